Source: an optimization exercise on an open RTL-to-GDS flow (aim: a short achievable clock period and few clock cycles). Production flows keep margins and buffers that such runs may drop.
Where RTL was checked, it was by simulation tests only, not by an equivalence proof against the original.
Runs are listed by start time; runs that overlapped did not see each other's results, and the first one shown may already differ from the original design.
The series may have gaps, and a smaller design here may also do less where the tests do not look.
For runs 4, 5, 12 to 19, 21, 24 to 27, 29, 35 to 38, 40 to 42 and 44, only the layout was checked, not whether the RTL still works.
The clock cells of runs 9 to 44 come from the design's own scripts or RTL, not from TritonCTS.
The clock input has no modelled driver; a real chip could not lean on it and would need a root buffer or a full tree.
No activity file was given, so power comes from the tool's default toggle rates.

<file path="design/flow/constraint.sdc">
create_clock -name core_clock -period 4.0 [get_ports {clk}]
set_input_delay 0.8000 -clock core_clock [delete_from_list [all_inputs] [get_ports {clk}]]
set_output_delay 0.8000 -clock core_clock [all_outputs]
set_load 0.01 [all_outputs]
</file>
<file path="design/flow/run.sh">
#!/bin/bash
# synth_recipe.tcl (not shown) runs the flow's synth.tcl, then flattens the netlist and writes it again
# the make line also repeats each setting of config.mk as NAME=value (left out here)
make -C /OpenROAD-flow-scripts/flow DESIGN_CONFIG=/design/flow/config.mk WORK_HOME=/design/flow/orfs CLKGATE_MAP_FILE= SYNTH_SCRIPT=/design/flow/synth_recipe.tcl finish
</file>
<file path="design/flow/design.v">
`timescale 1ns / 1ps
module day4_top( clk, rst, rom_addr, rom_data, sum_overlap, sum_contain, done );
    input clk;
    input rst;
    output [13:0] rom_addr;
    input [7:0] rom_data;
    output [15:0] sum_contain;
    output [15:0] sum_overlap;
    output done;
    localparam S_NEW = 0,    
               S_RA  = 1,    
               S_RD1 = 2,    
               S_RB2 = 3,    
               S_RC2 = 4,    
               S_RC  = 5,    
               S_RB3 = 6,    
               S_RD3 = 7,    
               S_RD4 = 8,    
               S_RB4 = 9,    
               S_IDL = 10;   
    localparam NS = 11;
    reg [13:0] addr;
    reg [7:0]  data_q;
    reg [NS-1:0] f_st, b_st;
    reg [11:0]   f_line, b_line;
    reg [6:0]    f_a, f_b, f_c, f_d;
    reg [6:0]    b_a, b_b, b_c, b_d;
    reg [11:0] next_line;
    reg        term;
    reg        r_v;
    reg [6:0]  r_a, r_b, r_c, r_d;
    reg        inc_c, inc_o;
    reg [15:0] cnt_c, cnt_o;
    reg [2:0]  fc, fo;         
    reg        all_idle_q;
    reg        int_done;
    assign rom_addr = addr;
    assign sum_contain = cnt_c;
    assign sum_overlap = cnt_o;
    assign done = int_done;
    wire [6:0] v = data_q[6:0];
    wire zero = (data_q == 8'd0);
    wire lt_a = v < f_a;
    wire lt_c = v < f_c;
    wire kill     = f_st[S_RA] & (zero | term);
    wire fin_dis  = (f_st[S_RD1] & lt_a) | (f_st[S_RB3] & lt_c) | (f_st[S_RD4] & lt_a);
    wire fin_full = f_st[S_RC2] | f_st[S_RD3] | f_st[S_RB4];
    wire free     = fin_dis | fin_full | f_st[S_NEW];
    wire new_line = free & ~term;
    wire to_idle  = kill | (free & term) | f_st[S_IDL];
    reg [NS-1:0] n_st;
    always @(*) begin
        n_st = {NS{1'b0}};
        if (new_line)
            n_st[S_RA] = 1'b1;
        else if (to_idle)
            n_st[S_IDL] = 1'b1;
        else begin
            n_st[S_RD1] = f_st[S_RA] & v[6];
            n_st[S_RC]  = f_st[S_RA] & ~v[6];
            n_st[S_RB2] = f_st[S_RD1];
            n_st[S_RC2] = f_st[S_RB2];
            n_st[S_RB3] = f_st[S_RC] & ~lt_a;
            n_st[S_RD4] = f_st[S_RC] & lt_a;
            n_st[S_RD3] = f_st[S_RB3];
            n_st[S_RB4] = f_st[S_RD4];
        end
    end
    wire [1:0] n_off = (n_st[S_RD1] | n_st[S_RD3] | n_st[S_RD4]) ? 2'd3 :
                       (n_st[S_RC2] | n_st[S_RC]) ? 2'd2 :
                       (n_st[S_RB2] | n_st[S_RB3] | n_st[S_RB4]) ? 2'd1 : 2'd0;
    wire [6:0] n_a = f_st[S_RA] ? v : f_a;
    wire [6:0] n_b = (f_st[S_RB2] | f_st[S_RB3] | f_st[S_RB4]) ? v : f_b;
    wire [6:0] n_c = (f_st[S_RC2] | f_st[S_RC]) ? v : f_c;
    wire [6:0] n_d = (f_st[S_RD1] | f_st[S_RD3] | f_st[S_RD4]) ? v : f_d;
    wire [11:0] n_line = new_line ? next_line : f_line;
    wire f_idle = f_st[S_IDL];
    wire b_idle = b_st[S_IDL];
    always @(posedge clk) begin
        data_q <= rom_data;
        if (rst) begin
            addr <= 14'd0;
            f_st <= {{(NS-1){1'b0}}, 1'b1} << S_NEW;
            b_st <= {{(NS-1){1'b0}}, 1'b1} << S_RA;
            f_line <= 12'd0;
            b_line <= 12'd0;
            next_line <= 12'd1;
            term <= 1'b0;
            r_v <= 1'b0;
            inc_c <= 1'b0;
            inc_o <= 1'b0;
            cnt_c <= 16'd0;
            cnt_o <= 16'd0;
            fc <= 3'd0;
            fo <= 3'd0;
            all_idle_q <= 1'b0;
            int_done <= 1'b0;
        end else begin
            addr <= {n_line, n_off};
            f_st <= b_st;
            f_line <= b_line;
            b_st <= n_st;
            b_line <= n_line;
            if (new_line)
                next_line <= next_line + 12'd1;
            if (f_st[S_RA] & zero)
                term <= 1'b1;
            r_v <= fin_full;
            inc_c <= r_v & (((r_a <= r_c) & (r_d <= r_b)) | ((r_c <= r_a) & (r_b <= r_d)));
            inc_o <= r_v & (r_a <= r_d) & (r_c <= r_b);
            if (inc_c) begin
                cnt_c[3:0] <= cnt_c[3:0] + 4'd1;
                if (fc[0]) cnt_c[7:4] <= cnt_c[7:4] + 4'd1;
                if (fc[0] & fc[1]) cnt_c[11:8] <= cnt_c[11:8] + 4'd1;
                if (fc[0] & fc[1] & fc[2]) cnt_c[15:12] <= cnt_c[15:12] + 4'd1;
                fc[0] <= (cnt_c[3:0] == 4'd14);
                if (fc[0]) fc[1] <= (cnt_c[7:4] == 4'd14);
                if (fc[0] & fc[1]) fc[2] <= (cnt_c[11:8] == 4'd14);
            end
            if (inc_o) begin
                cnt_o[3:0] <= cnt_o[3:0] + 4'd1;
                if (fo[0]) cnt_o[7:4] <= cnt_o[7:4] + 4'd1;
                if (fo[0] & fo[1]) cnt_o[11:8] <= cnt_o[11:8] + 4'd1;
                if (fo[0] & fo[1] & fo[2]) cnt_o[15:12] <= cnt_o[15:12] + 4'd1;
                fo[0] <= (cnt_o[3:0] == 4'd14);
                if (fo[0]) fo[1] <= (cnt_o[7:4] == 4'd14);
                if (fo[0] & fo[1]) fo[2] <= (cnt_o[11:8] == 4'd14);
            end
            all_idle_q <= term & f_idle & b_idle;
            if (all_idle_q)
                int_done <= 1'b1;
        end
        f_a <= b_a; f_b <= b_b; f_c <= b_c; f_d <= b_d;
        b_a <= n_a; b_b <= n_b; b_c <= n_c; b_d <= n_d;
        r_a <= n_a; r_b <= n_b; r_c <= n_c; r_d <= n_d;
    end
endmodule
</file>
<file path="design/flow/config.mk">
export PLATFORM = sky130hd
export DESIGN_NAME = day4_top
export DESIGN_NICKNAME = day4_top
export VERILOG_FILES = /design/flow/design.v
export SDC_FILE = /design/flow/constraint.sdc
export NUM_CORES = 4
export LEC_CHECK = 0
export CAP_MARGIN = 20
export CORE_MARGIN = 2
export CORE_UTILIZATION = 40
export SLEW_MARGIN = 20
</file>
==> flow_summary.toml, run 1 <==
[timing]
worst_slew_pin_slew_ps = 914
fin_crit_ps = 2570
timing.fmax_ghz = 0.389
fin_crit_sh_pct = 64.3
rsz0062_at_grt = "false"
setup_violations = 0
fin_setup_tns_ps = 0
finalHoldViolCount = 0
maxSlewViolCount = 0
relSlewSlack_pct = 38.8
finClkSkew_ps = 6.51

[clock_tree]
cts_tree = "built"
insertion_delay_ps = 420
post_cts_resized = 0
clock-root-buffer = "clkbuf_16"
cts_buffers = 17
holdBufCountCts = 0
clkSinkCount = 167
cts_buffer_depth = 2
path_clk_slew_ps = 60
post-cts-setup-buffers = 0
h-tree-depth = 4

[yosys]
async_flop_share_pct = 0
synth_ff_type = "dfxtp_1"
synth_seq_area_share_pct = 51.9
yosysUniqueCellTypes = 50
synth_edf_count = 0
ys_ff_latch = 167
synth-simple-area-share_pct = 15.7
synth_top_family_by_area = "simple AND/OR/NAND/NOR gates"
synthXorXnorAreaFrac_pct = 3.26
synth.area.mux_share_pct = 3.84
synth_compound_area_share_pct = 10.5
synthCells = 637
synth_fa_ha_area_share_pct = 10.7
netlist_area_um2 = 6450
syn-num-nets = 702
yosysWarnings = 1
avgSynthCellArea_um2 = 10.1

[worst_setup_path]
critPathLaunchType = "register"
max_stage_delay_ps = 630
cp_cell_sequence = "ha_1 -> and4_1 -> o21ai_0 -> o2111ai_1 -> o211ai_2 -> a2111oi_2 -> and3_2"
cpLargestDelayFamily = "compound AO/OA/AOI/OAI gates"
cp_max_fo = 16
crit_path_top_delay_cell = "a2111oi_2"
critPathBufInv = 0
critPathKind = "reg -> reg"
cp_num_cells = 7
r2r_cells = 7
cp.arrival_ps = 2940
required_ps = 4370
cp-end-kind = "register"

[final_layout]
final_cell_mix = "167 x dfxtp_1, 55 x ha_1, 55 x clkdlybuf4s50_1"
finalInstanceArea_um2 = 7740
layout-drive-gt1-share_pct = 8.95
final_common_cell = "dfxtp_1"
diodes = 0
syn_to_final_growth_pct = 20.1
fin_nets = 757

[route]
drtAntennaViolNets = 0
firstDrtPassIters = 4
drt_iter0_drc = 171
num_vias = 4488
routed_wl_mm = 12.5
post-route-drc-count = 0
avgRoutedWirePerCell_um = 13.6
via_per_inst = 4.88

[global_route]
grt_max_degree = 48
grt_antenna_before_repair = 0
grt_pass1_vias = 4325
grt_use_total_pct = 15.9
grt_pass1_wl_mm = 20.9
overflow = 0

[die]
pin_count = 57
die_h_um = 131
core_um2 = 15800
dieArea_um2 = 17100
die_w_um = 131
initial_core_util_pct = 40.7
row_count = 46

[pwr]
leakagePower_nw = 3.00
power_density_nw_per_um2 = 473
peakVddDrop_mv = 0.299

[hold_path]
hp-class = "reg -> reg"
min_path_cells = 0

[placed_design]
gp_congestion = 0.802
port_buffers = 56
dp_hpwl_mm = 8.95
dpl_cell_area_um2 = 7200

[status]
status = "timing/DRC/antenna clean"

[run]
max_cap_violations = 0
==> worst paths after layout <==
| path | start | end | slack [ps] |
|---|---|---|---|
| min reg2reg | r_d[1]$_DFF_P_ | f_d[1]$_DFF_P_ | 350 |
| max | data_q[5]$_DFF_P_ | b_st[6]$_SDFF_PP0_ | 1430 |
| min | r_d[1]$_DFF_P_ | f_d[1]$_DFF_P_ | 350 |
| max reg2reg | data_q[5]$_DFF_P_ | b_st[6]$_SDFF_PP0_ | 1430 |
==> final cells by class <==
cell class	instances	area (um^2)
Clock buffer	24	472
Clock inverter	7	72.6
Fill cell	1445	8080
Inverter	47	176
Multi-Input combinational cell	401	2840
Sequential cell	167	3340
Tap cell	216	270
Timing Repair Buffer	58	571
==> metrics by stage <==
stage               util, %  cells  worst slack [ps]  power [mW]  hold slack, ps
global placement       45.5    889              1530        2.18             342
detailed placement     45.5    889              1450        2.19             337
global route           48.9    920              1160        3.85             363
CTS                    48.9    920              1440        3.70             355
finish                 48.9    920              1430        3.67             353
floorplan                 -    637              1830        2.09             331
==> flip-flops by register name (all words and copies together), names as in the netlist, 3 cells and up <==
name	count
b_st	10
cnt_c	16
addr	14
r_c	7
f_a	7
data_q	8
next_line	12
fc	3
cnt_o	16
f_d	7
r_a	7
f_line	12
r_b	7
f_st	11
fo	3
f_c	7
r_d	7
f_b	7
==> synth_stat cells, types with 7 or more instances <==
cell type	n	area, um^2
dfxtp_1	167	3340
ha_1	55	688
inv_1	47	176
a21oi_1	42	210
nor2_1	42	158
nand2_1	41	154
nor2b_1	26	163
nand3_1	25	125
mux2_2	22	248
o21ai_0	20	100
nand4_1	17	106
xor2_1	17	149
clkbuf_1	16	60.1
a211oi_1	9	67.6
and2_1	9	56.3
nand2b_1	7	43.8
xnor2_1	7	61.3
==> where the power goes <==
group	internal [mW]	switching [mW]	leakage, nW	total (mW)
clock network	0.884	0.626	0.249	1.51
logic	0.163	0.176	1.38	0.339
registers	1.75	0.0617	1.36	1.82
==> routing by layer <==
| metal | routed length [um] | vias to the layer above | track usage, % |
|---|---|---|---|
| met5 | 0 | - | 0 |
| met2 | 5580 | 88 | 24.0 |
| li1 | - | 2302 | - |
| met3 | 470 | 25 | 4.40 |
| met1 | 6190 | 2073 | 21.2 |
| met4 | 273 | 0 | 6.82 |
==> cells by family (layout without fill, tap and decap cells) <==
logic type               count (synthesis)  count (layout)
flip-flops                             167             167
buffers and inverters                   69             136
AO/OA/AOI/OAI                          104             104
adder cells (fa/ha/maj)                 55              55
multiplexers                            22              22
AND/OR/NAND/NOR                        196             196
XOR/XNOR                                24              24
Testbench counts, summed over its fixed seeds: cycles 23,939.
==> run 2, diff against run 1 <==
--- a/design/flow/config.mk
+++ b/design/flow/config.mk
@@ -5,7 +5,11 @@
 export SDC_FILE = /design/flow/constraint.sdc
 export NUM_CORES = 4
 export LEC_CHECK = 0
+export ABC_CLOCK_PERIOD_IN_PS = 1500
 export CAP_MARGIN = 20
 export CORE_MARGIN = 2
-export CORE_UTILIZATION = 40
+export CORE_UTILIZATION = 60
+export PLACE_DENSITY = 0.7
+export SETUP_SLACK_MARGIN = 2.2
 export SLEW_MARGIN = 20
+export TNS_END_PERCENT = 100
==> flow_summary.toml, run 2 <==
[timing]
finClkSkew_ps = 7.38
timing.fmax_ghz = 0.446
rsz0062_at_grt = "true"
worst_slew_pin_slew_ps = 783
fin_crit_sh_pct = 56.1
setup_violations = 0
setup_slack_ps = 1760
finalHoldViolCount = 0
fin_crit_ps = 2240
fin_setup_tns_ps = 0
maxSlewViolCount = 0
relSlewSlack_pct = 47.3

[pwr]
peakVddDrop_mv = 0.448
power_density_nw_per_um2 = 442
leakagePower_nw = 3.52

[route]
post-route-drc-count = 0
drt_iter0_drc = 299
via_per_inst = 5.55
drtAntennaViolNets = 0
routed_wl_mm = 15.4
num_vias = 4988
firstDrtPassIters = 5
avgRoutedWirePerCell_um = 17.2

[hold_path]
hp-class = "reg -> reg"
min_path_cells = 0
holdPathEnd = "f_c[0]$_DFF_P_"
hp-start = "r_c[0]$_DFF_P_"

[final_layout]
fin_util_pct = 83.1
fin_nets = 814
final_common_cell = "dfxtp_1"
instances_no_fill = 898
diodes = 0
final_cell_mix = "106 x dfxtp_1, 50 x dfxtp_2, 50 x buf_4"
layout-drive-gt1-share_pct = 34.8
syn_to_final_growth_pct = 33.6
reg_top3 = "cnt_c (16), cnt_o (16), addr (14)"

[placed_design]
dp.cells = 810
gp_congestion = 0.822
port_buffers = 56
dp_hpwl_mm = 8.94
preCtsSetupSlack_ps = 1600

[worst_setup_path]
cp-end-kind = "register"
startpoint = "f_a[3]$_DFF_P_"
required_ps = 4460
r2r-start = "f_a[3]$_DFF_P_"
critPathLaunchType = "register"
critPathKind = "reg -> reg"
cp_max_fo = 5
worstReg2RegEnd = "next_line[3]$_SDFFE_PP0P_"
cp.arrival_ps = 2700
reg2reg_setup_slack_ps = 1760
r2r_cells = 9

[clock_tree]
cts_buffer_depth = 2
h-tree-depth = 4
cts_tree = "built"
holdBufCountCts = 0
clkSinkCount = 167
path_clk_slew_ps = 60
clock-root-buffer = "clkbuf_8"
insertion_delay_ps = 530
cts_buffers = 17

[die]
pin_count = 57
initial_core_util_pct = 62.2
die_h_um = 108
row_count = 37
die_w_um = 108
dieArea_um2 = 11600
core_um2 = 10400

[yosys]
yosys.area.top_type = "dfxtp_1"
yosys.cell_count.top_type = "dfxtp_1"
ys_ff_latch = 167
synth_common_cells = "167 x dfxtp_1, 55 x ha_1, 47 x inv_1"
yosysWarnings = 1
synth_ff_type = "dfxtp_1"
synthCells = 637
avgSynthCellArea_um2 = 10.1
syn-num-nets = 702
synth_top_area_share_pct = 51.9
netlist_top_cells_area = "dfxtp_1 52%, ha_1 11%, mux2_2 3.8%"
netlist_area_um2 = 6450
yosysUniqueCellTypes = 50
synth_edf_count = 0
async_flop_share_pct = 0
synth_seq_area_share_pct = 51.9

[global_route]
overflow = 0
grt.busiest_layer = "met2"
grt_antenna_before_repair = 0
grt_max_degree = 50
grt_use_met3_pct = 5.33
grt_pass1_vias = 4908
grt_use_total_pct = 26.6
grt_pass1_wl_mm = 23.8
met2_usage_pct = 44.5
grtUsageMet1_pct = 33.7

[run]
max_cap_violations = 0

[status]
status = "timing/DRC/antenna clean"
## run 2: cell counts after synthesis
No cell type changed its count.
## run 2: stage by stage
step / cell area (um^2) / hold WS, ps / power [mW]
global route: 8610 / 357 / 3.96
finish: 8610 / 349 / 3.81
floorplan: 6490 / 331 / 2.09
CTS: 8160 / 350 / 3.75
detailed placement: 7140 / 335 / 2.20
global placement: 7140 / 336 / 2.19
## run 2: worst max-delay path by stage
| stage | end | slack (ps) |
|---|---|---|
| global route | next_line[9]$_SDFFE_PP0P_ | 1680 |
| CTS | next_line[8]$_SDFFE_PP0P_ | 1810 |
| global placement | b_st[6]$_SDFF_PP0_ | 1620 |
| floorplan | next_line[7]$_SDFFE_PP0P_ | 1890 |
| detailed placement | b_st[6]$_SDFF_PP0_ | 1600 |
| finish | next_line[3]$_SDFFE_PP0P_ | 1760 |
## run 2: cell type report
class	count	area (um^2)
flip-flops and latches	167	3450
multi-input cells	405	3200
fillers	564	1760
repair buffers	111	1060
clock buffers	21	459
inverters	47	180
well taps	136	170
clock inverters	11	98.8
## run 2: repair_timing
action	in CTS	in global routing
pin swaps	13	13
hold endpoints to repair	0	0
buffers inserted	43	9
setup endpoints to repair	85	87
gates resized for setup	282	72
cloned	3	1
## run 2: cell families after synthesis
kind of cell	synth area share [%]
AOI/OAI and AO/OA	10.5
xor gates and xnor gates	3.26
adders and majority gates	10.7
buffers and inverters	4.15
DFF	51.9
muxes	3.84
and+or+nand+nor	15.7
## run 2: where the power goes
part,switching [mW],internal [mW]
Sequential,0.0671,1.75
Clock,0.644,0.873
Combinational,0.249,0.227
## run 2: worst max-delay path, cell delays in order (launching register included)
cell and delay [ps]:
dfxtp_1 340, inv_1 70, ha_1 180, a211o_1 330, a21oi_4 190, o21ai_4 110, buf_6 140, o311a_4 320
or3_4 360, a21oi_1 120
## run 2: per-layer routing
layer	wire length (um)	share of wire, %
met5	0	0
met2	7730	50
met4	190	1.2
met1	6880	45
met3	648	4.2
==> run 3, diff against run 2 <==
--- a/design/flow/config.mk
+++ b/design/flow/config.mk
@@ -8,8 +8,7 @@
 export ABC_CLOCK_PERIOD_IN_PS = 1500
 export CAP_MARGIN = 20
 export CORE_MARGIN = 2
-export CORE_UTILIZATION = 60
-export PLACE_DENSITY = 0.7
-export SETUP_SLACK_MARGIN = 2.2
+export CORE_UTILIZATION = 40
+export SETUP_SLACK_MARGIN = 2.5
 export SLEW_MARGIN = 20
 export TNS_END_PERCENT = 100
==> flow_summary.toml, run 3 <==
[pwr]
power_density_nw_per_um2 = 443
leakagePower_nw = 3.61
peakVddDrop_mv = 0.328

[route]
avgRoutedWirePerCell_um = 15.5
drt_iter0_drc = 403
num_vias = 4975
firstDrtPassIters = 6
post-route-drc-count = 0
drtAntennaViolNets = 0
routed_wl_mm = 15.2
via_per_inst = 5.07

[yosys]
synth_seq_area_share_pct = 51.9
yosysWarnings = 1
yosys.cell_count.top_type = "dfxtp_1"
async_flop_share_pct = 0
synth_edf_count = 0
yosysUniqueCellTypes = 50
syn-num-nets = 702
yosys.area.top_type = "dfxtp_1"
synth_ff_type = "dfxtp_1"
synth_common_cells = "167 x dfxtp_1, 55 x ha_1, 47 x inv_1"
synth_top_area_share_pct = 51.9
netlist_top_cells_area = "dfxtp_1 52%, ha_1 11%, mux2_2 3.8%"
netlist_area_um2 = 6450
synthCells = 637
ys_ff_latch = 167
avgSynthCellArea_um2 = 10.1

[timing]
finClkSkew_ps = 6.15
rsz0062_at_grt = "true"
finalHoldViolCount = 0
relSlewSlack_pct = 51.3
setup_slack_ps = 1730
fin_setup_tns_ps = 0
worst_slew_pin_slew_ps = 724
fin_crit_ps = 2270
setup_violations = 0
fin_crit_sh_pct = 56.7
timing.fmax_ghz = 0.441
maxSlewViolCount = 0

[global_route]
overflow = 0
grt_use_total_pct = 18.2
grt_max_degree = 54
grt_pass1_vias = 4962
grt_pass1_wl_mm = 24.2
grt_antenna_before_repair = 0

[placed_design]
port_buffers = 56
dp.cells = 889
dp_hpwl_mm = 8.98
gp_congestion = 0.772
preCtsSetupSlack_ps = 1490

[die]
initial_core_util_pct = 40.7
pin_count = 57
die_h_um = 131
core_um2 = 15800
die_w_um = 131
row_count = 46
dieArea_um2 = 17100

[run]
max_cap_violations = 0

[final_layout]
instances_no_fill = 981
fin_util_pct = 56.5
reg_top3 = "cnt_c (16), cnt_o (16), addr (14)"
diodes = 0
final_cell_mix = "101 x dfxtp_1, 54 x buf_4, 53 x dfxtp_2, 53 x buf_6, 46 x ha_1"
fin_nets = 820
fillers = 1342
final_common_cell = "dfxtp_1"
layout-drive-gt1-share_pct = 38.3
syn_to_final_growth_pct = 38.6

[clock_tree]
insertion_delay_ps = 420
clkSinkCount = 167
clock-root-buffer = "clkbuf_16"
cts_tree = "built"
h-tree-depth = 4
cts_buffer_depth = 2
path_clk_slew_ps = 60
cts_buffers = 17

[worst_setup_path]
reg2reg_setup_slack_ps = 1730
r2r_cells = 8
worstReg2RegEnd = "next_line[9]$_SDFFE_PP0P_"
cp_max_fo = 6
cp.arrival_ps = 2620
required_ps = 4350
critPathLaunchType = "register"
cp-end-kind = "register"
critPathKind = "reg -> reg"
r2r-start = "f_a[4]$_DFF_P_"

[hold_path]
min_path_cells = 0
hp-class = "reg -> reg"
hp-start = "r_d[3]$_DFF_P_"
holdPathEnd = "f_d[3]$_DFF_P_"

[status]
status = "timing/DRC/antenna clean"
-- run 3: cell counts after synthesis --
Identical to the previous run, type by type.
-- run 3: worst max path at each step --
stage | from | endpoint | slack [ps]
3_5_place_dp | data_q[6]$_DFF_P_ | next_line[9]$_SDFFE_PP0P_ | 1490
6_report | f_a[4]$_DFF_P_ | next_line[9]$_SDFFE_PP0P_ | 1730
4_1_cts | f_a[4]$_DFF_P_ | next_line[9]$_SDFFE_PP0P_ | 1790
3_3_place_gp | data_q[6]$_DFF_P_ | next_line[5]$_SDFFE_PP0P_ | 1600
5_1_grt | f_a[4]$_DFF_P_ | next_line[11]$_SDFFE_PP0P_ | 1690
2_1_floorplan | f_a[4]$_DFF_P_ | next_line[7]$_SDFFE_PP0P_ | 1890
-- run 3: routing by layer --
| metal | share of wire (%) | GRT usage (%) |
|---|---|---|
| met1 | 45 | 22.7 |
| met2 | 49 | 30.5 |
| met3 | 3.5 | 3.75 |
| met4 | 2.0 | 8.01 |
| met5 | 0 | 0 |
-- run 3: logic make-up after synthesis --
| group | synth area share (%) |
|---|---|
| simple gates | 15.7 |
| flops | 51.9 |
| compound gates | 10.5 |
| buf+inv | 4.15 |
| fa+ha+maj | 10.7 |
| xor+xnor | 3.26 |
| mux | 3.84 |
-- run 3: cell type report --
cell class	count	area, um^2	share of cell area, %
clock buffer	22	505	5.66
clock inverter	7	92.6	1.04
inverter	47	183	2.04
multi-input combinational	407	3340	37.4
sequential	167	3460	38.7
tap	216	270	3.02
timing repair buffer	115	1080	12.1
-- run 3: critical path, stage by stage, from the launching register on --
cell and delay (ps):
dfxtp_2 330, inv_2 50, ha_4 230, a211o_1 270
a21oi_2 210, o21ai_4 140, o311a_4 370, or4_4 430
a21oi_2 170
-- run 3: power by group --
| part | internal (mW) | switching [mW] |
|---|---|---|
| Combinational | 0.240 | 0.251 |
| Sequential | 1.75 | 0.0687 |
| Clock | 1.01 | 0.635 |
| Total | 3.00 | 0.955 |
-- run 3: through the flow --
stage | power (mW) | instance area [um^2] | hold slack, ps
floorplan | 2.10 | 6510 | 331
global placement | 2.19 | 7250 | 339
detailed placement | 2.21 | 7250 | 337
CTS | 3.94 | 8740 | 351
global route | 4.13 | 8940 | 360
finish | 3.96 | 8940 | 349
-- run 3: timing repair --
item / CTS / global route
hold buffers: 0 / 0
resized for setup: 355 / 35
gates cloned: 7 / 0
setup buffers: 48 / 8
setup endpoints to repair: 133 / 94
pin swaps: 28 / 27
==> run 4, diff against run 3 <==
==> design/flow/design.v (replaced) <==
`timescale 1ns / 1ps
module day4_top( clk, rst, rom_addr, rom_data, sum_overlap, sum_contain, done );
    input clk;
    input rst;
    output [13:0] rom_addr;
    input [7:0] rom_data;
    output [15:0] sum_contain;
    output [15:0] sum_overlap;
    output done;
    localparam S_NEW = 0,    
               S_RA  = 1,    
               S_RD1 = 2,    
               S_RB2 = 3,    
               S_RC2 = 4,    
               S_RC  = 5,    
               S_RB3 = 6,    
               S_RD3 = 7,    
               S_RD4 = 8,    
               S_RB4 = 9,    
               S_IDL = 10;   
    localparam NS = 11;
    reg [13:0] addr;
    reg [7:0]  data_q;
    reg [NS-1:0] st0;
    reg [11:0]   line0;
    reg [6:0]    a0, b0, c0, d0;
    reg [NS-1:0] st1;
    reg [11:0]   line1;
    reg [6:0]    a1, b1, c1, d1;
    reg          free1;       
    reg          both1;       
    reg          full1;       
    reg          zero1;       
    reg [NS-1:0] cont1;       
    reg [1:0]    off1;        
    reg [NS-1:0] st2;
    reg [11:0]   line2;
    reg [6:0]    a2, b2, c2, d2;
    reg [11:0] next_line;
    reg        term;
    reg        inc_c, inc_o;
    reg [15:0] cnt_c, cnt_o;
    reg [2:0]  fc, fo;         
    reg        int_done;
    assign rom_addr = addr;
    assign sum_contain = cnt_c;
    assign sum_overlap = cnt_o;
    assign done = int_done;
    wire [6:0] v = data_q[6:0];
    wire zero = (data_q == 8'd0);
    wire lt_a = v < a0;
    wire lt_c = v < c0;
    wire eq_a = v == a0;
    wire eq_d = v == d0;
    wire is99 = v == 7'd99;
    wire fin_dis  = (st0[S_RD1] & lt_a) | (st0[S_RB3] & lt_c) | (st0[S_RD4] & lt_a);
    wire fin_both = (st0[S_RB2] & eq_d) | (st0[S_RC] & eq_a) |
                    (st0[S_RB3] & ~lt_c & is99) | (st0[S_RD4] & ~lt_a & is99);
    wire fin_full = st0[S_RC2] | st0[S_RD3] | st0[S_RB4];
    wire [NS-1:0] cont;
    assign cont[S_NEW] = 1'b0;
    assign cont[S_RA]  = 1'b0;
    assign cont[S_RD1] = st0[S_RA] & v[6];
    assign cont[S_RC]  = st0[S_RA] & ~v[6];
    assign cont[S_RB2] = st0[S_RD1];
    assign cont[S_RC2] = st0[S_RB2];
    assign cont[S_RB3] = st0[S_RC] & ~lt_a;
    assign cont[S_RD4] = st0[S_RC] & lt_a;
    assign cont[S_RD3] = st0[S_RB3];
    assign cont[S_RB4] = st0[S_RD4];
    assign cont[S_IDL] = st0[S_IDL];
    wire [1:0] cont_off = (cont[S_RD1] | cont[S_RD3] | cont[S_RD4]) ? 2'd3 :
                          (cont[S_RC2] | cont[S_RC]) ? 2'd2 :
                          (cont[S_RB2] | cont[S_RB3] | cont[S_RB4]) ? 2'd1 : 2'd0;
    wire new_line = free1 & ~term;
    wire to_idle  = (st1[S_RA] & (zero1 | term)) | (free1 & term) | st1[S_IDL];
    wire [NS-1:0] n_st = new_line ? ({{(NS-1){1'b0}}, 1'b1} << S_RA) :
                         to_idle  ? ({{(NS-1){1'b0}}, 1'b1} << S_IDL) : cont1;
    wire [11:0] n_line = new_line ? next_line : line1;
    wire [1:0]  n_off  = new_line ? 2'd0 : off1;
    always @(posedge clk) begin
        data_q <= rom_data;
        if (rst) begin
            addr <= 14'd0;
            st0 <= {{(NS-1){1'b0}}, 1'b1} << S_NEW;
            st1 <= {{(NS-1){1'b0}}, 1'b1} << S_NEW;
            st2 <= {{(NS-1){1'b0}}, 1'b1} << S_RA;
            free1 <= 1'b1;
            both1 <= 1'b0;
            full1 <= 1'b0;
            zero1 <= 1'b0;
            line2 <= 12'd0;
            next_line <= 12'd1;
            term <= 1'b0;
            inc_c <= 1'b0;
            inc_o <= 1'b0;
            cnt_c <= 16'd0;
            cnt_o <= 16'd0;
            fc <= 3'd0;
            fo <= 3'd0;
            int_done <= 1'b0;
        end else begin
            st1 <= st0;
            free1 <= fin_dis | fin_both | fin_full | st0[S_NEW];
            both1 <= fin_both;
            full1 <= fin_full;
            zero1 <= st0[S_RA] & zero;
            addr <= {n_line, n_off};
            st2 <= n_st;
            line2 <= n_line;
            if (new_line)
                next_line <= next_line + 12'd1;
            if (st1[S_RA] & zero1)
                term <= 1'b1;
            st0 <= st2;
            inc_c <= both1 | (full1 & (((a1 <= c1) & (d1 <= b1)) | ((c1 <= a1) & (b1 <= d1))));
            inc_o <= both1 | (full1 & (a1 <= d1) & (c1 <= b1));
            if (inc_c) begin
                cnt_c[3:0] <= cnt_c[3:0] + 4'd1;
                if (fc[0]) cnt_c[7:4] <= cnt_c[7:4] + 4'd1;
                if (fc[0] & fc[1]) cnt_c[11:8] <= cnt_c[11:8] + 4'd1;
                if (fc[0] & fc[1] & fc[2]) cnt_c[15:12] <= cnt_c[15:12] + 4'd1;
                fc[0] <= (cnt_c[3:0] == 4'd14);
                if (fc[0]) fc[1] <= (cnt_c[7:4] == 4'd14);
                if (fc[0] & fc[1]) fc[2] <= (cnt_c[11:8] == 4'd14);
            end
            if (inc_o) begin
                cnt_o[3:0] <= cnt_o[3:0] + 4'd1;
                if (fo[0]) cnt_o[7:4] <= cnt_o[7:4] + 4'd1;
                if (fo[0] & fo[1]) cnt_o[11:8] <= cnt_o[11:8] + 4'd1;
                if (fo[0] & fo[1] & fo[2]) cnt_o[15:12] <= cnt_o[15:12] + 4'd1;
                fo[0] <= (cnt_o[3:0] == 4'd14);
                if (fo[0]) fo[1] <= (cnt_o[7:4] == 4'd14);
                if (fo[0] & fo[1]) fo[2] <= (cnt_o[11:8] == 4'd14);
            end
            if (term & st0[S_IDL] & st1[S_IDL] & st2[S_IDL])
                int_done <= 1'b1;
        end
        cont1 <= cont;
        off1 <= cont_off;
        line1 <= line0;
        a1 <= st0[S_RA] ? v : a0;
        b1 <= (st0[S_RB2] | st0[S_RB3] | st0[S_RB4]) ? v : b0;
        c1 <= (st0[S_RC2] | st0[S_RC]) ? v : c0;
        d1 <= (st0[S_RD1] | st0[S_RD3] | st0[S_RD4]) ? v : d0;
        a2 <= a1; b2 <= b1; c2 <= c1; d2 <= d1;
        line0 <= line2;
        a0 <= a2; b0 <= b2; c0 <= c2; d0 <= d2;
    end
endmodule
--- a/design/flow/config.mk
+++ b/design/flow/config.mk
@@ -8,7 +8,8 @@
 export ABC_CLOCK_PERIOD_IN_PS = 1500
 export CAP_MARGIN = 20
 export CORE_MARGIN = 2
-export CORE_UTILIZATION = 40
-export SETUP_SLACK_MARGIN = 2.5
+export CORE_UTILIZATION = 60
+export PLACE_DENSITY = 0.7
+export SETUP_SLACK_MARGIN = 2.4
 export SLEW_MARGIN = 20
 export TNS_END_PERCENT = 100
==> flow_summary.toml, run 4 <==
[route]
firstDrtPassIters = 4
post-route-drc-count = 0
drtAntennaViolNets = 0
via_per_inst = 5.17
routed_wl_mm = 15.1
avgRoutedWirePerCell_um = 14.9
num_vias = 5222
drt_iter0_drc = 250

[global_route]
grt_antenna_before_repair = 0
grt_max_degree = 63
grt_pass1_vias = 5089
grt_pass1_wl_mm = 24.3
overflow = 0
grt_use_total_pct = 22.4

[worst_setup_path]
startpoint = "a1[5]$_DFF_P_"
cp.arrival_ps = 2260
required_ps = 4390
r2r-start = "a1[5]$_DFF_P_"
crit_path_end = "inc_c$_SDFF_PP0_"
worstReg2RegEnd = "inc_c$_SDFF_PP0_"
cp-end-kind = "register"
critPathKind = "reg -> reg"
reg2reg_setup_slack_ps = 2130
critPathLaunchType = "register"
r2r_cells = 6
cp_max_fo = 3

[run]
max_cap_violations = 0

[timing]
fin_setup_tns_ps = 0
finClkSkew_ps = 12.3
relSlewSlack_pct = 55.3
rsz0062_at_grt = "true"
setup_violations = 0
maxSlewViolCount = 0
fin_crit_ps = 1870
fin_crit_sh_pct = 46.8
worst_slew_pin_slew_ps = 667
finalHoldViolCount = 0
timing.fmax_ghz = 0.534

[yosys]
yosys.cell_count.top_type = "dfxtp_1"
netlist_area_um2 = 7540
synth_common_cells = "222 x dfxtp_1, 61 x nor2_1, 56 x ha_1"
synthCells = 704
synth_ff_type = "dfxtp_1"
ys_ff_latch = 222
avgSynthCellArea_um2 = 10.7
synth_seq_area_share_pct = 58.9
yosysUniqueCellTypes = 41
yosys.area.top_type = "dfxtp_1"
syn-num-nets = 770
synth_edf_count = 0
async_flop_share_pct = 0
synth_top_area_share_pct = 58.9
netlist_top_cells_area = "dfxtp_1 59%, ha_1 9.3%, xor2_1 3.3%"
yosysWarnings = 1

[die]
dieArea_um2 = 13500
row_count = 40
die_w_um = 116
pin_count = 57
core_um2 = 12200
initial_core_util_pct = 62.0
die_h_um = 116

[status]
status = "timing/DRC/antenna clean"

[clock_tree]
insertion_delay_ps = 490
path_clk_slew_ps = 70
clkSinkCount = 222
clock-root-buffer = "clkbuf_16"
cts_tree = "built"
cts_buffer_depth = 3
cts_buffers = 21
h-tree-depth = 1

[final_layout]
final_common_cell = "dfxtp_1"
layout-drive-gt1-share_pct = 34.6
reg_top3 = "cnt_c (16), cnt_o (16)"
fin_nets = 895
final_cell_mix = "153 x dfxtp_1, 64 x buf_4, 57 x nor2_1"
fin_util_pct = 81.3
syn_to_final_growth_pct = 31.0
diodes = 0

[pwr]
peakVddDrop_mv = 0.381
power_density_nw_per_um2 = 469
leakagePower_nw = 4.08

[placed_design]
gp_congestion = 0.799
dp_hpwl_mm = 9.37
port_buffers = 56

[hold_path]
hp-class = "reg -> reg"
[run 4: cell types whose count changed in the layout (fill, tap and decap cells not counted), moves of 6 or more]
cell,delta
buf_4,+10
buf_6,-6
dfxtp_1,+52
nand2_1,+18
nand3_1,-12
nand4_1,+6
nor2_1,+17
nor2b_1,-9
o311a_4,-6
xor2_1,+11
[run 4: power by group]
part	total [mW]	internal [mW]	leakage, nW	switching, mW
Sequential	2.34	2.29	1.84	0.0548
Clock	1.94	1.16	0.346	0.788
Combinational	0.345	0.166	1.90	0.178
[run 4: cell families after synthesis]
group,Yosys count,synth area share (%)
flip-flops,222,58.9
adder cells (fa/ha/maj),56,9.29
buffers and inverters,64,3.53
AO/OA/AOI/OAI,90,6.88
AND/OR/NAND/NOR,216,14.2
XOR/XNOR,37,4.30
multiplexers,19,2.84
[run 4: worst max-delay path, cell delays in order, from the launching register on]
cell	delay (ps)
dfxtp_2	350
inv_1	60
ha_1	310
o21ai_1	180
o22ai_2	110
or4_4	480
a311oi_2	280
[run 4: worst min-delay path by stage]
| stage | startpoint | to | cells past startpoint |
|---|---|---|---|
| after floorplan | a2[0]$_DFF_P_ | a0[0]$_DFF_P_ | 0 |
| after global placement | c2[5]$_DFF_P_ | c0[5]$_DFF_P_ | 0 |
| after detailed placement | b2[0]$_DFF_P_ | b0[0]$_DFF_P_ | 0 |
| after CTS | d2[2]$_DFF_P_ | d0[2]$_DFF_P_ | 0 |
| after global routing | d2[2]$_DFF_P_ | d0[2]$_DFF_P_ | 0 |
| final | d2[2]$_DFF_P_ | d0[2]$_DFF_P_ | 0 |
[run 4: what timing repair did]
action / in CTS / in global routing
pin swaps: 12 / 14
endpoints found under the setup margin: 93 / 119
hold buffers: 0 / 0
gates resized for setup: 331 / 40
buffers inserted: 50 / 15
[run 4: cell type report]
| type | count | area (um^2) |
|---|---|---|
| Sequential cell | 222 | 4580 |
| Multi-Input combinational cell | 418 | 3140 |
| Fill cell | 745 | 2280 |
| Timing Repair Buffer | 122 | 1100 |
| Clock buffer | 30 | 629 |
| Tap cell | 168 | 210 |
| Inverter | 44 | 165 |
| Clock inverter | 6 | 58.8 |
[run 4: routing by layer]
metal	wire (um)	track usage, %	vias up
li1	-	-	2614
met1	6790	28.3	2473
met2	7300	39.7	109
met3	612	3.53	26
met4	378	7.30	0
met5	0	0	-
[run 4: stage by stage]
step	total power, mW	instances	cell area [um^2]	hold slack (ps)	setup WS (ps)
after floorplan	2.56	704	7600	310	2310
after global placement	2.63	909	8280	310	1980
after detailed placement	2.64	909	8280	312	1940
after CTS	4.61	995	9610	320	2100
after global routing	4.81	1010	9880	320	2060
final	4.63	1010	9880	313	2130
==> run 5, diff against run 4 <==
--- a/design/flow/design.v
+++ b/design/flow/design.v
@@ -19,6 +19,22 @@
                S_RB4 = 9,    
                S_IDL = 10;   
     localparam NS = 11;
+    function lt7(input [6:0] x, input [6:0] y);
+        reg [6:0] e;
+        begin
+            e = ~(x ^ y);
+            lt7 = (~x[6] & y[6]) |
+                  (e[6] & ~x[5] & y[5]) |
+                  (e[6] & e[5] & ~x[4] & y[4]) |
+                  (e[6] & e[5] & e[4] & ~x[3] & y[3]) |
+                  (e[6] & e[5] & e[4] & e[3] & ~x[2] & y[2]) |
+                  (e[6] & e[5] & e[4] & e[3] & e[2] & ~x[1] & y[1]) |
+                  (e[6] & e[5] & e[4] & e[3] & e[2] & e[1] & ~x[0] & y[0]);
+        end
+    endfunction
+    function eq7(input [6:0] x, input [6:0] y);
+        eq7 = (x == y);
+    endfunction
     reg [13:0] addr;
     reg [7:0]  data_q;
     reg [NS-1:0] st0;
@@ -27,6 +43,7 @@
     reg [NS-1:0] st1;
     reg [11:0]   line1;
     reg [6:0]    a1, b1, c1, d1;
+    reg          ac1, ca1, db1, bd1, ad1, cb1;   
     reg          free1;       
     reg          both1;       
     reg          full1;       
@@ -36,6 +53,8 @@
     reg [NS-1:0] st2;
     reg [11:0]   line2;
     reg [6:0]    a2, b2, c2, d2;
+    reg          ac2, ca2, db2, bd2, ad2, cb2;
+    reg          ac0, ca0, db0, bd0, ad0, cb0;
     reg [11:0] next_line;
     reg        term;
     reg        inc_c, inc_o;
@@ -48,11 +67,21 @@
     assign done = int_done;
     wire [6:0] v = data_q[6:0];
     wire zero = (data_q == 8'd0);
-    wire lt_a = v < a0;
-    wire lt_c = v < c0;
-    wire eq_a = v == a0;
-    wire eq_d = v == d0;
-    wire is99 = v == 7'd99;
+    wire lt_a = lt7(v, a0);
+    wire lt_b = lt7(v, b0);
+    wire lt_c = lt7(v, c0);
+    wire lt_d = lt7(v, d0);
+    wire eq_a = eq7(v, a0);
+    wire eq_b = eq7(v, b0);
+    wire eq_d = eq7(v, d0);
+    wire is99 = (v == 7'd99);
+    wire rd_b = st0[S_RB2] | st0[S_RB3] | st0[S_RB4];
+    wire rd_c = st0[S_RC2] | st0[S_RC];
+    wire rd_d = st0[S_RD1] | st0[S_RD3] | st0[S_RD4];
+    wire b_after_d = st0[S_RB2] | st0[S_RB4];
+    wire d_after_b = st0[S_RD3];
+    wire b_after_c = st0[S_RB3] | st0[S_RB4];
+    wire c_after_b = st0[S_RC2];
     wire fin_dis  = (st0[S_RD1] & lt_a) | (st0[S_RB3] & lt_c) | (st0[S_RD4] & lt_a);
     wire fin_both = (st0[S_RB2] & eq_d) | (st0[S_RC] & eq_a) |
                     (st0[S_RB3] & ~lt_c & is99) | (st0[S_RD4] & ~lt_a & is99);
@@ -113,8 +142,8 @@
             if (st1[S_RA] & zero1)
                 term <= 1'b1;
             st0 <= st2;
-            inc_c <= both1 | (full1 & (((a1 <= c1) & (d1 <= b1)) | ((c1 <= a1) & (b1 <= d1))));
-            inc_o <= both1 | (full1 & (a1 <= d1) & (c1 <= b1));
+            inc_c <= both1 | (full1 & ((ac1 & db1) | (ca1 & bd1)));
+            inc_o <= both1 | (full1 & ad1 & cb1);
             if (inc_c) begin
                 cnt_c[3:0] <= cnt_c[3:0] + 4'd1;
                 if (fc[0]) cnt_c[7:4] <= cnt_c[7:4] + 4'd1;
@@ -140,11 +169,19 @@
         off1 <= cont_off;
         line1 <= line0;
         a1 <= st0[S_RA] ? v : a0;
-        b1 <= (st0[S_RB2] | st0[S_RB3] | st0[S_RB4]) ? v : b0;
-        c1 <= (st0[S_RC2] | st0[S_RC]) ? v : c0;
-        d1 <= (st0[S_RD1] | st0[S_RD3] | st0[S_RD4]) ? v : d0;
+        b1 <= rd_b ? v : b0;
+        c1 <= rd_c ? v : c0;
+        d1 <= rd_d ? v : d0;
+        ac1 <= rd_c ? ~lt_a : ac0;
+        ca1 <= rd_c ? (lt_a | eq_a) : ca0;
+        ad1 <= rd_d ? ~lt_a : ad0;
+        db1 <= b_after_d ? ~lt_d : d_after_b ? (lt_b | eq_b) : db0;
+        bd1 <= b_after_d ? (lt_d | eq_d) : d_after_b ? ~lt_b : bd0;
+        cb1 <= b_after_c ? ~lt_c : c_after_b ? (lt_b | eq_b) : cb0;
         a2 <= a1; b2 <= b1; c2 <= c1; d2 <= d1;
+        ac2 <= ac1; ca2 <= ca1; db2 <= db1; bd2 <= bd1; ad2 <= ad1; cb2 <= cb1;
         line0 <= line2;
         a0 <= a2; b0 <= b2; c0 <= c2; d0 <= d2;
+        ac0 <= ac2; ca0 <= ca2; db0 <= db2; bd0 <= bd2; ad0 <= ad2; cb0 <= cb2;
     end
 endmodule
==> flow_summary.toml, run 5 <==
[status]
status = "timing/DRC/antenna clean"

[yosys]
ys_ff_latch = 240
synth_seq_area_share_pct = 64.0
netlist_top_cells_area = "dfxtp_1 64%, nand2_1 3.3%, ha_1 3.2%"
netlist_area_um2 = 7510
avgSynthCellArea_um2 = 10.8
syn-num-nets = 724
yosysUniqueCellTypes = 49
yosysWarnings = 1
synth_common_cells = "240 x dfxtp_1, 67 x nand2_1, 56 x nor2_1"
async_flop_share_pct = 0
synth_edf_count = 0
synth_top_area_share_pct = 64.0
yosys.area.top_type = "dfxtp_1"
synth_ff_type = "dfxtp_1"
yosys.cell_count.top_type = "dfxtp_1"
synthCells = 695

[global_route]
grt_pass1_vias = 5171
grt_pass1_wl_mm = 24.5
grt_use_total_pct = 22.9
overflow = 0
grt_max_degree = 51
grt_antenna_before_repair = 0

[final_layout]
final_cell_mix = "184 x dfxtp_1, 67 x nand2_1, 64 x buf_4"
reg_top3 = "cnt_c (16), cnt_o (16)"
instances_no_fill = 1004
final_common_cell = "dfxtp_1"
finalInstanceArea_um2 = 9840
fin_nets = 850
layout-drive-gt1-share_pct = 30.9
syn_to_final_growth_pct = 31.0
diodes = 0

[timing]
whs_ps = 325
fin_crit_ps = 2020
setup_violations = 0
fin_setup_tns_ps = 0
timing.fmax_ghz = 0.496
relSlewSlack_pct = 50.7
rsz0062_at_grt = "true"
finalHoldViolCount = 0
finClkSkew_ps = 12.7
maxSlewViolCount = 0
fin_crit_sh_pct = 50.4
worst_slew_pin_slew_ps = 733

[clock_tree]
cts_tree = "built"
clkSinkCount = 240
cts_buffers = 23
cts_buffer_depth = 3
holdBufCountCts = 0
path_clk_slew_ps = 60
h-tree-depth = 1
clock-root-buffer = "clkbuf_16"
insertion_delay_ps = 500

[die]
pin_count = 57
dieArea_um2 = 13400
core_um2 = 12100
die_w_um = 116
initial_core_util_pct = 62.0
row_count = 40
die_h_um = 116

[route]
routed_wl_mm = 15.7
drt_iter0_drc = 314
via_per_inst = 5.19
post-route-drc-count = 0
firstDrtPassIters = 7
drtAntennaViolNets = 0
num_vias = 5207
avgRoutedWirePerCell_um = 15.6

[placed_design]
dp_hpwl_mm = 9.08
port_buffers = 56
gp_congestion = 0.851
dp.cells = 896
dpl_cell_area_um2 = 8220

[pwr]
power_mw = 4.83
power_density_nw_per_um2 = 491
peakVddDrop_mv = 0.434
leakagePower_nw = 3.95

[worst_setup_path]
critPathLaunchType = "register"
cp-end-kind = "register"
cp.arrival_ps = 2380
cp_max_fo = 3
required_ps = 4370
critPathKind = "reg -> reg"

[run]
max_cap_violations = 0

[hold_path]
hp-class = "reg -> reg"
[run 5: layer usage]
| layer | share of wire (%) | routed length, um | GRT usage, % | vias to the layer above |
|---|---|---|---|---|
| li1 | - | - | - | 2576 |
| met1 | 43 | 6690 | 27.3 | 2463 |
| met2 | 50 | 7860 | 40.8 | 125 |
| met3 | 3.5 | 545 | 3.77 | 43 |
| met4 | 3.7 | 586 | 9.92 | 0 |
| met5 | 0 | 0 | 0 | - |
[run 5: logic make-up (layout without fill, tap and decap cells)]
kind of cell    after synthesis  after routing  share of synthesized area, %
simple gates                239            239                          15.9
mux                           9              9                          1.35
fa+ha+maj                    24             24                          3.83
flops                       240            240                          64.0
buf+inv                      45            186                          2.46
xor+xnor                     42             42                          4.90
compound gates               96             96                          7.58
[run 5: repair_timing]
item,4_1_cts,5_1_grt
buffers inserted,52,16
gates resized for setup,325,33
gates cloned,0,0
pin swaps,14,11
setup endpoints to repair,73,118
[run 5: power breakdown]
| group | leakage (nW) | internal (mW) | switching, mW |
|---|---|---|---|
| logic | 1.62 | 0.114 | 0.116 |
| clock network | 0.349 | 1.23 | 0.833 |
| registers | 1.98 | 2.48 | 0.0589 |
| total | 3.95 | 3.83 | 1.01 |
[run 5: final cells by class]
| class | instances | area [um^2] |
|---|---|---|
| Clock inverter | 6 | 86.3 |
| Multi-Input combinational cell | 410 | 2750 |
| Fill cell | 737 | 2270 |
| Clock buffer | 34 | 637 |
| Sequential cell | 240 | 4910 |
| Tap cell | 168 | 210 |
| Timing Repair Buffer | 128 | 1170 |
| Inverter | 18 | 80.1 |
[run 5: worst paths after layout]
kind / start / slack [ps] / depth (start not counted) / end
setup / recovery: data_q[6]$_DFF_P_ / 1980 / 7 / off1[1]$_SDFF_PP1_
hold reg to reg: b2[2]$_DFF_P_ / 330 / 0 / b0[2]$_DFF_P_
hold / removal: b2[2]$_DFF_P_ / 330 / 0 / b0[2]$_DFF_P_
setup reg to reg: data_q[6]$_DFF_P_ / 1980 / 7 / off1[1]$_SDFF_PP1_
[run 5: per-stage QoR]
step / setup WS [ps] / util, %
floorplan: 2070 / -
global placement: 1940 / 67.9
detailed placement: 1880 / 67.9
CTS: 2010 / 79.5
global route: 1940 / 81.2
finish: 1980 / 81.2
[run 5: critical path: stages, from the launching register on]
cell,delay [ps]
dfxtp_4,370
inv_6,30
ha_4,210
and3b_2,230
nor4_4,300
o311ai_2,160
and3_4,200
or4_1,390
==> run 6, diff against run 5 <==
==> design/flow/design.v (replaced) <==
`timescale 1ns / 1ps
module day4_top( clk, rst, rom_addr, rom_data, sum_overlap, sum_contain, done );
    input clk;
    input rst;
    output [13:0] rom_addr;
    input [7:0] rom_data;
    output [15:0] sum_contain;
    output [15:0] sum_overlap;
    output done;
    function lt7(input [6:0] x, input [6:0] y);
        reg [6:0] e;
        begin
            e = ~(x ^ y);
            lt7 = (~x[6] & y[6]) |
                  (e[6] & ~x[5] & y[5]) |
                  (e[6] & e[5] & ~x[4] & y[4]) |
                  (e[6] & e[5] & e[4] & ~x[3] & y[3]) |
                  (e[6] & e[5] & e[4] & e[3] & ~x[2] & y[2]) |
                  (e[6] & e[5] & e[4] & e[3] & e[2] & ~x[1] & y[1]) |
                  (e[6] & e[5] & e[4] & e[3] & e[2] & e[1] & ~x[0] & y[0]);
        end
    endfunction
    localparam S_NEW = 0,    
               S_RA  = 1,    
               S_RD1 = 2,    
               S_RB2 = 3,    
               S_RC2 = 4,    
               S_RC  = 5,    
               S_RB3 = 6,    
               S_RD3 = 7,    
               S_RD4 = 8,    
               S_RB4 = 9,    
               S_IDL = 10;   
    localparam NS = 11;
    reg [13:0] addr;
    reg [6:0]  data_q;
    reg q_lt_a, q_lt_b, q_lt_c, q_lt_d, q_eq_a, q_eq_b, q_eq_d, q_99, q_zero;
    reg [NS-1:0] f_st, b_st;
    reg [11:0]   f_line, b_line;
    reg [6:0]    f_a, f_b, f_c, f_d;
    reg [6:0]    b_a, b_b, b_c, b_d;
    reg          f_ac, f_ca, f_db, f_bd, f_ad, f_cb;
    reg          b_ac, b_ca, b_db, b_bd, b_ad, b_cb;
    reg [11:0] next_line;
    reg        term;
    reg        inc_c, inc_o;
    reg [15:0] cnt_c, cnt_o;
    reg [2:0]  fc, fo;         
    reg        int_done;
    assign rom_addr = addr;
    assign sum_contain = cnt_c;
    assign sum_overlap = cnt_o;
    assign done = int_done;
    wire [6:0] r = rom_data[6:0];
    wire in_lt_a = lt7(r, b_a);
    wire in_lt_b = lt7(r, b_b);
    wire in_lt_c = lt7(r, b_c);
    wire in_lt_d = lt7(r, b_d);
    wire in_eq_a = (r == b_a);
    wire in_eq_b = (r == b_b);
    wire in_eq_d = (r == b_d);
    wire in_99   = (r == 7'd99);
    wire in_zero = (rom_data == 8'd0);
    wire [6:0] v = data_q;
    wire kill     = f_st[S_RA] & (q_zero | term);
    wire fin_dis  = (f_st[S_RD1] & q_lt_a) | (f_st[S_RB3] & q_lt_c) | (f_st[S_RD4] & q_lt_a);
    wire fin_both = (f_st[S_RB2] & q_eq_d) | (f_st[S_RC] & q_eq_a) |
                    (f_st[S_RB3] & ~q_lt_c & q_99) | (f_st[S_RD4] & ~q_lt_a & q_99);
    wire fin_full = f_st[S_RC2] | f_st[S_RD3] | f_st[S_RB4];
    wire free     = fin_dis | fin_both | fin_full | f_st[S_NEW];
    wire new_line = free & ~term;
    wire to_idle  = kill | (free & term) | f_st[S_IDL];
    reg [NS-1:0] n_st;
    always @(*) begin
        n_st = {NS{1'b0}};
        if (new_line)
            n_st[S_RA] = 1'b1;
        else if (to_idle)
            n_st[S_IDL] = 1'b1;
        else begin
            n_st[S_RD1] = f_st[S_RA] & v[6];
            n_st[S_RC]  = f_st[S_RA] & ~v[6];
            n_st[S_RB2] = f_st[S_RD1];
            n_st[S_RC2] = f_st[S_RB2];
            n_st[S_RB3] = f_st[S_RC] & ~q_lt_a;
            n_st[S_RD4] = f_st[S_RC] & q_lt_a;
            n_st[S_RD3] = f_st[S_RB3];
            n_st[S_RB4] = f_st[S_RD4];
        end
    end
    wire [1:0] n_off = (n_st[S_RD1] | n_st[S_RD3] | n_st[S_RD4]) ? 2'd3 :
                       (n_st[S_RC2] | n_st[S_RC]) ? 2'd2 :
                       (n_st[S_RB2] | n_st[S_RB3] | n_st[S_RB4]) ? 2'd1 : 2'd0;
    wire rd_a = f_st[S_RA];
    wire rd_b = f_st[S_RB2] | f_st[S_RB3] | f_st[S_RB4];
    wire rd_c = f_st[S_RC2] | f_st[S_RC];
    wire rd_d = f_st[S_RD1] | f_st[S_RD3] | f_st[S_RD4];
    wire b_after_d = f_st[S_RB2] | f_st[S_RB4];
    wire d_after_b = f_st[S_RD3];
    wire b_after_c = f_st[S_RB3] | f_st[S_RB4];
    wire c_after_b = f_st[S_RC2];
    wire n_ac = rd_c ? ~q_lt_a : f_ac;
    wire n_ca = rd_c ? (q_lt_a | q_eq_a) : f_ca;
    wire n_ad = rd_d ? ~q_lt_a : f_ad;
    wire n_db = b_after_d ? ~q_lt_d : d_after_b ? (q_lt_b | q_eq_b) : f_db;
    wire n_bd = b_after_d ? (q_lt_d | q_eq_d) : d_after_b ? ~q_lt_b : f_bd;
    wire n_cb = b_after_c ? ~q_lt_c : c_after_b ? (q_lt_b | q_eq_b) : f_cb;
    wire [11:0] n_line = new_line ? next_line : f_line;
    always @(posedge clk) begin
        data_q <= rom_data[6:0];
        q_lt_a <= in_lt_a;
        q_lt_b <= in_lt_b;
        q_lt_c <= in_lt_c;
        q_lt_d <= in_lt_d;
        q_eq_a <= in_eq_a;
        q_eq_b <= in_eq_b;
        q_eq_d <= in_eq_d;
        q_99 <= in_99;
        q_zero <= in_zero;
        if (rst) begin
            addr <= 14'd0;
            f_st <= {{(NS-1){1'b0}}, 1'b1} << S_NEW;
            b_st <= {{(NS-1){1'b0}}, 1'b1} << S_RA;
            f_line <= 12'd0;
            b_line <= 12'd0;
            next_line <= 12'd1;
            term <= 1'b0;
            inc_c <= 1'b0;
            inc_o <= 1'b0;
            cnt_c <= 16'd0;
            cnt_o <= 16'd0;
            fc <= 3'd0;
            fo <= 3'd0;
            int_done <= 1'b0;
        end else begin
            addr <= {n_line, n_off};
            f_st <= b_st;
            f_line <= b_line;
            b_st <= n_st;
            b_line <= n_line;
            if (new_line)
                next_line <= next_line + 12'd1;
            if (f_st[S_RA] & q_zero)
                term <= 1'b1;
            inc_c <= fin_both | (fin_full & ((n_ac & n_db) | (n_ca & n_bd)));
            inc_o <= fin_both | (fin_full & n_ad & n_cb);
            if (inc_c) begin
                cnt_c[3:0] <= cnt_c[3:0] + 4'd1;
                if (fc[0]) cnt_c[7:4] <= cnt_c[7:4] + 4'd1;
                if (fc[0] & fc[1]) cnt_c[11:8] <= cnt_c[11:8] + 4'd1;
                if (fc[0] & fc[1] & fc[2]) cnt_c[15:12] <= cnt_c[15:12] + 4'd1;
                fc[0] <= (cnt_c[3:0] == 4'd14);
                if (fc[0]) fc[1] <= (cnt_c[7:4] == 4'd14);
                if (fc[0] & fc[1]) fc[2] <= (cnt_c[11:8] == 4'd14);
            end
            if (inc_o) begin
                cnt_o[3:0] <= cnt_o[3:0] + 4'd1;
                if (fo[0]) cnt_o[7:4] <= cnt_o[7:4] + 4'd1;
                if (fo[0] & fo[1]) cnt_o[11:8] <= cnt_o[11:8] + 4'd1;
                if (fo[0] & fo[1] & fo[2]) cnt_o[15:12] <= cnt_o[15:12] + 4'd1;
                fo[0] <= (cnt_o[3:0] == 4'd14);
                if (fo[0]) fo[1] <= (cnt_o[7:4] == 4'd14);
                if (fo[0] & fo[1]) fo[2] <= (cnt_o[11:8] == 4'd14);
            end
            if (term & f_st[S_IDL] & b_st[S_IDL])
                int_done <= 1'b1;
        end
        f_a <= b_a; f_b <= b_b; f_c <= b_c; f_d <= b_d;
        f_ac <= b_ac; f_ca <= b_ca; f_db <= b_db; f_bd <= b_bd; f_ad <= b_ad; f_cb <= b_cb;
        b_a <= rd_a ? v : f_a;
        b_b <= rd_b ? v : f_b;
        b_c <= rd_c ? v : f_c;
        b_d <= rd_d ? v : f_d;
        b_ac <= n_ac; b_ca <= n_ca; b_db <= n_db; b_bd <= n_bd; b_ad <= n_ad; b_cb <= n_cb;
    end
endmodule
==> flow_summary.toml, run 6 <==
[status]
status = "timing/DRC/antenna clean"

[final_layout]
syn_to_final_growth_pct = 34.3
finalInstanceArea_um2 = 8940
final_cell_mix = "122 x dfxtp_1, 64 x buf_4, 60 x buf_6"
diodes = 0
final_common_cell = "dfxtp_1"
reg_top3 = "cnt_c (16), cnt_o (16), addr (14)"
layout-drive-gt1-share_pct = 41.2
fin_nets = 792
fillers = 623

[run]
max_cap_violations = 0

[global_route]
grt_use_total_pct = 25.7
grt_pass1_vias = 4800
grt_pass1_wl_mm = 23.5
overflow = 0
grt_max_degree = 80
grt_antenna_before_repair = 0

[placed_design]
preCtsSetupSlack_ps = 1200
port_buffers = 56
gp_congestion = 0.833
dp_hpwl_mm = 8.53
dpl_cell_area_um2 = 7280

[timing]
maxSlewViolCount = 0
worst_slew_pin_slew_ps = 580
rsz0062_at_grt = "true"
finalHoldViolCount = 0
setup_violations = 0
timing.fmax_ghz = 0.546
fin_setup_tns_ps = 0
fin_crit_sh_pct = 45.8
setup_slack_ps = 2170
fin_crit_ps = 1830
relSlewSlack_pct = 61.2
finClkSkew_ps = 6.58

[clock_tree]
cts_tree = "built"
h-tree-depth = 4
clkSinkCount = 185
cts_buffers = 17
clock-root-buffer = "clkbuf_8"
cts_buffer_depth = 2
path_clk_slew_ps = 70
holdBufCountCts = 0
insertion_delay_ps = 520

[worst_setup_path]
startpoint = "f_st[9]$_SDFF_PP0_"
r2r_cells = 6
cp.arrival_ps = 2260
cp-end-kind = "register"
cp_cell_sequence = "nor3_4 -> nand3_4 -> buf_6 -> o311ai_4 -> o21ai_0 -> a21oi_1"
required_ps = 4430
r2r-start = "f_st[9]$_SDFF_PP0_"
max_stage_delay_ps = 390
critPathKind = "reg -> reg"
critPathLaunchType = "register"
cp_max_fo = 8
crit_path_top_delay_cell = "o311ai_4"

[hold_path]
hp-class = "reg -> reg"
min_path_cells = 0
hp-start = "b_ac$_DFF_P_"

[die]
dieArea_um2 = 12000
initial_core_util_pct = 61.4
row_count = 38
core_um2 = 10800
die_h_um = 109
pin_count = 57
die_w_um = 109

[route]
drt_iter0_drc = 358
via_per_inst = 5.59
firstDrtPassIters = 5
post-route-drc-count = 0
avgRoutedWirePerCell_um = 17.2
drtAntennaViolNets = 0
routed_wl_mm = 15.8
num_vias = 5120

[yosys]
syn-num-nets = 666
netlist_top_cells_area = "dfxtp_1 56%, mux2_2 4.6%, ha_1 3.6%"
netlist_area_um2 = 6660
async_flop_share_pct = 0
synth_top_area_share_pct = 55.6
synth_seq_area_share_pct = 55.6
yosys.cell_count.top_type = "dfxtp_1"
ys_ff_latch = 185
synthCells = 637
synth_edf_count = 0
synth_ff_type = "dfxtp_1"
synth_common_cells = "185 x dfxtp_1, 51 x nor2_1, 40 x a21oi_1"
yosys.area.top_type = "dfxtp_1"
avgSynthCellArea_um2 = 10.4
yosysUniqueCellTypes = 58
yosysWarnings = 1

[pwr]
peakVddDrop_mv = 0.476
power_density_nw_per_um2 = 440
power_mw = 3.94
leakagePower_nw = 3.61
## run 6: cell count changes after synthesis, moves of 8 or more
cell,delta
dfxtp_1,-55
nand2_1,-29
mux2_2,+18
and2_1,-8
## run 6: final timing paths
path / to / slack (ps)
setup / recovery: next_line[7]$_SDFFE_PP0N_ / 2170
hold / removal: f_ac$_DFF_P_ / 330
setup reg to reg: next_line[7]$_SDFFE_PP0N_ / 2170
hold reg to reg: f_ac$_DFF_P_ / 330
## run 6: kinds of logic (layout without fill, tap and decap cells)
group | count (synthesis) | after routing | share of synthesized area, %
fa+ha+maj | 32 | 32 | 5.66
mux | 29 | 29 | 4.91
flops | 185 | 185 | 55.6
compound gates | 104 | 104 | 9.72
simple gates | 202 | 205 | 16.0
xor+xnor | 37 | 37 | 4.87
buf+inv | 48 | 184 | 3.18
## run 6: area by class of cell
cell class | count | area, um^2 | area share [%]
tap | 140 | 175 | 1.96
inverter | 18 | 72.6 | 0.812
timing repair buffer | 134 | 1260 | 14.0
clock inverter | 12 | 140 | 1.57
multi-input combinational | 407 | 3020 | 33.8
clock buffer | 20 | 455 | 5.09
sequential | 185 | 3820 | 42.7
## run 6: per-stage QoR
stage,util [%],hold slack (ps),instances
final,82.5,329,916
after global routing,82.5,338,916
after CTS,79.1,330,890
after detailed placement,67.2,316,804
after global placement,67.2,311,804
after floorplan,-,310,637
## run 6: critical path: cells and delay by family (launching register included)
kind / cells / cell delay [ps]
AND/OR/NAND/NOR: 2 / 400
AO/OA/AOI/OAI: 3 / 810
buffers and inverters: 1 / 160
flip-flops: 1 / 370
## run 6: repair_timing
item                       CTS  global route
buffers inserted            51            26
cloned                       3             0
setup endpoints to repair  117            89
gates resized for setup    361            63
pin swaps                   16            38
## run 6: power breakdown
group          switching (mW)  total, mW  internal [mW]
Clock                   0.708       1.66          0.948
Combinational           0.121      0.255          0.134
Sequential             0.0783       2.02           1.95
## run 6: per-layer routing
metal  vias up  share of wire, %  track usage [%]
li1       2458                 -                -
met1      2509                42             30.0
met2       129                53             45.7
met3        24               3.9             6.46
met4         0               1.6             8.95
met5         -                 0                0
Testbench counts for the RTL of run 6, summed over its fixed seeds: cycles 23,671.
==> run 7, diff against run 6 <==
==> design/flow/design.v (replaced) <==
`timescale 1ns / 1ps
module day4_top( clk, rst, rom_addr, rom_data, sum_overlap, sum_contain, done );
    input clk;
    input rst;
    output [13:0] rom_addr;
    input [7:0] rom_data;
    output [15:0] sum_contain;
    output [15:0] sum_overlap;
    output done;
    localparam S_NEW = 0,    
               S_RA  = 1,    
               S_RD1 = 2,    
               S_RB2 = 3,    
               S_RC2 = 4,    
               S_RC  = 5,    
               S_RB3 = 6,    
               S_RD3 = 7,    
               S_RD4 = 8,    
               S_RB4 = 9,    
               S_IDL = 10;   
    localparam NS = 11;
    function lt7(input [6:0] x, input [6:0] y);
        reg [6:0] e;
        begin
            e = ~(x ^ y);
            lt7 = (~x[6] & y[6]) |
                  (e[6] & ~x[5] & y[5]) |
                  (e[6] & e[5] & ~x[4] & y[4]) |
                  (e[6] & e[5] & e[4] & ~x[3] & y[3]) |
                  (e[6] & e[5] & e[4] & e[3] & ~x[2] & y[2]) |
                  (e[6] & e[5] & e[4] & e[3] & e[2] & ~x[1] & y[1]) |
                  (e[6] & e[5] & e[4] & e[3] & e[2] & e[1] & ~x[0] & y[0]);
        end
    endfunction
    reg [13:0] addr;
    reg [6:0]  data_q;
    reg q_lt_a, q_lt_b, q_lt_c, q_lt_d, q_eq_a, q_eq_b, q_eq_d, q_99, q_zero;
    reg [NS-1:0] st0;
    reg [11:0]   line0;
    reg [6:0]    a0, b0, c0, d0;
    reg          ac0, ca0, db0, bd0, ad0, cb0;   
    reg [NS-1:0] st1;
    reg [11:0]   line1;
    reg [6:0]    a1, b1, c1, d1;
    reg          ac1, ca1, db1, bd1, ad1, cb1;
    reg          free1;       
    reg          zero1;       
    reg [NS-1:0] cont1;       
    reg [1:0]    off1;        
    reg [NS-1:0] st2;
    reg [11:0]   line2;
    reg [6:0]    a2, b2, c2, d2;
    reg          ac2, ca2, db2, bd2, ad2, cb2;
    reg [11:0] next_line;
    reg        term;
    reg        inc_c, inc_o;
    reg [15:0] cnt_c, cnt_o;
    reg [2:0]  fc, fo;         
    reg        int_done;
    assign rom_addr = addr;
    assign sum_contain = cnt_c;
    assign sum_overlap = cnt_o;
    assign done = int_done;
    wire [6:0] r = rom_data[6:0];
    wire in_lt_a = lt7(r, a2);
    wire in_lt_b = lt7(r, b2);
    wire in_lt_c = lt7(r, c2);
    wire in_lt_d = lt7(r, d2);
    wire in_eq_a = (r == a2);
    wire in_eq_b = (r == b2);
    wire in_eq_d = (r == d2);
    wire in_99   = (r == 7'd99);
    wire in_zero = (rom_data == 8'd0);
    wire [6:0] v = data_q;
    wire zero = q_zero;
    wire lt_a = q_lt_a;
    wire lt_b = q_lt_b;
    wire lt_c = q_lt_c;
    wire lt_d = q_lt_d;
    wire eq_a = q_eq_a;
    wire eq_b = q_eq_b;
    wire eq_d = q_eq_d;
    wire is99 = q_99;
    wire rd_a = st0[S_RA];
    wire rd_b = st0[S_RB2] | st0[S_RB3] | st0[S_RB4];
    wire rd_c = st0[S_RC2] | st0[S_RC];
    wire rd_d = st0[S_RD1] | st0[S_RD3] | st0[S_RD4];
    wire b_after_d = st0[S_RB2] | st0[S_RB4];
    wire d_after_b = st0[S_RD3];
    wire b_after_c = st0[S_RB3] | st0[S_RB4];
    wire c_after_b = st0[S_RC2];
    wire n_ac = rd_c ? ~lt_a : ac0;
    wire n_ca = rd_c ? (lt_a | eq_a) : ca0;
    wire n_ad = rd_d ? ~lt_a : ad0;
    wire n_db = b_after_d ? ~lt_d : d_after_b ? (lt_b | eq_b) : db0;
    wire n_bd = b_after_d ? (lt_d | eq_d) : d_after_b ? ~lt_b : bd0;
    wire n_cb = b_after_c ? ~lt_c : c_after_b ? (lt_b | eq_b) : cb0;
    wire fin_dis  = (st0[S_RD1] & lt_a) | (st0[S_RB3] & lt_c) | (st0[S_RD4] & lt_a);
    wire fin_both = (st0[S_RB2] & eq_d) | (st0[S_RC] & eq_a) |
                    (st0[S_RB3] & ~lt_c & is99) | (st0[S_RD4] & ~lt_a & is99);
    wire fin_full = st0[S_RC2] | st0[S_RD3] | st0[S_RB4];
    wire [NS-1:0] cont;
    assign cont[S_NEW] = 1'b0;
    assign cont[S_RA]  = 1'b0;
    assign cont[S_RD1] = st0[S_RA] & v[6];
    assign cont[S_RC]  = st0[S_RA] & ~v[6];
    assign cont[S_RB2] = st0[S_RD1];
    assign cont[S_RC2] = st0[S_RB2];
    assign cont[S_RB3] = st0[S_RC] & ~lt_a;
    assign cont[S_RD4] = st0[S_RC] & lt_a;
    assign cont[S_RD3] = st0[S_RB3];
    assign cont[S_RB4] = st0[S_RD4];
    assign cont[S_IDL] = st0[S_IDL];
    wire [1:0] cont_off = (cont[S_RD1] | cont[S_RD3] | cont[S_RD4]) ? 2'd3 :
                          (cont[S_RC2] | cont[S_RC]) ? 2'd2 :
                          (cont[S_RB2] | cont[S_RB3] | cont[S_RB4]) ? 2'd1 : 2'd0;
    wire new_line = free1 & ~term;
    wire to_idle  = (st1[S_RA] & (zero1 | term)) | (free1 & term) | st1[S_IDL];
    wire [NS-1:0] n_st = new_line ? ({{(NS-1){1'b0}}, 1'b1} << S_RA) :
                         to_idle  ? ({{(NS-1){1'b0}}, 1'b1} << S_IDL) : cont1;
    wire [11:0] n_line = new_line ? next_line : line1;
    wire [1:0]  n_off  = new_line ? 2'd0 : off1;
    always @(posedge clk) begin
        data_q <= rom_data[6:0];
        q_lt_a <= in_lt_a;
        q_lt_b <= in_lt_b;
        q_lt_c <= in_lt_c;
        q_lt_d <= in_lt_d;
        q_eq_a <= in_eq_a;
        q_eq_b <= in_eq_b;
        q_eq_d <= in_eq_d;
        q_99 <= in_99;
        q_zero <= in_zero;
        if (rst) begin
            addr <= 14'd0;
            st0 <= {{(NS-1){1'b0}}, 1'b1} << S_NEW;
            st1 <= {{(NS-1){1'b0}}, 1'b1} << S_NEW;
            st2 <= {{(NS-1){1'b0}}, 1'b1} << S_RA;
            free1 <= 1'b1;
            zero1 <= 1'b0;
            line2 <= 12'd0;
            next_line <= 12'd1;
            term <= 1'b0;
            inc_c <= 1'b0;
            inc_o <= 1'b0;
            cnt_c <= 16'd0;
            cnt_o <= 16'd0;
            fc <= 3'd0;
            fo <= 3'd0;
            int_done <= 1'b0;
        end else begin
            st1 <= st0;
            free1 <= fin_dis | fin_both | fin_full | st0[S_NEW];
            zero1 <= st0[S_RA] & zero;
            addr <= {n_line, n_off};
            st2 <= n_st;
            line2 <= n_line;
            if (new_line)
                next_line <= next_line + 12'd1;
            if (st1[S_RA] & zero1)
                term <= 1'b1;
            st0 <= st2;
            inc_c <= fin_both | (fin_full & ((n_ac & n_db) | (n_ca & n_bd)));
            inc_o <= fin_both | (fin_full & n_ad & n_cb);
            if (inc_c) begin
                cnt_c[3:0] <= cnt_c[3:0] + 4'd1;
                if (fc[0]) cnt_c[7:4] <= cnt_c[7:4] + 4'd1;
                if (fc[0] & fc[1]) cnt_c[11:8] <= cnt_c[11:8] + 4'd1;
                if (fc[0] & fc[1] & fc[2]) cnt_c[15:12] <= cnt_c[15:12] + 4'd1;
                fc[0] <= (cnt_c[3:0] == 4'd14);
                if (fc[0]) fc[1] <= (cnt_c[7:4] == 4'd14);
                if (fc[0] & fc[1]) fc[2] <= (cnt_c[11:8] == 4'd14);
            end
            if (inc_o) begin
                cnt_o[3:0] <= cnt_o[3:0] + 4'd1;
                if (fo[0]) cnt_o[7:4] <= cnt_o[7:4] + 4'd1;
                if (fo[0] & fo[1]) cnt_o[11:8] <= cnt_o[11:8] + 4'd1;
                if (fo[0] & fo[1] & fo[2]) cnt_o[15:12] <= cnt_o[15:12] + 4'd1;
                fo[0] <= (cnt_o[3:0] == 4'd14);
                if (fo[0]) fo[1] <= (cnt_o[7:4] == 4'd14);
                if (fo[0] & fo[1]) fo[2] <= (cnt_o[11:8] == 4'd14);
            end
            if (term & st0[S_IDL] & st1[S_IDL] & st2[S_IDL])
                int_done <= 1'b1;
        end
        cont1 <= cont;
        off1 <= cont_off;
        line1 <= line0;
        a1 <= rd_a ? v : a0;
        b1 <= rd_b ? v : b0;
        c1 <= rd_c ? v : c0;
        d1 <= rd_d ? v : d0;
        ac1 <= n_ac; ca1 <= n_ca; db1 <= n_db; bd1 <= n_bd; ad1 <= n_ad; cb1 <= n_cb;
        a2 <= a1; b2 <= b1; c2 <= c1; d2 <= d1;
        ac2 <= ac1; ca2 <= ca1; db2 <= db1; bd2 <= bd1; ad2 <= ad1; cb2 <= cb1;
        line0 <= line2;
        a0 <= a2; b0 <= b2; c0 <= c2; d0 <= d2;
        ac0 <= ac2; ca0 <= ca2; db0 <= db2; bd0 <= bd2; ad0 <= ad2; cb0 <= cb2;
    end
endmodule
==> design/flow/flow/run.sh (new file) <==
#!/bin/bash
# The standard layout, with the clock tree that ORFS's CTS builds replaced
# by a two-level one (flow/clocktree.tcl, run as ORFS's POST_CTS_TCL hook).
set -euo pipefail
here=$(pwd)
echo "export POST_CTS_TCL = $here/flow/clocktree.tcl" >> config.mk
bash standard.sh finish > standard_make.log 2>&1
==> design/flow/flow/clocktree.tcl (new file) <==
# Rebuild the clock tree with two levels of buffers: the clock port drives
# four clkbuf_16 buffers, one per quadrant of the registers' placement, and
# each of those drives LEAVES clkbuf_16 buffers, each driving the registers
# of one part of its quadrant (split at the median along the wider side).
# Run as POST_CTS_TCL, after ORFS's CTS.
set block [ord::get_db_block]
set db [ord::get_db]
set clk_net [$block findNet clk]
set bufm [$db findMaster sky130_fd_sc_hd__clkbuf_16]

# all clock sinks (register clock pins) reached from the clock port
set sinks {}
set cts_bufs {}
proc walk {net} {
  global sinks cts_bufs
  foreach it [$net getITerms] {
    set inst [$it getInst]
    if {[$it getIoType] != "INPUT"} { continue }
    set m [[$inst getMaster] getName]
    if {[string match "sky130_fd_sc_hd__clkbuf_*" $m] || [string match "sky130_fd_sc_hd__clkinv*" $m] || [string match "sky130_fd_sc_hd__buf_*" $m]} {
      lappend cts_bufs $inst
      foreach o [$inst getITerms] {
        if {[$o getIoType] == "OUTPUT" && [$o getNet] != "NULL"} { walk [$o getNet] }
      }
    } else {
      lappend sinks $it
    }
  }
}
walk $clk_net
puts "clocktree: [llength $sinks] sinks, [llength $cts_bufs] old buffers"


if {![info exists ::env(CT_LEAVES)]} { set ::env(CT_LEAVES) 3 }
set leaves_per_root $::env(CT_LEAVES)

# sink positions
set pos [dict create]
foreach it $sinks {
  set b [[$it getInst] getBBox]
  dict set pos $it [list [expr {([$b xMin] + [$b xMax]) / 2}] [expr {([$b yMin] + [$b yMax]) / 2}]]
}
proc ctr {items} {
  global pos
  set sx 0; set sy 0
  foreach it $items { lassign [dict get $pos $it] x y; incr sx $x; incr sy $y }
  set n [llength $items]
  return [list [expr {$sx / $n}] [expr {$sy / $n}]]
}
# split items into n parts of near-equal size, cutting across the wider side
proc bisect {items n} {
  global pos
  if {$n <= 1 || [llength $items] < 2} { return [list $items] }
  set xs {}; set ys {}
  foreach it $items { lassign [dict get $pos $it] x y; lappend xs $x; lappend ys $y }
  set xs [lsort -integer $xs]; set ys [lsort -integer $ys]
  set wx [expr {[lindex $xs end] - [lindex $xs 0]}]
  set wy [expr {[lindex $ys end] - [lindex $ys 0]}]
  set k [expr {$wx >= $wy ? 0 : 1}]
  set sorted [lsort -integer -index 1 [lmap it $items {list $it [lindex [dict get $pos $it] $k]}]]
  set n1 [expr {$n / 2}]
  set cut [expr {[llength $items] * $n1 / $n}]
  set a [lmap p [lrange $sorted 0 [expr {$cut - 1}]] {lindex $p 0}]
  set b [lmap p [lrange $sorted $cut end] {lindex $p 0}]
  return [concat [bisect $a $n1] [bisect $b [expr {$n - $n1}]]]
}
proc place_buf {name master x y} {
  global block
  set inst [odb::dbInst_create $block $master $name]
  $inst setLocation [expr {$x - [$master getWidth] / 2}] [expr {$y - [$master getHeight] / 2}]
  $inst setPlacementStatus PLACED
  return $inst
}
# drop the old tree
set old_nets {}
foreach inst $cts_bufs {
  foreach o [$inst getITerms] {
    if {[$o getIoType] == "OUTPUT" && [$o getNet] != "NULL"} { lappend old_nets [$o getNet] }
  }
}
foreach it $sinks { $it disconnect }
foreach inst $cts_bufs { odb::dbInst_destroy $inst }
foreach n [lsort -unique $old_nets] {
  if {[llength [$n getITerms]] == 0 && [llength [$n getBTerms]] == 0} { odb::dbNet_destroy $n }
}


set roots [bisect $sinks 4]
set r 0
foreach rg $roots {
  set rnet [odb::dbNet_create $block "clknet_r$r"]
  $rnet setSigType CLOCK
  set l 0
  set lcs {}
  foreach lg [bisect $rg $leaves_per_root] {
    set lnet [odb::dbNet_create $block "clknet_r${r}_l$l"]
    $lnet setSigType CLOCK
    lassign [ctr $lg] cx cy
    lappend lcs [list $cx $cy]
    set inst [place_buf "clkbuf_r${r}_l$l" $bufm $cx $cy]
    [$inst findITerm A] connect $rnet
    [$inst findITerm X] connect $lnet
    foreach it $lg { $it connect $lnet }
    puts "clocktree: root $r leaf $l: [llength $lg] sinks at [expr {$cx / 1000.0}] [expr {$cy / 1000.0}]"
    incr l
  }
  set sx 0; set sy 0
  foreach c $lcs { incr sx [lindex $c 0]; incr sy [lindex $c 1] }
  set inst [place_buf "clkbuf_r$r" $bufm [expr {$sx / [llength $lcs]}] [expr {$sy / [llength $lcs]}]]
  [$inst findITerm A] connect $clk_net
  [$inst findITerm X] connect $rnet
  incr r
}

detailed_placement
estimate_parasitics -placement
repair_timing_helper
detailed_placement
check_placement -verbose
==> design/flow/standard.sh (new file) <==
#!/bin/bash
# synth_recipe.tcl (not shown) runs the flow's synth.tcl, then flattens the netlist and writes it again
# the make line also repeats each setting of config.mk as NAME=value (left out here)
make -C /OpenROAD-flow-scripts/flow DESIGN_CONFIG=/design/flow/config.mk WORK_HOME=/design/flow/orfs CLKGATE_MAP_FILE= SYNTH_SCRIPT=/design/flow/synth_recipe.tcl "${@:-finish}"
--- a/design/flow/config.mk
+++ b/design/flow/config.mk
@@ -13,3 +13,4 @@
 export SETUP_SLACK_MARGIN = 2.4
 export SLEW_MARGIN = 20
 export TNS_END_PERCENT = 100
+export POST_CTS_TCL = /design/flow/flow/clocktree.tcl
removed: design/flow/run.sh
==> flow_summary.toml, run 7 <==
[yosys]
synth_common_cells = "246 x dfxtp_1, 50 x nor2_1, 42 x nand2_1"
netlist_top_cells_area = "dfxtp_1 63%, mux2_2 3.9%, ha_1 3.1%"
yosysWarnings = 1
syn-num-nets = 709
synth_top_area_share_pct = 63.4
yosys.cell_count.top_type = "dfxtp_1"
yosys.area.top_type = "dfxtp_1"
synthCells = 680
synth_ff_type = "dfxtp_1"
synth_seq_area_share_pct = 63.4
async_flop_share_pct = 0
ys_ff_latch = 246
avgSynthCellArea_um2 = 11.4
synth_edf_count = 0
netlist_area_um2 = 7760
yosysUniqueCellTypes = 57

[placed_design]
preCtsSetupSlack_ps = 1450
dp_hpwl_mm = 9.19
gp_congestion = 0.831
port_buffers = 56

[die]
die_w_um = 118
die_h_um = 118
initial_core_util_pct = 61.5
row_count = 41
pin_count = 57

[clock_tree]
clkSinkCount = 246

[status]
status = "stopped before the end"
stop_stage = "4_1_cts"
tool.error = "Error: cts.tcl, 90 divide by zero"
[run 7: changes by cell type after synthesis, moves of 6 or more]
cell | before | now
a21oi_1 | 40 | 30
and2_1 | 6 | 14
clkbuf_1 | 16 | 8
dfxtp_1 | 185 | 246
inv_1 | 17 | 23
maj3_2 | 7 | 0
nand2b_1 | 10 | 19
nor2b_1 | 29 | 23
o21ai_0 | 29 | 10
[run 7: worst min path at each step]
stage | slack, ps | depth (start not counted) | endpoint
after detailed placement | 310 | 0 | d2[6]$_DFF_P_
after global placement | 310 | 0 | db2$_DFF_P_
after floorplan | 310 | 0 | a2[0]$_DFF_P_
[run 7: power groups by stage]
stage	logic [mW]	clock network (mW)	registers, mW
2_1_floorplan	0.118	0	2.64
3_3_place_gp	0.146	0	2.66
3_5_place_dp	0.152	0	2.66
[run 7: stage by stage]
stage	std cells	utilization [%]	instance area (um^2)
after detailed placement	883	66.7	8420
after global placement	883	66.7	8420
after floorplan	680	-	7810
[run 7: kinds of logic after synthesis]
kind of cell / Yosys count / share of synthesized area, %
xor gates and xnor gates: 43 / 4.85
AOI/OAI and AO/OA: 74 / 6.17
and+or+nand+nor: 216 / 14.8
muxes: 29 / 4.17
adders and majority gates: 23 / 3.58
DFF: 246 / 63.4
buffers and inverters: 49 / 3.00
Testbench counts for the RTL of run 7, summed over its fixed seeds: cycles 23,731.
==> run 8, diff against run 7 <==
==> design/flow/run.sh (new file) <==
#!/bin/bash
# synth_recipe.tcl (not shown) runs the flow's synth.tcl, then flattens the netlist and writes it again
# the make line also repeats each setting of config.mk as NAME=value (left out here)
make -C /OpenROAD-flow-scripts/flow DESIGN_CONFIG=/design/flow/config.mk WORK_HOME=/design/flow/orfs CLKGATE_MAP_FILE= SYNTH_SCRIPT=/design/flow/synth_recipe.tcl finish
--- a/design/flow/config.mk
+++ b/design/flow/config.mk
@@ -13,4 +13,3 @@
 export SETUP_SLACK_MARGIN = 2.4
 export SLEW_MARGIN = 20
 export TNS_END_PERCENT = 100
-export POST_CTS_TCL = /design/flow/flow/clocktree.tcl
removed: design/flow/flow/run.sh
removed: design/flow/flow/clocktree.tcl
removed: design/flow/standard.sh
==> flow_summary.toml, run 8 <==
[global_route]
grt_pass1_wl_mm = 24.2
grt_use_total_pct = 21.2
met2_usage_pct = 36.9
grt.busiest_layer = "met2"
grt_pass1_vias = 4997
grt_use_met3_pct = 3.78
grt_max_degree = 59
grtUsageMet1_pct = 26.6
grt_antenna_before_repair = 0
overflow = 0

[yosys]
ys_ff_latch = 246
yosysUniqueCellTypes = 57
netlist_area_um2 = 7760
synth_top_area_share_pct = 63.4
synth_common_cells = "246 x dfxtp_1, 50 x nor2_1, 42 x nand2_1"
synth_edf_count = 0
yosys.cell_count.top_type = "dfxtp_1"
netlist_top_cells_area = "dfxtp_1 63%, mux2_2 3.9%, ha_1 3.1%"
syn-num-nets = 709
async_flop_share_pct = 0
yosys.area.top_type = "dfxtp_1"
avgSynthCellArea_um2 = 11.4
yosysWarnings = 1
synthCells = 680
synth_ff_type = "dfxtp_1"
synth_seq_area_share_pct = 63.4

[pwr]
switching_share_pct = 20.6
leakagePower_nw = 4.04
pwr-share-comb_pct = 3.2
clock_power_share_pct = 46.3
power_frac_seq_pct = 50.5
p_int_mw = 4.09
switchingPower_mw = 1.06
power_density_nw_per_um2 = 526
peakVddDrop_mv = 0.387

[final_layout]
diodes = 0
layout-drive-gt1-share_pct = 29.8
fin_nets = 811
final_cell_mix = "198 x dfxtp_1, 50 x nor2_1, 48 x buf_6"
finalInstanceArea_um2 = 9810
reg_top3 = "cnt_c (16), cnt_o (16)"
syn_to_final_growth_pct = 26.4
multiInputGateArea_um2 = 2690
fin_util_pct = 77.8
final_common_cell = "dfxtp_1"
instances_no_fill = 972
fillers = 842
regArea_um2 = 5000

[die]
core_um2 = 12600
pin_count = 57
dieArea_um2 = 13900
row_count = 41
die_w_um = 118
initial_core_util_pct = 61.5
die_h_um = 118

[timing]
fin_crit_sh_pct = 44.5
timing.fmax_ghz = 0.562
relSlewSlack_pct = 58.7
whs_ps = 325
worst_slew_pin_slew_ps = 619
rsz0062_at_grt = "true"
setup_violations = 0
fin_setup_tns_ps = 0
finalHoldViolCount = 0
maxSlewViolCount = 0
finClkSkew_ps = 26.9
fin_crit_ps = 1780

[placed_design]
dp_hpwl_mm = 9.19
port_buffers = 56
dp.cells = 883
dpl_cell_area_um2 = 8420
gp_congestion = 0.831

[clock_tree]
clkSinkCount = 246
cts_buffer_depth = 3
h-tree-depth = 1
clock-root-buffer = "clkbuf_16"
insertion_delay_ps = 520
cts_buffers = 24
path_clk_slew_ps = 60
holdBufCountCts = 0
cts_tree = "built"

[worst_setup_path]
reg2reg_setup_slack_ps = 2490
startpoint = "cnt_o[0]$_SDFFE_PP0P_"
cp_cell_sequence = "buf_6"
r2r_cells = 4
required_ps = 3200
r2r-start = "inc_o$_SDFF_PP0_"
cp.arrival_ps = 980
cp-end-kind = "output port"
critPathBufInv = 1
crit_path_end = "sum_overlap[0]"
max_stage_delay_ps = 350
critPathLaunchType = "register"
crit_path_top_delay_cell = "dfxtp_4"
cp_num_cells = 1
cpLargestDelayFamily = "flip-flops"
cp_max_fo = 2
critPathKind = "reg -> out"
worstReg2RegEnd = "cnt_o[15]$_SDFFE_PP0P_"

[route]
post-route-drc-count = 0
drtAntennaViolNets = 0
num_vias = 5004
firstDrtPassIters = 4
drt_iter0_drc = 231
avgRoutedWirePerCell_um = 15.4
via_per_inst = 5.15
routed_wl_mm = 14.9

[status]
status = "timing/DRC/antenna clean"

[hold_path]
hp-start = "bd1$_DFF_P_"
hp-class = "reg -> reg"

[run]
max_cap_violations = 0
run 8: cell counts after synthesis:
Identical to the previous run, type by type.
run 8: final cells by class:
class | instances | area share [%]
sequential | 246 | 51.0
multi-input combinational | 385 | 27.4
timing repair buffer | 102 | 9.52
clock buffer | 35 | 7.46
tap | 172 | 2.19
clock inverter | 9 | 1.52
inverter | 23 | 0.905
run 8: worst min-delay path by stage:
stage / to / depth (start not counted)
after CTS: bd2$_DFF_P_ / 0
final: bd2$_DFF_P_ / 0
after floorplan: a2[0]$_DFF_P_ / 0
after global placement: db2$_DFF_P_ / 0
after global routing: c2[4]$_DFF_P_ / 0
after detailed placement: d2[6]$_DFF_P_ / 0
run 8: kinds of logic (layout without fill, tap and decap cells):
family / after synthesis / after routing / share of synthesized area [%]
DFF: 246 / 246 / 63.4
and+or+nand+nor: 216 / 216 / 14.8
AOI/OAI and AO/OA: 74 / 74 / 6.17
buffers and inverters: 49 / 169 / 3.00
xor gates and xnor gates: 43 / 43 / 4.85
muxes: 29 / 29 / 4.17
adders and majority gates: 23 / 23 / 3.58
run 8: per-layer routing:
layer	up-vias	routed length, um
met5	-	0
met4	0	414
met3	31	483
met2	96	7420
met1	2379	6620
li1	2498	-
run 8: power groups by stage:
stage / Combinational [mW] / Clock (mW) / Sequential [mW]
2_1_floorplan: 0.118 / 0 / 2.64
3_3_place_gp: 0.146 / 0 / 2.66
3_5_place_dp: 0.152 / 0 / 2.66
4_1_cts: 0.162 / 2.42 / 2.61
5_1_grt: 0.180 / 2.53 / 2.61
6_report: 0.163 / 2.39 / 2.60
run 8: stage by stage:
step	total power, mW	setup WS, ps
floorplan	2.75	2220
global placement	2.80	1510
detailed placement	2.81	1450
CTS	5.19	2070
global route	5.32	2190
finish	5.16	2220
run 8: worst register-to-register path, stage by stage, from the launching register on:
cell and delay (ps):
dfxtp_1 490, and3_4 340, nand2_4 80, or3_1 350, a21oi_1 160
run 8: timing repair:
item / in CTS / in global routing
cloned: 0 / 0
endpoints found under the setup margin: 97 / 123
gates resized for setup: 317 / 13
pin swaps: 3 / 3
setup buffers: 33 / 12
==> run 9, diff against run 8 <==
==> design/flow/flow/run.sh (new file) <==
#!/bin/bash
# The standard layout, with the clock tree that ORFS's CTS builds replaced
# by a two-level one (flow/clocktree.tcl, run as ORFS's POST_CTS_TCL hook).
set -euo pipefail
here=$(pwd)
echo "export POST_CTS_TCL = $here/flow/clocktree.tcl" >> config.mk
bash standard.sh finish > standard_make.log 2>&1
==> design/flow/flow/clocktree.tcl (new file) <==
# Rebuild the clock tree with two levels of buffers: the clock port drives
# four clkbuf_16 buffers, one per quadrant of the registers' placement, and
# each of those drives LEAVES clkbuf_16 buffers, each driving the registers
# of one part of its quadrant (split at the median along the wider side).
# Run as POST_CTS_TCL, after ORFS's CTS.
set ::block [ord::get_db_block]
set db [ord::get_db]
set clk_net [$::block findNet clk]
set bufm [$db findMaster sky130_fd_sc_hd__clkbuf_16]

# all clock sinks (register clock pins) reached from the clock port
set ::sinks {}
set ::cts_bufs {}
proc walk {net} {
  foreach it [$net getITerms] {
    set inst [$it getInst]
    if {[$it getIoType] != "INPUT"} { continue }
    set m [[$inst getMaster] getName]
    if {[string match "sky130_fd_sc_hd__clkbuf_*" $m] || [string match "sky130_fd_sc_hd__clkinv*" $m] || [string match "sky130_fd_sc_hd__buf_*" $m]} {
      lappend ::cts_bufs $inst
      foreach o [$inst getITerms] {
        if {[$o getIoType] == "OUTPUT" && [$o getNet] != "NULL"} { walk [$o getNet] }
      }
    } else {
      lappend ::sinks $it
    }
  }
}
walk $clk_net
puts "clocktree: [llength $::sinks] sinks, [llength $::cts_bufs] old buffers"


if {![info exists ::env(CT_LEAVES)]} { set ::env(CT_LEAVES) 3 }
set leaves_per_root $::env(CT_LEAVES)

# sink positions
set ::pos [dict create]
foreach it $::sinks {
  set b [[$it getInst] getBBox]
  dict set ::pos $it [list [expr {([$b xMin] + [$b xMax]) / 2}] [expr {([$b yMin] + [$b yMax]) / 2}]]
}
proc ctr {items} {
  set sx 0; set sy 0
  foreach it $items { lassign [dict get $::pos $it] x y; incr sx $x; incr sy $y }
  set n [llength $items]
  return [list [expr {$sx / $n}] [expr {$sy / $n}]]
}
# split items into n parts of near-equal size, cutting across the wider side
proc bisect {items n} {
  if {$n <= 1 || [llength $items] < 2} { return [list $items] }
  set xs {}; set ys {}
  foreach it $items { lassign [dict get $::pos $it] x y; lappend xs $x; lappend ys $y }
  set xs [lsort -integer $xs]; set ys [lsort -integer $ys]
  set wx [expr {[lindex $xs end] - [lindex $xs 0]}]
  set wy [expr {[lindex $ys end] - [lindex $ys 0]}]
  set k [expr {$wx >= $wy ? 0 : 1}]
  set sorted [lsort -integer -index 1 [lmap it $items {list $it [lindex [dict get $::pos $it] $k]}]]
  set n1 [expr {$n / 2}]
  set cut [expr {[llength $items] * $n1 / $n}]
  set a [lmap p [lrange $sorted 0 [expr {$cut - 1}]] {lindex $p 0}]
  set b [lmap p [lrange $sorted $cut end] {lindex $p 0}]
  return [concat [bisect $a $n1] [bisect $b [expr {$n - $n1}]]]
}
proc place_buf {name master x y} {
  set inst [odb::dbInst_create $::block $master $name]
  $inst setLocation [expr {$x - [$master getWidth] / 2}] [expr {$y - [$master getHeight] / 2}]
  $inst setPlacementStatus PLACED
  return $inst
}
# drop the old tree
set old_nets {}
foreach inst $::cts_bufs {
  foreach o [$inst getITerms] {
    if {[$o getIoType] == "OUTPUT" && [$o getNet] != "NULL"} { lappend old_nets [$o getNet] }
  }
}
foreach it $::sinks { $it disconnect }
foreach inst $::cts_bufs { odb::dbInst_destroy $inst }
foreach n [lsort -unique $old_nets] {
  if {[llength [$n getITerms]] == 0 && [llength [$n getBTerms]] == 0} { odb::dbNet_destroy $n }
}


set roots [bisect $::sinks 4]
set r 0
foreach rg $roots {
  set rnet [odb::dbNet_create $::block "clknet_r$r"]
  $rnet setSigType CLOCK
  set l 0
  set lcs {}
  foreach lg [bisect $rg $leaves_per_root] {
    set lnet [odb::dbNet_create $::block "clknet_r${r}_l$l"]
    $lnet setSigType CLOCK
    lassign [ctr $lg] cx cy
    lappend lcs [list $cx $cy]
    set inst [place_buf "clkbuf_r${r}_l$l" $bufm $cx $cy]
    [$inst findITerm A] connect $rnet
    [$inst findITerm X] connect $lnet
    foreach it $lg { $it connect $lnet }
    puts "clocktree: root $r leaf $l: [llength $lg] sinks at [expr {$cx / 1000.0}] [expr {$cy / 1000.0}]"
    incr l
  }
  set sx 0; set sy 0
  foreach c $lcs { incr sx [lindex $c 0]; incr sy [lindex $c 1] }
  set inst [place_buf "clkbuf_r$r" $bufm [expr {$sx / [llength $lcs]}] [expr {$sy / [llength $lcs]}]]
  [$inst findITerm A] connect $clk_net
  [$inst findITerm X] connect $rnet
  incr r
}

detailed_placement
estimate_parasitics -placement
repair_timing_helper
detailed_placement
check_placement -verbose
==> design/flow/standard.sh (new file) <==
#!/bin/bash
# synth_recipe.tcl (not shown) runs the flow's synth.tcl, then flattens the netlist and writes it again
# the make line also repeats each setting of config.mk as NAME=value (left out here)
make -C /OpenROAD-flow-scripts/flow DESIGN_CONFIG=/design/flow/config.mk WORK_HOME=/design/flow/orfs CLKGATE_MAP_FILE= SYNTH_SCRIPT=/design/flow/synth_recipe.tcl "${@:-finish}"
--- a/design/flow/config.mk
+++ b/design/flow/config.mk
@@ -13,3 +13,4 @@
 export SETUP_SLACK_MARGIN = 2.4
 export SLEW_MARGIN = 20
 export TNS_END_PERCENT = 100
+export POST_CTS_TCL = /design/flow/flow/clocktree.tcl
removed: design/flow/run.sh
==> flow_summary.toml, run 9 <==
[run]
max_cap_violations = 0

[placed_design]
dp_hpwl_mm = 9.19
dpl_cell_area_um2 = 8420
gp_congestion = 0.831
port_buffers = 56
preCtsSetupSlack_ps = 1450

[yosys]
yosysWarnings = 1
synth_top_area_share_pct = 63.4
synth_ff_type = "dfxtp_1"
yosysUniqueCellTypes = 57
syn-num-nets = 709
yosys.cell_count.top_type = "dfxtp_1"
ys_ff_latch = 246
netlist_top_cells_area = "dfxtp_1 63%, mux2_2 3.9%, ha_1 3.1%"
synth_common_cells = "246 x dfxtp_1, 50 x nor2_1, 42 x nand2_1"
async_flop_share_pct = 0
yosys.area.top_type = "dfxtp_1"
netlist_area_um2 = 7760
avgSynthCellArea_um2 = 11.4
synth_edf_count = 0
synthCells = 680
synth_seq_area_share_pct = 63.4

[timing]
rsz0062_at_grt = "true"
relSlewSlack_pct = 57.9
whs_ps = 323
timing.fmax_ghz = 0.639
finalHoldViolCount = 0
finClkSkew_ps = 10.8
setup_slack_ps = 2430
fin_crit_sh_pct = 39.1
fin_crit_ps = 1570
fin_setup_tns_ps = 0
worst_slew_pin_slew_ps = 631
setup_violations = 0
maxSlewViolCount = 0

[final_layout]
fillers = 876
diodes = 0
fin_nets = 795
syn_to_final_growth_pct = 21.7
final_cell_mix = "199 x dfxtp_1, 50 x nor2_1, 50 x buf_6"
reg_top3 = "cnt_c (16), cnt_o (16)"
layout-drive-gt1-share_pct = 27.6
finalInstanceArea_um2 = 9450
final_common_cell = "dfxtp_1"

[pwr]
power_density_nw_per_um2 = 464
leakagePower_nw = 3.83
peakVddDrop_mv = 0.495

[die]
core_um2 = 12600
die_w_um = 118
pin_count = 57
die_h_um = 118
dieArea_um2 = 13900
row_count = 41
initial_core_util_pct = 61.5

[worst_setup_path]
reg2reg_setup_slack_ps = 2500
cp.arrival_ps = 1770
critPathLaunchType = "input port"
r2r-start = "term$_SDFFE_PP0P_"
required_ps = 4210
worstReg2RegEnd = "next_line[11]$_SDFFE_PP0P_"
r2r_cells = 4
cp_max_fo = 4
critPathKind = "in -> reg"
startpoint = "rom_data[6]"
cp-end-kind = "register"

[route]
routed_wl_mm = 14.6
drt_iter0_drc = 259
post-route-drc-count = 0
via_per_inst = 5.24
drtAntennaViolNets = 0
num_vias = 4921
avgRoutedWirePerCell_um = 15.6
firstDrtPassIters = 5

[global_route]
grt_antenna_before_repair = 0
grt_max_degree = 59
grt_use_total_pct = 21.3
grt_pass1_vias = 4958
grt_pass1_wl_mm = 24.1
overflow = 0

[hold_path]
min_path_cells = 0
hp-start = "ac2$_DFF_P_"
hp-class = "reg -> reg"
holdPathEnd = "ac0$_DFF_P_"

[clock_tree]
clkSinkCount = 246
insertion_delay_ps = 290
path_clk_slew_ps = 80

[status]
status = "timing/DRC/antenna clean"
[run 9: cell counts after synthesis]
No cell type changed its count.
[run 9: where the power goes]
part / switching [mW] / total (mW) / internal [mW]
Sequential: 0.0611 / 2.60 / 2.54
Combinational: 0.0886 / 0.173 / 0.0846
Clock: 0.697 / 1.61 / 0.915
[run 9: worst max-delay path by stage]
stage / to / slack [ps]
6_report: q_eq_a$_DFF_P_ / 2430
3_3_place_gp: q_lt_a$_DFF_P_ / 1510
5_1_grt: q_eq_d$_DFF_P_ / 2350
2_1_floorplan: q_lt_a$_DFF_P_ / 2220
3_5_place_dp: q_lt_a$_DFF_P_ / 1450
[run 9: per-layer routing]
metal	part of all wire [%]	track usage, %	wire length (um)	vias to the layer above
met2	50	37.3	7270	107
met5	0	0	0	-
met4	2.7	6.70	389	0
li1	-	-	-	2448
met1	44	26.6	6390	2334
met3	3.9	4.02	575	32
[run 9: layout make-up]
| cell class | instances | area (um^2) | share of cell area (%) |
|---|---|---|---|
| Multi-Input combinational cell | 385 | 2740 | 29.0 |
| Sequential cell | 246 | 5000 | 52.9 |
| Timing Repair Buffer | 94 | 911 | 9.64 |
| Clock inverter | 3 | 90.1 | 0.953 |
| Inverter | 23 | 91.3 | 0.966 |
| Buffer | 16 | 400 | 4.24 |
| Tap cell | 172 | 215 | 2.28 |
[run 9: worst max-delay path, stage by stage]
cell	delay (ps)
buf_6	90
inv_6	50
ha_4	260
and3_1	190
nand3_1	150
nor3_1	220
[run 9: through the flow]
step	instances	util, %	power [mW]
floorplan	680	-	2.75
global placement	883	66.7	2.80
detailed placement	883	66.7	2.81
global route	939	74.9	4.54
finish	939	74.9	4.39
[run 9: kinds of logic (layout without fill, tap and decap cells)]
logic type	Yosys count	after routing	synth area share [%]
AO/OA/AOI/OAI	74	74	6.17
XOR/XNOR	43	43	4.85
adder cells (fa/ha/maj)	23	23	3.58
buffers and inverters	49	136	3.00
flip-flops	246	246	63.4
multiplexers	29	29	4.17
AND/OR/NAND/NOR	216	216	14.8
==> run 10, diff against run 9 <==
--- a/design/flow/config.mk
+++ b/design/flow/config.mk
@@ -10,7 +10,7 @@
 export CORE_MARGIN = 2
 export CORE_UTILIZATION = 60
 export PLACE_DENSITY = 0.7
-export SETUP_SLACK_MARGIN = 2.4
+export SETUP_SLACK_MARGIN = 2.9
 export SLEW_MARGIN = 20
 export TNS_END_PERCENT = 100
 export POST_CTS_TCL = /design/flow/flow/clocktree.tcl
==> flow_summary.toml, run 10 <==
[route]
via_per_inst = 5.64
drt_iter0_drc = 389
wl_met3_um = 993
top_layer = "met4"
drt-met1-wl_mm = 8.84
route.met2.wl_mm = 11.6
routed_wl_mm = 22.4
firstDrtPassIters = 5
post-route-drc-count = 0
drtAntennaViolNets = 0
num_vias = 5744
avgRoutedWirePerCell_um = 22.0

[yosys]
ys_ff_latch = 246
netlist_top_cells_area = "dfxtp_1 63%, mux2_2 3.9%, ha_1 3.1%"
syn-num-nets = 709
netlist_area_um2 = 7760
yosysUniqueCellTypes = 57
synthCells = 680
synth_edf_count = 0
yosys.cell_count.top_type = "dfxtp_1"
avgSynthCellArea_um2 = 11.4
synth_common_cells = "246 x dfxtp_1, 50 x nor2_1, 42 x nand2_1"
async_flop_share_pct = 0
yosysWarnings = 1
synth_top_area_share_pct = 63.4
synth_ff_type = "dfxtp_1"
synth_seq_area_share_pct = 63.4
yosys.area.top_type = "dfxtp_1"

[final_layout]
fillers = 455
layout-drive-gt1-share_pct = 52.8
final_cell_mix = "170 x dfxtp_1, 84 x buf_6, 73 x buf_4"
fin_nets = 874
syn_to_final_growth_pct = 46.0
diodes = 0
reg_top3 = "cnt_c (16), cnt_o (16)"
final_common_cell = "dfxtp_1"

[worst_setup_path]
critPathLaunchType = "register"
cp_max_fo = 2
cp-end-kind = "output port"
critPathKind = "reg -> out"
required_ps = 3200
crit_path_top_delay_cell = "dfxtp_2"
cpLargestDelayFamily = "flip-flops"
cp_cell_sequence = "buf_6"
critPathBufInv = 1
cp.arrival_ps = 830
max_stage_delay_ps = 400

[global_route]
grt_antenna_before_repair = 0
overflow = 0
grt_use_total_pct = 27.0
grt_pass1_wl_mm = 29.9
grt_max_degree = 28
grt_pass1_vias = 5724

[pwr]
peakVddDrop_mv = 0.529
leakagePower_nw = 4.65
power_density_nw_per_um2 = 403

[clock_tree]
insertion_delay_ps = 300
path_clk_slew_ps = 90
clkSinkCount = 246

[die]
die_w_um = 118
dieArea_um2 = 13900
core_um2 = 12600
die_h_um = 118
initial_core_util_pct = 61.5
pin_count = 57
row_count = 41

[timing]
setup_violations = 0
setup_slack_ps = 2370
fin_crit_sh_pct = 40.6
finalHoldViolCount = 0
timing.fmax_ghz = 0.615
fin_setup_tns_ps = 0
fin_crit_ps = 1630
maxSlewViolCount = 0
rsz0062_at_grt = "true"
finClkSkew_ps = 19.2
worst_slew_pin_slew_ps = 364
relSlewSlack_pct = 75.5

[placed_design]
preCtsSetupSlack_ps = 1440
gp_congestion = 0.804
dp_hpwl_mm = 9.07
port_buffers = 56

[status]
status = "timing/DRC/antenna clean"

[hold_path]
hp-class = "reg -> reg"

[run]
max_cap_violations = 0
==> run 10: cell counts after synthesis <==
No cell type changed its count.
==> run 10: final cells by class <==
| cell class | count | area (um^2) | area share, % |
|---|---|---|---|
| buffer | 16 | 400 | 3.53 |
| multi-input combinational | 385 | 3570 | 31.5 |
| sequential | 246 | 5110 | 45.1 |
| timing repair buffer | 173 | 1850 | 16.3 |
| inverter | 23 | 98.8 | 0.872 |
| tap | 172 | 215 | 1.90 |
| clock inverter | 3 | 90.1 | 0.795 |
==> run 10: routing by layer <==
metal	global-route usage [%]	up-vias
met2	49.7	217
met1	32.3	2844
met4	8.58	0
met5	0	-
li1	-	2606
met3	4.22	77
==> run 10: worst paths after layout <==
path                                                start                          to  slack [ps]  cells after the start
worst max register to register  next_line[9]$_SDFFE_PP0P_  next_line[11]$_SDFFE_PP0P_        2590                      4
worst max-delay path               cnt_o[13]$_SDFFE_PP0P_             sum_overlap[13]        2370                      1
worst min-delay path                        a1[0]$_DFF_P_               a2[0]$_DFF_P_         330                      0
worst min register to register              a1[0]$_DFF_P_               a2[0]$_DFF_P_         330                      0
==> run 10: power breakdown <==
| part | switching [mW] | total [mW] | leakage [nW] | internal [mW] |
|---|---|---|---|---|
| clock network | 0.738 | 1.65 | 0.240 | 0.917 |
| logic | 0.150 | 0.319 | 2.36 | 0.169 |
| registers | 0.0666 | 2.59 | 2.05 | 2.53 |
==> run 10: cells by family (layout without fill, tap and decap cells) <==
| group | Yosys count | count (layout) | share of synthesized area, % |
|---|---|---|---|
| DFF | 246 | 246 | 63.4 |
| and+or+nand+nor | 216 | 216 | 14.8 |
| AOI/OAI and AO/OA | 74 | 74 | 6.17 |
| buffers and inverters | 49 | 215 | 3.00 |
| xor gates and xnor gates | 43 | 43 | 4.85 |
| muxes | 29 | 29 | 4.17 |
| adders and majority gates | 23 | 23 | 3.58 |
==> run 10: stage by stage <==
stage | instances | util, % | hold slack [ps] | instance area, um^2 | power, mW
2_1_floorplan | 680 | - | 310 | 8280 | 2.77
3_3_place_gp | 884 | 69.4 | 310 | 8750 | 2.80
3_5_place_dp | 884 | 69.4 | 312 | 8750 | 2.81
5_1_grt | 1018 | 89.8 | 338 | 11300 | 4.69
6_report | 1018 | 89.8 | 326 | 11300 | 4.57
==> run 11, diff against run 10 <==
--- a/design/flow/flow/clocktree.tcl
+++ b/design/flow/flow/clocktree.tcl
@@ -1,12 +1,15 @@
-# Rebuild the clock tree with two levels of buffers: the clock port drives
-# four clkbuf_16 buffers, one per quadrant of the registers' placement, and
-# each of those drives LEAVES clkbuf_16 buffers, each driving the registers
-# of one part of its quadrant (split at the median along the wider side).
-# Run as POST_CTS_TCL, after ORFS's CTS.
+# Rebuild the clock tree with two levels of inverters: the clock port drives
+# four clkinv_16, one per quadrant of the registers' placement, and each of
+# those drives CT_LEAVES clkinv_8, each driving the registers of one part of
+# its quadrant (split at the median along the wider side), so the registers
+# see the clock twice inverted. Run as POST_CTS_TCL, after ORFS's CTS.
 set ::block [ord::get_db_block]
 set db [ord::get_db]
 set clk_net [$::block findNet clk]
-set bufm [$db findMaster sky130_fd_sc_hd__clkbuf_16]
+if {![info exists ::env(CT_ROOT)]} { set ::env(CT_ROOT) sky130_fd_sc_hd__clkinv_16 }
+if {![info exists ::env(CT_LEAF)]} { set ::env(CT_LEAF) sky130_fd_sc_hd__clkinv_8 }
+set rootm [$db findMaster $::env(CT_ROOT)]
+set leafm [$db findMaster $::env(CT_LEAF)]
 
 # all clock sinks (register clock pins) reached from the clock port
 set ::sinks {}
@@ -16,7 +19,7 @@
     set inst [$it getInst]
     if {[$it getIoType] != "INPUT"} { continue }
     set m [[$inst getMaster] getName]
-    if {[string match "sky130_fd_sc_hd__clkbuf_*" $m] || [string match "sky130_fd_sc_hd__clkinv*" $m] || [string match "sky130_fd_sc_hd__buf_*" $m]} {
+    if {[string match "sky130_fd_sc_hd__clkbuf_*" $m] || [string match "sky130_fd_sc_hd__clkinv*" $m] || [string match "sky130_fd_sc_hd__buf_*" $m] || [string match "sky130_fd_sc_hd__inv_*" $m]} {
       lappend ::cts_bufs $inst
       foreach o [$inst getITerms] {
         if {[$o getIoType] == "OUTPUT" && [$o getNet] != "NULL"} { walk [$o getNet] }
@@ -30,7 +33,7 @@
 puts "clocktree: [llength $::sinks] sinks, [llength $::cts_bufs] old buffers"
 
 
-if {![info exists ::env(CT_LEAVES)]} { set ::env(CT_LEAVES) 3 }
+if {![info exists ::env(CT_LEAVES)]} { set ::env(CT_LEAVES) 4 }
 set leaves_per_root $::env(CT_LEAVES)
 
 # sink positions
@@ -60,6 +63,11 @@
   set a [lmap p [lrange $sorted 0 [expr {$cut - 1}]] {lindex $p 0}]
   set b [lmap p [lrange $sorted $cut end] {lindex $p 0}]
   return [concat [bisect $a $n1] [bisect $b [expr {$n - $n1}]]]
+}
+proc outpin {master} {
+  foreach mt [$master getMTerms] {
+    if {[$mt getIoType] == "OUTPUT"} { return [$mt getName] }
+  }
 }
 proc place_buf {name master x y} {
   set inst [odb::dbInst_create $::block $master $name]
@@ -93,18 +101,18 @@
     $lnet setSigType CLOCK
     lassign [ctr $lg] cx cy
     lappend lcs [list $cx $cy]
-    set inst [place_buf "clkbuf_r${r}_l$l" $bufm $cx $cy]
+    set inst [place_buf "clkbuf_r${r}_l$l" $leafm $cx $cy]
     [$inst findITerm A] connect $rnet
-    [$inst findITerm X] connect $lnet
+    [$inst findITerm [outpin $leafm]] connect $lnet
     foreach it $lg { $it connect $lnet }
     puts "clocktree: root $r leaf $l: [llength $lg] sinks at [expr {$cx / 1000.0}] [expr {$cy / 1000.0}]"
     incr l
   }
   set sx 0; set sy 0
   foreach c $lcs { incr sx [lindex $c 0]; incr sy [lindex $c 1] }
-  set inst [place_buf "clkbuf_r$r" $bufm [expr {$sx / [llength $lcs]}] [expr {$sy / [llength $lcs]}]]
+  set inst [place_buf "clkbuf_r$r" $rootm [expr {$sx / [llength $lcs]}] [expr {$sy / [llength $lcs]}]]
   [$inst findITerm A] connect $clk_net
-  [$inst findITerm X] connect $rnet
+  [$inst findITerm [outpin $rootm]] connect $rnet
   incr r
 }
 
--- a/design/flow/config.mk
+++ b/design/flow/config.mk
@@ -10,7 +10,7 @@
 export CORE_MARGIN = 2
 export CORE_UTILIZATION = 60
 export PLACE_DENSITY = 0.7
-export SETUP_SLACK_MARGIN = 2.9
+export SETUP_SLACK_MARGIN = 2.4
 export SLEW_MARGIN = 20
 export TNS_END_PERCENT = 100
 export POST_CTS_TCL = /design/flow/flow/clocktree.tcl
==> flow_summary.toml, run 11 <==
[status]
status = "timing/DRC/antenna clean"

[worst_setup_path]
critPathKind = "in -> reg"
cp.arrival_ps = 1790
cp_cell_sequence = "buf_8 -> inv_8 -> ha_4 -> nand4_1 -> a2111o_1 -> nor4_2"
cp-end-kind = "register"
critPathLaunchType = "input port"
max_stage_delay_ps = 330
required_ps = 4060
cp_max_fo = 4
crit_path_top_delay_cell = "a2111o_1"

[placed_design]
dp_hpwl_mm = 9.19
gp_congestion = 0.831
port_buffers = 56

[pwr]
power_frac_seq_pct = 62.5
leakagePower_nw = 3.82
switchingPower_mw = 1.07
switching_share_pct = 25.6
power_density_nw_per_um2 = 437
peakVddDrop_mv = 0.423
clock_power_share_pct = 33.0
p_int_mw = 3.09
pwr-share-comb_pct = 4.5

[clock_tree]
clkSinkCount = 246
path_clk_slew_ps = 60
insertion_delay_ps = 150

[yosys]
async_flop_share_pct = 0
synth_ff_type = "dfxtp_1"
yosysUniqueCellTypes = 57
synth_common_cells = "246 x dfxtp_1, 50 x nor2_1, 42 x nand2_1"
yosysWarnings = 1
synth_seq_area_share_pct = 63.4
netlist_top_cells_area = "dfxtp_1 63%, mux2_2 3.9%, ha_1 3.1%"
yosys.cell_count.top_type = "dfxtp_1"
avgSynthCellArea_um2 = 11.4
yosys.area.top_type = "dfxtp_1"
netlist_area_um2 = 7760
syn-num-nets = 709
synth_top_area_share_pct = 63.4
synthCells = 680
ys_ff_latch = 246
synth_edf_count = 0

[global_route]
grt_max_degree = 59
overflow = 0
grt_pass1_wl_mm = 24.2
grt_use_total_pct = 21.5
grt_pass1_vias = 4968
grt_antenna_before_repair = 0

[route]
post-route-drc-count = 0
firstDrtPassIters = 4
drtAntennaViolNets = 0
via_per_inst = 5.26
routed_wl_mm = 14.7
drt_iter0_drc = 194
num_vias = 4970
avgRoutedWirePerCell_um = 15.5

[final_layout]
layout-drive-gt1-share_pct = 29.0
diodes = 0
reg_top3 = "cnt_c (16), cnt_o (16)"
final_common_cell = "dfxtp_1"
fillers = 870
fin_nets = 801
final_cell_mix = "199 x dfxtp_1, 50 x nor2_1, 47 x buf_6"
regArea_um2 = 5000
multiInputGateArea_um2 = 2780
syn_to_final_growth_pct = 22.6

[die]
dieArea_um2 = 13900
die_h_um = 118
initial_core_util_pct = 61.5
pin_count = 57
die_w_um = 118
core_um2 = 12600
row_count = 41

[hold_path]
hp-class = "reg -> reg"

[timing]
fin_crit_sh_pct = 43.1
finClkSkew_ps = 13.2
timing.fmax_ghz = 0.580
rsz0062_at_grt = "true"
setup_violations = 0
maxSlewViolCount = 0
whs_ps = 323
worst_slew_pin_slew_ps = 612
fin_setup_tns_ps = 0
fin_crit_ps = 1720
finalHoldViolCount = 0
relSlewSlack_pct = 59.1

[run]
max_cap_violations = 0
## run 11: cell types whose count changed in the layout (fill, tap and decap cells not counted), sizes merged
cell and delta:
buf -77, bufbuf -2, clkbuf -16, clkdlybuf4s15 +1, clkdlybuf4s50 +1, clkinv +20
## run 11: path summary, 6_finish.rpt
path	from	endpoint	slack (ps)	cells after the start
max	rom_data[6]	q_eq_d$_DFF_P_	2280	6
min	ac2$_DFF_P_	ac0$_DFF_P_	320	0
max reg2reg	st0[4]$_SDFF_PP0_	inc_c$_SDFF_PP0_	2510	4
min reg2reg	ac2$_DFF_P_	ac0$_DFF_P_	320	0
## run 11: routing by layer
metal	GRT usage, %	vias up	routed length [um]
met5	0	-	0
met4	7.38	0	426
met3	4.60	40	488
met2	37.1	93	7260
met1	26.7	2367	6490
li1	-	2470	-
## run 11: cell families after synthesis
kind of cell | synth area share [%]
fa+ha+maj | 3.58
compound gates | 6.17
xor+xnor | 4.85
simple gates | 14.8
mux | 4.17
flops | 63.4
buf+inv | 3.00
## run 11: power groups by stage
stage               clock network (mW)  registers, mW  logic [mW]
floorplan                            0           2.64       0.118
finish                            1.37           2.60       0.187
global placement                     0           2.66       0.146
detailed placement                   0           2.66       0.152
global route                      1.51           2.61       0.204
## run 11: critical path: cells and delay by family
family / cells / cell delay (ps)
buf+inv: 2 / 130
fa+ha+maj: 1 / 250
compound gates: 1 / 330
simple gates: 2 / 270
## run 11: area by class of cell
class / count / area share (%)
flip-flops and latches: 246 / 52.6
multi-input cells: 385 / 29.2
repair buffers: 96 / 10.1
inverters: 43 / 4.98
well taps: 172 / 2.26
clock inverters: 3 / 0.947
## run 11: through the flow
stage          power [mW]  instances  setup slack, ps  area, um^2  util [%]
2_1_floorplan        2.75        680             2220        7810         -
3_3_place_gp         2.80        883             1510        8420      66.7
3_5_place_dp         2.81        883             1450        8420      66.7
5_1_grt              4.33        945             2200        9520      75.4
6_report             4.16        945             2280        9520      75.4
==> run 12, diff against run 11 <==
--- a/design/flow/design.v
+++ b/design/flow/design.v
@@ -19,22 +19,30 @@
                S_RB4 = 9,    
                S_IDL = 10;   
     localparam NS = 11;
-    function lt7(input [6:0] x, input [6:0] y);
+    function lt_hi(input [6:0] x, input [6:0] y);
         reg [6:0] e;
         begin
             e = ~(x ^ y);
-            lt7 = (~x[6] & y[6]) |
-                  (e[6] & ~x[5] & y[5]) |
-                  (e[6] & e[5] & ~x[4] & y[4]) |
-                  (e[6] & e[5] & e[4] & ~x[3] & y[3]) |
-                  (e[6] & e[5] & e[4] & e[3] & ~x[2] & y[2]) |
-                  (e[6] & e[5] & e[4] & e[3] & e[2] & ~x[1] & y[1]) |
-                  (e[6] & e[5] & e[4] & e[3] & e[2] & e[1] & ~x[0] & y[0]);
+            lt_hi = (~x[6] & y[6]) |
+                    (e[6] & ~x[5] & y[5]) |
+                    (e[6] & e[5] & ~x[4] & y[4]) |
+                    (e[6] & e[5] & e[4] & ~x[3] & y[3]);
+        end
+    endfunction
+    function lt_lo(input [6:0] x, input [6:0] y);
+        reg [6:0] e;
+        begin
+            e = ~(x ^ y);
+            lt_lo = (~x[2] & y[2]) |
+                    (e[2] & ~x[1] & y[1]) |
+                    (e[2] & e[1] & ~x[0] & y[0]);
         end
     endfunction
     reg [13:0] addr;
     reg [6:0]  data_q;
-    reg q_lt_a, q_lt_b, q_lt_c, q_lt_d, q_eq_a, q_eq_b, q_eq_d, q_99, q_zero;
+    reg [3:0] q_a, q_b, q_d;
+    reg [2:0] q_c;
+    reg q_99, q_zero;
     reg [NS-1:0] st0;
     reg [11:0]   line0;
     reg [6:0]    a0, b0, c0, d0;
@@ -62,24 +70,21 @@
     assign sum_overlap = cnt_o;
     assign done = int_done;
     wire [6:0] r = rom_data[6:0];
-    wire in_lt_a = lt7(r, a2);
-    wire in_lt_b = lt7(r, b2);
-    wire in_lt_c = lt7(r, c2);
-    wire in_lt_d = lt7(r, d2);
-    wire in_eq_a = (r == a2);
-    wire in_eq_b = (r == b2);
-    wire in_eq_d = (r == d2);
+    wire [3:0] in_a = {r[2:0] == a2[2:0], lt_lo(r, a2), r[6:3] == a2[6:3], lt_hi(r, a2)};
+    wire [3:0] in_b = {r[2:0] == b2[2:0], lt_lo(r, b2), r[6:3] == b2[6:3], lt_hi(r, b2)};
+    wire [2:0] in_c = {lt_lo(r, c2), r[6:3] == c2[6:3], lt_hi(r, c2)};
+    wire [3:0] in_d = {r[2:0] == d2[2:0], lt_lo(r, d2), r[6:3] == d2[6:3], lt_hi(r, d2)};
     wire in_99   = (r == 7'd99);
     wire in_zero = (rom_data == 8'd0);
     wire [6:0] v = data_q;
     wire zero = q_zero;
-    wire lt_a = q_lt_a;
-    wire lt_b = q_lt_b;
-    wire lt_c = q_lt_c;
-    wire lt_d = q_lt_d;
-    wire eq_a = q_eq_a;
-    wire eq_b = q_eq_b;
-    wire eq_d = q_eq_d;
+    wire lt_a = q_a[0] | (q_a[1] & q_a[2]);
+    wire lt_b = q_b[0] | (q_b[1] & q_b[2]);
+    wire lt_c = q_c[0] | (q_c[1] & q_c[2]);
+    wire lt_d = q_d[0] | (q_d[1] & q_d[2]);
+    wire eq_a = q_a[1] & q_a[3];
+    wire eq_b = q_b[1] & q_b[3];
+    wire eq_d = q_d[1] & q_d[3];
     wire is99 = q_99;
     wire rd_a = st0[S_RA];
     wire rd_b = st0[S_RB2] | st0[S_RB3] | st0[S_RB4];
@@ -122,13 +127,10 @@
     wire [1:0]  n_off  = new_line ? 2'd0 : off1;
     always @(posedge clk) begin
         data_q <= rom_data[6:0];
-        q_lt_a <= in_lt_a;
-        q_lt_b <= in_lt_b;
-        q_lt_c <= in_lt_c;
-        q_lt_d <= in_lt_d;
-        q_eq_a <= in_eq_a;
-        q_eq_b <= in_eq_b;
-        q_eq_d <= in_eq_d;
+        q_a <= in_a;
+        q_b <= in_b;
+        q_c <= in_c;
+        q_d <= in_d;
         q_99 <= in_99;
         q_zero <= in_zero;
         if (rst) begin
==> flow_summary.toml, run 12 <==
[yosys]
synth_fa_ha_area_share_pct = 4.00
synth_top_family_by_area = "simple AND/OR/NAND/NOR gates"
async_flop_share_pct = 0
synth_seq_area_share_pct = 64.0
ys_ff_latch = 254
synth_ff_type = "dfxtp_1"
synth-simple-area-share_pct = 13.4
yosysWarnings = 1
synthCells = 689
syn-num-nets = 722
synth.area.mux_share_pct = 4.16
synth_common_cells = "254 x dfxtp_1, 54 x nor2_1, 42 x nand2_1"
netlist_top_cells_area = "dfxtp_1 64%, mux2_2 4.0%, ha_1 3.6%"
avgSynthCellArea_um2 = 11.5
yosys.area.top_type = "dfxtp_1"
synth_compound_area_share_pct = 6.47
synth_top_area_share_pct = 64.0
yosys.cell_count.top_type = "dfxtp_1"
netlist_area_um2 = 7950
synthXorXnorAreaFrac_pct = 5.29
yosysUniqueCellTypes = 50
synth_edf_count = 0

[timing]
rsz0062_at_grt = "true"
finClkSkew_ps = 8.65
fin_setup_tns_ps = 0
timing.fmax_ghz = 0.636
maxSlewViolCount = 0
setup_violations = 0
fin_crit_ps = 1570
finalHoldViolCount = 0
worst_slew_pin_slew_ps = 632
fin_crit_sh_pct = 39.3
setup_slack_ps = 2430
relSlewSlack_pct = 57.8

[final_layout]
syn_to_final_growth_pct = 22.6
instances_no_fill = 961
fin_util_pct = 74.4
layout-drive-gt1-share_pct = 28.3
reg_top3 = "cnt_c (16), cnt_o (16)"
final_cell_mix = "209 x dfxtp_1, 54 x nor2_1, 45 x buf_6"
final_common_cell = "dfxtp_1"
fin_nets = 814
diodes = 0

[status]
status = "timing/DRC/antenna clean"

[global_route]
grt_pass1_wl_mm = 24.6
overflow = 0
grt_max_degree = 41
grt_antenna_before_repair = 0
grt_use_total_pct = 21.5
grt_pass1_vias = 5055

[pwr]
switching_share_pct = 24.5
power_frac_seq_pct = 60.0
p_int_mw = 3.38
leakagePower_nw = 4.01
power_density_nw_per_um2 = 460
power_mw = 4.48
clock_power_share_pct = 35.8
peakVddDrop_mv = 0.345
switchingPower_mw = 1.10
pwr-share-comb_pct = 4.1

[worst_setup_path]
critPathKind = "in -> reg"
cp_cell_sequence = "buf_4 -> inv_6 -> ha_4 -> nand3_2 -> nor3b_1 -> a211o_1"
cp.arrival_ps = 1670
required_ps = 4100
critPathLaunchType = "input port"
crit_path_top_delay_cell = "ha_4"
worstReg2RegEnd = "b1[1]$_DFF_P_"
r2r-start = "st0[3]$_SDFF_PP0_"
r2r_cells = 3
startpoint = "rom_data[6]"
cp-end-kind = "register"
crit_path_end = "q_b[0]$_DFF_P_"
reg2reg_setup_slack_ps = 2450
cp_max_fo = 4
max_stage_delay_ps = 270

[placed_design]
gp_congestion = 0.835
dp.cells = 898
port_buffers = 56
preCtsSetupSlack_ps = 1600
dp_hpwl_mm = 9.12

[hold_path]
hp-class = "reg -> reg"

[route]
routed_wl_mm = 14.9
firstDrtPassIters = 4
avgRoutedWirePerCell_um = 15.5
via_per_inst = 5.18
drtAntennaViolNets = 0
drt_iter0_drc = 257
post-route-drc-count = 0
num_vias = 4977

[die]
row_count = 42
initial_core_util_pct = 60.7
core_um2 = 13100
pin_count = 57
die_w_um = 119
dieArea_um2 = 14200
die_h_um = 119

[clock_tree]
clkSinkCount = 254
insertion_delay_ps = 150
path_clk_slew_ps = 60

[run]
max_cap_violations = 0
## run 12: logic make-up after synthesis
group / after synthesis
compound gates: 80
buf+inv: 46
xor+xnor: 48
flops: 254
mux: 29
fa+ha+maj: 26
simple gates: 206
## run 12: worst min path at each step
stage	startpoint	endpoint	slack (ps)	cells past startpoint
floorplan	a1[0]$_DFF_P_	a2[0]$_DFF_P_	310	0
global placement	cb1$_DFF_P_	cb2$_DFF_P_	310	0
detailed placement	b1[1]$_DFF_P_	b2[1]$_DFF_P_	310	0
global route	a1[4]$_DFF_P_	a2[4]$_DFF_P_	330	0
finish	d1[2]$_DFF_P_	d2[2]$_DFF_P_	320	0
## run 12: stage by stage
step / hold slack, ps / cell area (um^2)
floorplan: 310 / 7980
global placement: 310 / 8610
detailed placement: 312 / 8610
global route: 332 / 9740
finish: 325 / 9740
## run 12: cell type report
type	count	area (um^2)
multi-input cells	389	2770
repair buffers	94	945
inverters	42	468
fillers	874	3350
clock inverters	6	180
flip-flops and latches	254	5160
well taps	176	220
## run 12: critical path: cells and delay by family
family | cells | cell delay (ps)
compound gates | 1 | 130
fa+ha+maj | 1 | 270
buf+inv | 2 | 190
simple gates | 2 | 280
## run 12: routing by layer
metal	GRT usage [%]	wire, um
met3	3.78	477
met1	26.7	6630
met5	0	0
met4	5.28	299
met2	38.8	7530
## run 12: power by group through the flow
stage / clock network, mW / registers, mW / logic (mW)
after global routing: 1.74 / 2.70 / 0.203
final: 1.61 / 2.69 / 0.185
after global placement: 0 / 2.75 / 0.155
after detailed placement: 0 / 2.75 / 0.162
after floorplan: 0 / 2.73 / 0.125
==> run 13, diff against run 12 <==
--- a/design/flow/config.mk
+++ b/design/flow/config.mk
@@ -10,7 +10,7 @@
 export CORE_MARGIN = 2
 export CORE_UTILIZATION = 60
 export PLACE_DENSITY = 0.7
-export SETUP_SLACK_MARGIN = 2.4
+export SETUP_SLACK_MARGIN = 2.6
 export SLEW_MARGIN = 20
 export TNS_END_PERCENT = 100
 export POST_CTS_TCL = /design/flow/flow/clocktree.tcl
==> flow_summary.toml, run 13 <==
[die]
core_um2 = 13100
row_count = 42
dieArea_um2 = 14200
pin_count = 57
die_w_um = 119
initial_core_util_pct = 60.7
die_h_um = 119

[final_layout]
instances_no_fill = 981
layout-drive-gt1-share_pct = 35.9
fin_util_pct = 77.6
syn_to_final_growth_pct = 27.8
final_common_cell = "dfxtp_1"
fin_nets = 838
final_cell_mix = "195 x dfxtp_1, 57 x buf_4, 50 x nor2_1"
diodes = 0
reg_top3 = "cnt_c (16), cnt_o (16)"

[route]
via_per_inst = 5.26
drtAntennaViolNets = 0
firstDrtPassIters = 4
routed_wl_mm = 15.8
avgRoutedWirePerCell_um = 16.1
num_vias = 5163
post-route-drc-count = 0
drt_iter0_drc = 264

[yosys]
synth_top_area_share_pct = 64.0
avgSynthCellArea_um2 = 11.5
async_flop_share_pct = 0
yosys.cell_count.top_type = "dfxtp_1"
synthCells = 689
yosysUniqueCellTypes = 50
synth_edf_count = 0
synth_seq_area_share_pct = 64.0
netlist_top_cells_area = "dfxtp_1 64%, mux2_2 4.0%, ha_1 3.6%"
synth_common_cells = "254 x dfxtp_1, 54 x nor2_1, 42 x nand2_1"
ys_ff_latch = 254
yosysWarnings = 1
netlist_area_um2 = 7950
syn-num-nets = 722
synth_ff_type = "dfxtp_1"
yosys.area.top_type = "dfxtp_1"

[global_route]
overflow = 0
grt_max_degree = 43
grt_use_total_pct = 21.8
grt_antenna_before_repair = 0
grt_pass1_wl_mm = 25.1
grt_pass1_vias = 5237

[worst_setup_path]
cp.arrival_ps = 1780
cp_max_fo = 12
reg2reg_setup_slack_ps = 2590
critPathLaunchType = "input port"
r2r-start = "next_line[0]$_SDFFE_PP1P_"
startpoint = "rom_data[4]"
required_ps = 4090
worstReg2RegEnd = "next_line[6]$_SDFFE_PP0P_"
r2r_cells = 4
cp-end-kind = "register"
critPathKind = "in -> reg"

[timing]
finalHoldViolCount = 0
maxSlewViolCount = 0
fin_crit_ps = 1700
relSlewSlack_pct = 57.2
fin_setup_tns_ps = 0
setup_violations = 0
worst_slew_pin_slew_ps = 641
timing.fmax_ghz = 0.590
finClkSkew_ps = 17.2
rsz0062_at_grt = "true"
fin_crit_sh_pct = 42.4

[hold_path]
min_path_cells = 0
holdPathEnd = "ca0$_DFF_P_"
hp-class = "reg -> reg"
hp-start = "ca2$_DFF_P_"

[clock_tree]
clkSinkCount = 254
insertion_delay_ps = 160
path_clk_slew_ps = 70

[placed_design]
port_buffers = 56
dp.cells = 899
dp_hpwl_mm = 9.06
gp_congestion = 0.827

[pwr]
power_mw = 4.25
power_density_nw_per_um2 = 418
peakVddDrop_mv = 0.316
leakagePower_nw = 4.16

[status]
status = "timing/DRC/antenna clean"

[run]
max_cap_violations = 0
[run 13: kinds of logic (layout without fill, tap and decap cells)]
family          count (synthesis)  after routing  synth area share, %
compound gates                 80             80                 6.47
xor+xnor                       48             48                 5.29
fa+ha+maj                      26             26                 4.00
buf+inv                        46            162                 2.65
flops                         254            254                 64.0
mux                            29             29                 4.16
simple gates                  206            206                 13.4
[run 13: worst max path at each step]
stage                           to  slack, ps  depth (start not counted)
finish              q_c[0]$_DFF_P_       2300                          5
global route        q_c[0]$_DFF_P_       2310                          5
detailed placement  q_a[0]$_DFF_P_       1570                          4
global placement    q_a[0]$_DFF_P_       1630                          4
floorplan           q_a[0]$_DFF_P_       2410                          4
[run 13: cell type report]
type	instances	area, um^2
Sequential cell	254	5190
Multi-Input combinational cell	389	3020
Fill cell	823	2930
Timing Repair Buffer	118	1190
Inverter	42	483
Tap cell	176	220
Clock inverter	2	60.1
[run 13: where the power goes]
| part | leakage (nW) | internal [mW] | switching, mW |
|---|---|---|---|
| clock | 0.184 | 0.393 | 0.920 |
| combinational | 1.87 | 0.124 | 0.112 |
| sequential | 2.10 | 2.63 | 0.0675 |
| total | 4.16 | 3.15 | 1.10 |
[run 13: critical path: stages]
cell,delay [ps]
buf_12,120
xnor2_1,250
nand3_4,110
nor3b_1,340
a211o_1,160
[run 13: per-stage QoR]
stage | instance area [um^2] | hold WS (ps) | setup slack, ps
2_1_floorplan | 8130 | 310 | 2410
3_3_place_gp | 8690 | 311 | 1630
5_1_grt | 10200 | 327 | 2310
3_5_place_dp | 8690 | 312 | 1570
6_report | 10200 | 314 | 2300
[run 13: routing by layer]
| metal | share of wire, % | up-vias | routed length [um] | global-route usage [%] |
|---|---|---|---|---|
| met5 | 0 | - | 0 | 0 |
| met4 | 2.9 | 0 | 453 | 7.89 |
| met3 | 3.2 | 33 | 503 | 3.98 |
| met2 | 51 | 108 | 8000 | 37.6 |
| met1 | 43 | 2492 | 6820 | 27.4 |
| li1 | - | 2530 | - | - |
==> run 14, diff against run 13 <==
--- a/design/flow/config.mk
+++ b/design/flow/config.mk
@@ -10,7 +10,7 @@
 export CORE_MARGIN = 2
 export CORE_UTILIZATION = 60
 export PLACE_DENSITY = 0.7
-export SETUP_SLACK_MARGIN = 2.6
+export SETUP_SLACK_MARGIN = 2.8
 export SLEW_MARGIN = 20
 export TNS_END_PERCENT = 100
 export POST_CTS_TCL = /design/flow/flow/clocktree.tcl
==> flow_summary.toml, run 14 <==
[global_route]
grt.busiest_layer = "met2"
grt_use_total_pct = 26.4
grtUsageMet1_pct = 32.0
overflow = 0
grt_antenna_before_repair = 0
grt_pass1_wl_mm = 29.7
grt_max_degree = 33
grt_pass1_vias = 5780
met2_usage_pct = 48.0
grt_use_met3_pct = 4.21

[worst_setup_path]
r2r-start = "q_c[2]$_DFF_P_"
crit_path_top_delay_cell = "a211o_1"
cp_cell_sequence = "buf_12 -> inv_12 -> ha_4 -> nand3_4 -> nor3b_2 -> a211o_1"
critPathBufInv = 2
required_ps = 4030
critPathKind = "in -> reg"
cp-end-kind = "register"
critPathLaunchType = "input port"
cp_max_fo = 4
startpoint = "rom_data[6]"
max_stage_delay_ps = 230
cp.arrival_ps = 1540
cpLargestDelayFamily = "compound AO/OA/AOI/OAI gates"

[yosys]
synth_edf_count = 0
avgSynthCellArea_um2 = 11.5
yosysWarnings = 1
ys_ff_latch = 254
yosys.cell_count.top_type = "dfxtp_1"
synth_seq_area_share_pct = 64.0
yosys.area.top_type = "dfxtp_1"
synth_top_area_share_pct = 64.0
synth_common_cells = "254 x dfxtp_1, 54 x nor2_1, 42 x nand2_1"
synth_ff_type = "dfxtp_1"
synthCells = 689
netlist_top_cells_area = "dfxtp_1 64%, mux2_2 4.0%, ha_1 3.6%"
netlist_area_um2 = 7950
syn-num-nets = 722
yosysUniqueCellTypes = 50
async_flop_share_pct = 0

[final_layout]
final_common_cell = "dfxtp_1"
reg_top3 = "cnt_c (16), cnt_o (16)"
instances_no_fill = 1034
syn_to_final_growth_pct = 44.0
fin_util_pct = 87.4
finalInstanceArea_um2 = 11400
fillers = 551
regArea_um2 = 5220
final_cell_mix = "187 x dfxtp_1, 83 x buf_4, 64 x buf_6"
layout-drive-gt1-share_pct = 51.2
multiInputGateArea_um2 = 3610
fin_nets = 889
diodes = 0

[clock_tree]
path_clk_slew_ps = 60
insertion_delay_ps = 160
clkSinkCount = 254

[die]
die_w_um = 119
pin_count = 57
core_um2 = 13100
initial_core_util_pct = 60.7
die_h_um = 119
row_count = 42
dieArea_um2 = 14200

[timing]
timing.fmax_ghz = 0.665
fin_crit_ps = 1500
fin_setup_tns_ps = 0
fin_crit_sh_pct = 37.6
relSlewSlack_pct = 74.7
setup_slack_ps = 2500
rsz0062_at_grt = "true"
worst_slew_pin_slew_ps = 380
finalHoldViolCount = 0
finClkSkew_ps = 10.6
whs_ps = 324
setup_violations = 0
maxSlewViolCount = 0

[route]
num_vias = 5714
via_per_inst = 5.53
drtAntennaViolNets = 0
avgRoutedWirePerCell_um = 20.7
routed_wl_mm = 21.4
post-route-drc-count = 0
firstDrtPassIters = 5
drt_iter0_drc = 372

[pwr]
power_density_nw_per_um2 = 396
peakVddDrop_mv = 0.327
power_mw = 4.53
leakagePower_nw = 4.69

[run]
max_cap_violations = 0

[status]
status = "timing/DRC/antenna clean"

[hold_path]
hp-class = "reg -> reg"
hp-start = "b1[0]$_DFF_P_"

[placed_design]
port_buffers = 56
dp.cells = 899
dp_hpwl_mm = 9.14
preCtsSetupSlack_ps = 1540
gp_congestion = 0.851
dpl_cell_area_um2 = 8960
## run 14: area by class of cell
cell class,count,share of cell area [%]
clock inverters,4,1.05
inverters,42,4.32
repair buffers,169,15.5
multi-input cells,389,31.6
flip-flops and latches,254,45.6
well taps,176,1.93
## run 14: power breakdown
group / total, mW / switching [mW] / leakage, nW / internal, mW
logic: 0.346 / 0.161 / 2.37 / 0.185
clock network: 1.49 / 0.961 / 0.212 / 0.525
registers: 2.70 / 0.0756 / 2.11 / 2.62
## run 14: cell families (layout without fill, tap and decap cells)
group           count (synthesis)  after routing  synth area share (%)
flops                         254            254                  64.0
xor+xnor                       48             48                  5.29
compound gates                 80             80                  6.47
simple gates                  206            206                  13.4
fa+ha+maj                      26             26                  4.00
buf+inv                        46            215                  2.65
mux                            29             29                  4.16
## run 14: final timing paths
kind,to,slack [ps],depth (start not counted)
setup / recovery,q_c[0]$_DFF_P_,2500,6
hold / removal,b2[0]$_DFF_P_,320,0
setup reg to reg,inc_c$_SDFF_PP0_,2630,4
hold reg to reg,b2[0]$_DFF_P_,320,0
## run 14: routing by layer
layer / up-vias / wire (um)
li1: 2649 / -
met3: 63 / 800
met5: - / 0
met1: 2816 / 8490
met4: 0 / 753
met2: 186 / 11300
==> run 15, diff against run 14 <==
==> design/flow/design.v (replaced) <==
`timescale 1ns / 1ps
module day4_top( clk, rst, rom_addr, rom_data, sum_overlap, sum_contain, done );
    input clk;
    input rst;
    output [13:0] rom_addr;
    input [7:0] rom_data;
    output [15:0] sum_contain;
    output [15:0] sum_overlap;
    output done;
    function lt7(input [6:0] x, input [6:0] y);
        reg [6:0] e;
        begin
            e = ~(x ^ y);
            lt7 = (~x[6] & y[6]) |
                  (e[6] & ~x[5] & y[5]) |
                  (e[6] & e[5] & ~x[4] & y[4]) |
                  (e[6] & e[5] & e[4] & ~x[3] & y[3]) |
                  (e[6] & e[5] & e[4] & e[3] & ~x[2] & y[2]) |
                  (e[6] & e[5] & e[4] & e[3] & e[2] & ~x[1] & y[1]) |
                  (e[6] & e[5] & e[4] & e[3] & e[2] & e[1] & ~x[0] & y[0]);
        end
    endfunction
    localparam S_NEW = 0,    
               S_RA  = 1,    
               S_RD1 = 2,    
               S_RB2 = 3,    
               S_RC2 = 4,    
               S_RC  = 5,    
               S_RB3 = 6,    
               S_RD3 = 7,    
               S_RD4 = 8,    
               S_RB4 = 9,    
               S_IDL = 10;   
    localparam NS = 11;
    localparam [NS-1:0] ST_NEW = 1 << S_NEW, ST_RA = 1 << S_RA, ST_IDL = 1 << S_IDL;
    reg [13:0] addr;
    reg [7:0]  data_q;
    reg [NS-1:0] stA;
    reg [11:0]   lineA;
    reg [6:0]    aA, bA, cA, dA;
    reg          acA, caA, dbA, bdA, adA, cbA;   
    reg [NS-1:0] stB;
    reg [11:0]   lineB;
    reg [6:0]    aB, bB, cB, dB;
    reg          acB, caB, dbB, bdB, adB, cbB;
    reg          hiB;         
    reg          lt_a, lt_b, lt_c, lt_d, eq_a, eq_b, eq_d, is99, zero;
    reg [NS-1:0] stC;
    reg [11:0]   lineC;
    reg [6:0]    aC, bC, cC, dC;
    reg          acC, caC, dbC, bdC, adC, cbC;
    reg          freeC;       
    reg          zeroC;       
    reg [NS-1:0] contC;       
    reg [1:0]    offC;        
    reg [NS-1:0] stD;
    reg [11:0]   lineD;
    reg [6:0]    aD, bD, cD, dD;
    reg          acD, caD, dbD, bdD, adD, cbD;
    reg [11:0] next_line;
    reg        term;
    reg        inc_c, inc_o;
    reg [15:0] cnt_c, cnt_o;
    reg [2:0]  fc, fo;         
    reg        int_done;
    assign rom_addr = addr;
    assign sum_contain = cnt_c;
    assign sum_overlap = cnt_o;
    assign done = int_done;
    wire [6:0] v = data_q[6:0];
    wire rd_a = stA[S_RA];
    wire rd_b = stA[S_RB2] | stA[S_RB3] | stA[S_RB4];
    wire rd_c = stA[S_RC2] | stA[S_RC];
    wire rd_d = stA[S_RD1] | stA[S_RD3] | stA[S_RD4];
    wire fin_dis  = (stB[S_RD1] & lt_a) | (stB[S_RB3] & lt_c) | (stB[S_RD4] & lt_a);
    wire fin_both = (stB[S_RB2] & eq_d) | (stB[S_RC] & eq_a) |
                    (stB[S_RB3] & ~lt_c & is99) | (stB[S_RD4] & ~lt_a & is99);
    wire fin_full = stB[S_RC2] | stB[S_RD3] | stB[S_RB4];
    wire [NS-1:0] cont;
    assign cont[S_NEW] = 1'b0;
    assign cont[S_RA]  = 1'b0;
    assign cont[S_RD1] = stB[S_RA] & hiB;
    assign cont[S_RC]  = stB[S_RA] & ~hiB;
    assign cont[S_RB2] = stB[S_RD1];
    assign cont[S_RC2] = stB[S_RB2];
    assign cont[S_RB3] = stB[S_RC] & ~lt_a;
    assign cont[S_RD4] = stB[S_RC] & lt_a;
    assign cont[S_RD3] = stB[S_RB3];
    assign cont[S_RB4] = stB[S_RD4];
    assign cont[S_IDL] = stB[S_IDL];
    wire [1:0] cont_off = (cont[S_RD1] | cont[S_RD3] | cont[S_RD4]) ? 2'd3 :
                          (cont[S_RC2] | cont[S_RC]) ? 2'd2 :
                          (cont[S_RB2] | cont[S_RB3] | cont[S_RB4]) ? 2'd1 : 2'd0;
    wire b_after_d = stB[S_RB2] | stB[S_RB4];
    wire d_after_b = stB[S_RD3];
    wire b_after_c = stB[S_RB3] | stB[S_RB4];
    wire c_after_b = stB[S_RC2];
    wire c_read    = stB[S_RC2] | stB[S_RC];
    wire d_read    = stB[S_RD1] | stB[S_RD3] | stB[S_RD4];
    wire n_ac = c_read ? ~lt_a : acB;
    wire n_ca = c_read ? (lt_a | eq_a) : caB;
    wire n_ad = d_read ? ~lt_a : adB;
    wire n_db = b_after_d ? ~lt_d : d_after_b ? (lt_b | eq_b) : dbB;
    wire n_bd = b_after_d ? (lt_d | eq_d) : d_after_b ? ~lt_b : bdB;
    wire n_cb = b_after_c ? ~lt_c : c_after_b ? (lt_b | eq_b) : cbB;
    wire new_line = freeC & ~term;
    wire to_idle  = (stC[S_RA] & (zeroC | term)) | (freeC & term) | stC[S_IDL];
    wire [NS-1:0] n_st = new_line ? ST_RA : to_idle ? ST_IDL : contC;
    wire [11:0] n_line = new_line ? next_line : lineC;
    wire [1:0]  n_off  = new_line ? 2'd0 : offC;
    always @(posedge clk) begin
        data_q <= rom_data;
        if (rst) begin
            addr <= 14'd0;
            stA <= ST_NEW;
            stB <= ST_NEW;
            stC <= ST_NEW;
            stD <= ST_RA;
            freeC <= 1'b1;
            zeroC <= 1'b0;
            lineD <= 12'd0;
            next_line <= 12'd1;
            term <= 1'b0;
            inc_c <= 1'b0;
            inc_o <= 1'b0;
            cnt_c <= 16'd0;
            cnt_o <= 16'd0;
            fc <= 3'd0;
            fo <= 3'd0;
            int_done <= 1'b0;
        end else begin
            stB <= stA;
            stC <= stB;
            freeC <= fin_dis | fin_both | fin_full | stB[S_NEW];
            zeroC <= stB[S_RA] & zero;
            addr <= {n_line, n_off};
            stD <= n_st;
            lineD <= n_line;
            if (new_line)
                next_line <= next_line + 12'd1;
            if (stC[S_RA] & zeroC)
                term <= 1'b1;
            stA <= stD;
            inc_c <= fin_both | (fin_full & ((n_ac & n_db) | (n_ca & n_bd)));
            inc_o <= fin_both | (fin_full & n_ad & n_cb);
            if (inc_c) begin
                cnt_c[3:0] <= cnt_c[3:0] + 4'd1;
                if (fc[0]) cnt_c[7:4] <= cnt_c[7:4] + 4'd1;
                if (fc[0] & fc[1]) cnt_c[11:8] <= cnt_c[11:8] + 4'd1;
                if (fc[0] & fc[1] & fc[2]) cnt_c[15:12] <= cnt_c[15:12] + 4'd1;
                fc[0] <= (cnt_c[3:0] == 4'd14);
                if (fc[0]) fc[1] <= (cnt_c[7:4] == 4'd14);
                if (fc[0] & fc[1]) fc[2] <= (cnt_c[11:8] == 4'd14);
            end
            if (inc_o) begin
                cnt_o[3:0] <= cnt_o[3:0] + 4'd1;
                if (fo[0]) cnt_o[7:4] <= cnt_o[7:4] + 4'd1;
                if (fo[0] & fo[1]) cnt_o[11:8] <= cnt_o[11:8] + 4'd1;
                if (fo[0] & fo[1] & fo[2]) cnt_o[15:12] <= cnt_o[15:12] + 4'd1;
                fo[0] <= (cnt_o[3:0] == 4'd14);
                if (fo[0]) fo[1] <= (cnt_o[7:4] == 4'd14);
                if (fo[0] & fo[1]) fo[2] <= (cnt_o[11:8] == 4'd14);
            end
            if (term & stA[S_IDL] & stB[S_IDL] & stC[S_IDL] & stD[S_IDL])
                int_done <= 1'b1;
        end
        lineB <= lineA;
        aB <= rd_a ? v : aA;
        bB <= rd_b ? v : bA;
        cB <= rd_c ? v : cA;
        dB <= rd_d ? v : dA;
        acB <= acA; caB <= caA; dbB <= dbA; bdB <= bdA; adB <= adA; cbB <= cbA;
        hiB <= v[6];
        lt_a <= lt7(v, aA);
        lt_b <= lt7(v, bA);
        lt_c <= lt7(v, cA);
        lt_d <= lt7(v, dA);
        eq_a <= (v == aA);
        eq_b <= (v == bA);
        eq_d <= (v == dA);
        is99 <= (v == 7'd99);
        zero <= (data_q == 8'd0);
        lineC <= lineB;
        aC <= aB; bC <= bB; cC <= cB; dC <= dB;
        acC <= n_ac; caC <= n_ca; dbC <= n_db; bdC <= n_bd; adC <= n_ad; cbC <= n_cb;
        contC <= cont;
        offC <= cont_off;
        aD <= aC; bD <= bC; cD <= cC; dD <= dC;
        acD <= acC; caD <= caC; dbD <= dbC; bdD <= bdC; adD <= adC; cbD <= cbC;
        lineA <= lineD;
        aA <= aD; bA <= bD; cA <= cD; dA <= dD;
        acA <= acD; caA <= caD; dbA <= dbD; bdA <= bdD; adA <= adD; cbA <= cbD;
    end
endmodule
==> flow_summary.toml, run 15 <==
[yosys]
yosys.cell_count.top_type = "dfxtp_1"
yosysUniqueCellTypes = 51
synthCells = 766
synth.area.mux_share_pct = 1.38
synth_fa_ha_area_share_pct = 3.73
synth_edf_count = 0
ys_ff_latch = 305
synthXorXnorAreaFrac_pct = 4.63
synth-simple-area-share_pct = 13.1
synth_top_family_by_area = "simple AND/OR/NAND/NOR gates"
netlist_area_um2 = 8890
synth_ff_type = "dfxtp_1"
synth_compound_area_share_pct = 5.90
netlist_top_cells_area = "dfxtp_1 69%, ha_1 2.7%, nand2_1 2.7%"
async_flop_share_pct = 0
avgSynthCellArea_um2 = 11.6
synth_common_cells = "305 x dfxtp_1, 63 x nand2_1, 59 x nor2_1"
yosys.area.top_type = "dfxtp_1"
syn-num-nets = 795
synth_top_area_share_pct = 68.7
synth_seq_area_share_pct = 68.7
yosysWarnings = 1

[worst_setup_path]
critPathBufInv = 0
r2r_cells = 5
cp_cell_sequence = "nand2b_4 -> maj3_2 -> maj3_2 -> maj3_2 -> o21ai_2"
worstReg2RegEnd = "lt_d$_DFF_P_"
cp.arrival_ps = 1670
reg2reg_setup_slack_ps = 2430
cp-end-kind = "register"
cpLargestDelayFamily = "adder cells"
r2r-start = "data_q[0]$_DFF_P_"
max_stage_delay_ps = 360
crit_path_end = "lt_d$_DFF_P_"
cp_num_cells = 5
cp_max_fo = 5
crit_path_top_delay_cell = "dfxtp_4"
worst_path_most_repeated_cell = "maj3_2"
critPathKind = "reg -> reg"
startpoint = "data_q[0]$_DFF_P_"
critPathLaunchType = "register"
required_ps = 4090

[timing]
fin_crit_ps = 1570
maxSlewViolCount = 0
worst_slew_pin_slew_ps = 500
fin_setup_tns_ps = 0
fin_crit_sh_pct = 39.4
relSlewSlack_pct = 66.6
rsz0062_at_grt = "true"
setup_violations = 0
finClkSkew_ps = 10.7
timing.fmax_ghz = 0.635
finalHoldViolCount = 0
setup_slack_ps = 2430

[placed_design]
gp_congestion = 0.773
dp_hpwl_mm = 9.68
preCtsSetupSlack_ps = 1870
port_buffers = 56
dp.cells = 980

[global_route]
grt_pass1_vias = 5751
grt_max_degree = 34
grt_pass1_wl_mm = 28.6
grt_use_total_pct = 22.4
overflow = 0
grt_antenna_before_repair = 0

[route]
routed_wl_mm = 18.5
avgRoutedWirePerCell_um = 16.8
drtAntennaViolNets = 0
num_vias = 5741
drt_iter0_drc = 272
via_per_inst = 5.20
post-route-drc-count = 0
firstDrtPassIters = 4

[hold_path]
hp-class = "reg -> reg"
min_path_cells = 0
hp-start = "dC[3]$_DFF_P_"

[run]
max_cap_violations = 0

[final_layout]
multiInputGateArea_um2 = 3120
layout-drive-gt1-share_pct = 39.5
fin_util_pct = 81.4
final_common_cell = "dfxtp_1"
fillers = 800
diodes = 0
regArea_um2 = 6260
syn_to_final_growth_pct = 32.6
instances_no_fill = 1103
final_cell_mix = "236 x dfxtp_1, 78 x buf_4, 62 x buf_6"
reg_top3 = "cnt_c (16), cnt_o (16)"
fin_nets = 949

[pwr]
power_mw = 4.71
power_density_nw_per_um2 = 400
leakagePower_nw = 4.69
peakVddDrop_mv = 0.417

[die]
core_um2 = 14500
dieArea_um2 = 15800
row_count = 44
die_w_um = 126
initial_core_util_pct = 61.4
die_h_um = 126
pin_count = 57

[clock_tree]
insertion_delay_ps = 160
clkSinkCount = 305
path_clk_slew_ps = 70

[status]
status = "timing/DRC/antenna clean"
## run 15: worst min path at each step
stage                          endpoint  slack [ps]
after global routing      dD[4]$_DFF_P_         330
after global placement    dC[1]$_DFF_P_         310
after floorplan           aA[0]$_DFF_P_         310
final                     dD[3]$_DFF_P_         320
after detailed placement  dA[1]$_DFF_P_         310
## run 15: power breakdown
part           internal (mW)  switching, mW  total [mW]
clock                  0.328           1.03        1.36
sequential              3.10         0.0527        3.15
combinational          0.114         0.0907       0.205
total                   3.54           1.17        4.71
## run 15: kinds of logic after synthesis
| kind of cell | Yosys count |
|---|---|
| AOI/OAI and AO/OA | 90 |
| xor gates and xnor gates | 47 |
| adders and majority gates | 28 |
| buffers and inverters | 49 |
| DFF | 305 |
| muxes | 11 |
| and+or+nand+nor | 236 |
## run 15: stage by stage
stage / area (um^2) / hold WS [ps]
after global routing: 11800 / 334
after global placement: 9790 / 310
final: 11800 / 321
after floorplan: 9320 / 310
after detailed placement: 9790 / 312
## run 15: final cells by class
cell class | count | share of cell area [%]
sequential | 305 | 53.1
multi-input combinational | 412 | 26.5
timing repair buffer | 161 | 14.3
inverter | 40 | 3.91
tap | 184 | 1.95
clock inverter | 1 | 0.255
## run 15: routing by layer
layer	share of wire [%]	GRT usage (%)
met1	42	27.2
met2	51	39.6
met3	3.0	3.27
met4	3.3	10.2
met5	0	0
==> run 16, diff against run 15 <==
--- a/design/flow/config.mk
+++ b/design/flow/config.mk
@@ -10,7 +10,7 @@
 export CORE_MARGIN = 2
 export CORE_UTILIZATION = 60
 export PLACE_DENSITY = 0.7
-export SETUP_SLACK_MARGIN = 2.8
+export SETUP_SLACK_MARGIN = 2.4
 export SLEW_MARGIN = 20
 export TNS_END_PERCENT = 100
 export POST_CTS_TCL = /design/flow/flow/clocktree.tcl
==> flow_summary.toml, run 16 <==
[status]
status = "timing/DRC/antenna clean"

[global_route]
grt_max_degree = 58
grt_use_total_pct = 19.4
overflow = 0
grt_antenna_before_repair = 0
grt_pass1_wl_mm = 25.3
grt_pass1_vias = 5313

[final_layout]
final_common_cell = "dfxtp_1"
diodes = 0
final_cell_mix = "251 x dfxtp_1, 63 x nand2_1, 56 x nor2_1"
fin_nets = 892
finalInstanceArea_um2 = 10500
layout-drive-gt1-share_pct = 23.8
syn_to_final_growth_pct = 18.6
fin_util_pct = 72.8
reg_top3 = "cnt_c (16), cnt_o (16)"
instances_no_fill = 1046

[die]
die_h_um = 126
row_count = 44
dieArea_um2 = 15800
initial_core_util_pct = 61.4
die_w_um = 126
pin_count = 57
core_um2 = 14500

[timing]
relSlewSlack_pct = 61.9
fin_setup_tns_ps = 0
finClkSkew_ps = 11.5
fin_crit_ps = 1570
rsz0062_at_grt = "true"
worst_slew_pin_slew_ps = 570
timing.fmax_ghz = 0.636
setup_violations = 0
finalHoldViolCount = 0
fin_crit_sh_pct = 39.3
maxSlewViolCount = 0

[worst_setup_path]
r2r_cells = 5
cp.arrival_ps = 1650
reg2reg_setup_slack_ps = 2430
cp_max_fo = 4
cp-end-kind = "register"
r2r-start = "data_q[6]$_DFF_P_"
critPathLaunchType = "register"
required_ps = 4070
worstReg2RegEnd = "eq_a$_DFF_P_"
critPathKind = "reg -> reg"

[placed_design]
gp_congestion = 0.798
port_buffers = 56
dpl_cell_area_um2 = 9550
dp_hpwl_mm = 9.56
dp.cells = 981

[clock_tree]
clkSinkCount = 305
insertion_delay_ps = 160
path_clk_slew_ps = 70

[yosys]
synth_ff_type = "dfxtp_1"
synth_top_area_share_pct = 68.7
synth_edf_count = 0
synthCells = 766
avgSynthCellArea_um2 = 11.6
yosys.cell_count.top_type = "dfxtp_1"
ys_ff_latch = 305
synth_common_cells = "305 x dfxtp_1, 63 x nand2_1, 59 x nor2_1"
syn-num-nets = 795
synth_seq_area_share_pct = 68.7
yosysUniqueCellTypes = 51
netlist_area_um2 = 8890
async_flop_share_pct = 0
netlist_top_cells_area = "dfxtp_1 69%, ha_1 2.7%, nand2_1 2.7%"
yosys.area.top_type = "dfxtp_1"
yosysWarnings = 1

[pwr]
power_density_nw_per_um2 = 440
leakagePower_nw = 4.17
peakVddDrop_mv = 0.343

[route]
firstDrtPassIters = 4
drt_iter0_drc = 161
via_per_inst = 5.09
drtAntennaViolNets = 0
routed_wl_mm = 15.3
avgRoutedWirePerCell_um = 14.7
post-route-drc-count = 0
num_vias = 5324

[hold_path]
holdPathEnd = "bA[5]$_DFF_P_"
hp-start = "bD[5]$_DFF_P_"
hp-class = "reg -> reg"
min_path_cells = 0

[run]
max_cap_violations = 0
[run 16: changes by cell type in the layout (fill, tap and decap cells not counted), sizes merged]
| cell | change |
|---|---|
| buf | -54 |
| bufbuf | -2 |
| clkbuf | -1 |
[run 16: how the worst max path moves through the flow]
stage	start	endpoint	cells past startpoint
3_5_place_dp	rst	zeroC$_SDFF_PP0_	4
5_1_grt	data_q[6]$_DFF_P_	eq_a$_DFF_P_	5
3_3_place_gp	rst	zeroC$_SDFF_PP0_	4
2_1_floorplan	data_q[6]$_DFF_P_	lt_a$_DFF_P_	6
6_report	data_q[6]$_DFF_P_	eq_a$_DFF_P_	5
[run 16: kinds of logic after synthesis]
| kind of cell | count (synthesis) | synth area share (%) |
|---|---|---|
| xor+xnor | 47 | 4.63 |
| fa+ha+maj | 28 | 3.73 |
| simple gates | 236 | 13.1 |
| buf+inv | 49 | 2.60 |
| compound gates | 90 | 5.90 |
| mux | 11 | 1.38 |
| flops | 305 | 68.7 |
[run 16: report_power, final]
part	internal (mW)	leakage [nW]	switching, mW
registers	3.10	2.50	0.0487
clock network	0.329	0.170	1.03
logic	0.0633	1.49	0.0628
total	3.49	4.17	1.14
[run 16: through the flow]
stage / hold slack (ps) / total power, mW / setup slack, ps
2_1_floorplan: 310 / 3.30 / 2410
3_3_place_gp: 310 / 3.33 / 1660
3_5_place_dp: 312 / 3.34 / 1640
5_1_grt: 324 / 4.81 / 2360
6_report: 320 / 4.64 / 2430
[run 16: layout make-up]
type	instances	area, um^2
Fill cell	1019	3930
Clock inverter	1	30.0
Tap cell	184	230
Sequential cell	305	6210
Timing Repair Buffer	104	1000
Multi-Input combinational cell	412	2610
Inverter	40	463
[run 16: routing by layer]
metal | vias up | share of wire (%) | wire (um) | track usage, %
li1 | 2701 | - | - | -
met1 | 2531 | 44 | 6820 | 23.9
met2 | 67 | 52 | 7910 | 35.2
met3 | 25 | 2.0 | 307 | 2.59
met4 | 0 | 2.0 | 303 | 6.34
met5 | - | 0 | 0 | 0
[run 16: critical path: stages (launching register included)]
cell and delay [ps]:
dfxtp_4 380, inv_8 40, ha_4 260, nand3_2 60, or4_4 490, nor4_2 260
==> run 17, diff against run 16 <==
--- a/design/flow/design.v
+++ b/design/flow/design.v
@@ -8,16 +8,17 @@
     output [15:0] sum_overlap;
     output done;
     function lt7(input [6:0] x, input [6:0] y);
-        reg [6:0] e;
+        reg [6:0] g, n;
         begin
-            e = ~(x ^ y);
-            lt7 = (~x[6] & y[6]) |
-                  (e[6] & ~x[5] & y[5]) |
-                  (e[6] & e[5] & ~x[4] & y[4]) |
-                  (e[6] & e[5] & e[4] & ~x[3] & y[3]) |
-                  (e[6] & e[5] & e[4] & e[3] & ~x[2] & y[2]) |
-                  (e[6] & e[5] & e[4] & e[3] & e[2] & ~x[1] & y[1]) |
-                  (e[6] & e[5] & e[4] & e[3] & e[2] & e[1] & ~x[0] & y[0]);
+            g = ~x & y;
+            n = ~x | y;    
+            lt7 = g[6] |
+                  (n[6] & g[5]) |
+                  (n[6] & n[5] & g[4]) |
+                  (n[6] & n[5] & n[4] & g[3]) |
+                  (n[6] & n[5] & n[4] & n[3] & g[2]) |
+                  (n[6] & n[5] & n[4] & n[3] & n[2] & g[1]) |
+                  (n[6] & n[5] & n[4] & n[3] & n[2] & n[1] & g[0]);
         end
     endfunction
     localparam S_NEW = 0,    
@@ -175,9 +176,9 @@
         lt_b <= lt7(v, bA);
         lt_c <= lt7(v, cA);
         lt_d <= lt7(v, dA);
-        eq_a <= (v == aA);
-        eq_b <= (v == bA);
-        eq_d <= (v == dA);
+        eq_a <= ~lt7(v, aA) & ~lt7(aA, v);
+        eq_b <= ~lt7(v, bA) & ~lt7(bA, v);
+        eq_d <= ~lt7(v, dA) & ~lt7(dA, v);
         is99 <= (v == 7'd99);
         zero <= (data_q == 8'd0);
         lineC <= lineB;
==> flow_summary.toml, run 17 <==
[placed_design]
gp_congestion = 0.778
dpl_cell_area_um2 = 9600
dp_hpwl_mm = 9.57
dp.cells = 991
port_buffers = 56

[final_layout]
reg_top3 = "cnt_c (16), cnt_o (16)"
finalInstanceArea_um2 = 10500
diodes = 0
fin_nets = 896
instances_no_fill = 1053
syn_to_final_growth_pct = 18.4
layout-drive-gt1-share_pct = 23.0
final_common_cell = "dfxtp_1"
final_cell_mix = "248 x dfxtp_1, 66 x nand2_1, 58 x nor2_1"

[hold_path]
hp-class = "reg -> reg"

[global_route]
grt_antenna_before_repair = 0
grt_pass1_vias = 5441
grt_use_total_pct = 19.7
overflow = 0
grt_max_degree = 53
grt_pass1_wl_mm = 25.8

[pwr]
clock_power_share_pct = 28.0
pwr-share-comb_pct = 2.9
p_int_mw = 3.43
leakagePower_nw = 4.12
switching_share_pct = 24.9
power_density_nw_per_um2 = 433
peakVddDrop_mv = 0.315
power_frac_seq_pct = 69.1
switchingPower_mw = 1.14

[yosys]
yosysWarnings = 1
synthCells = 777
synth_common_cells = "305 x dfxtp_1, 66 x nand2_1, 59 x nor2_1"
netlist_area_um2 = 8910
synth_ff_type = "dfxtp_1"
synth_edf_count = 0
netlist_top_cells_area = "dfxtp_1 69%, nand2_1 2.8%, xor2_1 2.6%"
synth_seq_area_share_pct = 68.5
async_flop_share_pct = 0
avgSynthCellArea_um2 = 11.5
syn-num-nets = 802
ys_ff_latch = 305
yosys.cell_count.top_type = "dfxtp_1"
synth_top_area_share_pct = 68.5
yosysUniqueCellTypes = 51
yosys.area.top_type = "dfxtp_1"

[timing]
timing.fmax_ghz = 0.629
worst_slew_pin_slew_ps = 712
maxSlewViolCount = 0
whs_ps = 325
fin_crit_ps = 1590
setup_violations = 0
finalHoldViolCount = 0
fin_setup_tns_ps = 0
fin_crit_sh_pct = 39.8
relSlewSlack_pct = 52.4
rsz0062_at_grt = "true"
finClkSkew_ps = 9.18

[die]
die_w_um = 126
row_count = 44
core_um2 = 14500
initial_core_util_pct = 61.3
die_h_um = 126
pin_count = 57
dieArea_um2 = 15800

[clock_tree]
clkSinkCount = 305
insertion_delay_ps = 160
path_clk_slew_ps = 70

[run]
max_cap_violations = 0

[route]
avgRoutedWirePerCell_um = 14.5
drt_iter0_drc = 322
firstDrtPassIters = 4
routed_wl_mm = 15.3
num_vias = 5446
drtAntennaViolNets = 0
post-route-drc-count = 0
via_per_inst = 5.17

[worst_setup_path]
cp_max_fo = 5
cp.arrival_ps = 1630
cp-end-kind = "register"
critPathLaunchType = "register"
required_ps = 4040
critPathKind = "reg -> reg"

[status]
status = "timing/DRC/antenna clean"
[run 17: changes by cell type in the layout (fill, tap and decap cells not counted), moves of 4 or more]
| cell | previous run | this run |
|---|---|---|
| dfxtp_2 | 41 | 45 |
| inv_1 | 15 | 20 |
| inv_2 | 4 | 0 |
| nand2b_1 | 8 | 18 |
| o21ai_0 | 22 | 26 |
| o21ai_1 | 6 | 0 |
| o221ai_1 | 1 | 7 |
| xnor2_1 | 22 | 11 |
[run 17: cell families after synthesis]
group,after synthesis,share of synthesized area [%]
flops,305,68.5
simple gates,243,13.4
compound gates,100,7.04
buf+inv,53,2.36
xor+xnor,37,3.64
fa+ha+maj,26,3.37
mux,13,1.64
[run 17: routing by layer]
metal | up-vias | share of wire, % | track usage [%]
met1 | 2568 | 46 | 25.2
met5 | - | 0 | 0
met2 | 100 | 49 | 34.5
met3 | 30 | 3.0 | 3.40
met4 | 0 | 2.4 | 5.62
li1 | 2748 | - | -
[run 17: area by class of cell]
class | count | area, um^2
timing repair buffer | 102 | 986
sequential | 305 | 6210
inverter | 43 | 477
fill | 1015 | 3990
multi-input combinational | 419 | 2650
tap | 184 | 230
[run 17: final timing paths]
kind,startpoint,endpoint,slack [ps],cells past startpoint
max reg2reg,data_q[5]$_DFF_P_,lt_b$_DFF_P_,2410,5
max,data_q[5]$_DFF_P_,lt_b$_DFF_P_,2410,5
min,bC[0]$_DFF_P_,bD[0]$_DFF_P_,320,0
min reg2reg,bC[0]$_DFF_P_,bD[0]$_DFF_P_,320,0
[run 17: per-stage QoR]
stage | total power, mW | util [%] | setup slack, ps
detailed placement | 3.34 | 66.1 | 1630
floorplan | 3.29 | - | 2450
global route | 4.75 | 72.6 | 2300
finish | 4.56 | 72.6 | 2410
global placement | 3.33 | 66.1 | 1690
[run 17: power groups by stage]
stage | Clock [mW] | Combinational, mW | Sequential (mW)
after floorplan | 0 | 0.0844 | 3.21
after global placement | 0 | 0.104 | 3.23
after detailed placement | 0 | 0.108 | 3.23
after global routing | 1.43 | 0.148 | 3.16
final | 1.28 | 0.132 | 3.15
[run 17: critical path, stage by stage, from the launching register on]
cell and delay, ps:
dfxtp_4 400, clkinvlp_4 170, maj3_2 360, nor2b_1 160, a21oi_2 50, maj3_1 340
==> run 18, diff against run 17 <==
==> design/flow/config.mk (replaced) <==
export PLATFORM = sky130hd
export DESIGN_NAME = day4_top
export DESIGN_NICKNAME = day4_top
export VERILOG_FILES = /design/flow/design.v
export SDC_FILE = /design/flow/constraint.sdc
export NUM_CORES = 4
export LEC_CHECK = 0
export ABC_CLOCK_PERIOD_IN_PS = 1000
export CAP_MARGIN = 20
export CORE_MARGIN = 2
export CORE_UTILIZATION = 60
export PLACE_DENSITY = 0.7
export SETUP_SLACK_MARGIN = 2.8
export SLEW_MARGIN = 20
export TNS_END_PERCENT = 100
export POST_CTS_TCL = /design/flow/flow/clocktree.tcl
==> flow_summary.toml, run 18 <==
[global_route]
grt_pass1_wl_mm = 28.2
grt_pass1_vias = 5910
grt_use_total_pct = 21.7
grt_antenna_before_repair = 0
grt_max_degree = 25
overflow = 0

[hold_path]
holdPathEnd = "dbB$_DFF_P_"
min_path_cells = 0
hp-class = "reg -> reg"
hp-start = "dbA$_DFF_P_"

[pwr]
p_int_mw = 3.67
leakagePower_nw = 4.70
switching_share_pct = 24.5
clock_power_share_pct = 31.0
power_mw = 4.87
power_frac_seq_pct = 64.7
pwr-share-comb_pct = 4.3
peakVddDrop_mv = 0.475
switchingPower_mw = 1.20
power_density_nw_per_um2 = 411

[status]
status = "timing/DRC/antenna clean"

[worst_setup_path]
max_stage_delay_ps = 390
cp_max_fo = 4
r2r-start = "data_q[0]$_DFF_P_"
critPathLaunchType = "register"
critPathKind = "reg -> reg"
reg2reg_setup_slack_ps = 2370
worstReg2RegEnd = "lt_d$_DFF_P_"
cp.arrival_ps = 1730
r2r_cells = 5
cp_cell_sequence = "or3b_1 -> a222oi_1 -> nor2_1 -> o221ai_2 -> maj3_2"
startpoint = "data_q[0]$_DFF_P_"
cp-end-kind = "register"
required_ps = 4100
crit_path_top_delay_cell = "or3b_1"

[timing]
fin_crit_sh_pct = 40.6
setup_violations = 0
fin_setup_tns_ps = 0
fin_crit_ps = 1630
relSlewSlack_pct = 73.2
timing.fmax_ghz = 0.615
rsz0062_at_grt = "true"
whs_ps = 318
maxSlewViolCount = 0
finClkSkew_ps = 27.8
worst_slew_pin_slew_ps = 402
finalHoldViolCount = 0

[yosys]
syn-num-nets = 802
synth_top_area_share_pct = 68.5
synth_common_cells = "305 x dfxtp_1, 66 x nand2_1, 59 x nor2_1"
yosys.area.top_type = "dfxtp_1"
synth_seq_area_share_pct = 68.5
netlist_area_um2 = 8910
async_flop_share_pct = 0
netlist_top_cells_area = "dfxtp_1 69%, nand2_1 2.8%, xor2_1 2.6%"
synth_ff_type = "dfxtp_1"
ys_ff_latch = 305
synth_edf_count = 0
synthCells = 777
avgSynthCellArea_um2 = 11.5
yosysUniqueCellTypes = 51
yosys.cell_count.top_type = "dfxtp_1"
yosysWarnings = 1

[route]
via_per_inst = 5.32
drt_iter0_drc = 310
drtAntennaViolNets = 0
post-route-drc-count = 0
firstDrtPassIters = 4
routed_wl_mm = 19.1
num_vias = 5913
avgRoutedWirePerCell_um = 17.2

[die]
row_count = 44
dieArea_um2 = 15800
initial_core_util_pct = 61.3
core_um2 = 14500
pin_count = 57
die_w_um = 126
die_h_um = 126

[clock_tree]
clkSinkCount = 305
path_clk_slew_ps = 70
insertion_delay_ps = 180

[final_layout]
fillers = 779
fin_nets = 952
final_cell_mix = "228 x dfxtp_1, 74 x buf_4, 62 x nand2_1"
layout-drive-gt1-share_pct = 38.9
syn_to_final_growth_pct = 33.1
diodes = 0
final_common_cell = "dfxtp_1"
reg_top3 = "cnt_c (16), cnt_o (16)"

[placed_design]
dp_hpwl_mm = 9.28
gp_congestion = 0.792
port_buffers = 56

[run]
max_cap_violations = 0
-- run 18: cell count changes in the layout (fill, tap and decap cells not counted), moves of 6 or more --
cell	delta
dfxtp_2	+11
a21oi_2	+17
nor2_4	+12
nor2_1	-14
a211oi_1	-6
a21oi_1	-19
a211oi_2	+6
dfxtp_4	+9
buf_4	+29
buf_6	+13
dfxtp_1	-20
-- run 18: worst max-delay path by stage --
stage	to	depth (start not counted)
final	lt_d$_DFF_P_	5
after global routing	lt_d$_DFF_P_	5
after detailed placement	cnt_c[2]$_SDFFE_PP0P_	3
after global placement	cnt_c[0]$_SDFFE_PP0P_	3
after floorplan	lt_d$_DFF_P_	5
-- run 18: cell families after synthesis --
group,synth area share (%)
mux,1.64
xor+xnor,3.64
simple gates,13.4
buf+inv,2.36
compound gates,7.04
fa+ha+maj,3.37
flops,68.5
-- run 18: area by class of cell --
| type | instances | area [um^2] | area share, % |
|---|---|---|---|
| flip-flops and latches | 305 | 6250 | 52.7 |
| multi-input cells | 419 | 3140 | 26.4 |
| clock inverters | 3 | 90.1 | 0.760 |
| inverters | 43 | 483 | 4.07 |
| repair buffers | 158 | 1670 | 14.0 |
| well taps | 184 | 230 | 1.94 |
-- run 18: per-stage QoR --
| stage | utilization [%] | std cells | cell area, um^2 | setup slack (ps) |
|---|---|---|---|---|
| after floorplan | - | 777 | 9120 | 2570 |
| after global placement | 66.8 | 992 | 9710 | 1940 |
| after detailed placement | 66.8 | 992 | 9710 | 1900 |
| after global routing | 81.6 | 1112 | 11900 | 2300 |
| final | 81.6 | 1112 | 11900 | 2370 |
-- run 18: worst max-delay path: cells and delay by family (launching register included) --
kind	cells	cell delay, ps
and+or+nand+nor	2	490
AOI/OAI and AO/OA	2	520
adders and majority gates	1	210
DFF	1	360
-- run 18: power by group through the flow --
stage	Combinational, mW	Clock (mW)	Sequential, mW
5_1_grt	0.224	1.66	3.16
2_1_floorplan	0.0958	0	3.21
3_3_place_gp	0.111	0	3.23
6_report	0.209	1.51	3.15
3_5_place_dp	0.113	0	3.23
-- run 18: per-layer routing --
metal  global-route usage [%]  vias up  wire, um
met4                     7.37        0       470
met3                     4.12       39       620
met5                        0        -         0
li1                         -     2873         -
met2                     38.3      116      9640
met1                     27.0     2885      8350
==> run 19, diff against run 18 <==
--- a/design/flow/config.mk
+++ b/design/flow/config.mk
@@ -5,7 +5,7 @@
 export SDC_FILE = /design/flow/constraint.sdc
 export NUM_CORES = 4
 export LEC_CHECK = 0
-export ABC_CLOCK_PERIOD_IN_PS = 1000
+export ABC_CLOCK_PERIOD_IN_PS = 1500
 export CAP_MARGIN = 20
 export CORE_MARGIN = 2
 export CORE_UTILIZATION = 60
==> flow_summary.toml, run 19 <==
[yosys]
synth-simple-area-share_pct = 13.4
yosys.cell_count.top_type = "dfxtp_1"
synthCells = 777
synth_top_family_by_area = "simple AND/OR/NAND/NOR gates"
avgSynthCellArea_um2 = 11.5
synth_ff_type = "dfxtp_1"
synthXorXnorAreaFrac_pct = 3.64
synth_seq_area_share_pct = 68.5
yosys.area.top_type = "dfxtp_1"
netlist_area_um2 = 8910
async_flop_share_pct = 0
syn-num-nets = 802
synth_edf_count = 0
synth_compound_area_share_pct = 7.04
yosysWarnings = 1
synth_top_area_share_pct = 68.5
synth_common_cells = "305 x dfxtp_1, 66 x nand2_1, 59 x nor2_1"
synth_fa_ha_area_share_pct = 3.37
yosysUniqueCellTypes = 51
synth.area.mux_share_pct = 1.64
ys_ff_latch = 305
netlist_top_cells_area = "dfxtp_1 69%, nand2_1 2.8%, xor2_1 2.6%"

[worst_setup_path]
critPathKind = "reg -> reg"
cp-end-kind = "register"
critPathLaunchType = "register"
critPathBufInv = 0
required_ps = 4100
cp_cell_sequence = "or3b_1 -> a222oi_1 -> nor2_1 -> o221ai_2 -> maj3_2"
cpLargestDelayFamily = "compound AO/OA/AOI/OAI gates"
max_stage_delay_ps = 390
cp_max_fo = 4
crit_path_top_delay_cell = "or3b_1"
cp.arrival_ps = 1720

[placed_design]
dp_hpwl_mm = 9.28
port_buffers = 56
dp.cells = 992
gp_congestion = 0.792

[route]
avgRoutedWirePerCell_um = 17.1
num_vias = 5935
post-route-drc-count = 0
via_per_inst = 5.34
routed_wl_mm = 19.1
firstDrtPassIters = 5
drtAntennaViolNets = 0
drt_iter0_drc = 295

[pwr]
leakagePower_nw = 4.70
peakVddDrop_mv = 0.475
power_mw = 4.87
power_density_nw_per_um2 = 411

[final_layout]
final_common_cell = "dfxtp_1"
multiInputGateArea_um2 = 3140
regArea_um2 = 6250
syn_to_final_growth_pct = 33.1
diodes = 0
layout-drive-gt1-share_pct = 38.9
fin_nets = 952
fillers = 779
fin_util_pct = 81.6
reg_top3 = "cnt_c (16), cnt_o (16)"
final_cell_mix = "228 x dfxtp_1, 74 x buf_4, 62 x nand2_1"
instances_no_fill = 1112

[die]
core_um2 = 14500
pin_count = 57
initial_core_util_pct = 61.3
row_count = 44
die_w_um = 126
die_h_um = 126
dieArea_um2 = 15800

[hold_path]
hp-class = "reg -> reg"

[global_route]
overflow = 0
grt_pass1_vias = 5910
grt_max_degree = 25
grt_use_total_pct = 21.7
grt_pass1_wl_mm = 28.2
grt_antenna_before_repair = 0

[status]
status = "timing/DRC/antenna clean"

[clock_tree]
insertion_delay_ps = 180
path_clk_slew_ps = 80
clkSinkCount = 305

[timing]
timing.fmax_ghz = 0.616
maxSlewViolCount = 0
setup_violations = 0
relSlewSlack_pct = 72.8
rsz0062_at_grt = "true"
finClkSkew_ps = 27.2
fin_setup_tns_ps = 0
whs_ps = 317
worst_slew_pin_slew_ps = 407
fin_crit_ps = 1620
finalHoldViolCount = 0
fin_crit_sh_pct = 40.6

[run]
max_cap_violations = 0
==> run 19: cell counts in the layout (fill, tap and decap cells not counted) <==
No cell type changed its count.
==> run 19: path summary, 6_finish.rpt <==
kind / from / endpoint / slack [ps] / cells after the start
setup reg to reg: data_q[0]$_DFF_P_ / lt_d$_DFF_P_ / 2380 / 5
setup / recovery: data_q[0]$_DFF_P_ / lt_d$_DFF_P_ / 2380 / 5
hold / removal: cbD$_DFF_P_ / cbA$_DFF_P_ / 320 / 0
hold reg to reg: cbD$_DFF_P_ / cbA$_DFF_P_ / 320 / 0
==> run 19: per-layer routing <==
metal / vias up / global-route usage [%] / part of all wire [%]
met5: - / 0 / 0
met4: 0 / 7.37 / 2.5
met3: 39 / 4.12 / 3.5
met2: 131 / 38.3 / 51
met1: 2891 / 27.0 / 43
li1: 2874 / - / -
==> run 19: report_power, final <==
| part | internal [mW] | total [mW] | leakage [nW] | switching [mW] |
|---|---|---|---|---|
| sequential | 3.10 | 3.15 | 2.52 | 0.0481 |
| combinational | 0.112 | 0.209 | 1.99 | 0.0966 |
| clock | 0.460 | 1.51 | 0.198 | 1.05 |
| total | 3.67 | 4.87 | 4.70 | 1.19 |
==> run 19: final cells by class <==
class | instances | share of cell area, %
Inverter | 43 | 4.07
Timing Repair Buffer | 158 | 14.0
Multi-Input combinational cell | 419 | 26.4
Clock inverter | 3 | 0.760
Sequential cell | 305 | 52.7
Tap cell | 184 | 1.94
==> run 19: worst register-to-register path: stages (launching register included) <==
cell and delay, ps:
dfxtp_4 360, or3b_1 390, a222oi_1 310, nor2_1 100, o221ai_2 210, maj3_2 210
==> run 19: cell families (layout without fill, tap and decap cells) <==
| family | count (synthesis) | after routing |
|---|---|---|
| DFF | 305 | 305 |
| and+or+nand+nor | 243 | 243 |
| AOI/OAI and AO/OA | 100 | 100 |
| buffers and inverters | 53 | 204 |
| xor gates and xnor gates | 37 | 37 |
| adders and majority gates | 26 | 26 |
| muxes | 13 | 13 |
==> run 19: per-stage QoR <==
| step | instance area [um^2] | setup slack, ps |
|---|---|---|
| 2_1_floorplan | 9120 | 2570 |
| 3_3_place_gp | 9710 | 1940 |
| 3_5_place_dp | 9710 | 1900 |
| 5_1_grt | 11900 | 2300 |
| 6_report | 11900 | 2380 |
==> run 20, diff against run 19 <==
--- a/design/flow/design.v
+++ b/design/flow/design.v
@@ -7,18 +7,25 @@
     output [15:0] sum_contain;
     output [15:0] sum_overlap;
     output done;
-    function lt7(input [6:0] x, input [6:0] y);
+    function lt_hi(input [6:0] x, input [6:0] y);
         reg [6:0] g, n;
         begin
             g = ~x & y;
             n = ~x | y;    
-            lt7 = g[6] |
-                  (n[6] & g[5]) |
-                  (n[6] & n[5] & g[4]) |
-                  (n[6] & n[5] & n[4] & g[3]) |
-                  (n[6] & n[5] & n[4] & n[3] & g[2]) |
-                  (n[6] & n[5] & n[4] & n[3] & n[2] & g[1]) |
-                  (n[6] & n[5] & n[4] & n[3] & n[2] & n[1] & g[0]);
+            lt_hi = g[6] |
+                    (n[6] & g[5]) |
+                    (n[6] & n[5] & g[4]) |
+                    (n[6] & n[5] & n[4] & g[3]);
+        end
+    endfunction
+    function lt_lo(input [6:0] x, input [6:0] y);
+        reg [6:0] g, n;
+        begin
+            g = ~x & y;
+            n = ~x | y;
+            lt_lo = g[2] |
+                    (n[2] & g[1]) |
+                    (n[2] & n[1] & g[0]);
         end
     endfunction
     localparam S_NEW = 0,    
@@ -45,7 +52,9 @@
     reg [6:0]    aB, bB, cB, dB;
     reg          acB, caB, dbB, bdB, adB, cbB;
     reg          hiB;         
-    reg          lt_a, lt_b, lt_c, lt_d, eq_a, eq_b, eq_d, is99, zero;
+    reg [3:0]    ca, cb, cd;
+    reg [2:0]    cc;
+    reg          is99, zero;
     reg [NS-1:0] stC;
     reg [11:0]   lineC;
     reg [6:0]    aC, bC, cC, dC;
@@ -60,6 +69,7 @@
     reg          acD, caD, dbD, bdD, adD, cbD;
     reg [11:0] next_line;
     reg        term;
+    reg        rst_q;          
     reg        inc_c, inc_o;
     reg [15:0] cnt_c, cnt_o;
     reg [2:0]  fc, fo;         
@@ -73,6 +83,13 @@
     wire rd_b = stA[S_RB2] | stA[S_RB3] | stA[S_RB4];
     wire rd_c = stA[S_RC2] | stA[S_RC];
     wire rd_d = stA[S_RD1] | stA[S_RD3] | stA[S_RD4];
+    wire lt_a = ca[0] | (~ca[1] & ca[2]);
+    wire lt_b = cb[0] | (~cb[1] & cb[2]);
+    wire lt_c = cc[0] | (~cc[1] & cc[2]);
+    wire lt_d = cd[0] | (~cd[1] & cd[2]);
+    wire eq_a = ~|ca;
+    wire eq_b = ~|cb;
+    wire eq_d = ~|cd;
     wire fin_dis  = (stB[S_RD1] & lt_a) | (stB[S_RB3] & lt_c) | (stB[S_RD4] & lt_a);
     wire fin_both = (stB[S_RB2] & eq_d) | (stB[S_RC] & eq_a) |
                     (stB[S_RB3] & ~lt_c & is99) | (stB[S_RD4] & ~lt_a & is99);
@@ -122,12 +139,6 @@
             lineD <= 12'd0;
             next_line <= 12'd1;
             term <= 1'b0;
-            inc_c <= 1'b0;
-            inc_o <= 1'b0;
-            cnt_c <= 16'd0;
-            cnt_o <= 16'd0;
-            fc <= 3'd0;
-            fo <= 3'd0;
             int_done <= 1'b0;
         end else begin
             stB <= stA;
@@ -142,6 +153,18 @@
             if (stC[S_RA] & zeroC)
                 term <= 1'b1;
             stA <= stD;
+            if (term & stA[S_IDL] & stB[S_IDL] & stC[S_IDL] & stD[S_IDL])
+                int_done <= 1'b1;
+        end
+        rst_q <= rst;
+        if (rst_q) begin
+            inc_c <= 1'b0;
+            inc_o <= 1'b0;
+            cnt_c <= 16'd0;
+            cnt_o <= 16'd0;
+            fc <= 3'd0;
+            fo <= 3'd0;
+        end else begin
             inc_c <= fin_both | (fin_full & ((n_ac & n_db) | (n_ca & n_bd)));
             inc_o <= fin_both | (fin_full & n_ad & n_cb);
             if (inc_c) begin
@@ -162,8 +185,6 @@
                 if (fo[0]) fo[1] <= (cnt_o[7:4] == 4'd14);
                 if (fo[0] & fo[1]) fo[2] <= (cnt_o[11:8] == 4'd14);
             end
-            if (term & stA[S_IDL] & stB[S_IDL] & stC[S_IDL] & stD[S_IDL])
-                int_done <= 1'b1;
         end
         lineB <= lineA;
         aB <= rd_a ? v : aA;
@@ -172,13 +193,10 @@
         dB <= rd_d ? v : dA;
         acB <= acA; caB <= caA; dbB <= dbA; bdB <= bdA; adB <= adA; cbB <= cbA;
         hiB <= v[6];
-        lt_a <= lt7(v, aA);
-        lt_b <= lt7(v, bA);
-        lt_c <= lt7(v, cA);
-        lt_d <= lt7(v, dA);
-        eq_a <= ~lt7(v, aA) & ~lt7(aA, v);
-        eq_b <= ~lt7(v, bA) & ~lt7(bA, v);
-        eq_d <= ~lt7(v, dA) & ~lt7(dA, v);
+        ca <= {lt_lo(aA, v), lt_lo(v, aA), lt_hi(aA, v), lt_hi(v, aA)};
+        cb <= {lt_lo(bA, v), lt_lo(v, bA), lt_hi(bA, v), lt_hi(v, bA)};
+        cc <= {lt_lo(v, cA), lt_hi(cA, v), lt_hi(v, cA)};
+        cd <= {lt_lo(dA, v), lt_lo(v, dA), lt_hi(dA, v), lt_hi(v, dA)};
         is99 <= (v == 7'd99);
         zero <= (data_q == 8'd0);
         lineC <= lineB;
--- a/design/flow/config.mk
+++ b/design/flow/config.mk
@@ -10,7 +10,7 @@
 export CORE_MARGIN = 2
 export CORE_UTILIZATION = 60
 export PLACE_DENSITY = 0.7
-export SETUP_SLACK_MARGIN = 2.8
+export SETUP_SLACK_MARGIN = 2.4
 export SLEW_MARGIN = 20
 export TNS_END_PERCENT = 100
 export POST_CTS_TCL = /design/flow/flow/clocktree.tcl
==> flow_summary.toml, run 20 <==
[status]
status = "timing/DRC/antenna clean"

[timing]
setup_slack_ps = 2440
fin_crit_ps = 1560
relSlewSlack_pct = 60.4
timing.fmax_ghz = 0.643
maxSlewViolCount = 0
finalHoldViolCount = 0
fin_crit_sh_pct = 38.9
setup_violations = 0
worst_slew_pin_slew_ps = 592
finClkSkew_ps = 11.1
rsz0062_at_grt = "false"
fin_setup_tns_ps = 0

[die]
pin_count = 57
core_um2 = 15000
dieArea_um2 = 16200
row_count = 45
die_h_um = 127
initial_core_util_pct = 60.6
die_w_um = 127

[global_route]
grt_max_degree = 41
grt_pass1_vias = 5424
grt_use_total_pct = 19.4
overflow = 0
grt_antenna_before_repair = 0
grt_pass1_wl_mm = 25.5

[placed_design]
port_buffers = 56
dp_hpwl_mm = 9.67
preCtsSetupSlack_ps = 2100
dpl_cell_area_um2 = 9820
gp_congestion = 0.790

[yosys]
synthCells = 784
yosysWarnings = 1
yosys.area.top_type = "dfxtp_1"
synth_edf_count = 0
avgSynthCellArea_um2 = 11.6
async_flop_share_pct = 0
netlist_area_um2 = 9110
synth_seq_area_share_pct = 69.0
synth_common_cells = "314 x dfxtp_1, 62 x nand2_1, 58 x nor2_1"
yosys.cell_count.top_type = "dfxtp_1"
synth_top_area_share_pct = 69.0
syn-num-nets = 809
synth_ff_type = "dfxtp_1"
yosysUniqueCellTypes = 47
netlist_top_cells_area = "dfxtp_1 69%, a21oi_1 2.8%, nand2_1 2.6%"
ys_ff_latch = 314

[final_layout]
layout-drive-gt1-share_pct = 23.6
finalInstanceArea_um2 = 10800
syn_to_final_growth_pct = 18.4
diodes = 0
reg_top3 = "cnt_c (16), cnt_o (16)"
fin_nets = 900
final_cell_mix = "262 x dfxtp_1, 62 x nand2_1, 55 x nor2_1"
final_common_cell = "dfxtp_1"

[worst_setup_path]
cp-end-kind = "register"
crit_path_end = "cc[0]$_DFF_P_"
reg2reg_setup_slack_ps = 2440
startpoint = "data_q[3]$_DFF_P_"
critPathKind = "reg -> reg"
r2r-start = "data_q[3]$_DFF_P_"
worstReg2RegEnd = "cc[0]$_DFF_P_"
required_ps = 4050
cp_max_fo = 13
critPathLaunchType = "register"
r2r_cells = 4
cp.arrival_ps = 1600

[route]
drt_iter0_drc = 264
post-route-drc-count = 0
drtAntennaViolNets = 0
via_per_inst = 5.11
routed_wl_mm = 15.0
avgRoutedWirePerCell_um = 14.1
firstDrtPassIters = 5
num_vias = 5443

[clock_tree]
insertion_delay_ps = 160
path_clk_slew_ps = 70
clkSinkCount = 314

[hold_path]
hp-class = "reg -> reg"

[pwr]
peakVddDrop_mv = 0.372
power_density_nw_per_um2 = 458
leakagePower_nw = 4.32

[run]
max_cap_violations = 0
## run 20: changes by cell type after synthesis, moves of 4 or more
cell / change
dfxtp_1: +9
maj3_2: +13
o21bai_1: +6
nand2_1: -4
xnor2_1: -4
a21oi_1: +16
buf_2: -7
o221ai_1: -7
## run 20: cell families after synthesis
kind of cell	Yosys count	synth area share [%]
flip-flops	314	69.0
AND/OR/NAND/NOR	234	12.8
AO/OA/AOI/OAI	104	6.58
buffers and inverters	50	2.25
adder cells (fa/ha/maj)	37	4.68
XOR/XNOR	32	3.08
multiplexers	13	1.61
## run 20: how the worst min path moves through the flow
stage | slack, ps | from | cells after the start | end
after floorplan | 310 | aD[0]$_DFF_P_ | 0 | aA[0]$_DFF_P_
after detailed placement | 310 | aD[3]$_DFF_P_ | 0 | aA[3]$_DFF_P_
final | 320 | bD[1]$_DFF_P_ | 0 | bA[1]$_DFF_P_
after global routing | 330 | bdC$_DFF_P_ | 0 | bdD$_DFF_P_
after global placement | 310 | aC[1]$_DFF_P_ | 0 | aD[1]$_DFF_P_
## run 20: worst max-delay path, cell delays in order, from the launching register on
cell	delay [ps]
dfxtp_4	450
nor2b_1	80
maj3_2	310
maj3_2	310
maj3_2	310
## run 20: area by class of cell
class | count | area, um^2
timing repair buffer | 97 | 928
clock inverter | 4 | 120
inverter | 42 | 463
fill | 1040 | 4250
tap | 188 | 235
sequential | 314 | 6370
multi-input combinational | 420 | 2670
## run 20: per-stage QoR
| step | std cells | total power [mW] | util, % | hold WS [ps] |
|---|---|---|---|---|
| global placement | 1005 | 3.44 | 65.3 | 310 |
| floorplan | 784 | 3.40 | - | 310 |
| detailed placement | 1005 | 3.44 | 65.3 | 312 |
| finish | 1065 | 4.94 | 71.8 | 324 |
| global route | 1065 | 5.15 | 71.8 | 333 |
## run 20: metal layers
layer / vias to the layer above / wire [um] / GRT usage [%]
met1: 2573 / 6650 / 24.8
met2: 86 / 7520 / 33.5
met4: 0 / 333 / 5.75
li1: 2754 / - / -
met3: 30 / 520 / 3.81
met5: - / 0 / 0
## run 20: power by group
part,switching (mW),internal [mW]
Combinational,0.0651,0.0574
Sequential,0.0461,3.20
Clock,1.05,0.528
Testbench counts for the RTL of run 20, summed over its fixed seeds: cycles 23,775.
==> run 21, diff against run 20 <==
--- a/design/flow/design.v
+++ b/design/flow/design.v
@@ -7,25 +7,18 @@
     output [15:0] sum_contain;
     output [15:0] sum_overlap;
     output done;
-    function lt_hi(input [6:0] x, input [6:0] y);
+    function lt7(input [6:0] x, input [6:0] y);
         reg [6:0] g, n;
         begin
             g = ~x & y;
             n = ~x | y;    
-            lt_hi = g[6] |
-                    (n[6] & g[5]) |
-                    (n[6] & n[5] & g[4]) |
-                    (n[6] & n[5] & n[4] & g[3]);
-        end
-    endfunction
-    function lt_lo(input [6:0] x, input [6:0] y);
-        reg [6:0] g, n;
-        begin
-            g = ~x & y;
-            n = ~x | y;
-            lt_lo = g[2] |
-                    (n[2] & g[1]) |
-                    (n[2] & n[1] & g[0]);
+            lt7 = g[6] |
+                  (n[6] & g[5]) |
+                  (n[6] & n[5] & g[4]) |
+                  (n[6] & n[5] & n[4] & g[3]) |
+                  (n[6] & n[5] & n[4] & n[3] & g[2]) |
+                  (n[6] & n[5] & n[4] & n[3] & n[2] & g[1]) |
+                  (n[6] & n[5] & n[4] & n[3] & n[2] & n[1] & g[0]);
         end
     endfunction
     localparam S_NEW = 0,    
@@ -52,9 +45,7 @@
     reg [6:0]    aB, bB, cB, dB;
     reg          acB, caB, dbB, bdB, adB, cbB;
     reg          hiB;         
-    reg [3:0]    ca, cb, cd;
-    reg [2:0]    cc;
-    reg          is99, zero;
+    reg          lt_a, lt_b, lt_c, lt_d, eq_a, eq_b, eq_d, is99, zero;
     reg [NS-1:0] stC;
     reg [11:0]   lineC;
     reg [6:0]    aC, bC, cC, dC;
@@ -83,13 +74,6 @@
     wire rd_b = stA[S_RB2] | stA[S_RB3] | stA[S_RB4];
     wire rd_c = stA[S_RC2] | stA[S_RC];
     wire rd_d = stA[S_RD1] | stA[S_RD3] | stA[S_RD4];
-    wire lt_a = ca[0] | (~ca[1] & ca[2]);
-    wire lt_b = cb[0] | (~cb[1] & cb[2]);
-    wire lt_c = cc[0] | (~cc[1] & cc[2]);
-    wire lt_d = cd[0] | (~cd[1] & cd[2]);
-    wire eq_a = ~|ca;
-    wire eq_b = ~|cb;
-    wire eq_d = ~|cd;
     wire fin_dis  = (stB[S_RD1] & lt_a) | (stB[S_RB3] & lt_c) | (stB[S_RD4] & lt_a);
     wire fin_both = (stB[S_RB2] & eq_d) | (stB[S_RC] & eq_a) |
                     (stB[S_RB3] & ~lt_c & is99) | (stB[S_RD4] & ~lt_a & is99);
@@ -193,10 +177,13 @@
         dB <= rd_d ? v : dA;
         acB <= acA; caB <= caA; dbB <= dbA; bdB <= bdA; adB <= adA; cbB <= cbA;
         hiB <= v[6];
-        ca <= {lt_lo(aA, v), lt_lo(v, aA), lt_hi(aA, v), lt_hi(v, aA)};
-        cb <= {lt_lo(bA, v), lt_lo(v, bA), lt_hi(bA, v), lt_hi(v, bA)};
-        cc <= {lt_lo(v, cA), lt_hi(cA, v), lt_hi(v, cA)};
-        cd <= {lt_lo(dA, v), lt_lo(v, dA), lt_hi(dA, v), lt_hi(v, dA)};
+        lt_a <= lt7(v, aA);
+        lt_b <= lt7(v, bA);
+        lt_c <= lt7(v, cA);
+        lt_d <= lt7(v, dA);
+        eq_a <= ~lt7(v, aA) & ~lt7(aA, v);
+        eq_b <= ~lt7(v, bA) & ~lt7(bA, v);
+        eq_d <= ~lt7(v, dA) & ~lt7(dA, v);
         is99 <= (v == 7'd99);
         zero <= (data_q == 8'd0);
         lineC <= lineB;
==> flow_summary.toml, run 21 <==
[die]
initial_core_util_pct = 61.4
core_um2 = 14500
dieArea_um2 = 15900
pin_count = 57
die_w_um = 126
row_count = 44
die_h_um = 126

[hold_path]
hp-start = "caC$_DFF_P_"
holdPathEnd = "caD$_DFF_P_"
hp-class = "reg -> reg"
min_path_cells = 0

[placed_design]
gp_congestion = 0.844
port_buffers = 56
dp_hpwl_mm = 9.41

[clock_tree]
clkSinkCount = 306
path_clk_slew_ps = 80
insertion_delay_ps = 160

[yosys]
avgSynthCellArea_um2 = 11.4
yosys.cell_count.top_type = "dfxtp_1"
yosysUniqueCellTypes = 51
netlist_area_um2 = 8920
netlist_top_cells_area = "dfxtp_1 69%, nand2_1 3.1%, nor2_1 2.6%"
synth_edf_count = 0
synthCells = 783
synth_ff_type = "dfxtp_1"
synth_top_area_share_pct = 68.7
synth_common_cells = "306 x dfxtp_1, 74 x nand2_1, 61 x nor2_1"
syn-num-nets = 808
async_flop_share_pct = 0
synth_seq_area_share_pct = 68.7
ys_ff_latch = 306
yosys.area.top_type = "dfxtp_1"
yosysWarnings = 1

[worst_setup_path]
critPathKind = "in -> reg"
r2r-start = "data_q[6]$_DFF_P_"
worstReg2RegEnd = "eq_a$_DFF_P_"
cp-end-kind = "register"
cp_max_fo = 53
reg2reg_setup_slack_ps = 2510
required_ps = 4100
critPathLaunchType = "input port"
startpoint = "rst"
r2r_cells = 5
cp.arrival_ps = 1670

[timing]
fin_setup_tns_ps = 0
finalHoldViolCount = 0
fin_crit_sh_pct = 39.1
fin_crit_ps = 1570
whs_ps = 315
rsz0062_at_grt = "true"
finClkSkew_ps = 12.4
timing.fmax_ghz = 0.639
maxSlewViolCount = 0
setup_violations = 0
relSlewSlack_pct = 50.0
worst_slew_pin_slew_ps = 748

[pwr]
switchingPower_mw = 1.16
pwr-share-comb_pct = 2.3
power_density_nw_per_um2 = 474
power_frac_seq_pct = 62.4
clock_power_share_pct = 35.3
leakagePower_nw = 4.23
peakVddDrop_mv = 0.379
switching_share_pct = 23.0
p_int_mw = 3.89

[final_layout]
diodes = 0
final_cell_mix = "253 x dfxtp_1, 74 x nand2_1, 59 x nor2_1"
reg_top3 = "cnt_c (16), cnt_o (16)"
layout-drive-gt1-share_pct = 22.1
final_common_cell = "dfxtp_1"
fin_nets = 902
syn_to_final_growth_pct = 19.5

[global_route]
grt_antenna_before_repair = 0
grt_pass1_wl_mm = 25.2
overflow = 0
grt_use_total_pct = 19.1
grt_pass1_vias = 5337
grt_max_degree = 54

[route]
drtAntennaViolNets = 0
avgRoutedWirePerCell_um = 14.2
routed_wl_mm = 15.1
num_vias = 5401
via_per_inst = 5.07
firstDrtPassIters = 4
post-route-drc-count = 0
drt_iter0_drc = 226

[run]
max_cap_violations = 0

[status]
status = "timing/DRC/antenna clean"
[run 21: power groups by stage]
stage	logic [mW]	clock network, mW	registers [mW]
detailed placement	0.109	0	3.24
global route	0.131	1.96	3.17
floorplan	0.0814	0	3.22
finish	0.117	1.78	3.16
global placement	0.107	0	3.23
[run 21: worst max-delay path, cell delays in order]
cell and delay, ps:
clkbuf_8 240, nor2_2 190, inv_1 100, nor2_4 170, and2_1 150
[run 21: metal layers]
metal  GRT usage (%)  vias to the layer above  routed length, um
met5               0                        -                  0
met4            5.75                        0                279
met3            2.59                       29                372
met2            33.3                       91               7480
met1            24.8                     2519               6980
li1                -                     2762                  -
[run 21: per-stage QoR]
| stage | power (mW) | setup WS (ps) | utilization [%] | std cells | area (um^2) |
|---|---|---|---|---|---|
| after floorplan | 3.30 | 2460 | - | 783 | 8920 |
| after global placement | 3.34 | 1850 | 65.9 | 999 | 9580 |
| after detailed placement | 3.34 | 1790 | 65.9 | 999 | 9580 |
| after global routing | 5.26 | 2370 | 73.3 | 1066 | 10700 |
| final | 5.06 | 2430 | 73.3 | 1066 | 10700 |
[run 21: cells by family (layout without fill, tap and decap cells)]
kind of cell	Yosys count	count (layout)	share of synthesized area, %
flops	306	306	68.7
xor+xnor	34	34	3.34
buf+inv	52	151	2.72
simple gates	250	250	14.0
fa+ha+maj	22	22	2.90
mux	7	7	0.884
compound gates	112	112	7.49
[run 21: worst max path at each step]
| stage | to | slack [ps] | cells after the start |
|---|---|---|---|
| 2_1_floorplan | int_done$_SDFFE_PP0P_ | 2460 | 3 |
| 3_3_place_gp | stD[9]$_SDFF_PP0_ | 1850 | 5 |
| 3_5_place_dp | stD[5]$_SDFF_PP0_ | 1790 | 5 |
| 6_report | stD[5]$_SDFF_PP0_ | 2430 | 5 |
| 5_1_grt | stD[8]$_SDFF_PP0_ | 2370 | 5 |
[run 21: final cells by class]
type | instances | area (um^2)
flip-flops and latches | 306 | 6220
fillers | 1027 | 3870
multi-input cells | 425 | 2570
repair buffers | 99 | 946
inverters | 45 | 482
well taps | 184 | 230
clock inverters | 7 | 210
==> run 22, diff against run 21 <==
==> design/flow/design.v: back to that of run 20 <==
--- a/design/flow/config.mk
+++ b/design/flow/config.mk
@@ -10,7 +10,7 @@
 export CORE_MARGIN = 2
 export CORE_UTILIZATION = 60
 export PLACE_DENSITY = 0.7
-export SETUP_SLACK_MARGIN = 2.4
+export SETUP_SLACK_MARGIN = 2.8
 export SLEW_MARGIN = 20
 export TNS_END_PERCENT = 100
 export POST_CTS_TCL = /design/flow/flow/clocktree.tcl
==> flow_summary.toml, run 22 <==
[final_layout]
layout-drive-gt1-share_pct = 37.4
final_cell_mix = "239 x dfxtp_1, 82 x buf_4, 64 x buf_6"
diodes = 0
syn_to_final_growth_pct = 29.2
final_common_cell = "dfxtp_1"
reg_top3 = "cnt_c (16), cnt_o (16)"
finalInstanceArea_um2 = 11800
fin_nets = 966

[timing]
finalHoldViolCount = 0
timing.fmax_ghz = 0.675
relSlewSlack_pct = 68.0
finClkSkew_ps = 13.3
setup_violations = 0
worst_slew_pin_slew_ps = 479
whs_ps = 323
fin_crit_sh_pct = 37.0
maxSlewViolCount = 0
fin_crit_ps = 1480
setup_slack_ps = 2520
fin_setup_tns_ps = 0
rsz0062_at_grt = "true"

[route]
drt_iter0_drc = 234
via_per_inst = 5.13
post-route-drc-count = 0
firstDrtPassIters = 4
num_vias = 5798
avgRoutedWirePerCell_um = 15.7
routed_wl_mm = 17.7
drtAntennaViolNets = 0

[placed_design]
preCtsSetupSlack_ps = 1970
port_buffers = 56
dpl_cell_area_um2 = 9900
dp_hpwl_mm = 9.52
gp_congestion = 0.787

[die]
initial_core_util_pct = 60.6
row_count = 45
dieArea_um2 = 16200
die_h_um = 127
core_um2 = 15000
die_w_um = 127
pin_count = 57

[worst_setup_path]
critPathLaunchType = "register"
required_ps = 4050
cp_cell_sequence = "nor2b_2 -> maj3_2 -> maj3_2 -> maj3_2"
cp.arrival_ps = 1530
crit_path_top_delay_cell = "dfxtp_4"
critPathBufInv = 0
critPathKind = "reg -> reg"
cp-end-kind = "register"
cpLargestDelayFamily = "adder cells"
max_stage_delay_ps = 420
worst_path_most_repeated_cell = "maj3_2"
cp_max_fo = 8

[yosys]
syn-num-nets = 809
async_flop_share_pct = 0
yosys.area.top_type = "dfxtp_1"
netlist_top_cells_area = "dfxtp_1 69%, a21oi_1 2.8%, nand2_1 2.6%"
yosys.cell_count.top_type = "dfxtp_1"
synth_ff_type = "dfxtp_1"
synth_seq_area_share_pct = 69.0
yosysUniqueCellTypes = 47
synth_common_cells = "314 x dfxtp_1, 62 x nand2_1, 58 x nor2_1"
avgSynthCellArea_um2 = 11.6
synth_edf_count = 0
netlist_area_um2 = 9110
ys_ff_latch = 314
yosysWarnings = 1
synthCells = 784
synth_top_area_share_pct = 69.0

[global_route]
grt_pass1_vias = 5887
grt.busiest_layer = "met2"
grt_max_degree = 41
grt_pass1_wl_mm = 28.1
grt_use_met3_pct = 2.85
overflow = 0
grt_use_total_pct = 21.4
grtUsageMet1_pct = 26.3
met2_usage_pct = 39.0
grt_antenna_before_repair = 0

[pwr]
leakagePower_nw = 4.79
peakVddDrop_mv = 0.330
power_density_nw_per_um2 = 422

[clock_tree]
path_clk_slew_ps = 70
clkSinkCount = 314
insertion_delay_ps = 170

[status]
status = "timing/DRC/antenna clean"

[run]
max_cap_violations = 0

[hold_path]
hp-class = "reg -> reg"
==> run 22: cell count changes after synthesis, moves of 5 or more <==
cell      before  now
mux2_2         7   13
clkbuf_1      17   23
maj3_2         1   15
nand2_1       74   62
o21ai_0       38   25
a21oi_1       36   51
dfxtp_1      306  314
o21bai_1       2    7
o221ai_1       5    0
==> run 22: logic make-up after synthesis <==
logic type / synth area share, %
compound gates: 6.58
buf+inv: 2.25
flops: 69.0
xor+xnor: 3.08
simple gates: 12.8
fa+ha+maj: 4.68
mux: 1.61
==> run 22: stage by stage <==
step / utilization (%) / instances / power (mW)
after floorplan: - / 784 / 3.41
after global placement: 65.8 / 1004 / 3.45
after detailed placement: 65.8 / 1004 / 3.45
after global routing: 78.3 / 1130 / 5.13
final: 78.3 / 1130 / 4.96
==> run 22: power breakdown <==
group | internal, mW | leakage, nW | switching [mW] | total (mW)
Clock | 0.461 | 0.198 | 1.07 | 1.53
Combinational | 0.0968 | 2.00 | 0.0857 | 0.183
Sequential | 3.20 | 2.59 | 0.0520 | 3.25
Total | 3.76 | 4.79 | 1.21 | 4.96
==> run 22: cell type report <==
class | instances | area [um^2]
Multi-Input combinational cell | 420 | 2960
Fill cell | 867 | 3260
Timing Repair Buffer | 163 | 1580
Tap cell | 188 | 235
Clock inverter | 3 | 90.1
Inverter | 42 | 477
Sequential cell | 314 | 6430
==> run 22: worst paths after layout <==
| path | from | to | slack [ps] | depth (start not counted) |
|---|---|---|---|---|
| worst max-delay path | data_q[3]$_DFF_P_ | cc[0]$_DFF_P_ | 2520 | 4 |
| worst min register to register | aD[0]$_DFF_P_ | aA[0]$_DFF_P_ | 320 | 0 |
| worst min-delay path | aD[0]$_DFF_P_ | aA[0]$_DFF_P_ | 320 | 0 |
| worst max register to register | data_q[3]$_DFF_P_ | cc[0]$_DFF_P_ | 2520 | 4 |
==> run 22: worst reg2reg max path: stages (launching register included) <==
cell,delay (ps)
dfxtp_4,420
nor2b_2,60
maj3_2,300
maj3_2,300
maj3_2,280
==> run 22: routing by layer <==
metal,vias up,share of wire (%)
met5,-,0
met3,30,2.7
met4,0,2.0
li1,2890,-
met1,2763,43
met2,115,52
Testbench counts for the RTL of run 22, summed over its fixed seeds: cycles 23,775.
==> run 23, diff against run 22 <==
--- a/design/flow/config.mk
+++ b/design/flow/config.mk
@@ -10,7 +10,7 @@
 export CORE_MARGIN = 2
 export CORE_UTILIZATION = 60
 export PLACE_DENSITY = 0.7
-export SETUP_SLACK_MARGIN = 2.8
+export SETUP_SLACK_MARGIN = 2.6
 export SLEW_MARGIN = 20
 export TNS_END_PERCENT = 100
 export POST_CTS_TCL = /design/flow/flow/clocktree.tcl
==> flow_summary.toml, run 23 <==
[global_route]
grt.busiest_layer = "met2"
grt_max_degree = 54
grt_use_met3_pct = 2.97
grt_antenna_before_repair = 0
grt_pass1_vias = 5605
met2_usage_pct = 37.3
overflow = 0
grtUsageMet1_pct = 24.9
grt_use_total_pct = 20.5
grt_pass1_wl_mm = 27.0

[final_layout]
fin_nets = 925
layout-drive-gt1-share_pct = 29.9
reg_top3 = "cnt_c (16), cnt_o (16)"
final_cell_mix = "249 x dfxtp_1, 62 x nand2_1, 60 x buf_4"
fillers = 979
final_common_cell = "dfxtp_1"
finalInstanceArea_um2 = 11300
diodes = 0
syn_to_final_growth_pct = 24.1
instances_no_fill = 1094

[timing]
timing.fmax_ghz = 0.678
fin_crit_sh_pct = 36.9
fin_crit_ps = 1480
fin_setup_tns_ps = 0
setup_violations = 0
relSlewSlack_pct = 63.4
finClkSkew_ps = 19.2
rsz0062_at_grt = "true"
maxSlewViolCount = 0
finalHoldViolCount = 0
worst_slew_pin_slew_ps = 548
whs_ps = 315

[placed_design]
dp.cells = 1002
dp_hpwl_mm = 9.63
dpl_cell_area_um2 = 9810
port_buffers = 56
gp_congestion = 0.860

[pwr]
switching_share_pct = 23.0
clock_power_share_pct = 35.4
power_density_nw_per_um2 = 468
p_int_mw = 4.08
switchingPower_mw = 1.22
peakVddDrop_mv = 0.359
power_frac_seq_pct = 61.4
pwr-share-comb_pct = 3.2
leakagePower_nw = 4.56

[yosys]
yosys.area.top_type = "dfxtp_1"
yosysUniqueCellTypes = 47
async_flop_share_pct = 0
ys_ff_latch = 314
yosys.cell_count.top_type = "dfxtp_1"
synth_edf_count = 0
synthCells = 784
netlist_area_um2 = 9110
yosysWarnings = 1
synth_common_cells = "314 x dfxtp_1, 62 x nand2_1, 58 x nor2_1"
syn-num-nets = 809
netlist_top_cells_area = "dfxtp_1 69%, a21oi_1 2.8%, nand2_1 2.6%"
avgSynthCellArea_um2 = 11.6
synth_seq_area_share_pct = 69.0
synth_top_area_share_pct = 69.0
synth_ff_type = "dfxtp_1"

[route]
drtAntennaViolNets = 0
via_per_inst = 5.11
avgRoutedWirePerCell_um = 15.1
num_vias = 5590
routed_wl_mm = 16.5
firstDrtPassIters = 4
drt_iter0_drc = 196
post-route-drc-count = 0

[status]
status = "timing/DRC/antenna clean"

[worst_setup_path]
cp_cell_sequence = "nor2b_1 -> maj3_2 -> maj3_2 -> maj3_2"
cp_max_fo = 6
cp-end-kind = "register"
worst_path_most_repeated_cell = "maj3_2"
cp.arrival_ps = 1530
critPathKind = "reg -> reg"
required_ps = 4050
crit_path_top_delay_cell = "dfxtp_4"
critPathLaunchType = "register"
max_stage_delay_ps = 410

[hold_path]
hp-class = "reg -> reg"

[die]
core_um2 = 15000
initial_core_util_pct = 60.6
pin_count = 57
row_count = 45
dieArea_um2 = 16200
die_w_um = 127
die_h_um = 127

[run]
max_cap_violations = 0

[clock_tree]
path_clk_slew_ps = 80
insertion_delay_ps = 170
clkSinkCount = 314
## run 23: metal layers
metal | vias to the layer above | wire length [um]
met5 | - | 0
met4 | 0 | 432
met3 | 35 | 403
met2 | 92 | 8490
met1 | 2647 | 7180
li1 | 2816 | -
## run 23: power by group through the flow
stage	logic [mW]	registers (mW)	clock network, mW
5_1_grt	0.185	3.26	2.06
6_report	0.168	3.25	1.88
3_3_place_gp	0.117	3.32	0
2_1_floorplan	0.0921	3.31	0
3_5_place_dp	0.120	3.33	0
## run 23: worst max-delay path: cells and delay by family (launching register included)
kind / cells / cell delay (ps)
flip-flops: 1 / 410
AND/OR/NAND/NOR: 1 / 70
adder cells (fa/ha/maj): 3 / 900
## run 23: worst paths after layout
path                startpoint            end  slack, ps  depth (start not counted)
min              dD[2]$_DFF_P_  dA[2]$_DFF_P_        310                          0
max          data_q[3]$_DFF_P_  cb[0]$_DFF_P_       2520                          4
max reg2reg  data_q[3]$_DFF_P_  cb[0]$_DFF_P_       2520                          4
min reg2reg      dD[2]$_DFF_P_  dA[2]$_DFF_P_        310                          0
## run 23: kinds of logic after synthesis
kind of cell    Yosys count  synth area share [%]
compound gates          104                  6.58
xor+xnor                 32                  3.08
fa+ha+maj                37                  4.68
buf+inv                  50                  2.25
flops                   314                  69.0
mux                      13                  1.61
simple gates            234                  12.8
## run 23: final cells by class
type / instances / area [um^2] / area share (%)
clock inverter: 8 / 240 / 2.12
multi-input combinational: 420 / 2790 / 24.7
sequential: 314 / 6410 / 56.6
timing repair buffer: 122 / 1160 / 10.3
tap: 188 / 235 / 2.08
inverter: 42 / 472 / 4.17
## run 23: per-stage QoR
step	setup WS, ps	total power, mW	utilization, %
floorplan	2590	3.40	-
global placement	1840	3.44	65.3
detailed placement	1780	3.45	65.3
global route	2460	5.51	75.2
finish	2520	5.29	75.2
==> run 24, diff against run 23 <==
--- a/design/flow/design.v
+++ b/design/flow/design.v
@@ -153,7 +153,7 @@
             if (stC[S_RA] & zeroC)
                 term <= 1'b1;
             stA <= stD;
-            if (term & stA[S_IDL] & stB[S_IDL] & stC[S_IDL] & stD[S_IDL])
+            if (term & stA[S_IDL] & stB[S_IDL] & (stC[S_IDL] | stC[S_RA] | freeC) & stD[S_IDL])
                 int_done <= 1'b1;
         end
         rst_q <= rst;
==> flow_summary.toml, run 24 <==
[worst_setup_path]
required_ps = 4040
critPathKind = "reg -> reg"
cp_max_fo = 7
cp-end-kind = "register"
cp.arrival_ps = 1540
critPathLaunchType = "register"

[yosys]
synth_top_area_share_pct = 68.9
synth_seq_area_share_pct = 68.9
yosysWarnings = 1
yosysUniqueCellTypes = 46
netlist_area_um2 = 9120
avgSynthCellArea_um2 = 11.6
ys_ff_latch = 314
yosys.cell_count.top_type = "dfxtp_1"
synth_common_cells = "314 x dfxtp_1, 62 x nand2_1, 60 x nor2_1"
synthCells = 786
netlist_top_cells_area = "dfxtp_1 69%, a21oi_1 2.8%, nand2_1 2.6%"
syn-num-nets = 811
async_flop_share_pct = 0
synth_ff_type = "dfxtp_1"
synth_edf_count = 0
yosys.area.top_type = "dfxtp_1"

[run]
max_cap_violations = 0

[clock_tree]
path_clk_slew_ps = 70
clkSinkCount = 314
insertion_delay_ps = 160

[placed_design]
port_buffers = 56
gp_congestion = 0.873
dp_hpwl_mm = 9.70

[hold_path]
hp-class = "reg -> reg"

[timing]
fin_crit_sh_pct = 37.5
worst_slew_pin_slew_ps = 473
rsz0062_at_grt = "true"
finClkSkew_ps = 15.4
finalHoldViolCount = 0
fin_setup_tns_ps = 0
maxSlewViolCount = 0
setup_violations = 0
timing.fmax_ghz = 0.667
fin_crit_ps = 1500
relSlewSlack_pct = 68.4

[final_layout]
reg_top3 = "cnt_c (16), cnt_o (16)"
fin_nets = 925
diodes = 0
final_common_cell = "dfxtp_1"
layout-drive-gt1-share_pct = 29.6
fin_util_pct = 74.2
syn_to_final_growth_pct = 22.3
final_cell_mix = "253 x dfxtp_1, 62 x nand2_1, 56 x buf_4"

[route]
via_per_inst = 5.08
avgRoutedWirePerCell_um = 14.8
post-route-drc-count = 0
drtAntennaViolNets = 0
drt_iter0_drc = 224
routed_wl_mm = 16.1
num_vias = 5528
firstDrtPassIters = 7

[pwr]
power_density_nw_per_um2 = 435
peakVddDrop_mv = 0.469
leakagePower_nw = 4.48

[status]
status = "timing/DRC/antenna clean"

[die]
die_h_um = 127
pin_count = 57
die_w_um = 127
row_count = 45
initial_core_util_pct = 60.7
dieArea_um2 = 16200
core_um2 = 15000

[global_route]
grt_pass1_wl_mm = 26.5
grt_max_degree = 41
grt_use_total_pct = 20.1
grt_pass1_vias = 5520
grt_antenna_before_repair = 0
overflow = 0
## run 24: path summary, 6_finish.rpt
| check | startpoint | to | slack [ps] | depth (start not counted) |
|---|---|---|---|---|
| min | caD$_DFF_P_ | caA$_DFF_P_ | 320 | 0 |
| min reg2reg | caD$_DFF_P_ | caA$_DFF_P_ | 320 | 0 |
| max reg2reg | data_q[3]$_DFF_P_ | cb[0]$_DFF_P_ | 2500 | 4 |
| max | data_q[3]$_DFF_P_ | cb[0]$_DFF_P_ | 2500 | 4 |
## run 24: cell type report
class / count / area, um^2
Inverter: 42 / 465
Fill cell: 996 / 3880
Multi-Input combinational cell: 422 / 2830
Clock inverter: 2 / 60.1
Timing Repair Buffer: 120 / 1170
Sequential cell: 314 / 6400
Tap cell: 188 / 235
## run 24: cell families (layout without fill, tap and decap cells)
logic type | Yosys count | after routing | share of synthesized area [%]
DFF | 314 | 314 | 68.9
and+or+nand+nor | 237 | 237 | 13.0
AOI/OAI and AO/OA | 103 | 103 | 6.50
buffers and inverters | 50 | 164 | 2.25
adders and majority gates | 37 | 37 | 4.68
xor gates and xnor gates | 32 | 32 | 3.07
muxes | 13 | 13 | 1.61
## run 24: layer usage
layer	wire (um)	vias up	track usage, %
li1	-	2808	-
met1	7310	2597	25.6
met2	8110	87	35.5
met3	322	36	2.51
met4	376	0	7.18
met5	0	-	0
## run 24: report_power, final
group	internal, mW	switching, mW
Sequential	3.20	0.0520
Clock	0.395	1.05
Combinational	0.0801	0.0767
Total	3.67	1.18
## run 24: critical path, stage by stage, from the launching register on
cell,delay (ps)
dfxtp_4,420
nor2b_2,60
maj3_2,310
maj3_2,310
maj3_2,290
## run 24: stage by stage
stage / area, um^2 / power, mW / cells / setup slack (ps) / hold WS (ps)
3_3_place_gp: 9830 / 3.44 / 1006 / 2190 / 309
3_5_place_dp: 9830 / 3.45 / 1006 / 2140 / 312
2_1_floorplan: 9130 / 3.40 / 786 / 2590 / 310
5_1_grt: 11200 / 5.05 / 1088 / 2460 / 331
6_report: 11200 / 4.86 / 1088 / 2500 / 321
==> run 25, diff against run 24 <==
--- a/design/flow/design.v
+++ b/design/flow/design.v
@@ -7,25 +7,36 @@
     output [15:0] sum_contain;
     output [15:0] sum_overlap;
     output done;
-    function lt_hi(input [6:0] x, input [6:0] y);
-        reg [6:0] g, n;
-        begin
-            g = ~x & y;
-            n = ~x | y;    
-            lt_hi = g[6] |
-                    (n[6] & g[5]) |
-                    (n[6] & n[5] & g[4]) |
-                    (n[6] & n[5] & n[4] & g[3]);
-        end
-    endfunction
-    function lt_lo(input [6:0] x, input [6:0] y);
-        reg [6:0] g, n;
-        begin
-            g = ~x & y;
-            n = ~x | y;
-            lt_lo = g[2] |
-                    (n[2] & g[1]) |
-                    (n[2] & n[1] & g[0]);
+    function below16(input [15:0] oh, input [3:0] x);    
+        integer k;
+        begin
+            below16 = 1'b0;
+            for (k = 0; k < 16; k = k + 1)
+                below16 = below16 | (oh[k] & (x > k));
+        end
+    endfunction
+    function above16(input [15:0] oh, input [3:0] x);    
+        integer k;
+        begin
+            above16 = 1'b0;
+            for (k = 0; k < 16; k = k + 1)
+                above16 = above16 | (oh[k] & (x < k));
+        end
+    endfunction
+    function below8(input [7:0] oh, input [2:0] x);
+        integer k;
+        begin
+            below8 = 1'b0;
+            for (k = 0; k < 8; k = k + 1)
+                below8 = below8 | (oh[k] & (x > k));
+        end
+    endfunction
+    function above8(input [7:0] oh, input [2:0] x);
+        integer k;
+        begin
+            above8 = 1'b0;
+            for (k = 0; k < 8; k = k + 1)
+                above8 = above8 | (oh[k] & (x < k));
         end
     endfunction
     localparam S_NEW = 0,    
@@ -43,6 +54,8 @@
     localparam [NS-1:0] ST_NEW = 1 << S_NEW, ST_RA = 1 << S_RA, ST_IDL = 1 << S_IDL;
     reg [13:0] addr;
     reg [7:0]  data_q;
+    reg [15:0] vh;             
+    reg [7:0]  vl;             
     reg [NS-1:0] stA;
     reg [11:0]   lineA;
     reg [6:0]    aA, bA, cA, dA;
@@ -128,6 +141,8 @@
     wire [1:0]  n_off  = new_line ? 2'd0 : offC;
     always @(posedge clk) begin
         data_q <= rom_data;
+        vh <= 16'd1 << rom_data[6:3];
+        vl <= 8'd1 << rom_data[2:0];
         if (rst) begin
             addr <= 14'd0;
             stA <= ST_NEW;
@@ -193,10 +208,10 @@
         dB <= rd_d ? v : dA;
         acB <= acA; caB <= caA; dbB <= dbA; bdB <= bdA; adB <= adA; cbB <= cbA;
         hiB <= v[6];
-        ca <= {lt_lo(aA, v), lt_lo(v, aA), lt_hi(aA, v), lt_hi(v, aA)};
-        cb <= {lt_lo(bA, v), lt_lo(v, bA), lt_hi(bA, v), lt_hi(v, bA)};
-        cc <= {lt_lo(v, cA), lt_hi(cA, v), lt_hi(v, cA)};
-        cd <= {lt_lo(dA, v), lt_lo(v, dA), lt_hi(dA, v), lt_hi(v, dA)};
+        ca <= {above8(vl, aA[2:0]), below8(vl, aA[2:0]), above16(vh, aA[6:3]), below16(vh, aA[6:3])};
+        cb <= {above8(vl, bA[2:0]), below8(vl, bA[2:0]), above16(vh, bA[6:3]), below16(vh, bA[6:3])};
+        cc <= {below8(vl, cA[2:0]), above16(vh, cA[6:3]), below16(vh, cA[6:3])};
+        cd <= {above8(vl, dA[2:0]), below8(vl, dA[2:0]), above16(vh, dA[6:3]), below16(vh, dA[6:3])};
         is99 <= (v == 7'd99);
         zero <= (data_q == 8'd0);
         lineC <= lineB;
==> flow_summary.toml, run 25 <==
[final_layout]
instances_no_fill = 1394
diodes = 0
finalInstanceArea_um2 = 13300
layout-drive-gt1-share_pct = 29.7
final_cell_mix = "252 x dfxtp_1, 98 x nor2_1, 87 x buf_4"
fin_nets = 1192
regArea_um2 = 6970
fillers = 1219
syn_to_final_growth_pct = 22.1
final_common_cell = "dfxtp_1"
multiInputGateArea_um2 = 4050
reg_top3 = "cnt_c (16), cnt_o (16), vh (16)"

[placed_design]
gp_congestion = 0.863
dpl_cell_area_um2 = 11500
port_buffers = 56
dp_hpwl_mm = 13.2
dp.cells = 1276

[pwr]
power_density_nw_per_um2 = 391
switchingPower_mw = 1.35
switching_share_pct = 26.1
clock_power_share_pct = 26.6
p_int_mw = 3.83
pwr-share-comb_pct = 5.1
peakVddDrop_mv = 0.331
leakagePower_nw = 5.30
power_mw = 5.18
power_frac_seq_pct = 68.3

[timing]
finClkSkew_ps = 17.7
fin_setup_tns_ps = 0
relSlewSlack_pct = 60.1
fin_crit_sh_pct = 40.6
maxSlewViolCount = 0
rsz0062_at_grt = "true"
fin_crit_ps = 1620
whs_ps = 322
worst_slew_pin_slew_ps = 598
finalHoldViolCount = 0
setup_violations = 0
timing.fmax_ghz = 0.616

[run]
max_cap_violations = 0

[yosys]
syn-num-nets = 1061
netlist_area_um2 = 10900
netlist_top_cells_area = "dfxtp_1 62%, a21oi_1 3.8%, nor2_1 3.6%"
yosysWarnings = 1
synthCells = 1036
synth_top_area_share_pct = 62.3
yosysUniqueCellTypes = 64
synth_seq_area_share_pct = 62.3
synth_edf_count = 0
yosys.cell_count.top_type = "dfxtp_1"
synth_common_cells = "338 x dfxtp_1, 104 x nor2_1, 82 x a21oi_1"
synth_ff_type = "dfxtp_1"
async_flop_share_pct = 0
yosys.area.top_type = "dfxtp_1"
ys_ff_latch = 338
avgSynthCellArea_um2 = 10.5

[die]
initial_core_util_pct = 60.8
die_h_um = 139
die_w_um = 139
dieArea_um2 = 19200
pin_count = 57
row_count = 49
core_um2 = 17800

[worst_setup_path]
required_ps = 4030
critPathKind = "reg -> reg"
critPathLaunchType = "register"
cp-end-kind = "register"
cp_max_fo = 7
cp.arrival_ps = 1650

[route]
num_vias = 7863
firstDrtPassIters = 6
via_per_inst = 5.64
drt_iter0_drc = 635
drtAntennaViolNets = 0
routed_wl_mm = 23.6
avgRoutedWirePerCell_um = 17.0
post-route-drc-count = 0

[clock_tree]
path_clk_slew_ps = 80
clkSinkCount = 338
insertion_delay_ps = 170

[global_route]
grt_pass1_vias = 7263
grt_max_degree = 41
grt_use_total_pct = 23.3
grt_antenna_before_repair = 0
grt_pass1_wl_mm = 37.1
overflow = 0

[status]
status = "timing/DRC/antenna clean"

[hold_path]
hp-class = "reg -> reg"
[run 25: cell count changes after synthesis, moves of 13 or more]
| cell | before | now |
|---|---|---|
| nor3_1 | 9 | 22 |
| a21oi_1 | 51 | 82 |
| maj3_2 | 15 | 0 |
| nor2_1 | 60 | 104 |
| dfxtp_1 | 314 | 338 |
| o21ai_0 | 25 | 49 |
[run 25: area by class of cell]
class	instances	area share (%)
Inverter	54	3.88
Multi-Input combinational cell	616	30.6
Sequential cell	338	52.6
Tap cell	229	2.16
Timing Repair Buffer	157	10.8
[run 25: cells by family (layout without fill, tap and decap cells)]
kind of cell | after synthesis | count (layout) | share of synthesized area [%]
flops | 338 | 338 | 62.3
simple gates | 323 | 323 | 14.4
compound gates | 220 | 220 | 12.6
buf+inv | 82 | 211 | 3.61
xor+xnor | 32 | 32 | 2.58
mux | 25 | 25 | 2.59
fa+ha+maj | 16 | 16 | 1.82
[run 25: critical path, cell delays in order, from the launching register on]
cell       delay (ps)
dfxtp_4           390
buf_6             130
o41ai_4           210
o221ai_2          180
a2111oi_2         400
o21ai_1           160
[run 25: metal layers]
| layer | track usage, % | vias to the layer above | routed length (um) |
|---|---|---|---|
| met4 | 8.49 | 0 | 919 |
| met3 | 3.78 | 76 | 1430 |
| li1 | - | 3805 | - |
| met2 | 38.5 | 292 | 11100 |
| met5 | 0 | - | 0 |
| met1 | 31.3 | 3690 | 10200 |
[run 25: metrics by stage]
| stage | utilization [%] | worst slack [ps] |
|---|---|---|
| after global routing | 74.3 | 2350 |
| after global placement | 64.3 | 2000 |
| final | 74.3 | 2380 |
| after detailed placement | 64.3 | 1980 |
| after floorplan | - | 2550 |
[run 25: power by group through the flow]
stage	Combinational, mW	Clock (mW)	Sequential [mW]
2_1_floorplan	0.165	0	3.57
3_3_place_gp	0.183	0	3.62
3_5_place_dp	0.186	0	3.63
5_1_grt	0.289	1.55	3.55
6_report	0.265	1.38	3.54
[run 25: worst paths after layout]
kind	slack [ps]	from	cells past startpoint	to
worst max-delay path	2380	vh[12]$_SDFF_PN0_	5	cb[1]$_DFF_P_
worst min-delay path	320	dC[5]$_DFF_P_	0	dD[5]$_DFF_P_
worst min register to register	320	dC[5]$_DFF_P_	0	dD[5]$_DFF_P_
worst max register to register	2380	vh[12]$_SDFF_PN0_	5	cb[1]$_DFF_P_
==> run 26, diff against run 25 <==
==> design/flow/design.v: back to that of run 24 <==
--- a/design/flow/config.mk
+++ b/design/flow/config.mk
@@ -8,8 +8,8 @@
 export ABC_CLOCK_PERIOD_IN_PS = 1500
 export CAP_MARGIN = 20
 export CORE_MARGIN = 2
-export CORE_UTILIZATION = 60
-export PLACE_DENSITY = 0.7
+export CORE_UTILIZATION = 70
+export PLACE_DENSITY = 0.8
 export SETUP_SLACK_MARGIN = 2.6
 export SLEW_MARGIN = 20
 export TNS_END_PERCENT = 100
==> flow_summary.toml, run 26 <==
[status]
status = "timing/DRC/antenna clean"

[pwr]
leakagePower_nw = 4.54
power_density_nw_per_um2 = 436
p_int_mw = 3.68
pwr-share-comb_pct = 3.7
peakVddDrop_mv = 0.426
switchingPower_mw = 1.23
power_frac_seq_pct = 66.4
power_mw = 4.92
switching_share_pct = 25.1
clock_power_share_pct = 30.0

[worst_setup_path]
critPathKind = "reg -> reg"
r2r_cells = 6
cp_max_fo = 7
critPathLaunchType = "register"
critPathBufInv = 1
cp_num_cells = 6
cp-end-kind = "register"
crit_path_end = "cd[1]$_DFF_P_"
max_stage_delay_ps = 420
r2r-start = "data_q[3]$_DFF_P_"
worst_path_most_repeated_cell = "maj3_2"
reg2reg_setup_slack_ps = 2480
cpLargestDelayFamily = "adder cells"
cp.arrival_ps = 1610
cp_cell_sequence = "buf_6 -> nand2b_4 -> maj3_2 -> maj3_2 -> a21oi_2 -> o21bai_1"
crit_path_top_delay_cell = "dfxtp_4"
required_ps = 4090
worstReg2RegEnd = "cd[1]$_DFF_P_"
startpoint = "data_q[3]$_DFF_P_"

[route]
drt_iter0_drc = 361
firstDrtPassIters = 5
drtAntennaViolNets = 0
routed_wl_mm = 21.2
avgRoutedWirePerCell_um = 19.6
via_per_inst = 5.55
num_vias = 6003
post-route-drc-count = 0

[global_route]
grt_pass1_wl_mm = 32.6
overflow = 0
grt_pass1_vias = 6259
grt_max_degree = 41
grt_use_total_pct = 29.7
grt_antenna_before_repair = 0

[die]
die_w_um = 118
initial_core_util_pct = 72.0
row_count = 41
pin_count = 57
die_h_um = 118
dieArea_um2 = 14000
core_um2 = 12700

[yosys]
synth_edf_count = 0
synthCells = 786
avgSynthCellArea_um2 = 11.6
async_flop_share_pct = 0
synth_top_area_share_pct = 68.9
yosysUniqueCellTypes = 46
ys_ff_latch = 314
syn-num-nets = 811
netlist_top_cells_area = "dfxtp_1 69%, a21oi_1 2.8%, nand2_1 2.6%"
synth_ff_type = "dfxtp_1"
yosys.area.top_type = "dfxtp_1"
netlist_area_um2 = 9120
synth_seq_area_share_pct = 68.9
yosys.cell_count.top_type = "dfxtp_1"
yosysWarnings = 1
synth_common_cells = "314 x dfxtp_1, 62 x nand2_1, 60 x nor2_1"

[timing]
rsz0062_at_grt = "true"
finalHoldViolCount = 0
worst_slew_pin_slew_ps = 607
finClkSkew_ps = 11.8
relSlewSlack_pct = 59.5
fin_crit_sh_pct = 37.9
maxSlewViolCount = 0
setup_violations = 0
fin_crit_ps = 1520
fin_setup_tns_ps = 0
timing.fmax_ghz = 0.659

[clock_tree]
insertion_delay_ps = 170
path_clk_slew_ps = 70
clkSinkCount = 314

[final_layout]
fillers = 507
reg_top3 = "cnt_c (16), cnt_o (16)"
layout-drive-gt1-share_pct = 31.3
final_common_cell = "dfxtp_1"
finalInstanceArea_um2 = 11300
fin_nets = 935
diodes = 0
instances_no_fill = 1082
syn_to_final_growth_pct = 23.5
final_cell_mix = "247 x dfxtp_1, 65 x buf_4, 60 x nand2_1"

[placed_design]
dpl_cell_area_um2 = 9810
dp_hpwl_mm = 9.93
port_buffers = 56
dp.cells = 990
gp_congestion = 0.822

[run]
max_cap_violations = 0

[hold_path]
hp-class = "reg -> reg"
## run 26: cell type report
type / instances / area (um^2) / share of cell area (%)
Sequential cell: 314 / 6410 / 56.9
Clock inverter: 2 / 60.1 / 0.533
Inverter: 42 / 468 / 4.15
Tap cell: 172 / 215 / 1.91
Multi-Input combinational cell: 422 / 2830 / 25.1
Timing Repair Buffer: 130 / 1280 / 11.4
## run 26: worst min-delay path by stage
stage | slack (ps) | from | depth (start not counted) | end
after floorplan | 310 | aD[0]$_DFF_P_ | 0 | aA[0]$_DFF_P_
after global placement | 310 | adC$_DFF_P_ | 0 | adD$_DFF_P_
after detailed placement | 310 | bC[3]$_DFF_P_ | 0 | bD[3]$_DFF_P_
after global routing | 330 | cbA$_DFF_P_ | 0 | cbB$_DFF_P_
final | 320 | dD[3]$_DFF_P_ | 0 | dA[3]$_DFF_P_
## run 26: routing by layer
layer | up-vias | global-route usage (%) | share of wire (%)
met1 | 2929 | 33.7 | 39
met3 | 54 | 5.26 | 4.0
met5 | - | 0 | 0
met2 | 191 | 55.6 | 54
met4 | 0 | 10.8 | 3.2
li1 | 2829 | - | -
## run 26: cells by family after synthesis
group	count (synthesis)	share of synthesized area (%)
AOI/OAI and AO/OA	103	6.50
xor gates and xnor gates	32	3.07
adders and majority gates	37	4.68
buffers and inverters	50	2.25
DFF	314	68.9
muxes	13	1.61
and+or+nand+nor	237	13.0
## run 26: stage by stage
stage	setup slack, ps	hold slack, ps	util [%]
floorplan	2590	310	-
global placement	2190	310	77.4
detailed placement	2160	312	77.4
global route	2420	326	88.9
finish	2480	319	88.9
## run 26: power by group through the flow
stage	Sequential (mW)	Combinational (mW)	Clock, mW
finish	3.26	0.180	1.47
global route	3.27	0.193	1.60
detailed placement	3.33	0.121	0
global placement	3.32	0.116	0
floorplan	3.31	0.0923	0
==> run 27, diff against run 26 <==
--- a/design/flow/flow/clocktree.tcl
+++ b/design/flow/flow/clocktree.tcl
@@ -1,13 +1,13 @@
 # Rebuild the clock tree with two levels of inverters: the clock port drives
 # four clkinv_16, one per quadrant of the registers' placement, and each of
-# those drives CT_LEAVES clkinv_8, each driving the registers of one part of
+# those drives CT_LEAVES clkinv_16, each driving the registers of one part of
 # its quadrant (split at the median along the wider side), so the registers
 # see the clock twice inverted. Run as POST_CTS_TCL, after ORFS's CTS.
 set ::block [ord::get_db_block]
 set db [ord::get_db]
 set clk_net [$::block findNet clk]
 if {![info exists ::env(CT_ROOT)]} { set ::env(CT_ROOT) sky130_fd_sc_hd__clkinv_16 }
-if {![info exists ::env(CT_LEAF)]} { set ::env(CT_LEAF) sky130_fd_sc_hd__clkinv_8 }
+if {![info exists ::env(CT_LEAF)]} { set ::env(CT_LEAF) sky130_fd_sc_hd__clkinv_16 }
 set rootm [$db findMaster $::env(CT_ROOT)]
 set leafm [$db findMaster $::env(CT_LEAF)]
 
@@ -33,7 +33,7 @@
 puts "clocktree: [llength $::sinks] sinks, [llength $::cts_bufs] old buffers"
 
 
-if {![info exists ::env(CT_LEAVES)]} { set ::env(CT_LEAVES) 4 }
+if {![info exists ::env(CT_LEAVES)]} { set ::env(CT_LEAVES) 3 }
 set leaves_per_root $::env(CT_LEAVES)
 
 # sink positions
--- a/design/flow/config.mk
+++ b/design/flow/config.mk
@@ -8,8 +8,8 @@
 export ABC_CLOCK_PERIOD_IN_PS = 1500
 export CAP_MARGIN = 20
 export CORE_MARGIN = 2
-export CORE_UTILIZATION = 70
-export PLACE_DENSITY = 0.8
+export CORE_UTILIZATION = 60
+export PLACE_DENSITY = 0.7
 export SETUP_SLACK_MARGIN = 2.6
 export SLEW_MARGIN = 20
 export TNS_END_PERCENT = 100
==> flow_summary.toml, run 27 <==
[final_layout]
final_cell_mix = "253 x dfxtp_1, 62 x nand2_1, 59 x buf_4"
fin_util_pct = 75.0
syn_to_final_growth_pct = 23.6
layout-drive-gt1-share_pct = 29.5
fin_nets = 924
final_common_cell = "dfxtp_1"
diodes = 0
reg_top3 = "cnt_c (16), cnt_o (16)"

[pwr]
power_density_nw_per_um2 = 445
peakVddDrop_mv = 0.474
leakagePower_nw = 4.52
power_mw = 5.01

[global_route]
grt_pass1_vias = 5521
grt_max_degree = 41
grt_use_total_pct = 20.1
grt_antenna_before_repair = 0
overflow = 0
grt_pass1_wl_mm = 26.5

[die]
core_um2 = 15000
dieArea_um2 = 16200
row_count = 45
die_w_um = 127
die_h_um = 127
pin_count = 57
initial_core_util_pct = 60.7

[timing]
setup_violations = 0
whs_ps = 315
worst_slew_pin_slew_ps = 468
fin_setup_tns_ps = 0
timing.fmax_ghz = 0.667
finalHoldViolCount = 0
fin_crit_sh_pct = 37.5
maxSlewViolCount = 0
fin_crit_ps = 1500
relSlewSlack_pct = 68.8
rsz0062_at_grt = "true"
finClkSkew_ps = 13.6

[yosys]
synth_edf_count = 0
async_flop_share_pct = 0
synth_seq_area_share_pct = 68.9
yosys.area.top_type = "dfxtp_1"
syn-num-nets = 811
ys_ff_latch = 314
yosysUniqueCellTypes = 46
synth_top_area_share_pct = 68.9
netlist_area_um2 = 9120
synth_ff_type = "dfxtp_1"
avgSynthCellArea_um2 = 11.6
yosys.cell_count.top_type = "dfxtp_1"
yosysWarnings = 1
synth_common_cells = "314 x dfxtp_1, 62 x nand2_1, 60 x nor2_1"
netlist_top_cells_area = "dfxtp_1 69%, a21oi_1 2.8%, nand2_1 2.6%"
synthCells = 786

[hold_path]
hp-start = "dD[1]$_DFF_P_"
holdPathEnd = "dA[1]$_DFF_P_"
min_path_cells = 0
hp-class = "reg -> reg"

[placed_design]
dp_hpwl_mm = 9.70
port_buffers = 56
gp_congestion = 0.873

[route]
firstDrtPassIters = 4
avgRoutedWirePerCell_um = 14.9
drtAntennaViolNets = 0
via_per_inst = 5.09
routed_wl_mm = 16.2
post-route-drc-count = 0
drt_iter0_drc = 271
num_vias = 5537

[worst_setup_path]
cp.arrival_ps = 1590
r2r-start = "data_q[3]$_DFF_P_"
r2r_cells = 6
critPathLaunchType = "register"
cp_max_fo = 7
critPathKind = "reg -> reg"
cp-end-kind = "register"
worstReg2RegEnd = "cd[1]$_DFF_P_"
reg2reg_setup_slack_ps = 2500
required_ps = 4090

[status]
status = "timing/DRC/antenna clean"

[clock_tree]
path_clk_slew_ps = 60
insertion_delay_ps = 180
clkSinkCount = 314

[run]
max_cap_violations = 0
## run 27: final cells by class
class | instances | area, um^2
flip-flops and latches | 314 | 6400
fillers | 980 | 3760
multi-input cells | 422 | 2830
repair buffers | 123 | 1180
inverters | 38 | 566
well taps | 188 | 235
clock inverters | 2 | 60.1
## run 27: critical path: stages, from the launching register on
cell and delay, ps:
dfxtp_4 420, buf_6 120, nand2b_4 40, maj3_2 300, maj3_2 320, a21oi_2 110, o21bai_1 120
## run 27: routing by layer
metal	part of all wire, %	track usage, %	vias up
li1	-	-	2788
met1	45	25.0	2641
met2	51	36.2	83
met3	2.5	3.73	25
met4	1.7	5.37	0
met5	0	0	-
## run 27: cell families (layout without fill, tap and decap cells)
group | Yosys count | after routing | share of synthesized area (%)
mux | 13 | 13 | 1.61
compound gates | 103 | 103 | 6.50
buf+inv | 50 | 163 | 2.25
simple gates | 237 | 237 | 13.0
fa+ha+maj | 37 | 37 | 4.68
flops | 314 | 314 | 68.9
xor+xnor | 32 | 32 | 3.07
## run 27: report_power, final
part           leakage, nW  total, mW  switching, mW  internal (mW)
registers             2.58       3.25         0.0522           3.20
logic                 1.73      0.158         0.0785         0.0798
clock network        0.211       1.60           1.15          0.454
## run 27: worst max-delay path by stage
stage / from / endpoint / slack [ps] / cells after the start
floorplan: data_q[3]$_DFF_P_ / cd[0]$_DFF_P_ / 2590 / 6
global placement: rst / stD[5]$_SDFF_PP0_ / 2190 / 5
detailed placement: rst / stD[7]$_SDFF_PP0_ / 2140 / 5
global route: data_q[3]$_DFF_P_ / cd[1]$_DFF_P_ / 2450 / 6
finish: data_q[3]$_DFF_P_ / cd[1]$_DFF_P_ / 2500 / 6
## run 27: through the flow
step,area [um^2],setup WS [ps],cells
finish,11300,2500,1087
global route,11300,2450,1087
detailed placement,9830,2140,1006
global placement,9830,2190,1006
floorplan,9130,2590,786
==> run 28, diff against run 27 <==
--- a/design/flow/design.v
+++ b/design/flow/design.v
@@ -42,7 +42,9 @@
     localparam NS = 11;
     localparam [NS-1:0] ST_NEW = 1 << S_NEW, ST_RA = 1 << S_RA, ST_IDL = 1 << S_IDL;
     reg [13:0] addr;
-    reg [7:0]  data_q;
+    reg [6:0]  data_q;         
+    reg [6:0]  data_n;         
+    reg        in99, inzero;   
     reg [NS-1:0] stA;
     reg [11:0]   lineA;
     reg [6:0]    aA, bA, cA, dA;
@@ -78,7 +80,8 @@
     assign sum_contain = cnt_c;
     assign sum_overlap = cnt_o;
     assign done = int_done;
-    wire [6:0] v = data_q[6:0];
+    wire [6:0] v = data_q;
+    wire [6:0] w = ~data_n;    
     wire rd_a = stA[S_RA];
     wire rd_b = stA[S_RB2] | stA[S_RB3] | stA[S_RB4];
     wire rd_c = stA[S_RC2] | stA[S_RC];
@@ -127,7 +130,10 @@
     wire [11:0] n_line = new_line ? next_line : lineC;
     wire [1:0]  n_off  = new_line ? 2'd0 : offC;
     always @(posedge clk) begin
-        data_q <= rom_data;
+        data_q <= rom_data[6:0];
+        data_n <= ~rom_data[6:0];
+        in99 <= (rom_data[6:0] == 7'd99);
+        inzero <= (rom_data == 8'd0);
         if (rst) begin
             addr <= 14'd0;
             stA <= ST_NEW;
@@ -193,12 +199,12 @@
         dB <= rd_d ? v : dA;
         acB <= acA; caB <= caA; dbB <= dbA; bdB <= bdA; adB <= adA; cbB <= cbA;
         hiB <= v[6];
-        ca <= {lt_lo(aA, v), lt_lo(v, aA), lt_hi(aA, v), lt_hi(v, aA)};
-        cb <= {lt_lo(bA, v), lt_lo(v, bA), lt_hi(bA, v), lt_hi(v, bA)};
-        cc <= {lt_lo(v, cA), lt_hi(cA, v), lt_hi(v, cA)};
-        cd <= {lt_lo(dA, v), lt_lo(v, dA), lt_hi(dA, v), lt_hi(v, dA)};
-        is99 <= (v == 7'd99);
-        zero <= (data_q == 8'd0);
+        ca <= {lt_lo(aA, w), lt_lo(w, aA), lt_hi(aA, w), lt_hi(w, aA)};
+        cb <= {lt_lo(bA, w), lt_lo(w, bA), lt_hi(bA, w), lt_hi(w, bA)};
+        cc <= {lt_lo(w, cA), lt_hi(cA, w), lt_hi(w, cA)};
+        cd <= {lt_lo(dA, w), lt_lo(w, dA), lt_hi(dA, w), lt_hi(w, dA)};
+        is99 <= in99;
+        zero <= inzero;
         lineC <= lineB;
         aC <= aB; bC <= bB; cC <= cB; dC <= dB;
         acC <= n_ac; caC <= n_ca; dbC <= n_db; bdC <= n_bd; adC <= n_ad; cbC <= n_cb;
--- a/design/flow/flow/clocktree.tcl
+++ b/design/flow/flow/clocktree.tcl
@@ -1,13 +1,13 @@
 # Rebuild the clock tree with two levels of inverters: the clock port drives
 # four clkinv_16, one per quadrant of the registers' placement, and each of
-# those drives CT_LEAVES clkinv_16, each driving the registers of one part of
+# those drives CT_LEAVES clkinv_8, each driving the registers of one part of
 # its quadrant (split at the median along the wider side), so the registers
 # see the clock twice inverted. Run as POST_CTS_TCL, after ORFS's CTS.
 set ::block [ord::get_db_block]
 set db [ord::get_db]
 set clk_net [$::block findNet clk]
 if {![info exists ::env(CT_ROOT)]} { set ::env(CT_ROOT) sky130_fd_sc_hd__clkinv_16 }
-if {![info exists ::env(CT_LEAF)]} { set ::env(CT_LEAF) sky130_fd_sc_hd__clkinv_16 }
+if {![info exists ::env(CT_LEAF)]} { set ::env(CT_LEAF) sky130_fd_sc_hd__clkinv_8 }
 set rootm [$db findMaster $::env(CT_ROOT)]
 set leafm [$db findMaster $::env(CT_LEAF)]
 
@@ -33,7 +33,7 @@
 puts "clocktree: [llength $::sinks] sinks, [llength $::cts_bufs] old buffers"
 
 
-if {![info exists ::env(CT_LEAVES)]} { set ::env(CT_LEAVES) 3 }
+if {![info exists ::env(CT_LEAVES)]} { set ::env(CT_LEAVES) 4 }
 set leaves_per_root $::env(CT_LEAVES)
 
 # sink positions
==> flow_summary.toml, run 28 <==
[yosys]
synth_ff_type = "dfxtp_1"
syn-num-nets = 805
synth_top_area_share_pct = 69.3
netlist_top_cells_area = "dfxtp_1 69%, mux2_2 3.4%, nor2_1 2.7%"
synthCells = 780
synth_common_cells = "322 x dfxtp_1, 67 x nor2_1, 47 x nand2_1"
yosys.cell_count.top_type = "dfxtp_1"
synth_edf_count = 0
yosysWarnings = 1
ys_ff_latch = 322
yosys.area.top_type = "dfxtp_1"
yosysUniqueCellTypes = 53
async_flop_share_pct = 0
synth_seq_area_share_pct = 69.3
netlist_area_um2 = 9300
avgSynthCellArea_um2 = 11.9

[pwr]
switchingPower_mw = 1.24
leakagePower_nw = 4.66
pwr-share-comb_pct = 2.4
p_int_mw = 4.14
switching_share_pct = 23.1
power_frac_seq_pct = 62.1
peakVddDrop_mv = 0.439
power_density_nw_per_um2 = 475
clock_power_share_pct = 35.5

[die]
dieArea_um2 = 16500
core_um2 = 15200
die_h_um = 129
row_count = 45
initial_core_util_pct = 61.2
die_w_um = 129
pin_count = 57

[run]
max_cap_violations = 0

[final_layout]
layout-drive-gt1-share_pct = 28.7
fillers = 991
regArea_um2 = 6540
final_cell_mix = "265 x dfxtp_1, 62 x nor2_1, 57 x buf_4"
reg_top3 = "cnt_c (16), cnt_o (16)"
multiInputGateArea_um2 = 2800
final_common_cell = "dfxtp_1"
fin_nets = 919
syn_to_final_growth_pct = 21.7
diodes = 0

[timing]
timing.fmax_ghz = 0.692
worst_slew_pin_slew_ps = 564
fin_setup_tns_ps = 0
fin_crit_sh_pct = 36.1
finalHoldViolCount = 0
whs_ps = 326
finClkSkew_ps = 15.5
setup_violations = 0
rsz0062_at_grt = "true"
maxSlewViolCount = 0
fin_crit_ps = 1440
relSlewSlack_pct = 62.3

[hold_path]
hp-class = "reg -> reg"

[global_route]
grt_antenna_before_repair = 0
grt_pass1_vias = 5706
grt_max_degree = 41
overflow = 0
grt_pass1_wl_mm = 26.8
grt_use_total_pct = 20.1

[worst_setup_path]
required_ps = 3200
reg2reg_setup_slack_ps = 2570
critPathBufInv = 1
critPathLaunchType = "register"
cp-end-kind = "output port"
cpLargestDelayFamily = "flip-flops"
crit_path_top_delay_cell = "dfxtp_2"
cp_max_fo = 2
cp.arrival_ps = 640
critPathKind = "reg -> out"
max_stage_delay_ps = 360
cp_cell_sequence = "buf_6"

[clock_tree]
path_clk_slew_ps = 80
insertion_delay_ps = 170
clkSinkCount = 322

[placed_design]
port_buffers = 56
gp_congestion = 0.830
dp_hpwl_mm = 10.3

[route]
avgRoutedWirePerCell_um = 15.3
num_vias = 5649
drtAntennaViolNets = 0
routed_wl_mm = 16.6
post-route-drc-count = 0
via_per_inst = 5.19
drt_iter0_drc = 274
firstDrtPassIters = 4

[status]
status = "timing/DRC/antenna clean"
run 28: cell count changes in the layout (fill, tap and decap cells not counted), sizes merged, moves of 7 or more:
cell / before / now
a21oi: 51 / 39
a31oi: 0 / 8
buf: 114 / 106
clkdlybuf4s50: 8 / 0
dfxtp: 314 / 322
maj3: 22 / 9
mux2: 13 / 30
nand2: 62 / 49
nand2b: 18 / 11
nor2: 60 / 67
run 28: cells by family (layout without fill, tap and decap cells):
logic type,Yosys count,after routing,share of synthesized area (%)
flip-flops,322,322,69.3
AND/OR/NAND/NOR,231,231,12.5
AO/OA/AOI/OAI,99,99,6.54
buffers and inverters,42,162,1.95
XOR/XNOR,32,32,3.01
multiplexers,30,30,3.63
adder cells (fa/ha/maj),24,24,3.04
run 28: layout make-up:
| class | instances | share of cell area (%) |
|---|---|---|
| tap | 188 | 2.08 |
| sequential | 322 | 57.8 |
| multi-input combinational | 416 | 24.7 |
| clock inverter | 8 | 2.12 |
| timing repair buffer | 115 | 9.34 |
| inverter | 39 | 3.99 |
run 28: path summary, 6_finish.rpt:
check,from,cells after the start,to
hold / removal,bC[6]$_DFF_P_,0,bD[6]$_DFF_P_
setup / recovery,cnt_c[2]$_SDFFE_PP0P_,1,sum_contain[2]
setup reg to reg,stB[5]$_SDFF_PP0_,4,freeC$_SDFF_PP1_
hold reg to reg,bC[6]$_DFF_P_,0,bD[6]$_DFF_P_
run 28: per-layer routing:
| metal | track usage, % | routed length [um] |
|---|---|---|
| met4 | 7.42 | 445 |
| met1 | 24.4 | 7490 |
| met5 | 0 | 0 |
| met3 | 2.49 | 374 |
| met2 | 36.9 | 8320 |
run 28: through the flow:
| stage | power [mW] | worst slack, ps | util [%] | std cells | cell area (um^2) |
|---|---|---|---|---|---|
| 2_1_floorplan | 3.48 | 2610 | - | 780 | 9310 |
| 3_3_place_gp | 3.53 | 2150 | 65.8 | 1003 | 10000 |
| 3_5_place_dp | 3.54 | 2090 | 65.8 | 1003 | 10000 |
| 5_1_grt | 5.58 | 2520 | 74.5 | 1088 | 11300 |
| 6_report | 5.38 | 2560 | 74.5 | 1088 | 11300 |
run 28: power groups by stage:
stage / registers, mW / clock network, mW / logic [mW]
floorplan: 3.39 / 0 / 0.0867
finish: 3.34 / 1.91 / 0.130
global route: 3.36 / 2.08 / 0.144
global placement: 3.41 / 0 / 0.115
detailed placement: 3.42 / 0 / 0.118
Testbench counts for the RTL of run 28, summed over its fixed seeds: cycles 23,751.
==> run 29, diff against run 28 <==
--- a/design/flow/design.v
+++ b/design/flow/design.v
@@ -74,11 +74,12 @@
     reg        rst_q;          
     reg        inc_c, inc_o;
     reg [15:0] cnt_c, cnt_o;
+    reg [15:0] out_c, out_o;   
     reg [2:0]  fc, fo;         
     reg        int_done;
     assign rom_addr = addr;
-    assign sum_contain = cnt_c;
-    assign sum_overlap = cnt_o;
+    assign sum_contain = out_c;
+    assign sum_overlap = out_o;
     assign done = int_done;
     wire [6:0] v = data_q;
     wire [6:0] w = ~data_n;    
@@ -192,6 +193,20 @@
                 if (fo[0] & fo[1]) fo[2] <= (cnt_o[11:8] == 4'd14);
             end
         end
+        out_c <= cnt_c;
+        out_o <= cnt_o;
+        if (inc_c) begin
+            out_c[3:0] <= cnt_c[3:0] + 4'd1;
+            if (fc[0]) out_c[7:4] <= cnt_c[7:4] + 4'd1;
+            if (fc[0] & fc[1]) out_c[11:8] <= cnt_c[11:8] + 4'd1;
+            if (fc[0] & fc[1] & fc[2]) out_c[15:12] <= cnt_c[15:12] + 4'd1;
+        end
+        if (inc_o) begin
+            out_o[3:0] <= cnt_o[3:0] + 4'd1;
+            if (fo[0]) out_o[7:4] <= cnt_o[7:4] + 4'd1;
+            if (fo[0] & fo[1]) out_o[11:8] <= cnt_o[11:8] + 4'd1;
+            if (fo[0] & fo[1] & fo[2]) out_o[15:12] <= cnt_o[15:12] + 4'd1;
+        end
         lineB <= lineA;
         aB <= rd_a ? v : aA;
         bB <= rd_b ? v : bA;
==> flow_summary.toml, run 29 <==
[worst_setup_path]
crit_path_end = "inc_o$_SDFF_PP0_"
required_ps = 4070
reg2reg_setup_slack_ps = 2550
crit_path_top_delay_cell = "o41ai_1"
r2r_cells = 5
worstReg2RegEnd = "inc_o$_SDFF_PP0_"
cp_cell_sequence = "nand2b_1 -> a21oi_1 -> o41ai_1 -> nand3_1 -> a21oi_1"
r2r-start = "cb[2]$_DFF_P_"
startpoint = "cb[2]$_DFF_P_"
worst_path_most_repeated_cell = "a21oi_1"
cp_max_fo = 2
critPathKind = "reg -> reg"
critPathLaunchType = "register"
cp.arrival_ps = 1530
max_stage_delay_ps = 430
cp-end-kind = "register"

[die]
core_um2 = 16500
dieArea_um2 = 17800
row_count = 47
die_w_um = 133
die_h_um = 133
pin_count = 57
initial_core_util_pct = 60.9

[clock_tree]
insertion_delay_ps = 160
path_clk_slew_ps = 80
clkSinkCount = 354

[yosys]
synth_fa_ha_area_share_pct = 2.77
netlist_area_um2 = 10000
yosys.area.top_type = "dfxtp_1"
synth_top_family_by_area = "simple AND/OR/NAND/NOR gates"
synthCells = 820
synth_common_cells = "354 x dfxtp_1, 57 x nor2b_1, 56 x nand2_1"
synth_ff_type = "dfxtp_1"
avgSynthCellArea_um2 = 12.2
ys_ff_latch = 354
synthXorXnorAreaFrac_pct = 2.97
synth-simple-area-share_pct = 12.5
synth_top_area_share_pct = 70.7
async_flop_share_pct = 0
netlist_top_cells_area = "dfxtp_1 71%, nor2b_1 3.6%, mux2_2 3.5%"
syn-num-nets = 845
yosysWarnings = 1
synth_edf_count = 0
synth.area.mux_share_pct = 3.69
synth_seq_area_share_pct = 70.7
yosys.cell_count.top_type = "dfxtp_1"
synth_compound_area_share_pct = 5.57
yosysUniqueCellTypes = 53

[timing]
finClkSkew_ps = 10.1
relSlewSlack_pct = 66.0
fin_setup_tns_ps = 0
finalHoldViolCount = 0
maxSlewViolCount = 0
worst_slew_pin_slew_ps = 503
fin_crit_ps = 1450
fin_crit_sh_pct = 36.4
timing.fmax_ghz = 0.687
setup_violations = 0
rsz0062_at_grt = "true"

[status]
status = "timing/DRC/antenna clean"

[global_route]
grt_use_total_pct = 18.2
grt_pass1_vias = 5602
grt_antenna_before_repair = 0
overflow = 0
grt_max_degree = 54
grt_pass1_wl_mm = 26.6

[route]
routed_wl_mm = 16.4
firstDrtPassIters = 5
via_per_inst = 5.07
post-route-drc-count = 0
avgRoutedWirePerCell_um = 14.7
drtAntennaViolNets = 0
num_vias = 5646
drt_iter0_drc = 283

[final_layout]
fin_util_pct = 70.5
final_common_cell = "dfxtp_1"
fin_nets = 920
final_cell_mix = "310 x dfxtp_1, 56 x nand2_1, 56 x nor2b_1"
syn_to_final_growth_pct = 15.8
diodes = 0
instances_no_fill = 1114
layout-drive-gt1-share_pct = 23.9

[run]
max_cap_violations = 0

[pwr]
leakagePower_nw = 4.69
power_mw = 5.29
power_density_nw_per_um2 = 455
peakVddDrop_mv = 0.349

[placed_design]
dp_hpwl_mm = 10.2
gp_congestion = 0.809
dp.cells = 1074
port_buffers = 56

[hold_path]
hp-class = "reg -> reg"
-- run 29: cell types whose count changed in the layout (fill, tap and decap cells not counted), sizes merged, moves of 4 or more --
cell    before  now
a211oi       6    0
buf        106   65
bufinv       8    1
dfxtp      322  354
nand2       49   58
nand2b      11    7
nor2        67   43
nor2b       26   57
xnor2        9   23
xor2        23   11
-- run 29: worst min path at each step --
stage / from / to / slack, ps / cells past startpoint
6_report: lineB[11]$_DFF_P_ / lineC[11]$_DFF_P_ / 330 / 0
5_1_grt: dD[1]$_DFF_P_ / dA[1]$_DFF_P_ / 330 / 0
3_5_place_dp: bD[6]$_DFF_P_ / bA[6]$_DFF_P_ / 310 / 0
3_3_place_gp: acC$_DFF_P_ / acD$_DFF_P_ / 310 / 0
2_1_floorplan: aD[0]$_DFF_P_ / aA[0]$_DFF_P_ / 310 / 0
-- run 29: power breakdown --
part	internal (mW)	leakage (nW)	total [mW]	switching [mW]
logic	0.0769	1.63	0.154	0.0767
clock network	0.331	0.170	1.46	1.13
registers	3.61	2.90	3.67	0.0614
-- run 29: layer usage --
metal	vias to the layer above	wire length, um	track usage, %
li1	2849	-	-
met1	2663	7300	23.1
met2	100	8070	31.9
met3	34	521	3.61
met4	0	463	5.08
met5	-	0	0
-- run 29: worst max-delay path, delay by kind of cell (launching register included) --
family,cells,cell delay [ps]
flip-flops,1,360
AND/OR/NAND/NOR,2,290
AO/OA/AOI/OAI,3,710
-- run 29: per-stage QoR --
stage	hold slack, ps	setup slack, ps	cell area (um^2)
floorplan	310	2610	10000
global placement	310	1850	10800
detailed placement	312	1810	10800
global route	334	2450	11600
finish	325	2550	11600
-- run 29: area by class of cell --
class	count	area [um^2]
fillers	1152	4850
clock inverters	1	30.0
inverters	40	455
well taps	220	275
repair buffers	76	749
multi-input cells	423	2950
flip-flops and latches	354	7150
-- run 29: cell families after synthesis --
family	count (synthesis)
DFF	354
xor gates and xnor gates	34
AOI/OAI and AO/OA	92
and+or+nand+nor	240
buffers and inverters	43
adders and majority gates	24
muxes	33
==> run 30, diff against run 29 <==
--- a/design/flow/design.v
+++ b/design/flow/design.v
@@ -63,6 +63,8 @@
     reg          acC, caC, dbC, bdC, adC, cbC;
     reg          freeC;       
     reg          zeroC;       
+    reg          bothC;       
+    reg          fullC;       
     reg [NS-1:0] contC;       
     reg [1:0]    offC;        
     reg [NS-1:0] stD;
@@ -143,6 +145,8 @@
             stD <= ST_RA;
             freeC <= 1'b1;
             zeroC <= 1'b0;
+            bothC <= 1'b0;
+            fullC <= 1'b0;
             lineD <= 12'd0;
             next_line <= 12'd1;
             term <= 1'b0;
@@ -152,6 +156,8 @@
             stC <= stB;
             freeC <= fin_dis | fin_both | fin_full | stB[S_NEW];
             zeroC <= stB[S_RA] & zero;
+            bothC <= fin_both;
+            fullC <= fin_full;
             addr <= {n_line, n_off};
             stD <= n_st;
             lineD <= n_line;
@@ -160,7 +166,7 @@
             if (stC[S_RA] & zeroC)
                 term <= 1'b1;
             stA <= stD;
-            if (term & stA[S_IDL] & stB[S_IDL] & (stC[S_IDL] | stC[S_RA] | freeC) & stD[S_IDL])
+            if (term & stA[S_IDL] & stB[S_IDL] & stC[S_IDL] & stD[S_IDL])
                 int_done <= 1'b1;
         end
         rst_q <= rst;
@@ -172,8 +178,8 @@
             fc <= 3'd0;
             fo <= 3'd0;
         end else begin
-            inc_c <= fin_both | (fin_full & ((n_ac & n_db) | (n_ca & n_bd)));
-            inc_o <= fin_both | (fin_full & n_ad & n_cb);
+            inc_c <= bothC | (fullC & ((acC & dbC) | (caC & bdC)));
+            inc_o <= bothC | (fullC & adC & cbC);
             if (inc_c) begin
                 cnt_c[3:0] <= cnt_c[3:0] + 4'd1;
                 if (fc[0]) cnt_c[7:4] <= cnt_c[7:4] + 4'd1;
--- a/design/flow/config.mk
+++ b/design/flow/config.mk
@@ -10,7 +10,7 @@
 export CORE_MARGIN = 2
 export CORE_UTILIZATION = 60
 export PLACE_DENSITY = 0.7
-export SETUP_SLACK_MARGIN = 2.6
+export SETUP_SLACK_MARGIN = 2.8
 export SLEW_MARGIN = 20
 export TNS_END_PERCENT = 100
 export POST_CTS_TCL = /design/flow/flow/clocktree.tcl
==> flow_summary.toml, run 30 <==
[yosys]
synth_top_area_share_pct = 70.5
netlist_area_um2 = 10100
synthCells = 826
yosys.area.top_type = "dfxtp_1"
synth_common_cells = "356 x dfxtp_1, 62 x nand2_1, 58 x nor2b_1"
synth_seq_area_share_pct = 70.5
yosysWarnings = 1
yosys.cell_count.top_type = "dfxtp_1"
synth_edf_count = 0
syn-num-nets = 851
ys_ff_latch = 356
avgSynthCellArea_um2 = 12.2
yosysUniqueCellTypes = 50
netlist_top_cells_area = "dfxtp_1 70%, nor2b_1 3.6%, mux2_2 3.3%"
async_flop_share_pct = 0
synth_ff_type = "dfxtp_1"

[worst_setup_path]
critPathKind = "reg -> reg"
required_ps = 4060
cp_max_fo = 7
cp.arrival_ps = 1500
cp-end-kind = "register"
critPathLaunchType = "register"

[route]
avgRoutedWirePerCell_um = 15.7
routed_wl_mm = 18.1
drt_iter0_drc = 296
num_vias = 5943
post-route-drc-count = 0
drtAntennaViolNets = 0
firstDrtPassIters = 4
via_per_inst = 5.15

[final_layout]
fin_nets = 959
final_cell_mix = "298 x dfxtp_1, 57 x nand2_1, 53 x buf_6"
diodes = 0
layout-drive-gt1-share_pct = 32.5
syn_to_final_growth_pct = 20.9
regArea_um2 = 7220
fillers = 1118
instances_no_fill = 1153
finalInstanceArea_um2 = 12200
final_common_cell = "dfxtp_1"
multiInputGateArea_um2 = 3130

[placed_design]
dp.cells = 1077
port_buffers = 56
dpl_cell_area_um2 = 10800
gp_congestion = 0.770
dp_hpwl_mm = 10.7

[die]
initial_core_util_pct = 61.2
die_h_um = 134
die_w_um = 134
core_um2 = 16500
pin_count = 57
row_count = 47
dieArea_um2 = 17900

[pwr]
leakagePower_nw = 4.91
power_mw = 5.34
power_density_nw_per_um2 = 437
peakVddDrop_mv = 0.395

[timing]
fin_crit_ps = 1440
worst_slew_pin_slew_ps = 554
setup_violations = 0
timing.fmax_ghz = 0.694
maxSlewViolCount = 0
finalHoldViolCount = 0
fin_setup_tns_ps = 0
rsz0062_at_grt = "true"
fin_crit_sh_pct = 36.0
finClkSkew_ps = 11.7
relSlewSlack_pct = 63.0

[hold_path]
hp-class = "reg -> reg"

[global_route]
overflow = 0
grt_pass1_wl_mm = 29.0
grt_max_degree = 41
grt_pass1_vias = 5886
grt_use_total_pct = 20.1
grt_antenna_before_repair = 0

[clock_tree]
clkSinkCount = 356
path_clk_slew_ps = 80
insertion_delay_ps = 170

[run]
max_cap_violations = 0

[status]
status = "timing/DRC/antenna clean"
[run 30: cell count changes after synthesis, moves of 4 or more]
cell / before / now
o211ai_1: 0 / 5
maj3_1: 9 / 3
o21ai_1: 5 / 0
maj3_2: 0 / 6
buf_4: 4 / 0
o221ai_1: 0 / 4
or2_2: 6 / 1
nor2_1: 43 / 35
o31ai_1: 6 / 10
nand2_1: 56 / 62
and3_1: 4 / 10
[run 30: metal layers]
layer | global-route usage, % | share of wire, % | up-vias
li1 | - | - | 2964
met1 | 25.1 | 43 | 2844
met2 | 36.3 | 52 | 102
met3 | 3.29 | 2.9 | 33
met4 | 5.38 | 2.1 | 0
met5 | 0 | 0 | -
[run 30: per-stage QoR]
step                utilization (%)  hold WS [ps]  setup WS, ps
global route                   74.0           333          2530
finish                         74.0           324          2560
detailed placement             65.5           312          2030
global placement               65.5           310          2050
floorplan                         -           310          2590
[run 30: path summary, 6_finish.rpt]
| check | startpoint | end | slack [ps] | cells after the start |
|---|---|---|---|---|
| setup / recovery | data_n[3]$_DFF_P_ | ca[0]$_DFF_P_ | 2560 | 5 |
| hold reg to reg | cC[4]$_DFF_P_ | cD[4]$_DFF_P_ | 320 | 0 |
| hold / removal | cC[4]$_DFF_P_ | cD[4]$_DFF_P_ | 320 | 0 |
| setup reg to reg | data_n[3]$_DFF_P_ | ca[0]$_DFF_P_ | 2560 | 5 |
[run 30: kinds of logic (layout without fill, tap and decap cells)]
group	after synthesis	count (layout)	synth area share (%)
AND/OR/NAND/NOR	233	233	12.1
flip-flops	356	356	70.5
buffers and inverters	50	157	2.26
AO/OA/AOI/OAI	98	98	5.99
multiplexers	32	32	3.54
adder cells (fa/ha/maj)	24	24	2.82
XOR/XNOR	33	33	2.86
[run 30: report_power, final]
group	total (mW)	internal, mW	switching [mW]
Clock	1.48	0.329	1.15
Combinational	0.177	0.0925	0.0848
Sequential	3.69	3.63	0.0636
[run 30: final cells by class]
| type | instances | area share (%) |
|---|---|---|
| clock inverters | 1 | 0.245 |
| inverters | 42 | 3.78 |
| multi-input cells | 420 | 25.6 |
| flip-flops and latches | 356 | 59.0 |
| well taps | 220 | 2.25 |
| repair buffers | 114 | 9.10 |
[run 30: worst max-delay path: stages (launching register included)]
cell,delay (ps)
dfxtp_4,390
buf_6,150
a21oi_2,110
nor2_1,70
maj3_2,310
maj3_2,310
Testbench counts for the RTL of run 30, summed over its fixed seeds: cycles 23,775.
==> run 31, diff against run 30 <==
--- a/design/flow/config.mk
+++ b/design/flow/config.mk
@@ -10,7 +10,7 @@
 export CORE_MARGIN = 2
 export CORE_UTILIZATION = 60
 export PLACE_DENSITY = 0.7
-export SETUP_SLACK_MARGIN = 2.8
+export SETUP_SLACK_MARGIN = 2.6
 export SLEW_MARGIN = 20
 export TNS_END_PERCENT = 100
 export POST_CTS_TCL = /design/flow/flow/clocktree.tcl
==> flow_summary.toml, run 31 <==
[timing]
setup_violations = 0
relSlewSlack_pct = 63.8
finClkSkew_ps = 12.0
maxSlewViolCount = 0
fin_setup_tns_ps = 0
worst_slew_pin_slew_ps = 542
setup_slack_ps = 2580
finalHoldViolCount = 0
fin_crit_sh_pct = 35.5
fin_crit_ps = 1420
rsz0062_at_grt = "true"
timing.fmax_ghz = 0.705

[pwr]
switching_share_pct = 24.3
p_int_mw = 3.95
power_frac_seq_pct = 70.7
leakagePower_nw = 4.58
clock_power_share_pct = 26.9
peakVddDrop_mv = 0.327
pwr-share-comb_pct = 2.4
power_density_nw_per_um2 = 458
switchingPower_mw = 1.27

[die]
core_um2 = 16500
die_h_um = 134
row_count = 47
die_w_um = 134
dieArea_um2 = 17900
pin_count = 57
initial_core_util_pct = 61.2

[worst_setup_path]
cp_max_fo = 8
worst_path_most_repeated_cell = "maj3_2"
crit_path_top_delay_cell = "dfxtp_4"
max_stage_delay_ps = 390
critPathBufInv = 1
critPathKind = "reg -> reg"
cp.arrival_ps = 1470
cp-end-kind = "register"
cp_cell_sequence = "buf_4 -> a21oi_2 -> nor2_1 -> maj3_2 -> maj3_2"
required_ps = 4050
cpLargestDelayFamily = "adder cells"
critPathLaunchType = "register"

[placed_design]
gp_congestion = 0.799
preCtsSetupSlack_ps = 1950
port_buffers = 56
dp_hpwl_mm = 10.8

[yosys]
avgSynthCellArea_um2 = 12.2
syn-num-nets = 851
yosysWarnings = 1
synth_ff_type = "dfxtp_1"
ys_ff_latch = 356
synth_seq_area_share_pct = 70.5
synthCells = 826
netlist_top_cells_area = "dfxtp_1 70%, nor2b_1 3.6%, mux2_2 3.3%"
yosys.cell_count.top_type = "dfxtp_1"
async_flop_share_pct = 0
synth_common_cells = "356 x dfxtp_1, 62 x nand2_1, 58 x nor2b_1"
yosysUniqueCellTypes = 50
netlist_area_um2 = 10100
synth_edf_count = 0
synth_top_area_share_pct = 70.5
yosys.area.top_type = "dfxtp_1"

[run]
max_cap_violations = 0

[route]
firstDrtPassIters = 4
routed_wl_mm = 16.5
via_per_inst = 5.14
num_vias = 5687
post-route-drc-count = 0
drtAntennaViolNets = 0
avgRoutedWirePerCell_um = 14.9
drt_iter0_drc = 249

[global_route]
overflow = 0
grt_use_total_pct = 18.9
grt_pass1_vias = 5769
grt_pass1_wl_mm = 27.6
grt_max_degree = 41
grt_antenna_before_repair = 0

[final_layout]
final_common_cell = "dfxtp_1"
final_cell_mix = "315 x dfxtp_1, 62 x nand2_1, 57 x nor2b_1"
fin_nets = 914
syn_to_final_growth_pct = 12.7
layout-drive-gt1-share_pct = 20.7
diodes = 0
fin_util_pct = 69.0
fillers = 1193

[hold_path]
hp-class = "reg -> reg"

[clock_tree]
path_clk_slew_ps = 80
insertion_delay_ps = 170
clkSinkCount = 356

[status]
status = "timing/DRC/antenna clean"
run 31: path summary, 6_finish.rpt:
path,start,end,slack (ps),cells after the start
setup reg to reg,data_n[3]$_DFF_P_,ca[0]$_DFF_P_,2580,5
hold / removal,bC[3]$_DFF_P_,bD[3]$_DFF_P_,320,0
setup / recovery,data_n[3]$_DFF_P_,ca[0]$_DFF_P_,2580,5
hold reg to reg,bC[3]$_DFF_P_,bD[3]$_DFF_P_,320,0
run 31: cell type report:
cell class	instances	area [um^2]	area share (%)
repair buffers	69	624	5.48
inverters	42	463	4.06
multi-input cells	420	2850	25.0
flip-flops and latches	356	7190	63.0
well taps	220	275	2.41
run 31: worst reg2reg max path, stage by stage, from the launching register on:
cell,delay (ps)
dfxtp_4,390
buf_4,150
a21oi_2,110
nor2_1,60
maj3_2,290
maj3_2,310
run 31: logic make-up (layout without fill, tap and decap cells):
family | after synthesis | in the layout | synth area share [%]
buffers and inverters | 50 | 111 | 2.26
flip-flops | 356 | 356 | 70.5
adder cells (fa/ha/maj) | 24 | 24 | 2.82
AO/OA/AOI/OAI | 98 | 98 | 5.99
multiplexers | 32 | 32 | 3.54
XOR/XNOR | 33 | 33 | 2.86
AND/OR/NAND/NOR | 233 | 233 | 12.1
run 31: routing by layer:
layer  track usage [%]  vias to the layer above  share of wire, %
met5                 0                        -                 0
met4              6.15                        0               2.2
met3              2.72                       27               3.2
met2              33.3                       99                50
met1              24.1                     2690                45
li1                  -                     2871                 -
run 31: power groups by stage:
stage                     Sequential (mW)  Combinational (mW)  Clock, mW
after floorplan                      3.74              0.0922          0
after global placement               3.77               0.107          0
after detailed placement             3.77               0.111          0
after global routing                 3.70               0.140       1.59
final                                3.69               0.125       1.40
run 31: through the flow:
step	hold slack [ps]	cell area [um^2]	power (mW)	instances
2_1_floorplan	310	10100	3.83	826
3_3_place_gp	310	10800	3.87	1077
3_5_place_dp	312	10800	3.88	1077
5_1_grt	335	11400	5.43	1107
6_report	320	11400	5.22	1107
==> run 32, diff against run 31 <==
--- a/design/flow/flow/clocktree.tcl
+++ b/design/flow/flow/clocktree.tcl
@@ -1,12 +1,12 @@
 # Rebuild the clock tree with two levels of inverters: the clock port drives
-# four clkinv_16, one per quadrant of the registers' placement, and each of
+# four inv_16, one per quadrant of the registers' placement, and each of
 # those drives CT_LEAVES clkinv_8, each driving the registers of one part of
 # its quadrant (split at the median along the wider side), so the registers
 # see the clock twice inverted. Run as POST_CTS_TCL, after ORFS's CTS.
 set ::block [ord::get_db_block]
 set db [ord::get_db]
 set clk_net [$::block findNet clk]
-if {![info exists ::env(CT_ROOT)]} { set ::env(CT_ROOT) sky130_fd_sc_hd__clkinv_16 }
+if {![info exists ::env(CT_ROOT)]} { set ::env(CT_ROOT) sky130_fd_sc_hd__inv_16 }
 if {![info exists ::env(CT_LEAF)]} { set ::env(CT_LEAF) sky130_fd_sc_hd__clkinv_8 }
 set rootm [$db findMaster $::env(CT_ROOT)]
 set leafm [$db findMaster $::env(CT_LEAF)]
==> flow_summary.toml, run 32 <==
[placed_design]
gp_congestion = 0.799
port_buffers = 56
dp_hpwl_mm = 10.8
preCtsSetupSlack_ps = 1950

[final_layout]
final_cell_mix = "320 x dfxtp_1, 62 x nand2_1, 57 x nor2b_1"
diodes = 0
fin_nets = 915
fillers = 1208
syn_to_final_growth_pct = 12.0
final_common_cell = "dfxtp_1"
layout-drive-gt1-share_pct = 20.2

[clock_tree]
clkSinkCount = 356
path_clk_slew_ps = 80
insertion_delay_ps = 130

[yosys]
synthCells = 826
netlist_top_cells_area = "dfxtp_1 70%, nor2b_1 3.6%, mux2_2 3.3%"
yosys.area.top_type = "dfxtp_1"
synth_top_area_share_pct = 70.5
avgSynthCellArea_um2 = 12.2
synth_common_cells = "356 x dfxtp_1, 62 x nand2_1, 58 x nor2b_1"
synth_edf_count = 0
yosysWarnings = 1
netlist_area_um2 = 10100
yosysUniqueCellTypes = 50
syn-num-nets = 851
ys_ff_latch = 356
synth_ff_type = "dfxtp_1"
yosys.cell_count.top_type = "dfxtp_1"
synth_seq_area_share_pct = 70.5
async_flop_share_pct = 0

[timing]
finalHoldViolCount = 0
setup_violations = 0
fin_setup_tns_ps = 0
worst_slew_pin_slew_ps = 539
rsz0062_at_grt = "true"
setup_slack_ps = 2600
fin_crit_ps = 1400
timing.fmax_ghz = 0.716
relSlewSlack_pct = 63.9
maxSlewViolCount = 0
finClkSkew_ps = 11.9
fin_crit_sh_pct = 34.9

[global_route]
grt.busiest_layer = "met2"
grt_use_total_pct = 18.9
overflow = 0
grt_pass1_wl_mm = 27.6
met2_usage_pct = 33.4
grt_max_degree = 41
grt_antenna_before_repair = 0
grtUsageMet1_pct = 24.2
grt_use_met3_pct = 2.46
grt_pass1_vias = 5748

[die]
initial_core_util_pct = 61.2
row_count = 47
die_w_um = 134
pin_count = 57
core_um2 = 16500
die_h_um = 134
dieArea_um2 = 17900

[hold_path]
hp-start = "bC[3]$_DFF_P_"
hp-class = "reg -> reg"

[status]
status = "timing/DRC/antenna clean"

[run]
max_cap_violations = 0

[worst_setup_path]
cp.arrival_ps = 1410
r2r-start = "data_n[3]$_DFF_P_"
cp-end-kind = "register"
critPathLaunchType = "register"
required_ps = 4020
critPathKind = "reg -> reg"
cp_max_fo = 8
startpoint = "data_n[3]$_DFF_P_"

[pwr]
power_frac_seq_pct = 70.8
pwr-share-comb_pct = 2.5
p_int_mw = 3.94
clock_power_share_pct = 26.7
switchingPower_mw = 1.27
peakVddDrop_mv = 0.328
power_mw = 5.21
leakagePower_nw = 4.58
switching_share_pct = 24.3
power_density_nw_per_um2 = 460

[route]
drtAntennaViolNets = 0
routed_wl_mm = 16.6
drt_iter0_drc = 268
firstDrtPassIters = 4
post-route-drc-count = 0
avgRoutedWirePerCell_um = 15.0
via_per_inst = 5.15
num_vias = 5709
[run 32: cell types whose count changed in the layout (fill, tap and decap cells not counted), moves of 4 or more]
cell       delta
buf_2         +7
buf_6         -7
dfxtp_1       +5
dfxtp_2       -5
clkinv_16     -4
inv_16        +4
[run 32: area by class of cell]
class / instances / area (um^2) / area share, %
inverter: 42 / 423 / 3.73
multi-input combinational: 420 / 2840 / 25.0
sequential: 356 / 7180 / 63.4
tap: 220 / 275 / 2.43
timing repair buffer: 70 / 616 / 5.43
[run 32: layer usage]
metal	wire length (um)	vias to the layer above
li1	-	2878
met3	489	29
met1	7570	2716
met5	0	-
met2	8180	86
met4	385	0
[run 32: metrics by stage]
stage / utilization [%] / instances / instance area (um^2) / hold slack, ps
after floorplan: - / 826 / 10100 / 310
after global placement: 65.5 / 1077 / 10800 / 310
after detailed placement: 65.5 / 1077 / 10800 / 312
after global routing: 68.6 / 1108 / 11300 / 335
final: 68.6 / 1108 / 11300 / 320
[run 32: cell families (layout without fill, tap and decap cells)]
logic type	after synthesis	after routing	share of synthesized area, %
flops	356	356	70.5
buf+inv	50	112	2.26
mux	32	32	3.54
fa+ha+maj	24	24	2.82
compound gates	98	98	5.99
xor+xnor	33	33	2.86
simple gates	233	233	12.1
[run 32: final timing paths]
path	to	slack [ps]	depth (start not counted)
worst min-delay path	bD[3]$_DFF_P_	320	0
worst max register to register	ca[0]$_DFF_P_	2600	5
worst min register to register	bD[3]$_DFF_P_	320	0
worst max-delay path	ca[0]$_DFF_P_	2600	5
[run 32: critical path, cell delays in order (launching register included)]
cell and delay (ps):
dfxtp_4 380, buf_4 140, a21oi_2 110, nor2_1 60, maj3_2 290, maj3_2 300
[run 32: power groups by stage]
stage	Clock [mW]	Combinational, mW	Sequential [mW]
after global placement	0	0.107	3.77
after floorplan	0	0.0922	3.74
after detailed placement	0	0.111	3.77
final	1.39	0.129	3.69
after global routing	1.58	0.143	3.70
==> run 33, diff against run 32 <==
--- a/design/flow/config.mk
+++ b/design/flow/config.mk
@@ -10,7 +10,7 @@
 export CORE_MARGIN = 2
 export CORE_UTILIZATION = 60
 export PLACE_DENSITY = 0.7
-export SETUP_SLACK_MARGIN = 2.6
+export SETUP_SLACK_MARGIN = 2.7
 export SLEW_MARGIN = 20
 export TNS_END_PERCENT = 100
 export POST_CTS_TCL = /design/flow/flow/clocktree.tcl
==> flow_summary.toml, run 33 <==
[worst_setup_path]
cp-end-kind = "register"
reg2reg_setup_slack_ps = 2580
r2r_cells = 5
cp.arrival_ps = 1450
worstReg2RegEnd = "cc[0]$_DFF_P_"
r2r-start = "data_n[3]$_DFF_P_"
critPathKind = "reg -> reg"
critPathLaunchType = "register"
cpLargestDelayFamily = "adder cells"
worst_path_most_repeated_cell = "maj3_2"
cp_max_fo = 6
max_stage_delay_ps = 380
crit_path_top_delay_cell = "dfxtp_4"
critPathBufInv = 1
cp_cell_sequence = "buf_6 -> a31oi_1 -> nor2_1 -> maj3_2 -> maj3_2"
required_ps = 4030

[pwr]
p_int_mw = 4.01
switchingPower_mw = 1.27
power_frac_seq_pct = 69.8
peakVddDrop_mv = 0.310
pwr-share-comb_pct = 2.7
switching_share_pct = 24.0
power_density_nw_per_um2 = 457
leakagePower_nw = 4.65
clock_power_share_pct = 27.5

[route]
routed_wl_mm = 16.8
avgRoutedWirePerCell_um = 15.1
firstDrtPassIters = 4
drt_iter0_drc = 181
drtAntennaViolNets = 0
post-route-drc-count = 0
via_per_inst = 5.11
num_vias = 5695

[yosys]
netlist_area_um2 = 10100
synthCells = 826
netlist_top_cells_area = "dfxtp_1 70%, nor2b_1 3.6%, mux2_2 3.3%"
synth_top_area_share_pct = 70.5
synth_common_cells = "356 x dfxtp_1, 62 x nand2_1, 58 x nor2b_1"
synth_seq_area_share_pct = 70.5
yosys.area.top_type = "dfxtp_1"
yosysWarnings = 1
syn-num-nets = 851
yosys.cell_count.top_type = "dfxtp_1"
yosysUniqueCellTypes = 50
ys_ff_latch = 356
synth_ff_type = "dfxtp_1"
synth_edf_count = 0
avgSynthCellArea_um2 = 12.2
async_flop_share_pct = 0

[status]
status = "timing/DRC/antenna clean"

[timing]
rsz0062_at_grt = "true"
fin_setup_tns_ps = 0
fin_crit_ps = 1420
fin_crit_sh_pct = 35.5
relSlewSlack_pct = 63.9
setup_slack_ps = 2580
setup_violations = 0
maxSlewViolCount = 0
finClkSkew_ps = 17.2
timing.fmax_ghz = 0.704
finalHoldViolCount = 0
worst_slew_pin_slew_ps = 540

[die]
row_count = 47
core_um2 = 16500
die_h_um = 134
initial_core_util_pct = 61.2
die_w_um = 134
pin_count = 57
dieArea_um2 = 17900

[placed_design]
preCtsSetupSlack_ps = 1930
dp.cells = 1077
dp_hpwl_mm = 10.5
port_buffers = 56
gp_congestion = 0.790

[final_layout]
final_cell_mix = "314 x dfxtp_1, 62 x nand2_1, 56 x nor2b_1"
final_common_cell = "dfxtp_1"
instances_no_fill = 1114
fin_nets = 920
layout-drive-gt1-share_pct = 23.3
syn_to_final_growth_pct = 14.3
diodes = 0

[clock_tree]
insertion_delay_ps = 140
path_clk_slew_ps = 70
clkSinkCount = 356

[hold_path]
hp-class = "reg -> reg"
holdPathEnd = "bA[5]$_DFF_P_"
min_path_cells = 0
hp-start = "bD[5]$_DFF_P_"

[global_route]
grt_use_total_pct = 18.9
grt_pass1_vias = 5636
grt_max_degree = 41
grt_pass1_wl_mm = 27.3
overflow = 0
grt_antenna_before_repair = 0

[run]
max_cap_violations = 0
[run 33: cell counts after synthesis]
Identical to the previous run, type by type.
[run 33: cells by family (layout without fill, tap and decap cells)]
kind of cell    Yosys count  in the layout  synth area share [%]
mux                      32             32                  3.54
simple gates            233            233                  12.1
fa+ha+maj                24             24                  2.82
compound gates           98             98                  5.99
flops                   356            356                  70.5
buf+inv                  50            118                  2.26
xor+xnor                 33             33                  2.86
[run 33: how the worst max path moves through the flow]
stage | from | endpoint | slack (ps) | cells past startpoint
final | data_n[3]$_DFF_P_ | cc[0]$_DFF_P_ | 2580 | 5
after global routing | data_n[4]$_DFF_P_ | cd[0]$_DFF_P_ | 2550 | 5
after detailed placement | rst | addr[1]$_SDFF_PP0_ | 1930 | 4
after global placement | rst | addr[0]$_SDFF_PP0_ | 1970 | 4
after floorplan | rst | stD[2]$_SDFF_PP0_ | 2590 | 3
[run 33: final cells by class]
cell class                 count  area, um^2
fill                        1198        4960
clock inverter                 1        30.0
inverter                      42         423
timing repair buffer          75         726
multi-input combinational    420        2910
tap                          220         275
sequential                   356        7200
[run 33: per-stage QoR]
step	util [%]	power (mW)	cell area, um^2	hold slack, ps
6_report	70.0	5.28	11600	320
3_5_place_dp	65.5	3.88	10800	312
5_1_grt	70.0	5.48	11600	329
2_1_floorplan	-	3.83	10200	310
3_3_place_gp	65.5	3.87	10800	310
[run 33: power by group through the flow]
| stage | sequential [mW] | combinational, mW | clock (mW) |
|---|---|---|---|
| 2_1_floorplan | 3.74 | 0.0929 | 0 |
| 3_3_place_gp | 3.76 | 0.108 | 0 |
| 5_1_grt | 3.70 | 0.158 | 1.63 |
| 3_5_place_dp | 3.77 | 0.112 | 0 |
| 6_report | 3.69 | 0.143 | 1.45 |
[run 33: layer usage]
layer	part of all wire, %	track usage [%]
met1	44	23.4
met2	51	34.2
met4	1.8	4.49
met5	0	0
met3	2.9	3.55
==> run 34, diff against run 33 <==
--- a/design/flow/config.mk
+++ b/design/flow/config.mk
@@ -10,7 +10,7 @@
 export CORE_MARGIN = 2
 export CORE_UTILIZATION = 60
 export PLACE_DENSITY = 0.7
-export SETUP_SLACK_MARGIN = 2.7
+export SETUP_SLACK_MARGIN = 2.8
 export SLEW_MARGIN = 20
 export TNS_END_PERCENT = 100
 export POST_CTS_TCL = /design/flow/flow/clocktree.tcl
==> flow_summary.toml, run 34 <==
[status]
status = "timing/DRC/antenna clean"

[yosys]
avgSynthCellArea_um2 = 12.2
async_flop_share_pct = 0
yosys.area.top_type = "dfxtp_1"
yosys.cell_count.top_type = "dfxtp_1"
synth_ff_type = "dfxtp_1"
ys_ff_latch = 356
synthCells = 826
synth_common_cells = "356 x dfxtp_1, 62 x nand2_1, 58 x nor2b_1"
synth_edf_count = 0
synth_top_area_share_pct = 70.5
netlist_top_cells_area = "dfxtp_1 70%, nor2b_1 3.6%, mux2_2 3.3%"
syn-num-nets = 851
yosysUniqueCellTypes = 50
synth_seq_area_share_pct = 70.5
yosysWarnings = 1
netlist_area_um2 = 10100

[timing]
rsz0062_at_grt = "true"
finClkSkew_ps = 8.29
timing.fmax_ghz = 0.712
fin_crit_ps = 1410
fin_crit_sh_pct = 35.1
setup_violations = 0
worst_slew_pin_slew_ps = 564
whs_ps = 323
maxSlewViolCount = 0
relSlewSlack_pct = 62.4
setup_slack_ps = 2590
fin_setup_tns_ps = 0
finalHoldViolCount = 0

[worst_setup_path]
cp_cell_sequence = "buf_6 -> a21oi_2 -> nor2_1 -> maj3_2 -> maj3_2"
cp.arrival_ps = 1420
critPathLaunchType = "register"
cpLargestDelayFamily = "adder cells"
critPathKind = "reg -> reg"
crit_path_top_delay_cell = "dfxtp_4"
required_ps = 4020
cp-end-kind = "register"
r2r-start = "data_n[3]$_DFF_P_"
max_stage_delay_ps = 370
cp_max_fo = 7
startpoint = "data_n[3]$_DFF_P_"
worst_path_most_repeated_cell = "maj3_2"
critPathBufInv = 1

[run]
max_cap_violations = 0

[pwr]
pwr-share-comb_pct = 3.5
peakVddDrop_mv = 0.395
clock_power_share_pct = 27.5
power_frac_seq_pct = 69.0
power_mw = 5.34
leakagePower_nw = 4.93
switchingPower_mw = 1.30
power_density_nw_per_um2 = 438
p_int_mw = 4.04
switching_share_pct = 24.3

[final_layout]
final_common_cell = "dfxtp_1"
diodes = 0
multiInputGateArea_um2 = 3120
syn_to_final_growth_pct = 20.7
regArea_um2 = 7230
final_cell_mix = "297 x dfxtp_1, 60 x nand2_1, 52 x buf_6"
fillers = 1129
fin_nets = 958
layout-drive-gt1-share_pct = 31.9
instances_no_fill = 1152

[placed_design]
gp_congestion = 0.770
dp_hpwl_mm = 10.7
dp.cells = 1077
port_buffers = 56
preCtsSetupSlack_ps = 2030

[global_route]
grt_pass1_wl_mm = 28.8
grt_use_total_pct = 19.8
grt_max_degree = 41
overflow = 0
grt_antenna_before_repair = 0
grt_pass1_vias = 5918

[clock_tree]
clkSinkCount = 356
insertion_delay_ps = 130
path_clk_slew_ps = 80

[hold_path]
hp-start = "cC[4]$_DFF_P_"
hp-class = "reg -> reg"

[die]
pin_count = 57
die_h_um = 134
row_count = 47
dieArea_um2 = 17900
die_w_um = 134
core_um2 = 16500
initial_core_util_pct = 61.2

[route]
via_per_inst = 5.14
firstDrtPassIters = 4
drt_iter0_drc = 268
num_vias = 5925
drtAntennaViolNets = 0
post-route-drc-count = 0
routed_wl_mm = 18.0
avgRoutedWirePerCell_um = 15.6
[run 34: cell counts after synthesis]
No cell type changed its count.
[run 34: path summary, 6_finish.rpt]
kind                   endpoint  slack (ps)  depth (start not counted)
setup / recovery  ca[0]$_DFF_P_        2590                          5
hold / removal    cD[4]$_DFF_P_         320                          0
hold reg to reg   cD[4]$_DFF_P_         320                          0
setup reg to reg  ca[0]$_DFF_P_        2590                          5
[run 34: logic make-up (layout without fill, tap and decap cells)]
group,Yosys count,in the layout,synth area share [%]
simple gates,233,233,12.1
flops,356,356,70.5
compound gates,98,98,5.99
mux,32,32,3.54
buf+inv,50,156,2.26
xor+xnor,33,33,2.86
fa+ha+maj,24,24,2.82
[run 34: power groups by stage]
stage	Sequential (mW)	Combinational, mW	Clock (mW)
finish	3.69	0.186	1.47
global route	3.70	0.202	1.63
detailed placement	3.77	0.112	0
floorplan	3.74	0.0946	0
global placement	3.76	0.108	0
[run 34: per-layer routing]
metal	track usage, %	wire length [um]	share of wire [%]
met1	25.0	7850	44
met2	35.3	9160	51
met3	2.49	560	3.1
met4	6.97	436	2.4
met5	0	0	0
[run 34: layout make-up]
cell class,count,area share [%]
tap,220,2.25
clock inverter,1,0.246
inverter,42,3.46
sequential,356,59.2
multi-input combinational,420,25.5
timing repair buffer,113,9.31
[run 34: worst register-to-register path: stages, from the launching register on]
cell and delay [ps]:
dfxtp_4 370, buf_6 140, a21oi_2 100, nor2_1 70, maj3_2 310, maj3_2 310
[run 34: metrics by stage]
stage,instance area [um^2],utilization [%]
2_1_floorplan,10200,-
3_3_place_gp,10800,65.5
3_5_place_dp,10800,65.5
5_1_grt,12200,73.9
6_report,12200,73.9
==> run 35, diff against run 34 <==
--- a/design/flow/design.v
+++ b/design/flow/design.v
@@ -222,8 +222,8 @@
         hiB <= v[6];
         ca <= {lt_lo(aA, w), lt_lo(w, aA), lt_hi(aA, w), lt_hi(w, aA)};
         cb <= {lt_lo(bA, w), lt_lo(w, bA), lt_hi(bA, w), lt_hi(w, bA)};
-        cc <= {lt_lo(w, cA), lt_hi(cA, w), lt_hi(w, cA)};
-        cd <= {lt_lo(dA, w), lt_lo(w, dA), lt_hi(dA, w), lt_hi(w, dA)};
+        cc <= {lt_lo(v, cA), lt_hi(cA, v), lt_hi(v, cA)};
+        cd <= {lt_lo(dA, v), lt_lo(v, dA), lt_hi(dA, v), lt_hi(v, dA)};
         is99 <= in99;
         zero <= inzero;
         lineC <= lineB;
--- a/design/flow/config.mk
+++ b/design/flow/config.mk
@@ -10,7 +10,7 @@
 export CORE_MARGIN = 2
 export CORE_UTILIZATION = 60
 export PLACE_DENSITY = 0.7
-export SETUP_SLACK_MARGIN = 2.8
+export SETUP_SLACK_MARGIN = 2.6
 export SLEW_MARGIN = 20
 export TNS_END_PERCENT = 100
 export POST_CTS_TCL = /design/flow/flow/clocktree.tcl
==> flow_summary.toml, run 35 <==
[status]
status = "timing/DRC/antenna clean"

[yosys]
synth_seq_area_share_pct = 70.8
synthCells = 846
netlist_area_um2 = 10100
netlist_top_cells_area = "dfxtp_1 71%, nor2b_1 4.0%, nand2_1 2.6%"
synth_top_area_share_pct = 70.8
yosysWarnings = 1
ys_ff_latch = 356
synth_ff_type = "dfxtp_1"
yosys.area.top_type = "dfxtp_1"
synth_common_cells = "356 x dfxtp_1, 70 x nand2_1, 64 x nor2b_1"
async_flop_share_pct = 0
yosysUniqueCellTypes = 44
yosys.cell_count.top_type = "dfxtp_1"
synth_edf_count = 0
avgSynthCellArea_um2 = 11.9
syn-num-nets = 871

[global_route]
grt_pass1_vias = 5717
grt_antenna_before_repair = 0
grt_use_total_pct = 18.7
overflow = 0
grt_max_degree = 58
grt_pass1_wl_mm = 27.3

[pwr]
switchingPower_mw = 1.27
power_density_nw_per_um2 = 465
power_frac_seq_pct = 69.9
pwr-share-comb_pct = 2.4
p_int_mw = 4.00
switching_share_pct = 24.0
peakVddDrop_mv = 0.378
clock_power_share_pct = 27.7
leakagePower_nw = 4.51

[run]
max_cap_violations = 0

[final_layout]
final_common_cell = "dfxtp_1"
finalInstanceArea_um2 = 11300
fin_util_pct = 68.6
syn_to_final_growth_pct = 12.6
diodes = 0
layout-drive-gt1-share_pct = 18.9
fin_nets = 937
final_cell_mix = "322 x dfxtp_1, 70 x nand2_1, 61 x nor2b_1"

[worst_setup_path]
reg2reg_setup_slack_ps = 2510
critPathKind = "reg -> reg"
r2r-start = "data_q[3]$_DFF_P_"
worstReg2RegEnd = "cd[1]$_DFF_P_"
cp_max_fo = 6
crit_path_end = "cd[1]$_DFF_P_"
startpoint = "data_q[3]$_DFF_P_"
r2r_cells = 4
cp.arrival_ps = 1520
required_ps = 4020
cp-end-kind = "register"
critPathLaunchType = "register"

[timing]
rsz0062_at_grt = "true"
setup_violations = 0
finalHoldViolCount = 0
timing.fmax_ghz = 0.669
fin_crit_ps = 1490
maxSlewViolCount = 0
finClkSkew_ps = 8.31
fin_crit_sh_pct = 37.4
worst_slew_pin_slew_ps = 537
fin_setup_tns_ps = 0
relSlewSlack_pct = 64.2
setup_slack_ps = 2510
whs_ps = 328

[die]
core_um2 = 16500
initial_core_util_pct = 61.0
dieArea_um2 = 17800
die_h_um = 134
pin_count = 57
die_w_um = 134
row_count = 47

[route]
routed_wl_mm = 16.4
post-route-drc-count = 0
firstDrtPassIters = 4
avgRoutedWirePerCell_um = 14.5
drtAntennaViolNets = 0
num_vias = 5702
drt_iter0_drc = 210
via_per_inst = 5.04

[placed_design]
dp_hpwl_mm = 10.6
preCtsSetupSlack_ps = 1870
gp_congestion = 0.780
dpl_cell_area_um2 = 10800
port_buffers = 56

[clock_tree]
clkSinkCount = 356
path_clk_slew_ps = 80
insertion_delay_ps = 130

[hold_path]
hp-class = "reg -> reg"
run 35: changes by cell type after synthesis, sizes merged, moves of 5 or more:
cell / previous run / this run
nand2: 62 / 70
o21ai: 17 / 31
maj3: 9 / 20
clkbuf: 15 / 21
xnor2: 20 / 25
buf: 13 / 5
nor2: 35 / 30
nor2b: 58 / 64
inv: 22 / 36
mux2: 30 / 15
xor2: 13 / 6
run 35: layer usage:
layer | vias to the layer above | track usage (%) | share of wire (%)
met1 | 2701 | 23.8 | 45
met4 | 0 | 4.26 | 1.5
li1 | 2891 | - | -
met2 | 92 | 33.4 | 50
met3 | 18 | 3.39 | 3.3
met5 | - | 0 | 0
run 35: area by class of cell:
class | instances | area (um^2)
clock inverters | 1 | 30.0
fillers | 1184 | 5190
inverters | 56 | 478
multi-input cells | 428 | 2830
flip-flops and latches | 356 | 7180
well taps | 220 | 275
repair buffers | 70 | 551
run 35: worst max-delay path: stages, from the launching register on:
cell and delay (ps):
dfxtp_4 380, nor2b_4 130, maj3_2 290, maj3_2 310, maj3_2 290
run 35: worst min path at each step:
stage	start	end	slack (ps)	cells after the start
global route	cB[2]$_DFF_P_	cC[2]$_DFF_P_	330	0
finish	dB[2]$_DFF_P_	dC[2]$_DFF_P_	330	0
detailed placement	bB[2]$_DFF_P_	bC[2]$_DFF_P_	310	0
floorplan	aD[0]$_DFF_P_	aA[0]$_DFF_P_	310	0
global placement	dC[1]$_DFF_P_	dD[1]$_DFF_P_	310	0
run 35: cell families (layout without fill, tap and decap cells):
family,Yosys count,in the layout,synth area share (%)
flip-flops,356,356,70.8
multiplexers,17,17,1.88
buffers and inverters,62,127,2.34
XOR/XNOR,31,31,2.70
adder cells (fa/ha/maj),35,35,4.02
AND/OR/NAND/NOR,245,245,12.6
AO/OA/AOI/OAI,100,100,5.75
run 35: metrics by stage:
stage / power (mW) / cells
2_1_floorplan: 3.83 / 846
3_3_place_gp: 3.87 / 1099
3_5_place_dp: 3.88 / 1099
5_1_grt: 5.47 / 1131
6_report: 5.27 / 1131
run 35: power groups by stage:
stage	sequential [mW]	clock, mW	combinational [mW]
after floorplan	3.74	0	0.0885
after global placement	3.76	0	0.113
after detailed placement	3.76	0	0.117
after global routing	3.70	1.64	0.138
final	3.69	1.46	0.125
==> run 36, diff against run 35 <==
--- a/design/flow/design.v
+++ b/design/flow/design.v
@@ -7,26 +7,18 @@
     output [15:0] sum_contain;
     output [15:0] sum_overlap;
     output done;
-    function lt_hi(input [6:0] x, input [6:0] y);
-        reg [6:0] g, n;
-        begin
-            g = ~x & y;
-            n = ~x | y;    
-            lt_hi = g[6] |
-                    (n[6] & g[5]) |
-                    (n[6] & n[5] & g[4]) |
-                    (n[6] & n[5] & n[4] & g[3]);
-        end
+    function lt2(input x1, input x0, input y1, input y0);
+        lt2 = (~x1 & y1) | ((~x1 | y1) & ~x0 & y0);
     endfunction
-    function lt_lo(input [6:0] x, input [6:0] y);
-        reg [6:0] g, n;
-        begin
-            g = ~x & y;
-            n = ~x | y;
-            lt_lo = g[2] |
-                    (n[2] & g[1]) |
-                    (n[2] & n[1] & g[0]);
-        end
+    function [7:0] grp(input [6:0] x, input [6:0] y);
+        grp = {lt2(y[6], y[5], x[6], x[5]), lt2(y[4], y[3], x[4], x[3]),
+               lt2(y[2], y[1], x[2], x[1]), lt2(1'b0, y[0], 1'b0, x[0]),
+               lt2(x[6], x[5], y[6], y[5]), lt2(x[4], x[3], y[4], y[3]),
+               lt2(x[2], x[1], y[2], y[1]), lt2(1'b0, x[0], 1'b0, y[0])};
+    endfunction
+    function [3:0] halves(input [7:0] g);
+        halves = {g[5] | (~g[1] & g[4]), g[1] | (~g[5] & g[0]),
+                  g[7] | (~g[3] & g[6]), g[3] | (~g[7] & g[2])};
     endfunction
     localparam S_NEW = 0,    
                S_RA  = 1,    
@@ -43,7 +35,7 @@
     localparam [NS-1:0] ST_NEW = 1 << S_NEW, ST_RA = 1 << S_RA, ST_IDL = 1 << S_IDL;
     reg [13:0] addr;
     reg [6:0]  data_q;         
-    reg [6:0]  data_n;         
+    reg [7:0]  ga, gb, gc, gd;
     reg        in99, inzero;   
     reg [NS-1:0] stA;
     reg [11:0]   lineA;
@@ -55,7 +47,7 @@
     reg          acB, caB, dbB, bdB, adB, cbB;
     reg          hiB;         
     reg [3:0]    ca, cb, cd;
-    reg [2:0]    cc;
+    reg [3:0]    cc;
     reg          is99, zero;
     reg [NS-1:0] stC;
     reg [11:0]   lineC;
@@ -84,7 +76,6 @@
     assign sum_overlap = out_o;
     assign done = int_done;
     wire [6:0] v = data_q;
-    wire [6:0] w = ~data_n;    
     wire rd_a = stA[S_RA];
     wire rd_b = stA[S_RB2] | stA[S_RB3] | stA[S_RB4];
     wire rd_c = stA[S_RC2] | stA[S_RC];
@@ -134,7 +125,10 @@
     wire [1:0]  n_off  = new_line ? 2'd0 : offC;
     always @(posedge clk) begin
         data_q <= rom_data[6:0];
-        data_n <= ~rom_data[6:0];
+        ga <= grp(rom_data[6:0], aD);
+        gb <= grp(rom_data[6:0], bD);
+        gc <= grp(rom_data[6:0], cD);
+        gd <= grp(rom_data[6:0], dD);
         in99 <= (rom_data[6:0] == 7'd99);
         inzero <= (rom_data == 8'd0);
         if (rst) begin
@@ -220,10 +214,10 @@
         dB <= rd_d ? v : dA;
         acB <= acA; caB <= caA; dbB <= dbA; bdB <= bdA; adB <= adA; cbB <= cbA;
         hiB <= v[6];
-        ca <= {lt_lo(aA, w), lt_lo(w, aA), lt_hi(aA, w), lt_hi(w, aA)};
-        cb <= {lt_lo(bA, w), lt_lo(w, bA), lt_hi(bA, w), lt_hi(w, bA)};
-        cc <= {lt_lo(v, cA), lt_hi(cA, v), lt_hi(v, cA)};
-        cd <= {lt_lo(dA, v), lt_lo(v, dA), lt_hi(dA, v), lt_hi(v, dA)};
+        ca <= halves(ga);
+        cb <= halves(gb);
+        cc <= halves(gc);
+        cd <= halves(gd);
         is99 <= in99;
         zero <= inzero;
         lineC <= lineB;
==> flow_summary.toml, run 36 <==
[status]
status = "timing/DRC/antenna clean"

[global_route]
grt_use_total_pct = 19.3
grt_pass1_wl_mm = 28.7
grt_pass1_vias = 5981
grt_max_degree = 41
overflow = 0
grt_antenna_before_repair = 0

[worst_setup_path]
cp-end-kind = "register"
max_stage_delay_ps = 350
cp_num_cells = 4
startpoint = "stB[5]$_SDFF_PP0_"
crit_path_top_delay_cell = "dfxtp_4"
r2r-start = "stB[5]$_SDFF_PP0_"
critPathKind = "reg -> reg"
critPathBufInv = 0
r2r_cells = 4
cp_cell_sequence = "nor4b_4 -> a22o_1 -> a311o_1 -> or3_1"
required_ps = 4020
cp.arrival_ps = 1490
cpLargestDelayFamily = "compound AO/OA/AOI/OAI gates"
critPathLaunchType = "register"
cp_max_fo = 2

[yosys]
synth_edf_count = 0
ys_ff_latch = 380
yosys.cell_count.top_type = "dfxtp_1"
yosys.area.top_type = "dfxtp_1"
synthCells = 856
synth_seq_area_share_pct = 71.7
async_flop_share_pct = 0
netlist_area_um2 = 10600
synth_common_cells = "380 x dfxtp_1, 77 x nor2b_1, 50 x nand2_1"
syn-num-nets = 881
netlist_top_cells_area = "dfxtp_1 72%, nor2b_1 4.5%, mux2_2 3.2%"
yosysUniqueCellTypes = 39
synth_top_area_share_pct = 71.7
avgSynthCellArea_um2 = 12.4
synth_ff_type = "dfxtp_1"
yosysWarnings = 1

[placed_design]
dp_hpwl_mm = 11.2
gp_congestion = 0.763
port_buffers = 56
dpl_cell_area_um2 = 11400

[timing]
finalHoldViolCount = 0
timing.fmax_ghz = 0.679
fin_setup_tns_ps = 0
whs_ps = 324
fin_crit_ps = 1470
setup_violations = 0
maxSlewViolCount = 0
rsz0062_at_grt = "true"
finClkSkew_ps = 13.3
fin_crit_sh_pct = 36.8
worst_slew_pin_slew_ps = 509
relSlewSlack_pct = 66.0

[clock_tree]
insertion_delay_ps = 140
path_clk_slew_ps = 90
clkSinkCount = 380

[route]
drt_iter0_drc = 170
via_per_inst = 5.09
drtAntennaViolNets = 0
firstDrtPassIters = 4
routed_wl_mm = 17.6
avgRoutedWirePerCell_um = 15.3
num_vias = 5866
post-route-drc-count = 0

[final_layout]
fin_nets = 949
layout-drive-gt1-share_pct = 21.0
final_cell_mix = "345 x dfxtp_1, 73 x nor2b_1, 50 x nand2_1"
finalInstanceArea_um2 = 12100
diodes = 0
final_common_cell = "dfxtp_1"
syn_to_final_growth_pct = 14.4

[die]
initial_core_util_pct = 61.4
row_count = 48
die_h_um = 137
pin_count = 57
die_w_um = 137
dieArea_um2 = 18800
core_um2 = 17300

[hold_path]
hp-start = "lineA[0]$_DFF_P_"
min_path_cells = 0
hp-class = "reg -> reg"

[pwr]
peakVddDrop_mv = 0.331
power_density_nw_per_um2 = 492
leakagePower_nw = 5.03
power_mw = 5.97

[run]
max_cap_violations = 0
[run 36: changes by cell type after synthesis, moves of 12 or more]
cell | previous run | this run
nor2b_1 | 64 | 77
a21boi_0 | 0 | 12
maj3_2 | 14 | 0
dfxtp_1 | 356 | 380
mux2_2 | 15 | 30
nand2_1 | 70 | 50
o21ai_0 | 31 | 17
[run 36: layout make-up]
type	instances	area, um^2
Tap cell	225	282
Fill cell	1216	5150
Clock inverter	6	180
Sequential cell	380	7660
Multi-Input combinational cell	419	2900
Timing Repair Buffer	68	641
Inverter	55	482
[run 36: power breakdown]
| group | internal [mW] | switching [mW] | leakage [nW] | total [mW] |
|---|---|---|---|---|
| clock | 0.649 | 1.23 | 0.234 | 1.88 |
| sequential | 3.88 | 0.0579 | 3.11 | 3.94 |
| combinational | 0.0743 | 0.0787 | 1.69 | 0.153 |
| total | 4.61 | 1.36 | 5.03 | 5.97 |
[run 36: kinds of logic (layout without fill, tap and decap cells)]
family | count (synthesis) | in the layout | share of synthesized area [%]
buf+inv | 57 | 129 | 2.04
simple gates | 236 | 236 | 12.1
fa+ha+maj | 27 | 27 | 2.90
mux | 32 | 32 | 3.37
xor+xnor | 33 | 33 | 2.72
flops | 380 | 380 | 71.7
compound gates | 91 | 91 | 5.20
[run 36: worst paths after layout]
path                      end  slack, ps
min          lineB[0]$_DFF_P_        320
max reg2reg  freeC$_SDFF_PP1_       2530
min reg2reg  lineB[0]$_DFF_P_        320
max          freeC$_SDFF_PP1_       2530
[run 36: per-layer routing]
layer	wire [um]	part of all wire, %	track usage, %	vias to the layer above
li1	-	-	-	2932
met1	7940	45	24.2	2810
met2	8800	50	34.2	92
met3	501	2.8	2.78	32
met4	362	2.1	6.41	0
met5	0	0	0	-
[run 36: stage by stage]
| stage | setup WS, ps | cells | utilization, % |
|---|---|---|---|
| final | 2530 | 1153 | 70.2 |
| after global placement | 1940 | 1118 | 66.0 |
| after floorplan | 2510 | 856 | - |
| after detailed placement | 1910 | 1118 | 66.0 |
| after global routing | 2460 | 1153 | 70.2 |
==> run 37, diff against run 36 <==
--- a/design/flow/design.v
+++ b/design/flow/design.v
@@ -46,9 +46,11 @@
     reg [6:0]    aB, bB, cB, dB;
     reg          acB, caB, dbB, bdB, adB, cbB;
     reg          hiB;         
-    reg [3:0]    ca, cb, cd;
-    reg [3:0]    cc;
-    reg          is99, zero;
+    reg          lt_a, lt_b, lt_c, lt_d;    
+    reg          eq_a, eq_b, eq_d;          
+    reg          disB;        
+    reg          bothB;       
+    reg          zero;
     reg [NS-1:0] stC;
     reg [11:0]   lineC;
     reg [6:0]    aC, bC, cC, dC;
@@ -80,16 +82,20 @@
     wire rd_b = stA[S_RB2] | stA[S_RB3] | stA[S_RB4];
     wire rd_c = stA[S_RC2] | stA[S_RC];
     wire rd_d = stA[S_RD1] | stA[S_RD3] | stA[S_RD4];
-    wire lt_a = ca[0] | (~ca[1] & ca[2]);
-    wire lt_b = cb[0] | (~cb[1] & cb[2]);
-    wire lt_c = cc[0] | (~cc[1] & cc[2]);
-    wire lt_d = cd[0] | (~cd[1] & cd[2]);
-    wire eq_a = ~|ca;
-    wire eq_b = ~|cb;
-    wire eq_d = ~|cd;
-    wire fin_dis  = (stB[S_RD1] & lt_a) | (stB[S_RB3] & lt_c) | (stB[S_RD4] & lt_a);
-    wire fin_both = (stB[S_RB2] & eq_d) | (stB[S_RC] & eq_a) |
-                    (stB[S_RB3] & ~lt_c & is99) | (stB[S_RD4] & ~lt_a & is99);
+    wire [3:0] ha = halves(ga), hb = halves(gb), hc = halves(gc), hd = halves(gd);
+    wire a_lt_a = ha[0] | (~ha[1] & ha[2]);
+    wire a_lt_b = hb[0] | (~hb[1] & hb[2]);
+    wire a_lt_c = hc[0] | (~hc[1] & hc[2]);
+    wire a_lt_d = hd[0] | (~hd[1] & hd[2]);
+    wire a_eq_a = ~|ha;
+    wire a_eq_b = ~|hb;
+    wire a_eq_d = ~|hd;
+    wire a_99   = in99;
+    wire a_dis  = (stA[S_RD1] & a_lt_a) | (stA[S_RB3] & a_lt_c) | (stA[S_RD4] & a_lt_a);
+    wire a_both = (stA[S_RB2] & a_eq_d) | (stA[S_RC] & a_eq_a) |
+                  (stA[S_RB3] & ~a_lt_c & a_99) | (stA[S_RD4] & ~a_lt_a & a_99);
+    wire fin_dis  = disB;
+    wire fin_both = bothB;
     wire fin_full = stB[S_RC2] | stB[S_RD3] | stB[S_RB4];
     wire [NS-1:0] cont;
     assign cont[S_NEW] = 1'b0;
@@ -214,11 +220,15 @@
         dB <= rd_d ? v : dA;
         acB <= acA; caB <= caA; dbB <= dbA; bdB <= bdA; adB <= adA; cbB <= cbA;
         hiB <= v[6];
-        ca <= halves(ga);
-        cb <= halves(gb);
-        cc <= halves(gc);
-        cd <= halves(gd);
-        is99 <= in99;
+        lt_a <= a_lt_a;
+        lt_b <= a_lt_b;
+        lt_c <= a_lt_c;
+        lt_d <= a_lt_d;
+        eq_a <= a_eq_a;
+        eq_b <= a_eq_b;
+        eq_d <= a_eq_d;
+        disB <= a_dis;
+        bothB <= a_both;
         zero <= inzero;
         lineC <= lineB;
         aC <= aB; bC <= bB; cC <= cB; dC <= dB;
==> flow_summary.toml, run 37 <==
[timing]
worst_slew_pin_slew_ps = 610
finalHoldViolCount = 0
fin_setup_tns_ps = 0
relSlewSlack_pct = 59.3
finClkSkew_ps = 9.27
fin_crit_ps = 1440
setup_slack_ps = 2560
maxSlewViolCount = 0
fin_crit_sh_pct = 36.1
rsz0062_at_grt = "true"
timing.fmax_ghz = 0.693
setup_violations = 0
whs_ps = 327

[yosys]
ys_ff_latch = 373
synth_common_cells = "373 x dfxtp_1, 78 x nor2b_1, 56 x nand2_1"
synth_top_area_share_pct = 72.0
synth_edf_count = 0
synthCells = 829
synth_compound_area_share_pct = 4.95
yosys.cell_count.top_type = "dfxtp_1"
synth_fa_ha_area_share_pct = 2.97
syn-num-nets = 854
synth_top_family_by_area = "simple AND/OR/NAND/NOR gates"
async_flop_share_pct = 0
synth.area.mux_share_pct = 3.26
yosys.area.top_type = "dfxtp_1"
synth_seq_area_share_pct = 72.0
netlist_top_cells_area = "dfxtp_1 72%, nor2b_1 4.7%, mux2_2 3.3%"
synthXorXnorAreaFrac_pct = 2.70
yosysUniqueCellTypes = 43
yosysWarnings = 1
synth_ff_type = "dfxtp_1"
avgSynthCellArea_um2 = 12.5
netlist_area_um2 = 10400
synth-simple-area-share_pct = 12.6

[route]
avgRoutedWirePerCell_um = 15.4
post-route-drc-count = 0
via_per_inst = 5.00
drtAntennaViolNets = 0
firstDrtPassIters = 4
num_vias = 5675
routed_wl_mm = 17.4
drt_iter0_drc = 225

[die]
pin_count = 57
dieArea_um2 = 18300
core_um2 = 17100
die_w_um = 135
initial_core_util_pct = 60.6
die_h_um = 135
row_count = 48

[placed_design]
dp.cells = 1092
port_buffers = 56
gp_congestion = 0.851
dp_hpwl_mm = 11.2
preCtsSetupSlack_ps = 1890
dpl_cell_area_um2 = 11200

[worst_setup_path]
max_stage_delay_ps = 550
cp-end-kind = "register"
cp_cell_sequence = "or4_4 -> nor4b_4 -> a22oi_2 -> o221ai_2"
required_ps = 4050
critPathLaunchType = "register"
cpLargestDelayFamily = "simple AND/OR/NAND/NOR gates"
critPathKind = "reg -> reg"
critPathBufInv = 0
cp_max_fo = 2
cp.arrival_ps = 1490
crit_path_top_delay_cell = "or4_4"

[clock_tree]
path_clk_slew_ps = 80
clkSinkCount = 373
insertion_delay_ps = 130

[final_layout]
diodes = 0
instances_no_fill = 1134
final_cell_mix = "340 x dfxtp_1, 77 x nor2b_1, 55 x nand2_1"
fin_nets = 934
finalInstanceArea_um2 = 11900
fillers = 1233
layout-drive-gt1-share_pct = 22.9
multiInputGateArea_um2 = 2880
regArea_um2 = 7520
final_common_cell = "dfxtp_1"
syn_to_final_growth_pct = 14.8

[pwr]
p_int_mw = 4.27
leakagePower_nw = 4.81
peakVddDrop_mv = 0.377
clock_power_share_pct = 28.1
switchingPower_mw = 1.32
switching_share_pct = 23.6
pwr-share-comb_pct = 2.8
power_density_nw_per_um2 = 469
power_frac_seq_pct = 69.1

[global_route]
grt_pass1_vias = 5603
grt_max_degree = 42
grt_pass1_wl_mm = 27.6
overflow = 0
grt_antenna_before_repair = 0
grt_use_total_pct = 19.0

[run]
max_cap_violations = 0

[hold_path]
hp-class = "reg -> reg"

[status]
status = "timing/DRC/antenna clean"
==> run 37: cell types whose count changed after synthesis, sizes merged, moves of 4 or more <==
| cell | previous run | this run |
|---|---|---|
| a21o | 10 | 1 |
| nand2 | 50 | 57 |
| or4 | 0 | 4 |
| dfxtp | 380 | 373 |
| o21ai | 17 | 11 |
| inv | 35 | 19 |
| nor2 | 32 | 36 |
==> run 37: layer usage <==
| layer | vias up | routed length, um | global-route usage [%] |
|---|---|---|---|
| met2 | 94 | 8680 | 32.8 |
| li1 | 2890 | - | - |
| met3 | 37 | 539 | 3.63 |
| met1 | 2654 | 7670 | 23.8 |
| met4 | 0 | 540 | 6.71 |
| met5 | - | 0 | 0 |
==> run 37: power groups by stage <==
| stage | Clock, mW | Sequential, mW | Combinational [mW] |
|---|---|---|---|
| after global routing | 1.75 | 3.87 | 0.173 |
| after floorplan | 0 | 3.92 | 0.0876 |
| after detailed placement | 0 | 3.94 | 0.121 |
| after global placement | 0 | 3.94 | 0.116 |
| final | 1.57 | 3.86 | 0.156 |
==> run 37: layout make-up <==
cell class / instances / area share (%)
Sequential cell: 373 / 63.1
Tap cell: 225 / 2.36
Clock inverter: 2 / 0.504
Timing Repair Buffer: 79 / 6.26
Multi-Input combinational cell: 416 / 24.2
Inverter: 39 / 3.54
==> run 37: worst register-to-register path: stages, from the launching register on <==
cell and delay [ps]:
dfxtp_1 320, or4_4 550, nor4b_4 330, a22oi_2 100, o221ai_2 70
==> run 37: kinds of logic after synthesis <==
kind of cell / count (synthesis)
DFF: 373
AOI/OAI and AO/OA: 84
buffers and inverters: 40
adders and majority gates: 27
muxes: 30
and+or+nand+nor: 243
xor gates and xnor gates: 32
==> run 37: worst paths after layout <==
kind | end | depth (start not counted) | slack, ps | start
setup reg to reg | bothB$_DFF_P_ | 4 | 2560 | ga[2]$_DFF_P_
setup / recovery | bothB$_DFF_P_ | 4 | 2560 | ga[2]$_DFF_P_
hold / removal | cC[5]$_DFF_P_ | 0 | 330 | cB[5]$_DFF_P_
hold reg to reg | cC[5]$_DFF_P_ | 0 | 330 | cB[5]$_DFF_P_
==> run 37: per-stage QoR <==
step / total power, mW / util [%]
finish: 5.59 / 69.6
detailed placement: 4.07 / 65.2
floorplan: 4.01 / -
global placement: 4.06 / 65.2
global route: 5.79 / 69.6
==> run 38, diff against run 37 <==
--- a/design/flow/design.v
+++ b/design/flow/design.v
@@ -87,9 +87,12 @@
     wire a_lt_b = hb[0] | (~hb[1] & hb[2]);
     wire a_lt_c = hc[0] | (~hc[1] & hc[2]);
     wire a_lt_d = hd[0] | (~hd[1] & hd[2]);
-    wire a_eq_a = ~|ha;
-    wire a_eq_b = ~|hb;
-    wire a_eq_d = ~|hd;
+    wire a_gt_a = ha[1] | (~ha[0] & ha[3]);
+    wire a_gt_b = hb[1] | (~hb[0] & hb[3]);
+    wire a_gt_d = hd[1] | (~hd[0] & hd[3]);
+    wire a_eq_a = ~a_lt_a & ~a_gt_a;
+    wire a_eq_b = ~a_lt_b & ~a_gt_b;
+    wire a_eq_d = ~a_lt_d & ~a_gt_d;
     wire a_99   = in99;
     wire a_dis  = (stA[S_RD1] & a_lt_a) | (stA[S_RB3] & a_lt_c) | (stA[S_RD4] & a_lt_a);
     wire a_both = (stA[S_RB2] & a_eq_d) | (stA[S_RC] & a_eq_a) |
==> flow_summary.toml, run 38 <==
[die]
die_w_um = 136
die_h_um = 136
core_um2 = 17100
row_count = 48
initial_core_util_pct = 60.7
dieArea_um2 = 18400
pin_count = 57

[yosys]
synth_ff_type = "dfxtp_1"
synth_top_area_share_pct = 71.9
yosys.area.top_type = "dfxtp_1"
async_flop_share_pct = 0
netlist_area_um2 = 10400
synth_common_cells = "373 x dfxtp_1, 77 x nor2b_1, 53 x nand2_1"
ys_ff_latch = 373
yosysUniqueCellTypes = 47
yosys.cell_count.top_type = "dfxtp_1"
synthCells = 832
avgSynthCellArea_um2 = 12.5
synth_edf_count = 0
netlist_top_cells_area = "dfxtp_1 72%, nor2b_1 4.6%, mux2_2 3.3%"
yosysWarnings = 1
syn-num-nets = 857
synth_seq_area_share_pct = 71.9

[pwr]
peakVddDrop_mv = 0.388
power_density_nw_per_um2 = 491
leakagePower_nw = 4.74
power_mw = 5.79

[final_layout]
diodes = 0
final_common_cell = "dfxtp_1"
fillers = 1224
syn_to_final_growth_pct = 13.6
final_cell_mix = "345 x dfxtp_1, 76 x nor2b_1, 53 x nand2_1"
layout-drive-gt1-share_pct = 21.9
fin_nets = 927

[global_route]
grt_use_total_pct = 19.3
grt_pass1_vias = 5725
grt_pass1_wl_mm = 28.2
grt_antenna_before_repair = 0
overflow = 0
grt_max_degree = 57

[timing]
relSlewSlack_pct = 60.5
fin_crit_ps = 1390
timing.fmax_ghz = 0.718
worst_slew_pin_slew_ps = 592
fin_setup_tns_ps = 0
finalHoldViolCount = 0
setup_violations = 0
finClkSkew_ps = 14.8
rsz0062_at_grt = "true"
fin_crit_sh_pct = 34.8
maxSlewViolCount = 0

[worst_setup_path]
r2r_cells = 4
cp-end-kind = "register"
critPathKind = "reg -> reg"
cp.arrival_ps = 1470
crit_path_top_delay_cell = "or4_4"
required_ps = 4080
cp_max_fo = 5
max_stage_delay_ps = 440
critPathLaunchType = "register"
cp_cell_sequence = "and3b_2 -> nand3_2 -> or4_4 -> a21oi_2"

[placed_design]
dp_hpwl_mm = 10.7
port_buffers = 56
gp_congestion = 0.830

[clock_tree]
clkSinkCount = 373
insertion_delay_ps = 140
path_clk_slew_ps = 90

[run]
max_cap_violations = 0

[route]
routed_wl_mm = 17.1
via_per_inst = 5.08
firstDrtPassIters = 4
drtAntennaViolNets = 0
avgRoutedWirePerCell_um = 15.1
post-route-drc-count = 0
num_vias = 5737
drt_iter0_drc = 222

[status]
status = "timing/DRC/antenna clean"

[hold_path]
hp-class = "reg -> reg"
min_path_cells = 0
[run 38: changes by cell type after synthesis, sizes merged, moves of 2 or more]
cell | before | now
and4b | 2 | 0
or4 | 4 | 6
nand2 | 57 | 53
nor2 | 36 | 34
inv | 19 | 22
[run 38: power breakdown]
group	leakage, nW	switching, mW	internal (mW)
logic	1.48	0.0746	0.0642
clock network	0.220	1.22	0.583
registers	3.05	0.0518	3.80
[run 38: worst paths after layout]
| kind | to | from | slack [ps] |
|---|---|---|---|
| worst max-delay path | next_line[11]$_SDFFE_PP0P_ | term$_SDFFE_PP0P_ | 2610 |
| worst min-delay path | caA$_DFF_P_ | caD$_DFF_P_ | 320 |
| worst max register to register | next_line[11]$_SDFFE_PP0P_ | term$_SDFFE_PP0P_ | 2610 |
| worst min register to register | caA$_DFF_P_ | caD$_DFF_P_ | 320 |
[run 38: through the flow]
step                utilization, %  hold WS, ps  cells  worst slack, ps  area [um^2]
floorplan                        -          310    832             2490        10400
global placement              65.2          310   1092             1940        11200
detailed placement            65.2          312   1092             1890        11200
global route                  68.9          329   1130             2560        11800
finish                        68.9          322   1130             2610        11800
[run 38: final cells by class]
type                       count  area (um^2)  share of cell area (%)
tap                          225          282                    2.39
inverter                      42          433                    3.67
clock inverter                 5          150                    1.27
timing repair buffer          70          546                    4.63
sequential                   373         7510                    63.7
multi-input combinational    415         2870                    24.4
[run 38: worst max-delay path: cells and delay by family (launching register included)]
| family | cells | cell delay [ps] |
|---|---|---|
| simple gates | 3 | 860 |
| flops | 1 | 360 |
| compound gates | 1 | 120 |
[run 38: cells by family (layout without fill, tap and decap cells)]
logic type | after synthesis | after routing | synth area share [%]
flip-flops | 373 | 373 | 71.9
AND/OR/NAND/NOR | 240 | 240 | 12.5
AO/OA/AOI/OAI | 86 | 86 | 5.02
buffers and inverters | 44 | 117 | 1.65
XOR/XNOR | 31 | 31 | 2.61
multiplexers | 31 | 31 | 3.35
adder cells (fa/ha/maj) | 27 | 27 | 2.96
[run 38: per-layer routing]
metal | track usage, % | routed length (um) | vias to the layer above
met4 | 6.54 | 392 | 0
li1 | - | - | 2881
met3 | 2.43 | 458 | 30
met2 | 33.4 | 8530 | 87
met5 | 0 | 0 | -
met1 | 25.1 | 7680 | 2739
==> run 39, diff against run 38 <==
--- a/design/flow/design.v
+++ b/design/flow/design.v
@@ -66,6 +66,7 @@
     reg [6:0]    aD, bD, cD, dD;
     reg          acD, caD, dbD, bdD, adD, cbD;
     reg [11:0] next_line;
+    reg [1:0]  fn;             
     reg        term;
     reg        rst_q;          
     reg        inc_c, inc_o;
@@ -152,6 +153,7 @@
             fullC <= 1'b0;
             lineD <= 12'd0;
             next_line <= 12'd1;
+            fn <= 2'd0;
             term <= 1'b0;
             int_done <= 1'b0;
         end else begin
@@ -164,8 +166,13 @@
             addr <= {n_line, n_off};
             stD <= n_st;
             lineD <= n_line;
-            if (new_line)
-                next_line <= next_line + 12'd1;
+            if (new_line) begin
+                next_line[3:0] <= next_line[3:0] + 4'd1;
+                if (fn[0]) next_line[7:4] <= next_line[7:4] + 4'd1;
+                if (fn[0] & fn[1]) next_line[11:8] <= next_line[11:8] + 4'd1;
+                fn[0] <= (next_line[3:0] == 4'd14);
+                if (fn[0]) fn[1] <= (next_line[7:4] == 4'd14);
+            end
             if (stC[S_RA] & zeroC)
                 term <= 1'b1;
             stA <= stD;
==> flow_summary.toml, run 39 <==
[status]
status = "timing/DRC/antenna clean"

[yosys]
yosys.area.top_type = "dfxtp_1"
yosys.cell_count.top_type = "dfxtp_1"
synthCells = 836
netlist_area_um2 = 10500
synth_edf_count = 0
synth_common_cells = "375 x dfxtp_1, 76 x nor2b_1, 54 x nand2_1"
yosysUniqueCellTypes = 49
synth_ff_type = "dfxtp_1"
yosysWarnings = 1
synth_seq_area_share_pct = 71.5
async_flop_share_pct = 0
syn-num-nets = 865
netlist_top_cells_area = "dfxtp_1 71%, nor2b_1 4.5%, mux2_2 3.2%"
ys_ff_latch = 375
avgSynthCellArea_um2 = 12.6
synth_top_area_share_pct = 71.5

[clock_tree]
path_clk_slew_ps = 80
clkSinkCount = 375
insertion_delay_ps = 130

[worst_setup_path]
r2r_cells = 4
cp_cell_sequence = "buf_6"
critPathBufInv = 1
cp_num_cells = 1
startpoint = "int_done$_SDFFE_PP0P_"
worstReg2RegEnd = "next_line[11]$_SDFFE_PP0P_"
cp-end-kind = "output port"
cp.arrival_ps = 590
r2r-start = "freeC$_SDFF_PP1_"
required_ps = 3200
crit_path_end = "done"
reg2reg_setup_slack_ps = 2660
cpLargestDelayFamily = "flip-flops"
critPathKind = "reg -> out"
critPathLaunchType = "register"
crit_path_top_delay_cell = "dfxtp_2"
max_stage_delay_ps = 360
cp_max_fo = 2

[timing]
setup_slack_ps = 2610
fin_crit_sh_pct = 34.8
fin_setup_tns_ps = 0
worst_slew_pin_slew_ps = 571
timing.fmax_ghz = 0.718
finalHoldViolCount = 0
finClkSkew_ps = 10.7
rsz0062_at_grt = "true"
maxSlewViolCount = 0
relSlewSlack_pct = 61.9
fin_crit_ps = 1390
setup_violations = 0

[route]
avgRoutedWirePerCell_um = 14.9
firstDrtPassIters = 4
via_per_inst = 4.99
post-route-drc-count = 0
drtAntennaViolNets = 0
drt_iter0_drc = 234
num_vias = 5639
routed_wl_mm = 16.8

[global_route]
overflow = 0
grt_pass1_wl_mm = 27.7
grt_max_degree = 41
grt_pass1_vias = 5671
grt_antenna_before_repair = 0
grt_use_total_pct = 19.0

[final_layout]
layout-drive-gt1-share_pct = 19.2
syn_to_final_growth_pct = 11.8
diodes = 0
fillers = 1272
final_cell_mix = "355 x dfxtp_1, 76 x nor2b_1, 54 x nand2_1"
final_common_cell = "dfxtp_1"
fin_util_pct = 68.4
instances_no_fill = 1130
fin_nets = 935

[die]
dieArea_um2 = 18600
row_count = 48
die_h_um = 136
core_um2 = 17200
die_w_um = 136
initial_core_util_pct = 61.1
pin_count = 57

[run]
max_cap_violations = 0

[placed_design]
gp_congestion = 0.791
dp.cells = 1097
preCtsSetupSlack_ps = 1960
port_buffers = 56
dp_hpwl_mm = 10.9

[pwr]
peakVddDrop_mv = 0.299
power_mw = 5.52
power_density_nw_per_um2 = 470
leakagePower_nw = 4.75

[hold_path]
hp-class = "reg -> reg"
## run 39: cell count changes after synthesis, sizes merged, moves of 2 or more
cell    before  now
ha          15   19
clkbuf      18   14
a211oi       0    2
dfxtp      373  375
buf          4    8
nand2       53   55
## run 39: area by class of cell
cell class | instances | area (um^2) | share of cell area (%)
tap | 225 | 282 | 2.40
multi-input combinational | 417 | 2870 | 24.4
clock inverter | 1 | 30.0 | 0.256
timing repair buffer | 70 | 597 | 5.08
inverter | 42 | 430 | 3.67
sequential | 375 | 7540 | 64.2
## run 39: logic make-up after synthesis
family | Yosys count | share of synthesized area, %
and+or+nand+nor | 238 | 12.2
AOI/OAI and AO/OA | 86 | 5.05
adders and majority gates | 31 | 3.41
DFF | 375 | 71.5
buffers and inverters | 44 | 1.95
muxes | 31 | 3.31
xor gates and xnor gates | 31 | 2.59
## run 39: layer usage
metal | global-route usage (%) | vias to the layer above | part of all wire [%]
li1 | - | 2878 | -
met1 | 24.5 | 2674 | 47
met2 | 32.9 | 64 | 49
met3 | 3.43 | 23 | 2.9
met4 | 4.80 | 0 | 1.8
met5 | 0 | - | 0
## run 39: power by group
group	leakage, nW	switching [mW]	internal (mW)
clock	0.164	1.19	0.319
sequential	3.06	0.0530	3.83
combinational	1.53	0.0666	0.0665
## run 39: worst min path at each step
stage / startpoint / end / slack [ps] / cells after the start
3_5_place_dp: lineA[6]$_DFF_P_ / lineB[6]$_DFF_P_ / 310 / 0
5_1_grt: dB[4]$_DFF_P_ / dC[4]$_DFF_P_ / 330 / 0
3_3_place_gp: aC[5]$_DFF_P_ / aD[5]$_DFF_P_ / 310 / 0
6_report: dB[4]$_DFF_P_ / dC[4]$_DFF_P_ / 330 / 0
2_1_floorplan: aB[0]$_DFF_P_ / aC[0]$_DFF_P_ / 310 / 0
## run 39: stage by stage
stage | instance area, um^2 | hold WS (ps)
after global routing | 11700 | 326
after detailed placement | 11200 | 312
after floorplan | 10500 | 310
final | 11700 | 326
after global placement | 11200 | 310
Testbench counts for the RTL of run 39, summed over its fixed seeds: cycles 23,775.
==> run 40, diff against run 39 <==
--- a/design/flow/design.v
+++ b/design/flow/design.v
@@ -30,8 +30,10 @@
                S_RD3 = 7,    
                S_RD4 = 8,    
                S_RB4 = 9,    
-               S_IDL = 10;   
-    localparam NS = 11;
+               S_IDL = 10,   
+               S_RC5 = 11,   
+               S_RB6 = 12;   
+    localparam NS = 13;
     localparam [NS-1:0] ST_NEW = 1 << S_NEW, ST_RA = 1 << S_RA, ST_IDL = 1 << S_IDL;
     reg [13:0] addr;
     reg [6:0]  data_q;         
@@ -46,6 +48,7 @@
     reg [6:0]    aB, bB, cB, dB;
     reg          acB, caB, dbB, bdB, adB, cbB;
     reg          hiB;         
+    reg          is99B;       
     reg          lt_a, lt_b, lt_c, lt_d;    
     reg          eq_a, eq_b, eq_d;          
     reg          disB;        
@@ -80,8 +83,8 @@
     assign done = int_done;
     wire [6:0] v = data_q;
     wire rd_a = stA[S_RA];
-    wire rd_b = stA[S_RB2] | stA[S_RB3] | stA[S_RB4];
-    wire rd_c = stA[S_RC2] | stA[S_RC];
+    wire rd_b = stA[S_RB2] | stA[S_RB3] | stA[S_RB4] | stA[S_RB6];
+    wire rd_c = stA[S_RC2] | stA[S_RC] | stA[S_RC5];
     wire rd_d = stA[S_RD1] | stA[S_RD3] | stA[S_RD4];
     wire [3:0] ha = halves(ga), hb = halves(gb), hc = halves(gc), hd = halves(gd);
     wire a_lt_a = ha[0] | (~ha[1] & ha[2]);
@@ -97,16 +100,19 @@
     wire a_99   = in99;
     wire a_dis  = (stA[S_RD1] & a_lt_a) | (stA[S_RB3] & a_lt_c) | (stA[S_RD4] & a_lt_a);
     wire a_both = (stA[S_RB2] & a_eq_d) | (stA[S_RC] & a_eq_a) |
-                  (stA[S_RB3] & ~a_lt_c & a_99) | (stA[S_RD4] & ~a_lt_a & a_99);
+                  (stA[S_RB3] & ~a_lt_c & a_99) | (stA[S_RD4] & ~a_lt_a & a_99) |
+                  (stA[S_RC5] & (a_lt_a | a_eq_a));
     wire fin_dis  = disB;
     wire fin_both = bothB;
-    wire fin_full = stB[S_RC2] | stB[S_RD3] | stB[S_RB4];
+    wire fin_full = stB[S_RC2] | stB[S_RD3] | stB[S_RB4] | stB[S_RB6];
     wire [NS-1:0] cont;
     assign cont[S_NEW] = 1'b0;
     assign cont[S_RA]  = 1'b0;
     assign cont[S_RD1] = stB[S_RA] & hiB;
     assign cont[S_RC]  = stB[S_RA] & ~hiB;
-    assign cont[S_RB2] = stB[S_RD1];
+    assign cont[S_RB2] = stB[S_RD1] & ~is99B;
+    assign cont[S_RC5] = stB[S_RD1] & is99B;
+    assign cont[S_RB6] = stB[S_RC5];
     assign cont[S_RC2] = stB[S_RB2];
     assign cont[S_RB3] = stB[S_RC] & ~lt_a;
     assign cont[S_RD4] = stB[S_RC] & lt_a;
@@ -114,13 +120,13 @@
     assign cont[S_RB4] = stB[S_RD4];
     assign cont[S_IDL] = stB[S_IDL];
     wire [1:0] cont_off = (cont[S_RD1] | cont[S_RD3] | cont[S_RD4]) ? 2'd3 :
-                          (cont[S_RC2] | cont[S_RC]) ? 2'd2 :
-                          (cont[S_RB2] | cont[S_RB3] | cont[S_RB4]) ? 2'd1 : 2'd0;
-    wire b_after_d = stB[S_RB2] | stB[S_RB4];
+                          (cont[S_RC2] | cont[S_RC] | cont[S_RC5]) ? 2'd2 :
+                          (cont[S_RB2] | cont[S_RB3] | cont[S_RB4] | cont[S_RB6]) ? 2'd1 : 2'd0;
+    wire b_after_d = stB[S_RB2] | stB[S_RB4] | stB[S_RB6];
     wire d_after_b = stB[S_RD3];
-    wire b_after_c = stB[S_RB3] | stB[S_RB4];
+    wire b_after_c = stB[S_RB3] | stB[S_RB4] | stB[S_RB6];
     wire c_after_b = stB[S_RC2];
-    wire c_read    = stB[S_RC2] | stB[S_RC];
+    wire c_read    = stB[S_RC2] | stB[S_RC] | stB[S_RC5];
     wire d_read    = stB[S_RD1] | stB[S_RD3] | stB[S_RD4];
     wire n_ac = c_read ? ~lt_a : acB;
     wire n_ca = c_read ? (lt_a | eq_a) : caB;
@@ -230,6 +236,7 @@
         dB <= rd_d ? v : dA;
         acB <= acA; caB <= caA; dbB <= dbA; bdB <= bdA; adB <= adA; cbB <= cbA;
         hiB <= v[6];
+        is99B <= in99;
         lt_a <= a_lt_a;
         lt_b <= a_lt_b;
         lt_c <= a_lt_c;
==> flow_summary.toml, run 40 <==
[placed_design]
gp_congestion = 0.787
dp.cells = 1123
dp_hpwl_mm = 11.0
port_buffers = 56

[worst_setup_path]
required_ps = 4080
cp.arrival_ps = 1470
r2r-start = "stA[3]$_SDFF_PP0_"
cp_max_fo = 18
startpoint = "rst"
critPathKind = "in -> reg"
cp-end-kind = "register"
critPathLaunchType = "input port"

[global_route]
grt_pass1_vias = 5892
overflow = 0
grt_use_total_pct = 18.5
grt_max_degree = 41
grt_antenna_before_repair = 0
grt_pass1_wl_mm = 29.1

[die]
die_w_um = 138
pin_count = 57
row_count = 49
dieArea_um2 = 19100
initial_core_util_pct = 60.5
die_h_um = 138
core_um2 = 17800

[yosys]
ys_ff_latch = 384
syn-num-nets = 887
synth_seq_area_share_pct = 71.2
synth-simple-area-share_pct = 12.9
synth_top_area_share_pct = 71.2
yosys.area.top_type = "dfxtp_1"
yosysUniqueCellTypes = 55
synth_fa_ha_area_share_pct = 3.31
async_flop_share_pct = 0
synth.area.mux_share_pct = 3.31
synth_edf_count = 0
yosysWarnings = 1
netlist_area_um2 = 10800
avgSynthCellArea_um2 = 12.6
synth_ff_type = "dfxtp_1"
netlist_top_cells_area = "dfxtp_1 71%, nor2b_1 4.7%, mux2_2 3.1%"
synthXorXnorAreaFrac_pct = 2.51
synth_top_family_by_area = "simple AND/OR/NAND/NOR gates"
synth_compound_area_share_pct = 4.89
synth_common_cells = "384 x dfxtp_1, 81 x nor2b_1, 53 x nand2_1"
synthCells = 858
yosys.cell_count.top_type = "dfxtp_1"

[run]
max_cap_violations = 0

[timing]
maxSlewViolCount = 0
finClkSkew_ps = 16.1
setup_violations = 0
rsz0062_at_grt = "true"
timing.fmax_ghz = 0.718
finalHoldViolCount = 0
fin_crit_ps = 1390
worst_slew_pin_slew_ps = 594
fin_crit_sh_pct = 34.8
relSlewSlack_pct = 60.1
fin_setup_tns_ps = 0

[pwr]
peakVddDrop_mv = 0.348
power_density_nw_per_um2 = 480
leakagePower_nw = 4.95
power_mw = 5.88

[final_layout]
final_common_cell = "dfxtp_1"
fin_nets = 960
final_cell_mix = "354 x dfxtp_1, 81 x nor2b_1, 53 x nand2_1"
diodes = 0
fillers = 1286
layout-drive-gt1-share_pct = 20.4
syn_to_final_growth_pct = 13.4
instances_no_fill = 1162

[clock_tree]
clkSinkCount = 384
insertion_delay_ps = 140
path_clk_slew_ps = 100

[hold_path]
hp-start = "aC[5]$_DFF_P_"
hp-class = "reg -> reg"

[route]
avgRoutedWirePerCell_um = 15.2
drtAntennaViolNets = 0
num_vias = 5834
via_per_inst = 5.02
post-route-drc-count = 0
firstDrtPassIters = 4
routed_wl_mm = 17.6
drt_iter0_drc = 169

[status]
status = "timing/DRC/antenna clean"
-- run 40: changes by cell type after synthesis, moves of 2 or more --
cell,change
or4_1,-3
nor2b_1,+5
nor3_1,+3
nor2_1,-3
and2_1,+3
dfxtp_1,+9
nor4_1,+3
o31ai_1,-2
o21ai_0,-2
or3_1,+3
-- run 40: path summary, 6_finish.rpt --
path	endpoint	slack, ps	cells after the start
max	stD[11]$_SDFF_PP0_	2610	3
min	aD[5]$_DFF_P_	320	0
max reg2reg	bB[3]$_DFF_P_	2640	3
min reg2reg	aD[5]$_DFF_P_	320	0
-- run 40: through the flow --
step / instance area, um^2 / utilization (%) / hold WS [ps] / setup WS, ps
floorplan: 10800 / - / 310 / 2560
global placement: 11500 / 64.7 / 310 / 1960
detailed placement: 11500 / 64.7 / 312 / 1890
global route: 12200 / 68.6 / 319 / 2570
finish: 12200 / 68.6 / 316 / 2610
-- run 40: layout make-up --
cell class / count / area, um^2 / area share [%]
clock inverters: 4 / 120 / 0.981
inverters: 43 / 437 / 3.57
multi-input cells: 430 / 3000 / 24.5
flip-flops and latches: 384 / 7720 / 63.1
well taps: 229 / 287 / 2.34
repair buffers: 72 / 681 / 5.56
-- run 40: logic make-up (layout without fill, tap and decap cells) --
logic type / Yosys count / after routing
and+or+nand+nor: 251 / 252
adders and majority gates: 31 / 31
xor gates and xnor gates: 31 / 31
AOI/OAI and AO/OA: 84 / 84
DFF: 384 / 384
muxes: 32 / 32
buffers and inverters: 45 / 119
-- run 40: routing by layer --
layer | global-route usage (%) | wire [um] | share of wire (%) | vias to the layer above
li1 | - | - | - | 2976
met1 | 24.0 | 8270 | 47 | 2751
met2 | 32.3 | 8490 | 48 | 81
met3 | 3.53 | 513 | 2.9 | 26
met4 | 4.67 | 359 | 2.0 | 0
met5 | 0 | 0 | 0 | -
-- run 40: report_power, final --
group / internal (mW) / switching (mW) / total, mW
Sequential: 3.92 / 0.0572 / 3.98
Combinational: 0.0770 / 0.0750 / 0.152
Clock: 0.517 / 1.23 / 1.75
Total: 4.52 / 1.36 / 5.88
-- run 40: critical path: stages --
cell    delay (ps)
buf_16         140
nor3_2         340
and2_1         190
==> run 41, diff against run 40 <==
--- a/design/flow/design.v
+++ b/design/flow/design.v
@@ -147,7 +147,7 @@
         gd <= grp(rom_data[6:0], dD);
         in99 <= (rom_data[6:0] == 7'd99);
         inzero <= (rom_data == 8'd0);
-        if (rst) begin
+        if (rst_q) begin
             addr <= 14'd0;
             stA <= ST_NEW;
             stB <= ST_NEW;
@@ -161,7 +161,6 @@
             next_line <= 12'd1;
             fn <= 2'd0;
             term <= 1'b0;
-            int_done <= 1'b0;
         end else begin
             stB <= stA;
             stC <= stB;
@@ -182,9 +181,11 @@
             if (stC[S_RA] & zeroC)
                 term <= 1'b1;
             stA <= stD;
-            if (term & stA[S_IDL] & stB[S_IDL] & stC[S_IDL] & stD[S_IDL])
-                int_done <= 1'b1;
-        end
+        end
+        if (rst | rst_q)
+            int_done <= 1'b0;
+        else if (term & stA[S_IDL] & stB[S_IDL] & stC[S_IDL] & stD[S_IDL])
+            int_done <= 1'b1;
         rst_q <= rst;
         if (rst_q) begin
             inc_c <= 1'b0;
==> flow_summary.toml, run 41 <==
[die]
initial_core_util_pct = 60.6
dieArea_um2 = 19100
die_h_um = 138
core_um2 = 17800
row_count = 49
pin_count = 57
die_w_um = 138

[global_route]
grt_max_degree = 53
grt_antenna_before_repair = 0
grt_use_total_pct = 18.8
grt_pass1_wl_mm = 29.4
overflow = 0
grt_pass1_vias = 5989

[yosys]
avgSynthCellArea_um2 = 12.6
yosysWarnings = 1
yosysUniqueCellTypes = 54
synthCells = 859
synth_common_cells = "384 x dfxtp_1, 81 x nor2b_1, 53 x nand2_1"
netlist_area_um2 = 10800
yosys.area.top_type = "dfxtp_1"
synth_top_area_share_pct = 71.2
async_flop_share_pct = 0
ys_ff_latch = 384
netlist_top_cells_area = "dfxtp_1 71%, nor2b_1 4.7%, mux2_2 3.1%"
syn-num-nets = 888
synth_seq_area_share_pct = 71.2
synth_ff_type = "dfxtp_1"
synth_edf_count = 0
yosys.cell_count.top_type = "dfxtp_1"

[final_layout]
finalInstanceArea_um2 = 12100
syn_to_final_growth_pct = 11.8
fillers = 1298
final_cell_mix = "354 x dfxtp_1, 81 x nor2b_1, 53 x nand2_1"
final_common_cell = "dfxtp_1"
diodes = 0
fin_nets = 957
layout-drive-gt1-share_pct = 19.4

[timing]
worst_slew_pin_slew_ps = 562
fin_setup_tns_ps = 0
fin_crit_ps = 1410
finalHoldViolCount = 0
rsz0062_at_grt = "true"
maxSlewViolCount = 0
finClkSkew_ps = 12.3
timing.fmax_ghz = 0.711
setup_violations = 0
relSlewSlack_pct = 62.5
fin_crit_sh_pct = 35.2

[route]
drt_iter0_drc = 260
avgRoutedWirePerCell_um = 16.0
firstDrtPassIters = 4
via_per_inst = 5.10
drtAntennaViolNets = 0
post-route-drc-count = 0
num_vias = 5898
routed_wl_mm = 18.5

[pwr]
peakVddDrop_mv = 0.325
leakagePower_nw = 4.88
power_mw = 5.76
power_density_nw_per_um2 = 477

[worst_setup_path]
cp_cell_sequence = "buf_6"
critPathKind = "reg -> out"
cpLargestDelayFamily = "flip-flops"
critPathBufInv = 1
cp_max_fo = 2
crit_path_top_delay_cell = "dfxtp_2"
critPathLaunchType = "register"
required_ps = 3200
cp_num_cells = 1
cp.arrival_ps = 610
r2r_cells = 4
cp-end-kind = "output port"
max_stage_delay_ps = 360

[placed_design]
gp_congestion = 0.826
dpl_cell_area_um2 = 11500
port_buffers = 56
dp_hpwl_mm = 11.5

[clock_tree]
insertion_delay_ps = 130
path_clk_slew_ps = 90
clkSinkCount = 384

[hold_path]
hp-class = "reg -> reg"
min_path_cells = 0

[run]
max_cap_violations = 0

[status]
status = "timing/DRC/antenna clean"
-- run 41: cells by family after synthesis --
logic type                 synth area share [%]
adders and majority gates                  3.31
muxes                                      3.31
xor gates and xnor gates                   2.51
DFF                                        71.2
and+or+nand+nor                            12.9
buffers and inverters                      1.96
AOI/OAI and AO/OA                          4.89
-- run 41: through the flow --
step | util [%] | hold WS [ps] | cells | setup slack (ps)
floorplan | - | 310 | 859 | 2560
global placement | 64.7 | 310 | 1121 | 1990
detailed placement | 64.7 | 312 | 1121 | 1950
global route | 67.7 | 332 | 1157 | 2570
finish | 67.7 | 329 | 1157 | 2590
-- run 41: power breakdown --
part | total [mW] | switching, mW | internal (mW)
Clock | 1.62 | 1.23 | 0.385
Sequential | 4.00 | 0.0677 | 3.94
Combinational | 0.142 | 0.0733 | 0.0683
Total | 5.76 | 1.37 | 4.39
-- run 41: worst register-to-register path, delay by kind of cell, from the launching register on --
kind                   cells  cell delay, ps
buffers and inverters      1             140
muxes                      1             340
DFF                        1             310
and+or+nand+nor            2             460
-- run 41: worst paths after layout --
path                                             from            end  slack (ps)
worst max-delay path            int_done$_SDFFE_PP0P_           done        2590
worst min-delay path                    dC[3]$_DFF_P_  dD[3]$_DFF_P_         330
worst max register to register      stA[2]$_SDFF_PP0_  dB[3]$_DFF_P_        2640
worst min register to register          dC[3]$_DFF_P_  dD[3]$_DFF_P_         330
-- run 41: cell type report --
cell class              instances  area (um^2)  share of cell area (%)
clock inverters                 2         60.1                   0.497
inverters                      43          437                    3.62
multi-input cells             429         2960                    24.5
flip-flops and latches        384         7730                    64.0
well taps                     229          287                    2.37
repair buffers                 70          602                    4.98
-- run 41: per-layer routing --
metal  up-vias  wire, um  global-route usage (%)
met1      2808      8430                    23.3
met3        39       465                    3.39
met2        96      9200                    33.4
met4         0       451                    6.34
met5         -         0                       0
li1       2955         -                       -
==> run 42, diff against run 41 <==
--- a/design/flow/design.v
+++ b/design/flow/design.v
@@ -182,10 +182,7 @@
                 term <= 1'b1;
             stA <= stD;
         end
-        if (rst | rst_q)
-            int_done <= 1'b0;
-        else if (term & stA[S_IDL] & stB[S_IDL] & stC[S_IDL] & stD[S_IDL])
-            int_done <= 1'b1;
+        int_done <= ~rst & ~rst_q & term & stA[S_IDL] & stB[S_IDL] & stC[S_IDL] & stD[S_IDL];
         rst_q <= rst;
         if (rst_q) begin
             inc_c <= 1'b0;
==> flow_summary.toml, run 42 <==
[final_layout]
syn_to_final_growth_pct = 12.6
fillers = 1306
diodes = 0
final_common_cell = "dfxtp_1"
fin_nets = 955
finalInstanceArea_um2 = 12200
layout-drive-gt1-share_pct = 19.8
final_cell_mix = "356 x dfxtp_1, 81 x nor2b_1, 54 x nand2_1"
regArea_um2 = 7720
multiInputGateArea_um2 = 3010

[route]
avgRoutedWirePerCell_um = 16.1
routed_wl_mm = 18.6
drtAntennaViolNets = 0
drt_iter0_drc = 223
firstDrtPassIters = 4
post-route-drc-count = 0
via_per_inst = 5.06
num_vias = 5851

[worst_setup_path]
cp_cell_sequence = "buf_6"
critPathLaunchType = "register"
r2r-start = "stA[3]$_SDFF_PP0_"
critPathKind = "reg -> out"
max_stage_delay_ps = 340
critPathBufInv = 1
cp.arrival_ps = 580
cp-end-kind = "output port"
crit_path_top_delay_cell = "dfxtp_2"
required_ps = 3200
cpLargestDelayFamily = "flip-flops"
startpoint = "addr[0]$_SDFF_PP0_"
cp_max_fo = 1

[timing]
finClkSkew_ps = 14.2
fin_crit_sh_pct = 34.6
setup_violations = 0
worst_slew_pin_slew_ps = 542
relSlewSlack_pct = 63.6
rsz0062_at_grt = "true"
timing.fmax_ghz = 0.722
whs_ps = 326
fin_crit_ps = 1380
maxSlewViolCount = 0
finalHoldViolCount = 0
fin_setup_tns_ps = 0

[status]
status = "timing/DRC/antenna clean"

[global_route]
grtUsageMet1_pct = 24.7
grt_pass1_wl_mm = 29.7
grt_pass1_vias = 5924
met2_usage_pct = 33.2
grt.busiest_layer = "met2"
overflow = 0
grt_antenna_before_repair = 0
grt_max_degree = 52
grt_use_met3_pct = 3.64
grt_use_total_pct = 19.1

[pwr]
leakagePower_nw = 4.91
peakVddDrop_mv = 0.478
power_density_nw_per_um2 = 482

[yosys]
yosysUniqueCellTypes = 53
yosysWarnings = 1
synth_common_cells = "384 x dfxtp_1, 81 x nor2b_1, 54 x nand2_1"
synth_ff_type = "dfxtp_1"
yosys.area.top_type = "dfxtp_1"
netlist_area_um2 = 10800
netlist_top_cells_area = "dfxtp_1 71%, nor2b_1 4.7%, mux2_2 3.1%"
avgSynthCellArea_um2 = 12.6
synth_edf_count = 0
async_flop_share_pct = 0
synthCells = 859
yosys.cell_count.top_type = "dfxtp_1"
synth_seq_area_share_pct = 71.2
syn-num-nets = 888
synth_top_area_share_pct = 71.2
ys_ff_latch = 384

[placed_design]
dp_hpwl_mm = 11.4
port_buffers = 56
dpl_cell_area_um2 = 11500
gp_congestion = 0.810

[die]
initial_core_util_pct = 60.5
core_um2 = 17800
dieArea_um2 = 19100
pin_count = 57
die_h_um = 138
row_count = 49
die_w_um = 138

[hold_path]
hp-class = "reg -> reg"
hp-start = "bB[2]$_DFF_P_"

[clock_tree]
insertion_delay_ps = 130
path_clk_slew_ps = 80
clkSinkCount = 384

[run]
max_cap_violations = 0
run 42: changes by cell type after synthesis, sizes merged:
cell,delta
clkbuf,+1
nand3,+1
and3,-1
buf,-1
nand2,+1
a31oi,-1
run 42: per-stage QoR:
stage | total power, mW | instances | setup slack, ps | util (%)
2_1_floorplan | 4.15 | 859 | 2560 | -
6_report | 5.85 | 1156 | 2620 | 68.2
3_3_place_gp | 4.20 | 1121 | 1980 | 64.7
5_1_grt | 6.06 | 1156 | 2580 | 68.2
3_5_place_dp | 4.21 | 1121 | 1950 | 64.7
run 42: area by class of cell:
cell class | instances | area share [%]
inverter | 43 | 3.59
timing repair buffer | 68 | 5.03
sequential | 384 | 63.5
tap | 229 | 2.36
multi-input combinational | 429 | 24.7
clock inverter | 3 | 0.741
run 42: path summary, 6_finish.rpt:
path | slack [ps] | cells past startpoint | end
max | 2620 | 1 | rom_addr[0]
min | 330 | 0 | bC[2]$_DFF_P_
max reg2reg | 2630 | 3 | bB[5]$_DFF_P_
min reg2reg | 330 | 0 | bC[2]$_DFF_P_
run 42: cells by family after synthesis:
| logic type | Yosys count | synth area share [%] |
|---|---|---|
| flip-flops | 384 | 71.2 |
| AND/OR/NAND/NOR | 252 | 12.9 |
| AO/OA/AOI/OAI | 83 | 4.83 |
| buffers and inverters | 46 | 1.98 |
| multiplexers | 32 | 3.31 |
| XOR/XNOR | 31 | 2.51 |
| adder cells (fa/ha/maj) | 31 | 3.31 |
run 42: where the power goes:
group	internal [mW]	total [mW]	switching [mW]
registers	3.94	4.01	0.0691
logic	0.0745	0.153	0.0781
clock network	0.452	1.70	1.24
total	4.46	5.85	1.39
run 42: routing by layer:
metal  up-vias  share of wire (%)
met3        35                3.6
met5         -                  0
li1       2950                  -
met2       107                 49
met4         0                2.5
met1      2759                 45
==> run 43, diff against run 42 <==
--- a/design/flow/design.v
+++ b/design/flow/design.v
@@ -147,7 +147,7 @@
         gd <= grp(rom_data[6:0], dD);
         in99 <= (rom_data[6:0] == 7'd99);
         inzero <= (rom_data == 8'd0);
-        if (rst_q) begin
+        if (rst) begin
             addr <= 14'd0;
             stA <= ST_NEW;
             stB <= ST_NEW;
@@ -161,6 +161,7 @@
             next_line <= 12'd1;
             fn <= 2'd0;
             term <= 1'b0;
+            int_done <= 1'b0;
         end else begin
             stB <= stA;
             stC <= stB;
@@ -181,8 +182,8 @@
             if (stC[S_RA] & zeroC)
                 term <= 1'b1;
             stA <= stD;
-        end
-        int_done <= ~rst & ~rst_q & term & stA[S_IDL] & stB[S_IDL] & stC[S_IDL] & stD[S_IDL];
+            int_done <= term & stA[S_IDL] & stB[S_IDL] & stC[S_IDL] & stD[S_IDL];
+        end
         rst_q <= rst;
         if (rst_q) begin
             inc_c <= 1'b0;
==> flow_summary.toml, run 43 <==
[worst_setup_path]
r2r-start = "gc[5]$_DFF_P_"
critPathLaunchType = "register"
cp_cell_sequence = "buf_6"
cpLargestDelayFamily = "flip-flops"
required_ps = 3200
reg2reg_setup_slack_ps = 2650
cp.arrival_ps = 580
crit_path_top_delay_cell = "dfxtp_2"
critPathBufInv = 1
cp_max_fo = 1
r2r_cells = 4
max_stage_delay_ps = 340
cp-end-kind = "output port"
worstReg2RegEnd = "bothB$_DFF_P_"
critPathKind = "reg -> out"
cp_num_cells = 1

[yosys]
netlist_top_cells_area = "dfxtp_1 71%, nor2b_1 4.7%, mux2_2 3.1%"
async_flop_share_pct = 0
yosysWarnings = 1
synth_seq_area_share_pct = 71.2
syn-num-nets = 886
ys_ff_latch = 384
yosysUniqueCellTypes = 55
synth_top_area_share_pct = 71.2
yosys.area.top_type = "dfxtp_1"
synthCells = 857
yosys.cell_count.top_type = "dfxtp_1"
synth_edf_count = 0
netlist_area_um2 = 10800
synth_common_cells = "384 x dfxtp_1, 81 x nor2b_1, 53 x nand2_1"
synth_ff_type = "dfxtp_1"
avgSynthCellArea_um2 = 12.6

[final_layout]
finalInstanceArea_um2 = 12300
instances_no_fill = 1161
diodes = 0
regArea_um2 = 7730
multiInputGateArea_um2 = 2990
syn_to_final_growth_pct = 13.8
final_common_cell = "dfxtp_1"
final_cell_mix = "353 x dfxtp_1, 81 x nor2b_1, 53 x nand2_1"
fin_nets = 958
fillers = 1269
layout-drive-gt1-share_pct = 20.3

[run]
max_cap_violations = 0

[placed_design]
dp.cells = 1122
port_buffers = 56
dp_hpwl_mm = 11.5
gp_congestion = 0.780
dpl_cell_area_um2 = 11500

[route]
drtAntennaViolNets = 0
via_per_inst = 5.01
post-route-drc-count = 0
drt_iter0_drc = 223
num_vias = 5820
firstDrtPassIters = 4
routed_wl_mm = 17.7
avgRoutedWirePerCell_um = 15.3

[global_route]
grt_max_degree = 41
grt_pass1_vias = 5860
grt_use_total_pct = 18.6
grt_pass1_wl_mm = 29.2
grt_antenna_before_repair = 0
overflow = 0

[pwr]
peakVddDrop_mv = 0.311
leakagePower_nw = 4.97
p_int_mw = 4.58
power_frac_seq_pct = 66.8
switching_share_pct = 23.0
pwr-share-comb_pct = 2.5
power_density_nw_per_um2 = 484
switchingPower_mw = 1.37
clock_power_share_pct = 30.7
power_mw = 5.95

[clock_tree]
path_clk_slew_ps = 90
insertion_delay_ps = 140
clkSinkCount = 384

[die]
pin_count = 57
core_um2 = 17800
dieArea_um2 = 19100
die_w_um = 138
row_count = 49
die_h_um = 138
initial_core_util_pct = 60.7

[status]
status = "timing/DRC/antenna clean"

[hold_path]
hp-class = "reg -> reg"
min_path_cells = 0
holdPathEnd = "cC[2]$_DFF_P_"
hp-start = "cB[2]$_DFF_P_"

[timing]
timing.fmax_ghz = 0.722
relSlewSlack_pct = 56.3
maxSlewViolCount = 0
finalHoldViolCount = 0
fin_crit_sh_pct = 34.6
rsz0062_at_grt = "true"
fin_setup_tns_ps = 0
worst_slew_pin_slew_ps = 649
finClkSkew_ps = 12.1
fin_crit_ps = 1380
setup_violations = 0
whs_ps = 330
run 43: layout make-up:
class                      instances  area share (%)
clock inverter                     5            1.22
inverter                          43            3.53
multi-input combinational        428            24.3
sequential                       384            62.9
tap                              229            2.33
timing repair buffer              72            5.69
run 43: per-layer routing:
layer / share of wire (%) / track usage, % / wire [um] / vias to the layer above
li1: - / - / - / 2962
met1: 46 / 24.2 / 8230 / 2757
met3: 3.0 / 3.60 / 538 / 27
met4: 1.7 / 4.46 / 294 / 0
met2: 49 / 32.3 / 8660 / 74
met5: 0 / 0 / 0 / -
run 43: power groups by stage:
stage,Sequential (mW),Clock (mW),Combinational [mW]
after floorplan,4.04,0,0.0938
after global placement,4.06,0,0.122
after detailed placement,4.06,0,0.127
after global routing,3.99,2.01,0.167
final,3.98,1.82,0.151
run 43: kinds of logic (layout without fill, tap and decap cells):
| family | count (synthesis) | count (layout) | share of synthesized area (%) |
|---|---|---|---|
| AO/OA/AOI/OAI | 83 | 83 | 4.83 |
| XOR/XNOR | 31 | 31 | 2.51 |
| adder cells (fa/ha/maj) | 31 | 31 | 3.31 |
| buffers and inverters | 45 | 120 | 1.94 |
| flip-flops | 384 | 384 | 71.2 |
| multiplexers | 32 | 32 | 3.31 |
| AND/OR/NAND/NOR | 251 | 251 | 12.9 |
run 43: metrics by stage:
step / setup slack (ps) / utilization (%)
after floorplan: 2560 / -
after global placement: 1960 / 64.9
after detailed placement: 1930 / 64.9
after global routing: 2560 / 69.1
final: 2620 / 69.1
run 43: how the worst max path moves through the flow:
stage                     slack (ps)             end        startpoint
after detailed placement        1930   gd[7]$_DFF_P_       rom_data[6]
after global routing            2560   bothB$_DFF_P_     gc[5]$_DFF_P_
after global placement          1960    in99$_DFF_P_       rom_data[1]
after floorplan                 2560   ga[3]$_DFF_P_       rom_data[6]
final                           2620  sum_overlap[1]  out_o[1]$_DFF_P_
Testbench counts for the RTL of run 43, summed over its fixed seeds: cycles 23,748.
==> run 44, diff against run 43 <==
--- a/design/flow/design.v
+++ b/design/flow/design.v
@@ -60,8 +60,6 @@
     reg          acC, caC, dbC, bdC, adC, cbC;
     reg          freeC;       
     reg          zeroC;       
-    reg          bothC;       
-    reg          fullC;       
     reg [NS-1:0] contC;       
     reg [1:0]    offC;        
     reg [NS-1:0] stD;
@@ -155,8 +153,6 @@
             stD <= ST_RA;
             freeC <= 1'b1;
             zeroC <= 1'b0;
-            bothC <= 1'b0;
-            fullC <= 1'b0;
             lineD <= 12'd0;
             next_line <= 12'd1;
             fn <= 2'd0;
@@ -167,8 +163,6 @@
             stC <= stB;
             freeC <= fin_dis | fin_both | fin_full | stB[S_NEW];
             zeroC <= stB[S_RA] & zero;
-            bothC <= fin_both;
-            fullC <= fin_full;
             addr <= {n_line, n_off};
             stD <= n_st;
             lineD <= n_line;
@@ -182,7 +176,8 @@
             if (stC[S_RA] & zeroC)
                 term <= 1'b1;
             stA <= stD;
-            int_done <= term & stA[S_IDL] & stB[S_IDL] & stC[S_IDL] & stD[S_IDL];
+            int_done <= term & stA[S_IDL] & stB[S_IDL] & stD[S_IDL] &
+                        (stC[S_IDL] | stC[S_RA] | freeC);
         end
         rst_q <= rst;
         if (rst_q) begin
@@ -193,8 +188,8 @@
             fc <= 3'd0;
             fo <= 3'd0;
         end else begin
-            inc_c <= bothC | (fullC & ((acC & dbC) | (caC & bdC)));
-            inc_o <= bothC | (fullC & adC & cbC);
+            inc_c <= fin_both | (fin_full & ((n_ac & n_db) | (n_ca & n_bd)));
+            inc_o <= fin_both | (fin_full & n_ad & n_cb);
             if (inc_c) begin
                 cnt_c[3:0] <= cnt_c[3:0] + 4'd1;
                 if (fc[0]) cnt_c[7:4] <= cnt_c[7:4] + 4'd1;
==> flow_summary.toml, run 44 <==
[global_route]
grt_use_total_pct = 19.3
grt_max_degree = 39
grt_pass1_vias = 5782
overflow = 0
grt_antenna_before_repair = 0
grt_pass1_wl_mm = 28.5

[final_layout]
diodes = 0
final_cell_mix = "352 x dfxtp_1, 81 x nor2b_1, 53 x nand2_1"
fillers = 1223
finalInstanceArea_um2 = 12200
layout-drive-gt1-share_pct = 23.1
regArea_um2 = 7690
fin_util_pct = 70.6
fin_nets = 962
syn_to_final_growth_pct = 14.4
final_common_cell = "dfxtp_1"
multiInputGateArea_um2 = 3080

[yosys]
netlist_top_cells_area = "dfxtp_1 71%, nor2b_1 4.8%, mux2_2 3.2%"
yosys.cell_count.top_type = "dfxtp_1"
synth_common_cells = "382 x dfxtp_1, 82 x nor2b_1, 55 x nand2_1"
yosys.area.top_type = "dfxtp_1"
synth_top_area_share_pct = 71.4
synthCells = 857
synth_ff_type = "dfxtp_1"
synth_edf_count = 0
syn-num-nets = 886
netlist_area_um2 = 10700
synth_seq_area_share_pct = 71.4
yosysUniqueCellTypes = 49
async_flop_share_pct = 0
ys_ff_latch = 382
yosysWarnings = 1
avgSynthCellArea_um2 = 12.5

[route]
num_vias = 5878
post-route-drc-count = 0
drt_iter0_drc = 230
routed_wl_mm = 17.9
via_per_inst = 5.07
drtAntennaViolNets = 0
firstDrtPassIters = 4
avgRoutedWirePerCell_um = 15.4

[pwr]
power_mw = 5.80
power_frac_seq_pct = 68.2
peakVddDrop_mv = 0.380
switching_share_pct = 23.6
switchingPower_mw = 1.37
leakagePower_nw = 5.02
power_density_nw_per_um2 = 474
p_int_mw = 4.43
clock_power_share_pct = 28.9
pwr-share-comb_pct = 2.8

[timing]
rsz0062_at_grt = "true"
fin_crit_sh_pct = 35.0
maxSlewViolCount = 0
whs_ps = 324
worst_slew_pin_slew_ps = 635
finClkSkew_ps = 12.3
setup_violations = 0
relSlewSlack_pct = 57.6
fin_setup_tns_ps = 0
fin_crit_ps = 1400
timing.fmax_ghz = 0.715
finalHoldViolCount = 0

[die]
dieArea_um2 = 18900
row_count = 48
die_w_um = 138
pin_count = 57
core_um2 = 17400
die_h_um = 138
initial_core_util_pct = 61.7

[clock_tree]
insertion_delay_ps = 130
path_clk_slew_ps = 90
clkSinkCount = 382

[worst_setup_path]
r2r-start = "stB[4]$_SDFF_PP0_"
required_ps = 4020
worstReg2RegEnd = "inc_c$_SDFF_PP0_"
cp-end-kind = "register"
cp.arrival_ps = 1420
critPathLaunchType = "register"
critPathKind = "reg -> reg"
r2r_cells = 5
reg2reg_setup_slack_ps = 2600
cp_max_fo = 4

[status]
status = "timing/DRC/antenna clean"

[hold_path]
min_path_cells = 0
holdPathEnd = "dD[1]$_DFF_P_"
hp-class = "reg -> reg"
hp-start = "dC[1]$_DFF_P_"

[placed_design]
gp_congestion = 0.843
dp_hpwl_mm = 11.2
dpl_cell_area_um2 = 11500
port_buffers = 56

[run]
max_cap_violations = 0
-- run 44: worst max path at each step --
stage	from	to	slack [ps]	cells after the start
global route	inc_o$_SDFF_PP0_	cnt_o[15]$_SDFF_PP0_	2540	5
global placement	rom_data[6]	gd[3]$_DFF_P_	2000	3
finish	stB[4]$_SDFF_PP0_	inc_c$_SDFF_PP0_	2600	5
floorplan	rst	stB[0]$_SDFF_PP1_	2520	3
detailed placement	rom_data[6]	gb[7]$_DFF_P_	1900	4
-- run 44: power groups by stage --
stage | Combinational, mW | Sequential (mW) | Clock (mW)
after floorplan | 0.0924 | 4.02 | 0
after global placement | 0.121 | 4.04 | 0
after detailed placement | 0.127 | 4.04 | 0
after global routing | 0.181 | 3.97 | 1.86
final | 0.165 | 3.96 | 1.68
-- run 44: layout make-up --
type                    count  area share [%]
well taps                 225            2.30
repair buffers             77            5.38
multi-input cells         426            25.1
inverters                  46            3.66
clock inverters             3           0.736
flip-flops and latches    382            62.8
-- run 44: layer usage --
| layer | wire (um) | up-vias | GRT usage (%) | share of wire, % |
|---|---|---|---|---|
| li1 | - | 2954 | - | - |
| met1 | 8060 | 2805 | 24.4 | 45 |
| met2 | 8920 | 88 | 33.7 | 50 |
| met3 | 532 | 31 | 2.47 | 3.0 |
| met4 | 391 | 0 | 7.16 | 2.2 |
| met5 | 0 | - | 0 | 0 |
-- run 44: logic make-up (layout without fill, tap and decap cells) --
logic type	count (synthesis)	after routing	share of synthesized area [%]
xor gates and xnor gates	31	31	2.54
adders and majority gates	31	31	3.34
muxes	35	35	3.62
DFF	382	382	71.4
AOI/OAI and AO/OA	81	81	4.67
and+or+nand+nor	247	248	12.5
buffers and inverters	50	126	1.94
-- run 44: metrics by stage --
stage	worst slack, ps	std cells
6_report	2600	1159
5_1_grt	2540	1159
3_5_place_dp	1900	1117
3_3_place_gp	2000	1117
2_1_floorplan	2520	857
-- run 44: critical path, cell delays in order, from the launching register on --
cell and delay [ps]:
dfxtp_2 330, or3_4 430, nor2_4 90, a21oi_2 50
a221oi_2 330, nor3_2 70

[separate check: timing with driven ports]
The results above use ideal ports. As a check the final layouts listed here were re-extracted and re-timed, cells and wires unchanged.
Step 1 (the two cells are an assumption about what drives the block):
set clk [get_ports {clk}]
set_driving_cell -lib_cell sky130_fd_sc_hd__clkbuf_16 $clk
set_driving_cell -lib_cell sky130_fd_sc_hd__buf_2 [delete_from_list [all_inputs] $clk]
Step 2 times the ports against the registers' clock, not the clock port: input delays grow and output delays shrink by t, the midpoint of the rising clock arrivals with the driver on.
Slacks: ideal ports / drivers / drivers and shift; pairs: ideal ports / drivers.
run	shift t [ns]	setup WS [ns]	latest minus earliest clock arrival (ns)	slew at the worst register clock pin (ns)	cell pins on the clock port's net
run 1	0.461	1.427 / 1.427 / 1.427	0.008 / 0.008	0.06 / 0.06	1
run 2	0.568	1.756 / 1.756 / 1.756	0.008 / 0.008	0.07 / 0.07	1
run 3	0.468	1.734 / 1.734 / 1.734	0.007 / 0.006	0.06 / 0.06	1
run 4	0.526	2.127 / 2.127 / 2.077	0.014 / 0.014	0.07 / 0.07	1
run 5	0.531	1.983 / 1.983 / 1.983	0.014 / 0.014	0.06 / 0.06	1
run 6	0.556	2.170 / 2.170 / 1.802	0.007 / 0.007	0.07 / 0.07	1
run 8	0.545	2.221 / 2.182 / 1.926	0.029 / 0.030	0.06 / 0.06	1
run 9	0.375	2.435 / 2.355 / 2.112	0.012 / 0.012	0.09 / 0.09	4
run 10	0.382	2.375 / 2.283 / 2.116	0.021 / 0.021	0.09 / 0.09	4
run 11	0.358	2.276 / 2.227 / 2.079	0.014 / 0.015	0.06 / 0.07	4
run 12	0.364	2.428 / 2.327 / 2.249	0.013 / 0.013	0.07 / 0.07	4
run 13	0.364	2.304 / 2.361 / 2.096	0.017 / 0.020	0.07 / 0.07	4
run 14	0.363	2.497 / 2.368 / 2.287	0.012 / 0.012	0.07 / 0.07	4
run 15	0.370	2.425 / 2.350 / 2.311	0.013 / 0.013	0.08 / 0.08	4
run 16	0.367	2.429 / 2.354 / 2.315	0.017 / 0.018	0.07 / 0.07	4
run 17	0.365	2.410 / 2.365 / 2.263	0.011 / 0.011	0.07 / 0.07	4
run 18	0.378	2.375 / 2.326 / 2.374	0.031 / 0.034	0.08 / 0.09	4
run 19	0.379	2.376 / 2.327 / 2.376	0.033 / 0.035	0.08 / 0.09	4
run 20	0.367	2.444 / 2.362 / 2.316	0.012 / 0.013	0.08 / 0.08	4
run 21	0.368	2.435 / 2.349 / 2.245	0.019 / 0.021	0.08 / 0.08	4
run 22	0.375	2.518 / 2.341 / 2.484	0.019 / 0.018	0.09 / 0.09	4
run 23	0.376	2.524 / 2.341 / 2.360	0.027 / 0.028	0.09 / 0.09	4
run 24	0.373	2.500 / 2.341 / 2.429	0.023 / 0.024	0.08 / 0.08	4
run 25	0.379	2.377 / 2.354 / 2.377	0.020 / 0.023	0.08 / 0.09	4
run 26	0.374	2.483 / 2.338 / 2.346	0.017 / 0.017	0.08 / 0.08	4
run 27	0.393	2.501 / 2.332 / 2.425	0.015 / 0.015	0.07 / 0.07	4
run 28	0.376	2.555 / 2.341 / 2.431	0.023 / 0.024	0.09 / 0.09	4
run 29	0.381	2.545 / 2.355 / 2.402	0.011 / 0.012	0.08 / 0.08	4
run 30	0.381	2.558 / 2.362 / 2.420	0.013 / 0.013	0.08 / 0.08	4
run 31	0.379	2.581 / 2.369 / 2.413	0.013 / 0.013	0.08 / 0.09	4
run 32	0.316	2.604 / 2.432 / 2.395	0.013 / 0.015	0.08 / 0.08	4
run 33	0.314	2.580 / 2.435 / 2.460	0.017 / 0.019	0.08 / 0.08	4
run 34	0.312	2.595 / 2.432 / 2.415	0.010 / 0.010	0.08 / 0.08	4
run 35	0.315	2.506 / 2.412 / 2.477	0.010 / 0.009	0.08 / 0.08	4
run 36	0.318	2.528 / 2.414 / 2.309	0.018 / 0.018	0.09 / 0.09	4
run 37	0.319	2.556 / 2.421 / 2.383	0.012 / 0.014	0.08 / 0.09	4
run 38	0.317	2.607 / 2.425 / 2.452	0.020 / 0.019	0.09 / 0.10	4
run 39	0.318	2.607 / 2.412 / 2.440	0.011 / 0.013	0.09 / 0.09	4
run 40	0.323	2.607 / 2.428 / 2.393	0.017 / 0.018	0.10 / 0.10	4
run 41	0.320	2.593 / 2.399 / 2.473	0.017 / 0.019	0.09 / 0.09	4
run 42	0.322	2.616 / 2.421 / 2.486	0.016 / 0.018	0.09 / 0.09	4
run 43	0.321	2.615 / 2.423 / 2.412	0.015 / 0.016	0.09 / 0.10	4
run 44	0.321	2.602 / 2.424 / 2.430	0.013 / 0.014	0.09 / 0.09	4
After both steps every run listed still meets setup and hold. The setup slack of run 6, which loses most, moves by 0.000 ns with the drivers and by -0.368 ns with both steps.
